Background: an optimization exercise with open tools, aiming at small area, a short achievable clock period and few clock cycles. Do not read the settings as production practice. At most, simulation tests tie the RTL to the original design; equivalence was not proved. The runs stand in the order in which they began. Some may have run side by side, so a run need not build on the results above it, and the first need not be the original design. Not every run is shown, and edits may drop behaviour that the tests do not exercise. Only the layout flow was run in runs 3 to 5, 9, 10, 12 to 15, 17, 19, 20, 23, 25 and 29; the RTL was not checked for function there. No activity file was given, so power comes from the tool's default toggle rates.

==> run.sh <==
#!/bin/bash
# synth_recipe.tcl (not shown) runs the flow's synth.tcl, then flattens the netlist and writes it again
# the make line also repeats each setting of config.mk as NAME=value (left out here)
make -C /OpenROAD-flow-scripts/flow DESIGN_CONFIG=/design/flow/config.mk WORK_HOME=/design/flow/orfs CLKGATE_MAP_FILE= SYNTH_SCRIPT=/design/flow/synth_recipe.tcl finish
==> constraint.sdc <==
create_clock -name core_clock -period 10.0 [get_ports {clk}]
set_input_delay 2.0000 -clock core_clock [delete_from_list [all_inputs] [get_ports {clk}]]
set_output_delay 2.0000 -clock core_clock [all_outputs]
set_load 0.01 [all_outputs]
==> config.mk <==
export PLATFORM = sky130hd
export DESIGN_NAME = reuleaux
export DESIGN_NICKNAME = reuleaux
export VERILOG_FILES = /design/flow/design.v
export SDC_FILE = /design/flow/constraint.sdc
export NUM_CORES = 4
export LEC_CHECK = 0
export CAP_MARGIN = 20
export CORE_MARGIN = 2
export CORE_UTILIZATION = 40
export SLEW_MARGIN = 20
==> design.v <==
module reuleaux(input logic clk, input logic rst_n, input logic [2:0] colour,
                input logic [7:0] centre_x, input logic [6:0] centre_y, input logic [7:0] diameter,
                input logic start, output logic done,
                output logic [7:0] vga_x, output logic [6:0] vga_y,
                output logic [2:0] vga_colour, output logic vga_plot);
     wire [7:0]  di_2 = ((diameter + 1'b1) >> 1);
     wire [26:0] b_di = diameter;
     wire [7:0]  c_x1 = centre_x + di_2;
     wire [6:0]  c_y1 = centre_y + ((((b_di * 20'b0100_1001_1110_0110_1010) >> 19) + 1'b1) >> 1);
     wire signed [8:0]  c_x2 = centre_x - di_2;
     wire [6:0]  c_y2 = centre_y + ((((b_di * 20'b0100_1001_1110_0110_1010) >> 19) + 1'b1) >> 1);
     wire [7:0]  c_x3 = centre_x;
     wire signed [7:0]  c_y3 = centre_y - ((((b_di * 20'b1001_0011_1100_1101_0100) >> 19) + 1'b1) >> 1);
     enum {Soct6, Sreload, Scocked, Soct2, Soct3, Soct5, Soct7, Soct8} state;
     logic signed [8:0] x;
     logic signed [7:0] y;
     logic signed [9:0] crit;
     logic [8:0] offset_x;
     logic [8:0] offset_y;
     logic vga_plot_off;
     assign vga_x = x[7:0];
     assign vga_y = y[6:0];
     assign vga_plot = !(vga_plot_off | x[8] | y[7] | (vga_x >= 160) | (vga_y >= 120));
     assign vga_colour = colour;
     always_ff @(posedge clk) begin
          if (!rst_n) begin
               done <= 1'b0;
               vga_plot_off <= 1'b1;
               state <= Sreload;
          end else begin
               case(state)
                    Sreload: begin
                         if(!start) begin
                              done <= 1'b0;
                              vga_plot_off <= 1'b1;
                              state <= Scocked;
                         end else begin
                              state <= Sreload;
                         end
                    end
                    Scocked: begin
                         if(start) begin
                              crit <= 1'b1 - diameter;
                              offset_x <= diameter;
                              offset_y <= 0;
                              state <= Soct5;
                         end else begin
                              state <= Scocked;
                         end
                    end
                    Soct5: begin
                         vga_plot_off <= 1'b0;
                         x <= c_x1 - offset_x;
                         y <= c_y1 - offset_y;
                         if (offset_y < di_2) begin
                              state <= Soct2;
                         end else begin
                              state <= Soct6;
                         end
                    end
                    Soct2: begin
                         x <= c_x3 + offset_y;
                         y <= c_y3 + offset_x;
                         state <= Soct3;
                    end
                    Soct3: begin
                         x <= c_x3 - offset_y;
                         y <= c_y3 + offset_x;
                         state <= Soct8;
                    end
                    Soct6: begin
                         x <= c_x1 - offset_y;
                         y <= c_y1 - offset_x;
                         state <= Soct7;
                    end
                    Soct7: begin
                         x <= c_x2 + offset_y;
                         y <= c_y2 - offset_x;
                         state <= Soct8;
                    end
                    default: begin
                         x <= c_x2 + offset_x;
                         y <= c_y2 - offset_y;
                         if (offset_x - (crit > 0) < offset_y + 1) begin
                              done <= 1'b1;
                              state <= Sreload;
                         end else begin
                              if(crit <= 0) begin
                                   crit <= crit + (2'd2*(offset_y+1'b1))+1'b1;
                                   offset_y <= offset_y + 1'b1;
                              end else begin
                                   crit <= crit + 2'd2*((offset_y + 1'b1) - (offset_x - 1'b1)) + 1'b1;
                                   offset_x <= offset_x - 1'b1;
                                   offset_y <= offset_y + 1'b1;
                              end
                              state <= Soct5;
                         end
                    end
               endcase
          end
     end
endmodule
==> results of run 1 <==
[area by class of cell]
cell class                      instances  share of cell area
Clock inverter                          1             0.00287
Inverter                              131              0.0470
Timing Repair Buffer                   54              0.0488
Multi-Input combinational cell        864               0.711
Sequential cell                        50               0.139
Tap cell                              319              0.0382
Clock buffer                            7              0.0136
[sequential cells by signal, indices dropped and copies added (netlist names)]
register      count
crit             10
done              1
offset_x          9
offset_y          9
state             3
vga_plot_off      1
x                 9
y                 8
[cells in the final DEF (no fill, tap or decap), types with 4 or more instances in the layout]
cell,count
nor3_1,11
xor2_1,41
mux2i_1,17
ha_1,189
nor4_1,4
dfxtp_1,5
and3_1,7
xnor2_1,88
nor2b_1,15
o221ai_1,4
o21ai_0,46
a211oi_1,8
a21boi_0,5
nor2_1,64
nand2_1,56
nand2b_1,7
a31oi_1,10
nand3_1,19
o21a_1,6
clkbuf_16,5
nand4_1,11
a21oi_1,88
a211o_1,4
clkdlybuf4s50_1,42
edfxtp_1,45
fa_1,44
buf_4,12
mux2_2,4
a21o_1,33
o31ai_1,5
inv_1,130
o21bai_1,24
[metal layers]
metal	global-route usage	share of wire
met1	0.256	0.49
met2	0.304	0.46
met3	0.0245	0.036
met4	0.0388	0.014
met5	0	0
[logic make-up after synthesis]
logic type,synth area share
DFF,0.151
muxes,0.0223
xor gates and xnor gates,0.123
adders and majority gates,0.337
AOI/OAI and AO/OA,0.178
buffers and inverters,0.0779
and+or+nand+nor,0.112
[final timing paths]
kind	to	slack (ns)	depth (start not counted)
worst max-delay path	y[7]	1.07	27
worst min-delay path	done	0.50	1
worst max register to register	crit[9]	5.65	19
worst min register to register	done	0.50	1
[report_power, final]
part           total, W  internal, W  switching, W
sequential     0.000334     0.000311     0.0000225
combinational   0.00203     0.000921       0.00111
clock          0.000213     0.000126     0.0000873
total           0.00257      0.00136       0.00122
[per-stage QoR]
step | cells | hold WS (ns) | instance area, sq um | power [W] | utilization
6_report | 1426 | 0.502 | 10500 | 0.00257 | 0.444
5_1_grt | 1426 | 0.574 | 10500 | 0.00290 | 0.444
4_1_cts | 1426 | 0.515 | 10500 | 0.00260 | 0.444
3_5_place_dp | 1418 | 0.497 | 10300 | 0.00237 | 0.437
3_3_place_gp | 1418 | 0.488 | 10300 | 0.00236 | 0.437
2_1_floorplan | 1093 | 0.479 | 9640 | 0.00196 | -
[Yosys cell counts (4+ instances only)]
| cell | instances | area, sq um |
|---|---|---|
| nor2b_1 | 15 | 93.8 |
| a31oi_1 | 10 | 62.6 |
| xnor2_1 | 88 | 771 |
| nand3_1 | 19 | 95.1 |
| a21oi_1 | 88 | 440 |
| clkbuf_1 | 25 | 93.8 |
| fa_1 | 44 | 881 |
| o21bai_1 | 24 | 180 |
| o21a_1 | 6 | 45.0 |
| o221ai_1 | 4 | 35.0 |
| nand2b_1 | 7 | 43.8 |
| o31ai_1 | 5 | 37.5 |
| a211oi_1 | 8 | 60.1 |
| and3_1 | 7 | 43.8 |
| buf_4 | 19 | 143 |
| xor2_1 | 41 | 359 |
| a21o_1 | 33 | 248 |
| nor4_1 | 4 | 25.0 |
| nand4_1 | 11 | 68.8 |
| ha_1 | 189 | 2360 |
| a211o_1 | 4 | 35.0 |
| nand2_1 | 56 | 210 |
| mux2i_1 | 17 | 170 |
| nor3_1 | 11 | 55.1 |
| mux2_2 | 4 | 45.0 |
| a21boi_0 | 5 | 37.5 |
| dfxtp_1 | 5 | 100 |
| inv_1 | 130 | 488 |
| nor2_1 | 65 | 244 |
| edfxtp_1 | 45 | 1350 |
| o21ai_0 | 47 | 235 |
==> summary.txt, run 1 <==
Setup path
  – CP most frequent cell: ha_1
  – CP top delay family: adder cells
  – Crit-path slowest cell: clkdlybuf4s50_1
  – Worst setup SP type: input port
  – Worst Setup End Kind: register
  – Worst Path Max Fanout: 9
  – Crit path required time: 10.04 ns
  – FF-to-FF Start: offset_y[0]
  – CP peak stage delay: 0.82 ns
  – Crit Path Class: input port to register
  – Worst Setup SP: diameter[2]
  – Bufs and invs on worst path: 4
  – Worst EP arrival: 8.98 ns

Final layout
  – Ant diodes: 0
  – Register Area: 1450 sq um
  – Fillers: 2382
  – Area delta synth->final: 8.57%
  – Area of the multi-input gates: 7440 sq um
  – Nets: 1368
  – Share of cells above drive strength 1: 0.0461

Power and ir drop
  – Max IR drop VDD: 164 uV
  – Total power divided by cell area: 246 nW/um^2
  – Leak pwr: 4.83 nW

Floorplanning
  – IO Count: 49
  – Core Rows: 56
  – Width of the die: 159 microns
  – Initial Util: 0.409
  – Die ar.: 25300 sq um
  – Core Box Area: 23500 sq um
  – Die span in y: 159 microns

Yosys
  – Post-synth top flop: edfxtp_1
  – Syn_area_per_cell: 8.82 sq um
  – Sequential-to-total area share from yosys stat: 0.151
  – Synthesized flop and latch total: 50
  – Async set or reset register ratio after synthesis: 0
  – Yosys cell types: 72
  – Syn Std Cell Area: 9640 sq um
  – Syn Nets: 1355
  – Yosys warns: 1
  – Cells after Synth: 1093
  – Number of flops mapped to enable cells by yosys: 45

Timing
  – Slew Limit Fails: 0
  – Tcrit/Tclk final: 0.893
  – # setup viols final: 0
  – Slew headroom: 0.457
  – Maximum clock rate: 112 MHz
  – RSZ-0062 raised after global routing: no
  – Setup TNS: 0 ns
  – Final Hold Vio Count: 0
  – PnR worst setup slack: 1.07 ns
  – Skew final: 0.0106 ns
  – Worst-Margin Slew: 0.815 ns
  – Post-layout minimum cycle time: 8.93 ns

Drt
  – Routed wire length: 22.8 mm
  – Initial DRC count: 363
  – Vias per inst: 5.16
  – Wirelength per Cell: 16.0 microns
  – Antenna-violating nets left: 0
  – Vias: 7360
  – DRC viols: 0
  – Drt first pass iters: 5

Clocking
  – Clk Latency, worst-skew pair: 0.31 ns
  – CTS Buf Count: 5
  – H-tree depth: 2
  – CTS tree: yes
  – Post-cts repair resize count: 0
  – Clk sinks: 50
  – Postcts setup bufs: 0
  – Number of hold buffers added after CTS: 0
  – Maximum buffer depth of the clock tree: 2
  – CTS Root Cell: clkbuf_16
  – Reg clk slew, reported paths: 0.07 ns

GRT
  – Pin count of the biggest net entering global routing: 30
  – Global route overflow: 0
  – GRT Resource Usage Total: 0.184
  – Initial antenna violation count: 0
  – Vias in the first global route: 7368
  – Wire length of the first global-routing pass: 37.7 mm

Place
  – Gpl congestion: 0.864
  – Detailed placement HPWL: 19.0 mm
  – Input/output buffers: 42
  – Post-Place Worst Slack: 0.737 ns

Run
  – Max cap viols: 0

Min path
  – HP Class: register to register
  – Worst Min Path Start: done

Run status
  – Status: complete, no violations
Testbench counts, summed over its fixed seeds: cycles 112,504.
==> run 2: changes to the inputs <==
==> design.v (replaced) <==
module reuleaux(input logic clk, input logic rst_n, input logic [2:0] colour,
                input logic [7:0] centre_x, input logic [6:0] centre_y, input logic [7:0] diameter,
                input logic start, output logic done,
                output logic [7:0] vga_x, output logic [6:0] vga_y,
                output logic [2:0] vga_colour, output logic vga_plot);
     wire [7:0]  di2_w = 8'(diameter + 8'd1) >> 1;
     wire [20:0] pd    = ({13'd0, diameter} << 11) + ({13'd0, diameter} << 8)
                       + ({13'd0, diameter} << 6) - ({13'd0, diameter} << 2)
                       + {13'd0, diameter};
     wire [20:0] t6    = {1'b0, centre_y, 13'd0} + pd + 21'd4046;
     wire [20:0] t3    = {2'b0, centre_y, 12'd0} - pd + 21'd2072;
     wire        dhi   = diameter >= 8'd222;
     logic [7:0] cx1, cx3, cy3, di2;
     logic [8:0] cx2;
     logic [6:0] cy1;
     always_ff @(posedge clk) begin
          di2 <= di2_w;
          cx1 <= centre_x + di2_w;
          cx2 <= {1'b0, centre_x} - {1'b0, di2_w};
          cx3 <= centre_x;
          cy1 <= t6[19:13];
          cy3 <= {t3[19] ^ dhi, t3[18:12]};
     end
     logic [7:0] ox, oy;
     logic [9:0] crit;
     logic       ra;           
     logic [1:0] p;            
     logic       run;
     logic [7:0] xo;
     logic [6:0] yo;
     logic       plot_r;
     logic [2:0] col_r;
     wire [8:0] x0 = {1'b0, cx1} - {1'b0, ox};
     wire [8:0] x3 = cx2 + {1'b0, ox};
     wire [8:0] x1 = ra ? {1'b0, cx3} + {1'b0, oy} : {1'b0, cx1} - {1'b0, oy};
     wire [8:0] x2 = ra ? {1'b0, cx3} - {1'b0, oy} : cx2 + {1'b0, oy};
     wire [7:0] y0 = {1'b0, cy1} - oy;
     wire [7:0] y12 = ra ? cy3 + ox : {1'b0, cy1} - ox;
     function automatic logic onx(input logic [8:0] v);
          onx = !v[8] && !(v[7] && (v[6] || v[5]));
     endfunction
     function automatic logic ony(input logic [7:0] v);
          ony = !v[7] && !(v[6] && v[5] && v[4] && v[3]);
     endfunction
     wire oky0 = ony(y0), oky12 = ony(y12);
     wire [3:0] ok = {onx(x3) & oky0, onx(x2) & oky12, onx(x1) & oky12, onx(x0) & oky0};
     wire [3:0] ge = (p == 2'd0) ? 4'b1111 : (p == 2'd1) ? 4'b1110 :
                     (p == 2'd2) ? 4'b1100 : 4'b1000;
     wire [3:0] v  = ok & ge;
     logic [1:0] sel;
     logic       more;      
     always_comb begin
          sel  = 2'd3;
          more = 1'b0;
          if (v[0]) begin sel = 2'd0; more = v[1] | v[2] | v[3]; end
          else if (v[1]) begin sel = 2'd1; more = v[2] | v[3]; end
          else if (v[2]) begin sel = 2'd2; more = v[3]; end
     end
     logic [8:0] xs;
     logic [7:0] ys;
     always_comb begin
          case (sel)
               2'd0: begin xs = x0; ys = y0; end
               2'd1: begin xs = x1; ys = y12; end
               2'd2: begin xs = x2; ys = y12; end
               default: begin xs = x3; ys = y0; end
          endcase
     end
     wire cpos = !crit[9] && (crit != 10'd0);
     wire last = cpos ? ({1'b0, ox} <= {1'b0, oy} + 9'd1) : (ox <= oy);
     wire [7:0] oy1 = oy + 8'd1;
     always_ff @(posedge clk) begin
          col_r <= colour;
          if (!rst_n || !start) begin
               run <= 1'b0;
               done <= 1'b0;
               plot_r <= 1'b0;
          end else if (!run && !done) begin
               run <= 1'b1;
               plot_r <= 1'b0;
          end else if (run) begin
               plot_r <= |v;
               if (!more && last) begin
                    run <= 1'b0;
                    done <= 1'b1;
               end
          end else begin
               plot_r <= 1'b0;
          end
          if (!run) begin
               ox <= diameter;
               oy <= 8'd0;
               crit <= 10'd1 - {2'b0, diameter};
               ra <= diameter != 8'd255;
               p <= 2'd0;
          end else if (more) begin
               p <= sel + 2'd1;
          end else begin
               p <= 2'd0;
               ra <= ra && (oy1 != di2);
               oy <= oy1;
               if (cpos) begin
                    crit <= crit + {1'b0, oy, 1'b0} - {1'b0, ox, 1'b0} + 10'd5;
                    ox <= ox - 8'd1;
               end else begin
                    crit <= crit + {1'b0, oy, 1'b0} + 10'd3;
               end
          end
          xo <= xs[7:0];
          yo <= ys[6:0];
     end
     assign vga_x = xo;
     assign vga_y = yo;
     assign vga_plot = plot_r;
     assign vga_colour = col_r;
endmodule
==> run 2 against run 1 <==
  * Largest cell class unchanged
  * Setup slack better by 1.7 ns
  * Sequential power is about 90% higher
  * Sequential cell count is 46 higher
  * Critical path depth is 4 lower
  * Synthesized cell count is 16% higher
  * Still clean
  * Design area is 14% higher
  * Highest routed layer unchanged
  * Sequential share of layout area is 3.8 points higher
==> summary.txt, run 2 <==
Drt
  – Vias: 9233
  – DRC viols: 0
  – Routed wire length: 29.7 mm
  – Vias per inst: 5.61
  – Antenna-violating nets left: 0
  – Wirelength per Cell: 18.1 microns
  – Drt first pass iters: 5
  – Initial DRC count: 544

Power and ir drop
  – Switching Fraction: 0.476
  – Clk network pwr share: 0.111
  – Cell internal pwr: 0.00172 W
  – Power Total: 0.00328 W
  – NetSw: 0.00156 W
  – Total power divided by cell area: 274 nW/um^2
  – Combinational share of power: 0.696
  – Leak pwr: 5.24 nW
  – Max IR drop VDD: 144 uV
  – Seq pwr share: 0.193

Place
  – Post-placement cell count: 1632
  – Detailed placement HPWL: 24.3 mm
  – Placed instance area: 11700 sq um
  – Input/output buffers: 48
  – Gpl congestion: 0.881

Clocking
  – Postcts setup bufs: 0
  – CTS Root Cell: clkbuf_16
  – Number of hold buffers added after CTS: 0
  – Clk sinks: 96
  – Clk Latency, worst-skew pair: 0.37 ns
  – Post-cts repair resize count: 0
  – CTS Buf Count: 9
  – H-tree depth: 3
  – Maximum buffer depth of the clock tree: 2
  – CTS tree: yes
  – Reg clk slew, reported paths: 0.07 ns

Setup path
  – Worst setup SP type: input port
  – Crit-path slowest cell: clkdlybuf4s50_1
  – Reg2reg end: yo[6]
  – Crit path required time: 10.29 ns
  – Worst Path Max Fanout: 11
  – Worst EP arrival: 7.49 ns
  – Worst r2r path cells: 14
  – FF-to-FF Start: ox[1]
  – CP peak stage delay: 0.80 ns
  – CP most frequent cell: ha_1
  – Crit Path Class: input port to register
  – Reg-to-reg slack, setup: 4.54 ns
  – Worst Setup End Kind: register
  – CP Cell Sequence: clkdlybuf4s50_1 > inv_1 > ha_1 > ha_1 > ha_1 > a21o_1 > and4_1 > or2_2 > a221oi_1 > o21ai_0 > a21o_1 > xor2_1 > inv_1 > ha_1 > nand2_1 > nand2b_1 > a21o_1 > a31o_2 > a21oi_1 > inv_1 > a31oi_1 > xor2_1 > xnor2_1

Final layout
  – Commonest cells after routing, fill and taps aside: ha_1 (194), inv_1 (122), a21oi_1 (82), xnor2_1 (82), dfxtp_1 (76)
  – Post-route core utilization: 0.446
  – Ant diodes: 0
  – Most flop-heavy register: crit
  – Share of cells above drive strength 1: 0.0360
  – Layout Cells excl Fill: 1647
  – Area delta synth->final: 10.4%
  – Post-route cell area: 12000 sq um
  – Commonest non-fill, non-tap cell in the layout: ha_1
  – Max reg flops: 10
  – Nets: 1546

GRT
  – Met2 Track Usage GR: 0.382
  – Initial antenna violation count: 0
  – Global route overflow: 0
  – Pin count of the biggest net entering global routing: 57
  – Routing usage on met1: 0.254
  – Grt peak-use layer: met2
  – Vias in the first global route: 8981
  – Wire length of the first global-routing pass: 46.6 mm
  – GRT Resource Usage Total: 0.209
  – Met3 Track Usage GR: 0.0168

Timing
  – Skew final: 0.00788 ns
  – RSZ-0062 raised after global routing: no
  – Post-layout minimum cycle time: 7.19 ns
  – Setup TNS: 0 ns
  – Final Hold Vio Count: 0
  – Slew Limit Fails: 0
  – Tcrit/Tclk final: 0.719
  – # setup viols final: 0
  – Maximum clock rate: 139 MHz
  – Worst-Margin Slew: 0.740 ns
  – Slew headroom: 0.502

Min path
  – Hold Crit Depth: 1
  – Worst Min Path Start: done
  – HP Class: register to register
  – Worst hold endpoint: done

Yosys
  – Yosys cell types: 86
  – Syn Nets: 1512
  – Number of flops mapped to enable cells by yosys: 19
  – Synth top area share: 0.224
  – Synthesized flop and latch total: 96
  – Sequential-to-total area share from yosys stat: 0.195
  – Syn_area_per_cell: 8.54 sq um
  – Cells after Synth: 1268
  – Yosys warns: 1
  – Most common library cells after synthesis: ha_1 (194), inv_1 (122), a21oi_1 (82), xnor2_1 (82), dfxtp_1 (77)
  – Leading area contributor after synthesis: ha_1
  – Post-synth top flop: dfxtp_1
  – Syn Std Cell Area: 10800 sq um
  – Async set or reset register ratio after synthesis: 0
  – Main area contributors after synthesis: ha_1 (22%), dfxtp_1 (14%), xnor2_1 (6.6%), edfxtp_1 (5.3%), inv_1 (4.2%)
  – Most common cell in the netlist: ha_1

Floorplanning
  – Core Rows: 60
  – Die span in y: 169 microns
  – IO Count: 49
  – Core Box Area: 26800 sq um
  – Die ar.: 28400 sq um
  – Width of the die: 169 microns
  – Initial Util: 0.404

Run
  – Max cap viols: 0

Run status
  – Status: complete, no violations
==> run 2: cell count changes in the layout (fill, tap and decap cells not counted), moves of 15 or more <==
cell      delta
fa_1        -23
nor3_1      +19
dfxtp_1     +71
o21a_1      +15
o21ai_0     +17
edfxtp_1    -26
o211ai_1    +19
==> run 2: area by class of cell <==
cell class / instances / area, sq um
fillers: 2610 / 14800
multi-input cells: 1019 / 8140
flip-flops and latches: 96 / 2110
repair buffers: 53 / 518
inverters: 123 / 462
well taps: 341 / 427
clock buffers: 11 / 243
clock inverters: 4 / 52.6
==> run 2: metal layers <==
metal	wire length, microns	part of all wire
met4	940	0.032
met2	14800	0.50
met5	0	0
met3	608	0.020
met1	13400	0.45
==> run 2: power by group through the flow <==
stage / sequential [W] / combinational (W) / clock (W)
floorplan: 0.000616 / 0.00169 / 0
global placement: 0.000642 / 0.00223 / 0
detailed placement: 0.000641 / 0.00226 / 0
CTS: 0.000633 / 0.00228 / 0.000370
global route: 0.000644 / 0.00253 / 0.000380
finish: 0.000634 / 0.00228 / 0.000363
==> run 2: kinds of logic after synthesis <==
kind of cell | count (synthesis) | share of synthesized area
AO/OA/AOI/OAI | 359 | 0.227
AND/OR/NAND/NOR | 304 | 0.143
adder cells (fa/ha/maj) | 218 | 0.266
buffers and inverters | 153 | 0.0534
XOR/XNOR | 120 | 0.0985
flip-flops | 96 | 0.195
multiplexers | 18 | 0.0173
==> run 2: metrics by stage <==
stage / hold slack (ns) / setup slack [ns]
global route: 0.526 / 2.34
detailed placement: 0.491 / 2.45
finish: 0.500 / 2.81
CTS: 0.510 / 2.81
global placement: 0.475 / 2.53
floorplan: 0.529 / 3.40
==> run 2: worst max path at each step <==
stage / end / from
after detailed placement: cy3[7] / diameter[1]
after floorplan: cy3[7] / diameter[4]
after CTS: cy3[7] / diameter[1]
final: cy3[7] / diameter[1]
after global placement: cy3[7] / diameter[5]
after global routing: cy3[7] / diameter[1]
==> run 2: critical path, delay by kind of cell <==
family | cells | cell delay [ns]
AO/OA/AOI/OAI | 8 | 1.73
XOR/XNOR | 3 | 0.50
adder cells (fa/ha/maj) | 4 | 1.34
buffers and inverters | 4 | 1.21
AND/OR/NAND/NOR | 4 | 0.71
Testbench counts for the RTL of run 2, summed over its fixed seeds: cycles 65,545.
==> run 3: changes to the inputs <==
==> design.v (replaced) <==
module reuleaux(input logic clk, input logic rst_n, input logic [2:0] colour,
                input logic [7:0] centre_x, input logic [6:0] centre_y, input logic [7:0] diameter,
                input logic start, output logic done,
                output logic [7:0] vga_x, output logic [6:0] vga_y,
                output logic [2:0] vga_colour, output logic vga_plot);
     function automatic logic [12:0] rca(input logic [12:0] a, input logic [12:0] b, input logic ci);
          logic c;
          c = ci;
          for (int i = 0; i < 13; i++) begin
               rca[i] = a[i] ^ b[i] ^ c;
               c = (a[i] & b[i]) | (a[i] & c) | (b[i] & c);
          end
     endfunction
     localparam logic [12:0] C = 13'd1267;
     logic [7:0] di2, cx1, cx3, cy3;
     logic [8:0] cx2;
     logic [6:0] cy1;
     logic [10:0] acc;
     always_ff @(posedge clk) begin
          di2 <= 8'(diameter + 8'd1) >> 1;
          cx3 <= centre_x;
          cx1 <= rca({5'd0, cx3}, {5'd0, di2}, 1'b0);
          cx2 <= rca({5'd0, cx3}, ~{5'd0, di2}, 1'b1);
     end
     logic [7:0] ox, oy;
     logic [9:0] crit;
     logic       ra;           
     logic [1:0] p;            
     logic [1:0] ph;           
     logic       run;
     logic [7:0] xo;
     logic [6:0] yo;
     logic       plot_r;
     wire [8:0] x0 = rca({5'd0, cx1}, ~{5'd0, ox}, 1'b1);
     wire [8:0] x3 = rca({4'd0, cx2}, {5'd0, ox}, 1'b0);
     wire [8:0] x1 = rca(ra ? {5'd0, cx3} : {5'd0, cx1}, ra ? {5'd0, oy} : ~{5'd0, oy}, !ra);
     wire [8:0] x2 = rca(ra ? {5'd0, cx3} : {4'd0, cx2}, ra ? ~{5'd0, oy} : {5'd0, oy}, ra);
     wire [7:0] y0 = rca({6'd0, cy1}, ~{5'd0, oy}, 1'b1);
     wire [7:0] y12 = rca(ra ? {5'd0, cy3} : {6'd0, cy1}, ra ? {5'd0, ox} : ~{5'd0, ox}, !ra);
     function automatic logic onx(input logic [8:0] v);
          onx = !v[8] && !(v[7] && (v[6] || v[5]));
     endfunction
     function automatic logic ony(input logic [7:0] v);
          ony = !v[7] && !(v[6] && v[5] && v[4] && v[3]);
     endfunction
     wire oky0 = ony(y0), oky12 = ony(y12);
     wire [3:0] ok = {onx(x3) & oky0, onx(x2) & oky12, onx(x1) & oky12, onx(x0) & oky0};
     wire [3:0] ge = (p == 2'd0) ? 4'b1111 : (p == 2'd1) ? 4'b1110 :
                     (p == 2'd2) ? 4'b1100 : 4'b1000;
     wire [3:0] v  = ok & ge;
     logic [1:0] sel;
     logic       more;      
     always_comb begin
          sel  = 2'd3;
          more = 1'b0;
          if (v[0]) begin sel = 2'd0; more = v[1] | v[2] | v[3]; end
          else if (v[1]) begin sel = 2'd1; more = v[2] | v[3]; end
          else if (v[2]) begin sel = 2'd2; more = v[3]; end
     end
     logic [7:0] xs;
     logic [6:0] ys;
     always_comb begin
          case (sel)
               2'd0: begin xs = x0[7:0]; ys = y0[6:0]; end
               2'd1: begin xs = x1[7:0]; ys = y12[6:0]; end
               2'd2: begin xs = x2[7:0]; ys = y12[6:0]; end
               default: begin xs = x3[7:0]; ys = y0[6:0]; end
          endcase
     end
     wire cpos = !crit[9] && (crit != 10'd0);
     wire last = cpos ? ({1'b0, ox} <= {1'b0, oy} + 9'd1) : (ox <= oy);
     wire [7:0] oy1 = oy + 8'd1;
     wire [1:0]  k   = ph[1] ? ox[7:6] : ox[5:4];
     wire [12:0] kc  = k == 2'd0 ? 13'd0 : k == 2'd1 ? C : k == 2'd2 ? C << 1 : 3 * C;
     wire [12:0] acs = rca({2'd0, acc}, kc, 1'b0);
     wire [8:0]  q   = rca({5'd0, ox}, {7'd0, acc[10:5]}, 1'b0);
     wire [8:0]  a6  = rca({4'd0, cy1, 2'b10}, {4'd0, q}, 1'b0);
     wire [8:0]  a3  = rca({5'd0, cy1, 1'b0}, ~{4'd0, q}, 1'b1);
     always_ff @(posedge clk) begin
          if (!rst_n || !start) begin
               run <= 1'b0;
               done <= 1'b0;
               plot_r <= 1'b0;
               ph <= 2'd0;
          end else if (!run && !done) begin
               plot_r <= 1'b0;
               ph <= ph + 2'd1;
               if (ph == 2'd3) run <= 1'b1;
          end else if (run) begin
               plot_r <= |v;
               if (!more && last) begin
                    run <= 1'b0;
                    done <= 1'b1;
               end
          end else begin
               plot_r <= 1'b0;
          end
          if (!run) begin
               case (ph)
                    2'd0: begin
                         ox <= diameter;
                         cy1 <= centre_y;
                         acc <= 11'((15'd49 + 15'(diameter[3:0]) * 15'(C)) >> 4);
                    end
                    2'd1, 2'd2: acc <= acs[12:2];
                    default: begin
                         cy1 <= a6[8:2];
                         cy3 <= {a3[8] ^ (ox >= 8'd222), a3[7:1]};
                    end
               endcase
               oy <= 8'd0;
               crit <= 10'd1 - {2'b0, ox};
               ra <= ox != 8'd255;
               p <= 2'd0;
          end else if (more) begin
               p <= sel + 2'd1;
          end else begin
               p <= 2'd0;
               ra <= ra && (oy1 != di2);
               oy <= oy1;
               if (cpos) begin
                    crit <= crit + {1'b0, oy, 1'b0} - {1'b0, ox, 1'b0} + 10'd5;
                    ox <= ox - 8'd1;
               end else begin
                    crit <= crit + {1'b0, oy, 1'b0} + 10'd3;
               end
          end
          xo <= xs;
          yo <= ys;
     end
     assign vga_x = xo;
     assign vga_y = yo;
     assign vga_plot = plot_r;
     assign vga_colour = colour;
endmodule
--- a/config.mk
+++ b/config.mk
@@ -8,4 +8,5 @@
 export CAP_MARGIN = 20
 export CORE_MARGIN = 2
 export CORE_UTILIZATION = 40
+export SETUP_SLACK_MARGIN = 5
 export SLEW_MARGIN = 20
==> run 3 against run 2 <==
  * Still clean on timing, DRC and antenna
  * Synthesized cell count fell by 29%
  * Core utilization grew 3.1 points
  * Wire length decreased by 27%
  * Cell count shrank 24%
  * Design area is 10% lower
  * Global-route usage decreased by 2.4 points
  * Sequential cell count rose by 10
  * Critical path type is now register to register
==> summary.txt, run 3 <==
Run status
  – Status: complete, no violations

Final layout
  – Top flop regs: acc x11, crit x10, cx2 x9
  – Register Area: 2580 sq um
  – Commonest cells after routing, fill and taps aside: inv_1 (131), ha_1 (89), fa_1 (67)
  – Most flop-heavy register: acc
  – Fillers: 2050
  – Post-route core utilization: 0.477
  – Area delta synth->final: 17.6%
  – Ant diodes: 0
  – Area of the multi-input gates: 6160 sq um
  – Commonest non-fill, non-tap cell in the layout: inv_1
  – Max reg flops: 11
  – Nets: 1167
  – Share of cells above drive strength 1: 0.142

Yosys
  – Syn Std Cell Area: 9120 sq um
  – Async set or reset register ratio after synthesis: 0
  – Leading area contributor after synthesis: fa_1
  – Synthesized flop and latch total: 106
  – Most common cell in the netlist: inv_1
  – Main area contributors after synthesis: fa_1 (19%), edfxtp_1 (15%), dfxtp_1 (13%), ha_1 (13%), inv_1 (5.7%)
  – Yosys cell types: 69
  – Syn Nets: 1109
  – Yosys warns: 1
  – Post-Synth Adder-Cell Area: 0.315
  – Number of flops mapped to enable cells by yosys: 45
  – Xor/xnor share of the synthesized area: 0.0833
  – Compound-cell area share of the yosys netlist: 0.120
  – Post-synth top flop: dfxtp_1
  – Syn_area_per_cell: 10.1 sq um
  – Sequential-to-total area share from yosys stat: 0.282
  – Mux cell area share after synthesis: 0.0370
  – Main combinational cell family by area after synthesis: adder cells
  – Area fraction in and, or, nand and nor cells after synthesis: 0.0897
  – Most common library cells after synthesis: inv_1 (138), ha_1 (92), fa_1 (86), dfxtp_1 (61), xnor2_1 (57)
  – Cells after Synth: 902
  – Synth top area share: 0.189

Place
  – Input/output buffers: 42
  – Post-Place Worst Slack: 4.20 ns
  – Gpl congestion: 0.845
  – Detailed placement HPWL: 16.7 mm

Setup path
  – Crit path required time: 10.31 ns
  – CP Cell Sequence: buf_6 > buf_6 > mux2i_4 > fa_2 > fa_2 > inv_2 > fa_2 > fa_2 > inv_1 > fa_1 > inv_1 > fa_2 > inv_1 > fa_2 > o211ai_1 > nor3_2 > buf_4 > a211oi_4 > a21oi_4 > buf_6 > or3_1 > a21boi_2
  – Worst EP arrival: 5.19 ns
  – Worst setup SP type: register
  – Crit-path slowest cell: edfxtp_1
  – CP most frequent cell: fa_2
  – CP peak stage delay: 0.44 ns
  – Worst Setup End Kind: register
  – Crit Path Class: register to register
  – Worst Path Max Fanout: 13

Run
  – Max cap viols: 0

Drt
  – Vias per inst: 5.16
  – Routed wire length: 21.8 mm
  – DRC viols: 0
  – Initial DRC count: 375
  – Vias: 6451
  – Drt first pass iters: 5
  – Antenna-violating nets left: 0
  – Wirelength per Cell: 17.4 microns

Power and ir drop
  – Power Total: 0.00213 W
  – Cell internal pwr: 0.00133 W
  – NetSw: 0.000804 W
  – Leak pwr: 4.61 nW
  – Combinational share of power: 0.512
  – Max IR drop VDD: 110 uV
  – Clk network pwr share: 0.187
  – Total power divided by cell area: 199 nW/um^2
  – Seq pwr share: 0.301
  – Switching Fraction: 0.377

Clocking
  – CTS Root Cell: clkbuf_16
  – CTS tree: yes
  – Clk sinks: 106
  – Number of hold buffers added after CTS: 0
  – Reg clk slew, reported paths: 0.09 ns
  – H-tree depth: 3
  – Maximum buffer depth of the clock tree: 2
  – CTS Buf Count: 9
  – Clk Latency, worst-skew pair: 0.37 ns

GRT
  – Wire length of the first global-routing pass: 34.1 mm
  – GRT Resource Usage Total: 0.185
  – Global route overflow: 0
  – Vias in the first global route: 6539
  – Pin count of the biggest net entering global routing: 60
  – Initial antenna violation count: 0

Floorplanning
  – Core Box Area: 22500 sq um
  – Die ar.: 24000 sq um
  – Width of the die: 155 microns
  – Core Rows: 55
  – Die span in y: 155 microns
  – Initial Util: 0.405
  – IO Count: 49

Timing
  – Post-layout minimum cycle time: 4.89 ns
  – Skew final: 0.0180 ns
  – Tcrit/Tclk final: 0.489
  – RSZ-0062 raised after global routing: no
  – Slew headroom: 0.364
  – Slew Limit Fails: 0
  – Worst-Margin Slew: 0.950 ns
  – Maximum clock rate: 205 MHz
  – # setup viols final: 0
  – Final Hold Vio Count: 0
  – Setup TNS: 0 ns
  – PnR worst setup slack: 5.11 ns

Min path
  – HP Class: register to register
==> run 3: changes by cell type in the layout (fill, tap and decap cells not counted), sizes merged, moves of 23 or more <==
cell / before / now
o21bai: 26 / 3
buf: 5 / 37
nor2: 73 / 50
ha: 194 / 92
edfxtp: 19 / 45
a21oi: 82 / 43
fa: 21 / 86
o21ai: 64 / 36
xnor2: 82 / 59
==> run 3: cell families (layout without fill, tap and decap cells) <==
kind of cell    Yosys count  in the layout
flops                   106            106
compound gates          166            166
mux                      33             33
xor+xnor                 85             85
buf+inv                 169            232
fa+ha+maj               178            178
simple gates            165            165
==> run 3: cell type report <==
class / instances / share of cell area
Clock buffer: 9 / 0.0210
Inverter: 138 / 0.0483
Timing Repair Buffer: 78 / 0.0727
Multi-Input combinational cell: 627 / 0.574
Tap cell: 285 / 0.0332
Clock inverter: 7 / 0.00945
Sequential cell: 106 / 0.241
==> run 3: worst paths after layout <==
kind                              from      to  slack, ns  cells past startpoint
worst max-delay path                ra   oy[4]       5.11                     22
worst min-delay path            cx3[7]  cx1[7]       0.52                      1
worst min register to register  cx3[7]  cx1[7]       0.52                      1
worst max register to register      ra   oy[4]       5.11                     22
==> run 3: power by group through the flow <==
stage | clock [W] | combinational [W] | sequential [W]
finish | 0.000398 | 0.00109 | 0.000641
global route | 0.000418 | 0.00123 | 0.000653
CTS | 0.000403 | 0.00101 | 0.000639
detailed placement | 0 | 0.000946 | 0.000657
global placement | 0 | 0.000924 | 0.000657
floorplan | 0 | 0.000670 | 0.000655
==> run 3: through the flow <==
step | cell area (sq um) | std cells | hold slack, ns
6_report | 10700 | 1250 | 0.523
5_1_grt | 10700 | 1250 | 0.544
4_1_cts | 10300 | 1233 | 0.526
3_5_place_dp | 9790 | 1201 | 0.511
3_3_place_gp | 9790 | 1201 | 0.511
2_1_floorplan | 9140 | 902 | 0.475
==> run 3: what timing repair did <==
item	4_1_cts	5_1_grt
setup endpoints to repair	55	50
gates resized for setup	30	67
gates cloned	0	1
setup buffers	16	16
pin swaps	5	19
==> run 3: worst max-delay path, delay by kind of cell (launching register included) <==
kind,cells,cell delay (ns)
AOI/OAI and AO/OA,4,0.82
adders and majority gates,7,2.06
buffers and inverters,8,0.88
DFF,1,0.44
muxes,1,0.18
and+or+nand+nor,2,0.45
==> run 3: per-layer routing <==
layer	vias up	track usage	routed length, microns
li1	3153	-	-
met1	3142	0.251	10100
met2	129	0.310	10600
met3	27	0.0237	726
met4	0	0.0582	386
met5	-	0	0
==> run 4: changes to the inputs <==
--- a/config.mk
+++ b/config.mk
@@ -8,5 +8,4 @@
 export CAP_MARGIN = 20
 export CORE_MARGIN = 2
 export CORE_UTILIZATION = 40
-export SETUP_SLACK_MARGIN = 5
 export SLEW_MARGIN = 20
==> run 4 against run 3 <==
  * Cell count decreased by 2.7%
  * Wire length down 5.4%
  * Core utilization is 2.9 points lower
  * Die area did not move
  * Clock skew down 0.0021 ns
  * Worst hold slack improved by 0.0069 ns
  * Critical path type unchanged
  * Total power decreased by 8.2%
  * Via count shrank 2.7%
  * Global-route usage down 0.58 points
==> summary.txt, run 4 <==
Final layout
  – Ant diodes: 0
  – Nets: 1133
  – Fillers: 2128
  – Most flop-heavy register: acc
  – Top flop regs: acc x11, crit x10, cx2 x9
  – Share of cells above drive strength 1: 0.0451
  – Area of the multi-input gates: 5880 sq um
  – Max reg flops: 11
  – Register Area: 2570 sq um
  – Commonest non-fill, non-tap cell in the layout: inv_1
  – Area delta synth->final: 10.5%
  – Post-route cell area: 10100 sq um
  – Commonest cells after routing, fill and taps aside: inv_1 (138), ha_1 (92), fa_1 (86)

Clocking
  – CTS Root Cell: clkbuf_16
  – Clk sinks: 106
  – CTS Buf Count: 9
  – Postcts setup bufs: 0
  – H-tree depth: 3
  – Reg clk slew, reported paths: 0.08 ns
  – Maximum buffer depth of the clock tree: 2
  – Clk Latency, worst-skew pair: 0.37 ns
  – Number of hold buffers added after CTS: 0
  – CTS tree: yes
  – Post-cts repair resize count: 0

Drt
  – Drt first pass iters: 5
  – Vias per inst: 5.16
  – Antenna-violating nets left: 0
  – Wirelength per Cell: 17.0 microns
  – Vias: 6274
  – Initial DRC count: 375
  – Routed wire length: 20.6 mm
  – DRC viols: 0

Timing
  – Skew final: 0.0159 ns
  – Maximum clock rate: 175 MHz
  – Slew Limit Fails: 0
  – # setup viols final: 0
  – RSZ-0062 raised after global routing: no
  – Setup TNS: 0 ns
  – Tcrit/Tclk final: 0.572
  – Final Hold Vio Count: 0
  – Post-layout minimum cycle time: 5.72 ns
  – Slew headroom: 0.279
  – Worst-Margin Slew: 1.08 ns

Power and ir drop
  – Seq pwr share: 0.333
  – NetSw: 0.000747 W
  – Cell internal pwr: 0.00121 W
  – Leak pwr: 4.39 nW
  – Switching Fraction: 0.382
  – Total power divided by cell area: 194 nW/um^2
  – Max IR drop VDD: 89.3 uV
  – Combinational share of power: 0.474
  – Clk network pwr share: 0.192

GRT
  – Wire length of the first global-routing pass: 33.6 mm
  – Routing usage on met1: 0.243
  – Global route overflow: 0
  – Met3 Track Usage GR: 0.0301
  – Initial antenna violation count: 0
  – Met2 Track Usage GR: 0.305
  – Pin count of the biggest net entering global routing: 60
  – Grt peak-use layer: met2
  – Vias in the first global route: 6359
  – GRT Resource Usage Total: 0.180

Place
  – Detailed placement HPWL: 16.7 mm
  – Gpl congestion: 0.819
  – Placed instance area: 9770 sq um
  – Input/output buffers: 42

Min path
  – HP Class: register to register
  – Worst Min Path Start: cx3[7]
  – Hold Crit Depth: 1
  – Worst hold endpoint: cx1[7]

Floorplanning
  – Initial Util: 0.405
  – Die ar.: 24000 sq um
  – Die span in y: 155 microns
  – Core Box Area: 22500 sq um
  – Width of the die: 155 microns
  – Core Rows: 55
  – IO Count: 49

Yosys
  – Synthesized flop and latch total: 106
  – Syn Nets: 1109
  – Yosys warns: 1
  – Async set or reset register ratio after synthesis: 0
  – Syn Std Cell Area: 9120 sq um
  – Yosys cell types: 69
  – Cells after Synth: 902
  – Most common cell in the netlist: inv_1
  – Most common library cells after synthesis: inv_1 (138), ha_1 (92), fa_1 (86), dfxtp_1 (61), xnor2_1 (57)
  – Synth top area share: 0.189
  – Sequential-to-total area share from yosys stat: 0.282
  – Post-synth top flop: dfxtp_1
  – Syn_area_per_cell: 10.1 sq um
  – Leading area contributor after synthesis: fa_1
  – Number of flops mapped to enable cells by yosys: 45
  – Main area contributors after synthesis: fa_1 (19%), edfxtp_1 (15%), dfxtp_1 (13%), ha_1 (13%), inv_1 (5.7%)

Setup path
  – Reg-to-reg slack, setup: 4.28 ns
  – Crit Path Class: register to register
  – Worst Setup SP: ox[1]
  – CP most frequent cell: fa_1
  – Reg2reg end: ox[3]
  – FF-to-FF Start: ox[1]
  – Worst EP arrival: 5.70 ns
  – CP Cell Sequence: inv_1 > fa_1 > fa_1 > fa_1 > fa_1 > inv_1 > fa_1 > inv_1 > fa_1 > inv_1 > fa_1 > o2111a_1 > a211oi_2 > a21oi_4 > o22ai_1
  – Worst Path Max Fanout: 17
  – Worst Setup End Kind: register
  – Worst setup SP type: register
  – CP peak stage delay: 0.76 ns
  – Crit-path slowest cell: edfxtp_1
  – Crit path required time: 9.99 ns
  – Worst r2r path cells: 15

Run status
  – Status: complete, no violations

Run
  – Max cap viols: 0
run 4: cell counts after synthesis:
Identical to the previous run, type by type.
run 4: layout make-up:
cell class | instances | share of cell area
Timing Repair Buffer | 44 | 0.0432
Clock buffer | 9 | 0.0223
Clock inverter | 7 | 0.00844
Tap cell | 285 | 0.0354
Inverter | 138 | 0.0514
Sequential cell | 106 | 0.255
Multi-Input combinational cell | 627 | 0.584
run 4: cell families after synthesis:
group           after synthesis  share of synthesized area
fa+ha+maj                   178                      0.315
buf+inv                     169                     0.0728
compound gates              166                      0.120
simple gates                165                     0.0897
flops                       106                      0.282
xor+xnor                     85                     0.0833
mux                          33                     0.0370
run 4: worst max path at each step:
stage                     slack [ns]      to
after floorplan                 4.47   yo[3]
after global placement          4.27  acc[7]
after detailed placement        4.18  acc[7]
after CTS                       4.27   ox[3]
after global routing            4.02   ox[3]
final                           4.28   ox[3]
run 4: power by group through the flow:
stage	Sequential [W]	Combinational [W]	Clock [W]
2_1_floorplan	0.000655	0.000665	0
3_3_place_gp	0.000664	0.000917	0
3_5_place_dp	0.000665	0.000930	0
4_1_cts	0.000655	0.000937	0.000385
5_1_grt	0.000666	0.00106	0.000398
6_report	0.000652	0.000928	0.000376
run 4: per-stage QoR:
stage | hold slack, ns | utilization | setup slack (ns) | total power (W) | instances
finish | 0.530 | 0.448 | 4.28 | 0.00196 | 1216
global route | 0.578 | 0.448 | 4.02 | 0.00212 | 1216
CTS | 0.535 | 0.448 | 4.27 | 0.00198 | 1216
detailed placement | 0.519 | 0.434 | 4.18 | 0.00159 | 1200
global placement | 0.526 | 0.434 | 4.27 | 0.00158 | 1200
floorplan | 0.475 | - | 4.47 | 0.00132 | 902
run 4: worst max-delay path, delay by kind of cell (launching register included):
family | cells | cell delay (ns)
AOI/OAI and AO/OA | 4 | 1.48
DFF | 1 | 0.76
adders and majority gates | 7 | 2.59
buffers and inverters | 4 | 0.51
run 4: metal layers:
layer  share of wire  routed length, microns  vias to the layer above
li1                -                       -                     3089
met2            0.48                   10000                      134
met4           0.011                     219                        0
met5               0                       0                        -
met3           0.040                     817                       17
met1            0.46                    9580                     3034
==> run 5: changes to the inputs <==
==> design.v (replaced) <==
module reuleaux(input logic clk, input logic rst_n, input logic [2:0] colour,
                input logic [7:0] centre_x, input logic [6:0] centre_y, input logic [7:0] diameter,
                input logic start, output logic done,
                output logic [7:0] vga_x, output logic [6:0] vga_y,
                output logic [2:0] vga_colour, output logic vga_plot);
     localparam logic [14:0] C = 15'd1267;
     logic [8:0] x0, x1, x2, x3;
     logic [7:0] y0, y12;
     logic [9:0] crit;
     logic [7:0] m;
     logic [8:0] n2;
     logic       ra;           
     logic [1:0] p;            
     logic [7:0] cx, di2;
     logic [1:0] ph;           
     logic       run;
     logic [7:0] xo;
     logic [6:0] yo;
     logic       plot_r;
     logic [2:0] col_r;
     function automatic logic onx(input logic [8:0] v);
          onx = !v[8] && !(v[7] && (v[6] || v[5]));
     endfunction
     function automatic logic ony(input logic [7:0] v);
          ony = !v[7] && !(v[6] && v[5] && v[4] && v[3]);
     endfunction
     wire oky0 = ony(y0), oky12 = ony(y12);
     wire [3:0] ok = {onx(x3) & oky0, onx(x2) & oky12, onx(x1) & oky12, onx(x0) & oky0};
     wire [3:0] ge = (p == 2'd0) ? 4'b1111 : (p == 2'd1) ? 4'b1110 :
                     (p == 2'd2) ? 4'b1100 : 4'b1000;
     wire [3:0] v  = ok & ge;
     logic [1:0] sel;
     logic       more;      
     always_comb begin
          sel  = 2'd3;
          more = 1'b0;
          if (v[0]) begin sel = 2'd0; more = v[1] | v[2] | v[3]; end
          else if (v[1]) begin sel = 2'd1; more = v[2] | v[3]; end
          else if (v[2]) begin sel = 2'd2; more = v[3]; end
     end
     logic [7:0] xs;
     logic [6:0] ys;
     always_comb begin
          case (sel)
               2'd0: begin xs = x0[7:0]; ys = y0[6:0]; end
               2'd1: begin xs = x1[7:0]; ys = y12[6:0]; end
               2'd2: begin xs = x2[7:0]; ys = y12[6:0]; end
               default: begin xs = x3[7:0]; ys = y0[6:0]; end
          endcase
     end
     wire cpos = !crit[9] && (crit != 10'd0);
     wire last = !n2[8] && (n2[7:1] != 7'd0 || (cpos && n2[0]));    
     wire ra_n = ra && (m != di2);
     wire [7:0]  dd   = crit[7:0];
     wire [6:0]  cyt  = y0[6:0];
     wire [10:0] acc  = {x3[1:0], x0};
     wire [14:0] acc1 = (15'd49 + 15'(diameter[3:0]) * C) >> 4;
     wire [14:0] acc2 = ({4'd0, acc} + 15'(dd[7:4]) * C) >> 4;
     wire [5:0]  f    = acc[10:5];
     wire [8:0]  c1s  = {cyt, 2'b10} + {1'b0, dd} + {3'd0, f};
     wire [8:0]  c3s  = {1'b0, cyt, 1'b0} + {1'b0, dd} - {3'd0, f};
     wire [7:0]  y12i = (dd == 8'd255) ? {1'b0, 7'(cyt + 7'd74)} + 8'd1
                                       : {c3s[8] ^ (dd >= 8'd222), c3s[7:1]};
     wire [7:0]  h    = (dd == 8'd255) ? 8'd255 : {1'b0, dd[7:1]};
     wire [8:0]  cw   = {1'b0, cx} + {1'b0, di2};
     wire [8:0]  x0i  = ({1'b0, cx} - {1'b0, h}) ^ {cw[8], 8'd0};
     wire [8:0]  x3i  = {1'b0, cx} + {1'b0, h};
     always_ff @(posedge clk) begin
          col_r <= colour;
          cx <= centre_x;
          if (!rst_n || !start) begin
               run <= 1'b0;
               done <= 1'b0;
               plot_r <= 1'b0;
               ph <= 2'd0;
          end else if (run) begin
               plot_r <= |v;
               if (!more && last) begin
                    run <= 1'b0;
                    done <= 1'b1;
               end
          end else begin
               plot_r <= 1'b0;
               if (!done) begin
                    ph <= ph + 2'd1;
                    if (ph == 2'd2) run <= 1'b1;
               end
          end
          if (!run) begin
               case (ph)
                    2'd0: begin
                         crit <= {2'd0, diameter};
                         y0 <= {1'b0, centre_y};
                         {x3[1:0], x0} <= acc1[10:0];
                    end
                    2'd1: begin
                         {x3[1:0], x0} <= acc2[10:0];
                         di2 <= 8'(dd + 8'd1) >> 1;
                    end
                    default: begin
                         x0 <= x0i;
                         x3 <= x3i;
                         x1 <= {1'b0, cx};
                         x2 <= {1'b0, cx};
                         y0 <= {1'b0, c1s[8:2]};
                         y12 <= y12i;
                         crit <= 10'd1 - {2'd0, dd};
                         m <= 8'd1;
                         n2 <= 9'd2 - {1'b0, dd};
                         ra <= dd != 8'd255;
                    end
               endcase
               p <= 2'd0;
          end else if (more) begin
               p <= sel + 2'd1;
          end else begin
               p <= 2'd0;
               m <= m + 8'd1;
               n2 <= n2 + {7'd0, cpos, !cpos};
               crit <= crit + (cpos ? {n2, 1'b1} : {1'b0, m, 1'b1});
               ra <= ra_n;
               x0 <= x0 + {8'd0, cpos};
               x3 <= x3 - {8'd0, cpos};
               y0 <= y0 - 8'd1;
               if (ra_n) begin
                    x1 <= x1 + 9'd1;
                    x2 <= x2 - 9'd1;
                    y12 <= y12 - {7'd0, cpos};
               end else if (ra) begin
                    x1 <= {cw[8], cx};
                    x2 <= {1'b0, cx};
                    y12 <= y0 + n2[7:0] + {7'd0, cpos} - 8'd2;
               end else begin
                    x1 <= x1 - 9'd1;
                    x2 <= x2 + 9'd1;
                    y12 <= y12 + {7'd0, cpos};
               end
          end
          xo <= xs;
          yo <= ys;
     end
     assign vga_x = xo;
     assign vga_y = yo;
     assign vga_plot = plot_r;
     assign vga_colour = col_r;
endmodule
--- a/config.mk
+++ b/config.mk
@@ -8,4 +8,5 @@
 export CAP_MARGIN = 20
 export CORE_MARGIN = 2
 export CORE_UTILIZATION = 40
+export SETUP_SLACK_MARGIN = 5
 export SLEW_MARGIN = 20
==> run 5 against run 4 <==
  * Total power is 86% higher
  * Sequential power grew 35%
  * Clock skew down 0.0061 ns
  * Clock power grew 65%
  * Wire length is 66% higher
  * Critical endpoint is now x0[7]
  * First-iteration DRC count grew to 2.6 times the previous value
  * Sequential share of layout area shrank 0.67 points
  * Register-to-register slack better by 0.96 ns
==> summary.txt, run 5 <==
Clocking
  – Reg clk slew, reported paths: 0.07 ns
  – CTS tree: yes
  – Clk Latency, worst-skew pair: 0.43 ns
  – CTS Root Cell: clkbuf_16
  – H-tree depth: 4
  – Clk sinks: 120
  – Maximum buffer depth of the clock tree: 2
  – CTS Buf Count: 17

Final layout
  – Ant diodes: 0
  – Share of cells above drive strength 1: 0.0597
  – Commonest cells after routing, fill and taps aside: ha_1 (147), inv_1 (142), nand2_1 (96)
  – Nets: 1554
  – Fillers: 2810
  – Most flop-heavy register: crit
  – Commonest non-fill, non-tap cell in the layout: ha_1
  – Max reg flops: 10
  – Area delta synth->final: 12.6%

Yosys
  – Yosys cell types: 77
  – Number of flops mapped to enable cells by yosys: 87
  – Main area contributors after synthesis: edfxtp_1 (22%), ha_1 (16%), xnor2_1 (6.6%), dfxtp_1 (5.6%), fa_1 (5.3%)
  – Synth top area share: 0.223
  – Cells after Synth: 1317
  – Synthesized flop and latch total: 120
  – Most common library cells after synthesis: ha_1 (150), inv_1 (142), nand2_1 (96), xnor2_1 (88), edfxtp_1 (87)
  – Leading area contributor after synthesis: edfxtp_1
  – Async set or reset register ratio after synthesis: 0
  – Yosys warns: 1
  – Syn Nets: 1527
  – Syn Std Cell Area: 11700 sq um
  – Most common cell in the netlist: ha_1
  – Sequential-to-total area share from yosys stat: 0.280
  – Post-synth top flop: edfxtp_1
  – Syn_area_per_cell: 8.88 sq um

Drt
  – Wirelength per Cell: 19.6 microns
  – Vias per inst: 5.70
  – Vias: 9921
  – Antenna-violating nets left: 0
  – Initial DRC count: 987
  – Drt first pass iters: 5
  – Routed wire length: 34.2 mm
  – DRC viols: 0

Timing
  – PnR worst setup slack: 5.14 ns
  – # setup viols final: 0
  – RSZ-0062 raised after global routing: no
  – Slew headroom: 0.374
  – Skew final: 0.00980 ns
  – Maximum clock rate: 206 MHz
  – Worst-Margin Slew: 0.932 ns
  – Final Hold Vio Count: 0
  – Slew Limit Fails: 0
  – Tcrit/Tclk final: 0.486
  – Setup TNS: 0 ns
  – Post-layout minimum cycle time: 4.86 ns

Place
  – Detailed placement HPWL: 25.6 mm
  – Post-Place Worst Slack: 4.19 ns
  – Gpl congestion: 0.916
  – Input/output buffers: 48

Setup path
  – Crit path required time: 10.18 ns
  – Reg2reg end: crit[9]
  – Worst Setup End Kind: register
  – Worst EP arrival: 5.04 ns
  – CP endpoint: x0[7]
  – Worst r2r path cells: 13
  – Reg-to-reg slack, setup: 5.24 ns
  – Worst Setup SP: diameter[3]
  – Worst Path Max Fanout: 7
  – Crit Path Class: input port to register
  – FF-to-FF Start: crit[4]
  – Worst setup SP type: input port

Floorplanning
  – Core Box Area: 28800 sq um
  – Die span in y: 175 microns
  – Initial Util: 0.406
  – Width of the die: 175 microns
  – Core Rows: 62
  – IO Count: 49
  – Die ar.: 30600 sq um

Power and ir drop
  – Leak pwr: 5.53 nW
  – Total power divided by cell area: 277 nW/um^2
  – Max IR drop VDD: 129 uV

Run
  – Max cap viols: 0

Min path
  – Worst Min Path Start: ph[1]
  – HP Class: register to register

GRT
  – Initial antenna violation count: 0
  – Global route overflow: 0
  – GRT Resource Usage Total: 0.227
  – Wire length of the first global-routing pass: 54.0 mm
  – Vias in the first global route: 9699
  – Pin count of the biggest net entering global routing: 80

Run status
  – Status: complete, no violations
-- run 5: cell types whose count changed after synthesis, moves of 25 or more --
cell	previous run	this run
ha_1	92	150
xnor2_1	57	88
edfxtp_1	45	87
nor2_1	49	80
fa_1	86	31
nand2_1	41	96
nor3_1	14	39
o21ai_0	33	75
dfxtp_1	61	33
nand3_1	12	37
a21oi_1	41	80
-- run 5: worst max-delay path: stages --
cell      delay [ns]
buf_2           0.15
fa_1            0.58
fa_1            0.46
ha_4            0.30
ha_4            0.22
nor3_4          0.25
nor3b_4         0.08
a311oi_4        0.33
xnor2_1         0.13
a221o_1         0.30
o31a_1          0.23
-- run 5: stage by stage --
stage	util	area (sq um)	power, W	std cells	hold WS, ns
2_1_floorplan	-	11700	0.00240	1317	0.470
3_3_place_gp	0.435	12500	0.00295	1701	0.487
3_5_place_dp	0.435	12500	0.00298	1701	0.493
4_1_cts	0.455	13100	0.00362	1734	0.514
5_1_grt	0.458	13200	0.00395	1741	0.546
6_report	0.458	13200	0.00365	1741	0.511
-- run 5: area by class of cell --
class                   count  area, sq um  area share
clock buffers              18          429      0.0326
clock inverters            14          138      0.0104
inverters                 144          541      0.0410
multi-input cells         998         7730       0.587
flip-flops and latches    120         3280       0.249
well taps                 384          480      0.0365
repair buffers             63          581      0.0441
-- run 5: logic make-up after synthesis --
group           after synthesis  synth area share
compound gates              305             0.172
xor+xnor                    131            0.0981
fa+ha+maj                   181             0.213
buf+inv                     199            0.0657
flops                       120             0.280
mux                          20            0.0175
simple gates                361             0.154
-- run 5: where the power goes --
part	leakage [nW]	switching, W	internal [W]
registers	1.12	0.000186	0.000696
clock network	0.283	0.000271	0.000349
logic	4.13	0.00118	0.000962
-- run 5: metal layers --
| layer | wire length [microns] | share of wire | vias up | track usage |
|---|---|---|---|---|
| met5 | 0 | 0 | - | 0 |
| met4 | 883 | 0.026 | 0 | 0.0781 |
| met3 | 1970 | 0.058 | 61 | 0.0281 |
| met2 | 15900 | 0.47 | 352 | 0.375 |
| met1 | 15400 | 0.45 | 4775 | 0.307 |
| li1 | - | - | 4733 | - |
-- run 5: how the worst min path moves through the flow --
stage,endpoint,cells after the start
after floorplan,ph[1],2
after global placement,ph[1],2
after detailed placement,done,2
after CTS,ph[1],2
after global routing,ph[1],2
final,ph[1],2
-- run 5: repair_timing --
item | CTS | global route
buffers inserted | 1 | 7
gates cloned | 0 | 0
pin swaps | 2 | 8
endpoints found under the setup margin | 7 | 6
gates resized for setup | 10 | 12
hold buffers | 0 | 0
==> run 6: changes to the inputs <==
==> design.v (replaced) <==
module reuleaux(input logic clk, input logic rst_n, input logic [2:0] colour,
                input logic [7:0] centre_x, input logic [6:0] centre_y, input logic [7:0] diameter,
                input logic start, output logic done,
                output logic [7:0] vga_x, output logic [6:0] vga_y,
                output logic [2:0] vga_colour, output logic vga_plot);
     function automatic logic [9:0] rca(input logic [9:0] a, input logic [9:0] b, input logic ci);
          logic c;
          c = ci;
          for (int i = 0; i < 10; i++) begin
               rca[i] = a[i] ^ b[i] ^ c;
               c = (a[i] & b[i]) | (a[i] & c) | (b[i] & c);
          end
     endfunction
     localparam logic [159:0] FA = {10'd593, 10'd555, 10'd518, 10'd476, 10'd439, 10'd396, 10'd359, 10'd317, 10'd280, 10'd238, 10'd200, 10'd158, 10'd121, 10'd79, 10'd42, 10'd0};
     localparam logic [95:0]  FB = {6'd36, 6'd34, 6'd32, 6'd26, 6'd24, 6'd22, 6'd21, 6'd19, 6'd17, 6'd15, 6'd9, 6'd7, 6'd5, 6'd4, 6'd2, 6'd0};
     function automatic logic [9:0] fa(input logic [3:0] h);
          fa = 10'(FA >> (10 * h));
     endfunction
     function automatic logic [5:0] fb(input logic [3:0] l);
          fb = 6'(FB >> (6 * l));
     endfunction
     logic [7:0] di2, cx1, cx3, cy3;
     logic [8:0] cx2;
     logic [6:0] cy1;
     always_ff @(posedge clk) begin
          di2 <= 8'(diameter + 8'd1) >> 1;
          cx3 <= centre_x;
          cx1 <= 8'(rca({2'd0, cx3}, {2'd0, di2}, 1'b0));
          cx2 <= 9'(rca({2'd0, cx3}, ~{2'd0, di2}, 1'b1));
     end
     logic [7:0] ox, oy;
     logic [9:0] crit;
     logic       ra;           
     logic [1:0] p;            
     logic [1:0] ph;           
     logic       run;
     logic [7:0] xo;
     logic [6:0] yo;
     logic       plot_r;
     wire [8:0] x0 = 9'(rca({2'd0, cx1}, ~{2'd0, ox}, 1'b1));
     wire [8:0] x3 = 9'(rca({1'd0, cx2}, {2'd0, ox}, 1'b0));
     wire [8:0] x1 = 9'(rca(ra ? {2'd0, cx3} : {2'd0, cx1}, ra ? {2'd0, oy} : ~{2'd0, oy}, !ra));
     wire [8:0] x2 = 9'(rca(ra ? {2'd0, cx3} : {1'd0, cx2}, ra ? ~{2'd0, oy} : {2'd0, oy}, ra));
     wire [7:0] y0 = 8'(rca({3'd0, cy1}, ~{2'd0, oy}, 1'b1));
     wire [7:0] y12 = 8'(rca(ra ? {2'd0, cy3} : {3'd0, cy1}, ra ? {2'd0, ox} : ~{2'd0, ox}, !ra));
     function automatic logic onx(input logic [8:0] v);
          onx = !v[8] && !(v[7] && (v[6] || v[5]));
     endfunction
     function automatic logic ony(input logic [7:0] v);
          ony = !v[7] && !(v[6] && v[5] && v[4] && v[3]);
     endfunction
     wire oky0 = ony(y0), oky12 = ony(y12);
     wire [3:0] ok = {onx(x3) & oky0, onx(x2) & oky12, onx(x1) & oky12, onx(x0) & oky0};
     wire [3:0] ge = (p == 2'd0) ? 4'b1111 : (p == 2'd1) ? 4'b1110 :
                     (p == 2'd2) ? 4'b1100 : 4'b1000;
     wire [3:0] v  = ok & ge;
     logic [1:0] sel;
     logic       more;      
     always_comb begin
          sel  = 2'd3;
          more = 1'b0;
          if (v[0]) begin sel = 2'd0; more = v[1] | v[2] | v[3]; end
          else if (v[1]) begin sel = 2'd1; more = v[2] | v[3]; end
          else if (v[2]) begin sel = 2'd2; more = v[3]; end
     end
     logic [7:0] xs;
     logic [6:0] ys;
     always_comb begin
          case (sel)
               2'd0: begin xs = x0[7:0]; ys = y0[6:0]; end
               2'd1: begin xs = x1[7:0]; ys = y12[6:0]; end
               2'd2: begin xs = x2[7:0]; ys = y12[6:0]; end
               default: begin xs = x3[7:0]; ys = y0[6:0]; end
          endcase
     end
     wire       cpos = !crit[9] && (crit != 10'd0);
     wire [7:0] oy1  = oy + 8'd1;
     wire [7:0] oy2  = {oy[7:1] + 7'd1, oy[0]};
     wire [8:0] u    = 9'(rca({2'd0, oy2}, ~{2'd0, ox}, cpos));
     wire       last = !u[8] && (u != 9'd0);
     wire [9:0] crn  = rca(crit, cpos ? {u, 1'b1} : {1'b0, oy1, 1'b1}, 1'b0);
     wire [9:0] fs  = rca(fa(ox[7:4]), {4'd0, fb(ox[3:0])}, 1'b0);
     wire [8:0] q   = 9'(rca({2'd0, ox}, {4'd0, oy[5:0]}, 1'b0));
     wire [8:0] a6  = 9'(rca({1'd0, cy1, 2'b10}, {1'd0, q}, 1'b0));
     wire [8:0] a3  = 9'(rca({2'd0, cy1, 1'b0}, ~{1'd0, q}, 1'b1));
     always_ff @(posedge clk) begin
          if (!rst_n || !start) begin
               run <= 1'b0;
               done <= 1'b0;
               plot_r <= 1'b0;
               ph <= 2'd0;
          end else if (run) begin
               plot_r <= |v;
               if (!more && last) begin
                    run <= 1'b0;
                    done <= 1'b1;
               end
          end else begin
               plot_r <= 1'b0;
               if (!done) begin
                    ph <= ph + 2'd1;
                    if (ph == 2'd2) run <= 1'b1;
               end
          end
          if (!run) begin
               case (ph)
                    2'd0: begin
                         ox <= diameter;
                         cy1 <= centre_y;
                    end
                    2'd1: oy <= {2'd0, fs[9:4]};
                    default: begin
                         cy1 <= a6[8:2];
                         cy3 <= {a3[8] ^ (ox >= 8'd222), a3[7:1]};
                         oy <= 8'd0;
                    end
               endcase
               crit <= 10'd1 - {2'b0, ox};
               ra <= ox != 8'd255;
               p <= 2'd0;
          end else if (more) begin
               p <= sel + 2'd1;
          end else begin
               p <= 2'd0;
               ra <= ra && (oy1 != di2);
               oy <= oy1;
               crit <= crn;
               if (cpos) ox <= ox - 8'd1;
          end
          xo <= xs;
          yo <= ys;
     end
     assign vga_x = xo;
     assign vga_y = yo;
     assign vga_plot = plot_r;
     assign vga_colour = colour;
endmodule
==> run 6 against run 5 <==
  * Sequential power decreased by about 30%
  * Largest power group unchanged
  * Highest routed layer unchanged
  * Wire length decreased by 43%
  * Setup slack got worse by 0.43 ns
  * Critical path type is now register to register
  * Design area decreased by 32%
  * Still clean on timing, DRC and antenna
  * Synthesized cell count decreased by 47%
  * Core utilization increased by 4.1 points
  * Via count decreased by 47%
==> summary.txt, run 6 <==
Run status
  – Status: complete, no violations

Timing
  – Slew headroom: 0.396
  – Post-layout minimum cycle time: 5.29 ns
  – RSZ-0062 raised after global routing: yes
  – Slew Limit Fails: 0
  – # setup viols final: 0
  – Final Hold Vio Count: 0
  – Maximum clock rate: 189 MHz
  – Worst-Margin Slew: 0.907 ns
  – Setup TNS: 0 ns
  – Tcrit/Tclk final: 0.529
  – Skew final: 0.00955 ns

Final layout
  – Top flop regs: crit x10, cx2 x9
  – Post-route cell area: 8990 sq um
  – Most flop-heavy register: crit
  – Commonest non-fill, non-tap cell in the layout: inv_1
  – Ant diodes: 0
  – Fillers: 1633
  – Area of the multi-input gates: 4800 sq um
  – Nets: 919
  – Max reg flops: 10
  – Share of cells above drive strength 1: 0.203
  – Commonest cells after routing, fill and taps aside: inv_1 (96), fa_1 (60), dfxtp_1 (53)
  – Area delta synth->final: 21.9%
  – Register Area: 2320 sq um

Floorplanning
  – Width of the die: 140 microns
  – Core Rows: 49
  – Core Box Area: 18000 sq um
  – IO Count: 49
  – Die span in y: 140 microns
  – Initial Util: 0.409
  – Die ar.: 19500 sq um

Clocking
  – CTS Root Cell: clkbuf_16
  – CTS tree: yes
  – Reg clk slew, reported paths: 0.07 ns
  – Number of hold buffers added after CTS: 0
  – Clk sinks: 95
  – Clk Latency, worst-skew pair: 0.36 ns
  – H-tree depth: 3
  – CTS Buf Count: 9
  – Maximum buffer depth of the clock tree: 2

Setup path
  – Worst Setup End Kind: register
  – Reg2reg end: crit[8]
  – Crit Path Class: register to register
  – CP endpoint: crit[8]
  – Worst setup SP type: register
  – FF-to-FF Start: crit[7]
  – Worst r2r path cells: 15
  – Worst Setup SP: crit[7]
  – Crit path required time: 10.21 ns
  – Worst Path Max Fanout: 2
  – Reg-to-reg slack, setup: 4.71 ns
  – Worst EP arrival: 5.50 ns

Place
  – Gpl congestion: 0.947
  – Detailed placement HPWL: 14.6 mm
  – Placed instance area: 8050 sq um
  – Input/output buffers: 42

Yosys
  – Leading area contributor after synthesis: fa_1
  – Synthesized flop and latch total: 95
  – Syn Std Cell Area: 7370 sq um
  – Most common cell in the netlist: inv_1
  – Main area contributors after synthesis: fa_1 (24%), edfxtp_1 (17%), dfxtp_1 (14%), ha_1 (5.4%), inv_1 (5.4%)
  – Syn_area_per_cell: 10.6 sq um
  – Yosys cell types: 58
  – Yosys warns: 1
  – Sequential-to-total area share from yosys stat: 0.315
  – Synth top area share: 0.239
  – Most common library cells after synthesis: inv_1 (106), fa_1 (88), dfxtp_1 (53), xnor2_1 (44), edfxtp_1 (42)
  – Number of flops mapped to enable cells by yosys: 42
  – Cells after Synth: 698
  – Syn Nets: 847
  – Post-synth top flop: dfxtp_1
  – Async set or reset register ratio after synthesis: 0

Run
  – Max cap viols: 0

Drt
  – Initial DRC count: 383
  – Antenna-violating nets left: 0
  – Vias per inst: 5.27
  – Drt first pass iters: 4
  – Routed wire length: 19.6 mm
  – Wirelength per Cell: 19.6 microns
  – Vias: 5288
  – DRC viols: 0

GRT
  – Vias in the first global route: 5555
  – GRT Resource Usage Total: 0.203
  – Pin count of the biggest net entering global routing: 51
  – Initial antenna violation count: 0
  – Wire length of the first global-routing pass: 30.3 mm
  – Global route overflow: 0

Power and ir drop
  – Max IR drop VDD: 174 uV
  – Total power divided by cell area: 253 nW/um^2
  – Leak pwr: 3.77 nW

Min path
  – HP Class: register to register
==> run 6: cell types whose count changed in the layout (fill, tap and decap cells not counted), sizes merged, moves of 44 or more <==
cell / delta
nand2: -61
xnor2: -44
ha: -118
edfxtp: -45
nor2: -47
fa: +57
a21oi: -49
==> run 6: what timing repair did <==
item	CTS	global route
pin swaps	6	15
gates cloned	0	2
resized for setup	18	48
endpoints found under the setup margin	51	50
buffers inserted	22	20
==> run 6: logic make-up (layout without fill, tap and decap cells) <==
group	Yosys count	after routing	synth area share
DFF	95	95	0.315
AOI/OAI and AO/OA	108	108	0.0886
xor gates and xnor gates	63	63	0.0748
muxes	49	49	0.0694
and+or+nand+nor	123	123	0.0787
buffers and inverters	137	214	0.0757
adders and majority gates	123	123	0.298
==> run 6: worst min path at each step <==
stage	startpoint	endpoint	slack, ns	cells past startpoint
3_3_place_gp	ph[1]	ph[1]	0.48	2
3_5_place_dp	ph[1]	ph[1]	0.50	2
5_1_grt	ph[1]	ph[1]	0.55	2
6_report	ph[1]	ph[1]	0.50	2
4_1_cts	ph[1]	ph[1]	0.51	2
2_1_floorplan	ph[1]	ph[1]	0.47	2
==> run 6: worst max-delay path, cell delays in order, from the launching register on <==
cell and delay, ns:
edfxtp_1 0.39, or4_4 0.55, nor4_4 0.22, nor2_4 0.07
fa_2 0.37, fa_2 0.34, fa_2 0.35, fa_2 0.34
fa_2 0.36, fa_2 0.35, fa_2 0.35, fa_1 0.46
mux2_4 0.29, fa_2 0.54, inv_1 0.04, a21oi_1 0.13
==> run 6: layout make-up <==
type,count,area share
Multi-Input combinational cell,466,0.534
Timing Repair Buffer,89,0.0956
Clock inverter,4,0.00418
Inverter,109,0.0475
Sequential cell,95,0.258
Tap cell,229,0.0319
Clock buffer,12,0.0288
==> run 6: through the flow <==
step | hold WS, ns | utilization | worst slack, ns | std cells | power [W]
finish | 0.503 | 0.499 | 4.71 | 1004 | 0.00228
global route | 0.548 | 0.499 | 4.55 | 1004 | 0.00243
CTS | 0.510 | 0.477 | 4.62 | 982 | 0.00216
detailed placement | 0.501 | 0.447 | 4.02 | 944 | 0.00175
global placement | 0.482 | 0.446 | 4.17 | 943 | 0.00171
floorplan | 0.470 | - | 4.76 | 698 | 0.00139
==> run 6: power breakdown <==
group / switching (W) / internal (W) / total (W)
sequential: 0.0000841 / 0.000533 / 0.000617
combinational: 0.000684 / 0.000626 / 0.00131
clock: 0.000159 / 0.000189 / 0.000348
==> run 6: metal layers <==
metal | GRT usage | share of wire | up-vias
li1 | - | - | 2434
met1 | 0.262 | 0.42 | 2648
met2 | 0.341 | 0.50 | 163
met3 | 0.0379 | 0.049 | 43
met4 | 0.0700 | 0.033 | 0
met5 | 0 | 0 | -
Testbench counts for the RTL of run 6, summed over its fixed seeds: cycles 66,569.
==> run 7: changes to the inputs <==
--- a/config.mk
+++ b/config.mk
@@ -5,6 +5,7 @@
 export SDC_FILE = /design/flow/constraint.sdc
 export NUM_CORES = 4
 export LEC_CHECK = 0
+export ABC_AREA = 1
 export CAP_MARGIN = 20
 export CORE_MARGIN = 2
 export CORE_UTILIZATION = 40
==> run 7 against run 6 <==
  * Synthesized area fell by 0.12%
  * Cell count rose by 13%
  * Global-route usage fell by 0.18 points
  * Combinational power fell by 27%
  * Clock skew rose by 0.0037 ns
  * Setup slack improved by 0.082 ns
  * First-iteration DRC count rose by 22%
  * Clock power rose by 6.9%
  * Die area fell by 0.11%
  * Design area fell by 0.65%
  * Sequential share of layout area rose by 0.17 points
  * Fmax rose by 1.6%
==> summary.txt, run 7 <==
Timing
  – Maximum clock rate: 192 MHz
  – Slew headroom: 0.434
  – RSZ-0062 raised after global routing: yes
  – Slew Limit Fails: 0
  – Worst-Margin Slew: 0.847 ns
  – Post-layout minimum cycle time: 5.21 ns
  – Tcrit/Tclk final: 0.521
  – Setup TNS: 0 ns
  – # setup viols final: 0
  – Final Hold Vio Count: 0
  – PnR worst setup slack: 4.79 ns
  – Skew final: 0.0132 ns

Floorplanning
  – Die span in y: 140 microns
  – Core Box Area: 18000 sq um
  – Initial Util: 0.409
  – Die ar.: 19500 sq um
  – IO Count: 49
  – Core Rows: 49
  – Width of the die: 140 microns

Yosys
  – Syn Std Cell Area: 7360 sq um
  – Leading area contributor after synthesis: fa_1
  – Post-synth top flop: dfxtp_1
  – Number of flops mapped to enable cells by yosys: 42
  – Yosys warns: 1
  – Main area contributors after synthesis: fa_1 (24%), edfxtp_1 (17%), dfxtp_1 (14%), nand2_1 (9.2%), inv_1 (6.9%)
  – Yosys cell types: 40
  – Async set or reset register ratio after synthesis: 0
  – Most common cell in the netlist: nand2_1
  – Synthesized flop and latch total: 95
  – Most common library cells after synthesis: nand2_1 (180), inv_1 (135), fa_1 (88), o21ai_0 (57), dfxtp_1 (53)
  – Syn Nets: 973
  – Cells after Synth: 824
  – Synth top area share: 0.239
  – Sequential-to-total area share from yosys stat: 0.315
  – Syn_area_per_cell: 8.94 sq um

Final layout
  – Ant diodes: 0
  – Area delta synth->final: 21.3%
  – Top flop regs: crit x10, cx2 x9
  – Most flop-heavy register: crit
  – Commonest cells after routing, fill and taps aside: nand2_1 (177), inv_1 (129), fa_1 (64)
  – Commonest non-fill, non-tap cell in the layout: nand2_1
  – Share of cells above drive strength 1: 0.159
  – Fillers: 1685
  – Nets: 1046
  – Max reg flops: 10

Clocking
  – CTS tree: yes
  – Clk sinks: 95
  – Clk Latency, worst-skew pair: 0.36 ns
  – CTS Root Cell: clkbuf_16
  – CTS Buf Count: 9
  – Reg clk slew, reported paths: 0.07 ns
  – Number of hold buffers added after CTS: 0
  – H-tree depth: 3
  – Maximum buffer depth of the clock tree: 2

Setup path
  – Bufs and invs on worst path: 1
  – CP most frequent cell: fa_2
  – Reg2reg end: crit[9]
  – FF-to-FF Start: crit[4]
  – Crit-path slowest cell: fa_2
  – Worst Setup End Kind: register
  – Worst EP arrival: 5.31 ns
  – CP peak stage delay: 0.44 ns
  – Critical path depth: 18
  – CP Cell Sequence: nor4_2 > nand3_1 > nand2_4 > clkinvlp_4 > fa_2 > fa_2 > fa_2 > fa_2 > fa_2 > nor2_1 > a31oi_1 > fa_2 > fa_2 > fa_2 > fa_2 > nand3b_1 > nand3_1 > nand2_1
  – Worst Path Max Fanout: 2
  – Reg-to-reg slack, setup: 4.79 ns
  – Worst r2r path cells: 18
  – Worst setup SP type: register
  – CP top delay family: adder cells
  – CP endpoint: crit[9]
  – Worst Setup SP: crit[4]
  – Crit Path Class: register to register
  – Crit path required time: 10.10 ns

Place
  – Gpl congestion: 0.929
  – Input/output buffers: 42
  – Post-Place Worst Slack: 4.29 ns
  – Detailed placement HPWL: 14.9 mm

GRT
  – GRT Resource Usage Total: 0.201
  – Pin count of the biggest net entering global routing: 39
  – Vias in the first global route: 5616
  – Wire length of the first global-routing pass: 30.0 mm
  – Global route overflow: 0
  – Initial antenna violation count: 0

Drt
  – Initial DRC count: 468
  – DRC viols: 0
  – Drt first pass iters: 5
  – Wirelength per Cell: 17.1 microns
  – Routed wire length: 19.3 mm
  – Vias: 5689
  – Antenna-violating nets left: 0
  – Vias per inst: 5.03

Min path
  – HP Class: register to register

Power and ir drop
  – Max IR drop VDD: 145 uV
  – Power Total: 0.00190 W
  – Leak pwr: 3.97 nW
  – Total power divided by cell area: 212 nW/um^2

Run
  – Max cap viols: 0

Run status
  – Status: complete, no violations
[run 7: changes by cell type in the layout (fill, tap and decap cells not counted), sizes merged, moves of 8 or more]
cell	delta
xnor2	-28
mux2	-17
nand3	+20
mux2i	-30
nor2b	-8
xor2	+9
o21ai	+21
nand2	+148
nor2	+22
inv	+33
[run 7: area by class of cell]
cell class	count	area [sq um]	share of cell area
Clock buffer	12	260	0.0291
Clock inverter	4	51.3	0.00574
Inverter	143	556	0.0622
Multi-Input combinational cell	561	4610	0.516
Sequential cell	95	2320	0.260
Tap cell	229	287	0.0321
Timing Repair Buffer	86	838	0.0939
Timing Repair inverter	1	5.00	0.000560
[run 7: worst register-to-register path, stage by stage (launching register included)]
cell and delay [ns]:
edfxtp_1 0.41, nor4_2 0.30, nand3_1 0.19, nand2_4 0.12, clkinvlp_4 0.11, fa_2 0.35
fa_2 0.36, fa_2 0.36, fa_2 0.37, fa_2 0.44, nor2_1 0.12, a31oi_1 0.09
fa_2 0.38, fa_2 0.35, fa_2 0.35, fa_2 0.35, nand3b_1 0.16, nand3_1 0.09
nand2_1 0.06
[run 7: worst min path at each step]
stage                start      to  slack [ns]  cells after the start
floorplan           cx3[7]  cx1[7]        0.46                      1
global placement     ph[0]   ph[0]        0.47                      2
detailed placement   ph[0]   ph[0]        0.48                      2
CTS                  ph[0]   ph[0]        0.49                      2
global route         ph[0]   ph[0]        0.53                      2
finish               ph[0]   ph[0]        0.48                      2
[run 7: cell families (layout without fill, tap and decap cells)]
logic type,after synthesis,in the layout,synth area share
DFF,95,95,0.315
xor gates and xnor gates,44,44,0.0523
muxes,2,2,0.00272
adders and majority gates,120,120,0.294
and+or+nand+nor,286,286,0.163
buffers and inverters,168,246,0.0917
AOI/OAI and AO/OA,109,109,0.0809
[run 7: repair_timing]
item,4_1_cts,5_1_grt
gates cloned,1,2
setup endpoints to repair,49,49
pin swaps,6,15
setup buffers,14,25
resized for setup,13,54
endpoints found under the hold margin,0,0
[run 7: power by group]
| part | total, W | internal [W] | switching (W) |
|---|---|---|---|
| clock | 0.000372 | 0.000211 | 0.000160 |
| combinational | 0.000954 | 0.000417 | 0.000537 |
| sequential | 0.000570 | 0.000509 | 0.0000615 |
[run 7: per-layer routing]
layer  wire, microns  track usage  up-vias
met5               0            0        -
met4             819        0.102        0
met3            1090       0.0310       60
met2            9000        0.318      222
met1            8370        0.268     2687
li1                -            -     2720
[run 7: per-stage QoR]
stage | cell area, sq um | utilization | hold WS [ns] | std cells
detailed placement | 8000 | 0.444 | 0.478 | 1073
finish | 8930 | 0.495 | 0.485 | 1131
global placement | 8000 | 0.444 | 0.472 | 1073
global route | 8930 | 0.495 | 0.530 | 1131
floorplan | 7410 | - | 0.455 | 824
CTS | 8470 | 0.470 | 0.488 | 1104
==> run 8: changes to the inputs <==
--- a/config.mk
+++ b/config.mk
@@ -9,5 +9,4 @@
 export CAP_MARGIN = 20
 export CORE_MARGIN = 2
 export CORE_UTILIZATION = 40
-export SETUP_SLACK_MARGIN = 5
 export SLEW_MARGIN = 20
==> run 8 against run 7 <==
  * Cell count down 3.7%
  * Design area down 7.9%
  * Critical path type unchanged
  * Largest power group unchanged
  * Sequential share of layout area increased by 2.2 points
  * Sequential power grew 1%
  * Worst hold slack gained 0.0014 ns
  * Largest cell class unchanged
==> summary.txt, run 8 <==
Setup path
  – Crit path required time: 10.11 ns
  – Worst setup SP type: register
  – FF-to-FF Start: crit[3]
  – Worst Path Max Fanout: 12
  – Worst Setup SP: crit[3]
  – Worst EP arrival: 5.80 ns
  – Worst Setup End Kind: register
  – Crit Path Class: register to register
  – Reg-to-reg slack, setup: 4.31 ns
  – CP endpoint: crit[9]
  – Worst r2r path cells: 18
  – Reg2reg end: crit[9]

Drt
  – Vias: 5453
  – Drt first pass iters: 5
  – Met3 Wirelength: 963 microns
  – Top Metal Used: met4
  – Routed wire length: 18.2 mm
  – WL met2: 8.49 mm
  – Antenna-violating nets left: 0
  – Wirelength per Cell: 16.8 microns
  – DRC viols: 0
  – Routed met1 length: 8.24 mm
  – Vias per inst: 5.01
  – Initial DRC count: 369

Power and ir drop
  – NetSw: 0.000704 W
  – Max IR drop VDD: 141 uV
  – Switching Fraction: 0.408
  – Total power divided by cell area: 210 nW/um^2
  – Combinational share of power: 0.477
  – Seq pwr share: 0.334
  – Power Total: 0.00173 W
  – Clk network pwr share: 0.189
  – Leak pwr: 3.72 nW
  – Cell internal pwr: 0.00102 W

Timing
  – Tcrit/Tclk final: 0.569
  – Worst-Margin Slew: 0.805 ns
  – Post-layout minimum cycle time: 5.69 ns
  – Setup TNS: 0 ns
  – Slew Limit Fails: 0
  – RSZ-0062 raised after global routing: no
  – Skew final: 0.00917 ns
  – # setup viols final: 0
  – Final Hold Vio Count: 0
  – Maximum clock rate: 176 MHz
  – PnR worst setup slack: 4.31 ns
  – Slew headroom: 0.456

Run
  – Max cap viols: 0

Clocking
  – Postcts setup bufs: 0
  – Reg clk slew, reported paths: 0.07 ns
  – CTS Root Cell: clkbuf_16
  – CTS tree: yes
  – Clk Latency, worst-skew pair: 0.36 ns
  – H-tree depth: 3
  – Clk sinks: 95
  – Number of hold buffers added after CTS: 0
  – Post-cts repair resize count: 0
  – CTS Buf Count: 9
  – Maximum buffer depth of the clock tree: 2

Place
  – Post-Place Worst Slack: 4.32 ns
  – Gpl congestion: 0.913
  – Detailed placement HPWL: 14.6 mm
  – Post-placement cell count: 1073
  – Input/output buffers: 42

Yosys
  – Syn Std Cell Area: 7360 sq um
  – Main area contributors after synthesis: fa_1 (24%), edfxtp_1 (17%), dfxtp_1 (14%), nand2_1 (9.2%), inv_1 (6.9%)
  – Async set or reset register ratio after synthesis: 0
  – Yosys cell types: 40
  – Cells after Synth: 824
  – Most common cell in the netlist: nand2_1
  – Most common library cells after synthesis: nand2_1 (180), inv_1 (135), fa_1 (88), o21ai_0 (57), dfxtp_1 (53)
  – Sequential-to-total area share from yosys stat: 0.315
  – Synthesized flop and latch total: 95
  – Synth top area share: 0.239
  – Syn Nets: 973
  – Number of flops mapped to enable cells by yosys: 42
  – Leading area contributor after synthesis: fa_1
  – Yosys warns: 1
  – Post-synth top flop: dfxtp_1
  – Syn_area_per_cell: 8.94 sq um

Floorplanning
  – Core Rows: 49
  – Die ar.: 19500 sq um
  – Core Box Area: 18000 sq um
  – Initial Util: 0.409
  – Width of the die: 140 microns
  – IO Count: 49
  – Die span in y: 140 microns

Final layout
  – Layout Cells excl Fill: 1089
  – Commonest non-fill, non-tap cell in the layout: nand2_1
  – Top flop regs: crit x10, cx2 x9
  – Max reg flops: 10
  – Ant diodes: 0
  – Area delta synth->final: 11.7%
  – Nets: 1004
  – Share of cells above drive strength 1: 0.0465
  – Commonest cells after routing, fill and taps aside: nand2_1 (180), inv_1 (136), fa_1 (88)
  – Most flop-heavy register: crit
  – Fillers: 1795

GRT
  – GRT Resource Usage Total: 0.197
  – Wire length of the first global-routing pass: 29.6 mm
  – Initial antenna violation count: 0
  – Vias in the first global route: 5530
  – Pin count of the biggest net entering global routing: 40
  – Global route overflow: 0

Min path
  – Worst Min Path Start: ph[0]
  – HP Class: register to register

Run status
  – Status: complete, no violations
[run 8: cell count changes in the layout (fill, tap and decap cells not counted), sizes merged]
cell / change
buf: -39
clkbuf: -4
inv: +3
bufinv: -1
clkinv: +2
clkinvlp: -3
[run 8: metal layers]
layer  vias up  GRT usage
met2       186      0.322
met5         -          0
li1       2635          -
met4         0     0.0768
met1      2596      0.265
met3        36     0.0272
[run 8: power by group through the flow]
stage                     sequential (W)  clock [W]  combinational (W)
after floorplan                 0.000577          0           0.000574
after global placement          0.000585          0           0.000817
after detailed placement        0.000587          0           0.000822
after CTS                       0.000579   0.000332           0.000827
after global routing            0.000589   0.000347           0.000941
final                           0.000577   0.000326           0.000823
[run 8: worst min-delay path by stage]
stage | endpoint | slack [ns] | cells after the start
final | ph[0] | 0.49 | 2
after global routing | ph[0] | 0.51 | 2
after CTS | ph[0] | 0.49 | 2
after detailed placement | ph[0] | 0.48 | 2
after global placement | ph[0] | 0.47 | 2
after floorplan | cx1[7] | 0.46 | 1
[run 8: area by class of cell]
cell class                      count  area, sq um  area share
Multi-Input combinational cell    561         4370       0.531
Tap cell                          229          287      0.0348
Clock inverter                      6         37.5     0.00456
Inverter                          143          538      0.0654
Timing Repair Buffer               45          443      0.0538
Clock buffer                       10          229      0.0278
Sequential cell                    95         2320       0.282
[run 8: per-stage QoR]
stage	util	hold WS [ns]	cell area (sq um)
final	0.456	0.486	8230
after global routing	0.456	0.510	8230
after CTS	0.456	0.490	8220
after detailed placement	0.441	0.480	7960
after global placement	0.441	0.472	7960
after floorplan	-	0.455	7360
[run 8: kinds of logic (layout without fill, tap and decap cells)]
kind of cell / count (synthesis) / count (layout) / share of synthesized area
and+or+nand+nor: 286 / 286 / 0.163
buffers and inverters: 168 / 204 / 0.0917
adders and majority gates: 120 / 120 / 0.294
AOI/OAI and AO/OA: 109 / 109 / 0.0809
DFF: 95 / 95 / 0.315
xor gates and xnor gates: 44 / 44 / 0.0523
muxes: 2 / 2 / 0.00272
[run 8: worst max-delay path: stages, from the launching register on]
cell and delay, ns:
edfxtp_1 0.43, nor4_1 0.29, nand3_1 0.13, nand2_1 0.21
inv_1 0.20, fa_1 0.43, fa_1 0.40, fa_1 0.39
fa_1 0.48, nand2_1 0.09, o21ai_0 0.11, fa_1 0.44
fa_1 0.38, fa_1 0.38, fa_1 0.38, fa_1 0.38
nand3b_1 0.17, nand3_1 0.08, nand2_1 0.05
==> run 9: changes to the inputs <==
--- a/design.v
+++ b/design.v
@@ -76,9 +76,10 @@
      wire       cpos = !crit[9] && (crit != 10'd0);
      wire [7:0] oy1  = oy + 8'd1;
      wire [7:0] oy2  = {oy[7:1] + 7'd1, oy[0]};
-     wire [8:0] u    = 9'(rca({2'd0, oy2}, ~{2'd0, ox}, cpos));
-     wire       last = !u[8] && (u != 9'd0);
-     wire [9:0] crn  = rca(crit, cpos ? {u, 1'b1} : {1'b0, oy1, 1'b1}, 1'b0);
+     wire [8:0] u    = 9'(rca({2'd0, oy2}, ~{2'd0, ox}, 1'b1));
+     wire       last = !u[8] && (u[7:1] != 7'd0 || (cpos && u[0]));
+     wire [9:0] cra  = rca(crit, {1'b0, oy1, 1'b1}, 1'b0);
+     wire [9:0] crb  = rca(crit, {u, 1'b1}, 1'b0);
      wire [9:0] fs  = rca(fa(ox[7:4]), {4'd0, fb(ox[3:0])}, 1'b0);
      wire [8:0] q   = 9'(rca({2'd0, ox}, {4'd0, oy[5:0]}, 1'b0));
      wire [8:0] a6  = 9'(rca({1'd0, cy1, 2'b10}, {1'd0, q}, 1'b0));
@@ -124,7 +125,7 @@
                p <= 2'd0;
                ra <= ra && (oy1 != di2);
                oy <= oy1;
-               crit <= crn;
+               crit <= cpos ? crb : cra;
                if (cpos) ox <= ox - 8'd1;
           end
           xo <= xs;
==> run 9 against run 8 <==
  * Largest power group unchanged
  * Sequential share of layout area down 0.76 points
  * Sequential cell count did not move
  * Combinational power rose by 12%
==> summary.txt, run 9 <==
Setup path
  – CP Cell Sequence: inv_1 > fa_1 > fa_1 > fa_1 > fa_1 > inv_1 > fa_1 > inv_1 > fa_1 > inv_1 > fa_1 > a21oi_1 > nor3_2 > nand2_4 > inv_2 > a21oi_1 > ha_1 > inv_1 > o21ai_0 > o22ai_1
  – Crit-path slowest cell: edfxtp_1
  – Crit Path Class: register to register
  – Worst Path Max Fanout: 8
  – Worst EP arrival: 5.84 ns
  – Worst setup SP type: register
  – FF-to-FF Start: ox[1]
  – Worst r2r path cells: 20
  – Reg2reg end: yo[0]
  – Crit path required time: 10.26 ns
  – Critical path depth: 20
  – Worst Setup End Kind: register
  – Reg-to-reg slack, setup: 4.42 ns
  – CP peak stage delay: 0.71 ns
  – CP top delay family: adder cells
  – CP most frequent cell: fa_1
  – Bufs and invs on worst path: 6

GRT
  – Initial antenna violation count: 0
  – Global route overflow: 0
  – GRT Resource Usage Total: 0.199
  – Vias in the first global route: 5470
  – Pin count of the biggest net entering global routing: 38
  – Wire length of the first global-routing pass: 30.0 mm

Clocking
  – Clk sinks: 95
  – Post-cts repair resize count: 0
  – CTS tree: yes
  – CTS Buf Count: 9
  – Maximum buffer depth of the clock tree: 2
  – H-tree depth: 3
  – Postcts setup bufs: 0
  – Clk Latency, worst-skew pair: 0.36 ns
  – Reg clk slew, reported paths: 0.07 ns
  – Number of hold buffers added after CTS: 0
  – CTS Root Cell: clkbuf_16

Final layout
  – Most flop-heavy register: crit
  – Ant diodes: 0
  – Max reg flops: 10
  – Fillers: 1794
  – Nets: 1013
  – Share of cells above drive strength 1: 0.0671
  – Commonest cells after routing, fill and taps aside: nand2_1 (144), inv_1 (142), fa_1 (93)
  – Post-route cell area: 8450 sq um
  – Post-route core utilization: 0.455
  – Area delta synth->final: 12.1%
  – Commonest non-fill, non-tap cell in the layout: nand2_1

Drt
  – Antenna-violating nets left: 0
  – Wirelength per Cell: 17.3 microns
  – DRC viols: 0
  – Routed wire length: 19.0 mm
  – Drt first pass iters: 5
  – Vias per inst: 5.01
  – Initial DRC count: 469
  – Vias: 5504

Run status
  – Status: complete, no violations

Timing
  – Slew Limit Fails: 0
  – Slew headroom: 0.305
  – Maximum clock rate: 179 MHz
  – Skew final: 0.00652 ns
  – Worst-Margin Slew: 1.04 ns
  – Worst Hold Slack: 0.486 ns
  – Post-layout minimum cycle time: 5.58 ns
  – # setup viols final: 0
  – RSZ-0062 raised after global routing: no
  – Final Hold Vio Count: 0
  – Setup TNS: 0 ns
  – Tcrit/Tclk final: 0.558

Yosys
  – Synth top area share: 0.247
  – Post-synth top flop: dfxtp_1
  – Most common library cells after synthesis: nand2_1 (144), inv_1 (142), fa_1 (93), nor2_1 (58)
  – Synthesized flop and latch total: 95
  – Sequential-to-total area share from yosys stat: 0.308
  – Yosys cell types: 45
  – Number of flops mapped to enable cells by yosys: 42
  – Syn Nets: 980
  – Cells after Synth: 826
  – Main area contributors after synthesis: fa_1 (25%), edfxtp_1 (17%), dfxtp_1 (14%), nand2_1 (7.2%), inv_1 (7.1%)
  – Syn_area_per_cell: 9.13 sq um
  – Async set or reset register ratio after synthesis: 0
  – Most common cell in the netlist: nand2_1
  – Leading area contributor after synthesis: fa_1
  – Syn Std Cell Area: 7540 sq um
  – Yosys warns: 1

Min path
  – Worst hold endpoint: ph[0]
  – Hold Crit Depth: 2
  – HP Class: register to register
  – Worst Min Path Start: ph[0]

Place
  – Placed instance area: 8160 sq um
  – Gpl congestion: 0.860
  – Detailed placement HPWL: 15.2 mm
  – Input/output buffers: 42

Power and ir drop
  – Leak pwr: 3.80 nW
  – Max IR drop VDD: 91.5 uV
  – Total power divided by cell area: 218 nW/um^2

Floorplanning
  – Core Box Area: 18600 sq um
  – IO Count: 49
  – Die ar.: 20000 sq um
  – Core Rows: 50
  – Initial Util: 0.406
  – Die span in y: 141 microns
  – Width of the die: 141 microns

Run
  – Max cap viols: 0
[run 9: cell types whose count changed in the layout (fill, tap and decap cells not counted), sizes merged, moves of 4 or more]
| cell | change |
|---|---|
| nand2 | -33 |
| a21oi | +9 |
| inv | +9 |
| nor2 | +6 |
| fa | +5 |
| nand3b | -4 |
| nor3 | +4 |
| o211ai | +4 |
| or2 | +4 |
[run 9: area by class of cell]
cell class / instances / area (sq um) / area share
Multi-Input combinational cell: 557 / 4530 / 0.536
Sequential cell: 95 / 2320 / 0.275
Inverter: 150 / 571 / 0.0675
Timing Repair Buffer: 46 / 450 / 0.0533
Tap cell: 234 / 293 / 0.0346
Clock buffer: 9 / 225 / 0.0266
Clock inverter: 7 / 63.8 / 0.00755
[run 9: power breakdown]
group / leakage (nW) / internal [W] / switching (W)
combinational: 2.79 / 0.000384 / 0.000534
sequential: 0.860 / 0.000509 / 0.0000651
clock: 0.144 / 0.000175 / 0.000174
[run 9: worst max path at each step]
stage	startpoint	to	slack [ns]
after floorplan	ra	yo[0]	5.15
after global placement	ox[1]	yo[0]	4.64
after detailed placement	ox[1]	yo[0]	4.48
after CTS	ox[1]	yo[0]	4.46
after global routing	ra	yo[0]	4.17
final	ox[1]	yo[0]	4.42
[run 9: per-stage QoR]
step | instances | setup slack, ns | total power [W]
after detailed placement | 1082 | 4.48 | 0.00150
after global placement | 1082 | 4.64 | 0.00149
after global routing | 1098 | 4.17 | 0.00200
after CTS | 1098 | 4.46 | 0.00186
final | 1098 | 4.42 | 0.00184
after floorplan | 826 | 5.15 | 0.00121
[run 9: tightest hold or removal path: stages (launching register included)]
cell     delay, ns
dfxtp_1       0.33
nand2_1       0.07
a21oi_1       0.05
[run 9: kinds of logic (layout without fill, tap and decap cells)]
| logic type | after synthesis | after routing | share of synthesized area |
|---|---|---|---|
| and+or+nand+nor | 262 | 262 | 0.151 |
| buffers and inverters | 174 | 212 | 0.0925 |
| adders and majority gates | 125 | 125 | 0.300 |
| AOI/OAI and AO/OA | 122 | 122 | 0.0914 |
| DFF | 95 | 95 | 0.308 |
| xor gates and xnor gates | 46 | 46 | 0.0544 |
| muxes | 2 | 2 | 0.00265 |
[run 9: layer usage]
layer / up-vias / wire length, microns / global-route usage
met5: - / 0 / 0
met4: 0 / 585 / 0.0832
met3: 36 / 873 / 0.0260
met2: 136 / 8920 / 0.321
met1: 2677 / 8610 / 0.271
li1: 2655 / - / -
==> run 10: changes to the inputs <==
--- a/design.v
+++ b/design.v
@@ -37,12 +37,12 @@
      logic [7:0] xo;
      logic [6:0] yo;
      logic       plot_r;
-     wire [8:0] x0 = 9'(rca({2'd0, cx1}, ~{2'd0, ox}, 1'b1));
-     wire [8:0] x3 = 9'(rca({1'd0, cx2}, {2'd0, ox}, 1'b0));
-     wire [8:0] x1 = 9'(rca(ra ? {2'd0, cx3} : {2'd0, cx1}, ra ? {2'd0, oy} : ~{2'd0, oy}, !ra));
-     wire [8:0] x2 = 9'(rca(ra ? {2'd0, cx3} : {1'd0, cx2}, ra ? ~{2'd0, oy} : {2'd0, oy}, ra));
-     wire [7:0] y0 = 8'(rca({3'd0, cy1}, ~{2'd0, oy}, 1'b1));
-     wire [7:0] y12 = 8'(rca(ra ? {2'd0, cy3} : {3'd0, cy1}, ra ? {2'd0, ox} : ~{2'd0, ox}, !ra));
+     wire [8:0] x0 = {1'b0, cx1} - {1'b0, ox};
+     wire [8:0] x3 = cx2 + {1'b0, ox};
+     wire [8:0] x1 = (ra ? {1'b0, cx3} : {1'b0, cx1}) + (ra ? {1'b0, oy} : ~{1'b0, oy}) + {8'd0, !ra};
+     wire [8:0] x2 = (ra ? {1'b0, cx3} : cx2) + (ra ? ~{1'b0, oy} : {1'b0, oy}) + {8'd0, ra};
+     wire [7:0] y0 = {1'b0, cy1} - oy;
+     wire [7:0] y12 = (ra ? cy3 : {1'b0, cy1}) + (ra ? ox : ~ox) + {7'd0, !ra};
      function automatic logic onx(input logic [8:0] v);
           onx = !v[8] && !(v[7] && (v[6] || v[5]));
      endfunction
==> run 10 against run 9 <==
  * Non-clock buffer count is the same
  * Cell count grew 28%
  * Core utilization shrank 0.28 points
  * Total power grew 5.8%
  * Combinational power grew 13%
  * Highest routed layer is now met5
  * Sequential share of layout area shrank 2.9 points
  * Setup slack gained 0.49 ns
  * Sequential power shrank 0.7%
  * Sequential cell count is the same
  * Design area grew 12%
==> summary.txt, run 10 <==
Power and ir drop
  – Leak pwr: 4.49 nW
  – Max IR drop VDD: 89.0 uV
  – Total power divided by cell area: 206 nW/um^2

Timing
  – Final Hold Vio Count: 0
  – Setup TNS: 0 ns
  – Maximum clock rate: 196 MHz
  – # setup viols final: 0
  – Slew headroom: 0.467
  – Slew Limit Fails: 0
  – Worst-Margin Slew: 0.800 ns
  – RSZ-0062 raised after global routing: no
  – Tcrit/Tclk final: 0.509
  – Post-layout minimum cycle time: 5.09 ns
  – Skew final: 0.00751 ns
  – PnR worst setup slack: 4.91 ns

Run
  – Max cap viols: 0

Drt
  – Vias per inst: 5.13
  – WL met2: 11.1 mm
  – Routed wire length: 23.8 mm
  – Vias: 7188
  – Initial DRC count: 763
  – DRC viols: 0
  – Wirelength per Cell: 17.0 microns
  – Top Metal Used: met5
  – Antenna-violating nets left: 0
  – Drt first pass iters: 5
  – Routed met1 length: 10.6 mm
  – Met3 Wirelength: 1.60 mm

Clocking
  – CTS tree: yes
  – Clk Latency, worst-skew pair: 0.35 ns
  – H-tree depth: 3
  – Number of hold buffers added after CTS: 0
  – Reg clk slew, reported paths: 0.07 ns
  – Post-cts repair resize count: 0
  – CTS Buf Count: 9
  – CTS Root Cell: clkbuf_16
  – Postcts setup bufs: 0
  – Maximum buffer depth of the clock tree: 2
  – Clk sinks: 95

Final layout
  – Area delta synth->final: 11.5%
  – Most flop-heavy register: crit
  – Post-route cell area: 9450 sq um
  – Share of cells above drive strength 1: 0.0311
  – Ant diodes: 0
  – Fillers: 2076
  – Max reg flops: 10
  – Commonest non-fill, non-tap cell in the layout: nand2_1
  – Nets: 1285
  – Commonest cells after routing, fill and taps aside: nand2_1 (257), inv_1 (170), o21ai_0 (81)

Floorplanning
  – Core Box Area: 20900 sq um
  – Core Rows: 53
  – Die ar.: 22400 sq um
  – IO Count: 49
  – Width of the die: 150 microns
  – Die span in y: 150 microns
  – Initial Util: 0.406

Yosys
  – Synthesized flop and latch total: 95
  – Cells after Synth: 1088
  – Async set or reset register ratio after synthesis: 0
  – Yosys cell types: 50
  – Yosys warns: 1
  – Most common cell in the netlist: nand2_1
  – Post-synth top flop: dfxtp_1
  – Most common library cells after synthesis: nand2_1 (257), inv_1 (170), o21ai_0 (81), ha_1 (75), nor2_1 (69)
  – Synth top area share: 0.149
  – Syn Std Cell Area: 8480 sq um
  – Number of flops mapped to enable cells by yosys: 42
  – Leading area contributor after synthesis: edfxtp_1
  – Main area contributors after synthesis: edfxtp_1 (15%), fa_1 (14%), dfxtp_1 (13%), nand2_1 (11%), ha_1 (11%)
  – Sequential-to-total area share from yosys stat: 0.274
  – Syn_area_per_cell: 7.79 sq um
  – Syn Nets: 1251

GRT
  – Wire length of the first global-routing pass: 37.5 mm
  – Pin count of the biggest net entering global routing: 24
  – GRT Resource Usage Total: 0.221
  – Global route overflow: 0
  – Initial antenna violation count: 1
  – Vias in the first global route: 6885

Setup path
  – Worst Path Max Fanout: 9
  – Worst Setup End Kind: register
  – Worst EP arrival: 5.18 ns
  – Crit path required time: 10.09 ns
  – Worst setup SP type: register
  – Crit Path Class: register to register

Min path
  – HP Class: register to register

Place
  – Detailed placement HPWL: 19.3 mm
  – Post-Place Worst Slack: 4.93 ns
  – Input/output buffers: 42
  – Placed instance area: 9160 sq um
  – Gpl congestion: 0.939

Run status
  – Status: complete, no violations
==> run 10: final cells by class <==
cell class,count,area (sq um),share of cell area
clock buffer,11,243,0.0257
clock inverter,5,42.5,0.00450
inverter,177,664,0.0703
multi-input combinational,793,5380,0.570
sequential,95,2320,0.246
tap,275,344,0.0364
timing repair buffer,46,450,0.0477
==> run 10: final timing paths <==
kind	start	to	slack [ns]	cells past startpoint
worst min-delay path	done	done	0.51	2
worst min register to register	done	done	0.51	2
worst max-delay path	ox[1]	cy1[6]	4.91	12
worst max register to register	ox[1]	cy1[6]	4.91	12
==> run 10: logic make-up (layout without fill, tap and decap cells) <==
| group | Yosys count | in the layout | synth area share |
|---|---|---|---|
| AND/OR/NAND/NOR | 433 | 433 | 0.216 |
| XOR/XNOR | 56 | 56 | 0.0579 |
| AO/OA/AOI/OAI | 168 | 168 | 0.108 |
| adder cells (fa/ha/maj) | 135 | 135 | 0.251 |
| multiplexers | 1 | 1 | 0.00118 |
| buffers and inverters | 200 | 239 | 0.0918 |
| flip-flops | 95 | 95 | 0.274 |
==> run 10: stage by stage <==
stage	utilization	instances	hold WS (ns)	total power (W)
final	0.452	1402	0.512	0.00195
after global routing	0.452	1402	0.560	0.00211
after CTS	0.452	1402	0.516	0.00196
after detailed placement	0.439	1386	0.502	0.00161
after global placement	0.438	1386	0.496	0.00160
after floorplan	-	1088	0.455	0.00128
==> run 10: routing by layer <==
layer / global-route usage / vias up
met5: 0 / -
met3: 0.0314 / 33
met1: 0.308 / 3337
li1: - / 3578
met2: 0.361 / 238
met4: 0.0571 / 2
==> run 10: critical path, cell delays in order (launching register included) <==
cell,delay [ns]
edfxtp_1,0.63
inv_1,0.35
fa_1,0.51
fa_1,0.51
fa_1,0.44
fa_1,0.39
fa_1,0.40
fa_1,0.41
fa_1,0.39
fa_1,0.39
xnor2_1,0.18
xnor2_1,0.14
o21ai_0,0.08
==> run 10: power by group <==
| part | internal, W | switching, W | leakage (nW) | total [W] |
|---|---|---|---|---|
| Combinational | 0.000413 | 0.000623 | 3.50 | 0.00104 |
| Clock | 0.000178 | 0.000164 | 0.136 | 0.000342 |
| Sequential | 0.000505 | 0.0000649 | 0.860 | 0.000570 |
| Total | 0.00110 | 0.000852 | 4.49 | 0.00195 |
==> run 11: changes to the inputs <==
--- a/design.v
+++ b/design.v
@@ -37,12 +37,12 @@
      logic [7:0] xo;
      logic [6:0] yo;
      logic       plot_r;
-     wire [8:0] x0 = {1'b0, cx1} - {1'b0, ox};
-     wire [8:0] x3 = cx2 + {1'b0, ox};
-     wire [8:0] x1 = (ra ? {1'b0, cx3} : {1'b0, cx1}) + (ra ? {1'b0, oy} : ~{1'b0, oy}) + {8'd0, !ra};
-     wire [8:0] x2 = (ra ? {1'b0, cx3} : cx2) + (ra ? ~{1'b0, oy} : {1'b0, oy}) + {8'd0, ra};
-     wire [7:0] y0 = {1'b0, cy1} - oy;
-     wire [7:0] y12 = (ra ? cy3 : {1'b0, cy1}) + (ra ? ox : ~ox) + {7'd0, !ra};
+     wire [8:0] x0 = 9'(rca({2'd0, cx1}, ~{2'd0, ox}, 1'b1));
+     wire [8:0] x3 = 9'(rca({1'd0, cx2}, {2'd0, ox}, 1'b0));
+     wire [8:0] x1 = 9'(rca(ra ? {2'd0, cx3} : {2'd0, cx1}, ra ? {2'd0, oy} : ~{2'd0, oy}, !ra));
+     wire [8:0] x2 = 9'(rca(ra ? {2'd0, cx3} : {1'd0, cx2}, ra ? ~{2'd0, oy} : {2'd0, oy}, ra));
+     wire [7:0] y0 = 8'(rca({3'd0, cy1}, ~{2'd0, oy}, 1'b1));
+     wire [7:0] y12 = 8'(rca(ra ? {2'd0, cy3} : {3'd0, cy1}, ra ? {2'd0, ox} : ~{2'd0, ox}, !ra));
      function automatic logic onx(input logic [8:0] v);
           onx = !v[8] && !(v[7] && (v[6] || v[5]));
      endfunction
@@ -76,10 +76,9 @@
      wire       cpos = !crit[9] && (crit != 10'd0);
      wire [7:0] oy1  = oy + 8'd1;
      wire [7:0] oy2  = {oy[7:1] + 7'd1, oy[0]};
-     wire [8:0] u    = 9'(rca({2'd0, oy2}, ~{2'd0, ox}, 1'b1));
-     wire       last = !u[8] && (u[7:1] != 7'd0 || (cpos && u[0]));
-     wire [9:0] cra  = rca(crit, {1'b0, oy1, 1'b1}, 1'b0);
-     wire [9:0] crb  = rca(crit, {u, 1'b1}, 1'b0);
+     wire [8:0] u    = 9'(rca({2'd0, oy2}, ~{2'd0, ox}, cpos));
+     wire       last = !u[8] && (u != 9'd0);
+     wire [9:0] crn  = rca(crit, cpos ? {u, 1'b1} : {1'b0, oy1, 1'b1}, 1'b0);
      wire [9:0] fs  = rca(fa(ox[7:4]), {4'd0, fb(ox[3:0])}, 1'b0);
      wire [8:0] q   = 9'(rca({2'd0, ox}, {4'd0, oy[5:0]}, 1'b0));
      wire [8:0] a6  = 9'(rca({1'd0, cy1, 2'b10}, {1'd0, q}, 1'b0));
@@ -125,7 +124,7 @@
                p <= 2'd0;
                ra <= ra && (oy1 != di2);
                oy <= oy1;
-               crit <= cpos ? crb : cra;
+               crit <= crn;
                if (cpos) ox <= ox - 8'd1;
           end
           xo <= xs;
--- a/config.mk
+++ b/config.mk
@@ -8,5 +8,5 @@
 export ABC_AREA = 1
 export CAP_MARGIN = 20
 export CORE_MARGIN = 2
-export CORE_UTILIZATION = 40
+export CORE_UTILIZATION = 65
 export SLEW_MARGIN = 20
==> run 11 against run 10 <==
  * Still clean
  * Fmax down 12%
  * Die area down 45%
  * Clock skew up 0.0014 ns
  * Wire length down 21%
  * Setup slack worse by 0.70 ns
  * First-iteration DRC count down 24%
  * Non-clock buffer count unchanged
  * Synthesized area down 13%
  * Largest cell class unchanged
==> summary.txt, run 11 <==
Floorplanning
  – Core Box Area: 10900 sq um
  – Initial Util: 0.673
  – Die ar.: 12200 sq um
  – Die span in y: 110 microns
  – Core Rows: 38
  – Width of the die: 110 microns
  – IO Count: 49

Clocking
  – Clk sinks: 95
  – CTS Buf Count: 9
  – Postcts setup bufs: 0
  – Post-cts repair resize count: 0
  – Clk Latency, worst-skew pair: 0.36 ns
  – Maximum buffer depth of the clock tree: 2
  – Reg clk slew, reported paths: 0.06 ns
  – H-tree depth: 3
  – CTS tree: yes
  – Number of hold buffers added after CTS: 0
  – CTS Root Cell: clkbuf_16

Yosys
  – Most common cell in the netlist: nand2_1
  – Syn Nets: 973
  – Most common library cells after synthesis: nand2_1 (180), inv_1 (135), fa_1 (88), o21ai_0 (57), dfxtp_1 (53)
  – Async set or reset register ratio after synthesis: 0
  – Cells after Synth: 824
  – Yosys warns: 1
  – Synthesized flop and latch total: 95
  – Synth top area share: 0.239
  – Syn Std Cell Area: 7360 sq um
  – Leading area contributor after synthesis: fa_1
  – Syn_area_per_cell: 8.94 sq um
  – Main area contributors after synthesis: fa_1 (24%), edfxtp_1 (17%), dfxtp_1 (14%), nand2_1 (9.2%), inv_1 (6.9%)
  – Number of flops mapped to enable cells by yosys: 42
  – Yosys cell types: 40
  – Post-synth top flop: dfxtp_1
  – Sequential-to-total area share from yosys stat: 0.315

Power and ir drop
  – Max IR drop VDD: 183 uV
  – Total power divided by cell area: 217 nW/um^2
  – Leak pwr: 3.75 nW

Timing
  – Slew Limit Fails: 0
  – Post-layout minimum cycle time: 5.79 ns
  – Setup TNS: 0 ns
  – Worst-Margin Slew: 0.745 ns
  – Final Hold Vio Count: 0
  – Tcrit/Tclk final: 0.579
  – Maximum clock rate: 173 MHz
  – RSZ-0062 raised after global routing: no
  – # setup viols final: 0
  – Slew headroom: 0.504
  – Skew final: 0.00889 ns

Setup path
  – Worst setup SP type: register
  – Worst r2r path cells: 18
  – Worst EP arrival: 5.89 ns
  – Reg2reg end: crit[9]
  – Worst Setup End Kind: register
  – Reg-to-reg slack, setup: 4.21 ns
  – Crit path required time: 10.10 ns
  – FF-to-FF Start: crit[3]
  – Worst Path Max Fanout: 12
  – Crit Path Class: register to register

Final layout
  – Area delta synth->final: 10.9%
  – Post-route cell area: 8160 sq um
  – Fillers: 794
  – Nets: 1005
  – Ant diodes: 0
  – Commonest non-fill, non-tap cell in the layout: nand2_1
  – Top flop regs: crit x10, cx2 x9
  – Most flop-heavy register: crit
  – Commonest cells after routing, fill and taps aside: nand2_1 (180), inv_1 (134), fa_1 (88)
  – Share of cells above drive strength 1: 0.0488
  – Max reg flops: 10

Min path
  – Worst Min Path Start: ph[0]
  – HP Class: register to register
  – Worst hold endpoint: ph[0]
  – Hold Crit Depth: 2

GRT
  – Global route overflow: 0
  – Vias in the first global route: 5853
  – GRT Resource Usage Total: 0.322
  – Initial antenna violation count: 0
  – Wire length of the first global-routing pass: 30.1 mm
  – Pin count of the biggest net entering global routing: 39

Place
  – Gpl congestion: 1.04
  – Placed instance area: 7850 sq um
  – Input/output buffers: 42
  – Detailed placement HPWL: 14.8 mm

Drt
  – Initial DRC count: 578
  – Routed wire length: 18.8 mm
  – Drt first pass iters: 6
  – DRC viols: 0
  – Antenna-violating nets left: 0
  – Vias: 5672
  – Wirelength per Cell: 18.7 microns
  – Vias per inst: 5.67

Run status
  – Status: complete, no violations

Run
  – Max cap viols: 0
run 11: cell types whose count changed after synthesis, sizes merged, moves of 24 or more:
cell   before  now
a21oi      57   24
fa         59   88
ha         75   32
inv       174  142
nand2     259  184
nand3      58   31
nand4      25    1
run 11: per-layer routing:
| metal | share of wire | wire [microns] | GRT usage |
|---|---|---|---|
| met1 | 0.40 | 7490 | 0.411 |
| met2 | 0.48 | 9090 | 0.536 |
| met3 | 0.083 | 1560 | 0.0757 |
| met4 | 0.033 | 621 | 0.121 |
| met5 | 0 | 0 | 0 |
run 11: worst max-delay path, stage by stage, from the launching register on:
cell and delay (ns):
edfxtp_1 0.42, nor4_1 0.34, nand3_1 0.14, nand2_1 0.20, inv_1 0.21, fa_1 0.43
fa_1 0.39, fa_1 0.40, fa_1 0.48, nand2_1 0.08, o21ai_0 0.12, fa_1 0.44
fa_1 0.42, fa_1 0.40, fa_1 0.39, fa_1 0.38, nand3b_1 0.17, nand3_1 0.08
nand2_1 0.05
run 11: power breakdown:
part / switching (W) / total [W] / leakage [nW] / internal, W
registers: 0.0000662 / 0.000575 / 0.860 / 0.000509
clock network: 0.000155 / 0.000349 / 0.147 / 0.000193
logic: 0.000501 / 0.000851 / 2.74 / 0.000350
total: 0.000722 / 0.00177 / 3.75 / 0.00105
run 11: kinds of logic (layout without fill, tap and decap cells):
group	count (synthesis)	in the layout	synth area share
AND/OR/NAND/NOR	286	286	0.163
buffers and inverters	168	205	0.0917
adder cells (fa/ha/maj)	120	120	0.294
AO/OA/AOI/OAI	109	109	0.0809
flip-flops	95	95	0.315
XOR/XNOR	44	44	0.0523
multiplexers	2	2	0.00272
run 11: area by class of cell:
class                   count  area, sq um  area share
multi-input cells         561         4370       0.535
repair buffers             46          468      0.0573
inverters                 143          538      0.0659
well taps                 140          175      0.0215
clock buffers              10          229      0.0280
clock inverters             6         60.1     0.00736
flip-flops and latches     95         2320       0.284
run 11: stage by stage:
stage          hold slack [ns]  total power (W)  utilization  setup WS [ns]  std cells
2_1_floorplan            0.455          0.00115            -           4.62        824
3_3_place_gp             0.465          0.00139        0.717           4.38        984
3_5_place_dp             0.482          0.00141        0.717           4.25        984
4_1_cts                  0.492          0.00177        0.744           4.22       1000
5_1_grt                  0.522          0.00190        0.747           3.87       1001
6_report                 0.484          0.00177        0.747           4.21       1001
run 11: how the worst max path moves through the flow:
stage                     startpoint      end  cells past startpoint  slack (ns)
after CTS                    crit[3]  crit[9]                     18        4.22
after floorplan              crit[3]  crit[9]                     19        4.62
after global routing         crit[3]  crit[9]                     18        3.87
final                        crit[3]  crit[9]                     18        4.21
after detailed placement     crit[3]  crit[9]                     18        4.25
after global placement       crit[3]  crit[9]                     18        4.38
Testbench counts for the RTL of run 11, summed over its fixed seeds: cycles 66,569.
==> run 12: changes to the inputs <==
==> design.v (replaced) <==
module reuleaux(input logic clk, input logic rst_n, input logic [2:0] colour,
                input logic [7:0] centre_x, input logic [6:0] centre_y, input logic [7:0] diameter,
                input logic start, output logic done,
                output logic [7:0] vga_x, output logic [6:0] vga_y,
                output logic [2:0] vga_colour, output logic vga_plot);
     localparam logic [159:0] FA = {10'd593, 10'd555, 10'd518, 10'd476, 10'd439, 10'd396, 10'd359, 10'd317, 10'd280, 10'd238, 10'd200, 10'd158, 10'd121, 10'd79, 10'd42, 10'd0};
     localparam logic [95:0]  FB = {6'd36, 6'd34, 6'd32, 6'd26, 6'd24, 6'd22, 6'd21, 6'd19, 6'd17, 6'd15, 6'd9, 6'd7, 6'd5, 6'd4, 6'd2, 6'd0};
     function automatic logic [9:0] fa(input logic [3:0] h);
          fa = 10'(FA >> (10 * h));
     endfunction
     function automatic logic [5:0] fb(input logic [3:0] l);
          fb = 6'(FB >> (6 * l));
     endfunction
     logic [7:0] di2, cx1, cx3, cy3;
     logic [8:0] cx2;
     logic [6:0] cy1;
     always_ff @(posedge clk) begin
          di2 <= 8'(diameter + 8'd1) >> 1;
          cx3 <= centre_x;
          cx1 <= cx3 + di2;
          cx2 <= {1'b0, cx3} - {1'b0, di2};
     end
     logic [7:0] ox, oy;
     logic [9:0] crit;
     logic       ra;           
     logic [1:0] p;            
     logic       ph;           
     logic       run;
     logic [7:0] xo;
     logic [6:0] yo;
     logic       plot_r;
     wire [8:0] x0 = {1'b0, cx1} - {1'b0, ox};
     wire [8:0] x3 = cx2 + {1'b0, ox};
     wire [8:0] x1 = (ra ? {1'b0, cx3} : {1'b0, cx1}) + (ra ? {1'b0, oy} : ~{1'b0, oy}) + {8'd0, !ra};
     wire [8:0] x2 = (ra ? {1'b0, cx3} : cx2) + (ra ? ~{1'b0, oy} : {1'b0, oy}) + {8'd0, ra};
     wire [7:0] y0 = {1'b0, cy1} - oy;
     wire [7:0] y12 = (ra ? cy3 : {1'b0, cy1}) + (ra ? ox : ~ox) + {7'd0, !ra};
     function automatic logic onx(input logic [8:0] v);
          onx = !v[8] && !(v[7] && (v[6] || v[5]));
     endfunction
     function automatic logic ony(input logic [7:0] v);
          ony = !v[7] && !(v[6] && v[5] && v[4] && v[3]);
     endfunction
     wire oky0 = ony(y0), oky12 = ony(y12);
     wire [3:0] ok = {onx(x3) & oky0, onx(x2) & oky12, onx(x1) & oky12, onx(x0) & oky0};
     wire [3:0] ge = (p == 2'd0) ? 4'b1111 : (p == 2'd1) ? 4'b1110 :
                     (p == 2'd2) ? 4'b1100 : 4'b1000;
     wire [3:0] v  = ok & ge;
     logic [1:0] sel;
     logic       more;      
     always_comb begin
          sel  = 2'd3;
          more = 1'b0;
          if (v[0]) begin sel = 2'd0; more = v[1] | v[2] | v[3]; end
          else if (v[1]) begin sel = 2'd1; more = v[2] | v[3]; end
          else if (v[2]) begin sel = 2'd2; more = v[3]; end
     end
     logic [7:0] xs;
     logic [6:0] ys;
     always_comb begin
          case (sel)
               2'd0: begin xs = x0[7:0]; ys = y0[6:0]; end
               2'd1: begin xs = x1[7:0]; ys = y12[6:0]; end
               2'd2: begin xs = x2[7:0]; ys = y12[6:0]; end
               default: begin xs = x3[7:0]; ys = y0[6:0]; end
          endcase
     end
     wire       cpos = !crit[9] && (crit != 10'd0);
     wire [7:0] oy1  = oy + 8'd1;
     wire [7:0] oy2  = {oy[7:1] + 7'd1, oy[0]};
     wire [8:0] u    = {1'b0, oy2} - {1'b0, ox};
     wire       last = !u[8] && (u[7:1] != 7'd0 || (cpos && u[0]));
     wire [9:0] cra  = crit + {1'b0, oy1, 1'b1};
     wire [9:0] crb  = crit + {u, 1'b1};
     wire [9:0] fs  = fa(diameter[7:4]) + {4'd0, fb(diameter[3:0])};
     wire [8:0] q   = {1'b0, ox} + {3'd0, oy[5:0]};
     wire [8:0] a6  = {cy1, 2'b10} + q;
     wire [8:0] a3  = {1'b0, cy1, 1'b0} - q;
     always_ff @(posedge clk) begin
          if (!rst_n || !start) begin
               run <= 1'b0;
               done <= 1'b0;
               plot_r <= 1'b0;
               ph <= 1'b0;
          end else if (run) begin
               plot_r <= |v;
               if (!more && last) begin
                    run <= 1'b0;
                    done <= 1'b1;
               end
          end else begin
               plot_r <= 1'b0;
               if (!done) begin
                    ph <= 1'b1;
                    if (ph) run <= 1'b1;
               end
          end
          if (!run) begin
               if (!ph) begin
                    ox <= diameter;
                    oy <= {2'd0, fs[9:4]};
                    cy1 <= centre_y;
               end else begin
                    cy1 <= a6[8:2];
                    cy3 <= {a3[8] ^ (ox >= 8'd222), a3[7:1]};
                    oy <= 8'd0;
               end
               crit <= 10'd1 - {2'b0, ox};
               ra <= ox != 8'd255;
               p <= 2'd0;
          end else if (more) begin
               p <= sel + 2'd1;
          end else begin
               p <= 2'd0;
               ra <= ra && (oy1 != di2);
               oy <= oy1;
               crit <= cpos ? crb : cra;
               if (cpos) ox <= ox - 8'd1;
          end
          xo <= xs;
          yo <= ys;
     end
     assign vga_x = xo;
     assign vga_y = yo;
     assign vga_plot = plot_r;
     assign vga_colour = colour;
endmodule
--- a/config.mk
+++ b/config.mk
@@ -8,5 +8,5 @@
 export ABC_AREA = 1
 export CAP_MARGIN = 20
 export CORE_MARGIN = 2
-export CORE_UTILIZATION = 65
+export CORE_UTILIZATION = 40
 export SLEW_MARGIN = 20
==> run 12 against run 11 <==
  * Still clean
  * Sequential cell count decreased by 1
  * Highest routed layer unchanged
  * Clock-buffer cell count increased by 2
  * Combinational power increased by 100%
  * Global-route usage decreased by 11 points
  * Core utilization decreased by 29 points
==> summary.txt, run 12 <==
Timing
  – Slew headroom: 0.405
  – RSZ-0062 raised after global routing: no
  – Post-layout minimum cycle time: 4.58 ns
  – Final Hold Vio Count: 0
  – Skew final: 0.0131 ns
  – Setup TNS: 0 ns
  – Slew Limit Fails: 0
  – Maximum clock rate: 219 MHz
  – Worst-Margin Slew: 0.892 ns
  – Tcrit/Tclk final: 0.458
  – # setup viols final: 0

Power and ir drop
  – Total power divided by cell area: 270 nW/um^2
  – Switching Fraction: 0.481
  – NetSw: 0.00130 W
  – Cell internal pwr: 0.00140 W
  – Power Total: 0.00270 W
  – Leak pwr: 5.02 nW
  – Max IR drop VDD: 118 uV
  – Clk network pwr share: 0.132
  – Combinational share of power: 0.633
  – Seq pwr share: 0.235

Yosys
  – Syn Std Cell Area: 9030 sq um
  – Cells after Synth: 1270
  – Yosys warns: 1
  – Number of flops mapped to enable cells by yosys: 42
  – Most common cell in the netlist: nand2_1
  – Async set or reset register ratio after synthesis: 0
  – Synth top area share: 0.161
  – Main area contributors after synthesis: ha_1 (16%), edfxtp_1 (14%), nand2_1 (13%), dfxtp_1 (12%), inv_1 (7.1%)
  – Sequential-to-total area share from yosys stat: 0.255
  – Post-synth top flop: dfxtp_1
  – Syn_area_per_cell: 7.11 sq um
  – Syn Nets: 1428
  – Yosys cell types: 51
  – Leading area contributor after synthesis: ha_1
  – Most common library cells after synthesis: nand2_1 (324), inv_1 (172), ha_1 (116), nor2_1 (101), a21oi_1 (84)
  – Synthesized flop and latch total: 94

Run status
  – Status: complete, no violations

Drt
  – Initial DRC count: 543
  – DRC viols: 0
  – Vias per inst: 5.12
  – Antenna-violating nets left: 0
  – Drt first pass iters: 5
  – Vias: 8119
  – Wirelength per Cell: 15.4 microns
  – Routed wire length: 24.4 mm

Floorplanning
  – Width of the die: 154 microns
  – Core Rows: 54
  – Core Box Area: 22000 sq um
  – Die span in y: 154 microns
  – Initial Util: 0.410
  – Die ar.: 23800 sq um
  – IO Count: 49

Setup path
  – Crit path required time: 10.12 ns
  – Worst EP arrival: 4.69 ns
  – Worst setup SP type: input port
  – Reg-to-reg slack, setup: 5.44 ns
  – Crit Path Class: input port to register
  – Worst Path Max Fanout: 5
  – Worst Setup End Kind: register

Clocking
  – Reg clk slew, reported paths: 0.08 ns
  – CTS Root Cell: clkbuf_16
  – Maximum buffer depth of the clock tree: 2
  – Clk sinks: 94
  – CTS tree: yes
  – CTS Buf Count: 9
  – Number of hold buffers added after CTS: 0
  – Clk Latency, worst-skew pair: 0.36 ns
  – H-tree depth: 3
  – Postcts setup bufs: 0
  – Post-cts repair resize count: 0

Final layout
  – Area of the multi-input gates: 5930 sq um
  – Nets: 1459
  – Max reg flops: 10
  – Ant diodes: 0
  – Register Area: 2300 sq um
  – Commonest cells after routing, fill and taps aside: nand2_1 (324), inv_1 (172), ha_1 (116)
  – Top flop regs: crit x10, cx2 x9
  – Fillers: 2281
  – Share of cells above drive strength 1: 0.0299
  – Commonest non-fill, non-tap cell in the layout: nand2_1
  – Area delta synth->final: 10.8%
  – Most flop-heavy register: crit

GRT
  – Global route overflow: 0
  – Pin count of the biggest net entering global routing: 27
  – GRT Resource Usage Total: 0.211
  – Wire length of the first global-routing pass: 39.6 mm
  – Initial antenna violation count: 0
  – Vias in the first global route: 7710

Min path
  – HP Class: register to register

Place
  – Detailed placement HPWL: 19.5 mm
  – Gpl congestion: 0.889
  – Input/output buffers: 42

Run
  – Max cap viols: 0
==> run 12: worst paths after layout <==
kind / from / endpoint / cells past startpoint
worst min-delay path: done / done / 2
worst max-delay path: diameter[1] / oy[5] / 16
worst max register to register: ra / yo[5] / 23
worst min register to register: done / done / 2
==> run 12: logic make-up after synthesis <==
kind of cell / after synthesis / synth area share
compound gates: 209 / 0.129
simple gates: 550 / 0.256
mux: 2 / 0.00222
xor+xnor: 82 / 0.0795
fa+ha+maj: 129 / 0.189
flops: 94 / 0.255
buf+inv: 204 / 0.0884
==> run 12: layout make-up <==
type	instances	share of cell area
timing repair buffer	46	0.0450
clock inverter	4	0.00350
clock buffer	12	0.0268
inverter	178	0.0670
sequential	94	0.230
multi-input combinational	972	0.593
tap	280	0.0350
==> run 12: power by group through the flow <==
stage          Clock, W  Sequential (W)  Combinational [W]
6_report       0.000357        0.000634            0.00171
4_1_cts        0.000365        0.000633            0.00171
2_1_floorplan         0        0.000610            0.00130
3_3_place_gp          0        0.000641            0.00169
5_1_grt        0.000380        0.000645            0.00196
3_5_place_dp          0        0.000642            0.00170
==> run 12: through the flow <==
stage                     std cells   util  worst slack, ns  instance area, sq um  hold WS, ns
after global routing           1586  0.454             5.00                 10000        0.530
after detailed placement       1570  0.441             5.03                  9710        0.477
after CTS                      1586  0.454             5.39                 10000        0.494
after global placement         1570  0.441             5.07                  9710        0.464
after floorplan                1270      -             5.87                  9030        0.483
final                          1586  0.454             5.42                 10000        0.482
==> run 12: critical path, cell delays in order <==
cell and delay (ns):
clkdlybuf4s50_1 0.54, inv_1 0.11, ha_1 0.33, nor2_1 0.04, a2111oi_0 0.40, ha_1 0.31
nand2_1 0.09, a21oi_1 0.05, a211oi_1 0.18, nand2_1 0.10, nand2_1 0.08, nand2_1 0.06
nand2_1 0.09, nor2_1 0.06, o21ai_0 0.16, nand2_1 0.07
==> run 12: per-layer routing <==
layer  global-route usage  routed length, microns  part of all wire
met3               0.0412                    1240             0.051
met4               0.0538                     455             0.019
met1                0.291                   11900              0.49
met2                0.339                   10800              0.44
met5                    0                       0                 0
==> run 13: changes to the inputs <==
--- a/design.v
+++ b/design.v
@@ -3,26 +3,29 @@
                 input logic start, output logic done,
                 output logic [7:0] vga_x, output logic [6:0] vga_y,
                 output logic [2:0] vga_colour, output logic vga_plot);
-     localparam logic [159:0] FA = {10'd593, 10'd555, 10'd518, 10'd476, 10'd439, 10'd396, 10'd359, 10'd317, 10'd280, 10'd238, 10'd200, 10'd158, 10'd121, 10'd79, 10'd42, 10'd0};
-     localparam logic [95:0]  FB = {6'd36, 6'd34, 6'd32, 6'd26, 6'd24, 6'd22, 6'd21, 6'd19, 6'd17, 6'd15, 6'd9, 6'd7, 6'd5, 6'd4, 6'd2, 6'd0};
+     localparam logic [159:0] FA = {10'd593, 10'd555, 10'd518, 10'd476, 10'd439, 10'd396, 10'd359, 10'd317,
+                                    10'd280, 10'd238, 10'd200, 10'd158, 10'd121, 10'd79, 10'd42, 10'd0};
+     localparam logic [95:0]  FB = {6'd36, 6'd34, 6'd32, 6'd26, 6'd24, 6'd22, 6'd21, 6'd19,
+                                    6'd17, 6'd15, 6'd9, 6'd7, 6'd5, 6'd4, 6'd2, 6'd0};
      function automatic logic [9:0] fa(input logic [3:0] h);
           fa = 10'(FA >> (10 * h));
      endfunction
      function automatic logic [5:0] fb(input logic [3:0] l);
           fb = 6'(FB >> (6 * l));
      endfunction
-     logic [7:0] di2, cx1, cx3, cy3;
+     logic [7:0] di2, cx1;
      logic [8:0] cx2;
-     logic [6:0] cy1;
      always_ff @(posedge clk) begin
           di2 <= 8'(diameter + 8'd1) >> 1;
-          cx3 <= centre_x;
-          cx1 <= cx3 + di2;
-          cx2 <= {1'b0, cx3} - {1'b0, di2};
+          cx1 <= centre_x + di2;
+          cx2 <= {1'b0, centre_x} - {1'b0, di2};
      end
      logic [7:0] ox, oy;
      logic [9:0] crit;
      logic       ra;           
+     logic [8:0] b1;
+     logic [7:0] b2, by;
+     logic [6:0] cy1;
      logic [1:0] p;            
      logic       ph;           
      logic       run;
@@ -31,17 +34,18 @@
      logic       plot_r;
      wire [8:0] x0 = {1'b0, cx1} - {1'b0, ox};
      wire [8:0] x3 = cx2 + {1'b0, ox};
-     wire [8:0] x1 = (ra ? {1'b0, cx3} : {1'b0, cx1}) + (ra ? {1'b0, oy} : ~{1'b0, oy}) + {8'd0, !ra};
-     wire [8:0] x2 = (ra ? {1'b0, cx3} : cx2) + (ra ? ~{1'b0, oy} : {1'b0, oy}) + {8'd0, ra};
+     wire [8:0] x1 = b1 + {1'b0, oy};
+     wire [8:0] x2 = {1'b0, b2} - {1'b0, oy};
      wire [7:0] y0 = {1'b0, cy1} - oy;
-     wire [7:0] y12 = (ra ? cy3 : {1'b0, cy1}) + (ra ? ox : ~ox) + {7'd0, !ra};
+     wire [7:0] s12 = by + ox;
+     wire [7:0] y12 = ra ? s12 : ~s12;
      function automatic logic onx(input logic [8:0] v);
           onx = !v[8] && !(v[7] && (v[6] || v[5]));
      endfunction
      function automatic logic ony(input logic [7:0] v);
           ony = !v[7] && !(v[6] && v[5] && v[4] && v[3]);
      endfunction
-     wire oky0 = ony(y0), oky12 = ony(y12);
+     wire oky0 = ony(y0), oky12 = ra ? ony(s12) : ony(~s12);
      wire [3:0] ok = {onx(x3) & oky0, onx(x2) & oky12, onx(x1) & oky12, onx(x0) & oky0};
      wire [3:0] ge = (p == 2'd0) ? 4'b1111 : (p == 2'd1) ? 4'b1110 :
                      (p == 2'd2) ? 4'b1100 : 4'b1000;
@@ -100,9 +104,11 @@
                     ox <= diameter;
                     oy <= {2'd0, fs[9:4]};
                     cy1 <= centre_y;
+                    b1 <= {1'b0, centre_x};
+                    b2 <= centre_x;
                end else begin
                     cy1 <= a6[8:2];
-                    cy3 <= {a3[8] ^ (ox >= 8'd222), a3[7:1]};
+                    by <= (ox == 8'd255) ? ~{1'b0, a6[8:2]} : {a3[8] ^ (ox >= 8'd222), a3[7:1]};
                     oy <= 8'd0;
                end
                crit <= 10'd1 - {2'b0, ox};
@@ -112,10 +118,15 @@
                p <= sel + 2'd1;
           end else begin
                p <= 2'd0;
-               ra <= ra && (oy1 != di2);
                oy <= oy1;
                crit <= cpos ? crb : cra;
                if (cpos) ox <= ox - 8'd1;
+               if (ra && oy1 == di2) begin
+                    ra <= 1'b0;
+                    b1 <= cx2;
+                    b2 <= cx1;
+                    by <= ~{1'b0, cy1};
+               end
           end
           xo <= xs;
           yo <= ys;
==> run 13 against run 12 <==
  * Still clean on timing, DRC and antenna
  * Via count up 5.1%
  * Design area up 5.2%
  * Wire length up 11%
  * Sequential cell count up 8
  * Combinational power up 19%
  * Register-to-register slack better by 0.23 ns
  * Fmax down 0.80%
  * Setup slack worse by 0.037 ns
  * Cell count up 3.6%
  * Highest routed layer is now met5
==> summary.txt, run 13 <==
Run status
  – Status: complete, no violations

Clocking
  – CTS Root Cell: clkbuf_16
  – Number of hold buffers added after CTS: 0
  – Post-cts repair resize count: 0
  – Maximum buffer depth of the clock tree: 2
  – Reg clk slew, reported paths: 0.09 ns
  – Postcts setup bufs: 0
  – H-tree depth: 3
  – CTS tree: yes
  – Clk Latency, worst-skew pair: 0.37 ns
  – Clk sinks: 102
  – CTS Buf Count: 9

Final layout
  – Post-route cell area: 10500 sq um
  – Post-route core utilization: 0.451
  – Commonest non-fill, non-tap cell in the layout: nand2_1
  – Ant diodes: 0
  – Area delta synth->final: 11.2%
  – Nets: 1477
  – Max reg flops: 10
  – Most flop-heavy register: crit
  – Top flop regs: crit x10, b1 x9, cx2 x9
  – Fillers: 2384
  – Commonest cells after routing, fill and taps aside: nand2_1 (302), inv_1 (181), ha_1 (116)
  – Share of cells above drive strength 1: 0.0438

GRT
  – Pin count of the biggest net entering global routing: 53
  – Global route overflow: 0
  – GRT Resource Usage Total: 0.230
  – Wire length of the first global-routing pass: 43.5 mm
  – Initial antenna violation count: 1
  – Vias in the first global route: 8108

Setup path
  – CP most frequent cell: o21ai_0
  – Worst Path Max Fanout: 6
  – Crit-path slowest cell: clkdlybuf4s50_1
  – Worst Setup End Kind: register
  – CP peak stage delay: 0.61 ns
  – Worst setup SP type: input port
  – Worst EP arrival: 4.82 ns
  – Crit path required time: 10.21 ns
  – Crit Path Class: input port to register
  – CP Cell Sequence: clkdlybuf4s50_1 > inv_1 > ha_1 > nor2_1 > nand2_1 > o211ai_1 > o21ai_0 > ha_1 > nand3_1 > o21ai_0 > nand4_1 > nand2_1 > nand3_1 > nor2_1 > o21ai_0 > o21ai_0

Timing
  – Slew Limit Fails: 0
  – Tcrit/Tclk final: 0.461
  – Skew final: 0.0149 ns
  – # setup viols final: 0
  – Setup TNS: 0 ns
  – Final Hold Vio Count: 0
  – Worst-Margin Slew: 1.12 ns
  – RSZ-0062 raised after global routing: no
  – Maximum clock rate: 217 MHz
  – Slew headroom: 0.256
  – Post-layout minimum cycle time: 4.61 ns

Yosys
  – Cells after Synth: 1282
  – Syn Nets: 1440
  – Number of flops mapped to enable cells by yosys: 58
  – Synthesized flop and latch total: 102
  – Most common library cells after synthesis: nand2_1 (302), inv_1 (181), ha_1 (116), nor2_1 (98), nand3_1 (79)
  – Yosys cell types: 52
  – Syn_area_per_cell: 7.39 sq um
  – Most common cell in the netlist: nand2_1
  – Sequential-to-total area share from yosys stat: 0.277
  – Async set or reset register ratio after synthesis: 0
  – Synth top area share: 0.184
  – Main area contributors after synthesis: edfxtp_1 (18%), ha_1 (15%), nand2_1 (12%), dfxtp_1 (9.3%), inv_1 (7.2%)
  – Yosys warns: 1
  – Post-synth top flop: edfxtp_1
  – Leading area contributor after synthesis: edfxtp_1
  – Syn Std Cell Area: 9470 sq um

Drt
  – Wirelength per Cell: 16.5 microns
  – Drt first pass iters: 5
  – Antenna-violating nets left: 0
  – Initial DRC count: 561
  – Routed wire length: 27.1 mm
  – Vias per inst: 5.20
  – Vias: 8537
  – DRC viols: 0

Place
  – Detailed placement HPWL: 21.4 mm
  – Input/output buffers: 42
  – Placed instance area: 10200 sq um
  – Gpl congestion: 0.896

Power and ir drop
  – Leak pwr: 5.13 nW
  – Total power divided by cell area: 296 nW/um^2
  – Max IR drop VDD: 110 uV

Floorplanning
  – Width of the die: 158 microns
  – Core Box Area: 23300 sq um
  – Die ar.: 24900 sq um
  – Initial Util: 0.406
  – IO Count: 49
  – Core Rows: 56
  – Die span in y: 158 microns

Run
  – Max cap viols: 0

Min path
  – HP Class: register to register
run 13: path summary, 6_finish.rpt:
check         startpoint     to  slack (ns)  cells past startpoint
max          diameter[4]  oy[5]        5.39                     16
min                 done   done        0.49                      2
max reg2reg        oy[1]  ox[0]        5.67                     15
min reg2reg         done   done        0.49                      2
run 13: worst max-delay path: cells and delay by family:
| family | cells | cell delay [ns] |
|---|---|---|
| buffers and inverters | 2 | 0.75 |
| and+or+nand+nor | 7 | 0.88 |
| AOI/OAI and AO/OA | 5 | 0.66 |
| adders and majority gates | 2 | 0.54 |
run 13: per-layer routing:
layer  global-route usage  wire [microns]  vias up  share of wire
met4               0.0861             888        2          0.033
met5                    0              13        -        0.00048
met1                0.304           12500     3900           0.46
met3               0.0416            1650       56          0.061
li1                     -               -     4342              -
met2                0.375           12100      237           0.45
run 13: layout make-up:
type | instances | area, sq um | area share
Clock buffer | 9 | 225 | 0.0214
Clock inverter | 7 | 76.3 | 0.00725
Inverter | 185 | 697 | 0.0662
Multi-Input combinational cell | 975 | 6060 | 0.575
Sequential cell | 102 | 2620 | 0.249
Tap cell | 319 | 399 | 0.0379
Timing Repair Buffer | 46 | 450 | 0.0428
run 13: per-stage QoR:
step                      std cells  power (W)  hold slack (ns)  worst slack [ns]
after floorplan                1282    0.00219            0.485              5.88
after global placement         1627    0.00272            0.472              5.03
after detailed placement       1627    0.00274            0.463              5.01
after CTS                      1643    0.00311            0.486              5.38
after global routing           1643    0.00344            0.544              4.91
final                          1643    0.00312            0.488              5.39
run 13: power by group:
part           leakage (nW)  switching, W  internal, W
Clock                 0.148      0.000189     0.000178
Combinational          4.02       0.00126     0.000780
Sequential            0.965      0.000118     0.000596
run 13: cell families after synthesis:
group / Yosys count / synth area share
AOI/OAI and AO/OA: 195 / 0.117
DFF: 102 / 0.277
muxes: 4 / 0.00423
adders and majority gates: 129 / 0.181
and+or+nand+nor: 568 / 0.264
buffers and inverters: 205 / 0.0835
xor gates and xnor gates: 79 / 0.0730
==> run 14: changes to the inputs <==
--- a/config.mk
+++ b/config.mk
@@ -5,7 +5,6 @@
 export SDC_FILE = /design/flow/constraint.sdc
 export NUM_CORES = 4
 export LEC_CHECK = 0
-export ABC_AREA = 1
 export CAP_MARGIN = 20
 export CORE_MARGIN = 2
 export CORE_UTILIZATION = 40
==> run 14 against run 13 <==
  * Design area down 4.6%
  * Sequential share of layout area up 1.2 points
  * Highest routed layer is now met4
  * Cell count down 19%
  * Core utilization down 0.37 points
  * Critical path type unchanged
  * Setup slack worse by 0.28 ns
  * Clock skew down 0.0019 ns
  * Still clean on timing, DRC and antenna
==> summary.txt, run 14 <==
GRT
  – Initial antenna violation count: 0
  – Global route overflow: 0
  – Wire length of the first global-routing pass: 36.7 mm
  – Vias in the first global route: 6710
  – Pin count of the biggest net entering global routing: 73
  – GRT Resource Usage Total: 0.200

Drt
  – DRC viols: 0
  – Vias: 7204
  – Vias per inst: 5.40
  – Routed wire length: 23.4 mm
  – Initial DRC count: 438
  – Drt first pass iters: 5
  – Wirelength per Cell: 17.5 microns
  – Antenna-violating nets left: 0

Timing
  – Slew Limit Fails: 0
  – Tcrit/Tclk final: 0.489
  – Maximum clock rate: 205 MHz
  – Worst-Margin Slew: 1.06 ns
  – Skew final: 0.0130 ns
  – RSZ-0062 raised after global routing: no
  – Slew headroom: 0.292
  – PnR worst setup slack: 5.11 ns
  – # setup viols final: 0
  – Final Hold Vio Count: 0
  – Setup TNS: 0 ns
  – Post-layout minimum cycle time: 4.89 ns
  – Worst Hold Slack: 0.512 ns

Clocking
  – Reg clk slew, reported paths: 0.08 ns
  – CTS tree: yes
  – CTS Buf Count: 9
  – Maximum buffer depth of the clock tree: 2
  – CTS Root Cell: clkbuf_16
  – Postcts setup bufs: 0
  – H-tree depth: 3
  – Clk sinks: 102
  – Post-cts repair resize count: 0
  – Clk Latency, worst-skew pair: 0.37 ns
  – Number of hold buffers added after CTS: 0

Min path
  – HP Class: register to register

Yosys
  – Cells after Synth: 1018
  – Sequential-to-total area share from yosys stat: 0.289
  – Leading area contributor after synthesis: edfxtp_1
  – Yosys cell types: 69
  – Most common library cells after synthesis: ha_1 (116), nor2_1 (104), a21oi_1 (95), inv_1 (78), xnor2_1 (74)
  – Synthesized flop and latch total: 102
  – Post-synth top flop: edfxtp_1
  – Number of flops mapped to enable cells by yosys: 58
  – Main area contributors after synthesis: edfxtp_1 (19%), ha_1 (16%), dfxtp_1 (9.7%), xnor2_1 (7.1%), a21oi_1 (5.2%)
  – Syn Nets: 1176
  – Synth top area share: 0.192
  – Syn_area_per_cell: 8.92 sq um
  – Syn Std Cell Area: 9080 sq um
  – Async set or reset register ratio after synthesis: 0
  – Most common cell in the netlist: ha_1
  – Yosys warns: 1

Setup path
  – CP endpoint: oy[4]
  – Worst setup SP type: input port
  – Worst Path Max Fanout: 8
  – Reg-to-reg slack, setup: 5.27 ns
  – Worst Setup SP: diameter[5]
  – Worst EP arrival: 4.99 ns
  – Worst Setup End Kind: register
  – Worst r2r path cells: 11
  – CP peak stage delay: 0.64 ns
  – Reg2reg end: b2[5]
  – CP most frequent cell: o21ai_0
  – CP Cell Sequence: clkdlybuf4s50_1 > inv_1 > ha_1 > nor2b_1 > a211oi_1 > a21oi_1 > ha_1 > o21ai_0 > o21bai_1 > a21oi_1 > o21ai_0 > and2_1 > o2111ai_1 > o21ai_0 > o22ai_1
  – Crit Path Class: input port to register
  – FF-to-FF Start: ox[3]
  – Crit path required time: 10.10 ns
  – Crit-path slowest cell: clkdlybuf4s50_1

Run status
  – Status: complete, no violations

Final layout
  – Commonest cells after routing, fill and taps aside: ha_1 (116), nor2_1 (104), a21oi_1 (95)
  – Fillers: 2219
  – Share of cells above drive strength 1: 0.0429
  – Nets: 1203
  – Most flop-heavy register: crit
  – Ant diodes: 0
  – Area delta synth->final: 10.6%
  – Max reg flops: 10
  – Commonest non-fill, non-tap cell in the layout: ha_1
  – Top flop regs: crit x10, b1 x9, cx2 x9

Floorplanning
  – Core Rows: 55
  – Core Box Area: 22400 sq um
  – Initial Util: 0.405
  – Die ar.: 23900 sq um
  – IO Count: 49
  – Width of the die: 155 microns
  – Die span in y: 155 microns

Power and ir drop
  – Total power divided by cell area: 282 nW/um^2
  – Max IR drop VDD: 100 uV
  – Power Total: 0.00284 W
  – Leak pwr: 4.29 nW

Place
  – Input/output buffers: 42
  – Post-Place Worst Slack: 4.71 ns
  – Detailed placement HPWL: 18.5 mm
  – Gpl congestion: 0.909

Run
  – Max cap viols: 0
==> run 14: report_power, final <==
part / switching [W] / internal, W / leakage [nW]
clock: 0.000181 / 0.000176 / 0.144
sequential: 0.000103 / 0.000586 / 0.963
combinational: 0.000978 / 0.000812 / 3.18
==> run 14: worst min-delay path by stage <==
| stage | to | from | cells after the start |
|---|---|---|---|
| floorplan | xo[7] | p[0] | 2 |
| global placement | done | done | 1 |
| detailed placement | done | done | 1 |
| CTS | done | done | 1 |
| global route | done | done | 1 |
| finish | done | done | 1 |
==> run 14: critical path: cells and delay by family <==
kind,cells,cell delay [ns]
simple gates,2,0.33
buf+inv,2,0.79
fa+ha+maj,2,0.67
compound gates,9,1.19
==> run 14: cell families after synthesis <==
logic type	share of synthesized area
AOI/OAI and AO/OA	0.167
muxes	0.0466
xor gates and xnor gates	0.111
and+or+nand+nor	0.151
adders and majority gates	0.188
DFF	0.289
buffers and inverters	0.0474
==> run 14: per-stage QoR <==
step                instances  utilization  instance area [sq um]
global placement         1319        0.435                   9750
finish                   1335        0.448                  10000
CTS                      1335        0.448                  10000
detailed placement       1319        0.435                   9750
floorplan                1018            -                   9080
global route             1335        0.448                  10000
==> run 14: routing by layer <==
layer | wire length [microns] | vias up | GRT usage
li1 | - | 3650 | -
met4 | 617 | 0 | 0.0794
met3 | 1110 | 36 | 0.0219
met5 | 0 | - | 0
met2 | 10700 | 183 | 0.320
met1 | 10900 | 3335 | 0.277
==> run 14: final cells by class <==
class                      instances  area, sq um  share of cell area
clock buffer                       9          225              0.0224
clock inverter                     7         63.8             0.00635
inverter                          78          293              0.0292
multi-input combinational        808         6030               0.600
sequential                       102         2620               0.261
tap                              285          357              0.0355
timing repair buffer              46          450              0.0448
==> run 15: changes to the inputs <==
--- a/design.v
+++ b/design.v
@@ -24,10 +24,10 @@
      logic [9:0] crit;
      logic       ra;           
      logic [8:0] b1;
-     logic [7:0] b2, by;
+     logic [7:0] by;
      logic [6:0] cy1;
      logic [1:0] p;            
-     logic       ph;           
+     logic [1:0] ph;           
      logic       run;
      logic [7:0] xo;
      logic [6:0] yo;
@@ -35,7 +35,7 @@
      wire [8:0] x0 = {1'b0, cx1} - {1'b0, ox};
      wire [8:0] x3 = cx2 + {1'b0, ox};
      wire [8:0] x1 = b1 + {1'b0, oy};
-     wire [8:0] x2 = {1'b0, b2} - {1'b0, oy};
+     wire [8:0] x2 = {1'b0, ra ? b1[7:0] : cx1} - {1'b0, oy};
      wire [7:0] y0 = {1'b0, cy1} - oy;
      wire [7:0] s12 = by + ox;
      wire [7:0] y12 = ra ? s12 : ~s12;
@@ -76,7 +76,7 @@
      wire       last = !u[8] && (u[7:1] != 7'd0 || (cpos && u[0]));
      wire [9:0] cra  = crit + {1'b0, oy1, 1'b1};
      wire [9:0] crb  = crit + {u, 1'b1};
-     wire [9:0] fs  = fa(diameter[7:4]) + {4'd0, fb(diameter[3:0])};
+     wire [9:0] fs  = fa(ox[7:4]) + {4'd0, fb(ox[3:0])};
      wire [8:0] q   = {1'b0, ox} + {3'd0, oy[5:0]};
      wire [8:0] a6  = {cy1, 2'b10} + q;
      wire [8:0] a3  = {1'b0, cy1, 1'b0} - q;
@@ -85,7 +85,7 @@
                run <= 1'b0;
                done <= 1'b0;
                plot_r <= 1'b0;
-               ph <= 1'b0;
+               ph <= 2'd0;
           end else if (run) begin
                plot_r <= |v;
                if (!more && last) begin
@@ -95,17 +95,17 @@
           end else begin
                plot_r <= 1'b0;
                if (!done) begin
-                    ph <= 1'b1;
-                    if (ph) run <= 1'b1;
+                    ph <= {ph[0], 1'b1};
+                    if (ph[1]) run <= 1'b1;
                end
           end
           if (!run) begin
-               if (!ph) begin
+               if (!ph[0]) begin
                     ox <= diameter;
-                    oy <= {2'd0, fs[9:4]};
                     cy1 <= centre_y;
                     b1 <= {1'b0, centre_x};
-                    b2 <= centre_x;
+               end else if (!ph[1]) begin
+                    oy <= {2'd0, fs[9:4]};
                end else begin
                     cy1 <= a6[8:2];
                     by <= (ox == 8'd255) ? ~{1'b0, a6[8:2]} : {a3[8] ^ (ox >= 8'd222), a3[7:1]};
@@ -124,7 +124,6 @@
                if (ra && oy1 == di2) begin
                     ra <= 1'b0;
                     b1 <= cx2;
-                    b2 <= cx1;
                     by <= ~{1'b0, cy1};
                end
           end
--- a/config.mk
+++ b/config.mk
@@ -5,6 +5,7 @@
 export SDC_FILE = /design/flow/constraint.sdc
 export NUM_CORES = 4
 export LEC_CHECK = 0
+export ABC_AREA = 1
 export CAP_MARGIN = 20
 export CORE_MARGIN = 2
 export CORE_UTILIZATION = 40
==> run 15 against run 14 <==
  * Combinational power shrank about 40%
  * Still clean on timing, DRC and antenna
  * Largest power group unchanged
  * Fmax grew 11%
  * Sequential cell count shrank 6
  * Sequential share of layout area shrank 2.8 points
  * Highest routed layer unchanged
==> summary.txt, run 15 <==
Setup path
  – CP peak stage delay: 0.85 ns
  – Crit Path Class: register to register
  – CP most frequent cell: nand2_1
  – CP Cell Sequence: inv_1 > nand2_1 > o21ai_0 > ha_1 > fa_1 > inv_1 > nand4_1 > nand4_1 > nand2_1 > nand2_1 > nand2_1 > nand2_1 > nor2_4 > nand2_4 > nand3_1 > nand2_2 > nand3_2 > o21ai_1
  – Worst EP arrival: 4.40 ns
  – Worst Setup End Kind: register
  – Worst setup SP type: register
  – Worst Path Max Fanout: 16
  – Crit path required time: 9.99 ns
  – Crit-path slowest cell: edfxtp_1

Power and ir drop
  – Combinational share of power: 0.534
  – Cell internal pwr: 0.00112 W
  – Leak pwr: 5.10 nW
  – Switching Fraction: 0.441
  – Seq pwr share: 0.289
  – Max IR drop VDD: 82.9 uV
  – NetSw: 0.000884 W
  – Clk network pwr share: 0.177
  – Total power divided by cell area: 192 nW/um^2

Clocking
  – H-tree depth: 3
  – Postcts setup bufs: 0
  – Post-cts repair resize count: 0
  – Maximum buffer depth of the clock tree: 2
  – CTS Buf Count: 9
  – Clk Latency, worst-skew pair: 0.36 ns
  – Reg clk slew, reported paths: 0.07 ns
  – CTS Root Cell: clkbuf_16
  – Clk sinks: 96
  – CTS tree: yes
  – Number of hold buffers added after CTS: 0

Timing
  – Worst-Margin Slew: 0.889 ns
  – Slew headroom: 0.404
  – Final Hold Vio Count: 0
  – Tcrit/Tclk final: 0.441
  – RSZ-0062 raised after global routing: no
  – # setup viols final: 0
  – Skew final: 0.00938 ns
  – Slew Limit Fails: 0
  – Setup TNS: 0 ns
  – Maximum clock rate: 227 MHz
  – Post-layout minimum cycle time: 4.41 ns

GRT
  – Wire length of the first global-routing pass: 43.3 mm
  – Initial antenna violation count: 0
  – Vias in the first global route: 8154
  – Global route overflow: 0
  – GRT Resource Usage Total: 0.231
  – Pin count of the biggest net entering global routing: 46

Place
  – Input/output buffers: 42
  – Gpl congestion: 0.962
  – Detailed placement HPWL: 22.1 mm
  – Post-placement cell count: 1638

Drt
  – Wirelength per Cell: 16.8 microns
  – Vias per inst: 5.19
  – Drt first pass iters: 5
  – Routed wire length: 27.8 mm
  – Antenna-violating nets left: 0
  – DRC viols: 0
  – Vias: 8591
  – Initial DRC count: 654

Floorplanning
  – Width of the die: 158 microns
  – Die ar.: 24800 sq um
  – Initial Util: 0.404
  – Core Box Area: 23300 sq um
  – Die span in y: 158 microns
  – IO Count: 49
  – Core Rows: 56

Final layout
  – Fillers: 2331
  – Layout Cells excl Fill: 1654
  – Top flop regs: crit x10, b1 x9, cx2 x9
  – Ant diodes: 0
  – Nets: 1487
  – Area delta synth->final: 10.7%
  – Commonest cells after routing, fill and taps aside: nand2_1 (322), inv_1 (174), ha_1 (115)
  – Max reg flops: 10
  – Most flop-heavy register: crit
  – Share of cells above drive strength 1: 0.0487
  – Commonest non-fill, non-tap cell in the layout: nand2_1

Yosys
  – Post-synth top flop: edfxtp_1
  – Sequential-to-total area share from yosys stat: 0.258
  – Synth top area share: 0.162
  – Leading area contributor after synthesis: edfxtp_1
  – Cells after Synth: 1298
  – Synthesized flop and latch total: 96
  – Most common cell in the netlist: nand2_1
  – Yosys cell types: 55
  – Syn Nets: 1455
  – Main area contributors after synthesis: edfxtp_1 (16%), ha_1 (15%), nand2_1 (13%), dfxtp_1 (9.6%), inv_1 (6.9%)
  – Syn_area_per_cell: 7.27 sq um
  – Async set or reset register ratio after synthesis: 0
  – Syn Std Cell Area: 9430 sq um
  – Number of flops mapped to enable cells by yosys: 51
  – Most common library cells after synthesis: nand2_1 (322), inv_1 (174), ha_1 (115), nor2_1 (93), a21oi_1 (74)
  – Yosys warns: 1

Min path
  – HP Class: register to register

Run status
  – Status: complete, no violations

Run
  – Max cap viols: 0
==> run 15: cell count changes in the layout (fill, tap and decap cells not counted), sizes merged, moves of 10 or more <==
| cell | before | now |
|---|---|---|
| a21oi | 96 | 74 |
| inv | 83 | 180 |
| mux2 | 10 | 0 |
| mux2i | 28 | 5 |
| nand2 | 65 | 336 |
| nand2b | 10 | 0 |
| nand3 | 18 | 77 |
| nand4 | 7 | 39 |
| nor2b | 19 | 0 |
| o21ai | 46 | 75 |
| xnor2 | 74 | 20 |
| xor2 | 41 | 55 |
==> run 15: worst max-delay path, delay by kind of cell, from the launching register on <==
kind	cells	cell delay [ns]
fa+ha+maj	2	0.67
buf+inv	2	0.53
simple gates	12	1.16
flops	1	0.85
compound gates	2	0.82
==> run 15: final timing paths <==
| check | startpoint | to | slack [ns] | cells past startpoint |
|---|---|---|---|---|
| worst max register to register | ra | b1[1] | 5.59 | 18 |
| worst max-delay path | ra | b1[1] | 5.59 | 18 |
| worst min-delay path | done | done | 0.52 | 2 |
| worst min register to register | done | done | 0.52 | 2 |
==> run 15: power groups by stage <==
stage	clock, W	combinational [W]	sequential (W)
4_1_cts	0.000358	0.00106	0.000578
3_3_place_gp	0	0.00105	0.000586
5_1_grt	0.000373	0.00121	0.000585
6_report	0.000354	0.00107	0.000579
3_5_place_dp	0	0.00106	0.000587
2_1_floorplan	0	0.000767	0.000568
==> run 15: per-stage QoR <==
stage          total power [W]   util  hold slack [ns]  area, sq um  worst slack (ns)
2_1_floorplan          0.00133      -            0.478         9430              5.88
3_3_place_gp           0.00164  0.435            0.481        10100              5.68
3_5_place_dp           0.00165  0.435            0.507        10100              5.64
4_1_cts                0.00200  0.447            0.518        10400              5.60
5_1_grt                0.00217  0.447            0.547        10400              5.30
6_report               0.00200  0.447            0.518        10400              5.59
==> run 15: per-layer routing <==
layer,GRT usage,vias to the layer above,share of wire
li1,-,4370,-
met1,0.312,3938,0.48
met2,0.369,230,0.45
met3,0.0341,53,0.047
met4,0.0922,0,0.028
met5,0,-,0
==> run 15: logic make-up after synthesis <==
| kind of cell | after synthesis | share of synthesized area |
|---|---|---|
| AO/OA/AOI/OAI | 203 | 0.124 |
| XOR/XNOR | 75 | 0.0705 |
| adder cells (fa/ha/maj) | 128 | 0.180 |
| buffers and inverters | 205 | 0.0848 |
| flip-flops | 96 | 0.258 |
| multiplexers | 5 | 0.00531 |
| AND/OR/NAND/NOR | 586 | 0.278 |
==> run 15: cell type report <==
class,count,area (sq um),area share
timing repair buffer,44,435,0.0417
clock inverter,5,35.0,0.00336
sequential,96,2430,0.233
multi-input combinational,997,6200,0.594
inverter,182,684,0.0656
clock buffer,11,254,0.0243
tap,319,399,0.0382
==> run 16: changes to the inputs <==
--- a/design.v
+++ b/design.v
@@ -24,7 +24,7 @@
      logic [9:0] crit;
      logic       ra;           
      logic [8:0] b1;
-     logic [7:0] by;
+     logic [7:0] b2, by;
      logic [6:0] cy1;
      logic [1:0] p;            
      logic [1:0] ph;           
@@ -35,7 +35,7 @@
      wire [8:0] x0 = {1'b0, cx1} - {1'b0, ox};
      wire [8:0] x3 = cx2 + {1'b0, ox};
      wire [8:0] x1 = b1 + {1'b0, oy};
-     wire [8:0] x2 = {1'b0, ra ? b1[7:0] : cx1} - {1'b0, oy};
+     wire [8:0] x2 = {1'b0, b2} - {1'b0, oy};
      wire [7:0] y0 = {1'b0, cy1} - oy;
      wire [7:0] s12 = by + ox;
      wire [7:0] y12 = ra ? s12 : ~s12;
@@ -104,6 +104,7 @@
                     ox <= diameter;
                     cy1 <= centre_y;
                     b1 <= {1'b0, centre_x};
+                    b2 <= centre_x;
                end else if (!ph[1]) begin
                     oy <= {2'd0, fs[9:4]};
                end else begin
@@ -124,6 +125,7 @@
                if (ra && oy1 == di2) begin
                     ra <= 1'b0;
                     b1 <= cx2;
+                    b2 <= cx1;
                     by <= ~{1'b0, cy1};
                end
           end
==> run 16 against run 15 <==
  * Sequential share of layout area grew 1.2 points
  * Largest power group unchanged
  * Highest routed layer unchanged
  * Via count grew 1.1%
  * Fmax grew 5.9%
==> summary.txt, run 16 <==
Setup path
  – Worst EP arrival: 4.26 ns
  – Bufs and invs on worst path: 2
  – Critical path depth: 20
  – Crit Path Class: register to register
  – Crit-path slowest cell: edfxtp_1
  – Worst Setup End Kind: register
  – CP most frequent cell: nand2_1
  – Crit path required time: 10.10 ns
  – Worst Path Max Fanout: 11
  – CP Cell Sequence: inv_1 > ha_1 > nand2_1 > o21ai_0 > nand4_1 > nand2_1 > nand2_1 > nand2_1 > inv_1 > nand2_1 > o21ai_0 > ha_1 > nand2_1 > nor3_1 > nand2_1 > o211ai_1 > a31oi_1 > xnor2_1 > nand2_1 > nand2_1
  – Worst r2r path cells: 20
  – Worst setup SP type: register
  – CP peak stage delay: 0.87 ns
  – CP top delay family: simple AND/OR/NAND/NOR gates

Power and ir drop
  – Power Total: 0.00201 W
  – Cell internal pwr: 0.00115 W
  – Switching Fraction: 0.429
  – Leak pwr: 5.32 nW
  – Total power divided by cell area: 186 nW/um^2
  – Combinational share of power: 0.516
  – Max IR drop VDD: 87.9 uV
  – Seq pwr share: 0.299
  – NetSw: 0.000863 W
  – Clk network pwr share: 0.186

Yosys
  – Synth top area share: 0.179
  – Yosys warns: 1
  – Leading area contributor after synthesis: edfxtp_1
  – Sequential-to-total area share from yosys stat: 0.271
  – Main area contributors after synthesis: edfxtp_1 (18%), ha_1 (15%), nand2_1 (13%), dfxtp_1 (9.3%), inv_1 (7.3%)
  – Cells after Synth: 1339
  – Most common library cells after synthesis: nand2_1 (349), inv_1 (189), ha_1 (115), nor2_1 (101), nand3_1 (83)
  – Syn_area_per_cell: 7.27 sq um
  – Post-synth top flop: edfxtp_1
  – Most common cell in the netlist: nand2_1
  – Syn Nets: 1496
  – Syn Std Cell Area: 9740 sq um
  – Synthesized flop and latch total: 103
  – Async set or reset register ratio after synthesis: 0
  – Number of flops mapped to enable cells by yosys: 58
  – Yosys cell types: 49

Floorplanning
  – Core Rows: 57
  – Initial Util: 0.404
  – Die ar.: 25600 sq um
  – Core Box Area: 24100 sq um
  – Width of the die: 160 microns
  – IO Count: 49
  – Die span in y: 160 microns

Timing
  – Worst-Margin Slew: 0.823 ns
  – Final Hold Vio Count: 0
  – Tcrit/Tclk final: 0.417
  – Slew Limit Fails: 0
  – Post-layout minimum cycle time: 4.17 ns
  – Slew headroom: 0.451
  – Worst Hold Slack: 0.485 ns
  – Skew final: 0.0132 ns
  – # setup viols final: 0
  – Setup TNS: 0 ns
  – Maximum clock rate: 240 MHz
  – RSZ-0062 raised after global routing: no

GRT
  – Initial antenna violation count: 0
  – Pin count of the biggest net entering global routing: 42
  – Wire length of the first global-routing pass: 43.9 mm
  – Vias in the first global route: 8302
  – GRT Resource Usage Total: 0.219
  – Global route overflow: 0

Clocking
  – H-tree depth: 3
  – Post-cts repair resize count: 0
  – Clk Latency, worst-skew pair: 0.37 ns
  – Reg clk slew, reported paths: 0.08 ns
  – CTS Root Cell: clkbuf_16
  – Maximum buffer depth of the clock tree: 2
  – CTS tree: yes
  – Clk sinks: 103
  – CTS Buf Count: 9
  – Postcts setup bufs: 0
  – Number of hold buffers added after CTS: 0

Place
  – Detailed placement HPWL: 22.2 mm
  – Post-placement cell count: 1688
  – Input/output buffers: 42
  – Gpl congestion: 0.943

Final layout
  – Fillers: 2579
  – Area delta synth->final: 10.8%
  – Commonest cells after routing, fill and taps aside: nand2_1 (349), inv_1 (189), ha_1 (115)
  – Max reg flops: 10
  – Ant diodes: 0
  – Top flop regs: crit x10, b1 x9, cx2 x9
  – Most flop-heavy register: crit
  – Share of cells above drive strength 1: 0.0514
  – Layout Cells excl Fill: 1704
  – Nets: 1532
  – Commonest non-fill, non-tap cell in the layout: nand2_1

Run
  – Max cap viols: 0

Drt
  – Vias: 8687
  – Routed wire length: 27.5 mm
  – DRC viols: 0
  – Wirelength per Cell: 16.1 microns
  – Vias per inst: 5.10
  – Antenna-violating nets left: 0
  – Drt first pass iters: 5
  – Initial DRC count: 546

Min path
  – Hold Crit Depth: 2
  – HP Class: register to register

Run status
  – Status: complete, no violations
## run 16: cell types whose count changed in the layout (fill, tap and decap cells not counted), sizes merged, moves of 5 or more
| cell | previous run | this run |
|---|---|---|
| inv | 180 | 194 |
| nand3 | 77 | 92 |
| nand4 | 39 | 31 |
| a31oi | 8 | 3 |
| edfxtp | 51 | 58 |
| nor3 | 12 | 17 |
| nand2 | 336 | 361 |
## run 16: kinds of logic after synthesis
logic type / after synthesis / synth area share
muxes: 3 / 0.00308
and+or+nand+nor: 630 / 0.287
adders and majority gates: 128 / 0.175
xor gates and xnor gates: 77 / 0.0693
buffers and inverters: 214 / 0.0862
AOI/OAI and AO/OA: 184 / 0.108
DFF: 103 / 0.271
## run 16: final timing paths
check,startpoint,endpoint,slack (ns)
max reg2reg,ox[1],crit[9],5.83
min reg2reg,ph[1],run,0.48
min,ph[1],run,0.48
max,ox[1],crit[9],5.83
## run 16: worst register-to-register path, stage by stage (launching register included)
cell and delay (ns):
edfxtp_1 0.87, inv_1 0.48, ha_1 0.46, nand2_1 0.05, o21ai_0 0.32, nand4_1 0.18
nand2_1 0.11, nand2_1 0.05, nand2_1 0.05, inv_1 0.05, nand2_1 0.04, o21ai_0 0.09
ha_1 0.35, nand2_1 0.08, nor3_1 0.21, nand2_1 0.08, o211ai_1 0.09, a31oi_1 0.07
xnor2_1 0.14, nand2_1 0.06, nand2_1 0.05
## run 16: layout make-up
class                           count  area [sq um]  area share
Tap cell                          324           405      0.0376
Clock buffer                        9           225      0.0209
Clock inverter                      7          80.1     0.00743
Sequential cell                   103          2640       0.245
Multi-Input combinational cell   1022          6250       0.580
Inverter                          193           724      0.0672
Timing Repair Buffer               46           450      0.0418
## run 16: power by group through the flow
stage,Sequential [W],Combinational (W),Clock [W]
6_report,0.000600,0.00104,0.000374
5_1_grt,0.000610,0.00118,0.000398
4_1_cts,0.000600,0.00103,0.000380
3_5_place_dp,0.000610,0.00103,0
3_3_place_gp,0.000609,0.00102,0
2_1_floorplan,0.000599,0.000742,0
## run 16: layer usage
metal | global-route usage | share of wire
met1 | 0.298 | 0.47
met2 | 0.360 | 0.45
met3 | 0.0314 | 0.048
met4 | 0.0684 | 0.024
met5 | 0 | 0
## run 16: per-stage QoR
step | util | worst slack [ns] | cell area, sq um
3_5_place_dp | 0.435 | 5.89 | 10500
6_report | 0.447 | 5.83 | 10800
2_1_floorplan | - | 5.88 | 9740
3_3_place_gp | 0.435 | 5.91 | 10500
5_1_grt | 0.447 | 5.47 | 10800
4_1_cts | 0.447 | 5.87 | 10800
Testbench counts for the RTL of run 16, summed over its fixed seeds: cycles 66,569.
==> run 17: changes to the inputs <==
--- a/design.v
+++ b/design.v
@@ -3,6 +3,14 @@
                 input logic start, output logic done,
                 output logic [7:0] vga_x, output logic [6:0] vga_y,
                 output logic [2:0] vga_colour, output logic vga_plot);
+     function automatic logic [9:0] rca(input logic [9:0] a, input logic [9:0] b, input logic ci);
+          logic c;
+          c = ci;
+          for (int i = 0; i < 10; i++) begin
+               rca[i] = a[i] ^ b[i] ^ c;
+               c = (a[i] & b[i]) | (a[i] & c) | (b[i] & c);
+          end
+     endfunction
      localparam logic [159:0] FA = {10'd593, 10'd555, 10'd518, 10'd476, 10'd439, 10'd396, 10'd359, 10'd317,
                                     10'd280, 10'd238, 10'd200, 10'd158, 10'd121, 10'd79, 10'd42, 10'd0};
      localparam logic [95:0]  FB = {6'd36, 6'd34, 6'd32, 6'd26, 6'd24, 6'd22, 6'd21, 6'd19,
@@ -76,10 +84,10 @@
      wire       last = !u[8] && (u[7:1] != 7'd0 || (cpos && u[0]));
      wire [9:0] cra  = crit + {1'b0, oy1, 1'b1};
      wire [9:0] crb  = crit + {u, 1'b1};
-     wire [9:0] fs  = fa(ox[7:4]) + {4'd0, fb(ox[3:0])};
-     wire [8:0] q   = {1'b0, ox} + {3'd0, oy[5:0]};
-     wire [8:0] a6  = {cy1, 2'b10} + q;
-     wire [8:0] a3  = {1'b0, cy1, 1'b0} - q;
+     wire [9:0] fs  = rca(fa(ox[7:4]), {4'd0, fb(ox[3:0])}, 1'b0);
+     wire [8:0] q   = 9'(rca({2'd0, ox}, {4'd0, oy[5:0]}, 1'b0));
+     wire [8:0] a6  = 9'(rca({1'd0, cy1, 2'b10}, {1'd0, q}, 1'b0));
+     wire [8:0] a3  = 9'(rca({2'd0, cy1, 1'b0}, ~{1'd0, q}, 1'b1));
      always_ff @(posedge clk) begin
           if (!rst_n || !start) begin
                run <= 1'b0;
==> run 17 against run 16 <==
  * Still clean on timing, DRC and antenna
  * Register-to-register slack worse by 0.71 ns
  * First-iteration DRC count fell by 4.0%
  * Core utilization increased by 0.28 points
  * Worst hold slack lost 0.018 ns
  * Via count down 7.7%
  * Design area fell by 5.2%
  * Sequential cell count unchanged
  * Clock-buffer cell count rose by 1
  * Critical path depth fell by 6
  * Synthesized area shrank 4.8%
  * Non-clock buffer count unchanged
==> summary.txt, run 17 <==
Final layout
  – Max reg flops: 10
  – Commonest non-fill, non-tap cell in the layout: nand2_1
  – Share of cells above drive strength 1: 0.0523
  – Commonest cells after routing, fill and taps aside: nand2_1 (302), inv_1 (159), ha_1 (104)
  – Top flop regs: crit x10, cx2 x9
  – Nets: 1396
  – Ant diodes: 0
  – Post-route cell area: 10200 sq um
  – Area delta synth->final: 10.3%
  – Most flop-heavy register: crit
  – Layout Cells excl Fill: 1527

Setup path
  – Worst Path Max Fanout: 12
  – Worst Setup End Kind: register
  – Worst setup SP type: register
  – Worst r2r path cells: 14
  – Worst EP arrival: 4.97 ns
  – FF-to-FF Start: ox[0]
  – Reg2reg end: by[6]
  – Reg-to-reg slack, setup: 5.13 ns
  – Crit Path Class: register to register
  – Crit path required time: 10.10 ns

Floorplanning
  – IO Count: 49
  – Die span in y: 156 microns
  – Core Rows: 55
  – Initial Util: 0.408
  – Core Box Area: 22700 sq um
  – Die ar.: 24400 sq um
  – Width of the die: 156 microns

Clocking
  – Clk sinks: 103
  – Post-cts repair resize count: 0
  – Number of hold buffers added after CTS: 0
  – CTS Root Cell: clkbuf_16
  – CTS Buf Count: 9
  – Maximum buffer depth of the clock tree: 2
  – Clk Latency, worst-skew pair: 0.36 ns
  – CTS tree: yes
  – H-tree depth: 3
  – Postcts setup bufs: 0
  – Reg clk slew, reported paths: 0.08 ns

Yosys
  – Most common library cells after synthesis: nand2_1 (302), inv_1 (159), ha_1 (104), nor2_1 (73), o21ai_0 (70)
  – Syn Nets: 1359
  – Main combinational cell family by area after synthesis: simple AND/OR/NAND/NOR gates
  – Yosys cell types: 58
  – Compound-cell area share of the yosys netlist: 0.131
  – Cells after Synth: 1200
  – Synth top area share: 0.188
  – Area fraction in and, or, nand and nor cells after synthesis: 0.240
  – Mux cell area share after synthesis: 0.00108
  – Yosys warns: 1
  – Syn_area_per_cell: 7.73 sq um
  – Syn Std Cell Area: 9270 sq um
  – Number of flops mapped to enable cells by yosys: 58
  – Xor/xnor share of the synthesized area: 0.0614
  – Sequential-to-total area share from yosys stat: 0.285
  – Post-synth top flop: edfxtp_1
  – Post-Synth Adder-Cell Area: 0.199
  – Leading area contributor after synthesis: edfxtp_1
  – Async set or reset register ratio after synthesis: 0
  – Main area contributors after synthesis: edfxtp_1 (19%), ha_1 (14%), nand2_1 (12%), dfxtp_1 (9.7%), inv_1 (6.4%)
  – Most common cell in the netlist: nand2_1
  – Synthesized flop and latch total: 103

Min path
  – Worst Min Path Start: ph[1]
  – Hold Crit Depth: 2
  – Worst hold endpoint: run
  – HP Class: register to register

Run status
  – Status: complete, no violations

Power and ir drop
  – Max IR drop VDD: 78.2 uV
  – Total power divided by cell area: 194 nW/um^2
  – Leak pwr: 4.83 nW

Drt
  – Vias: 8020
  – Drt first pass iters: 5
  – Antenna-violating nets left: 0
  – Vias per inst: 5.25
  – Wirelength per Cell: 17.2 microns
  – Routed wire length: 26.3 mm
  – Initial DRC count: 524
  – DRC viols: 0

Timing
  – Slew headroom: 0.416
  – Skew final: 0.0125 ns
  – Tcrit/Tclk final: 0.487
  – RSZ-0062 raised after global routing: no
  – Post-layout minimum cycle time: 4.87 ns
  – Setup TNS: 0 ns
  – Maximum clock rate: 205 MHz
  – Final Hold Vio Count: 0
  – # setup viols final: 0
  – PnR worst setup slack: 5.13 ns
  – Slew Limit Fails: 0
  – Worst-Margin Slew: 0.874 ns

GRT
  – Wire length of the first global-routing pass: 41.4 mm
  – Pin count of the biggest net entering global routing: 49
  – Initial antenna violation count: 1
  – Vias in the first global route: 7633
  – GRT Resource Usage Total: 0.222
  – Global route overflow: 0

Place
  – Post-Place Worst Slack: 5.13 ns
  – Detailed placement HPWL: 21.0 mm
  – Input/output buffers: 42
  – Post-placement cell count: 1511
  – Placed instance area: 9950 sq um
  – Gpl congestion: 0.899

Run
  – Max cap viols: 0
[run 17: cell count changes after synthesis, sizes merged, moves of 7 or more]
cell | before | now
or2 | 14 | 2
o21bai | 10 | 3
nand2 | 361 | 316
ha | 115 | 104
nand3 | 92 | 64
nor2 | 104 | 81
inv | 192 | 163
fa | 13 | 26
nor3 | 17 | 10
o221ai | 1 | 8
[run 17: final cells by class]
| type | instances | area [sq um] |
|---|---|---|
| inverter | 169 | 637 |
| sequential | 103 | 2640 |
| clock buffer | 10 | 229 |
| clock inverter | 6 | 42.5 |
| fill | 2310 | 12500 |
| timing repair buffer | 46 | 450 |
| multi-input combinational | 908 | 5870 |
| tap | 285 | 357 |
[run 17: how the worst max path moves through the flow]
| stage | startpoint | to | slack (ns) | cells past startpoint |
|---|---|---|---|---|
| after CTS | ox[0] | by[6] | 5.11 | 14 |
| after global placement | ox[0] | by[6] | 5.19 | 14 |
| after detailed placement | oy[0] | by[6] | 5.13 | 14 |
| after floorplan | oy[0] | by[6] | 5.47 | 14 |
| final | ox[0] | by[6] | 5.13 | 14 |
| after global routing | oy[0] | by[6] | 4.94 | 14 |
[run 17: critical path, stage by stage (launching register included)]
cell	delay (ns)
edfxtp_1	0.67
ha_1	0.25
fa_1	0.16
inv_1	0.05
fa_1	0.37
fa_1	0.38
fa_1	0.39
fa_1	0.54
inv_1	0.07
fa_1	0.40
fa_1	0.38
fa_1	0.39
xnor2_1	0.22
xor2_1	0.21
o221ai_1	0.12
[run 17: logic make-up (layout without fill, tap and decap cells)]
| group | Yosys count | after routing |
|---|---|---|
| AND/OR/NAND/NOR | 507 | 507 |
| buffers and inverters | 189 | 231 |
| multiplexers | 1 | 1 |
| adder cells (fa/ha/maj) | 132 | 132 |
| flip-flops | 103 | 103 |
| XOR/XNOR | 65 | 65 |
| AO/OA/AOI/OAI | 203 | 203 |
[run 17: power by group]
part	leakage, nW	internal (W)	switching (W)
clock	0.131	0.000171	0.000174
combinational	3.75	0.000412	0.000618
sequential	0.953	0.000542	0.0000658
[run 17: per-layer routing]
metal,part of all wire,global-route usage,up-vias
met2,0.45,0.359,226
met1,0.47,0.303,3679
met4,0.029,0.0695,0
met5,0,0,-
li1,-,-,4071
met3,0.058,0.0388,44
[run 17: per-stage QoR]
stage | total power [W] | util | hold slack [ns]
4_1_cts | 0.00199 | 0.450 | 0.463
5_1_grt | 0.00214 | 0.450 | 0.486
3_5_place_dp | 0.00164 | 0.438 | 0.451
6_report | 0.00198 | 0.450 | 0.466
2_1_floorplan | 0.00132 | - | 0.426
3_3_place_gp | 0.00163 | 0.438 | 0.434
==> run 18: changes to the inputs <==
--- a/design.v
+++ b/design.v
@@ -3,14 +3,6 @@
                 input logic start, output logic done,
                 output logic [7:0] vga_x, output logic [6:0] vga_y,
                 output logic [2:0] vga_colour, output logic vga_plot);
-     function automatic logic [9:0] rca(input logic [9:0] a, input logic [9:0] b, input logic ci);
-          logic c;
-          c = ci;
-          for (int i = 0; i < 10; i++) begin
-               rca[i] = a[i] ^ b[i] ^ c;
-               c = (a[i] & b[i]) | (a[i] & c) | (b[i] & c);
-          end
-     endfunction
      localparam logic [159:0] FA = {10'd593, 10'd555, 10'd518, 10'd476, 10'd439, 10'd396, 10'd359, 10'd317,
                                     10'd280, 10'd238, 10'd200, 10'd158, 10'd121, 10'd79, 10'd42, 10'd0};
      localparam logic [95:0]  FB = {6'd36, 6'd34, 6'd32, 6'd26, 6'd24, 6'd22, 6'd21, 6'd19,
@@ -84,10 +76,10 @@
      wire       last = !u[8] && (u[7:1] != 7'd0 || (cpos && u[0]));
      wire [9:0] cra  = crit + {1'b0, oy1, 1'b1};
      wire [9:0] crb  = crit + {u, 1'b1};
-     wire [9:0] fs  = rca(fa(ox[7:4]), {4'd0, fb(ox[3:0])}, 1'b0);
-     wire [8:0] q   = 9'(rca({2'd0, ox}, {4'd0, oy[5:0]}, 1'b0));
-     wire [8:0] a6  = 9'(rca({1'd0, cy1, 2'b10}, {1'd0, q}, 1'b0));
-     wire [8:0] a3  = 9'(rca({2'd0, cy1, 1'b0}, ~{1'd0, q}, 1'b1));
+     wire [9:0] fs  = fa(ox[7:4]) + {4'd0, fb(ox[3:0])};
+     wire [8:0] q   = {1'b0, ox} + {3'd0, oy[5:0]};
+     wire [8:0] a6  = {cy1, 2'b10} + q;
+     wire [8:0] a3  = {1'b0, cy1, 1'b0} - q;
      always_ff @(posedge clk) begin
           if (!rst_n || !start) begin
                run <= 1'b0;
--- a/config.mk
+++ b/config.mk
@@ -5,7 +5,6 @@
 export SDC_FILE = /design/flow/constraint.sdc
 export NUM_CORES = 4
 export LEC_CHECK = 0
-export ABC_AREA = 1
 export CAP_MARGIN = 20
 export CORE_MARGIN = 2
 export CORE_UTILIZATION = 40
==> run 18 against run 17 <==
  * Synthesized cell count shrank 12%
  * Clock power grew 2%
  * Register-to-register slack better by 0.31 ns
  * Critical path depth is 3 lower
  * Sequential share of layout area grew 0.062 points
  * Sequential cell count stayed put
  * Non-clock buffer count stayed put
  * Design area barely moved
  * Highest routed layer unchanged
==> summary.txt, run 18 <==
Timing
  – Skew final: 0.0128 ns
  – Final Hold Vio Count: 0
  – Post-layout minimum cycle time: 4.56 ns
  – Slew headroom: 0.364
  – Worst-Margin Slew: 0.953 ns
  – Tcrit/Tclk final: 0.456
  – Worst Hold Slack: 0.509 ns
  – RSZ-0062 raised after global routing: no
  – # setup viols final: 0
  – Slew Limit Fails: 0
  – Setup TNS: 0 ns
  – Maximum clock rate: 219 MHz

Clocking
  – Clk sinks: 103
  – Postcts setup bufs: 0
  – H-tree depth: 3
  – Reg clk slew, reported paths: 0.08 ns
  – Post-cts repair resize count: 0
  – Maximum buffer depth of the clock tree: 2
  – CTS Buf Count: 9
  – CTS tree: yes
  – Clk Latency, worst-skew pair: 0.36 ns
  – CTS Root Cell: clkbuf_16
  – Number of hold buffers added after CTS: 0

Place
  – Input/output buffers: 42
  – Gpl congestion: 0.959
  – Detailed placement HPWL: 20.2 mm
  – Placed instance area: 9920 sq um

Final layout
  – Area delta synth->final: 10.3%
  – Commonest cells after routing, fill and taps aside: ha_1 (115), a21oi_1 (98), nor2_1 (97)
  – Commonest non-fill, non-tap cell in the layout: ha_1
  – Top flop regs: crit x10, b1 x9, cx2 x9
  – Most flop-heavy register: crit
  – Max reg flops: 10
  – Ant diodes: 0
  – Share of cells above drive strength 1: 0.0450
  – Post-route cell area: 10200 sq um
  – Nets: 1242

Drt
  – DRC viols: 0
  – Vias: 7713
  – Wirelength per Cell: 18.5 microns
  – Vias per inst: 5.61
  – Drt first pass iters: 5
  – Initial DRC count: 535
  – Antenna-violating nets left: 0
  – Routed wire length: 25.5 mm

Setup path
  – Bufs and invs on worst path: 1
  – CP Cell Sequence: inv_1 > ha_1 > nor2b_1 > o31a_1 > or3_1 > a22oi_1 > o21ai_0 > nand3_1 > and2_4 > nand2b_1 > a31o_1
  – CP peak stage delay: 0.82 ns
  – Crit path required time: 10.00 ns
  – Worst EP arrival: 4.56 ns
  – CP top delay family: simple AND/OR/NAND/NOR gates
  – Worst setup SP type: register
  – Worst Setup End Kind: register
  – Crit Path Class: register to register
  – Crit-path slowest cell: edfxtp_1
  – Worst Path Max Fanout: 16

Min path
  – HP Class: register to register

Floorplanning
  – Core Rows: 55
  – IO Count: 49
  – Width of the die: 156 microns
  – Initial Util: 0.408
  – Core Box Area: 22700 sq um
  – Die ar.: 24400 sq um
  – Die span in y: 156 microns

Yosys
  – Syn_area_per_cell: 8.73 sq um
  – Yosys cell types: 80
  – Synth top area share: 0.188
  – Synthesized flop and latch total: 103
  – Syn Std Cell Area: 9260 sq um
  – Post-synth top flop: edfxtp_1
  – Syn Nets: 1218
  – Cells after Synth: 1061
  – Most common library cells after synthesis: ha_1 (115), a21oi_1 (98), nor2_1 (97), xnor2_1 (78), nand2_1 (76)
  – Leading area contributor after synthesis: edfxtp_1
  – Most common cell in the netlist: ha_1
  – Sequential-to-total area share from yosys stat: 0.285
  – Number of flops mapped to enable cells by yosys: 58
  – Yosys warns: 1
  – Main area contributors after synthesis: edfxtp_1 (19%), ha_1 (16%), dfxtp_1 (9.7%), xnor2_1 (7.4%), a21oi_1 (5.3%)
  – Async set or reset register ratio after synthesis: 0

GRT
  – Vias in the first global route: 7114
  – Wire length of the first global-routing pass: 39.4 mm
  – Initial antenna violation count: 0
  – Pin count of the biggest net entering global routing: 76
  – GRT Resource Usage Total: 0.211
  – Global route overflow: 0

Power and ir drop
  – Leak pwr: 4.20 nW
  – Max IR drop VDD: 81.7 uV
  – Total power divided by cell area: 205 nW/um^2

Run status
  – Status: complete, no violations

Run
  – Max cap viols: 0
-- run 18: changes by cell type after synthesis, sizes merged, moves of 21 or more --
cell and delta:
a21o +21, a21oi +26, inv -93, nand2 -240, nand2b +24, nand3 -43
nor2b +21, xnor2 +64, xor2 -24
-- run 18: kinds of logic after synthesis --
family,share of synthesized area
XOR/XNOR,0.0993
flip-flops,0.285
AND/OR/NAND/NOR,0.167
adder cells (fa/ha/maj),0.184
multiplexers,0.0186
AO/OA/AOI/OAI,0.202
buffers and inverters,0.0441
-- run 18: area by class of cell --
cell class              count  area, sq um
clock buffers               9          225
multi-input cells         855         6210
well taps                 285          357
inverters                  70          263
flip-flops and latches    103         2650
fillers                  2237        12500
clock inverters             7         63.8
repair buffers             46          450
-- run 18: stage by stage --
stage | utilization | worst slack (ns) | std cells | power, W
final | 0.450 | 5.44 | 1375 | 0.00210
after global routing | 0.450 | 5.09 | 1375 | 0.00225
after CTS | 0.450 | 5.48 | 1375 | 0.00209
after detailed placement | 0.437 | 5.52 | 1359 | 0.00173
after global placement | 0.437 | 5.60 | 1359 | 0.00173
after floorplan | - | 5.88 | 1061 | 0.00143
-- run 18: layer usage --
| metal | vias up | share of wire | track usage |
|---|---|---|---|
| met5 | - | 0 | 0 |
| met4 | 0 | 0.025 | 0.0708 |
| met3 | 31 | 0.051 | 0.0283 |
| met2 | 222 | 0.44 | 0.325 |
| met1 | 3603 | 0.48 | 0.304 |
| li1 | 3857 | - | - |
-- run 18: worst reg2reg max path: stages, from the launching register on --
cell	delay [ns]
edfxtp_1	0.82
inv_1	0.35
ha_1	0.35
nor2b_1	0.14
o31a_1	0.28
or3_1	0.33
a22oi_1	0.27
o21ai_0	0.14
nand3_1	0.44
and2_4	0.28
nand2b_1	0.16
a31o_1	0.63
-- run 18: path summary, 6_finish.rpt --
check                            from    end  slack (ns)  cells after the start
worst max register to register  ox[1]  b1[7]        5.44                     11
worst min register to register   done   done        0.51                      2
worst min-delay path             done   done        0.51                      2
worst max-delay path            ox[1]  b1[7]        5.44                     11
-- run 18: where the power goes --
group	internal (W)	switching, W	leakage, nW
clock network	0.000174	0.000178	0.136
registers	0.000545	0.0000745	0.951
logic	0.000513	0.000611	3.11
Testbench counts for the RTL of run 18, summed over its fixed seeds: cycles 66,569.
==> run 19: changes to the inputs <==
--- a/design.v
+++ b/design.v
@@ -3,6 +3,14 @@
                 input logic start, output logic done,
                 output logic [7:0] vga_x, output logic [6:0] vga_y,
                 output logic [2:0] vga_colour, output logic vga_plot);
+     function automatic logic [9:0] rca(input logic [9:0] a, input logic [9:0] b, input logic ci);
+          logic c;
+          c = ci;
+          for (int i = 0; i < 10; i++) begin
+               rca[i] = a[i] ^ b[i] ^ c;
+               c = (a[i] & b[i]) | (a[i] & c) | (b[i] & c);
+          end
+     endfunction
      localparam logic [159:0] FA = {10'd593, 10'd555, 10'd518, 10'd476, 10'd439, 10'd396, 10'd359, 10'd317,
                                     10'd280, 10'd238, 10'd200, 10'd158, 10'd121, 10'd79, 10'd42, 10'd0};
      localparam logic [95:0]  FB = {6'd36, 6'd34, 6'd32, 6'd26, 6'd24, 6'd22, 6'd21, 6'd19,
@@ -76,10 +84,10 @@
      wire       last = !u[8] && (u[7:1] != 7'd0 || (cpos && u[0]));
      wire [9:0] cra  = crit + {1'b0, oy1, 1'b1};
      wire [9:0] crb  = crit + {u, 1'b1};
-     wire [9:0] fs  = fa(ox[7:4]) + {4'd0, fb(ox[3:0])};
-     wire [8:0] q   = {1'b0, ox} + {3'd0, oy[5:0]};
-     wire [8:0] a6  = {cy1, 2'b10} + q;
-     wire [8:0] a3  = {1'b0, cy1, 1'b0} - q;
+     wire [9:0] fs  = rca(fa(ox[7:4]), {4'd0, fb(ox[3:0])}, 1'b0);
+     wire [8:0] q   = 9'(rca({2'd0, ox}, {4'd0, oy[5:0]}, 1'b0));
+     wire [8:0] a6  = 9'(rca({1'd0, cy1, 2'b10}, {1'd0, b1}, 1'b0));
+     wire [8:0] a3  = 9'(rca({2'd0, cy1, 1'b0}, ~{1'd0, b1}, 1'b1));
      always_ff @(posedge clk) begin
           if (!rst_n || !start) begin
                run <= 1'b0;
@@ -95,19 +103,21 @@
           end else begin
                plot_r <= 1'b0;
                if (!done) begin
-                    ph <= {ph[0], 1'b1};
-                    if (ph[1]) run <= 1'b1;
+                    ph <= ph + 2'd1;
+                    if (ph == 2'd3) run <= 1'b1;
                end
           end
           if (!run) begin
-               if (!ph[0]) begin
+               if (ph == 2'd0) begin
                     ox <= diameter;
                     cy1 <= centre_y;
+               end else if (ph == 2'd1) begin
+                    oy <= {2'd0, fs[9:4]};
+               end else if (ph == 2'd2) begin
+                    b1 <= q;
+               end else begin
                     b1 <= {1'b0, centre_x};
                     b2 <= centre_x;
-               end else if (!ph[1]) begin
-                    oy <= {2'd0, fs[9:4]};
-               end else begin
                     cy1 <= a6[8:2];
                     by <= (ox == 8'd255) ? ~{1'b0, a6[8:2]} : {a3[8] ^ (ox >= 8'd222), a3[7:1]};
                     oy <= 8'd0;
--- a/config.mk
+++ b/config.mk
@@ -5,6 +5,7 @@
 export SDC_FILE = /design/flow/constraint.sdc
 export NUM_CORES = 4
 export LEC_CHECK = 0
+export ABC_AREA = 1
 export CAP_MARGIN = 20
 export CORE_MARGIN = 2
 export CORE_UTILIZATION = 40
==> run 19 against run 18 <==
  * Clock skew up 0.0021 ns
  * Design area grew 2.0%
  * Highest routed layer unchanged
  * Synthesized cell count grew 19%
  * Via count rose by 9.9%
  * Clock-buffer cell count increased by 3
  * Setup slack improved by 0.42 ns
==> summary.txt, run 19 <==
Run status
  – Status: complete, no violations

Yosys
  – Synthesized flop and latch total: 104
  – Syn_area_per_cell: 7.45 sq um
  – Yosys cell types: 48
  – Cells after Synth: 1264
  – Most common cell in the netlist: nand2_1
  – Yosys warns: 1
  – Syn Nets: 1428
  – Sequential-to-total area share from yosys stat: 0.284
  – Number of flops mapped to enable cells by yosys: 59
  – Synth top area share: 0.188
  – Most common library cells after synthesis: nand2_1 (283), inv_1 (180), nor2_1 (131), ha_1 (105), o21ai_0 (79)
  – Post-synth top flop: edfxtp_1
  – Leading area contributor after synthesis: edfxtp_1
  – Main area contributors after synthesis: edfxtp_1 (19%), ha_1 (14%), nand2_1 (11%), dfxtp_1 (9.6%), inv_1 (7.2%)
  – Async set or reset register ratio after synthesis: 0
  – Syn Std Cell Area: 9410 sq um

Setup path
  – Crit-path slowest cell: edfxtp_1
  – Crit Path Class: register to register
  – Worst r2r path cells: 18
  – Bufs and invs on worst path: 2
  – CP most frequent cell: nand2_1
  – CP peak stage delay: 0.87 ns
  – CP Cell Sequence: inv_1 > ha_1 > nand2_1 > o21ai_0 > nand2_1 > nand2_1 > nand2_1 > nand2_1 > xor2_1 > o21ai_0 > ha_1 > inv_1 > nor3_1 > nand3_1 > o2111ai_1 > xor2_1 > nand2_1 > nand2_1
  – Crit path required time: 10.11 ns
  – Worst Setup End Kind: register
  – Worst Path Max Fanout: 13
  – CP top delay family: simple AND/OR/NAND/NOR gates
  – Reg-to-reg slack, setup: 5.85 ns
  – Reg2reg end: crit[9]
  – FF-to-FF Start: ox[2]
  – Worst EP arrival: 4.25 ns
  – Worst setup SP type: register

Run
  – Max cap viols: 0

Final layout
  – Top flop regs: crit x10, b1 x9
  – Commonest non-fill, non-tap cell in the layout: nand2_1
  – Commonest cells after routing, fill and taps aside: nand2_1 (283), inv_1 (180), nor2_1 (131)
  – Max reg flops: 10
  – Ant diodes: 0
  – Most flop-heavy register: crit
  – Nets: 1460
  – Area delta synth->final: 10.7%
  – Share of cells above drive strength 1: 0.0369

Drt
  – Vias per inst: 5.23
  – Drt first pass iters: 5
  – Wirelength per Cell: 17.3 microns
  – DRC viols: 0
  – Routed wire length: 28.0 mm
  – Initial DRC count: 543
  – Antenna-violating nets left: 0
  – Vias: 8478

Min path
  – Hold Crit Depth: 2
  – Worst hold endpoint: done
  – Worst Min Path Start: done
  – HP Class: register to register

Power and ir drop
  – Total power divided by cell area: 170 nW/um^2
  – Leak pwr: 4.99 nW
  – Max IR drop VDD: 88.5 uV

Clocking
  – Clk Latency, worst-skew pair: 0.36 ns
  – Postcts setup bufs: 0
  – CTS Buf Count: 9
  – Number of hold buffers added after CTS: 0
  – Clk sinks: 104
  – Maximum buffer depth of the clock tree: 2
  – Post-cts repair resize count: 0
  – CTS tree: yes
  – H-tree depth: 3
  – Reg clk slew, reported paths: 0.07 ns
  – CTS Root Cell: clkbuf_16

Floorplanning
  – IO Count: 49
  – Die span in y: 157 microns
  – Core Rows: 56
  – Core Box Area: 23300 sq um
  – Die ar.: 24800 sq um
  – Initial Util: 0.405
  – Width of the die: 157 microns

Timing
  – Skew final: 0.0149 ns
  – Tcrit/Tclk final: 0.415
  – Maximum clock rate: 241 MHz
  – Setup TNS: 0 ns
  – Post-layout minimum cycle time: 4.15 ns
  – Final Hold Vio Count: 0
  – RSZ-0062 raised after global routing: no
  – Slew headroom: 0.459
  – Worst-Margin Slew: 0.812 ns
  – Slew Limit Fails: 0
  – # setup viols final: 0
  – Worst Hold Slack: 0.477 ns

GRT
  – Initial antenna violation count: 0
  – Wire length of the first global-routing pass: 43.7 mm
  – Pin count of the biggest net entering global routing: 41
  – GRT Resource Usage Total: 0.232
  – Global route overflow: 0
  – Vias in the first global route: 8224

Place
  – Input/output buffers: 42
  – Detailed placement HPWL: 22.1 mm
  – Gpl congestion: 0.954
## run 19: stage by stage
step / total power (W) / cells / cell area (sq um) / setup WS, ns / util
2_1_floorplan: 0.00115 / 1264 / 9410 / 5.88 / -
3_3_place_gp: 0.00141 / 1604 / 10100 / 5.91 / 0.436
3_5_place_dp: 0.00142 / 1604 / 10100 / 5.86 / 0.436
4_1_cts: 0.00177 / 1620 / 10400 / 5.85 / 0.448
5_1_grt: 0.00190 / 1620 / 10400 / 5.55 / 0.448
6_report: 0.00177 / 1620 / 10400 / 5.85 / 0.448
## run 19: cells by family (layout without fill, tap and decap cells)
kind of cell,Yosys count,after routing,share of synthesized area
compound gates,206,206,0.125
flops,104,104,0.284
xor+xnor,56,56,0.0521
simple gates,553,553,0.249
fa+ha+maj,136,136,0.204
buf+inv,209,246,0.0856
## run 19: worst max path at each step
| stage | startpoint | to | cells past startpoint |
|---|---|---|---|
| after CTS | ox[4] | oy[5] | 18 |
| after global routing | ox[2] | crit[9] | 18 |
| after floorplan | colour[0] | vga_colour[0] | 1 |
| after global placement | centre_x[0] | cx2[8] | 12 |
| final | ox[2] | crit[9] | 18 |
| after detailed placement | centre_x[2] | cx1[7] | 9 |
## run 19: metal layers
metal | up-vias | part of all wire | track usage | wire, microns
li1 | 4227 | - | - | -
met1 | 3925 | 0.45 | 0.305 | 12500
met2 | 259 | 0.46 | 0.382 | 12800
met3 | 67 | 0.055 | 0.0352 | 1540
met4 | 0 | 0.039 | 0.0944 | 1080
met5 | - | 0 | 0 | 0
## run 19: power by group
group	leakage [nW]	switching (W)	internal (W)
Sequential	0.951	0.0000598	0.000535
Clock	0.137	0.000175	0.000178
Combinational	3.90	0.000494	0.000326
Total	4.99	0.000729	0.00104
## run 19: tightest hold or removal path: stages (launching register included)
cell and delay (ns):
dfxtp_1 0.33, nand2_1 0.07, nand2_1 0.04
## run 19: layout make-up
class	instances	area (sq um)
Tap cell	319	399
Multi-Input combinational cell	951	5930
Clock buffer	12	246
Inverter	185	694
Sequential cell	104	2670
Timing Repair Buffer	45	443
Fill cell	2391	12800
Clock inverter	4	28.8
==> run 20: changes to the inputs <==
--- a/design.v
+++ b/design.v
@@ -3,14 +3,6 @@
                 input logic start, output logic done,
                 output logic [7:0] vga_x, output logic [6:0] vga_y,
                 output logic [2:0] vga_colour, output logic vga_plot);
-     function automatic logic [9:0] rca(input logic [9:0] a, input logic [9:0] b, input logic ci);
-          logic c;
-          c = ci;
-          for (int i = 0; i < 10; i++) begin
-               rca[i] = a[i] ^ b[i] ^ c;
-               c = (a[i] & b[i]) | (a[i] & c) | (b[i] & c);
-          end
-     endfunction
      localparam logic [159:0] FA = {10'd593, 10'd555, 10'd518, 10'd476, 10'd439, 10'd396, 10'd359, 10'd317,
                                     10'd280, 10'd238, 10'd200, 10'd158, 10'd121, 10'd79, 10'd42, 10'd0};
      localparam logic [95:0]  FB = {6'd36, 6'd34, 6'd32, 6'd26, 6'd24, 6'd22, 6'd21, 6'd19,
@@ -41,20 +33,20 @@
      logic [6:0] yo;
      logic       plot_r;
      wire [8:0] x0 = {1'b0, cx1} - {1'b0, ox};
-     wire [8:0] x3 = cx2 + {1'b0, ox};
-     wire [8:0] x1 = b1 + {1'b0, oy};
+     wire [9:0] x3 = {cx2[8], cx2} + {2'b0, ox};
+     wire [9:0] x1 = {b1[8], b1} + {2'b0, oy};
      wire [8:0] x2 = {1'b0, b2} - {1'b0, oy};
-     wire [7:0] y0 = {1'b0, cy1} - oy;
-     wire [7:0] s12 = by + ox;
-     wire [7:0] y12 = ra ? s12 : ~s12;
+     wire [8:0] y0 = {2'b0, cy1} - {1'b0, oy};
+     wire [8:0] s12 = {1'b1, by} + {1'b0, ox};
+     wire [7:0] y12 = ra ? s12[7:0] : ~s12[7:0];
      function automatic logic onx(input logic [8:0] v);
           onx = !v[8] && !(v[7] && (v[6] || v[5]));
      endfunction
      function automatic logic ony(input logic [7:0] v);
           ony = !v[7] && !(v[6] && v[5] && v[4] && v[3]);
      endfunction
-     wire oky0 = ony(y0), oky12 = ra ? ony(s12) : ony(~s12);
-     wire [3:0] ok = {onx(x3) & oky0, onx(x2) & oky12, onx(x1) & oky12, onx(x0) & oky0};
+     wire oky0 = ony(y0[7:0]), oky12 = ra ? ony(s12[7:0]) : ony(~s12[7:0]);
+     wire [3:0] ok = {onx(x3[8:0]) & oky0, onx(x2) & oky12, onx(x1[8:0]) & oky12, onx(x0) & oky0};
      wire [3:0] ge = (p == 2'd0) ? 4'b1111 : (p == 2'd1) ? 4'b1110 :
                      (p == 2'd2) ? 4'b1100 : 4'b1000;
      wire [3:0] v  = ok & ge;
@@ -84,10 +76,16 @@
      wire       last = !u[8] && (u[7:1] != 7'd0 || (cpos && u[0]));
      wire [9:0] cra  = crit + {1'b0, oy1, 1'b1};
      wire [9:0] crb  = crit + {u, 1'b1};
-     wire [9:0] fs  = rca(fa(ox[7:4]), {4'd0, fb(ox[3:0])}, 1'b0);
-     wire [8:0] q   = 9'(rca({2'd0, ox}, {4'd0, oy[5:0]}, 1'b0));
-     wire [8:0] a6  = 9'(rca({1'd0, cy1, 2'b10}, {1'd0, b1}, 1'b0));
-     wire [8:0] a3  = 9'(rca({2'd0, cy1, 1'b0}, ~{1'd0, b1}, 1'b1));
+     wire [8:0] y12t = ~s12;
+     wire yoff = (y0[8] && (!y12t[8] || y12t[7:0] >= 8'd120)) ||
+                 (!y12t[8] && y12t[7:0] >= 8'd120);
+     wire gx1 = x2[8] || (!x0[8] && x0[7] && (x0[6] || x0[5]));
+     wire gx2 = x3[9] || (!x1[9] && (x1[8] || (x1[7] && (x1[6] || x1[5]))));
+     wire fin = !ra && (gx1 || yoff) && (gx2 || yoff);
+     wire [9:0] fs  = fa(ox[7:4]) + {4'd0, fb(ox[3:0])};
+     wire [8:0] q   = {1'b0, ox} + {3'd0, oy[5:0]};
+     wire [8:0] a6  = {cy1, 2'b10} + q;
+     wire [8:0] a3  = {1'b0, cy1, 1'b0} - q;
      always_ff @(posedge clk) begin
           if (!rst_n || !start) begin
                run <= 1'b0;
@@ -96,28 +94,26 @@
                ph <= 2'd0;
           end else if (run) begin
                plot_r <= |v;
-               if (!more && last) begin
+               if ((!more && last) || fin) begin
                     run <= 1'b0;
                     done <= 1'b1;
                end
           end else begin
                plot_r <= 1'b0;
                if (!done) begin
-                    ph <= ph + 2'd1;
-                    if (ph == 2'd3) run <= 1'b1;
+                    ph <= {ph[0], 1'b1};
+                    if (ph[1]) run <= 1'b1;
                end
           end
           if (!run) begin
-               if (ph == 2'd0) begin
+               if (!ph[0]) begin
                     ox <= diameter;
                     cy1 <= centre_y;
-               end else if (ph == 2'd1) begin
-                    oy <= {2'd0, fs[9:4]};
-               end else if (ph == 2'd2) begin
-                    b1 <= q;
-               end else begin
                     b1 <= {1'b0, centre_x};
                     b2 <= centre_x;
+               end else if (!ph[1]) begin
+                    oy <= {2'd0, fs[9:4]};
+               end else begin
                     cy1 <= a6[8:2];
                     by <= (ox == 8'd255) ? ~{1'b0, a6[8:2]} : {a3[8] ^ (ox >= 8'd222), a3[7:1]};
                     oy <= 8'd0;
==> run 20 against run 19 <==
  * Die area up 1.5%
  * Synthesized area grew 1.5%
  * Sequential power is 2% higher
  * Critical path depth down 2
  * Core utilization up 0.56 points
  * Highest routed layer unchanged
  * Register-to-register slack lost 0.09 ns
  * Combinational power up 24%
  * Clock skew decreased by 0.0053 ns
  * Sequential share of layout area down 0.82 points
  * Still clean on timing, DRC and antenna
  * Via count is 0.83% higher
  * Non-clock buffer count did not move
==> summary.txt, run 20 <==
Yosys
  – Number of flops mapped to enable cells by yosys: 58
  – Post-synth top flop: edfxtp_1
  – Yosys warns: 1
  – Most common cell in the netlist: nand2_1
  – Most common library cells after synthesis: nand2_1 (323), inv_1 (166), ha_1 (116), nor2_1 (94), nand3_1 (84)
  – Yosys cell types: 52
  – Async set or reset register ratio after synthesis: 0
  – Sequential-to-total area share from yosys stat: 0.276
  – Syn Nets: 1452
  – Leading area contributor after synthesis: edfxtp_1
  – Synth top area share: 0.182
  – Cells after Synth: 1294
  – Main area contributors after synthesis: edfxtp_1 (18%), ha_1 (15%), nand2_1 (13%), dfxtp_1 (9.4%), inv_1 (6.5%)
  – Syn Std Cell Area: 9560 sq um
  – Synthesized flop and latch total: 103
  – Syn_area_per_cell: 7.39 sq um

Floorplanning
  – IO Count: 49
  – Initial Util: 0.407
  – Die span in y: 159 microns
  – Die ar.: 25100 sq um
  – Core Rows: 56
  – Width of the die: 159 microns
  – Core Box Area: 23500 sq um

Timing
  – Maximum clock rate: 236 MHz
  – # setup viols final: 0
  – Slew Limit Fails: 0
  – Post-layout minimum cycle time: 4.24 ns
  – Slew headroom: 0.404
  – RSZ-0062 raised after global routing: no
  – Tcrit/Tclk final: 0.424
  – Worst-Margin Slew: 0.888 ns
  – Setup TNS: 0 ns
  – PnR worst setup slack: 5.76 ns
  – Skew final: 0.00966 ns
  – Final Hold Vio Count: 0

Power and ir drop
  – Total power divided by cell area: 190 nW/um^2
  – Max IR drop VDD: 91.0 uV
  – Clk network pwr share: 0.195
  – Switching Fraction: 0.420
  – Cell internal pwr: 0.00117 W
  – Combinational share of power: 0.506
  – Leak pwr: 5.23 nW
  – Seq pwr share: 0.299
  – NetSw: 0.000849 W

Clocking
  – Maximum buffer depth of the clock tree: 2
  – Number of hold buffers added after CTS: 0
  – Post-cts repair resize count: 0
  – Clk Latency, worst-skew pair: 0.36 ns
  – H-tree depth: 3
  – Postcts setup bufs: 0
  – CTS tree: yes
  – Reg clk slew, reported paths: 0.08 ns
  – CTS Buf Count: 9
  – Clk sinks: 103
  – CTS Root Cell: clkbuf_16

GRT
  – GRT Resource Usage Total: 0.221
  – Pin count of the biggest net entering global routing: 48
  – Vias in the first global route: 7890
  – Initial antenna violation count: 0
  – Global route overflow: 0
  – Wire length of the first global-routing pass: 42.4 mm

Min path
  – Hold Crit Depth: 2
  – Worst Min Path Start: done
  – HP Class: register to register

Setup path
  – Worst Path Max Fanout: 11
  – Worst Setup SP: ox[1]
  – Crit path required time: 10.11 ns
  – Worst setup SP type: register
  – Crit Path Class: register to register
  – Worst EP arrival: 4.35 ns
  – Worst r2r path cells: 16
  – Worst Setup End Kind: register
  – FF-to-FF Start: ox[1]

Final layout
  – Nets: 1489
  – Most flop-heavy register: crit
  – Post-route cell area: 10600 sq um
  – Post-route core utilization: 0.454
  – Area delta synth->final: 11.4%
  – Commonest non-fill, non-tap cell in the layout: nand2_1
  – Ant diodes: 0
  – Max reg flops: 10
  – Share of cells above drive strength 1: 0.0509
  – Commonest cells after routing, fill and taps aside: nand2_1 (323), inv_1 (166), ha_1 (116)

Drt
  – Drt first pass iters: 5
  – Antenna-violating nets left: 0
  – Wirelength per Cell: 16.2 microns
  – Vias per inst: 5.16
  – Routed wire length: 26.9 mm
  – Initial DRC count: 534
  – Vias: 8548
  – DRC viols: 0

Place
  – Post-Place Worst Slack: 5.76 ns
  – Gpl congestion: 0.964
  – Input/output buffers: 42
  – Placed instance area: 10300 sq um
  – Detailed placement HPWL: 21.7 mm

Run status
  – Status: complete, no violations

Run
  – Max cap viols: 0
run 20: path summary, 6_finish.rpt:
check | endpoint | slack (ns)
worst max register to register | crit[8] | 5.76
worst min-delay path | done | 0.48
worst max-delay path | crit[8] | 5.76
worst min register to register | done | 0.48
run 20: area by class of cell:
cell class	instances	area, sq um
repair buffers	45	443
well taps	319	399
clock buffers	13	314
clock inverters	3	23.8
flip-flops and latches	103	2640
fillers	2373	12800
multi-input cells	994	6150
inverters	178	673
run 20: power groups by stage:
| stage | sequential [W] | combinational [W] | clock, W |
|---|---|---|---|
| 6_report | 0.000605 | 0.00102 | 0.000394 |
| 3_3_place_gp | 0.000614 | 0.00100 | 0 |
| 3_5_place_dp | 0.000615 | 0.00101 | 0 |
| 2_1_floorplan | 0.000599 | 0.000732 | 0 |
| 5_1_grt | 0.000614 | 0.00116 | 0.000416 |
| 4_1_cts | 0.000605 | 0.00102 | 0.000403 |
run 20: critical path, cell delays in order (launching register included):
cell and delay, ns:
edfxtp_1 0.89, inv_1 0.46, ha_1 0.45, nand2_1 0.05, o21ai_0 0.40, xnor2_1 0.14, o21ai_0 0.25, ha_1 0.33
o21ai_0 0.12, nand2_1 0.07, a21oi_1 0.18, nor2_1 0.08, nor2_1 0.09, o21bai_1 0.08, or2_2 0.27, nand3_1 0.07
nand2_1 0.05
run 20: through the flow:
stage / std cells / total power, W / hold slack (ns)
floorplan: 1294 / 0.00133 / 0.470
global placement: 1639 / 0.00162 / 0.464
detailed placement: 1639 / 0.00163 / 0.473
CTS: 1655 / 0.00203 / 0.484
global route: 1655 / 0.00219 / 0.521
finish: 1655 / 0.00202 / 0.480
run 20: routing by layer:
metal / global-route usage / vias to the layer above / part of all wire
met4: 0.0532 / 0 / 0.014
met1: 0.304 / 3926 / 0.47
met5: 0 / - / 0
met2: 0.369 / 234 / 0.46
li1: - / 4365 / -
met3: 0.0283 / 23 / 0.052
run 20: cell families (layout without fill, tap and decap cells):
logic type / count (synthesis) / in the layout / share of synthesized area
AOI/OAI and AO/OA: 191 / 191 / 0.113
xor gates and xnor gates: 76 / 76 / 0.0696
buffers and inverters: 197 / 239 / 0.0802
DFF: 103 / 103 / 0.276
and+or+nand+nor: 590 / 590 / 0.274
muxes: 8 / 8 / 0.00838
adders and majority gates: 129 / 129 / 0.179
==> run 21: changes to the inputs <==
--- a/design.v
+++ b/design.v
@@ -3,6 +3,14 @@
                 input logic start, output logic done,
                 output logic [7:0] vga_x, output logic [6:0] vga_y,
                 output logic [2:0] vga_colour, output logic vga_plot);
+     function automatic logic [9:0] rca(input logic [9:0] a, input logic [9:0] b, input logic ci);
+          logic c;
+          c = ci;
+          for (int i = 0; i < 10; i++) begin
+               rca[i] = a[i] ^ b[i] ^ c;
+               c = (a[i] & b[i]) | (a[i] & c) | (b[i] & c);
+          end
+     endfunction
      localparam logic [159:0] FA = {10'd593, 10'd555, 10'd518, 10'd476, 10'd439, 10'd396, 10'd359, 10'd317,
                                     10'd280, 10'd238, 10'd200, 10'd158, 10'd121, 10'd79, 10'd42, 10'd0};
      localparam logic [95:0]  FB = {6'd36, 6'd34, 6'd32, 6'd26, 6'd24, 6'd22, 6'd21, 6'd19,
@@ -26,6 +34,7 @@
      logic [8:0] b1;
      logic [7:0] b2, by;
      logic [6:0] cy1;
+     logic       w1;           
      logic [1:0] p;            
      logic [1:0] ph;           
      logic       run;
@@ -77,15 +86,18 @@
      wire [9:0] cra  = crit + {1'b0, oy1, 1'b1};
      wire [9:0] crb  = crit + {u, 1'b1};
      wire [8:0] y12t = ~s12;
-     wire yoff = (y0[8] && (!y12t[8] || y12t[7:0] >= 8'd120)) ||
-                 (!y12t[8] && y12t[7:0] >= 8'd120);
-     wire gx1 = x2[8] || (!x0[8] && x0[7] && (x0[6] || x0[5]));
-     wire gx2 = x3[9] || (!x1[9] && (x1[8] || (x1[7] && (x1[6] || x1[5]))));
-     wire fin = !ra && (gx1 || yoff) && (gx2 || yoff);
-     wire [9:0] fs  = fa(ox[7:4]) + {4'd0, fb(ox[3:0])};
-     wire [8:0] q   = {1'b0, ox} + {3'd0, oy[5:0]};
-     wire [8:0] a6  = {cy1, 2'b10} + q;
-     wire [8:0] a3  = {1'b0, cy1, 1'b0} - q;
+     wire yoffb = (y0[8] && (!y12t[8] || y12t[7:0] >= 8'd120)) ||
+                  (!y12t[8] && y12t[7:0] >= 8'd120);
+     wire yoffa = y0[8] && ox <= 8'd136;
+     wire x0hi = !x0[8] && x0[7] && (x0[6] || x0[5]);
+     wire finb = !ra && (x2[8] || x0hi || yoffb) &&
+                 (x3[9] || (!x1[9] && (x1[8] || (x1[7] && (x1[6] || x1[5])))) || yoffb);
+     wire fina = ra && w1 && (x0hi || yoffa) && (x3[9] || yoffa);
+     wire fin = fina || finb;
+     wire [9:0] fs  = rca(fa(ox[7:4]), {4'd0, fb(ox[3:0])}, 1'b0);
+     wire [8:0] q   = 9'(rca({2'd0, ox}, {4'd0, oy[5:0]}, 1'b0));
+     wire [9:0] a6  = rca({1'd0, cy1, 2'b10}, {1'd0, b1}, 1'b0);
+     wire [8:0] a3  = 9'(rca({2'd0, cy1, 1'b0}, ~{1'd0, b1}, 1'b1));
      always_ff @(posedge clk) begin
           if (!rst_n || !start) begin
                run <= 1'b0;
@@ -101,20 +113,23 @@
           end else begin
                plot_r <= 1'b0;
                if (!done) begin
-                    ph <= {ph[0], 1'b1};
-                    if (ph[1]) run <= 1'b1;
+                    ph <= ph + 2'd1;
+                    if (ph == 2'd3) run <= 1'b1;
                end
           end
           if (!run) begin
-               if (!ph[0]) begin
+               if (ph == 2'd0) begin
                     ox <= diameter;
                     cy1 <= centre_y;
+               end else if (ph == 2'd1) begin
+                    oy <= {2'd0, fs[9:4]};
+               end else if (ph == 2'd2) begin
+                    b1 <= q;
+               end else begin
                     b1 <= {1'b0, centre_x};
                     b2 <= centre_x;
-               end else if (!ph[1]) begin
-                    oy <= {2'd0, fs[9:4]};
-               end else begin
                     cy1 <= a6[8:2];
+                    w1 <= a6[9] && ox < 8'd222;
                     by <= (ox == 8'd255) ? ~{1'b0, a6[8:2]} : {a3[8] ^ (ox >= 8'd222), a3[7:1]};
                     oy <= 8'd0;
                end
==> run 21 against run 20 <==
  * Total power fell by 9.0%
  * Clock power fell by 7.9%
  * Via count rose by 3.3%
  * Cell count rose by 1.6%
  * Synthesized cell count rose by 1.9%
  * Sequential cell count rose by 2
  * Design area rose by 1.3%
  * Wire length rose by 14%
==> summary.txt, run 21 <==
Drt
  – Wirelength per Cell: 18.2 microns
  – Routed wire length: 30.7 mm
  – Vias: 8834
  – Initial DRC count: 875
  – Vias per inst: 5.25
  – Drt first pass iters: 6
  – DRC viols: 0
  – Antenna-violating nets left: 0

Clocking
  – Reg clk slew, reported paths: 0.07 ns
  – Postcts setup bufs: 0
  – Number of hold buffers added after CTS: 0
  – CTS Root Cell: clkbuf_16
  – CTS tree: yes
  – Clk Latency, worst-skew pair: 0.36 ns
  – Post-cts repair resize count: 0
  – Maximum buffer depth of the clock tree: 2
  – H-tree depth: 3
  – CTS Buf Count: 9
  – Clk sinks: 105

Timing
  – Final Hold Vio Count: 0
  – Setup TNS: 0 ns
  – Worst Hold Slack: 0.493 ns
  – Post-layout minimum cycle time: 4.21 ns
  – Worst-Margin Slew: 0.859 ns
  – Slew headroom: 0.421
  – Maximum clock rate: 238 MHz
  – # setup viols final: 0
  – Slew Limit Fails: 0
  – RSZ-0062 raised after global routing: no
  – Tcrit/Tclk final: 0.421
  – Skew final: 0.0129 ns

GRT
  – Initial antenna violation count: 0
  – Vias in the first global route: 8407
  – Grt peak-use layer: met2
  – Wire length of the first global-routing pass: 48.0 mm
  – Global route overflow: 0
  – Met2 Track Usage GR: 0.417
  – Met3 Track Usage GR: 0.0265
  – GRT Resource Usage Total: 0.244
  – Routing usage on met1: 0.327
  – Pin count of the biggest net entering global routing: 59

Final layout
  – Commonest cells after routing, fill and taps aside: nand2_1 (371), inv_1 (186), ha_1 (103)
  – Layout Cells excl Fill: 1682
  – Top flop regs: crit x10, b1 x9, cx2 x9
  – Ant diodes: 0
  – Commonest non-fill, non-tap cell in the layout: nand2_1
  – Share of cells above drive strength 1: 0.0493
  – Max reg flops: 10
  – Fillers: 2510
  – Nets: 1516
  – Most flop-heavy register: crit
  – Area delta synth->final: 10.7%

Setup path
  – Bufs and invs on worst path: 3
  – Crit path required time: 10.07 ns
  – Crit-path slowest cell: edfxtp_1
  – CP most frequent cell: ha_1
  – Crit Path Class: register to register
  – Worst setup SP type: register
  – CP top delay family: adder cells
  – Worst Path Max Fanout: 11
  – CP Cell Sequence: inv_1 > ha_1 > inv_1 > nand2_1 > o211ai_1 > maj3_1 > nor2_1 > o21ai_0 > nand2_1 > o21ai_0 > fa_1 > inv_1 > fa_1 > ha_1 > ha_1 > ha_1 > xnor2_1 > o22ai_1
  – CP peak stage delay: 0.74 ns
  – Worst Setup End Kind: register
  – Worst EP arrival: 4.28 ns

Yosys
  – Async set or reset register ratio after synthesis: 0
  – Syn Std Cell Area: 9740 sq um
  – Most common cell in the netlist: nand2_1
  – Yosys warns: 1
  – Post-synth top flop: edfxtp_1
  – Number of flops mapped to enable cells by yosys: 60
  – Leading area contributor after synthesis: edfxtp_1
  – Syn Nets: 1481
  – Synthesized flop and latch total: 105
  – Sequential-to-total area share from yosys stat: 0.277
  – Main area contributors after synthesis: edfxtp_1 (18%), nand2_1 (14%), ha_1 (13%), dfxtp_1 (9.2%), inv_1 (7.2%)
  – Yosys cell types: 50
  – Cells after Synth: 1318
  – Syn_area_per_cell: 7.39 sq um
  – Most common library cells after synthesis: nand2_1 (371), inv_1 (186), ha_1 (103), nor2_1 (90), o21ai_0 (82)
  – Synth top area share: 0.185

Place
  – Gpl congestion: 0.959
  – Detailed placement HPWL: 24.6 mm
  – Input/output buffers: 42
  – Post-placement cell count: 1666

Min path
  – HP Class: register to register

Floorplanning
  – Initial Util: 0.404
  – Core Box Area: 24100 sq um
  – Die span in y: 160 microns
  – Width of the die: 160 microns
  – Core Rows: 57
  – IO Count: 49
  – Die ar.: 25600 sq um

Power and ir drop
  – Combinational share of power: 0.476
  – Clk network pwr share: 0.197
  – Cell internal pwr: 0.00106 W
  – Max IR drop VDD: 85.4 uV
  – Total power divided by cell area: 171 nW/um^2
  – Seq pwr share: 0.326
  – Switching Fraction: 0.421
  – Leak pwr: 5.21 nW
  – NetSw: 0.000774 W

Run
  – Max cap viols: 0

Run status
  – Status: complete, no violations
==> run 21: layout make-up <==
type                            instances  area, sq um  share of cell area
Clock buffer                           11          254              0.0236
Clock inverter                          5         36.3             0.00337
Inverter                              194          733              0.0680
Multi-Input combinational cell        997         6200               0.575
Sequential cell                       105         2700               0.251
Tap cell                              324          405              0.0376
Timing Repair Buffer                   46          450              0.0418
==> run 21: worst register-to-register path, stage by stage (launching register included) <==
cell      delay (ns)
edfxtp_1        0.74
inv_1           0.50
ha_1            0.36
inv_1           0.10
nand2_1         0.08
o211ai_1        0.14
maj3_1          0.21
nor2_1          0.04
o21ai_0         0.16
nand2_1         0.06
o21ai_0         0.09
fa_1            0.20
inv_1           0.05
fa_1            0.36
ha_1            0.19
ha_1            0.18
ha_1            0.19
xnor2_1         0.18
o22ai_1         0.09
==> run 21: cell families (layout without fill, tap and decap cells) <==
kind of cell	Yosys count	count (layout)	synth area share
AO/OA/AOI/OAI	195	195	0.113
XOR/XNOR	54	54	0.0485
adder cells (fa/ha/maj)	135	135	0.197
buffers and inverters	216	256	0.0863
flip-flops	105	105	0.277
multiplexers	3	3	0.00308
AND/OR/NAND/NOR	610	610	0.274
==> run 21: path summary, 6_finish.rpt <==
check         from  endpoint  slack (ns)  cells after the start
max          ox[1]     oy[5]        5.79                     18
min           done      done        0.49                      2
max reg2reg  ox[1]     oy[5]        5.79                     18
min reg2reg   done      done        0.49                      2
==> run 21: per-layer routing <==
layer,vias up,wire (microns),part of all wire
li1,4372,-,-
met1,4112,13800,0.45
met2,305,14500,0.47
met3,45,1640,0.054
met4,0,737,0.024
met5,-,0,0
==> run 21: power by group through the flow <==
stage               registers (W)  clock network (W)  logic, W
global placement         0.000610                  0  0.000867
global route             0.000609           0.000385  0.000987
floorplan                0.000601                  0  0.000586
CTS                      0.000600           0.000367  0.000873
finish                   0.000600           0.000363  0.000876
detailed placement       0.000609                  0  0.000869
==> run 21: per-stage QoR <==
stage | util | instance area [sq um] | worst slack (ns) | power [W]
floorplan | - | 9740 | 5.88 | 0.00119
global placement | 0.435 | 10500 | 5.86 | 0.00148
detailed placement | 0.435 | 10500 | 5.84 | 0.00148
CTS | 0.447 | 10800 | 5.81 | 0.00184
global route | 0.447 | 10800 | 5.46 | 0.00198
finish | 0.447 | 10800 | 5.79 | 0.00184
Testbench counts for the RTL of run 21, summed over its fixed seeds: cycles 61,709.
==> run 22: changes to the inputs <==
--- a/config.mk
+++ b/config.mk
@@ -9,4 +9,5 @@
 export CAP_MARGIN = 20
 export CORE_MARGIN = 2
 export CORE_UTILIZATION = 40
+export CTS_BUF_LIST = sky130_fd_sc_hd__clkbuf_8
 export SLEW_MARGIN = 20
==> run 22 against run 21 <==
  * Sequential cell count unchanged
  * Largest power group unchanged
  * Worst hold slack improved by 0.0060 ns
  * Fmax is 0.97% lower
  * Via count shrank 0.45%
  * Critical path type unchanged
  * Wire length shrank 0.20%
  * Setup slack got worse by 0.041 ns
  * Clock power down 22%
  * Global-route usage barely moved
  * Die area did not move
  * Core utilization down 0.40 points
==> summary.txt, run 22 <==
Yosys
  – Leading area contributor after synthesis: edfxtp_1
  – Most common cell in the netlist: nand2_1
  – Syn Nets: 1481
  – Yosys warns: 1
  – Most common library cells after synthesis: nand2_1 (371), inv_1 (186), ha_1 (103), nor2_1 (90), o21ai_0 (82)
  – Main area contributors after synthesis: edfxtp_1 (18%), nand2_1 (14%), ha_1 (13%), dfxtp_1 (9.2%), inv_1 (7.2%)
  – Post-synth top flop: edfxtp_1
  – Number of flops mapped to enable cells by yosys: 60
  – Async set or reset register ratio after synthesis: 0
  – Synthesized flop and latch total: 105
  – Synth top area share: 0.185
  – Sequential-to-total area share from yosys stat: 0.277
  – Syn_area_per_cell: 7.39 sq um
  – Syn Std Cell Area: 9740 sq um
  – Yosys cell types: 50
  – Cells after Synth: 1318

Floorplanning
  – IO Count: 49
  – Width of the die: 160 microns
  – Core Rows: 57
  – Initial Util: 0.404
  – Core Box Area: 24100 sq um
  – Die span in y: 160 microns
  – Die ar.: 25600 sq um

Power and ir drop
  – Leak pwr: 5.17 nW
  – Seq pwr share: 0.341
  – Max IR drop VDD: 67.4 uV
  – Switching Fraction: 0.434
  – Combinational share of power: 0.498
  – Cell internal pwr: 0.000995 W
  – NetSw: 0.000764 W
  – Clk network pwr share: 0.161
  – Power Total: 0.00176 W
  – Total power divided by cell area: 165 nW/um^2

Place
  – Detailed placement HPWL: 24.6 mm
  – Input/output buffers: 42
  – Gpl congestion: 0.959
  – Placed instance area: 10500 sq um

Clocking
  – Maximum buffer depth of the clock tree: 2
  – Number of hold buffers added after CTS: 0
  – H-tree depth: 3
  – CTS Root Cell: clkbuf_8
  – Clk sinks: 105
  – CTS Buf Count: 9
  – Postcts setup bufs: 0
  – Post-cts repair resize count: 0
  – CTS tree: yes
  – Reg clk slew, reported paths: 0.11 ns
  – Clk Latency, worst-skew pair: 0.41 ns

Drt
  – Routed wire length: 30.6 mm
  – Wirelength per Cell: 18.2 microns
  – Vias: 8794
  – Vias per inst: 5.23
  – DRC viols: 0
  – Antenna-violating nets left: 0
  – Drt first pass iters: 6
  – Initial DRC count: 864

Timing
  – # setup viols final: 0
  – Final Hold Vio Count: 0
  – Tcrit/Tclk final: 0.425
  – Slew headroom: 0.422
  – Maximum clock rate: 235 MHz
  – Worst Hold Slack: 0.499 ns
  – Setup TNS: 0 ns
  – Skew final: 0.0234 ns
  – Post-layout minimum cycle time: 4.25 ns
  – Worst-Margin Slew: 0.858 ns
  – RSZ-0062 raised after global routing: no
  – Slew Limit Fails: 0

Setup path
  – Worst setup SP type: register
  – Bufs and invs on worst path: 4
  – CP peak stage delay: 0.75 ns
  – Crit path required time: 10.13 ns
  – Worst Path Max Fanout: 13
  – Reg-to-reg slack, setup: 5.75 ns
  – CP top delay family: adder cells
  – CP Cell Sequence: inv_1 > ha_1 > inv_1 > nand2_1 > o211ai_1 > o221ai_1 > inv_1 > maj3_1 > nor2_1 > o21ai_0 > nand2_1 > o21ai_0 > fa_1 > inv_1 > fa_1 > ha_1 > ha_1 > ha_1 > xnor2_1 > o22ai_1
  – Worst EP arrival: 4.37 ns
  – Crit Path Class: register to register
  – Crit-path slowest cell: edfxtp_1
  – Worst Setup End Kind: register

Final layout
  – Most flop-heavy register: crit
  – Post-route cell area: 10700 sq um
  – Nets: 1516
  – Ant diodes: 0
  – Commonest cells after routing, fill and taps aside: nand2_1 (371), inv_1 (187), ha_1 (103)
  – Top flop regs: crit x10, b1 x9, cx2 x9
  – Max reg flops: 10
  – Area delta synth->final: 9.67%
  – Share of cells above drive strength 1: 0.0493
  – Commonest non-fill, non-tap cell in the layout: nand2_1

Run status
  – Status: complete, no violations

Min path
  – HP Class: register to register

GRT
  – Vias in the first global route: 8372
  – Initial antenna violation count: 0
  – GRT Resource Usage Total: 0.244
  – Pin count of the biggest net entering global routing: 59
  – Global route overflow: 0
  – Wire length of the first global-routing pass: 47.9 mm

Run
  – Max cap viols: 0
[run 22: cell counts after synthesis]
Identical to the previous run, type by type.
[run 22: routing by layer]
| layer | part of all wire | vias up | GRT usage |
|---|---|---|---|
| met5 | 0 | - | 0 |
| met3 | 0.050 | 52 | 0.0262 |
| li1 | - | 4373 | - |
| met4 | 0.028 | 0 | 0.0774 |
| met2 | 0.47 | 311 | 0.414 |
| met1 | 0.45 | 4058 | 0.326 |
[run 22: cell families after synthesis]
| kind of cell | count (synthesis) | synth area share |
|---|---|---|
| flops | 105 | 0.277 |
| buf+inv | 216 | 0.0863 |
| fa+ha+maj | 135 | 0.197 |
| xor+xnor | 54 | 0.0485 |
| simple gates | 610 | 0.274 |
| compound gates | 195 | 0.113 |
| mux | 3 | 0.00308 |
[run 22: area by class of cell]
class,count,area [sq um]
sequential,105,2700
clock buffer,9,124
fill,2517,13400
multi-input combinational,997,6200
tap,324,405
inverter,194,733
timing repair buffer,46,450
clock inverter,7,70.1
[run 22: worst paths after layout]
| check | start | to | cells past startpoint |
|---|---|---|---|
| worst max-delay path | ox[4] | oy[5] | 20 |
| worst min register to register | done | done | 2 |
| worst min-delay path | done | done | 2 |
| worst max register to register | ox[4] | oy[5] | 20 |
[run 22: metrics by stage]
step	instances	util	setup WS, ns
floorplan	1318	-	5.88
global placement	1666	0.435	5.86
detailed placement	1666	0.435	5.84
CTS	1682	0.443	5.81
global route	1682	0.443	5.45
finish	1682	0.443	5.75
[run 22: worst register-to-register path, stage by stage (launching register included)]
cell	delay, ns
edfxtp_1	0.75
inv_1	0.36
ha_1	0.39
inv_1	0.07
nand2_1	0.08
o211ai_1	0.13
o221ai_1	0.14
inv_1	0.08
maj3_1	0.16
nor2_1	0.04
o21ai_0	0.17
nand2_1	0.07
o21ai_0	0.09
fa_1	0.20
inv_1	0.05
fa_1	0.35
ha_1	0.19
ha_1	0.18
ha_1	0.19
xnor2_1	0.18
o22ai_1	0.09
[run 22: power by group through the flow]
stage	sequential, W	clock [W]	combinational, W
3_5_place_dp	0.000609	0	0.000869
3_3_place_gp	0.000610	0	0.000867
4_1_cts	0.000600	0.000289	0.000873
2_1_floorplan	0.000601	0	0.000586
6_report	0.000600	0.000284	0.000875
5_1_grt	0.000608	0.000307	0.000986
==> run 23: changes to the inputs <==
--- a/design.v
+++ b/design.v
@@ -29,6 +29,7 @@
           cx2 <= {1'b0, centre_x} - {1'b0, di2};
      end
      logic [7:0] ox, oy;
+     logic [7:0] nx;           
      logic [9:0] crit;
      logic       ra;           
      logic [8:0] b1;
@@ -41,7 +42,7 @@
      logic [7:0] xo;
      logic [6:0] yo;
      logic       plot_r;
-     wire [8:0] x0 = {1'b0, cx1} - {1'b0, ox};
+     wire [8:0] x0 = {1'b0, cx1} + {1'b1, nx} + 9'd1;
      wire [9:0] x3 = {cx2[8], cx2} + {2'b0, ox};
      wire [9:0] x1 = {b1[8], b1} + {2'b0, oy};
      wire [8:0] x2 = {1'b0, b2} - {1'b0, oy};
@@ -81,7 +82,7 @@
      wire       cpos = !crit[9] && (crit != 10'd0);
      wire [7:0] oy1  = oy + 8'd1;
      wire [7:0] oy2  = {oy[7:1] + 7'd1, oy[0]};
-     wire [8:0] u    = {1'b0, oy2} - {1'b0, ox};
+     wire [8:0] u    = {1'b0, oy2} + {1'b1, nx} + 9'd1;
      wire       last = !u[8] && (u[7:1] != 7'd0 || (cpos && u[0]));
      wire [9:0] cra  = crit + {1'b0, oy1, 1'b1};
      wire [9:0] crb  = crit + {u, 1'b1};
@@ -120,6 +121,7 @@
           if (!run) begin
                if (ph == 2'd0) begin
                     ox <= diameter;
+                    nx <= ~diameter;
                     cy1 <= centre_y;
                end else if (ph == 2'd1) begin
                     oy <= {2'd0, fs[9:4]};
@@ -133,7 +135,7 @@
                     by <= (ox == 8'd255) ? ~{1'b0, a6[8:2]} : {a3[8] ^ (ox >= 8'd222), a3[7:1]};
                     oy <= 8'd0;
                end
-               crit <= 10'd1 - {2'b0, ox};
+               crit <= {2'b11, nx} + 10'd2;
                ra <= ox != 8'd255;
                p <= 2'd0;
           end else if (more) begin
@@ -142,7 +144,10 @@
                p <= 2'd0;
                oy <= oy1;
                crit <= cpos ? crb : cra;
-               if (cpos) ox <= ox - 8'd1;
+               if (cpos) begin
+                    ox <= ox - 8'd1;
+                    nx <= nx + 8'd1;
+               end
                if (ra && oy1 == di2) begin
                     ra <= 1'b0;
                     b1 <= cx2;
--- a/config.mk
+++ b/config.mk
@@ -9,5 +9,4 @@
 export CAP_MARGIN = 20
 export CORE_MARGIN = 2
 export CORE_UTILIZATION = 40
-export CTS_BUF_LIST = sky130_fd_sc_hd__clkbuf_8
 export SLEW_MARGIN = 20
==> run 23 against run 22 <==
  * Synthesized area increased by 2.5%
  * Combinational power is 0.7% higher
  * Design area rose by 5.5%
  * Highest routed layer unchanged
  * Critical endpoint unchanged
  * Clock power grew 110%
  * Cell count rose by 1.5%
==> summary.txt, run 23 <==
Run status
  – Status: complete, no violations

Yosys
  – Leading area contributor after synthesis: edfxtp_1
  – Sequential-to-total area share from yosys stat: 0.295
  – Xor/xnor share of the synthesized area: 0.0474
  – Mux cell area share after synthesis: 0.00200
  – Syn Std Cell Area: 9990 sq um
  – Compound-cell area share of the yosys netlist: 0.132
  – Yosys warns: 1
  – Synthesized flop and latch total: 113
  – Most common cell in the netlist: nand2_1
  – Synth top area share: 0.204
  – Post-Synth Adder-Cell Area: 0.195
  – Area fraction in and, or, nand and nor cells after synthesis: 0.242
  – Number of flops mapped to enable cells by yosys: 68
  – Most common library cells after synthesis: nand2_1 (324), inv_1 (192), o21ai_0 (109), ha_1 (106), nor2_1 (97)
  – Syn Nets: 1497
  – Post-synth top flop: edfxtp_1
  – Main area contributors after synthesis: edfxtp_1 (20%), ha_1 (13%), nand2_1 (12%), dfxtp_1 (9.0%), inv_1 (7.2%)
  – Syn_area_per_cell: 7.50 sq um
  – Cells after Synth: 1331
  – Async set or reset register ratio after synthesis: 0
  – Yosys cell types: 51
  – Main combinational cell family by area after synthesis: simple AND/OR/NAND/NOR gates

Setup path
  – FF-to-FF Start: ox[5]
  – CP top delay family: adder cells
  – Crit path required time: 10.16 ns
  – Worst EP arrival: 4.21 ns
  – Worst setup SP type: register
  – CP peak stage delay: 0.75 ns
  – Reg2reg end: oy[5]
  – Bufs and invs on worst path: 2
  – Worst Setup End Kind: register
  – Crit Path Class: register to register
  – Reg-to-reg slack, setup: 5.95 ns
  – CP Cell Sequence: inv_1 > ha_1 > nand2_1 > nor2_1 > a21oi_1 > o221ai_1 > nor2_1 > a21oi_1 > a21oi_1 > nor2_1 > a21oi_1 > fa_1 > inv_1 > fa_1 > ha_1 > ha_1 > ha_1 > xnor2_1 > o21ai_0
  – Worst Path Max Fanout: 9
  – Worst r2r path cells: 19
  – Crit-path slowest cell: edfxtp_1

Drt
  – Routed wire length: 29.9 mm
  – Vias per inst: 5.25
  – Drt first pass iters: 6
  – Antenna-violating nets left: 0
  – Vias: 8954
  – Wirelength per Cell: 17.5 microns
  – DRC viols: 0
  – Initial DRC count: 662

Power and ir drop
  – Seq pwr share: 0.306
  – Switching Fraction: 0.392
  – Total power divided by cell area: 189 nW/um^2
  – Max IR drop VDD: 100 uV
  – Combinational share of power: 0.413
  – Leak pwr: 5.37 nW
  – Cell internal pwr: 0.00130 W
  – NetSw: 0.000836 W
  – Clk network pwr share: 0.281

Place
  – Post-Place Worst Slack: 5.85 ns
  – Gpl congestion: 0.914
  – Input/output buffers: 42
  – Detailed placement HPWL: 23.4 mm

Final layout
  – Commonest non-fill, non-tap cell in the layout: nand2_1
  – Nets: 1536
  – Max reg flops: 10
  – Top flop regs: crit x10, b1 x9, cx2 x9
  – Area delta synth->final: 12.9%
  – Share of cells above drive strength 1: 0.0470
  – Most flop-heavy register: crit
  – Commonest cells after routing, fill and taps aside: nand2_1 (324), inv_1 (192), o21ai_0 (109)
  – Ant diodes: 0

GRT
  – GRT Resource Usage Total: 0.234
  – Pin count of the biggest net entering global routing: 57
  – Wire length of the first global-routing pass: 47.0 mm
  – Vias in the first global route: 8717
  – Global route overflow: 0
  – Initial antenna violation count: 0

Clocking
  – H-tree depth: 4
  – CTS Root Cell: clkbuf_16
  – CTS Buf Count: 17
  – Maximum buffer depth of the clock tree: 2
  – Postcts setup bufs: 0
  – Reg clk slew, reported paths: 0.05 ns
  – Number of hold buffers added after CTS: 0
  – Clk Latency, worst-skew pair: 0.42 ns
  – Clk sinks: 113
  – Post-cts repair resize count: 0
  – CTS tree: yes

Floorplanning
  – Core Box Area: 24400 sq um
  – Core Rows: 57
  – Die span in y: 162 microns
  – IO Count: 49
  – Initial Util: 0.409
  – Die ar.: 26200 sq um
  – Width of the die: 162 microns

Timing
  – Setup TNS: 0 ns
  – Tcrit/Tclk final: 0.405
  – Slew headroom: 0.414
  – # setup viols final: 0
  – Post-layout minimum cycle time: 4.05 ns
  – Worst-Margin Slew: 0.877 ns
  – Slew Limit Fails: 0
  – PnR worst setup slack: 5.95 ns
  – Maximum clock rate: 247 MHz
  – RSZ-0062 raised after global routing: no
  – Final Hold Vio Count: 0
  – Skew final: 0.00800 ns

Min path
  – Hold Crit Depth: 2
  – Worst Min Path Start: done
  – HP Class: register to register
  – Worst hold endpoint: done

Run
  – Max cap viols: 0
[run 23: cell types whose count changed after synthesis, moves of 5 or more]
cell	change
inv_1	+6
o21ai_0	+27
a21oi_1	+21
or2_2	-5
edfxtp_1	+8
nor3_1	+5
a21o_1	-5
nand3_2	-5
a31oi_1	-7
nor2_1	+7
nand2_1	-47
[run 23: logic make-up after synthesis]
| kind of cell | count (synthesis) |
|---|---|
| and+or+nand+nor | 564 |
| buffers and inverters | 223 |
| xor gates and xnor gates | 54 |
| AOI/OAI and AO/OA | 238 |
| DFF | 113 |
| muxes | 2 |
| adders and majority gates | 137 |
[run 23: per-stage QoR]
step	total power, W	area [sq um]	hold slack [ns]	instances	util
global placement	0.00153	10700	0.470	1675	0.439
detailed placement	0.00154	10700	0.477	1675	0.439
finish	0.00213	11300	0.477	1707	0.462
floorplan	0.00125	9990	0.486	1331	-
global route	0.00228	11300	0.511	1707	0.462
CTS	0.00213	11300	0.484	1707	0.462
[run 23: cell type report]
cell class	instances	area (sq um)
Sequential cell	113	2940
Multi-Input combinational cell	995	6170
Tap cell	324	405
Clock inverter	13	119
Clock buffer	19	443
Inverter	197	739
Fill cell	2477	13100
Timing Repair Buffer	46	450
[run 23: worst reg2reg max path, delay by kind of cell, from the launching register on]
family	cells	cell delay, ns
adder cells (fa/ha/maj)	6	1.46
flip-flops	1	0.75
AO/OA/AOI/OAI	6	0.73
AND/OR/NAND/NOR	4	0.36
buffers and inverters	2	0.29
XOR/XNOR	1	0.20
[run 23: per-layer routing]
metal	up-vias	part of all wire	track usage
li1	4475	-	-
met1	4178	0.45	0.314
met2	260	0.47	0.388
met3	41	0.050	0.0370
met4	0	0.025	0.0696
met5	-	0	0
[run 23: how the worst max path moves through the flow]
stage | from | end | slack (ns) | cells past startpoint
6_report | ox[5] | oy[5] | 5.95 | 19
5_1_grt | nx[0] | ox[0] | 5.66 | 16
4_1_cts | ox[4] | oy[5] | 5.99 | 19
3_5_place_dp | centre_x[0] | cx2[6] | 5.85 | 9
3_3_place_gp | centre_x[0] | cx2[6] | 5.89 | 9
2_1_floorplan | colour[0] | vga_colour[0] | 5.88 | 1
[run 23: power by group through the flow]
stage / sequential, W / clock [W] / combinational, W
floorplan: 0.000646 / 0 / 0.000604
global placement: 0.000662 / 0 / 0.000872
detailed placement: 0.000662 / 0 / 0.000874
CTS: 0.000653 / 0.000598 / 0.000880
global route: 0.000661 / 0.000619 / 0.00100
finish: 0.000654 / 0.000599 / 0.000881
==> run 24: changes to the inputs <==
--- a/design.v
+++ b/design.v
@@ -29,7 +29,6 @@
           cx2 <= {1'b0, centre_x} - {1'b0, di2};
      end
      logic [7:0] ox, oy;
-     logic [7:0] nx;           
      logic [9:0] crit;
      logic       ra;           
      logic [8:0] b1;
@@ -42,7 +41,7 @@
      logic [7:0] xo;
      logic [6:0] yo;
      logic       plot_r;
-     wire [8:0] x0 = {1'b0, cx1} + {1'b1, nx} + 9'd1;
+     wire [8:0] x0 = {1'b0, cx1} - {1'b0, ox};
      wire [9:0] x3 = {cx2[8], cx2} + {2'b0, ox};
      wire [9:0] x1 = {b1[8], b1} + {2'b0, oy};
      wire [8:0] x2 = {1'b0, b2} - {1'b0, oy};
@@ -82,7 +81,7 @@
      wire       cpos = !crit[9] && (crit != 10'd0);
      wire [7:0] oy1  = oy + 8'd1;
      wire [7:0] oy2  = {oy[7:1] + 7'd1, oy[0]};
-     wire [8:0] u    = {1'b0, oy2} + {1'b1, nx} + 9'd1;
+     wire [8:0] u    = {1'b0, oy2} - {1'b0, ox};
      wire       last = !u[8] && (u[7:1] != 7'd0 || (cpos && u[0]));
      wire [9:0] cra  = crit + {1'b0, oy1, 1'b1};
      wire [9:0] crb  = crit + {u, 1'b1};
@@ -121,7 +120,6 @@
           if (!run) begin
                if (ph == 2'd0) begin
                     ox <= diameter;
-                    nx <= ~diameter;
                     cy1 <= centre_y;
                end else if (ph == 2'd1) begin
                     oy <= {2'd0, fs[9:4]};
@@ -135,7 +133,7 @@
                     by <= (ox == 8'd255) ? ~{1'b0, a6[8:2]} : {a3[8] ^ (ox >= 8'd222), a3[7:1]};
                     oy <= 8'd0;
                end
-               crit <= {2'b11, nx} + 10'd2;
+               crit <= 10'd1 - {2'b0, ox};
                ra <= ox != 8'd255;
                p <= 2'd0;
           end else if (more) begin
@@ -144,10 +142,7 @@
                p <= 2'd0;
                oy <= oy1;
                crit <= cpos ? crb : cra;
-               if (cpos) begin
-                    ox <= ox - 8'd1;
-                    nx <= nx + 8'd1;
-               end
+               if (cpos) ox <= ox - 8'd1;
                if (ra && oy1 == di2) begin
                     ra <= 1'b0;
                     b1 <= cx2;
==> flow/run.sh (new file) <==
#!/bin/bash
# The standard layout (standard.sh: ORFS synthesis to finish, unchanged), except that
# the buffer placed on every input and output port is the plain sky130 buf_1 rather than
# the delay buffer (clkdlybuf4s50_1) that buffer_ports picks by default.
set -euo pipefail
export BUFFER_PORTS_ARGS="-buffer_cell sky130_fd_sc_hd__buf_1"
bash standard.sh > standard.log 2>&1
==> standard.sh (new file) <==
#!/bin/bash
# synth_recipe.tcl (not shown) runs the flow's synth.tcl, then flattens the netlist and writes it again
# the make line also repeats each setting of config.mk as NAME=value (left out here)
make -C /OpenROAD-flow-scripts/flow DESIGN_CONFIG=/design/flow/config.mk WORK_HOME=/design/flow/orfs CLKGATE_MAP_FILE= SYNTH_SCRIPT=/design/flow/synth_recipe.tcl "${@:-finish}"
removed: run.sh
==> run 24 against run 23 <==
  * Core utilization decreased by 2.7 points
  * Clock-buffer cell count decreased by 8
  * Sequential share of layout area decreased by 0.38 points
  * Critical endpoint is now b2[3]
  * Largest cell class unchanged
  * Highest routed layer unchanged
==> summary.txt, run 24 <==
Run status
  – Status: complete, no violations

Min path
  – Worst Min Path Start: done
  – Worst hold endpoint: done
  – HP Class: register to register
  – Hold Crit Depth: 2

Yosys
  – Synth top area share: 0.185
  – Yosys cell types: 50
  – Async set or reset register ratio after synthesis: 0
  – Syn_area_per_cell: 7.39 sq um
  – Synthesized flop and latch total: 105
  – Sequential-to-total area share from yosys stat: 0.277
  – Cells after Synth: 1318
  – Leading area contributor after synthesis: edfxtp_1
  – Most common library cells after synthesis: nand2_1 (371), inv_1 (186), ha_1 (103), nor2_1 (90), o21ai_0 (82)
  – Most common cell in the netlist: nand2_1
  – Number of flops mapped to enable cells by yosys: 60
  – Post-synth top flop: edfxtp_1
  – Syn Std Cell Area: 9740 sq um
  – Syn Nets: 1481
  – Main area contributors after synthesis: edfxtp_1 (18%), nand2_1 (14%), ha_1 (13%), dfxtp_1 (9.2%), inv_1 (7.2%)
  – Yosys warns: 1

Timing
  – RSZ-0062 raised after global routing: no
  – Skew final: 0.0151 ns
  – Slew Limit Fails: 0
  – Final Hold Vio Count: 0
  – Setup TNS: 0 ns
  – Worst-Margin Slew: 0.918 ns
  – Tcrit/Tclk final: 0.461
  – Slew headroom: 0.386
  – Post-layout minimum cycle time: 4.61 ns
  – Maximum clock rate: 217 MHz
  – # setup viols final: 0

Setup path
  – Worst Path Max Fanout: 14
  – Worst EP arrival: 4.68 ns
  – Crit Path Class: register to register
  – FF-to-FF Start: ox[4]
  – Crit path required time: 10.07 ns
  – Worst r2r path cells: 15
  – Reg-to-reg slack, setup: 5.39 ns
  – CP Cell Sequence: inv_1 > ha_1 > a21oi_1 > o21a_1 > nand3_1 > nand2_1 > nand2_2 > nand2_2 > nor2_4 > nor2_1 > nand2_1 > nand3_2 > nand3_2 > nor2_1 > buf_4
  – CP peak stage delay: 0.83 ns
  – Worst Setup End Kind: register
  – Crit-path slowest cell: edfxtp_1
  – Reg2reg end: b2[3]
  – Worst setup SP type: register

Drt
  – WL met2: 13.9 mm
  – Routed wire length: 29.8 mm
  – Vias: 8687
  – Top Metal Used: met4
  – Antenna-violating nets left: 0
  – Drt first pass iters: 5
  – Vias per inst: 5.16
  – Initial DRC count: 733
  – Wirelength per Cell: 17.7 microns
  – Routed met1 length: 13.2 mm
  – DRC viols: 0
  – Met3 Wirelength: 1.86 mm

Final layout
  – Commonest non-fill, non-tap cell in the layout: nand2_1
  – Ant diodes: 0
  – Commonest cells after routing, fill and taps aside: nand2_1 (371), inv_1 (186), ha_1 (103)
  – Share of cells above drive strength 1: 0.0508
  – Max reg flops: 10
  – Most flop-heavy register: crit
  – Nets: 1517
  – Area delta synth->final: 7.80%
  – Fillers: 2577
  – Layout Cells excl Fill: 1683
  – Top flop regs: crit x10, b1 x9, cx2 x9

Clocking
  – CTS tree: yes
  – CTS Root Cell: clkbuf_16
  – Post-cts repair resize count: 0
  – CTS Buf Count: 9
  – H-tree depth: 3
  – Postcts setup bufs: 0
  – Reg clk slew, reported paths: 0.07 ns
  – Clk Latency, worst-skew pair: 0.37 ns
  – Maximum buffer depth of the clock tree: 2
  – Number of hold buffers added after CTS: 0
  – Clk sinks: 105

GRT
  – Global route overflow: 0
  – Vias in the first global route: 8442
  – Wire length of the first global-routing pass: 46.5 mm
  – GRT Resource Usage Total: 0.236
  – Initial antenna violation count: 0
  – Pin count of the biggest net entering global routing: 58

Floorplanning
  – Core Rows: 57
  – Initial Util: 0.404
  – Die ar.: 25600 sq um
  – Core Box Area: 24100 sq um
  – Width of the die: 160 microns
  – Die span in y: 160 microns
  – IO Count: 49

Power and ir drop
  – Max IR drop VDD: 85.9 uV
  – Leak pwr: 5.09 nW
  – Total power divided by cell area: 169 nW/um^2

Place
  – Post-placement cell count: 1667
  – Detailed placement HPWL: 23.9 mm
  – Input/output buffers: 42
  – Gpl congestion: 0.932

Run
  – Max cap viols: 0
==> run 24: changes by cell type after synthesis, sizes merged, moves of 5 or more <==
cell    delta
a21oi     -18
nand3      +7
a31oi      +7
nand2     +45
a21o       +5
o21ai     -25
clkbuf     -5
edfxtp     -8
==> run 24: routing by layer <==
layer / global-route usage / vias up
met1: 0.305 / 3980
met4: 0.0713 / 0
met2: 0.398 / 275
li1: - / 4383
met3: 0.0486 / 49
met5: 0 / -
==> run 24: layout make-up <==
| cell class | instances | area [sq um] | share of cell area |
|---|---|---|---|
| Clock buffer | 11 | 233 | 0.0222 |
| Clock inverter | 5 | 33.8 | 0.00322 |
| Inverter | 194 | 733 | 0.0698 |
| Multi-Input combinational cell | 997 | 6200 | 0.590 |
| Sequential cell | 105 | 2700 | 0.257 |
| Tap cell | 324 | 405 | 0.0386 |
| Timing Repair Buffer | 47 | 195 | 0.0186 |
==> run 24: where the power goes <==
| group | internal [W] | switching, W |
|---|---|---|
| Clock | 0.000170 | 0.000174 |
| Combinational | 0.000293 | 0.000535 |
| Sequential | 0.000540 | 0.0000593 |
==> run 24: cells by family (layout without fill, tap and decap cells) <==
family / after synthesis / after routing / share of synthesized area
compound gates: 195 / 195 / 0.113
xor+xnor: 54 / 54 / 0.0485
buf+inv: 216 / 257 / 0.0863
flops: 105 / 105 / 0.277
simple gates: 610 / 610 / 0.274
mux: 3 / 3 / 0.00308
fa+ha+maj: 135 / 135 / 0.197
==> run 24: stage by stage <==
step	setup WS [ns]	hold slack [ns]	instance area, sq um	util	total power (W)
after floorplan	5.88	0.486	9740	-	0.00119
after global placement	5.61	0.474	10200	0.425	0.00143
after detailed placement	5.53	0.474	10200	0.425	0.00143
after CTS	5.51	0.484	10500	0.436	0.00177
after global routing	5.17	0.512	10500	0.436	0.00191
final	5.39	0.480	10500	0.436	0.00177
==> run 24: critical path: cells and delay by family, from the launching register on <==
kind            cells  cell delay (ns)
simple gates       10             1.82
flops               1             0.83
buf+inv             2             0.72
compound gates      2             0.47
fa+ha+maj           1             0.46
==> run 24: worst max-delay path by stage <==
stage,startpoint,slack [ns],to,cells past startpoint
detailed placement,ox[4],5.53,b2[1],15
global route,ox[4],5.17,b2[3],16
CTS,ox[4],5.51,b2[3],15
global placement,ox[4],5.61,b2[0],15
finish,ox[4],5.39,b2[3],15
floorplan,colour[0],5.88,vga_colour[0],1
Testbench counts for the RTL of run 24, summed over its fixed seeds: cycles 61,709.
==> run 25: changes to the inputs <==
--- a/design.v
+++ b/design.v
@@ -36,7 +36,6 @@
      logic [6:0] cy1;
      logic       w1;           
      logic [1:0] p;            
-     logic [1:0] ph;           
      logic       run;
      logic [7:0] xo;
      logic [6:0] yo;
@@ -103,7 +102,6 @@
                run <= 1'b0;
                done <= 1'b0;
                plot_r <= 1'b0;
-               ph <= 2'd0;
           end else if (run) begin
                plot_r <= |v;
                if ((!more && last) || fin) begin
@@ -113,17 +111,16 @@
           end else begin
                plot_r <= 1'b0;
                if (!done) begin
-                    ph <= ph + 2'd1;
-                    if (ph == 2'd3) run <= 1'b1;
+                    if (p == 2'd3) run <= 1'b1;
                end
           end
           if (!run) begin
-               if (ph == 2'd0) begin
+               if (p == 2'd0) begin
                     ox <= diameter;
                     cy1 <= centre_y;
-               end else if (ph == 2'd1) begin
+               end else if (p == 2'd1) begin
                     oy <= {2'd0, fs[9:4]};
-               end else if (ph == 2'd2) begin
+               end else if (p == 2'd2) begin
                     b1 <= q;
                end else begin
                     b1 <= {1'b0, centre_x};
@@ -135,7 +132,7 @@
                end
                crit <= 10'd1 - {2'b0, ox};
                ra <= ox != 8'd255;
-               p <= 2'd0;
+               p <= (rst_n && start && !done) ? p + 2'd1 : 2'd0;
           end else if (more) begin
                p <= sel + 2'd1;
           end else begin
==> run.sh (new file) <==
#!/bin/bash
# synth_recipe.tcl (not shown) runs the flow's synth.tcl, then flattens the netlist and writes it again
# the make line also repeats each setting of config.mk as NAME=value (left out here)
make -C /OpenROAD-flow-scripts/flow DESIGN_CONFIG=/design/flow/config.mk WORK_HOME=/design/flow/orfs CLKGATE_MAP_FILE= SYNTH_SCRIPT=/design/flow/synth_recipe.tcl finish
removed: flow/run.sh
removed: standard.sh
==> run 25 against run 24 <==
  * Still clean
  * Via count shrank 3.1%
  * Register-to-register slack improved by 0.21 ns
  * Fmax up 4.9%
  * Synthesized cell count down 6.4%
  * Setup slack improved by 0.21 ns
  * Die area decreased by 2.4%
  * Largest power group unchanged
  * Highest routed layer unchanged
==> summary.txt, run 25 <==
Yosys
  – Leading area contributor after synthesis: edfxtp_1
  – Most common cell in the netlist: nand2_1
  – Async set or reset register ratio after synthesis: 0
  – Synth top area share: 0.190
  – Main area contributors after synthesis: edfxtp_1 (19%), ha_1 (14%), nand2_1 (11%), dfxtp_1 (9.1%), inv_1 (6.6%)
  – Post-synth top flop: edfxtp_1
  – Syn Std Cell Area: 9500 sq um
  – Most common library cells after synthesis: nand2_1 (276), inv_1 (168), ha_1 (107), nor2_1 (93), o21ai_0 (84)
  – Syn_area_per_cell: 7.71 sq um
  – Yosys warns: 1
  – Sequential-to-total area share from yosys stat: 0.280
  – Number of flops mapped to enable cells by yosys: 60
  – Cells after Synth: 1233
  – Yosys cell types: 55
  – Synthesized flop and latch total: 103
  – Syn Nets: 1400

Min path
  – Hold Crit Depth: 2
  – HP Class: register to register

Setup path
  – Crit path required time: 9.99 ns
  – Worst EP arrival: 4.39 ns
  – CP peak stage delay: 0.70 ns
  – Worst Path Max Fanout: 14
  – CP Cell Sequence: inv_1 > fa_1 > inv_1 > nand3_1 > nand3_1 > nand2_2 > nor2_1 > nand3_1 > nand2_2 > nand2_2 > nand4_1 > nand3_2 > nand3_2 > nand2_2 > nor2_1
  – Worst r2r path cells: 15
  – Worst Setup End Kind: register
  – CP most frequent cell: nand2_2
  – Crit-path slowest cell: nor2_1
  – Worst setup SP type: register
  – Crit Path Class: register to register

Final layout
  – Area delta synth->final: 10.5%
  – Layout Cells excl Fill: 1589
  – Most flop-heavy register: crit
  – Share of cells above drive strength 1: 0.0559
  – Post-route core utilization: 0.449
  – Commonest cells after routing, fill and taps aside: nand2_1 (276), inv_1 (168), ha_1 (107)
  – Max reg flops: 10
  – Top flop regs: crit x10, b1 x9
  – Fillers: 2390
  – Nets: 1432
  – Commonest non-fill, non-tap cell in the layout: nand2_1
  – Ant diodes: 0

Timing
  – Slew Limit Fails: 0
  – Slew headroom: 0.392
  – Setup TNS: 0 ns
  – Skew final: 0.0132 ns
  – Maximum clock rate: 227 MHz
  – # setup viols final: 0
  – Worst Hold Slack: 0.502 ns
  – Worst-Margin Slew: 0.912 ns
  – RSZ-0062 raised after global routing: no
  – Tcrit/Tclk final: 0.440
  – PnR worst setup slack: 5.60 ns
  – Post-layout minimum cycle time: 4.40 ns
  – Final Hold Vio Count: 0

Clocking
  – Maximum buffer depth of the clock tree: 2
  – Clk Latency, worst-skew pair: 0.37 ns
  – CTS tree: yes
  – Post-cts repair resize count: 0
  – CTS Root Cell: clkbuf_16
  – Reg clk slew, reported paths: 0.07 ns
  – Clk sinks: 103
  – Postcts setup bufs: 0
  – H-tree depth: 3
  – CTS Buf Count: 9
  – Number of hold buffers added after CTS: 0

Floorplanning
  – Die span in y: 158 microns
  – Core Box Area: 23400 sq um
  – Width of the die: 158 microns
  – Core Rows: 56
  – Die ar.: 25000 sq um
  – Initial Util: 0.406
  – IO Count: 49

Power and ir drop
  – Total power divided by cell area: 179 nW/um^2
  – Max IR drop VDD: 84.7 uV
  – Leak pwr: 4.94 nW

Place
  – Gpl congestion: 0.930
  – Post-placement cell count: 1573
  – Detailed placement HPWL: 23.0 mm
  – Post-Place Worst Slack: 5.57 ns
  – Input/output buffers: 42

Run status
  – Status: complete, no violations

Drt
  – Drt first pass iters: 5
  – Vias per inst: 5.30
  – Routed wire length: 29.2 mm
  – DRC viols: 0
  – Vias: 8415
  – Wirelength per Cell: 18.4 microns
  – Antenna-violating nets left: 0
  – Initial DRC count: 710

GRT
  – Vias in the first global route: 8272
  – Initial antenna violation count: 0
  – Global route overflow: 0
  – Pin count of the biggest net entering global routing: 56
  – GRT Resource Usage Total: 0.243
  – Wire length of the first global-routing pass: 45.6 mm

Run
  – Max cap viols: 0
==> run 25: per-stage QoR <==
step           total power (W)  area, sq um
2_1_floorplan          0.00122         9500
3_3_place_gp           0.00152        10200
3_5_place_dp           0.00153        10200
4_1_cts                0.00188        10500
5_1_grt                0.00202        10500
6_report               0.00188        10500
==> run 25: where the power goes <==
group / switching (W) / total [W] / internal (W)
combinational: 0.000566 / 0.000932 / 0.000366
sequential: 0.0000641 / 0.000600 / 0.000536
clock: 0.000179 / 0.000350 / 0.000170
==> run 25: area by class of cell <==
| class | count | area [sq um] | area share |
|---|---|---|---|
| clock buffers | 11 | 233 | 0.0222 |
| well taps | 319 | 399 | 0.0380 |
| repair buffers | 47 | 458 | 0.0436 |
| inverters | 174 | 653 | 0.0622 |
| flip-flops and latches | 103 | 2660 | 0.254 |
| clock inverters | 5 | 33.8 | 0.00322 |
| multi-input cells | 930 | 6060 | 0.577 |
==> run 25: kinds of logic (layout without fill, tap and decap cells) <==
| family | count (synthesis) | count (layout) | synth area share |
|---|---|---|---|
| buf+inv | 200 | 237 | 0.0816 |
| xor+xnor | 61 | 61 | 0.0570 |
| compound gates | 221 | 221 | 0.136 |
| fa+ha+maj | 140 | 140 | 0.208 |
| mux | 6 | 6 | 0.00632 |
| flops | 103 | 103 | 0.280 |
| simple gates | 502 | 502 | 0.231 |
==> run 25: path summary, 6_finish.rpt <==
check        start  slack, ns     to
max          ox[1]       5.60  b1[3]
min           done       0.50   done
max reg2reg  ox[1]       5.60  b1[3]
min reg2reg   done       0.50   done
==> run 25: worst max-delay path: cells and delay by family (launching register included) <==
kind,cells,cell delay (ns)
flip-flops,1,0.63
buffers and inverters,2,0.59
adder cells (fa/ha/maj),1,0.61
AND/OR/NAND/NOR,12,2.18
==> run 25: metal layers <==
metal | part of all wire | track usage | wire length, microns
met2 | 0.47 | 0.407 | 13700
met1 | 0.45 | 0.329 | 13200
met5 | 0 | 0 | 0
met3 | 0.062 | 0.0337 | 1810
met4 | 0.020 | 0.0652 | 592
==> run 26: changes to the inputs <==
--- a/design.v
+++ b/design.v
@@ -36,6 +36,7 @@
      logic [6:0] cy1;
      logic       w1;           
      logic [1:0] p;            
+     logic [1:0] ph;           
      logic       run;
      logic [7:0] xo;
      logic [6:0] yo;
@@ -102,6 +103,7 @@
                run <= 1'b0;
                done <= 1'b0;
                plot_r <= 1'b0;
+               ph <= 2'd0;
           end else if (run) begin
                plot_r <= |v;
                if ((!more && last) || fin) begin
@@ -111,16 +113,17 @@
           end else begin
                plot_r <= 1'b0;
                if (!done) begin
-                    if (p == 2'd3) run <= 1'b1;
+                    ph <= ph + 2'd1;
+                    if (ph == 2'd3) run <= 1'b1;
                end
           end
           if (!run) begin
-               if (p == 2'd0) begin
+               if (ph == 2'd0) begin
                     ox <= diameter;
                     cy1 <= centre_y;
-               end else if (p == 2'd1) begin
+               end else if (ph == 2'd1) begin
                     oy <= {2'd0, fs[9:4]};
-               end else if (p == 2'd2) begin
+               end else if (ph == 2'd2) begin
                     b1 <= q;
                end else begin
                     b1 <= {1'b0, centre_x};
@@ -132,7 +135,7 @@
                end
                crit <= 10'd1 - {2'b0, ox};
                ra <= ox != 8'd255;
-               p <= (rst_n && start && !done) ? p + 2'd1 : 2'd0;
+               p <= 2'd0;
           end else if (more) begin
                p <= sel + 2'd1;
           end else begin
==> flow/run.sh (new file) <==
#!/bin/bash
# The standard layout (standard.sh: ORFS from synthesis to finish, unchanged), with the
# timing repair asked to leave 6.5 ns of setup slack (SETUP_SLACK_MARGIN) rather than none.
set -euo pipefail
export SETUP_SLACK_MARGIN=6.5
bash standard.sh > standard.log 2>&1
==> standard.sh (new file) <==
#!/bin/bash
# synth_recipe.tcl (not shown) runs the flow's synth.tcl, then flattens the netlist and writes it again
# the make line also repeats each setting of config.mk as NAME=value (left out here)
make -C /OpenROAD-flow-scripts/flow DESIGN_CONFIG=/design/flow/config.mk WORK_HOME=/design/flow/orfs CLKGATE_MAP_FILE= SYNTH_SCRIPT=/design/flow/synth_recipe.tcl "${@:-finish}"
removed: run.sh
==> run 26 against run 25 <==
  * Still clean on timing, DRC and antenna
  * Design area up 15%
  * Worst hold slack got worse by 0.027 ns
  * Synthesized area up 2.5%
  * Core utilization is 5.1 points higher
  * Fmax up 9.9%
  * Non-clock buffer count is 81 higher
  * Critical path type is now input port to output port
  * Largest cell class unchanged
  * Highest routed layer unchanged
==> summary.txt, run 26 <==
Drt
  – Initial DRC count: 805
  – Vias per inst: 5.27
  – Vias: 9299
  – WL met2: 14.9 mm
  – Routed wire length: 31.9 mm
  – DRC viols: 0
  – Routed met1 length: 13.5 mm
  – Top Metal Used: met4
  – Wirelength per Cell: 18.1 microns
  – Drt first pass iters: 5
  – Met3 Wirelength: 2.30 mm
  – Antenna-violating nets left: 0

Final layout
  – Layout Cells excl Fill: 1765
  – Area delta synth->final: 23.6%
  – Register Area: 2700 sq um
  – Commonest non-fill, non-tap cell in the layout: nand2_1
  – Share of cells above drive strength 1: 0.178
  – Most flop-heavy register: crit
  – Fillers: 2385
  – Post-route core utilization: 0.500
  – Ant diodes: 0
  – Area of the multi-input gates: 6730 sq um
  – Nets: 1599
  – Max reg flops: 10
  – Top flop regs: crit x10, b1 x9, cx2 x9
  – Commonest cells after routing, fill and taps aside: nand2_1 (362), inv_1 (170), nor2_1 (88)

Clocking
  – Reg clk slew, reported paths: 0.08 ns
  – H-tree depth: 3
  – Clk Latency, worst-skew pair: 0.38 ns
  – CTS Buf Count: 9
  – CTS Root Cell: clkbuf_16
  – Maximum buffer depth of the clock tree: 2
  – Clk sinks: 105
  – CTS tree: yes
  – Number of hold buffers added after CTS: 0

Setup path
  – Worst setup SP type: input port
  – Worst Setup End Kind: output port
  – Worst EP arrival: 2.00 ns
  – Crit path required time: 8.00 ns
  – Worst Path Max Fanout: 1
  – Crit Path Class: input port to output port

Yosys
  – Most common library cells after synthesis: nand2_1 (371), inv_1 (186), ha_1 (103), nor2_1 (90), o21ai_0 (82)
  – Yosys cell types: 50
  – Synthesized flop and latch total: 105
  – Post-synth top flop: edfxtp_1
  – Synth top area share: 0.185
  – Syn Std Cell Area: 9740 sq um
  – Leading area contributor after synthesis: edfxtp_1
  – Syn_area_per_cell: 7.39 sq um
  – Sequential-to-total area share from yosys stat: 0.277
  – Async set or reset register ratio after synthesis: 0
  – Yosys warns: 1
  – Syn Nets: 1481
  – Main area contributors after synthesis: edfxtp_1 (18%), nand2_1 (14%), ha_1 (13%), dfxtp_1 (9.2%), inv_1 (7.2%)
  – Most common cell in the netlist: nand2_1
  – Cells after Synth: 1318
  – Number of flops mapped to enable cells by yosys: 60

Place
  – Detailed placement HPWL: 23.8 mm
  – Gpl congestion: 0.926
  – Post-placement cell count: 1667
  – Post-Place Worst Slack: 5.70 ns
  – Input/output buffers: 42

Timing
  – Skew final: 0.0166 ns
  – Worst-Margin Slew: 0.835 ns
  – Worst Hold Slack: 0.475 ns
  – Setup TNS: 0 ns
  – Tcrit/Tclk final: 0.400
  – Maximum clock rate: 250 MHz
  – Slew Limit Fails: 0
  – Post-layout minimum cycle time: 4.00 ns
  – Slew headroom: 0.441
  – Final Hold Vio Count: 0
  – PnR worst setup slack: 6.00 ns
  – # setup viols final: 0
  – RSZ-0062 raised after global routing: yes

Power and ir drop
  – Switching Fraction: 0.421
  – Clk network pwr share: 0.181
  – Max IR drop VDD: 74.5 uV
  – Combinational share of power: 0.518
  – Total power divided by cell area: 162 nW/um^2
  – NetSw: 0.000823 W
  – Leak pwr: 5.65 nW
  – Seq pwr share: 0.301
  – Cell internal pwr: 0.00113 W

Floorplanning
  – Width of the die: 160 microns
  – Core Rows: 57
  – Initial Util: 0.404
  – Die ar.: 25600 sq um
  – Core Box Area: 24100 sq um
  – IO Count: 49
  – Die span in y: 160 microns

GRT
  – Vias in the first global route: 8714
  – Wire length of the first global-routing pass: 47.9 mm
  – Initial antenna violation count: 0
  – Global route overflow: 0
  – GRT Resource Usage Total: 0.244
  – Pin count of the biggest net entering global routing: 58

Min path
  – HP Class: register to register

Run status
  – Status: complete, no violations

Run
  – Max cap viols: 0
[run 26: what timing repair did]
item | CTS | global route
hold endpoints to repair | 0 | 0
resized for setup | 61 | 88
setup endpoints to repair | 79 | 63
cloned | 0 | 1
buffers inserted | 55 | 26
pin swaps | 24 | 41
[run 26: final cells by class]
type                            count  area share
Sequential cell                   105       0.224
Timing Repair Buffer              128      0.0954
Timing Repair inverter              1    0.000416
Tap cell                          324      0.0337
Clock inverter                      7     0.00426
Clock buffer                        9      0.0187
Inverter                          194      0.0641
Multi-Input combinational cell    997       0.559
[run 26: metrics by stage]
stage | cell area (sq um) | power [W]
floorplan | 9780 | 0.00119
global placement | 10500 | 0.00147
global route | 12000 | 0.00209
finish | 12000 | 0.00195
detailed placement | 10500 | 0.00147
CTS | 11500 | 0.00189
[run 26: final timing paths]
path,from,to,slack [ns],depth (start not counted)
worst max-delay path,colour[0],vga_colour[0],6.00,0
worst min-delay path,done,done,0.47,2
worst max register to register,cy1[0],by[6],6.33,11
worst min register to register,done,done,0.47,2
[run 26: layer usage]
| metal | global-route usage | up-vias |
|---|---|---|
| li1 | - | 4562 |
| met1 | 0.314 | 4311 |
| met2 | 0.407 | 341 |
| met3 | 0.0421 | 85 |
| met4 | 0.0966 | 0 |
| met5 | 0 | - |
[run 26: logic make-up after synthesis]
| group | synth area share |
|---|---|
| compound gates | 0.113 |
| xor+xnor | 0.0485 |
| fa+ha+maj | 0.197 |
| buf+inv | 0.0863 |
| flops | 0.277 |
| mux | 0.00308 |
| simple gates | 0.274 |
[run 26: power groups by stage]
stage               registers [W]  clock network, W  logic (W)
floorplan                0.000601                 0   0.000589
CTS                      0.000586          0.000357   0.000946
global route             0.000595          0.000374    0.00112
detailed placement       0.000607                 0   0.000862
global placement         0.000606                 0   0.000860
finish                   0.000587          0.000353    0.00101
Testbench counts for the RTL of run 26, summed over its fixed seeds: cycles 61,709.
==> run 27: changes to the inputs <==
==> flow/run.sh (replaced) <==
#!/bin/bash
# The standard layout (standard.sh: ORFS from synthesis to finish, unchanged), with the
# timing repair asked to leave 6.5 ns of setup slack (SETUP_SLACK_MARGIN) rather than none,
# and the plain sky130 buf_2 as the buffer on every input and output port instead of the
# delay buffer (clkdlybuf4s50_1) that buffer_ports picks by default.
set -euo pipefail
export SETUP_SLACK_MARGIN=6.5
export BUFFER_PORTS_ARGS="-buffer_cell sky130_fd_sc_hd__buf_2"
bash standard.sh > standard.log 2>&1
==> run 27 against run 26 <==
  * Via count decreased by 0.96%
  * Wire length decreased by 0.74%
  * Core utilization decreased by 1.7 points
  * Combinational power decreased by 4%
  * Register-to-register slack got worse by 0.03 ns
  * Total power decreased by 1.2%
  * Sequential share of layout area increased by 0.77 points
  * Critical path depth unchanged
  * Global-route usage increased by 0.068 points
  * Synthesized cell count unchanged
==> summary.txt, run 27 <==
Run status
  – Status: complete, no violations

Run
  – Max cap viols: 0

Place
  – Post-Place Worst Slack: 5.66 ns
  – Input/output buffers: 42
  – Detailed placement HPWL: 23.9 mm
  – Post-placement cell count: 1664
  – Gpl congestion: 0.929

Timing
  – Worst-Margin Slew: 0.779 ns
  – # setup viols final: 0
  – Setup TNS: 0 ns
  – RSZ-0062 raised after global routing: yes
  – Final Hold Vio Count: 0
  – Slew Limit Fails: 0
  – Maximum clock rate: 250 MHz
  – Post-layout minimum cycle time: 4.00 ns
  – Worst Hold Slack: 0.484 ns
  – Skew final: 0.0108 ns
  – Tcrit/Tclk final: 0.400
  – PnR worst setup slack: 6.00 ns
  – Slew headroom: 0.479

Final layout
  – Top flop regs: crit x10, b1 x9, cx2 x9
  – Commonest non-fill, non-tap cell in the layout: nand2_1
  – Max reg flops: 10
  – Most flop-heavy register: crit
  – Commonest cells after routing, fill and taps aside: nand2_1 (361), inv_1 (173), ha_1 (92)
  – Nets: 1592
  – Fillers: 2424
  – Ant diodes: 0
  – Area delta synth->final: 19.5%
  – Share of cells above drive strength 1: 0.194
  – Layout Cells excl Fill: 1758

GRT
  – GRT Resource Usage Total: 0.244
  – Pin count of the biggest net entering global routing: 58
  – Global route overflow: 0
  – Vias in the first global route: 8575
  – Initial antenna violation count: 0
  – Wire length of the first global-routing pass: 47.9 mm

Drt
  – Drt first pass iters: 5
  – Wirelength per Cell: 18.0 microns
  – Vias: 9210
  – Vias per inst: 5.24
  – Initial DRC count: 784
  – Routed wire length: 31.7 mm
  – DRC viols: 0
  – Antenna-violating nets left: 0

Min path
  – HP Class: register to register
  – Hold Crit Depth: 2

Setup path
  – Worst Path Max Fanout: 1
  – Crit Path Class: input port to output port
  – Crit path required time: 8.00 ns
  – Worst EP arrival: 2.00 ns
  – Critical path depth: 0
  – Worst Setup End Kind: output port
  – Worst r2r path cells: 10
  – Worst setup SP type: input port

Yosys
  – Number of flops mapped to enable cells by yosys: 60
  – Synth top area share: 0.185
  – Post-synth top flop: edfxtp_1
  – Sequential-to-total area share from yosys stat: 0.277
  – Synthesized flop and latch total: 105
  – Yosys warns: 1
  – Main area contributors after synthesis: edfxtp_1 (18%), nand2_1 (14%), ha_1 (13%), dfxtp_1 (9.2%), inv_1 (7.2%)
  – Async set or reset register ratio after synthesis: 0
  – Most common library cells after synthesis: nand2_1 (371), inv_1 (186), ha_1 (103), nor2_1 (90), o21ai_0 (82)
  – Syn Std Cell Area: 9740 sq um
  – Leading area contributor after synthesis: edfxtp_1
  – Syn_area_per_cell: 7.39 sq um
  – Most common cell in the netlist: nand2_1
  – Yosys cell types: 50
  – Syn Nets: 1481
  – Cells after Synth: 1318

Power and ir drop
  – Switching Fraction: 0.425
  – Leak pwr: 5.61 nW
  – Combinational share of power: 0.505
  – Seq pwr share: 0.304
  – Clk network pwr share: 0.192
  – Total power divided by cell area: 166 nW/um^2
  – NetSw: 0.000820 W
  – Max IR drop VDD: 74.3 uV
  – Cell internal pwr: 0.00111 W

Floorplanning
  – Initial Util: 0.404
  – Core Box Area: 24100 sq um
  – Width of the die: 160 microns
  – Die span in y: 160 microns
  – Core Rows: 57
  – IO Count: 49
  – Die ar.: 25600 sq um

Clocking
  – CTS Buf Count: 9
  – Reg clk slew, reported paths: 0.07 ns
  – H-tree depth: 3
  – Clk Latency, worst-skew pair: 0.37 ns
  – CTS Root Cell: clkbuf_16
  – Maximum buffer depth of the clock tree: 2
  – Clk sinks: 105
  – CTS tree: yes
[run 27: cell counts after synthesis]
Identical to the previous run, type by type.
[run 27: final cells by class]
cell class              instances  area, sq um  share of cell area
multi-input cells             997         6620               0.569
flip-flops and latches        105         2700               0.232
repair buffers                121          860              0.0738
inverters                     194          758              0.0651
well taps                     324          405              0.0348
clock buffers                  11          233              0.0200
clock inverters                 5         57.6             0.00494
repair inverters                1         7.51            0.000645
[run 27: power by group through the flow]
stage	combinational [W]	clock, W	sequential (W)
after floorplan	0.000589	0	0.000601
final	0.000973	0.000370	0.000586
after CTS	0.000894	0.000374	0.000586
after global routing	0.00108	0.000393	0.000593
after global placement	0.000829	0	0.000613
after detailed placement	0.000826	0	0.000614
[run 27: path summary, 6_finish.rpt]
path,start,endpoint,slack (ns)
worst min register to register,done,done,0.48
worst max register to register,b1[0],by[6],6.30
worst min-delay path,done,done,0.48
worst max-delay path,colour[0],vga_colour[0],6.00
[run 27: what timing repair did]
| item | CTS | global route |
|---|---|---|
| pin swaps | 10 | 42 |
| endpoints found under the setup margin | 83 | 60 |
| hold buffers | 0 | 0 |
| gates cloned | 0 | 1 |
| resized for setup | 36 | 90 |
| buffers inserted | 49 | 28 |
[run 27: cell families after synthesis]
kind of cell | synth area share
AO/OA/AOI/OAI | 0.113
XOR/XNOR | 0.0485
adder cells (fa/ha/maj) | 0.197
buffers and inverters | 0.0863
flip-flops | 0.277
multiplexers | 0.00308
AND/OR/NAND/NOR | 0.274
[run 27: metrics by stage]
step / total power, W / cell area, sq um / utilization
after global placement: 0.00144 / 10300 / 0.427
final: 0.00193 / 11600 / 0.483
after detailed placement: 0.00144 / 10300 / 0.427
after global routing: 0.00207 / 11600 / 0.483
after CTS: 0.00185 / 11100 / 0.460
after floorplan: 0.00119 / 9780 / -
[run 27: metal layers]
metal / GRT usage / vias up / share of wire
met5: 0 / - / 0
met4: 0.0807 / 0 / 0.029
met3: 0.0369 / 54 / 0.066
met2: 0.408 / 326 / 0.46
met1: 0.325 / 4303 / 0.44
li1: - / 4527 / -
==> run 28: changes to the inputs <==
==> flow/run.sh (replaced) <==
#!/bin/bash
# The standard layout (standard.sh: ORFS from synthesis to finish, unchanged), except that
# the buffer put on every input and output port is the plain sky130 buf_2 instead of the
# delay buffer (clkdlybuf4s50_1) that buffer_ports picks by default.
set -euo pipefail
export BUFFER_PORTS_ARGS="-buffer_cell sky130_fd_sc_hd__buf_2"
bash standard.sh > standard.log 2>&1
==> run 28 against run 27 <==
  * Still clean
  * Die area unchanged
  * Via count down 4.7%
  * Fmax down 6.5%
  * Synthesized cell count unchanged
  * Global-route usage up 0.19 points
  * Core utilization down 4.4 points
  * Cell count down 4.3%
  * Setup slack worse by 0.28 ns
  * Non-clock buffer count down 75
  * Worst hold slack worse by 0.010 ns
  * Largest cell class unchanged
  * Largest power group unchanged
  * Highest routed layer unchanged
==> summary.txt, run 28 <==
Run status
  – Status: complete, no violations

Final layout
  – Ant diodes: 0
  – Max reg flops: 10
  – Most flop-heavy register: crit
  – Area of the multi-input gates: 6200 sq um
  – Post-route cell area: 10600 sq um
  – Layout Cells excl Fill: 1682
  – Commonest cells after routing, fill and taps aside: nand2_1 (371), inv_1 (186), ha_1 (103)
  – Area delta synth->final: 8.58%
  – Share of cells above drive strength 1: 0.0817
  – Fillers: 2554
  – Top flop regs: crit x10, b1 x9, cx2 x9
  – Register Area: 2700 sq um
  – Commonest non-fill, non-tap cell in the layout: nand2_1
  – Nets: 1516

Drt
  – Vias per inst: 5.22
  – Routed wire length: 30.9 mm
  – Initial DRC count: 796
  – DRC viols: 0
  – Wirelength per Cell: 18.4 microns
  – Vias: 8777
  – Drt first pass iters: 5
  – Antenna-violating nets left: 0

Place
  – Placed instance area: 10300 sq um
  – Input/output buffers: 42
  – Gpl congestion: 0.954
  – Detailed placement HPWL: 25.0 mm
  – Post-Place Worst Slack: 5.83 ns
  – Post-placement cell count: 1666

GRT
  – Pin count of the biggest net entering global routing: 42
  – Vias in the first global route: 8481
  – GRT Resource Usage Total: 0.246
  – Initial antenna violation count: 0
  – Wire length of the first global-routing pass: 48.2 mm
  – Global route overflow: 0

Yosys
  – Yosys cell types: 50
  – Sequential-to-total area share from yosys stat: 0.277
  – Number of flops mapped to enable cells by yosys: 60
  – Leading area contributor after synthesis: edfxtp_1
  – Syn Nets: 1481
  – Syn Std Cell Area: 9740 sq um
  – Most common library cells after synthesis: nand2_1 (371), inv_1 (186), ha_1 (103), nor2_1 (90), o21ai_0 (82)
  – Syn_area_per_cell: 7.39 sq um
  – Synthesized flop and latch total: 105
  – Post-synth top flop: edfxtp_1
  – Synth top area share: 0.185
  – Yosys warns: 1
  – Async set or reset register ratio after synthesis: 0
  – Main area contributors after synthesis: edfxtp_1 (18%), nand2_1 (14%), ha_1 (13%), dfxtp_1 (9.2%), inv_1 (7.2%)
  – Cells after Synth: 1318
  – Most common cell in the netlist: nand2_1

Setup path
  – Worst EP arrival: 4.33 ns
  – Worst Setup End Kind: register
  – Crit-path slowest cell: edfxtp_1
  – Worst Setup SP: ox[6]
  – Crit path required time: 10.05 ns
  – CP most frequent cell: nand2_1
  – FF-to-FF Start: ox[6]
  – Crit Path Class: register to register
  – CP Cell Sequence: clkinv_1 > ha_1 > a21oi_1 > o21a_1 > nand2_1 > nand2_1 > nand2_1 > nand2_2 > nand2_2 > nor2_4 > nor2_1 > nand2_1 > nand3_2 > o211ai_1 > inv_1
  – CP peak stage delay: 0.84 ns
  – Worst Path Max Fanout: 14
  – Worst setup SP type: register

Timing
  – Final Hold Vio Count: 0
  – Setup TNS: 0 ns
  – # setup viols final: 0
  – Worst-Margin Slew: 1.00 ns
  – PnR worst setup slack: 5.72 ns
  – Skew final: 0.0108 ns
  – Post-layout minimum cycle time: 4.28 ns
  – Tcrit/Tclk final: 0.428
  – RSZ-0062 raised after global routing: no
  – Slew headroom: 0.330
  – Maximum clock rate: 234 MHz
  – Slew Limit Fails: 0

Power and ir drop
  – Clk network pwr share: 0.206
  – Seq pwr share: 0.330
  – Total power divided by cell area: 172 nW/um^2
  – Leak pwr: 5.22 nW
  – Max IR drop VDD: 72.8 uV
  – NetSw: 0.000784 W
  – Combinational share of power: 0.464
  – Cell internal pwr: 0.00104 W
  – Switching Fraction: 0.430

Clocking
  – CTS Buf Count: 9
  – Clk sinks: 105
  – Number of hold buffers added after CTS: 0
  – Reg clk slew, reported paths: 0.07 ns
  – Maximum buffer depth of the clock tree: 2
  – Clk Latency, worst-skew pair: 0.37 ns
  – Post-cts repair resize count: 0
  – CTS Root Cell: clkbuf_16
  – CTS tree: yes
  – Postcts setup bufs: 0
  – H-tree depth: 3

Floorplanning
  – Initial Util: 0.404
  – Width of the die: 160 microns
  – Core Rows: 57
  – Core Box Area: 24100 sq um
  – Die ar.: 25600 sq um
  – IO Count: 49
  – Die span in y: 160 microns

Min path
  – Worst Min Path Start: done
  – HP Class: register to register

Run
  – Max cap viols: 0
-- run 28: per-stage QoR --
stage	utilization	hold WS, ns	power (W)
2_1_floorplan	-	0.486	0.00119
3_3_place_gp	0.426	0.470	0.00145
3_5_place_dp	0.426	0.467	0.00144
4_1_cts	0.439	0.477	0.00182
5_1_grt	0.439	0.540	0.00196
6_report	0.439	0.474	0.00182
-- run 28: path summary, 6_finish.rpt --
path	end	slack (ns)	cells after the start
min	done	0.47	2
max reg2reg	oy[7]	5.72	15
min reg2reg	done	0.47	2
max	oy[7]	5.72	15
-- run 28: routing by layer --
metal / up-vias / share of wire / GRT usage
li1: 4386 / - / -
met1: 4007 / 0.44 / 0.328
met2: 310 / 0.46 / 0.401
met3: 74 / 0.064 / 0.0421
met4: 0 / 0.035 / 0.0950
met5: - / 0 / 0
-- run 28: worst max-delay path, delay by kind of cell, from the launching register on --
| kind | cells | cell delay (ns) |
|---|---|---|
| AOI/OAI and AO/OA | 3 | 0.56 |
| and+or+nand+nor | 9 | 1.29 |
| adders and majority gates | 1 | 0.50 |
| buffers and inverters | 2 | 0.76 |
| DFF | 1 | 0.84 |
-- run 28: final cells by class --
class,count,area share
clock buffer,12,0.0253
inverter,194,0.0693
clock inverter,4,0.00284
tap,324,0.0383
timing repair buffer,46,0.0227
sequential,105,0.256
multi-input combinational,997,0.586
-- run 28: logic make-up after synthesis --
kind of cell	share of synthesized area
and+or+nand+nor	0.274
buffers and inverters	0.0863
AOI/OAI and AO/OA	0.113
adders and majority gates	0.197
DFF	0.277
xor gates and xnor gates	0.0485
muxes	0.00308
-- run 28: power by group through the flow --
stage               Clock, W  Combinational [W]  Sequential (W)
finish              0.000375           0.000845        0.000601
floorplan                  0           0.000586        0.000601
global route        0.000399           0.000950        0.000608
global placement           0           0.000837        0.000610
detailed placement         0           0.000835        0.000609
CTS                 0.000381           0.000840        0.000600
==> run 29: changes to the inputs <==
--- a/design.v
+++ b/design.v
@@ -36,7 +36,6 @@
      logic [6:0] cy1;
      logic       w1;           
      logic [1:0] p;            
-     logic [1:0] ph;           
      logic       run;
      logic [7:0] xo;
      logic [6:0] yo;
@@ -48,6 +47,13 @@
      wire [8:0] y0 = {2'b0, cy1} - {1'b0, oy};
      wire [8:0] s12 = {1'b1, by} + {1'b0, ox};
      wire [7:0] y12 = ra ? s12[7:0] : ~s12[7:0];
+     wire       cpos = !crit[9] && (crit != 10'd0);
+     wire [7:0] oy1  = oy + 8'd1;
+     wire [7:0] oy2  = {oy[7:1] + 7'd1, oy[0]};
+     wire [8:0] u    = {1'b0, oy2} - {1'b0, ox};
+     wire       last = !u[8] && (u[7:1] != 7'd0 || (cpos && u[0]));
+     wire [9:0] cra  = crit + {1'b0, oy1, 1'b1};
+     wire [9:0] crb  = crit + {u, 1'b1};
      function automatic logic onx(input logic [8:0] v);
           onx = !v[8] && !(v[7] && (v[6] || v[5]));
      endfunction
@@ -55,7 +61,9 @@
           ony = !v[7] && !(v[6] && v[5] && v[4] && v[3]);
      endfunction
      wire oky0 = ony(y0[7:0]), oky12 = ra ? ony(s12[7:0]) : ony(~s12[7:0]);
-     wire [3:0] ok = {onx(x3[8:0]) & oky0, onx(x2) & oky12, onx(x1[8:0]) & oky12, onx(x0) & oky0};
+     wire rep12 = !ra && (u == 9'd2);
+     wire rep2  = rep12 || (ra && oy == 8'd0);
+     wire [3:0] ok = {onx(x3[8:0]) & oky0, onx(x2) & oky12 & !rep2, onx(x1[8:0]) & oky12 & !rep12, onx(x0) & oky0};
      wire [3:0] ge = (p == 2'd0) ? 4'b1111 : (p == 2'd1) ? 4'b1110 :
                      (p == 2'd2) ? 4'b1100 : 4'b1000;
      wire [3:0] v  = ok & ge;
@@ -78,13 +86,6 @@
                default: begin xs = x3[7:0]; ys = y0[6:0]; end
           endcase
      end
-     wire       cpos = !crit[9] && (crit != 10'd0);
-     wire [7:0] oy1  = oy + 8'd1;
-     wire [7:0] oy2  = {oy[7:1] + 7'd1, oy[0]};
-     wire [8:0] u    = {1'b0, oy2} - {1'b0, ox};
-     wire       last = !u[8] && (u[7:1] != 7'd0 || (cpos && u[0]));
-     wire [9:0] cra  = crit + {1'b0, oy1, 1'b1};
-     wire [9:0] crb  = crit + {u, 1'b1};
      wire [8:0] y12t = ~s12;
      wire yoffb = (y0[8] && (!y12t[8] || y12t[7:0] >= 8'd120)) ||
                   (!y12t[8] && y12t[7:0] >= 8'd120);
@@ -103,7 +104,6 @@
                run <= 1'b0;
                done <= 1'b0;
                plot_r <= 1'b0;
-               ph <= 2'd0;
           end else if (run) begin
                plot_r <= |v;
                if ((!more && last) || fin) begin
@@ -113,17 +113,16 @@
           end else begin
                plot_r <= 1'b0;
                if (!done) begin
-                    ph <= ph + 2'd1;
-                    if (ph == 2'd3) run <= 1'b1;
+                    if (p == 2'd3) run <= 1'b1;
                end
           end
           if (!run) begin
-               if (ph == 2'd0) begin
+               if (p == 2'd0) begin
                     ox <= diameter;
                     cy1 <= centre_y;
-               end else if (ph == 2'd1) begin
+               end else if (p == 2'd1) begin
                     oy <= {2'd0, fs[9:4]};
-               end else if (ph == 2'd2) begin
+               end else if (p == 2'd2) begin
                     b1 <= q;
                end else begin
                     b1 <= {1'b0, centre_x};
@@ -135,7 +134,7 @@
                end
                crit <= 10'd1 - {2'b0, ox};
                ra <= ox != 8'd255;
-               p <= 2'd0;
+               p <= (rst_n && start && !done) ? p + 2'd1 : 2'd0;
           end else if (more) begin
                p <= sel + 2'd1;
           end else begin
==> run.sh (new file) <==
#!/bin/bash
# synth_recipe.tcl (not shown) runs the flow's synth.tcl, then flattens the netlist and writes it again
# the make line also repeats each setting of config.mk as NAME=value (left out here)
make -C /OpenROAD-flow-scripts/flow DESIGN_CONFIG=/design/flow/config.mk WORK_HOME=/design/flow/orfs CLKGATE_MAP_FILE= SYNTH_SCRIPT=/design/flow/synth_recipe.tcl finish
removed: flow/run.sh
removed: standard.sh
==> run 29 against run 28 <==
  * Wire length fell by 2.8%
  * Sequential power barely moved
  * Die area down 0.12%
  * Largest cell class unchanged
  * Synthesized cell count decreased by 2.2%
  * Non-clock buffer count fell by 1
  * Design area increased by 1.1%
  * Critical path type unchanged
  * First-iteration DRC count is 12% lower
  * Critical path depth increased by 2
  * Combinational power is 11% higher
==> summary.txt, run 29 <==
Run status
  – Status: complete, no violations

Clocking
  – Number of hold buffers added after CTS: 0
  – H-tree depth: 3
  – Clk sinks: 103
  – Post-cts repair resize count: 0
  – Postcts setup bufs: 0
  – CTS Root Cell: clkbuf_16
  – CTS Buf Count: 9
  – CTS tree: yes
  – Clk Latency, worst-skew pair: 0.36 ns
  – Reg clk slew, reported paths: 0.08 ns
  – Maximum buffer depth of the clock tree: 2

Setup path
  – Worst EP arrival: 4.56 ns
  – Worst setup SP type: register
  – Worst Setup End Kind: register
  – CP Cell Sequence: inv_1 > nor3_1 > xor2_1 > ha_1 > nand2_1 > inv_1 > a21oi_1 > nand2_1 > nand2_1 > nand2_1 > nor2_1 > nand3_2 > nand4_2 > nand3_2 > nand3_2 > nand2_2 > nor3_4
  – CP most frequent cell: nand2_1
  – Crit-path slowest cell: edfxtp_1
  – Crit path required time: 9.99 ns
  – Worst Path Max Fanout: 16
  – CP peak stage delay: 0.71 ns
  – Crit Path Class: register to register
  – Bufs and invs on worst path: 2
  – CP top delay family: simple AND/OR/NAND/NOR gates

Timing
  – Slew Limit Fails: 0
  – Final Hold Vio Count: 0
  – Skew final: 0.0111 ns
  – # setup viols final: 0
  – Worst-Margin Slew: 1.00 ns
  – Maximum clock rate: 219 MHz
  – Post-layout minimum cycle time: 4.57 ns
  – Worst Hold Slack: 0.509 ns
  – Tcrit/Tclk final: 0.457
  – Slew headroom: 0.331
  – RSZ-0062 raised after global routing: no
  – Setup TNS: 0 ns

Drt
  – Vias per inst: 5.38
  – DRC viols: 0
  – Routed wire length: 30.0 mm
  – Antenna-violating nets left: 0
  – Wirelength per Cell: 18.3 microns
  – Initial DRC count: 702
  – Drt first pass iters: 5
  – Vias: 8842

Floorplanning
  – Width of the die: 160 microns
  – Die span in y: 160 microns
  – IO Count: 49
  – Core Box Area: 24100 sq um
  – Die ar.: 25600 sq um
  – Core Rows: 57
  – Initial Util: 0.404

Min path
  – HP Class: register to register

Yosys
  – Main area contributors after synthesis: edfxtp_1 (19%), ha_1 (14%), nand2_1 (12%), dfxtp_1 (8.8%), inv_1 (6.6%)
  – Sequential-to-total area share from yosys stat: 0.274
  – Most common library cells after synthesis: nand2_1 (309), inv_1 (170), ha_1 (109), nor2_1 (97), o21ai_0 (87)
  – Synth top area share: 0.185
  – Yosys cell types: 57
  – Synthesized flop and latch total: 103
  – Number of flops mapped to enable cells by yosys: 60
  – Async set or reset register ratio after synthesis: 0
  – Cells after Synth: 1289
  – Syn_area_per_cell: 7.55 sq um
  – Syn Std Cell Area: 9730 sq um
  – Post-synth top flop: edfxtp_1
  – Leading area contributor after synthesis: edfxtp_1
  – Most common cell in the netlist: nand2_1
  – Yosys warns: 1
  – Syn Nets: 1458

Final layout
  – Nets: 1485
  – Top flop regs: crit x10, b1 x9, cx2 x9
  – Ant diodes: 0
  – Most flop-heavy register: crit
  – Fillers: 2509
  – Commonest cells after routing, fill and taps aside: nand2_1 (309), inv_1 (170), ha_1 (109)
  – Post-route core utilization: 0.444
  – Area delta synth->final: 9.97%
  – Share of cells above drive strength 1: 0.0462
  – Commonest non-fill, non-tap cell in the layout: nand2_1
  – Max reg flops: 10

Place
  – Gpl congestion: 0.951
  – Input/output buffers: 42
  – Detailed placement HPWL: 23.9 mm

GRT
  – Pin count of the biggest net entering global routing: 55
  – Vias in the first global route: 8575
  – GRT Resource Usage Total: 0.235
  – Wire length of the first global-routing pass: 46.7 mm
  – Global route overflow: 0
  – Initial antenna violation count: 0

Power and ir drop
  – Max IR drop VDD: 84.4 uV
  – Total power divided by cell area: 177 nW/um^2
  – Leak pwr: 5.01 nW

Run
  – Max cap viols: 0
[run 29: per-layer routing]
layer | share of wire | track usage | up-vias
met5 | 0 | 0 | -
met4 | 0.026 | 0.0680 | 0
met3 | 0.066 | 0.0275 | 46
met2 | 0.47 | 0.398 | 321
met1 | 0.44 | 0.317 | 4137
li1 | - | - | 4338
[run 29: logic make-up (layout without fill, tap and decap cells)]
logic type	after synthesis	in the layout	share of synthesized area
simple gates	554	554	0.248
flops	103	103	0.274
mux	2	2	0.00206
compound gates	225	225	0.132
xor+xnor	59	59	0.0531
buf+inv	204	236	0.0855
fa+ha+maj	142	142	0.206
[run 29: path summary, 6_finish.rpt]
path	startpoint	end	slack (ns)	cells past startpoint
setup reg to reg	oy[1]	b2[2]	5.43	17
hold / removal	done	done	0.51	2
setup / recovery	oy[1]	b2[2]	5.43	17
hold reg to reg	done	done	0.51	2
[run 29: per-stage QoR]
step / power, W / cell area, sq um / std cells / worst slack (ns)
floorplan: 0.00123 / 9730 / 1289 / 5.88
global placement: 0.00153 / 10400 / 1629 / 5.26
detailed placement: 0.00153 / 10400 / 1629 / 5.43
CTS: 0.00190 / 10700 / 1645 / 5.43
global route: 0.00204 / 10700 / 1645 / 5.09
finish: 0.00190 / 10700 / 1645 / 5.43
[run 29: power by group]
part,switching (W),internal (W)
sequential,0.0000635,0.000536
clock,0.000182,0.000180
combinational,0.000578,0.000359
[run 29: layout make-up]
class	instances	area [sq um]	share of cell area
Inverter	175	657	0.0614
Sequential cell	103	2660	0.249
Clock inverter	6	51.3	0.00479
Tap cell	324	405	0.0379
Timing Repair Buffer	45	443	0.0414
Clock buffer	10	239	0.0223
Multi-Input combinational cell	982	6240	0.583
[run 29: tightest hold or removal path, delay by kind of cell, from the launching register on]
family,cells,cell delay (ns)
AOI/OAI and AO/OA,1,0.06
buffers and inverters,1,0.09
DFF,1,0.33

separate check: timing with driven ports:
In the flow no input, the clock included, has a driving cell. The finished layouts below were timed again as built, in two steps.
Step 1 (the two cells are an assumption about what drives the block):
set clk [get_ports {clk}]
set_driving_cell -lib_cell sky130_fd_sc_hd__clkbuf_16 $clk
set_driving_cell -lib_cell sky130_fd_sc_hd__buf_2 [delete_from_list [all_inputs] $clk]
Step 2, shift: input delay + t, output delay - t, t = (earliest + latest rising clock arrival at the registers) / 2. This alone moves slack from input paths to output paths.
Slacks: ideal ports / drivers / drivers and shift; pairs: ideal ports / drivers.
run | t (ns) | slack for setup (ns) | worst setup path at the end | slew at the worst register clock pin (ns)
run 1 | 0.350 | 1.065 / 1.087 / 0.737 | input to register | 0.08 / 0.08
run 2 | 0.407 | 2.805 / 2.830 / 2.423 | input to register | 0.07 / 0.07
run 3 | 0.413 | 5.115 / 5.115 / 4.840 | input to register | 0.09 / 0.09
run 4 | 0.402 | 4.283 / 4.283 / 4.209 | input to register | 0.08 / 0.08
run 5 | 0.475 | 5.143 / 5.176 / 4.701 | input to register | 0.07 / 0.07
run 6 | 0.395 | 4.712 / 4.712 / 4.712 | register to register | 0.07 / 0.07
run 7 | 0.399 | 4.794 / 4.794 / 4.794 | register to register | 0.07 / 0.07
run 8 | 0.399 | 4.310 / 4.310 / 4.310 | register to register | 0.07 / 0.07
run 9 | 0.399 | 4.418 / 4.418 / 4.418 | register to register | 0.08 / 0.08
run 10 | 0.396 | 4.908 / 4.908 / 4.908 | register to register | 0.07 / 0.07
run 11 | 0.394 | 4.209 / 4.209 / 4.209 | register to register | 0.07 / 0.07
run 12 | 0.401 | 5.425 / 5.438 / 5.044 | input to register | 0.08 / 0.08
run 13 | 0.412 | 5.388 / 5.410 / 4.998 | input to register | 0.09 / 0.09
run 14 | 0.411 | 5.112 / 5.139 / 4.727 | input to register | 0.08 / 0.08
run 15 | 0.405 | 5.589 / 5.589 / 5.589 | register to register | 0.07 / 0.07
run 16 | 0.404 | 5.833 / 5.833 / 5.833 | register to register | 0.08 / 0.08
run 17 | 0.401 | 5.128 / 5.128 / 5.128 | register to register | 0.08 / 0.08
run 18 | 0.403 | 5.437 / 5.437 / 5.437 | register to register | 0.08 / 0.08
run 19 | 0.402 | 5.853 / 5.853 / 5.841 | input to register | 0.08 / 0.08
run 20 | 0.404 | 5.763 / 5.763 / 5.735 | input to register | 0.08 / 0.08
run 21 | 0.404 | 5.795 / 5.795 / 5.795 | register to register | 0.08 / 0.08
run 22 | 0.440 | 5.754 / 5.754 / 5.754 | register to register | 0.12 / 0.12
run 23 | 0.467 | 5.953 / 5.953 / 5.815 | input to register | 0.06 / 0.06
run 24 | 0.403 | 5.388 / 5.388 / 5.388 | register to register | 0.08 / 0.08
run 25 | 0.408 | 5.602 / 5.602 / 5.602 | register to register | 0.08 / 0.08
run 26 | 0.412 | 6.000 / 5.959 / 5.959 | input to output | 0.08 / 0.08
run 27 | 0.408 | 6.000 / 5.959 / 5.959 | input to output | 0.08 / 0.08
run 28 | 0.409 | 5.722 / 5.722 / 5.722 | register to register | 0.08 / 0.08
run 29 | 0.403 | 5.434 / 5.434 / 5.434 | register to register | 0.08 / 0.08
After both steps every run listed still meets setup and hold. For run 5, which loses most, drivers alone change the setup slack by +0.033 ns; drivers and shift together by -0.442 ns.
